This design comes from an exercise in tuning for small area, a short achievable clock period and few clock cycles on the open sky130 flow, not from production work.
At most, simulation tests tie the RTL to the original design; equivalence was not proved.
The runs stand in the order in which they began. Some may have run side by side, so a run need not build on the results above it, and the first need not be the original design.
Not every run is shown, and edits may drop behaviour that the tests do not exercise.
Only the layout flow was run in runs 4 to 6, 12 to 15, 19, 27 to 35, 37 to 39, 42, 45, 47, 48, 52, 54 and 55; the RTL was not checked for function there.
The flow treats the clock pin as an ideal source, which a real chip does not have.

==> flow/design.v <==
module Adder (data1, data2, data_out) ;
    output [31:0]data_out;
    input [31:0]data1, data2;
    assign data_out = data1 + data2;
endmodule
module ALU (
    output reg [31:0]data_out,
    output reg zero,
    input [31:0]src_data,
    input [31:0]tar_data,
    input [4:0]shamt,
    input [5:0]funct
);
    always@(*)begin
        case(funct)
            6'b001001:  data_out <= src_data + tar_data;
            6'b001010:  data_out <= src_data - tar_data;
            6'b010010:  data_out <= src_data | tar_data;
            6'b100010:  data_out <= src_data >> shamt;
            default:    data_out <= 32'd0;
        endcase
        zero <= (data_out == 0)? 1'b1 : 1'b0;
    end
endmodule
module ALU_Control (
    output reg [5:0]funct,
    input [5:0]funct_ctrl,
    input [1:0]ALU_OP
);
    always@(*)begin
        if(ALU_OP == 2'b10)begin
            case(funct_ctrl)
                6'b001011:  funct <= 6'b001001;  
                6'b001101:  funct <= 6'b001010;  
                6'b100101:  funct <= 6'b010010;  
                6'b000010:  funct <= 6'b100010;  
                default:    funct <= 6'b000000;
            endcase
        end 
        else if(ALU_OP == 2'b00)begin
            funct <= 6'b001001;
        end
        else if(ALU_OP == 2'b01)begin
            funct <= 6'b001010;
        end
        else begin
            funct <= 0;
        end
    end
endmodule
module Control(
    output reg [1:0]ALU_OP,
    output reg reg_write,
    output reg reg_dst,
    output reg ALU_src,
    output reg mem_write,
    output reg mem_read,
    output reg mem2reg,
    output reg branch,
    output reg jump,
    input [5:0]OP
);
    always@(*)begin
        case(OP)
        6'd0:begin
            ALU_OP <= 2'b10;
            reg_write <= 1;
            reg_dst <= 1;
            ALU_src <= 0;
            mem_write <= 0;
            mem_read <= 0;
            mem2reg <= 0;
            branch <= 0;
            jump <= 0;
        end
        6'b001100:begin
            ALU_OP <= 2'b00;
            reg_write <= 1;
            reg_dst <= 0;
            ALU_src <= 1;
            mem_write <= 0;
            mem_read <= 0;
            mem2reg <= 0;
            branch <= 0;
            jump <= 0;
        end
        6'b001101:begin
            ALU_OP <= 2'b01;
            reg_write <= 1;
            reg_dst <= 0;
            ALU_src <= 1;
            mem_write <= 0;
            mem_read <= 0;
            mem2reg <= 0;
            branch <= 0;
            jump <= 0;
        end
        6'b010000:begin
            ALU_OP <= 2'b00;
            reg_write <= 0;
            reg_dst <= 0;	 
            ALU_src <= 1;
            mem_write <= 1;
            mem_read <= 0;
            mem2reg <= 0;	 
            branch <= 0;
            jump <= 0;
        end
        6'b010001:begin
            ALU_OP <= 2'b00;
            reg_write <= 1;
            reg_dst <= 0;
            ALU_src <= 1;
            mem_write <= 0;
            mem_read <= 1;
            mem2reg <= 1;
            branch <= 0;
            jump <= 0;
        end
        6'b010011:begin
            ALU_OP <= 2'b01;
            reg_write <= 0;
            reg_dst <= 0;	 
            ALU_src <= 0;
            mem_write <= 0;
            mem_read <= 0;
            mem2reg <= 0;	 
            branch <= 1;
            jump <= 0;
        end
        6'b011100:begin
            ALU_OP <= 2'b01;
            reg_write <= 0;
            reg_dst <= 0;	 
            ALU_src <= 0;
            mem_write <= 0;
            mem_read <= 0;
            mem2reg <= 0;	 
            branch <= 0;
            jump <= 1;
        end
        default:begin
            ALU_OP <= 2'b00;
            reg_write <= 0;
            reg_dst <= 0;
            ALU_src <= 0;
            mem_write <= 0;
            mem_read <= 0;
            mem2reg <= 0;
            branch <= 0;
		jump <= 0;
        end
        endcase
    end
endmodule
module DM(
	output [31:0]read_data,
	input [31:0]write_data,
	input [31:0]addr,
	input mem_read,
	input mem_write,
	input clk
);
	reg [7:0]DataMem[0:128 - 1];
	wire [6:0]a0 = addr[6:0];
	wire [6:0]a1 = addr[6:0] + 7'd1;
	wire [6:0]a2 = addr[6:0] + 7'd2;
	wire [6:0]a3 = addr[6:0] + 7'd3;
	assign read_data = {DataMem[a0], DataMem[a1], DataMem[a2], DataMem[a3]};
	always@(posedge clk)begin
		if(mem_write && !mem_read)begin
			DataMem[a0] <= write_data[31:24];
			DataMem[a1] <= write_data[23:16];
			DataMem[a2] <= write_data[15:8];
			DataMem[a3] <= write_data[7:0];
		end
	end
endmodule
module EX_MEM(
    output wb_out,
    output mem_read_out,
    output mem_write_out,
    output mem2reg_out,
    output branch_out,
    output jump_out,
    output [31:0]mem_write_data_out,
    output [31:0]ALU_result_out,
    output [4:0]dst_addr_out,
    input wb_in,
    input mem_read_in,
    input mem_write_in,
    input mem2reg_in,
    input branch_in,
    input jump_in,
    input [31:0]mem_write_data_in,
    input [31:0]ALU_result_in,
    input [4:0]dst_addr_in,
    input clk,
    input rst
);
reg wb, mem_read, mem_write, mem2reg, branch, jump;
reg [31:0]ALU_result, mem_write_data;
reg [4:0]dst_addr;
always @(posedge clk) begin
    if(rst)begin
        wb <= 1'b0;
        mem_read <= 1'b0;
        mem_write <= 1'b0;
        branch <= 1'b0;
        jump <= 1'b0;
    end
    else begin
        wb <= wb_in;
        mem_read <= mem_read_in;
        mem_write <= mem_write_in;
        branch <= branch_in;
        jump <= jump_in;
    end
    mem2reg <= mem2reg_in;
    mem_write_data <= mem_write_data_in;
    ALU_result <= ALU_result_in;
    dst_addr <= dst_addr_in;
end
assign wb_out = wb;
assign mem_read_out = mem_read;
assign mem_write_out = mem_write;
assign mem2reg_out = mem2reg;
assign branch_out = branch;
assign jump_out = jump;
assign mem_write_data_out = mem_write_data;
assign ALU_result_out = ALU_result;
assign dst_addr_out = dst_addr;
endmodule
module Forward(
    output reg [1:0]forward_src,
    output reg [1:0]forward_tar,
    input [4:0]MEM_dst_addr,
    input [4:0]dst_addr,
    input [4:0]EX_src_addr,
    input [4:0]I_dst_addr,
    input MEM_reg_write,
    input reg_write
);
always@(*)begin
    if(MEM_reg_write && (MEM_dst_addr != 0) && (MEM_dst_addr == EX_src_addr))begin
        forward_src <= 2'b10;
    end
    else if(reg_write && (dst_addr != 0) && (dst_addr ==EX_src_addr))begin
        forward_src = 2'b01;
    end
    else forward_src = 0;
    if(MEM_reg_write && (MEM_dst_addr != 0) && (MEM_dst_addr == I_dst_addr))begin
        forward_tar <= 2'b10;
    end
    else if(reg_write && (dst_addr != 0) && (dst_addr ==I_dst_addr))begin
        forward_tar = 2'b01;
    end
    else forward_tar = 0;
end
endmodule
module Hazard_Detection (
    output reg PC_write,
    output reg stall,
    output reg IF_ID_write,
    input [4:0]EX_tar_addr,
    input [4:0]ID_tar_addr,
    input [4:0]ID_src_addr,
    input EX_mem_read
);
    always @(*) begin
        if(EX_mem_read && ((ID_src_addr == EX_tar_addr) || (EX_tar_addr == ID_tar_addr)))begin
            stall <= 1;
            IF_ID_write <= 0;
            PC_write <= 0;
        end
        else begin
            stall <= 0;
            IF_ID_write <= 1;
            PC_write <= 1;
        end
    end
endmodule
module ID_EX(
    output wb_out,
    output ALU_src_out,
    output mem_read_out,
    output mem_write_out,
    output reg_dst_out,
    output mem2reg_out,
    output branch_out,
    output jump_out,
    output [1:0]ALU_OP_out,
    output [31:0]src_data_out,
    output [31:0]R_tar_data_out,
    output [31:0]I_tar_data_out,
    output [4:0]shamt_out,
    output [4:0]R_dst_addr_out,
    output [4:0]I_dst_addr_out,
    output [4:0]src_addr_out,
    output [5:0]funct_ctrl_out,
    input wb_in,
    input ALU_src_in,
    input mem_read_in,
    input mem_write_in,
    input reg_dst_in,
    input mem2reg_in,
    input branch_in,
    input jump_in,
    input [1:0]ALU_OP_in,
    input [31:0]src_data_in,
    input [31:0]R_tar_data_in,
    input [31:0]I_tar_data_in,
    input [4:0]shamt_in,
    input [4:0]R_dst_addr_in,
    input [4:0]I_dst_addr_in,
    input [4:0]src_addr_in,
    input [5:0]funct_ctrl_in,
    input clk,
    input rst
);
reg wb, ALU_src, mem_read, mem_write, reg_dst, mem2reg;
reg branch, jump;
reg [1:0]ALU_OP;
reg [31:0]src_data, R_tar_data, I_tar_data;
reg [4:0]shamt, R_dst_addr, I_dst_addr, src_addr;
reg [5:0]funct_ctrl;
always @(posedge clk) begin
    if(rst)begin
        wb <= 1'b0;
        mem_read <= 1'b0;
        mem_write <= 1'b0;
        branch <= 1'b0;
        jump <= 1'b0;
    end
    else begin
        wb <= wb_in;
        mem_read <= mem_read_in;
        mem_write <= mem_write_in;
        branch <= branch_in;
        jump <= jump_in;
    end
    ALU_src <= ALU_src_in;
    mem2reg <= mem2reg_in;
    reg_dst <= reg_dst_in;
    ALU_OP <= ALU_OP_in;
    src_data <= src_data_in;
    R_tar_data <= R_tar_data_in;
    I_tar_data <= I_tar_data_in;
    src_addr <= src_addr_in;
    shamt <= shamt_in;
    R_dst_addr <= R_dst_addr_in;
    I_dst_addr <= I_dst_addr_in;
    funct_ctrl <= funct_ctrl_in;
end
assign wb_out = wb;
assign ALU_src_out = ALU_src;
assign mem_read_out = mem_read;
assign mem_write_out = mem_write;
assign reg_dst_out = reg_dst;
assign mem2reg_out = mem2reg;
assign branch_out = branch;
assign jump_out = jump;
assign ALU_OP_out = ALU_OP;
assign src_data_out = src_data;
assign R_tar_data_out = R_tar_data;
assign I_tar_data_out = I_tar_data;
assign shamt_out = shamt;
assign R_dst_addr_out = R_dst_addr;
assign I_dst_addr_out = I_dst_addr;
assign src_addr_out = src_addr;
assign funct_ctrl_out = funct_ctrl;
endmodule
module IF_ID(
    output [31:0]instr_out,
    input [31:0]instr_in,
    input IF_ID_write,
    input clk,
    input rst
);
reg [31:0]instr_reg;
always @(posedge clk) begin
    if(rst)begin
        instr_reg <= 32'd0;
    end
    else if(IF_ID_write)begin
        instr_reg <= instr_in;
    end
end
assign instr_out = instr_reg;
endmodule
module MEM_WB(
    output wb_out,
    output mem2reg_out,
    output [31:0]mem_read_data_out,
    output [31:0]ALU_result_out,
    output [4:0]dst_addr_out,
    input wb_in,
    input mem2reg_in,
    input [31:0]mem_read_data_in,
    input [31:0]ALU_result_in,
    input [4:0]dst_addr_in,
    input clk,
    input rst
);
reg wb, mem2reg;
reg [31:0]ALU_result, mem_read_data;
reg [4:0]dst_addr;
always @(posedge clk) begin
    if(rst)begin
        wb <= 1'b0;
    end
    else begin
        wb <= wb_in;
    end
    mem2reg <= mem2reg_in;
    mem_read_data <= mem_read_data_in;
    ALU_result <= ALU_result_in;
    dst_addr <= dst_addr_in;
end
assign wb_out = wb;
assign mem2reg_out = mem2reg;
assign mem_read_data_out = mem_read_data;
assign ALU_result_out = ALU_result;
assign dst_addr_out = dst_addr;
endmodule
module MUX32(
	output reg [31:0]data_out,
	input [31:0]data0,
	input [31:0]data1,
	input select
);
always @(*) begin
	if(select)begin
		data_out <= data1;
	end else begin
		data_out <= data0;
	end
end
endmodule
module MUX32_3(
	output reg [31:0]data_out,
	input [31:0]data0,
	input [31:0]data1,
    input [31:0]data2,
	input [1:0]select
);
always @(*) begin
	case(select)
		0:  data_out <= data0;
		1:  data_out <= data1;
        2:  data_out <= data2;
        default:
            data_out <= 0;
	endcase
end
endmodule
module MUX5(
	output reg [4:0]data_out,
	input [4:0]data0,
	input [4:0]data1,
	input select
);
always @(*) begin
	if(select)begin
		data_out <= data1;
	end else begin
		data_out <= data0;
	end
end
endmodule
module RF(
	output [31:0]src_data,
	output [31:0]tar_data,
	input [4:0]src_addr,
	input [4:0]tar_addr,
	input [4:0]dst_addr,
	input [31:0]dst_data,
	input clk,
	input reg_write
);
	reg [31:0]R[0:32 - 1];
		assign src_data = (src_addr == 5'd0) ? 32'd0 :
			(reg_write && (dst_addr == src_addr)) ? dst_data : R[src_addr];
		assign tar_data = (tar_addr == 5'd0) ? 32'd0 :
			(reg_write && (dst_addr == tar_addr)) ? dst_data : R[tar_addr];
	always@(posedge clk)begin
		if(reg_write && (dst_addr != 5'd0))begin
			R[dst_addr] <= dst_data;
		end
	end
endmodule
module Sign_Extend(
    output reg [31:0]extend_out,
    input [15:0]immediate
);
always @(*) begin
    if(immediate[15] == 0)begin
        extend_out <= {16'd0, immediate};
    end
    else begin
        extend_out <= {16'hFFFF, immediate};
    end
end
endmodule
module Stall_MUX(
    output reg [4:0]src_addr_out,
    output reg [4:0]I_dst_addr_out,
    output reg [1:0]ALU_OP_out,
    output reg reg_write_out,
    output reg reg_dst_out,
    output reg ALU_src_out,
    output reg mem_write_out,
    output reg mem_read_out,
    output reg mem2reg_out,
    output reg branch_out,
    output reg jump_out,
    input [4:0]src_addr_in,
    input [4:0]I_dst_addr_in,
    input [1:0]ALU_OP_in,
    input reg_write_in,
    input reg_dst_in,
    input ALU_src_in,
    input mem_write_in,
    input mem_read_in,
    input mem2reg_in,
    input branch_in,
    input jump_in,
    input stall
);
always@(*)begin
    if(stall)begin
        src_addr_out <= 0;
        I_dst_addr_out <= 0;
        ALU_OP_out <= 0;
        reg_write_out <= 0;
        reg_dst_out <= 0;
        ALU_src_out <= 0;
        mem_write_out <= 0;
        mem_read_out <= 0;
        mem2reg_out <= 0;
        branch_out <= 0;
        jump_out <= 0;
    end
    else begin
        src_addr_out <= src_addr_in;
        I_dst_addr_out <= I_dst_addr_in;
        ALU_OP_out <= ALU_OP_in;
        reg_write_out <= reg_write_in;
        reg_dst_out <= reg_dst_in;
        ALU_src_out <= ALU_src_in;
        mem_write_out <= mem_write_in;
        mem_read_out <= mem_read_in;
        mem2reg_out <= mem2reg_in;
        branch_out <= branch_in;
        jump_out <= jump_in;
    end
end
endmodule
module FinalCPU(
	output	wire	[31:0]	imem_addr,
	output	wire			wb_valid,
	output	wire	[4:0]	wb_addr,
	output	wire	[31:0]	wb_data,
	input	wire	[31:0]	imem_data,
	input	wire			rst,
	input	wire			clk
);
	wire [31:0]IM_OUT, INSTR;
	wire [31:0]ID_SRC_DATA, SRC_DATA, FORWARD_SRC_DATA;
	wire [31:0]ID_R_TAR_DATA, R_TAR_DATA, FORWARD_TAR_DATA;
	wire [31:0]ID_I_TAR_DATA, I_TAR_DATA, TAR_DATA;
	wire [31:0]ALU_OUT, MEM_ALU_OUT, WB_ALU_OUT;
	wire [31:0]MEM_READ_DATA, WB_MEM_READ_DATA;
	wire [31:0]MEM_WRITE_DATA;
	wire [31:0]DST_DATA;
	wire [5:0]FUNCT_CTRL, FUNCT;
	wire [4:0]R_DST_ADDR, I_DST_ADDR, EX_DST_ADDR, MEM_DST_ADDR, DST_ADDR;
	wire [4:0]EX_SRC_ADDR;
	wire [4:0]ID_I_DST_ADDR, ID_SRC_ADDR;
	wire [4:0]SHAMT;
	wire [1:0]CTRL_ALU_OP, ID_ALU_OP, ALU_OP;
	wire [1:0]FORWARD_TAR, FORWARD_SRC;
	wire CTRL_REG_WRITE, ID_REG_WRITE, EX_REG_WRITE, MEM_REG_WRITE, REG_WRITE;
	wire CTRL_REG_DST, ID_REG_DST, REG_DST;
	wire CTRL_ALU_SRC, ID_ALU_SRC, ALU_SRC;
	wire CTRL_MEM_WRITE, ID_MEM_WRITE, EX_MEM_WRITE, MEM_WRITE;
	wire CTRL_MEM_READ, ID_MEM_READ, EX_MEM_READ, MEM_READ;
	wire CTRL_MEM2REG, ID_MEM2REG, EX_MEM2REG, MEM_MEM2REG, MEM2REG;
	wire CTRL_BRANCH, ID_BRANCH, EX_BRANCH, BRANCH;
	wire CTRL_JUMP, ID_JUMP, EX_JUMP, JUMP;
	wire ZERO_FLAG;
	wire STALL, IF_ID_WRITE;
	wire PCWrite;
	wire [31:0]Addr_In, Addr_Out;
	reg [31:0]PC;
	always @(posedge clk) begin
		if(rst)begin
			PC <= 32'd0;
		end
		else if(PCWrite)begin
			PC <= Addr_Out;
		end
	end
	assign Addr_In = PC;
	assign imem_addr = PC;
	assign IM_OUT = imem_data;
	assign wb_valid = REG_WRITE && (DST_ADDR != 5'd0);
	assign wb_addr = DST_ADDR;
	assign wb_data = DST_DATA;
	Adder Address_Adder(
		.data_out(Addr_Out),
		.data1(Addr_In),
		.data2(32'd4)
	);
	IF_ID IF_ID_Register(
		.instr_out(INSTR),
		.instr_in(IM_OUT),
		.IF_ID_write(IF_ID_WRITE),
		.clk(clk),
		.rst(rst)
	);
	Hazard_Detection Hazard_Detection_Unit(
		.PC_write(PCWrite),
		.stall(STALL),
		.IF_ID_write(IF_ID_WRITE),
		.EX_tar_addr(I_DST_ADDR),
		.ID_tar_addr(INSTR[20:16]),
		.ID_src_addr(INSTR[25:21]),
		.EX_mem_read(EX_MEM_READ)
	);
	Control Controller(
		.ALU_OP(CTRL_ALU_OP),
		.reg_write(CTRL_REG_WRITE),
		.reg_dst(CTRL_REG_DST),
		.ALU_src(CTRL_ALU_SRC),
		.mem_write(CTRL_MEM_WRITE),
		.mem_read(CTRL_MEM_READ),
		.mem2reg(CTRL_MEM2REG),
		.branch(CTRL_BRANCH),
		.jump(CTRL_JUMP),
		.OP(INSTR[31:26])
	);
	Stall_MUX Stallation_MUX(
		.src_addr_out(ID_SRC_ADDR),
		.I_dst_addr_out(ID_I_DST_ADDR),
		.ALU_OP_out(ID_ALU_OP),
		.reg_write_out(ID_REG_WRITE),
		.reg_dst_out(ID_REG_DST),
		.ALU_src_out(ID_ALU_SRC),
		.mem_write_out(ID_MEM_WRITE),
		.mem_read_out(ID_MEM_READ),
		.mem2reg_out(ID_MEM2REG),
		.branch_out(ID_BRANCH),
		.jump_out(ID_JUMP),
		.src_addr_in(INSTR[25:21]),
		.I_dst_addr_in(INSTR[20:16]),
		.ALU_OP_in(CTRL_ALU_OP),
		.reg_write_in(CTRL_REG_WRITE),
		.reg_dst_in(CTRL_REG_DST),
		.ALU_src_in(CTRL_ALU_SRC),
		.mem_write_in(CTRL_MEM_WRITE),
		.mem_read_in(CTRL_MEM_READ),
		.mem2reg_in(CTRL_MEM2REG),
		.branch_in(CTRL_BRANCH),
		.jump_in(CTRL_JUMP),
		.stall(STALL)
	);
	RF Register_File(
		.src_data(ID_SRC_DATA),
		.tar_data(ID_R_TAR_DATA),
		.src_addr(INSTR[25:21]),
		.tar_addr(INSTR[20:16]),
		.dst_addr(DST_ADDR),
		.dst_data(DST_DATA),
		.reg_write(REG_WRITE),
		.clk(clk)
	);
	Sign_Extend Sign_Extension(
		.extend_out(ID_I_TAR_DATA),
		.immediate(INSTR[15:0])
	);
	ID_EX ID_EX_Register(
		.wb_out(EX_REG_WRITE),
		.ALU_src_out(ALU_SRC),
		.mem_read_out(EX_MEM_READ),
		.mem_write_out(EX_MEM_WRITE),
		.reg_dst_out(REG_DST),
		.mem2reg_out(EX_MEM2REG),
		.branch_out(EX_BRANCH),
		.jump_out(EX_JUMP),
		.ALU_OP_out(ALU_OP),
		.src_data_out(SRC_DATA),
		.R_tar_data_out(R_TAR_DATA),
		.I_tar_data_out(I_TAR_DATA),
		.shamt_out(SHAMT),
		.R_dst_addr_out(R_DST_ADDR),
		.I_dst_addr_out(I_DST_ADDR),
		.src_addr_out(EX_SRC_ADDR),
		.funct_ctrl_out(FUNCT_CTRL),
		.wb_in(ID_REG_WRITE),
		.ALU_src_in(ID_ALU_SRC),
		.mem_read_in(ID_MEM_READ),
		.mem_write_in(ID_MEM_WRITE),
		.reg_dst_in(ID_REG_DST),
		.mem2reg_in(ID_MEM2REG),
		.branch_in(ID_BRANCH),
		.jump_in(ID_JUMP),
		.ALU_OP_in(ID_ALU_OP),
		.src_data_in(ID_SRC_DATA),
		.R_tar_data_in(ID_R_TAR_DATA),
		.I_tar_data_in(ID_I_TAR_DATA),
		.shamt_in(INSTR[10:6]),
		.R_dst_addr_in(INSTR[15:11]),
		.I_dst_addr_in(ID_I_DST_ADDR),
		.src_addr_in(ID_SRC_ADDR),
		.funct_ctrl_in(INSTR[5:0]),
		.clk(clk),
		.rst(rst)
	);
	Forward Forwarding_Unit(
		.forward_src(FORWARD_SRC),
		.forward_tar(FORWARD_TAR),
		.MEM_dst_addr(MEM_DST_ADDR),
		.dst_addr(DST_ADDR),
		.EX_src_addr(EX_SRC_ADDR),
		.I_dst_addr(I_DST_ADDR),
		.MEM_reg_write(MEM_REG_WRITE),
		.reg_write(REG_WRITE)
	);
	MUX32_3 Forward_SRC_MUX(
		.data_out(FORWARD_SRC_DATA),
		.data0(SRC_DATA),
		.data1(DST_DATA),
		.data2(MEM_ALU_OUT),
		.select(FORWARD_SRC)
	);
	MUX32_3 Forward_TAR_MUX(
		.data_out(FORWARD_TAR_DATA),
		.data0(R_TAR_DATA),
		.data1(DST_DATA),
		.data2(MEM_ALU_OUT),
		.select(FORWARD_TAR)
	);
	ALU_Control ALU_Controller(
		.funct(FUNCT),
		.funct_ctrl(FUNCT_CTRL),
		.ALU_OP(ALU_OP)
	);
	MUX32 ALU_SRC_MUX(
		.data_out(TAR_DATA),
		.data0(FORWARD_TAR_DATA),
		.data1(I_TAR_DATA),
		.select(ALU_SRC)
	);
	ALU ALU_Unit(
		.data_out(ALU_OUT),
		.zero(ZERO_FLAG),
		.src_data(FORWARD_SRC_DATA),
		.tar_data(TAR_DATA),
		.shamt(SHAMT),
		.funct(FUNCT)
	);
	MUX5 Reg_Dst_MUX(
		.data_out(EX_DST_ADDR),
		.data0(I_DST_ADDR),
		.data1(R_DST_ADDR),
		.select(REG_DST)
	);
	EX_MEM EX_MEM_Register(
		.wb_out(MEM_REG_WRITE),
		.mem_read_out(MEM_READ),
		.mem_write_out(MEM_WRITE),
		.mem2reg_out(MEM_MEM2REG),
		.branch_out(BRANCH),
		.jump_out(JUMP),
		.mem_write_data_out(MEM_WRITE_DATA),
		.ALU_result_out(MEM_ALU_OUT),
		.dst_addr_out(MEM_DST_ADDR),
		.wb_in(EX_REG_WRITE),
		.mem_read_in(EX_MEM_READ),
		.mem_write_in(EX_MEM_WRITE),
		.mem2reg_in(EX_MEM2REG),
		.branch_in(EX_BRANCH),
		.jump_in(EX_JUMP),
		.mem_write_data_in(FORWARD_TAR_DATA),
		.ALU_result_in(ALU_OUT),
		.dst_addr_in(EX_DST_ADDR),
		.clk(clk),
		.rst(rst)
	);
	DM Data_Memory(
		.read_data(MEM_READ_DATA),
		.write_data(MEM_WRITE_DATA),
		.addr(MEM_ALU_OUT),
		.mem_read(MEM_READ),
		.mem_write(MEM_WRITE),
		.clk(clk)
	);
	MEM_WB MEM_WB_Register(
		.wb_out(REG_WRITE),
		.mem2reg_out(MEM2REG),
		.mem_read_data_out(WB_MEM_READ_DATA),
		.ALU_result_out(WB_ALU_OUT),
		.dst_addr_out(DST_ADDR),
		.wb_in(MEM_REG_WRITE),
		.mem2reg_in(MEM_MEM2REG),
		.mem_read_data_in(MEM_READ_DATA),
		.ALU_result_in(MEM_ALU_OUT),
		.dst_addr_in(MEM_DST_ADDR),
		.clk(clk),
		.rst(rst)
	);
	MUX32 Dst_Data_MUX(
		.data_out(DST_DATA),
		.data0(WB_ALU_OUT),
		.data1(WB_MEM_READ_DATA),
		.select(MEM2REG)
	);
endmodule
==> flow/run.sh <==
#!/bin/bash
# synth_recipe.tcl (not shown) runs the flow's synth.tcl, then flattens the netlist and writes it again
# the make line also repeats each setting of config.mk as NAME=value (left out here)
make -C /OpenROAD-flow-scripts/flow DESIGN_CONFIG=/design/flow/config.mk WORK_HOME=/design/flow/orfs CLKGATE_MAP_FILE= SYNTH_SCRIPT=/design/flow/synth_recipe.tcl finish
==> flow/config.mk <==
export PLATFORM = sky130hd
export DESIGN_NAME = FinalCPU
export DESIGN_NICKNAME = FinalCPU
export VERILOG_FILES = /design/flow/design.v
export SDC_FILE = /design/flow/constraint.sdc
export NUM_CORES = 8
export LEC_CHECK = 0
export CAP_MARGIN = 20
export CORE_MARGIN = 2
export CORE_UTILIZATION = 40
export SLEW_MARGIN = 20
==> flow/constraint.sdc <==
create_clock -name core_clock -period 8.0 [get_ports {clk}]
set_input_delay 1.6000 -clock core_clock [delete_from_list [all_inputs] [get_ports {clk}]]
set_output_delay 1.6000 -clock core_clock [all_outputs]
set_load 0.01 [all_outputs]
==> flow_summary.toml, run 1 <==
[timing]
worst_slew_pin_slew_ps = 1430
setup_violations = 0
clock_skew_ps = 99.9
slew_viol_final = 0
tns_ps = 0
rsz0062_at_grt = "false"
fin_crit_ps = 7310
period_share_pct = 91.4
relSlewSlack_pct = 1.64
max_freq_mhz = 137
finalHoldViolations = 0

[setup_path]
endpoint = "EX_MEM_Register.ALU_result[28]"
cp.depth = 23
timing.critical_path.mode_cell = "o21ai_0"
arrival_ps = 8270
slowest_stage = "dfxtp_1"
path_buf_inv = 1
crit_path_start = "MEM_WB_Register.dst_addr[3]"
criticalPathCategory = "register to register"
rr_worst_depth = 23
start_kind = "register"
crit_path_end_kind = "register"
critPathMaxFanout = 14
r2r-end = "EX_MEM_Register.ALU_result[28]"
rrSetupSlack_ps = 690
path_delay_family = "compound AO/OA/AOI/OAI gates"
rr_startpoint = "MEM_WB_Register.dst_addr[3]"
slowest_delay_ps = 660
path_cells = "xnor2_1 -> nand4_1 -> nor2_4 -> buf_4 -> mux2i_1 -> o21ai_0 -> o21ai_0 -> ha_1 -> nand2_1 -> nand4b_1 -> o21ai_0 -> xnor2_1 -> ha_1 -> a21o_1 -> a221o_1 -> a21oi_1 -> o31ai_1 -> o31ai_1 -> o21ai_0 -> a21oi_1 -> o21ai_0 -> a2111o_1 -> nand3_1"
required_ps = 8960

[yosys]
synth_cell_type_count = 85
yosysTopAreaCell = "edfxtp_1"
synthesis.area_um2 = 162000
ys_top_cells_by_area = "edfxtp_1 (38%), mux4_2 (24%), mux2i_1 (5.7%)"
yosysWarnings = 17
synth_cells = 14008
yosys.area.top_type_share_pct = 38.0
yosysSeqAreaShare_pct = 41.7
synth_edf_count = 2048
avgSynthCellArea_um2 = 11.6
synth-main-ff-cell = "edfxtp_1"
ys_ff_latch = 2352
ys_async_sr_fraction_pct = 0

[global_routing]
grt_max_degree = 111
grt_pass1_wl_um = 1040000
grt_usage_pct = 36.2
overflow = 0
grt_pass1_vias = 124350
antenna_found_initial = 115

[clock_tree]
cts_setup_buffers = 0
cts_tree = "done"
htreeDepth = 5
post_cts_resized = 0
numCtsBuffers = 278
worstSkewPairLatency_ps = 1040
postCtsHoldBufs = 0
clockBufferDepth = 4
clockRootBuffer = "clkbuf_16"
clock_sinks = 2352
path_clk_slew_ps = 60

[die]
io_pins = 104
num_rows = 233
initial_core_util_pct = 40.2
dieArea_um2 = 410000
core_area_um2 = 403000
die_y_um = 640
fp.dieW_um = 640

[routing]
wl_um = 763000
wire_per_inst_um = 39.9
drc = 0
met2_length_um = 311000
ant_nets = 0
vias = 137903
drt_iter0_drc = 27048
viasPerCell = 7.21
wl_met3_um = 125000
drtPass1Iterations = 10
wl_met1_um = 257000
routed.top_layer = "met5"

[placed_design]
gp_congestion = 1.06
port_buffers = 101
dp_hpwl_um = 482000

[min_path]
min_path_type = "register to register"

[final_layout]
multi_input_area_um2 = 89600
drive_above_1_share_pct = 24.4
nets = 13492
syn2layout_area_growth_pct = 10.0
largestRegisters = "Data_Memory.DataMem (1024), Register_File.R (1024)"
fill_cells = 36738
register_area_um2 = 67800

[outcome]
status = "finished clean"

[job]
drv_cap = 0
## logic make-up (layout without fill, tap and decap cells)
kind of cell               Yosys count  in the layout  synth area share (%)
muxes                             3221           3221                  33.6
AOI/OAI and AO/OA                 2840           2840                  9.66
xor gates and xnor gates           147            147                 0.795
buffers and inverters             1480           1079                  3.47
adders and majority gates           42             42                 0.329
and+or+nand+nor                   3925           3925                  10.4
other                                1            117               0.00232
DFF                               2352           2352                  41.7
## layer usage
metal  GRT usage (%)  vias to the layer above
li1                -                    53388
met1            44.4                    67806
met2            50.1                    13209
met3            15.9                     3426
met4            26.4                       74
met5           0.756                        -
## worst min-delay path by stage
stage                                                to  cells past startpoint                          from  slack, ps
final                     ID_EX_Register.I_tar_data[30]                      0  IF_ID_Register.instr_reg[15]        310
after global routing            EX_MEM_Register.mem2reg                      0        ID_EX_Register.mem2reg        330
after CTS                       EX_MEM_Register.mem2reg                      0        ID_EX_Register.mem2reg        300
after detailed placement        EX_MEM_Register.mem2reg                      0        ID_EX_Register.mem2reg        320
after global placement          EX_MEM_Register.mem2reg                      0        ID_EX_Register.mem2reg        310
after floorplan                 EX_MEM_Register.mem2reg                      0        ID_EX_Register.mem2reg        310
## synth_stat cells, types with 23 or more instances
library cell and number:
o211ai_1 34, nand3b_1 60, ha_1 41, dfxtp_1 304, mux2_2 575, xor2_1 60
a221o_1 61, mux2i_1 928, and2_1 35, clkbuf_1 1155, o221ai_1 30, o21ai_0 1838
and3_1 23, nand4_1 24, nor2b_1 23, o22ai_1 112, edfxtp_1 2048, a211oi_1 60
nand2b_1 42, xnor2_1 87, nand2_1 1921, nor3_1 63, inv_1 42, buf_1 237
nand3_1 839, mux4_2 1718, buf_2 39, a221oi_1 48, nor2_1 809, a21oi_1 511
## placed cells by master, fill, tap and decap left out, types with 51 or more instances in the layout
master           synthesis  final
buf_4                    2    389
clkinv_1                 2     52
clkbuf_1              1155     52
nor3_1                  63     51
mux4_2                1718   1718
nand3_1                839    835
a211oi_1                60     60
nor2_1                 809    758
clkdlybuf4s50_1          0    100
diode_2                  0     83
o22ai_1                112    111
nand2_1               1921   1909
xor2_1                  60     52
a221o_1                 61     61
nand3b_1                60     60
xnor2_1                 87     77
mux2i_1                928    925
mux2_2                 575    575
edfxtp_1              2048   2048
a21oi_1                511    511
clkbuf_16                0    283
dfxtp_1                304    253
o21ai_0               1838   1831
## cell type report
cell class,count,share of cell area (%)
repair buffers,529,2.63
clock inverters,161,0.911
inverters,46,0.107
diodes,83,0.117
flip-flops and latches,2352,38.0
clock buffers,343,4.14
well taps,5405,3.80
multi-input cells,10209,50.3
## metrics by stage
| stage | utilization [%] | hold WS (ps) | instances | area [um^2] | setup WS [ps] |
|---|---|---|---|---|---|
| finish | 44.2 | 309 | 19128 | 178000 | 691 |
| global route | 44.2 | 325 | 19052 | 178000 | 167 |
| CTS | 44.1 | 303 | 19042 | 178000 | 840 |
| detailed placement | 41.9 | 322 | 18538 | 169000 | 855 |
| global placement | 41.9 | 312 | 18535 | 169000 | 860 |
| floorplan | - | 310 | 14041 | 162000 | 1530 |
Testbench counts, summed over its fixed seeds: cycles 4,759.
Power of run 1 is not shown: the default activity estimate is doubtful for this run.
--- run 2: outline of the changes from run 1 ---
flow/design.v: 819 -> 206 lines; modules unchanged: 0
  DM: edited, 23 -> 39 lines, not shown
  DM_Bank: new, 21 lines
  RF: edited, 21 -> 30 lines, not shown
  FinalCPU: edited, 261 -> 116 lines, not shown
  removed: Adder, ALU, ALU_Control, Control, EX_MEM, Forward, Hazard_Detection, ID_EX, IF_ID, MEM_WB, MUX32, MUX32_3, MUX5, Sign_Extend, Stall_MUX
==> module DM_Bank as of run 2 <==
module DM_Bank(
	output [7:0] q,
	input  [4:0] row,
	input  [7:0] d,
	input        we,
	input        clk
);
	reg [7:0] M [0:31];
	integer i;
	always @(posedge clk) begin
		for (i = 0; i < 32; i = i + 1)
			if (we && row == i) M[i] <= d;
	end
	reg [7:0] r;
	always @(*) begin
		r = 8'd0;
		for (i = 0; i < 32; i = i + 1)
			r = r | ({8{row == i}} & M[i]);
	end
	assign q = r;
endmodule
==> flow_summary.toml, run 2 <==
[outcome]
status = "finished clean"

[setup_path]
slowest_delay_ps = 950
path_cells = "buf_4 -> mux2_2 -> ha_1 -> mux2i_1 -> or3_2 -> nor4_1 -> a221oi_1 -> o2111ai_1 -> nor4_1 -> buf_4 -> a2bb2oi_1 -> a22o_1 -> a211o_1"
start_kind = "register"
crit_path_end_kind = "register"
arrival_ps = 7030
rr_worst_depth = 13
cp.depth = 13
path_delay_family = "simple AND/OR/NAND/NOR gates"
slowest_stage = "ha_1"
criticalPathCategory = "register to register"
required_ps = 8750
crit_path_start = "w_data[5]"
r2r-end = "w_data[25]"
rrSetupSlack_ps = 1720
critPathMaxFanout = 38
rr_startpoint = "w_data[5]"
endpoint = "w_data[25]"
path_buf_inv = 2

[die]
io_pins = 104
fp.dieW_um = 494
num_rows = 180
dieArea_um2 = 245000
die_y_um = 494
core_area_um2 = 240000
initial_core_util_pct = 40.1

[timing]
finalHoldViolations = 0
max_freq_mhz = 159
clock_skew_ps = 70.7
rsz0062_at_grt = "false"
relSlewSlack_pct = 14.4
slew_viol_final = 0
setup_violations = 0
fin_crit_ps = 6280
worst_slew_pin_slew_ps = 1270
period_share_pct = 78.5
tns_ps = 0
whs_ps = 393

[routing]
wl_met1_um = 144000
wire_per_inst_um = 39.3
drc = 0
met2_length_um = 177000
vias = 74434
viasPerCell = 7.10
drt_iter0_drc = 14864
ant_nets = 0
drtPass1Iterations = 10
wl_met3_um = 60700
wl_um = 413000
routed.top_layer = "met5"

[clock_tree]
numCtsBuffers = 224
htreeDepth = 4
post_cts_resized = 0
clockBufferDepth = 3
path_clk_slew_ps = 60
clockRootBuffer = "clkbuf_16"
cts_setup_buffers = 0
worstSkewPairLatency_ps = 920
clock_sinks = 2225
postCtsHoldBufs = 0
cts_tree = "done"

[placed_design]
dp_hpwl_um = 242000
gp_congestion = 1.02
port_buffers = 101

[yosys]
synth_cell_type_count = 105
synth-main-ff-cell = "edfxtp_1"
synth_edf_count = 2016
ys_top_cells_by_count = "edfxtp_1 (2016), a22oi_1 (750), nand2_1 (470)"
yosys.area.top_type_share_pct = 62.9
ys_async_sr_fraction_pct = 0
ys_ff_latch = 2225
synth_cells = 6951
ys_top_cells_by_area = "edfxtp_1 (63%), a22oi_1 (5.9%), dfxtp_1 (4.3%)"
yosysSeqAreaShare_pct = 67.3
synth_most_common_cell = "edfxtp_1"
synthesis.area_um2 = 96200
yosysTopAreaCell = "edfxtp_1"
yosysWarnings = 6
avgSynthCellArea_um2 = 13.8

[final_layout]
final_cell_mix = "edfxtp_1 (2016), a22oi_1 (750), nand2_1 (464)"
largest_reg_flops = 992
layout_commonest_cell = "edfxtp_1"
syn2layout_area_growth_pct = 14.7
nets = 7192
drive_above_1_share_pct = 13.2
max_flop_register = "Register_File.R"

[min_path]
min_path_type = "register to register"

[global_routing]
grt_pass1_wl_um = 563000
grt_pass1_vias = 70200
antenna_found_initial = 23
overflow = 0
grt_max_degree = 61
grt_usage_pct = 32.7

[job]
drv_cap = 0
==> run 2: worst min path at each step <==
stage	from	end	slack [ps]	depth (start not counted)
after global placement	e_dst[2]	w_dst[2]	380	0
after floorplan	ir[4]	e_off3[4]	330	0
after detailed placement	e_dst[3]	w_dst[3]	380	0
after CTS	e_dst[1]	w_dst[1]	390	0
after global routing	e_dst[1]	w_dst[1]	410	0
final	e_dst[1]	w_dst[1]	390	0
==> run 2: cell families after synthesis <==
group           share of synthesized area [%]
buf+inv                                  2.12
flops                                    67.3
simple gates                             8.34
fa+ha+maj                               0.788
mux                                      3.93
xor+xnor                                 1.47
compound gates                           16.1
other cells                           0.00390
==> run 2: per-stage QoR <==
stage / std cells / utilization [%] / setup slack [ps] / instance area, um^2
floorplan: 6952 / - / 2810 / 96200
global placement: 10051 / 42.7 / 1940 / 102000
detailed placement: 10054 / 42.8 / 1730 / 103000
CTS: 10474 / 46.0 / 1700 / 110000
global route: 10478 / 46.0 / 1720 / 110000
finish: 10488 / 46.0 / 1720 / 110000
==> run 2: per-layer routing <==
layer / vias up / GRT usage [%]
met3: 1933 / 11.5
met2: 7013 / 48.3
li1: 28774 / -
met5: - / 0.176
met4: 24 / 19.1
met1: 36690 / 41.3
==> run 2: layout make-up <==
class                           count  area [um^2]
Inverter                           60          225
Fill cell                       21029       129000
Sequential cell                  2225        64700
Tap cell                         3185         3990
Clock buffer                      276         5860
Timing Repair Buffer              383         3170
Clock inverter                    144         1880
Antenna cell                       11         27.5
Multi-Input combinational cell   4204        30500
Testbench counts for the RTL of run 2, summed over its fixed seeds: cycles 4,616.
Power of run 2 is not shown: the default activity estimate is doubtful for this run.
==> run 3: changes to the inputs <==
--- a/flow/config.mk
+++ b/flow/config.mk
@@ -5,7 +5,9 @@
 export SDC_FILE = /design/flow/constraint.sdc
 export NUM_CORES = 8
 export LEC_CHECK = 0
+export ABC_CLOCK_PERIOD_IN_PS = 3000
 export CAP_MARGIN = 20
 export CORE_MARGIN = 2
-export CORE_UTILIZATION = 40
+export CORE_UTILIZATION = 60
+export SETUP_SLACK_MARGIN = 5
 export SLEW_MARGIN = 20
==> flow_summary.toml, run 3 <==
[outcome]
status = "did not finish"
haltStage = "global routing (5_1_grt)"
error = "[ERROR GRT-0232] Routing congestion too high. Check the congestion heatmap in the GUI."

[yosys]
ys_ff_latch = 2225
yosysTopAreaCell = "edfxtp_1"
yosysSeqAreaShare_pct = 67.3
synth_cell_type_count = 105
ys_async_sr_fraction_pct = 0
yosysWarnings = 6
synth_most_common_cell = "edfxtp_1"
ys_top_cells_by_count = "edfxtp_1 (2016), a22oi_1 (750), nand2_1 (470)"
yosys.area.top_type_share_pct = 62.9
ys_top_cells_by_area = "edfxtp_1 (63%), a22oi_1 (5.9%), dfxtp_1 (4.3%)"
synthesis.area_um2 = 96200
synth-main-ff-cell = "edfxtp_1"
synth_cells = 6951
avgSynthCellArea_um2 = 13.8
synth_edf_count = 2016

[global_routing]
overflow = 3
grt_max_degree = 45
grt_usage_pct = 70.0

[die]
fp.dieW_um = 404
num_rows = 146
die_y_um = 404
initial_core_util_pct = 60.6
io_pins = 104

[clock_tree]
postCtsHoldBufs = 0
htreeDepth = 4
clock_sinks = 2225
clockBufferDepth = 3
numCtsBuffers = 215
clockRootBuffer = "clkbuf_16"

[placed_design]
dp_hpwl_um = 244000
port_buffers = 101
gp_congestion = 1.02
## run 3: cell counts after synthesis
No cell type changed its count.
## run 3: per-layer routing
| layer | overflow | global-route usage (%) |
|---|---|---|
| met3 | 0 | 53.6 |
| met4 | 1 | 62.3 |
| met2 | 1 | 85.3 |
| met5 | 0 | 32.7 |
| met1 | 1 | 74.3 |
## run 3: cells by family after synthesis
kind of cell,after synthesis,synth area share [%]
adders and majority gates,60,0.788
muxes,307,3.93
AOI/OAI and AO/OA,2025,16.1
xor gates and xnor gates,151,1.47
other,1,0.00390
and+or+nand+nor,1659,8.34
DFF,2225,67.3
buffers and inverters,523,2.12
## run 3: repair_timing
action,4_1_cts
buffers inserted,847
pin swaps,379
cloned,115
hold endpoints to repair,0
gates resized for setup,1728
setup endpoints to repair,2212
## run 3: how the worst min path moves through the flow
stage                   from         end  slack [ps]  cells past startpoint
CTS                 e_dst[2]    w_dst[2]         370                      0
detailed placement     ir[8]  e_shamt[2]         370                      0
global placement       ir[8]  e_shamt[2]         370                      0
floorplan              ir[4]   e_off3[4]         330                      0
## run 3: through the flow
stage          instances  util [%]  instance area, um^2  setup slack [ps]  hold slack, ps
3_5_place_dp        8885      64.4               102000              1760             374
4_1_cts            10256      80.0               127000              3720             374
3_3_place_gp        8884      64.3               102000              1870             374
2_1_floorplan       6952         -                98200              3900             329
==> run 4: changes to the inputs <==
--- a/flow/design.v
+++ b/flow/design.v
@@ -9,11 +9,7 @@
 	input         mem_write,
 	input         clk
 );
-	wire [6:0] a0 = base + off0;
-	wire [6:0] a1 = base + off1;
-	wire [6:0] a2 = base + off2;
-	wire [6:0] a3 = base + off3;	 
-	wire [1:0] o = a3[1:0];
+	wire [1:0] o = base[1:0] + off3[1:0];	 
 	wire [7:0] q0, q1, q2, q3;
 	reg [31:0] rd;
 	reg [7:0] d0, d1, d2, d3;
@@ -32,29 +28,65 @@
 		endcase
 	end
 	assign read_data = rd;
-	DM_Bank b0(.q(q0), .row(a0[6:2]), .d(d0), .we(mem_write), .clk(clk));
-	DM_Bank b1(.q(q1), .row(a1[6:2]), .d(d1), .we(mem_write), .clk(clk));
-	DM_Bank b2(.q(q2), .row(a2[6:2]), .d(d2), .we(mem_write), .clk(clk));
-	DM_Bank b3(.q(q3), .row(a3[6:2]), .d(d3), .we(mem_write), .clk(clk));
+	DM_Bank b0(.q(q0), .base(base), .off(off0), .d(d0), .we(mem_write), .clk(clk));
+	DM_Bank b1(.q(q1), .base(base), .off(off1), .d(d1), .we(mem_write), .clk(clk));
+	DM_Bank b2(.q(q2), .base(base), .off(off2), .d(d2), .we(mem_write), .clk(clk));
+	DM_Bank b3(.q(q3), .base(base), .off(off3), .d(d3), .we(mem_write), .clk(clk));
 endmodule
 module DM_Bank(
 	output [7:0] q,
-	input  [4:0] row,
+	input  [6:0] base,	 
+	input  [6:0] off,	 
 	input  [7:0] d,
 	input        we,
 	input        clk
 );
+	wire [4:0] u = base[6:2];
+	wire [4:0] v = off[6:2];
+	wire [4:0] p = u ^ v;
+	wire [4:0] g = u & v;
+	wire c = (base[1] & off[1]) | ((base[1] ^ off[1]) & base[0] & off[0]);
+	wire [4:0] t0a, t0b, t1a, t1b;
+	assign t0a[0] = ~(p[0] ^ c);
+	assign t1a[0] =  (p[0] ^ c);
+	assign t0b[0] = t0a[0];
+	assign t1b[0] = t1a[0];
+	genvar j;
+	generate
+		for (j = 1; j < 5; j = j + 1) begin : bits
+			wire ca = g[j-1] | p[j-1];	 
+			wire cb = g[j-1];		 
+			assign t0a[j] = ~(p[j] ^ ca);
+			assign t1a[j] =  (p[j] ^ ca);
+			assign t0b[j] = ~(p[j] ^ cb);
+			assign t1b[j] =  (p[j] ^ cb);
+		end
+	endgenerate
+	reg [31:0] sel;
+	integer k, i;
+	reg m;
+	always @(*) begin
+		for (k = 0; k < 32; k = k + 1) begin
+			m = 1'b1;
+			for (i = 0; i < 5; i = i + 1) begin
+				if (i == 0 || !k[i-1])
+					m = m & (k[i] ? t1a[i] : t0a[i]);
+				else
+					m = m & (k[i] ? t1b[i] : t0b[i]);
+			end
+			sel[k] = m;
+		end
+	end
 	reg [7:0] M [0:31];
-	integer i;
 	always @(posedge clk) begin
 		for (i = 0; i < 32; i = i + 1)
-			if (we && row == i) M[i] <= d;
+			if (we && sel[i]) M[i] <= d;
 	end
 	reg [7:0] r;
 	always @(*) begin
 		r = 8'd0;
 		for (i = 0; i < 32; i = i + 1)
-			r = r | ({8{row == i}} & M[i]);
+			r = r | ({8{sel[i]}} & M[i]);
 	end
 	assign q = r;
 endmodule
@@ -78,15 +110,15 @@
 	wire byp_t = reg_write && (dst_addr == tar_addr);
 	reg [31:0] s, t;
 	always @(*) begin
-		s = {32{byp_s}} & dst_data;
-		t = {32{byp_t}} & dst_data;
+		s = 32'd0;
+		t = 32'd0;
 		for (i = 1; i < 32; i = i + 1) begin
-			s = s | ({32{!byp_s && src_addr == i}} & R[i]);
-			t = t | ({32{!byp_t && tar_addr == i}} & R[i]);
-		end
-	end
-	assign src_data = s;
-	assign tar_data = t;
+			s = s | ({32{src_addr == i}} & R[i]);
+			t = t | ({32{tar_addr == i}} & R[i]);
+		end
+	end
+	assign src_data = byp_s ? dst_data : s;
+	assign tar_data = byp_t ? dst_data : t;
 endmodule
 module FinalCPU(
 	output	wire	[31:0]	imem_addr,
@@ -103,12 +135,8 @@
 		else     pc <= pc + 30'd1;
 	end
 	assign imem_addr = {pc, 2'b00};
-	reg [31:0] ir;
-	reg        d_valid;
-	always @(posedge clk) begin
-		ir      <= imem_data;
-		d_valid <= !rst;
-	end
+	wire [31:0] ir = imem_data;
+	wire        d_valid = !rst;
 	wire [5:0] op    = ir[31:26];
 	wire [4:0] rs    = ir[25:21];
 	wire [4:0] rt    = ir[20:16];
--- a/flow/config.mk
+++ b/flow/config.mk
@@ -5,9 +5,9 @@
 export SDC_FILE = /design/flow/constraint.sdc
 export NUM_CORES = 8
 export LEC_CHECK = 0
-export ABC_CLOCK_PERIOD_IN_PS = 3000
 export CAP_MARGIN = 20
 export CORE_MARGIN = 2
-export CORE_UTILIZATION = 60
+export CORE_UTILIZATION = 45
 export SETUP_SLACK_MARGIN = 5
 export SLEW_MARGIN = 20
+export TNS_END_PERCENT = 0
==> flow_summary.toml, run 4 <==
[setup_path]
criticalPathCategory = "input port to register"
arrival_ps = 5180
path_buf_inv = 2
path_cells = "clkdlybuf4s50_1 -> or3b_2 -> nor2_4 -> buf_6 -> a221oi_1 -> nand4_1 -> nor3_1 -> a21oi_1"
critPathMaxFanout = 24
crit_path_end_kind = "register"
slowest_delay_ps = 730
path_delay_family = "simple AND/OR/NAND/NOR gates"
required_ps = 8700
slowest_stage = "clkdlybuf4s50_1"
start_kind = "input port"

[final_layout]
max_flop_register = "Register_File.R"
fill_cells = 16591
syn2layout_area_growth_pct = 19.4
design_area_um2 = 111000
post-route-util_pct = 53.9
largest_reg_flops = 992
final_cell_mix = "edfxtp_1 (2016), a22oi_1 (576), buf_4 (453)"
multi_input_area_um2 = 30800
layout_commonest_cell = "edfxtp_1"
fin_cells = 9878
register_area_um2 = 64100
drive_above_1_share_pct = 20.3
nets = 7080

[yosys]
synth_most_common_cell = "edfxtp_1"
yosysSeqAreaShare_pct = 68.6
yosysWarnings = 6
synth_edf_count = 2016
yosys.area.top_type_share_pct = 64.8
ys_async_sr_fraction_pct = 0
synth_cells = 6493
yosysTopAreaCell = "edfxtp_1"
synth-main-ff-cell = "edfxtp_1"
ys_top_cells_by_area = "edfxtp_1 (65%), a22oi_1 (4.7%), dfxtp_1 (3.8%)"
synthesis.area_um2 = 93400
ys_ff_latch = 2192
avgSynthCellArea_um2 = 14.4
synth_cell_type_count = 99
ys_top_cells_by_count = "edfxtp_1 (2016), a22oi_1 (588), nor2_1 (405)"

[routing]
wl_met3_um = 72200
met2_length_um = 164000
routed.top_layer = "met5"
wl_met1_um = 147000
drc = 0
ant_nets = 0
vias = 73968
drt_iter0_drc = 17097
drtPass1Iterations = 15
viasPerCell = 7.49
wl_um = 413000
wire_per_inst_um = 41.8

[placed_design]
port_buffers = 101
placedInstanceArea_um2 = 100000
dp_hpwl_um = 245000
dp_slack_ps = 2380
dp.cells = 9214
gp_congestion = 0.997

[clock_tree]
clockRootBuffer = "clkbuf_16"
numCtsBuffers = 219
htreeDepth = 4
clockBufferDepth = 3
worstSkewPairLatency_ps = 900
cts_tree = "done"
path_clk_slew_ps = 60
postCtsHoldBufs = 0
clock_sinks = 2192

[die]
fp.dieW_um = 460
io_pins = 104
core_area_um2 = 207000
dieArea_um2 = 211000
die_y_um = 460
initial_core_util_pct = 45.2
num_rows = 167

[timing]
clock_skew_ps = 47.7
setup_violations = 0
worst_slew_pin_slew_ps = 1230
period_share_pct = 56.0
whs_ps = 400
tns_ps = 0
rsz0062_at_grt = "true"
relSlewSlack_pct = 17.5
finalHoldViolations = 0
fin_crit_ps = 4480
slew_viol_final = 0
max_freq_mhz = 223
worst_slack_ps = 3520

[global_routing]
grt_pass1_wl_um = 558000
overflow = 0
antenna_found_initial = 32
grt_max_degree = 65
grt_usage_pct = 38.0
grt_pass1_vias = 69053

[min_path]
min_path_type = "register to register"

[job]
drv_cap = 0

[outcome]
status = "finished clean"
==> run 4: cell count changes after synthesis, moves of 42 or more <==
cell      delta
nand2_1    -208
a22oi_1    -162
a22o_1      +98
and3_1      +52
a222oi_1    +49
nor3_1      +47
nor4_1      -43
a221oi_1    +42
==> run 4: layout make-up <==
class	count	share of cell area [%]
clock inverters	152	1.13
well taps	2704	3.04
inverters	59	0.216
clock buffers	260	5.20
multi-input cells	3862	27.6
flip-flops and latches	2192	57.5
repair buffers	637	5.27
diodes	12	0.0269
==> run 4: timing repair <==
| item | CTS | global route |
|---|---|---|
| gates cloned | 4 | 2 |
| resized for setup | 304 | 90 |
| buffers inserted | 163 | 60 |
| endpoints found under the setup margin | 2213 | 2355 |
| pin swaps | 86 | 53 |
==> run 4: kinds of logic after synthesis <==
kind of cell             after synthesis  share of synthesized area (%)
XOR/XNOR                             175                           1.89
flip-flops                          2192                           68.6
adder cells (fa/ha/maj)               75                           1.00
multiplexers                         220                           2.64
buffers and inverters                442                           1.88
AND/OR/NAND/NOR                     1488                           7.84
other                                  1                        0.00402
AO/OA/AOI/OAI                       1900                           16.1
==> run 4: worst register-to-register path, cell delays in order (launching register included) <==
cell	delay, ps
dfxtp_4	450
buf_4	170
mux2i_4	250
buf_12	170
clkinvlp_4	150
buf_12	170
ha_1	210
xor2_1	210
nand2_1	210
nor2_1	70
buf_4	210
a222oi_1	460
nor2_1	160
and4b_2	390
nand4_1	110
buf_4	190
mux2_2	280
nand2_1	90
o2111ai_1	140
==> run 4: final timing paths <==
kind | slack (ps) | end | cells after the start | start
setup / recovery | 3520 | e_a[19] | 8 | imem_data[24]
hold / removal | 400 | w_dst[0] | 0 | e_dst[0]
setup reg to reg | 3730 | w_data[10] | 18 | e_fa
hold reg to reg | 400 | w_dst[0] | 0 | e_dst[0]
==> run 4: metal layers <==
metal,track usage (%),vias up
met3,16.7,1914
met4,19.5,40
li1,-,27888
met5,0.344,-
met1,51.2,36376
met2,51.8,7750
Power of run 4 is not shown: the default activity estimate is doubtful for this run.
==> run 5: changes to the inputs <==
--- a/flow/config.mk
+++ b/flow/config.mk
@@ -5,9 +5,10 @@
 export SDC_FILE = /design/flow/constraint.sdc
 export NUM_CORES = 8
 export LEC_CHECK = 0
+export ABC_CLOCK_PERIOD_IN_PS = 2500
 export CAP_MARGIN = 20
 export CORE_MARGIN = 2
-export CORE_UTILIZATION = 45
+export CORE_UTILIZATION = 50
 export SETUP_SLACK_MARGIN = 5
 export SLEW_MARGIN = 20
 export TNS_END_PERCENT = 0
==> flow_summary.toml, run 5 <==
[clock_tree]
numCtsBuffers = 218
cts_tree = "done"
clockBufferDepth = 3
clock_sinks = 2192
path_clk_slew_ps = 60
clockRootBuffer = "clkbuf_16"
worstSkewPairLatency_ps = 930
htreeDepth = 4
postCtsHoldBufs = 0

[final_layout]
max_flop_register = "Register_File.R"
layout_commonest_cell = "edfxtp_1"
final_cell_mix = "edfxtp_1 (2016), a22oi_1 (580), buf_4 (381)"
nets = 7003
fill_cells = 14320
drive_above_1_share_pct = 18.9
largest_reg_flops = 992
syn2layout_area_growth_pct = 18.3

[setup_path]
rr_startpoint = "w_data[3]"
critPathMaxFanout = 17
r2r-end = "w_data[30]"
required_ps = 8810
rrSetupSlack_ps = 3580
rr_worst_depth = 14
start_kind = "input port"
crit_path_end_kind = "register"
arrival_ps = 5330
criticalPathCategory = "input port to register"

[min_path]
worstHoldEndpoint = "w_dst[2]"
min_path_type = "register to register"
min_from = "e_dst[2]"
holdPathStages = 0

[global_routing]
grt_pass1_wl_um = 554000
met1_usage_pct = 58.0
met3_usage_pct = 17.0
grt_usage_pct = 41.9
busiest_layer = "met1"
overflow = 0
grt_pass1_vias = 67470
grt_max_degree = 65
antenna_found_initial = 27
use_met2_pct = 57.4

[yosys]
ys_ff_latch = 2192
ys_top_cells_by_area = "edfxtp_1 (65%), a22oi_1 (4.7%), dfxtp_1 (3.8%)"
avgSynthCellArea_um2 = 14.4
synth-main-ff-cell = "edfxtp_1"
synthesis.area_um2 = 93400
ys_top_cells_by_count = "edfxtp_1 (2016), a22oi_1 (588), nor2_1 (405)"
synth_most_common_cell = "edfxtp_1"
synth_edf_count = 2016
yosysTopAreaCell = "edfxtp_1"
yosys.area.top_type_share_pct = 64.8
ys_async_sr_fraction_pct = 0
synth_cells = 6493
yosysSeqAreaShare_pct = 68.6
yosysWarnings = 6
synth_cell_type_count = 99

[timing]
relSlewSlack_pct = 14.3
rsz0062_at_grt = "true"
setup_violations = 0
fin_crit_ps = 4510
period_share_pct = 56.4
worst_slew_pin_slew_ps = 1290
max_freq_mhz = 222
tns_ps = 0
clock_skew_ps = 39.5
finalHoldViolations = 0
slew_viol_final = 0

[routing]
routed.top_layer = "met5"
wl_met3_um = 69900
vias = 73303
wl_um = 410000
wire_per_inst_um = 42.7
met2_length_um = 164000
drtPass1Iterations = 14
drt_iter0_drc = 16761
ant_nets = 0
drc = 0
wl_met1_um = 149000
viasPerCell = 7.65

[die]
die_y_um = 436
io_pins = 104
initial_core_util_pct = 50.4
dieArea_um2 = 190000
core_area_um2 = 185000
num_rows = 158
fp.dieW_um = 436

[outcome]
status = "finished clean"

[job]
drv_cap = 0

[placed_design]
port_buffers = 101
dp_hpwl_um = 246000
gp_congestion = 0.992
==> run 5: cell counts after synthesis <==
No cell type changed its count.
==> run 5: what timing repair did <==
item,4_1_cts,5_1_grt
resized for setup,245,97
endpoints found under the setup margin,2255,2616
setup buffers,139,39
pin swaps,72,40
gates cloned,4,0
==> run 5: cell families (layout without fill, tap and decap cells) <==
family | Yosys count | after routing | share of synthesized area [%]
compound gates | 1900 | 1900 | 16.1
xor+xnor | 175 | 175 | 1.89
fa+ha+maj | 75 | 75 | 1.00
buf+inv | 442 | 1026 | 1.88
flops | 2192 | 2192 | 68.6
mux | 220 | 220 | 2.64
other cells | 1 | 28 | 0.00402
simple gates | 1488 | 1490 | 7.84
==> run 5: layout make-up <==
class,instances,area [um^2],share of cell area [%]
antenna,26,65.1,0.0589
clock buffer,287,5970,5.41
clock inverter,119,1240,1.12
inverter,59,233,0.211
multi-input combinational,3862,30500,27.6
sequential,2192,64100,58.0
tap,2480,3100,2.81
timing repair buffer,561,5280,4.78
==> run 5: metrics by stage <==
step | worst slack [ps] | area, um^2 | hold slack [ps] | cells | util, %
2_1_floorplan | 4430 | 93900 | 373 | 6494 | -
3_3_place_gp | 2130 | 99400 | 382 | 8950 | 53.6
3_5_place_dp | 2050 | 99600 | 380 | 8958 | 53.7
4_1_cts | 3800 | 109000 | 393 | 9507 | 59.0
5_1_grt | 3600 | 110000 | 404 | 9568 | 59.5
6_report | 3490 | 110000 | 390 | 9586 | 59.6
==> run 5: worst max path at each step <==
stage | startpoint | endpoint | slack [ps] | cells past startpoint
2_1_floorplan | e_fa | w_data[30] | 4430 | 15
3_3_place_gp | e_fa | w_data[21] | 2130 | 13
3_5_place_dp | e_fa | w_data[21] | 2050 | 15
4_1_cts | e_fa | w_data[20] | 3800 | 15
5_1_grt | e_fa | w_data[30] | 3600 | 14
6_report | imem_data[25] | e_a[12] | 3490 | 9
==> run 5: worst max-delay path: stages <==
cell and delay, ps:
clkdlybuf4s50_1 770, nand3b_1 480, nor2_4 1060, buf_4 640, a22o_1 230, a221oi_1 50
nand4_1 160, nor3_1 140, a21oi_1 160
Power of run 5 is not shown: the default activity estimate is doubtful for this run.
## Run 6: large edit since run 5, in outline
flow/design.v: 234 -> 460 lines; modules unchanged: 0
  ALU_AddSub: new, 57 lines, not shown
  ALU_Shr: new, 26 lines, not shown
  ALU_ResBit: new, 17 lines, not shown
  DM: edited, 35 -> 32 lines, not shown
  DM_Bank: edited, 57 -> 27 lines, not shown
  DM_RowSel: new, 45 lines, not shown
  g_aoi22: new, 3 lines, not shown
  g_aoi21: new, 3 lines, not shown
  g_oai21: new, 3 lines, not shown
  g_nand2: new, 3 lines, not shown
  g_nand3: new, 3 lines, not shown
  g_nand4: new, 3 lines, not shown
  g_nor2: new, 3 lines, not shown
  g_xor2: new, 3 lines, not shown
  g_xnor2: new, 3 lines, not shown
  g_inv: new, 3 lines
  g_mux2i: new, 3 lines, not shown
  g_ao32: new, 18 lines, not shown
  g_ao31: new, 19 lines, not shown
  RF: edited, 30 -> 36 lines, not shown
  RF_Dec: new, 8 lines, not shown
  FinalCPU: edited, 112 -> 142 lines, shown in part
==> module g_inv as of run 6 <==
module g_inv(input a, output y);
	assign y = ~a;
endmodule
==> module FinalCPU, changes in run 6, first 6 of 69 lines <==
@@ -80,17 +80,32 @@
 			e_sw  <= d_valid && is_sw;
 		end
 	end
-	wire [31:0] a = e_fa ? w_data : e_a;
-	wire [31:0] b = e_fb ? w_data : e_b;
==> flow/config.mk (replaced) <==
export PLATFORM = sky130hd
export DESIGN_NAME = FinalCPU
export DESIGN_NICKNAME = FinalCPU
export VERILOG_FILES = /design/flow/design.v
export SDC_FILE = /design/flow/constraint.sdc
export NUM_CORES = 8
export LEC_CHECK = 0
export CAP_MARGIN = 20
export CORE_MARGIN = 2
export CORE_UTILIZATION = 45
export SETUP_SLACK_MARGIN = 5
export SLEW_MARGIN = 20
export SYNTH_HIERARCHICAL = 1
export SYNTH_MINIMUM_KEEP_SIZE = 0
export TNS_END_PERCENT = 0
==> flow_summary.toml, run 6 <==
[final_layout]
syn2layout_area_growth_pct = 20.8
drive_above_1_share_pct = 44.1
design_area_um2 = 121000
fin_cells = 10280
nets = 7132
largest_reg_flops = 992
max_flop_register = "Register_File.R"
final_cell_mix = "edfxtp_1 (2016), a22oi_2 (1568), nand4_1 (427)"
post-route-util_pct = 54.6
layout_commonest_cell = "edfxtp_1"

[yosys]
synth-main-ff-cell = "edfxtp_1"
synth_cell_type_count = 50
synth_edf_count = 2016
yosysTopAreaCell = "edfxtp_1"
synth_cells = 6445
ys_top_cells_by_area = "edfxtp_1 (60%), a22oi_2 (20%), dfxtp_1 (3.5%)"
ys_async_sr_fraction_pct = 0
ys_top_cells_by_count = "edfxtp_1 (2016), a22oi_2 (1568), nor2_1 (545)"
yosys.area.top_type_share_pct = 60.4
synth_most_common_cell = "edfxtp_1"
synthesis.area_um2 = 100000
yosysSeqAreaShare_pct = 63.9
yosysWarnings = 14
avgSynthCellArea_um2 = 15.6
ys_ff_latch = 2192

[routing]
viasPerCell = 6.39
wire_per_inst_um = 34.6
wl_um = 356000
drt_iter0_drc = 8415
ant_nets = 0
drc = 0
vias = 65725
drtPass1Iterations = 5

[global_routing]
grt_max_degree = 80
grt_pass1_vias = 63631
grt_pass1_wl_um = 489000
overflow = 0
grt_usage_pct = 30.6
antenna_found_initial = 30

[setup_path]
required_ps = 8760
slowest_delay_ps = 540
critPathMaxFanout = 15
arrival_ps = 4420
criticalPathCategory = "input port to register"
path_delay_family = "simple AND/OR/NAND/NOR gates"
slowest_stage = "nand4_1"
crit_path_end_kind = "register"
start_kind = "input port"
path_buf_inv = 3
path_cells = "clkdlybuf4s15_2 -> or2_4 -> buf_4 -> nor2_4 -> buf_4 -> a22oi_2 -> nand4_1 -> nor2_4 -> nand2_1 -> mux2_4"

[clock_tree]
path_clk_slew_ps = 60
htreeDepth = 4
clock_sinks = 2192
cts_setup_buffers = 115
postCtsHoldBufs = 0
clockBufferDepth = 3
post_cts_resized = 687
clockRootBuffer = "clkbuf_16"
worstSkewPairLatency_ps = 910
numCtsBuffers = 224
cts_tree = "done"

[placed_design]
placedInstanceArea_um2 = 107000
dp_hpwl_um = 208000
dp_slack_ps = 2440
port_buffers = 101
gp_congestion = 0.985
dp.cells = 9632

[job]
drv_cap = 0

[outcome]
status = "finished clean"

[timing]
setup_violations = 0
max_freq_mhz = 273
clock_skew_ps = 74.9
worst_slew_pin_slew_ps = 1050
worst_slack_ps = 4340
tns_ps = 0
fin_crit_ps = 3660
relSlewSlack_pct = 30.1
whs_ps = 381
finalHoldViolations = 0
slew_viol_final = 0
period_share_pct = 45.8
rsz0062_at_grt = "true"

[die]
fp.dieW_um = 476
core_area_um2 = 222000
num_rows = 173
io_pins = 104
die_y_um = 476
initial_core_util_pct = 45.2
dieArea_um2 = 227000

[min_path]
min_path_type = "register to register"
==> run 6: cell types whose count changed in the layout (fill, tap and decap cells not counted), sizes merged, moves of 95 or more <==
cell,previous run,this run
a221oi,310,0
a222oi,97,0
a22o,302,0
a22oi,592,1568
and2,32,136
and3,99,4
buf,456,346
nand2,263,458
nand3,246,147
nand4,199,427
nor2,408,553
nor3,134,6
o21ai,164,63
==> run 6: metal layers <==
layer | GRT usage [%] | vias up | part of all wire [%]
met5 | 0 | - | 0.035
met4 | 16.1 | 20 | 6.5
met3 | 6.99 | 816 | 9.3
met2 | 46.8 | 3273 | 45
met1 | 40.8 | 33915 | 39
li1 | - | 27701 | -
==> run 6: worst paths after layout <==
path                            cells past startpoint          start    endpoint  slack [ps]
worst max-delay path                               10  imem_data[24]     e_a[20]        4340
worst min-delay path                                0       e_dst[4]    w_dst[4]         380
worst max register to register                     13           e_fa  w_data[23]        4470
worst min register to register                      0       e_dst[4]    w_dst[4]         380
==> run 6: cells by family after synthesis <==
kind of cell / Yosys count / share of synthesized area, %
DFF: 2192 / 63.9
and+or+nand+nor: 1796 / 8.77
AOI/OAI and AO/OA: 1747 / 20.8
muxes: 340 / 3.65
xor gates and xnor gates: 236 / 2.08
buffers and inverters: 121 / 0.633
adders and majority gates: 12 / 0.145
other: 1 / 0.00374
==> run 6: area by class of cell <==
type / count / area (um^2)
inverter: 62 / 233
fill: 17715 / 101000
multi-input combinational: 4144 / 40100
clock buffer: 287 / 5990
antenna: 17 / 42.5
timing repair buffer: 466 / 5170
tap: 2975 / 3720
sequential: 2192 / 64200
clock inverter: 137 / 1630
==> run 6: modules after synthesis (local to each module, per instance), a selection <==
module | area (um^2) | copies in the design | flip-flops and latches
g_xnor2 | 8.76 | 87 | 0
FinalCPU | 5260 | 1 | 176
g_inv | 3.75 | 32 | 0
g_aoi21 | 8.76 | 73 | 0
DM_Bank | 7940 | 4 | 256
DM_RowSel | 43.8 | 4 | 0
DM | 828 | 1 | 0
RF | 31100 | 1 | 992
RF_Dec | 218 | 2 | 0
g_nand2 | 3.75 | 430 | 0
Power of run 6 is not shown: the default activity estimate is doubtful for this run.
==> run 7: changes to the inputs <==
--- a/flow/design.v
+++ b/flow/design.v
@@ -105,7 +105,10 @@
 	output [7:0]  q3,
 	output [3:0]  oh,
 	input  [31:0] nwrite_data,	 
-	input  [6:0]  nbase,
+	input         base_fwd_next,	 
+	input  [6:0]  base_reg,	 
+	input  [6:0]  base_wb,	 
+	input  [1:0]  nbase_lo,	 
 	input  [6:0]  off0,
 	input  [6:0]  off1,
 	input  [6:0]  off2,
@@ -113,7 +116,7 @@
 	input         mem_write,
 	input         clk
 );
-	wire [1:0] o = ~nbase[1:0] + off3[1:0];
+	wire [1:0] o = ~nbase_lo + off3[1:0];
 	assign oh = 4'b0001 << o;
 	wire [31:0] wd = ~nwrite_data;
 	reg [7:0] d0, d1, d2, d3;
@@ -125,19 +128,30 @@
 			default: {d3, d0, d1, d2} = wd;
 		endcase
 	end
-	DM_Bank b0(.q(q0), .nbase(nbase), .off(off0), .d(d0), .we(mem_write), .clk(clk));
-	DM_Bank b1(.q(q1), .nbase(nbase), .off(off1), .d(d1), .we(mem_write), .clk(clk));
-	DM_Bank b2(.q(q2), .nbase(nbase), .off(off2), .d(d2), .we(mem_write), .clk(clk));
-	DM_Bank b3(.q(q3), .nbase(nbase), .off(off3), .d(d3), .we(mem_write), .clk(clk));
+	DM_Bank b0(.q(q0), .fwd_next(base_fwd_next), .base_reg(base_reg), .base_wb(base_wb), .off(off0), .d(d0), .we(mem_write), .clk(clk));
+	DM_Bank b1(.q(q1), .fwd_next(base_fwd_next), .base_reg(base_reg), .base_wb(base_wb), .off(off1), .d(d1), .we(mem_write), .clk(clk));
+	DM_Bank b2(.q(q2), .fwd_next(base_fwd_next), .base_reg(base_reg), .base_wb(base_wb), .off(off2), .d(d2), .we(mem_write), .clk(clk));
+	DM_Bank b3(.q(q3), .fwd_next(base_fwd_next), .base_reg(base_reg), .base_wb(base_wb), .off(off3), .d(d3), .we(mem_write), .clk(clk));
 endmodule
 module DM_Bank(
 	output [7:0] q,
-	input  [6:0] nbase,	 
+	input        fwd_next,
+	input  [6:0] base_reg,
+	input  [6:0] base_wb,
 	input  [6:0] off,	 
 	input  [7:0] d,
 	input        we,
 	input        clk
 );
+	reg fwd;
+	always @(posedge clk) fwd <= fwd_next;
+	wire [6:0] nbase;
+	genvar m;
+	generate
+		for (m = 0; m < 7; m = m + 1) begin : bm
+			g_mux2i g(.a0(base_reg[m]), .a1(base_wb[m]), .s(fwd), .y(nbase[m]));
+		end
+	endgenerate
 	wire [31:0] sel;
 	DM_RowSel rowsel(.sel(sel), .nbase(nbase), .off(off));
 	reg [7:0] M [0:31];
@@ -417,13 +431,16 @@
 	wire [7:0] q [0:3];
 	wire [3:0] oh;
 	DM Data_Memory(
+		.base_fwd_next(e_wen && (e_dst == rs)),
+		.base_reg(e_a[6:0]),
+		.base_wb(w_data[6:0]),
+		.nbase_lo(na[1:0]),
 		.q0(q[0]),
 		.q1(q[1]),
 		.q2(q[2]),
 		.q3(q[3]),
 		.oh(oh),
 		.nwrite_data(nb),
-		.nbase(na[6:0]),
 		.off0(e_off0),
 		.off1(e_off1),
 		.off2(e_off2),
@@ -454,7 +471,28 @@
 		if (rst) w_wen <= 1'b0;
 		else     w_wen <= e_wen;
 	end
-	assign wb_valid = w_wen;
-	assign wb_addr  = w_dst;
-	assign wb_data  = w_data;
+	Out_Reg Output_Register(
+		.wb_valid(wb_valid),
+		.wb_addr(wb_addr),
+		.wb_data(wb_data),
+		.valid_in(!rst && e_wen),
+		.addr_in(e_dst),
+		.data_in(result),
+		.clk(clk)
+	);
+endmodule
+module Out_Reg(
+	output reg        wb_valid,
+	output reg [4:0]  wb_addr,
+	output reg [31:0] wb_data,
+	input             valid_in,
+	input      [4:0]  addr_in,
+	input      [31:0] data_in,
+	input             clk
+);
+	always @(posedge clk) begin
+		wb_valid <= valid_in;
+		wb_addr  <= addr_in;
+		wb_data  <= data_in;
+	end
 endmodule
==> flow_summary.toml, run 7 <==
[outcome]
status = "finished clean"

[global_routing]
overflow = 0
antenna_found_initial = 18
grt_usage_pct = 29.2
grt_pass1_wl_um = 480000
grt_pass1_vias = 64348
grt_max_degree = 71

[final_layout]
seq_share_pct = 53.7
flops_and_latches = 2234
multi_input_area_share_pct = 33.3
syn2layout_area_growth_pct = 19.3
nClkBuffers = 308
drive_above_1_share_pct = 43.9
largest_cell_class = "flip-flops and latches"
layout_commonest_cell = "edfxtp_1"
area_share_nonclk_buffers_pct = 3.44
n_antenna_cell = 10
buffers = 452
clk_share_pct = 6.20
fill_cells = 17917
largest_reg_flops = 992
register_area_um2 = 65000
comb.multi_input.count = 4165
inv_count = 62
max_flop_register = "Register_File.R"
nets = 7186
final_cell_mix = "edfxtp_1 (2016), a22oi_2 (1568), nand4_1 (425)"
multi_input_area_um2 = 40300

[min_path]
min_path_type = "register to register"

[die]
die_y_um = 479
fp.dieW_um = 479
num_rows = 174
io_pins = 104
dieArea_um2 = 229000
initial_core_util_pct = 45.2
core_area_um2 = 224000
well_tap_count = 2992

[timing]
slew_viol_final = 0
finalHoldViolations = 0
clock_skew_ps = 43.3
fin_crit_ps = 3600
tns_ps = 0
worst_slew_pin_slew_ps = 1070
period_share_pct = 45.1
rsz0062_at_grt = "true"
max_freq_mhz = 277
setup_violations = 0
relSlewSlack_pct = 28.4

[yosys]
ys_top_cells_by_count = "edfxtp_1 (2016), a22oi_2 (1568), nor2_1 (547)"
synth_most_common_cell = "edfxtp_1"
yosysSeqAreaShare_pct = 64.0
yosysTopAreaCell = "edfxtp_1"
ys_async_sr_fraction_pct = 0
ys_top_cells_by_area = "edfxtp_1 (60%), a22oi_2 (19%), dfxtp_1 (4.3%)"
synth_cells = 6515
yosysWarnings = 15
synthesis.area_um2 = 101000
yosys.area.top_type_share_pct = 59.7
synth_cell_type_count = 50
avgSynthCellArea_um2 = 15.6
synth_edf_count = 2016
synth-main-ff-cell = "edfxtp_1"
ys_ff_latch = 2234

[setup_path]
path_delay_family = "compound AO/OA/AOI/OAI gates"
crit_path_end_kind = "register"
path_cells = "buf_8 -> buf_8 -> buf_12 -> mux2i_4 -> xor2_2 -> xor2_2 -> nand2_1 -> nor2_4 -> nand2_1 -> o21ai_1 -> a21oi_2 -> xnor2_1 -> a22oi_2 -> nand4_1 -> buf_4"
path_buf_inv = 4
slowest_delay_ps = 520
criticalPathCategory = "register to register"
required_ps = 8750
slowest_stage = "dfxtp_4"
arrival_ps = 4350
start_kind = "register"
critPathMaxFanout = 8

[routing]
drc = 0
wire_per_inst_um = 32.9
wl_um = 341000
met2_length_um = 155000
drtPass1Iterations = 6
wl_met3_um = 30300
wl_met1_um = 141000
routed.top_layer = "met5"
drt_iter0_drc = 7526
ant_nets = 0
viasPerCell = 6.32
vias = 65415

[clock_tree]
clockBufferDepth = 3
worstSkewPairLatency_ps = 890
path_clk_slew_ps = 60
clockRootBuffer = "clkbuf_16"
numCtsBuffers = 229
clock_sinks = 2234
cts_tree = "done"
htreeDepth = 4

[job]
drv_cap = 0

[placed_design]
dp_hpwl_um = 215000
port_buffers = 101
gp_congestion = 0.954
==> run 7: cells by family after synthesis <==
logic type,after synthesis,synth area share [%]
and+or+nand+nor,1796,8.67
AOI/OAI and AO/OA,1742,20.5
other,1,0.00370
DFF,2234,64.0
adders and majority gates,12,0.143
muxes,370,3.91
buffers and inverters,124,0.638
xor gates and xnor gates,236,2.05
==> run 7: per-stage QoR <==
step / instances / util (%) / hold WS (ps) / worst slack (ps) / instance area (um^2)
floorplan: 6516 / - / 382 / 4600 / 102000
global placement: 9733 / 48.0 / 408 / 2830 / 108000
detailed placement: 9733 / 48.0 / 412 / 2810 / 108000
CTS: 10309 / 53.5 / 421 / 4580 / 120000
global route: 10336 / 53.9 / 425 / 4400 / 121000
finish: 10345 / 53.9 / 408 / 4400 / 121000
==> run 7: worst reg2reg max path: cells and delay by family, from the launching register on <==
kind | cells | cell delay (ps)
flip-flops | 1 | 520
multiplexers | 1 | 290
AO/OA/AOI/OAI | 3 | 720
buffers and inverters | 4 | 680
XOR/XNOR | 3 | 620
AND/OR/NAND/NOR | 4 | 660
==> run 7: timing repair <==
item / 4_1_cts / 5_1_grt
pin swaps: 78 / 29
setup buffers: 137 / 26
gates resized for setup: 821 / 83
hold buffers: 0 / 0
endpoints found under the setup margin: 2248 / 2113
cloned: 9 / 0
==> run 7: Yosys stat by module (local to each module, per instance), excerpt <==
module   cell area [um^2]  cells  flip-flops and latches
g_xnor2              8.76      1                       0
g_nand3              5.00      1                       0
DM                    828     79                       0
g_xor2               8.76      1                       0
RF_Dec                218     46                       0
DM_Bank              7960    292                     257
==> run 7: worst paths after layout <==
check / from / to / slack [ps] / cells after the start
max: e_fb / Output_Register.wb_data[27] / 4400 / 15
min: e_dst[0] / w_dst[0] / 410 / 0
max reg2reg: e_fb / Output_Register.wb_data[27] / 4400 / 15
min reg2reg: e_dst[0] / w_dst[0] / 410 / 0
==> run 7: layer usage <==
metal	vias up	GRT usage, %
met3	617	6.35
met5	-	0.456
li1	27824	-
met2	3009	44.9
met4	18	11.6
met1	33947	40.3
Testbench counts for the RTL of run 7, summed over its fixed seeds: cycles 4,608.
Power of run 7 is not shown: the default activity estimate is doubtful for this run.
==> run 8: changes to the inputs <==
==> flow/flow/run.sh (new file) <==
#!/bin/bash
# Layout flow: the standard flow, with one extra step before floorplanning
# (flow/downsize.tcl, run by ORFS's PRE_FLOORPLAN_TCL hook) that returns each
# combinational cell to its smallest size; timing repair then upsizes where
# needed. Each step's full output goes to a log file here.
set -euo pipefail
W=$(pwd)
bash standard.sh synth > synth.log 2>&1
bash standard.sh floorplan PRE_FLOORPLAN_TCL="$W/flow/downsize.tcl" > floorplan.log 2>&1
bash standard.sh finish > layout.log 2>&1
test -f out/final.def
==> flow/flow/downsize.tcl (new file) <==
# Swap each combinational cell (not buffers, inverters or flip-flops) for the
# smallest-area cell of the same function and footprint family. Synthesis maps
# the small gate modules of this design one at a time and sizes each for an
# assumed load; the timing repair that follows upsizes where timing needs it.
set swapped 0
set saved 0.0
foreach inst [get_cells *] {
  set lc [get_lib_cells -of_objects $inst]
  set name [get_name $lc]
  if {![regexp {^sky130_fd_sc_hd__([a-z0-9]+)_([0-9]+)$} $name -> base drive]} { continue }
  if {[regexp {^(df|edf|sdf|dl|sdl|buf|inv|clk|conb|tap|fill|decap|dly|probe|lpflow|ebuf|einv|bufinv|bufbuf|macro|diode)} $base]} { continue }
  set best $lc
  set best_area [get_property $lc area]
  foreach cand [get_lib_cells sky130_fd_sc_hd__${base}_*] {
    if {![regexp "^sky130_fd_sc_hd__${base}_\[0-9\]+\$" [get_name $cand]]} { continue }
    if {[get_property $cand dont_use]} { continue }
    set a [get_property $cand area]
    if {$a < $best_area} { set best $cand; set best_area $a }
  }
  if {$best ne $lc} {
    set saved [expr {$saved + [get_property $lc area] - $best_area}]
    replace_cell $inst $best
    incr swapped
  }
}
puts "downsize: swapped $swapped cells, saved [format %.1f $saved] um2"
==> flow/standard.sh (new file) <==
#!/bin/bash
# synth_recipe.tcl (not shown) runs the flow's synth.tcl, then flattens the netlist and writes it again
# the make line also repeats each setting of config.mk as NAME=value (left out here)
make -C /OpenROAD-flow-scripts/flow DESIGN_CONFIG=/design/flow/config.mk WORK_HOME=/design/flow/orfs CLKGATE_MAP_FILE= SYNTH_SCRIPT=/design/flow/synth_recipe.tcl "${@:-finish}"
removed: flow/run.sh
==> flow_summary.toml, run 8 <==
[global_routing]
busiest_layer = "met2"
antenna_found_initial = 26
overflow = 0
grt_pass1_vias = 65249
grt_max_degree = 71
grt_usage_pct = 31.8
met1_usage_pct = 41.8
met3_usage_pct = 8.91
grt_pass1_wl_um = 479000
use_met2_pct = 47.6

[clock_tree]
numCtsBuffers = 223
htreeDepth = 4
path_clk_slew_ps = 60
worstSkewPairLatency_ps = 880
cts_tree = "done"
postCtsHoldBufs = 0
clock_sinks = 2234
clockBufferDepth = 3
clockRootBuffer = "clkbuf_16"

[routing]
ant_nets = 0
drt_iter0_drc = 9559
vias = 67651
drtPass1Iterations = 8
wl_um = 343000
wire_per_inst_um = 33.9
viasPerCell = 6.70
drc = 0

[setup_path]
slowest_stage = "nor2_2"
criticalPathCategory = "input port to register"
path_delay_family = "simple AND/OR/NAND/NOR gates"
slowest_delay_ps = 380
required_ps = 8720
crit_path_end_kind = "register"
arrival_ps = 4160
path_cells = "buf_2 -> nand3b_1 -> buf_4 -> nor2_4 -> buf_4 -> a22oi_1 -> nand4_1 -> nor2_2 -> nand2_1 -> mux2_1 -> nand2_1 -> o21ai_0"
start_kind = "input port"
critPathMaxFanout = 32
rrSetupSlack_ps = 4560
path_buf_inv = 3

[die]
fp.dieW_um = 458
die_y_um = 458
dieArea_um2 = 210000
initial_core_util_pct = 45.3
num_rows = 166
io_pins = 104
core_area_um2 = 205000

[final_layout]
fill_cells = 16054
largest_reg_flops = 992
final_cell_mix = "edfxtp_1 (2016), a22oi_1 (1460), nand4_1 (425)"
max_flop_register = "Register_File.R"
layout_commonest_cell = "edfxtp_1"
nets = 7242
drive_above_1_share_pct = 23.5

[timing]
max_freq_mhz = 290
tns_ps = 0
rsz0062_at_grt = "true"
relSlewSlack_pct = 14.8
worst_slew_pin_slew_ps = 1280
clock_skew_ps = 64.0
worst_slack_ps = 4550
period_share_pct = 43.1
setup_violations = 0
fin_crit_ps = 3450
finalHoldViolations = 0
slew_viol_final = 0

[placed_design]
dp_hpwl_um = 205000
port_buffers = 101
gp_congestion = 1.05
dp_slack_ps = 2860

[yosys]
yosysWarnings = 15
synth_cells = 6515

[job]
drv_cap = 0

[outcome]
status = "finished clean"

[min_path]
min_path_type = "register to register"
[run 8: layout make-up]
type | instances | area [um^2] | area share, %
multi-input cells | 4187 | 33500 | 29.3
flip-flops and latches | 2234 | 65000 | 56.7
clock inverters | 145 | 1620 | 1.42
repair buffers | 492 | 4880 | 4.26
inverters | 62 | 233 | 0.203
clock buffers | 275 | 5970 | 5.21
well taps | 2688 | 3360 | 2.93
diodes | 19 | 47.5 | 0.0415
[run 8: worst register-to-register path: stages (launching register included)]
cell     delay, ps
dfxtp_4        430
buf_16         190
buf_16         220
buf_12         130
mux2i_4        250
xor2_2         230
nor2_1         120
a21oi_1        320
o21ai_2        150
a21oi_2        220
o21ai_1        130
a21oi_2        190
xnor2_1        110
a22oi_2        250
nand4_1        280
[run 8: stage by stage]
stage / util [%] / cells / hold WS [ps] / cell area, um^2
6_report: 55.9 / 10102 / 459 / 115000
2_1_floorplan: - / 6516 / 382 / 93300
3_5_place_dp: 48.4 / 9423 / 452 / 99200
5_1_grt: 55.9 / 10093 / 487 / 115000
4_1_cts: 55.1 / 10041 / 463 / 113000
3_3_place_gp: 48.2 / 9409 / 436 / 98900
[run 8: repair_timing]
action / in CTS / in global routing
pin swaps: 159 / 101
endpoints found under the setup margin: 2256 / 1803
gates cloned: 33 / 5
gates resized for setup: 1066 / 231
setup buffers: 165 / 37
[run 8: per-layer routing]
layer	vias to the layer above	routed length (um)
met5	-	319
met4	20	22300
met3	978	40600
met2	4528	151000
met1	34116	128000
li1	28009	-
[run 8: worst paths after layout]
path | endpoint | depth (start not counted) | start
worst min register to register | pc[0] | 1 | pc[0]
worst min-delay path | pc[0] | 1 | pc[0]
worst max register to register | w_data[30] | 14 | e_fb
worst max-delay path | e_b[0] | 12 | imem_data[16]
Power of run 8 is not shown: the default activity estimate is doubtful for this run.
==> run 9: changes to the inputs <==
==> flow/run.sh (new file) <==
#!/bin/bash
# synth_recipe.tcl (not shown) runs the flow's synth.tcl, then flattens the netlist and writes it again
# the make line also repeats each setting of config.mk as NAME=value (left out here)
make -C /OpenROAD-flow-scripts/flow DESIGN_CONFIG=/design/flow/config.mk WORK_HOME=/design/flow/orfs CLKGATE_MAP_FILE= SYNTH_SCRIPT=/design/flow/synth_recipe.tcl finish
--- a/flow/config.mk
+++ b/flow/config.mk
@@ -7,7 +7,9 @@
 export LEC_CHECK = 0
 export CAP_MARGIN = 20
 export CORE_MARGIN = 2
-export CORE_UTILIZATION = 45
+export CORE_UTILIZATION = 55
+export CTS_CLUSTER_DIAMETER = 100
+export CTS_CLUSTER_SIZE = 30
 export SETUP_SLACK_MARGIN = 5
 export SLEW_MARGIN = 20
 export SYNTH_HIERARCHICAL = 1
removed: flow/flow/run.sh
removed: flow/flow/downsize.tcl
removed: flow/standard.sh
==> flow_summary.toml, run 9 <==
[global_routing]
met3_usage_pct = 8.84
grt_pass1_vias = 63375
antenna_found_initial = 26
grt_max_degree = 66
use_met2_pct = 55.5
overflow = 0
met1_usage_pct = 50.4
grt_pass1_wl_um = 481000
grt_usage_pct = 36.5
busiest_layer = "met2"

[final_layout]
layout_commonest_cell = "edfxtp_1"
drive_above_1_share_pct = 43.6
max_flop_register = "Register_File.R"
nets = 7088
fin_cells = 9599
final_cell_mix = "edfxtp_1 (2016), a22oi_2 (1568), nand4_1 (425)"
design_area_um2 = 117000
largest_reg_flops = 992
syn2layout_area_growth_pct = 15.1
post-route-util_pct = 63.7

[yosys]
yosysWarnings = 15
ys_async_sr_fraction_pct = 0
yosysTopAreaCell = "edfxtp_1"
yosys.area.top_type_share_pct = 59.7
synth_mux_area_share_pct = 3.91
synth_cell_type_count = 50
synthAdderAreaFrac_pct = 0.143
synth_top_family_by_area = "compound AO/OA/AOI/OAI gates"
synthXorXnorAreaFrac_pct = 2.05
ys_ff_latch = 2234
synth_edf_count = 2016
ys_top_cells_by_count = "edfxtp_1 (2016), a22oi_2 (1568), nor2_1 (547)"
synth_simple_gate_area_share_pct = 8.67
ys_top_cells_by_area = "edfxtp_1 (60%), a22oi_2 (19%), dfxtp_1 (4.3%)"
avgSynthCellArea_um2 = 15.6
synthesis.area_um2 = 101000
synth_most_common_cell = "edfxtp_1"
synth-main-ff-cell = "edfxtp_1"
synth_cells = 6515
yosysSeqAreaShare_pct = 64.0
synth-compound-area-share_pct = 20.5

[die]
fp.dieW_um = 433
initial_core_util_pct = 55.4
core_area_um2 = 183000
die_y_um = 433
dieArea_um2 = 188000
io_pins = 104
num_rows = 157

[timing]
worst_slack_ps = 4530
worst_slew_pin_slew_ps = 1050
setup_violations = 0
clock_skew_ps = 35.0
relSlewSlack_pct = 29.2
fin_crit_ps = 3470
finalHoldViolations = 0
slew_viol_final = 0
rsz0062_at_grt = "true"
whs_ps = 437
period_share_pct = 43.4
tns_ps = 0
max_freq_mhz = 288

[setup_path]
rr_startpoint = "w_data[8]"
criticalPathCategory = "register to register"
critPathMaxFanout = 35
slowest_delay_ps = 780
path_buf_inv = 2
crit_path_start = "w_data[8]"
path_cells = "buf_12 -> mux2i_1 -> xor2_2 -> a21oi_2 -> o21ai_2 -> a21oi_2 -> o21ai_2 -> a21oi_4 -> xnor2_1 -> a22oi_2 -> nand4_1 -> buf_4"
path_delay_family = "compound AO/OA/AOI/OAI gates"
slowest_stage = "mux2i_1"
crit_path_end_kind = "register"
start_kind = "register"
required_ps = 8690
arrival_ps = 4160

[min_path]
min_path_type = "register to register"
min_from = "e_dst[3]"

[routing]
ant_nets = 0
viasPerCell = 6.86
met2_length_um = 157000
routed.top_layer = "met5"
drtPass1Iterations = 7
wl_um = 348000
wire_per_inst_um = 36.2
drc = 0
drt_iter0_drc = 8498
vias = 65822
wl_met3_um = 36200
wl_met1_um = 138000

[placed_design]
placedInstanceArea_um2 = 107000
dp_hpwl_um = 217000
dp.cells = 9189
port_buffers = 101
gp_congestion = 0.993
dp_slack_ps = 2660

[clock_tree]
clockBufferDepth = 3
cts_tree = "done"
numCtsBuffers = 89
worstSkewPairLatency_ps = 800
path_clk_slew_ps = 110
htreeDepth = 3
clockRootBuffer = "clkbuf_16"
clock_sinks = 2234

[outcome]
status = "finished clean"

[job]
drv_cap = 0
## run 9: cell count changes in the layout (fill, tap and decap cells not counted), moves of 30 or more
cell,before,now
mux2_1,36,6
and2_2,1,128
a21oi_2,37,70
clkinv_1,49,0
a21oi_1,44,14
bufinv_16,32,0
a22oi_2,108,1568
clkbuf_16,229,94
nor2_2,126,72
a22oi_1,1460,0
clkinv_2,39,1
and2_0,128,0
## run 9: cell type report
cell class              count  area, um^2
fillers                 13321       66400
flip-flops and latches   2234       65100
multi-input cells        4177       40900
repair buffers            482        4580
well taps                2464        3080
clock buffers             150        2580
inverters                  62         233
clock inverters            16         214
diodes                     14        35.0
## run 9: per-module statistics from Yosys (local to each module, per instance), excerpt
| module | cell area, um^2 | flip-flops and latches |
|---|---|---|
| Out_Reg | 761 | 38 |
| FinalCPU | 5260 | 176 |
| DM_RowSel | 43.8 | 0 |
| ALU_Shr | 7.51 | 0 |
| g_oai21 | 5.00 | 0 |
| g_inv | 3.75 | 0 |
| DM | 828 | 0 |
| RF_Dec | 218 | 0 |
| g_nor2 | 3.75 | 0 |
| DM_Bank | 7960 | 257 |
| g_mux2i | 10.0 | 0 |
| g_xnor2 | 8.76 | 0 |
| RF | 31100 | 992 |
| g_nand3 | 5.00 | 0 |
## run 9: worst paths after layout
kind	endpoint	slack, ps	cells past startpoint
min reg2reg	Output_Register.wb_addr[3]	440	0
max	Output_Register.wb_data[29]	4530	12
max reg2reg	Output_Register.wb_data[29]	4530	12
min	Output_Register.wb_addr[3]	440	0
## run 9: kinds of logic (layout without fill, tap and decap cells)
family | Yosys count | in the layout
AOI/OAI and AO/OA | 1742 | 1742
xor gates and xnor gates | 236 | 237
adders and majority gates | 12 | 12
buffers and inverters | 124 | 710
DFF | 2234 | 2234
muxes | 370 | 382
other | 1 | 16
and+or+nand+nor | 1796 | 1802
## run 9: timing repair
action | 4_1_cts | 5_1_grt
resized for setup | 985 | 102
setup endpoints to repair | 2255 | 1971
pin swaps | 130 | 45
hold buffers | 0 | 0
buffers inserted | 183 | 23
gates cloned | 22 | 2
Power of run 9 is not shown: the default activity estimate is doubtful for this run.
==> run 10: changes to the inputs <==
==> flow/flow/run.sh (new file) <==
#!/bin/bash
# Layout flow: the standard flow, with one extra step before floorplanning
# (flow/downsize.tcl, run by ORFS's PRE_FLOORPLAN_TCL hook) that returns each
# combinational cell to its smallest size; timing repair then upsizes where
# needed. Each step's full output goes to a log file here.
set -euo pipefail
W=$(pwd)
bash standard.sh synth > synth.log 2>&1
bash standard.sh floorplan PRE_FLOORPLAN_TCL="$W/flow/downsize.tcl" > floorplan.log 2>&1
bash standard.sh finish > layout.log 2>&1
test -f out/final.def
==> flow/flow/downsize.tcl (new file) <==
# Swap each combinational cell (not buffers, inverters or flip-flops) for the
# smallest-area cell of the same function and footprint family. Synthesis maps
# the small gate modules of this design one at a time and sizes each for an
# assumed load; the timing repair that follows upsizes where timing needs it.
set swapped 0
set saved 0.0
foreach inst [get_cells *] {
  set lc [get_lib_cells -of_objects $inst]
  set name [get_name $lc]
  if {![regexp {^sky130_fd_sc_hd__([a-z0-9]+)_([0-9]+)$} $name -> base drive]} { continue }
  if {[regexp {^(df|edf|sdf|dl|sdl|buf|inv|clk|conb|tap|fill|decap|dly|probe|lpflow|ebuf|einv|bufinv|bufbuf|macro|diode)} $base]} { continue }
  set best $lc
  set best_area [get_property $lc area]
  foreach cand [get_lib_cells sky130_fd_sc_hd__${base}_*] {
    if {![regexp "^sky130_fd_sc_hd__${base}_\[0-9\]+\$" [get_name $cand]]} { continue }
    if {[get_property $cand dont_use]} { continue }
    set a [get_property $cand area]
    if {$a < $best_area} { set best $cand; set best_area $a }
  }
  if {$best ne $lc} {
    set saved [expr {$saved + [get_property $lc area] - $best_area}]
    replace_cell $inst $best
    incr swapped
  }
}
puts "downsize: swapped $swapped cells, saved [format %.1f $saved] um2"
==> flow/standard.sh (new file) <==
#!/bin/bash
# synth_recipe.tcl (not shown) runs the flow's synth.tcl, then flattens the netlist and writes it again
# the make line also repeats each setting of config.mk as NAME=value (left out here)
make -C /OpenROAD-flow-scripts/flow DESIGN_CONFIG=/design/flow/config.mk WORK_HOME=/design/flow/orfs CLKGATE_MAP_FILE= SYNTH_SCRIPT=/design/flow/synth_recipe.tcl "${@:-finish}"
--- a/flow/config.mk
+++ b/flow/config.mk
@@ -8,8 +8,8 @@
 export CAP_MARGIN = 20
 export CORE_MARGIN = 2
 export CORE_UTILIZATION = 55
-export CTS_CLUSTER_DIAMETER = 100
-export CTS_CLUSTER_SIZE = 30
+export CTS_CLUSTER_DIAMETER = 80
+export CTS_CLUSTER_SIZE = 24
 export SETUP_SLACK_MARGIN = 5
 export SLEW_MARGIN = 20
 export SYNTH_HIERARCHICAL = 1
removed: flow/run.sh
==> flow_summary.toml, run 10 <==
[placed_design]
dp_slack_ps = 2800
port_buffers = 101
dp_hpwl_um = 205000
gp_congestion = 1.04

[global_routing]
grt_pass1_vias = 63521
grt_usage_pct = 37.8
antenna_found_initial = 27
overflow = 0
grt_max_degree = 69
grt_pass1_wl_um = 464000

[clock_tree]
clockBufferDepth = 3
postCtsHoldBufs = 0
numCtsBuffers = 120
cts_tree = "done"
clockRootBuffer = "clkbuf_16"
path_clk_slew_ps = 90
htreeDepth = 3
worstSkewPairLatency_ps = 830
clock_sinks = 2234

[timing]
clock_skew_ps = 46.9
worst_slew_pin_slew_ps = 1210
worst_slack_ps = 4570
setup_violations = 0
slew_viol_final = 0
relSlewSlack_pct = 18.5
fin_crit_ps = 3430
max_freq_mhz = 291
whs_ps = 435
period_share_pct = 42.9
rsz0062_at_grt = "true"
tns_ps = 0
finalHoldViolations = 0

[routing]
drtPass1Iterations = 6
wl_um = 334000
vias = 66715
viasPerCell = 7.12
drt_iter0_drc = 10049
wire_per_inst_um = 35.6
drc = 0
ant_nets = 0

[final_layout]
drive_above_1_share_pct = 19.7
nets = 7097
largest_reg_flops = 992
max_flop_register = "Register_File.R"
final_cell_mix = "edfxtp_1 (2016), a22oi_1 (1523), nand4_1 (425)"
layout_commonest_cell = "edfxtp_1"
fill_cells = 12258

[die]
die_y_um = 415
initial_core_util_pct = 55.5
num_rows = 150
core_area_um2 = 167000
fp.dieW_um = 415
dieArea_um2 = 172000
io_pins = 104

[yosys]
yosysWarnings = 15
synth_cells = 6515

[setup_path]
arrival_ps = 4070
crit_path_end_kind = "register"
criticalPathCategory = "register to register"
critPathMaxFanout = 8
start_kind = "register"
required_ps = 8640

[outcome]
status = "finished clean"

[job]
drv_cap = 0

[min_path]
min_path_type = "register to register"
-- run 10: cell count changes in the layout (fill, tap and decap cells not counted), sizes merged, moves of 9 or more --
| cell | change |
|---|---|
| clkinv | +18 |
| mux2 | -12 |
| clkdlybuf4s50 | -13 |
| dlygate4sd2 | +13 |
| clkbuf | +15 |
| inv | +9 |
| buf | -13 |
-- run 10: through the flow --
step / utilization (%) / instances / instance area [um^2]
finish: 65.0 / 9364 / 109000
global route: 65.0 / 9358 / 109000
CTS: 64.3 / 9314 / 108000
detailed placement: 58.7 / 8937 / 98400
global placement: 58.7 / 8937 / 98400
floorplan: - / 6516 / 93300
-- run 10: what timing repair did --
item | CTS | global route
endpoints found under the setup margin | 2256 | 2251
setup buffers | 148 | 39
endpoints found under the hold margin | 0 | 0
pin swaps | 109 | 57
cloned | 11 | 2
gates resized for setup | 921 | 195
-- run 10: cell type report --
| cell class | instances | area [um^2] | share of cell area (%) |
|---|---|---|---|
| tap | 2204 | 2760 | 2.53 |
| inverter | 62 | 233 | 0.214 |
| clock inverter | 53 | 742 | 0.682 |
| antenna | 9 | 22.5 | 0.0207 |
| clock buffer | 165 | 3360 | 3.09 |
| timing repair buffer | 469 | 4260 | 3.91 |
| multi-input combinational | 4168 | 32500 | 29.8 |
| sequential | 2234 | 65000 | 59.7 |
-- run 10: path summary, 6_finish.rpt --
kind	from	end	slack, ps	cells after the start
min reg2reg	e_dst[4]	w_dst[4]	440	0
max	e_fb	Output_Register.wb_data[30]	4570	13
max reg2reg	e_fb	Output_Register.wb_data[30]	4570	13
min	e_dst[4]	w_dst[4]	440	0
-- run 10: layer usage --
metal	up-vias	GRT usage [%]	routed length (um)
met5	-	0.417	173
met4	14	18.3	18900
met3	866	11.1	42700
met2	4650	56.2	147000
met1	33654	51.3	125000
li1	27531	-	-
-- run 10: worst max-delay path, stage by stage (launching register included) --
cell and delay, ps:
dfxtp_4 510, buf_12 220, mux2i_1 250, buf_4 240
xor2_4 230, xor2_4 320, nand2_2 170, o21ai_4 210
a21oi_2 60, o21ai_1 220, a21oi_2 120, xnor2_1 150
a22oi_2 280, nand4_1 240
Power of run 10 is not shown: the default activity estimate is doubtful for this run.
==> run 11: changes to the inputs <==
--- a/flow/design.v
+++ b/flow/design.v
@@ -1,12 +1,27 @@
 module ALU_AddSub(
 	output [31:0] sum,
-	input  [31:0] na,
-	input  [31:0] nb,
-	input         sub
+	input  [31:0] a_reg,	 
+	input  [31:0] b_reg,
+	input  [31:0] wb,	 
+	input         fa_next,	 
+	input         fb_next,
+	input         sub,
+	input         clk
 );
-	wire [31:0] nbx, p, g;
+	reg fa, fb;
+	always @(posedge clk) begin
+		fa <= fa_next;
+		fb <= fb_next;
+	end
+	wire [31:0] na, nb, nbx, p, g;
 	genvar i, l;
 	generate
+		for (i = 0; i < 32; i = i + 1) begin : fwd
+			g_mux2i ma(.a0(a_reg[i]), .a1(wb[i]), .s(fa), .y(na[i]));
+			g_mux2i mb(.a0(b_reg[i]), .a1(wb[i]), .s(fb), .y(nb[i]));
+		end
+	endgenerate
+	generate
 		for (i = 0; i < 32; i = i + 1) begin : pg
 			g_xor2 gx(.a(nb[i]), .b(sub), .y(nbx[i]));	 
 			g_xor2 gpp(.a(na[i]), .b(nbx[i]), .y(p[i]));	 
@@ -412,16 +427,27 @@
 			e_sw  <= d_valid && is_sw;
 		end
 	end
+	wire [31:0] w_fwd;
+	wire [31:0] result;
 	wire [31:0] na, nb;
 	genvar i;
 	generate
 		for (i = 0; i < 32; i = i + 1) begin : fwd
-			g_mux2i ma(.a0(e_a[i]), .a1(w_data[i]), .s(e_fa), .y(na[i]));
-			g_mux2i mb(.a0(e_b[i]), .a1(w_data[i]), .s(e_fb), .y(nb[i]));
+			g_mux2i ma(.a0(e_a[i]), .a1(w_fwd[i]), .s(e_fa), .y(na[i]));
+			g_mux2i mb(.a0(e_b[i]), .a1(w_fwd[i]), .s(e_fb), .y(nb[i]));
 		end
 	endgenerate
 	wire [31:0] sum, srl, orv;
-	ALU_AddSub adder(.sum(sum), .na(na), .nb(nb), .sub(e_sub));
+	ALU_AddSub adder(
+		.sum(sum),
+		.a_reg(e_a),
+		.b_reg(e_b),
+		.wb(w_fwd),
+		.fa_next(e_wen && (e_dst == rs)),
+		.fb_next(d_use_rt && e_wen && (e_dst == rt)),
+		.sub(e_sub),
+		.clk(clk)
+	);
 	ALU_Shr shifter(.y(srl), .na(na), .sh(e_shamt));
 	generate
 		for (i = 0; i < 32; i = i + 1) begin : orb
@@ -433,7 +459,7 @@
 	DM Data_Memory(
 		.base_fwd_next(e_wen && (e_dst == rs)),
 		.base_reg(e_a[6:0]),
-		.base_wb(w_data[6:0]),
+		.base_wb(w_fwd[6:0]),
 		.nbase_lo(na[1:0]),
 		.q0(q[0]),
 		.q1(q[1]),
@@ -449,7 +475,6 @@
 		.clk(clk)
 	);
 	wire [3:0] l = {4{e_ld}} & oh;
-	wire [31:0] result;
 	generate
 		for (i = 0; i < 32; i = i + 1) begin : res
 			localparam integer K = 3 - i / 8;
@@ -465,6 +490,7 @@
 			);
 		end
 	endgenerate
+	Fwd_Reg Forward_Register(.q(w_fwd), .d(result), .clk(clk));
 	always @(posedge clk) begin
 		w_data <= result;
 		w_dst  <= e_dst;
@@ -496,3 +522,10 @@
 		wb_data  <= data_in;
 	end
 endmodule
+module Fwd_Reg(
+	output reg [31:0] q,
+	input      [31:0] d,
+	input             clk
+);
+	always @(posedge clk) q <= d;
+endmodule
==> flow_summary.toml, run 11 <==
[routing]
drt_iter0_drc = 9866
wire_per_inst_um = 34.4
ant_nets = 0
wl_um = 323000
drtPass1Iterations = 8
vias = 66149
drc = 0
viasPerCell = 7.03

[clock_tree]
worstSkewPairLatency_ps = 840
clock_sinks = 2268
clockBufferDepth = 3
path_clk_slew_ps = 100
clockRootBuffer = "clkbuf_16"
cts_tree = "done"
htreeDepth = 3
numCtsBuffers = 118
postCtsHoldBufs = 0

[timing]
fin_crit_ps = 3290
worst_slack_ps = 4710
whs_ps = 413
clock_skew_ps = 42.8
tns_ps = 0
rsz0062_at_grt = "true"
period_share_pct = 41.2
worst_slew_pin_slew_ps = 1090
finalHoldViolations = 0
max_freq_mhz = 304
setup_violations = 0
slew_viol_final = 0
relSlewSlack_pct = 27.0

[setup_path]
required_ps = 8700
path_cells = "buf_4 -> mux2i_4 -> buf_12 -> xnor2_4 -> buf_6 -> xnor2_1 -> buf_4 -> nand3_2 -> nor2_4 -> a22oi_1 -> nand4_1 -> nor2_4 -> nand2_8 -> a22oi_1 -> nand4_1 -> buf_4"
critPathMaxFanout = 9
slowest_stage = "dfxtp_4"
crit_path_end_kind = "register"
rrSetupSlack_ps = 4710
path_delay_family = "simple AND/OR/NAND/NOR gates"
arrival_ps = 4000
start_kind = "register"
path_buf_inv = 5
slowest_delay_ps = 390
criticalPathCategory = "register to register"
timing.critical_path.mode_cell = "buf_4"

[yosys]
yosysWarnings = 16
synth_cells = 6613

[die]
io_pins = 104
initial_core_util_pct = 55.5
die_y_um = 418
num_rows = 151
fp.dieW_um = 418
core_area_um2 = 170000
dieArea_um2 = 175000

[final_layout]
nets = 7118
layout_commonest_cell = "edfxtp_1"
fill_cells = 12360
largest_reg_flops = 992
drive_above_1_share_pct = 18.9
max_flop_register = "Register_File.R"
register_area_um2 = 65700
final_cell_mix = "edfxtp_1 (2016), a22oi_1 (1428), nand4_1 (425)"
multi_input_area_um2 = 32900

[job]
drv_cap = 0

[placed_design]
dp_slack_ps = 2960
port_buffers = 101
dp_hpwl_um = 206000
gp_congestion = 1.05

[global_routing]
overflow = 0
grt_pass1_wl_um = 456000
grt_max_degree = 75
grt_usage_pct = 36.4
grt_pass1_vias = 63169
antenna_found_initial = 13

[min_path]
min_path_type = "register to register"

[outcome]
status = "finished clean"
run 11: layout make-up:
cell class / instances / area share, %
flip-flops and latches: 2268 / 60.1
multi-input cells: 4230 / 30.1
repair buffers: 396 / 3.50
clock buffers: 169 / 3.03
well taps: 2218 / 2.54
clock inverters: 50 / 0.523
inverters: 62 / 0.213
diodes: 10 / 0.0229
run 11: worst register-to-register path, cell delays in order (launching register included):
cell and delay (ps):
dfxtp_4 390, buf_4 160, mux2i_4 250, buf_12 160, xnor2_4 90, buf_6 140
xnor2_1 140, buf_4 200, nand3_2 110, nor2_4 90, a22oi_1 220, nand4_1 240
nor2_4 260, nand2_8 140, a22oi_1 250, nand4_1 130, buf_4 210
run 11: timing repair:
action / in CTS / in global routing
cloned: 10 / 4
pin swaps: 173 / 108
gates resized for setup: 944 / 178
setup buffers: 124 / 11
endpoints found under the hold margin: 0 / 0
endpoints found under the setup margin: 2288 / 2223
run 11: stage by stage:
step                cells  instance area, um^2  utilization (%)
floorplan            6614                94600                -
global placement     9012                99400             58.5
detailed placement   9025                99700             58.7
CTS                  9378               108000             63.8
global route         9396               109000             64.4
finish               9403               109000             64.4
run 11: path summary, 6_finish.rpt:
kind                                      end                from  depth (start not counted)
hold reg to reg    Output_Register.wb_addr[4]            e_dst[4]                          0
setup / recovery  Output_Register.wb_data[31]  Data_Memory.b1.fwd                         16
setup reg to reg  Output_Register.wb_data[31]  Data_Memory.b1.fwd                         16
hold / removal     Output_Register.wb_addr[4]            e_dst[4]                          0
run 11: per-layer routing:
metal / GRT usage, % / vias up / share of wire, %
met3: 7.84 / 835 / 11
met4: 16.9 / 12 / 5.5
met2: 55.0 / 4157 / 45
met5: 0 / - / 0.022
met1: 50.6 / 33370 / 39
li1: - / 27775 / -
Testbench counts for the RTL of run 11, summed over its fixed seeds: cycles 4,608.
Power of run 11 is not shown: the default activity estimate is doubtful for this run.
--- run 12: outline of the changes from run 11 ---
flow/design.v: 531 -> 546 lines; modules unchanged: 20
  ALU_AddSub: edited, 72 -> 67 lines, not shown
  g_ao31: edited, 19 -> 19 lines, not shown
  RF: edited, 36 -> 39 lines, not shown
  FinalCPU: edited, 162 -> 163 lines, not shown
  Fwd_Mux8: new, 16 lines
==> module Fwd_Mux8 as of run 12 <==
module Fwd_Mux8(
	output [7:0] y,
	input  [7:0] a0,
	input  [7:0] a1,
	input        s_next,
	input        clk
);
	reg s;
	always @(posedge clk) s <= s_next;
	genvar i;
	generate
		for (i = 0; i < 8; i = i + 1) begin : m
			g_mux2i g(.a0(a0[i]), .a1(a1[i]), .s(s), .y(y[i]));
		end
	endgenerate
endmodule
==> flow_summary.toml, run 12 <==
[final_layout]
drive_above_1_share_pct = 19.7
final_cell_mix = "edfxtp_1 (2016), a22oi_1 (1503), nand4_1 (425)"
max_flop_register = "Register_File.R"
layout_commonest_cell = "edfxtp_1"
largest_reg_flops = 992
nets = 7170

[clock_tree]
htreeDepth = 4
cts_tree = "done"
clock_sinks = 2280
worstSkewPairLatency_ps = 860
clockRootBuffer = "clkbuf_16"
path_clk_slew_ps = 90
numCtsBuffers = 131
postCtsHoldBufs = 0
clockBufferDepth = 3

[die]
die_y_um = 419
initial_core_util_pct = 55.2
fp.dieW_um = 419
num_rows = 152
core_area_um2 = 171000
io_pins = 104
dieArea_um2 = 175000

[min_path]
min_from = "pc[0]"
holdPathStages = 1
min_path_type = "register to register"
worstHoldEndpoint = "pc[0]"

[global_routing]
overflow = 0
grt_pass1_vias = 63663
grt_max_degree = 79
grt_pass1_wl_um = 471000
grt_usage_pct = 37.8
antenna_found_initial = 14

[routing]
wire_per_inst_um = 35.7
drt_iter0_drc = 10922
vias = 68114
wl_um = 341000
drtPass1Iterations = 7
drc = 0
viasPerCell = 7.13
ant_nets = 0

[placed_design]
dp_hpwl_um = 211000
gp_congestion = 0.998
port_buffers = 101

[timing]
max_freq_mhz = 299
slew_viol_final = 0
tns_ps = 0
period_share_pct = 41.8
setup_violations = 0
rsz0062_at_grt = "true"
worst_slew_pin_slew_ps = 1050
finalHoldViolations = 0
relSlewSlack_pct = 30.3
fin_crit_ps = 3340
clock_skew_ps = 46.7

[setup_path]
crit_path_end_kind = "register"
path_delay_family = "simple AND/OR/NAND/NOR gates"
start_kind = "register"
rr_worst_depth = 15
criticalPathCategory = "register to register"
slowest_delay_ps = 410
path_cells = "buf_8 -> mux2i_4 -> buf_12 -> xnor2_4 -> buf_4 -> xor2_4 -> nand3_2 -> nor2_4 -> a22oi_2 -> nand4_1 -> nor2_4 -> nand2_4 -> a22oi_2 -> nand4_1 -> buf_6"
rrSetupSlack_ps = 4660
rr_startpoint = "e_a[4]"
required_ps = 8750
critPathMaxFanout = 8
slowest_stage = "xor2_4"
path_buf_inv = 4
r2r-end = "Forward_Register.q[31]"
arrival_ps = 4100

[yosys]
synth_cells = 6626
yosysWarnings = 17

[job]
drv_cap = 0

[outcome]
status = "finished clean"
==> run 12: cell types whose count changed in the layout (fill, tap and decap cells not counted), moves of 32 or more <==
| cell | previous run | this run |
|---|---|---|
| nor2_1 | 216 | 119 |
| a22oi_2 | 140 | 193 |
| mux2_2 | 47 | 8 |
| a41oi_1 | 0 | 32 |
| mux2_1 | 36 | 0 |
| nand3_1 | 114 | 196 |
| nand2_1 | 419 | 336 |
| a22oi_1 | 1428 | 1503 |
==> run 12: what timing repair did <==
item,4_1_cts,5_1_grt
endpoints found under the setup margin,2286,2073
setup buffers,109,32
pin swaps,146,168
gates resized for setup,900,341
gates cloned,31,18
==> run 12: how the worst max path moves through the flow <==
stage	cells past startpoint	end	start	slack (ps)
global route	15	Output_Register.wb_data[21]	e_a[4]	4640
CTS	13	w_data[6]	Data_Memory.b3.fwd	4810
finish	15	Forward_Register.q[31]	e_a[4]	4660
detailed placement	9	e_b[17]	imem_data[26]	2620
global placement	9	e_b[17]	imem_data[26]	2590
floorplan	7	e_b[0]	imem_data[29]	3220
==> run 12: per-layer routing <==
metal  routed length (um)  track usage (%)  up-vias
met5                  117                0        -
met4                20900             19.9        8
met1               128000             51.8    34222
met2               151000             56.1     4724
li1                     -                -    28350
met3                40600             9.35      810
==> run 12: final cells by class <==
cell class	count	area [um^2]
antenna	15	37.5
clock buffer	170	3540
clock inverter	65	856
fill	12259	59800
inverter	63	236
multi-input combinational	4251	34000
sequential	2280	66000
tap	2310	2890
timing repair buffer	401	4080
==> run 12: metrics by stage <==
stage / hold slack, ps / util (%) / worst slack, ps / instance area [um^2] / cells
final: 473 / 65.1 / 4660 / 112000 / 9555
after floorplan: 382 / - / 3220 / 94700 / 6627
after detailed placement: 458 / 58.4 / 2620 / 100000 / 9115
after global placement: 449 / 58.3 / 2590 / 99900 / 9111
after global routing: 486 / 65.1 / 4640 / 112000 / 9541
after CTS: 478 / 63.8 / 4810 / 109000 / 9490
Power of run 12 is not shown: the default activity estimate is doubtful for this run.
==> run 13: changes to the inputs <==
==> flow/flow/run.sh (replaced) <==
#!/bin/bash
# Layout flow: the standard flow, with one extra step before floorplanning
# (flow/downsize.tcl, run by ORFS's PRE_FLOORPLAN_TCL hook) that returns each
# combinational cell to its smallest size; timing repair then upsizes where
# needed. The timing repair right after clock-tree synthesis is skipped; the
# one after global routing remains. Each step's full output goes to a log
# file here.
set -euo pipefail
W=$(pwd)
bash standard.sh synth > synth.log 2>&1
bash standard.sh floorplan PRE_FLOORPLAN_TCL="$W/flow/downsize.tcl" > floorplan.log 2>&1
bash standard.sh finish SKIP_CTS_REPAIR_TIMING=1 > layout.log 2>&1
test -f out/final.def
==> flow_summary.toml, run 13 <==
[min_path]
holdPathStages = 1
min_path_type = "register to register"

[setup_path]
required_ps = 8700
arrival_ps = 4130
criticalPathCategory = "register to register"
crit_path_end_kind = "register"
start_kind = "register"
critPathMaxFanout = 9
rr_worst_depth = 14

[final_layout]
layout_commonest_cell = "edfxtp_1"
register_area_um2 = 65900
final_cell_mix = "edfxtp_1 (2016), a22oi_1 (1605), nand4_1 (425)"
nets = 7086
post-route-util_pct = 63.6
largest_reg_flops = 992
drive_above_1_share_pct = 15.8
fill_cells = 12588
multi_input_area_um2 = 32200
fin_cells = 9465
max_flop_register = "Register_File.R"

[placed_design]
gp_congestion = 0.998
dp_hpwl_um = 211000
dp.cells = 9115
port_buffers = 101

[timing]
period_share_pct = 42.9
slew_viol_final = 0
rsz0062_at_grt = "true"
relSlewSlack_pct = 32.8
finalHoldViolations = 0
max_freq_mhz = 291
tns_ps = 0
setup_violations = 0
fin_crit_ps = 3430
clock_skew_ps = 46.2
worst_slew_pin_slew_ps = 979

[routing]
wire_per_inst_um = 35.0
viasPerCell = 7.08
drtPass1Iterations = 7
ant_nets = 0
wl_um = 331000
vias = 67037
drc = 0
drt_iter0_drc = 10566

[outcome]
status = "finished clean"

[global_routing]
grt_pass1_wl_um = 452000
overflow = 0
antenna_found_initial = 13
grt_usage_pct = 36.1
met3_usage_pct = 7.93
grt_pass1_vias = 61428
busiest_layer = "met2"
use_met2_pct = 53.7
met1_usage_pct = 50.8
grt_max_degree = 97

[die]
die_y_um = 419
core_area_um2 = 171000
io_pins = 104
fp.dieW_um = 419
dieArea_um2 = 175000
initial_core_util_pct = 55.2
num_rows = 152

[clock_tree]
htreeDepth = 4
clockRootBuffer = "clkbuf_16"
path_clk_slew_ps = 90
cts_tree = "done"
numCtsBuffers = 131
worstSkewPairLatency_ps = 860
clockBufferDepth = 3
clock_sinks = 2280

[job]
drv_cap = 0

[yosys]
yosysWarnings = 17
synth_cells = 6626
==> run 13: stage by stage <==
| step | hold WS (ps) | instance area [um^2] | worst slack, ps |
|---|---|---|---|
| final | 476 | 109000 | 4570 |
| after global routing | 489 | 109000 | 4470 |
| after CTS | 480 | 104000 | 3270 |
| after detailed placement | 458 | 100000 | 2620 |
| after global placement | 449 | 99900 | 2590 |
| after floorplan | 382 | 94700 | 3220 |
==> run 13: cell type report <==
type,instances,area share [%]
clock inverter,65,0.785
inverter,63,0.217
timing repair buffer,334,3.04
antenna,9,0.0207
sequential,2280,60.5
tap,2310,2.65
multi-input combinational,4234,29.5
clock buffer,170,3.25
==> run 13: per-layer routing <==
metal  part of all wire, %  vias to the layer above
li1                      -                    28131
met1                    38                    33693
met2                    44                     4435
met3                    12                      772
met4                   6.1                        6
met5                 0.037                        -
==> run 13: worst max-delay path, cell delays in order (launching register included) <==
cell     delay (ps)
dfxtp_4         430
buf_4           160
mux2i_4         410
xnor2_4         180
buf_12          170
xor2_4          220
nand3_1         180
nor2_4           90
a22oi_2         230
nand4_1         170
nor2_2          260
nand2_4         170
a22oi_2         240
nand4_1         140
buf_4           220
==> run 13: path summary, 6_finish.rpt <==
path | from | endpoint | slack, ps
setup / recovery | Data_Memory.b1.fwd | Forward_Register.q[26] | 4570
hold reg to reg | pc[0] | pc[0] | 480
hold / removal | pc[0] | pc[0] | 480
setup reg to reg | Data_Memory.b1.fwd | Forward_Register.q[26] | 4570
Power of run 13 is not shown: the default activity estimate is doubtful for this run.
==> run 14: changes to the inputs <==
--- a/flow/design.v
+++ b/flow/design.v
@@ -8,17 +8,18 @@
 	input         sub,
 	input         clk
 );
-	wire [31:0] na, nb, nbx, p, g;
+	wire [31:0] na, nbx, p, g;
+	wire [31:0] bx_reg = b_reg ^ {32{sub}};
+	wire [31:0] bx_wb = wb ^ {32{sub}};
 	genvar i, l;
 	generate
 		for (i = 0; i < 32; i = i + 8) begin : fwd
 			Fwd_Mux8 ma(.y(na[i+7:i]), .a0(a_reg[i+7:i]), .a1(wb[i+7:i]), .s_next(fa_next), .clk(clk));
-			Fwd_Mux8 mb(.y(nb[i+7:i]), .a0(b_reg[i+7:i]), .a1(wb[i+7:i]), .s_next(fb_next), .clk(clk));
+			Fwd_Mux8 mb(.y(nbx[i+7:i]), .a0(bx_reg[i+7:i]), .a1(bx_wb[i+7:i]), .s_next(fb_next), .clk(clk));
 		end
 	endgenerate
 	generate
 		for (i = 0; i < 32; i = i + 1) begin : pg
-			g_xor2 gx(.a(nb[i]), .b(sub), .y(nbx[i]));	 
 			g_xor2 gpp(.a(na[i]), .b(nbx[i]), .y(p[i]));	 
 			g_nor2 ggg(.a(na[i]), .b(nbx[i]), .y(g[i]));	 
 		end
@@ -385,9 +386,9 @@
 	reg        e_addsub, e_sub, e_or, e_srl, e_ld;
 	reg        e_wen, e_sw;
 	reg [4:0]  e_dst;
-	reg        w_wen;
-	reg [4:0]  w_dst;
-	reg [31:0] w_data;
+	wire        w_wen;
+	wire [4:0]  w_dst;
+	wire [31:0] w_data;
 	wire [31:0] rs_val, rt_val;	 
 	RF Register_File(
 		.src_data(rs_val),
@@ -490,21 +491,18 @@
 		end
 	endgenerate
 	Fwd_Reg Forward_Register(.q(w_fwd), .d(result), .clk(clk));
-	always @(posedge clk) begin
-		w_data <= result;
-		w_dst  <= e_dst;
-		if (rst) w_wen <= 1'b0;
-		else     w_wen <= e_wen;
-	end
 	Out_Reg Output_Register(
-		.wb_valid(wb_valid),
-		.wb_addr(wb_addr),
-		.wb_data(wb_data),
+		.wb_valid(w_wen),
+		.wb_addr(w_dst),
+		.wb_data(w_data),
 		.valid_in(!rst && e_wen),
 		.addr_in(e_dst),
 		.data_in(result),
 		.clk(clk)
 	);
+	assign wb_valid = w_wen;
+	assign wb_addr  = w_dst;
+	assign wb_data  = w_data;
 endmodule
 module Out_Reg(
 	output reg        wb_valid,
==> flow/flow/run.sh (replaced) <==
#!/bin/bash
# Layout flow: the standard flow, with one extra step before floorplanning
# (flow/downsize.tcl, run by ORFS's PRE_FLOORPLAN_TCL hook) that returns each
# combinational cell to its smallest size; timing repair then upsizes where
# needed. Each step's full output goes to a log file here.
set -euo pipefail
W=$(pwd)
bash standard.sh synth > synth.log 2>&1
bash standard.sh floorplan PRE_FLOORPLAN_TCL="$W/flow/downsize.tcl" > floorplan.log 2>&1
bash standard.sh finish > layout.log 2>&1
test -f out/final.def
==> flow_summary.toml, run 14 <==
[final_layout]
final_cell_mix = "edfxtp_1 (2016), a22oi_1 (1613), nand4_1 (421)"
fin_cells = 9405
max_flop_register = "Register_File.R"
drive_above_1_share_pct = 16.7
multi_input_area_um2 = 32100
largest_reg_flops = 992
design_area_um2 = 109000
layout_commonest_cell = "edfxtp_1"
register_area_um2 = 65300
nets = 7123
fill_cells = 12324

[timing]
whs_ps = 396
max_freq_mhz = 288
relSlewSlack_pct = 28.0
period_share_pct = 43.4
slew_viol_final = 0
rsz0062_at_grt = "true"
finalHoldViolations = 0
tns_ps = 0
fin_crit_ps = 3480
worst_slew_pin_slew_ps = 1050
setup_violations = 0
clock_skew_ps = 56.4

[placed_design]
placedInstanceArea_um2 = 99600
port_buffers = 101
dp_hpwl_um = 203000
gp_congestion = 0.983
dp.cells = 9032

[setup_path]
crit_path_end_kind = "register"
timing.critical_path.mode_cell = "buf_4"
rr_worst_depth = 14
slowest_delay_ps = 470
slowest_stage = "dlygate4sd2_1"
start_kind = "input port"
arrival_ps = 4150
required_ps = 8670
criticalPathCategory = "input port to register"
path_cells = "dlygate4sd2_1 -> nand3b_1 -> buf_4 -> nor2_4 -> buf_4 -> a22oi_1 -> nand4_1 -> a22oi_2 -> nand3_1"
rrSetupSlack_ps = 4600
critPathMaxFanout = 32

[routing]
viasPerCell = 7.14
drt_iter0_drc = 10386
vias = 67179
drtPass1Iterations = 6
wire_per_inst_um = 35.9
drc = 0
ant_nets = 0
wl_um = 337000

[clock_tree]
path_clk_slew_ps = 90
clockBufferDepth = 3
worstSkewPairLatency_ps = 840
clockRootBuffer = "clkbuf_16"
numCtsBuffers = 118
cts_tree = "done"
clock_sinks = 2242
htreeDepth = 3

[global_routing]
grt_usage_pct = 38.1
met3_usage_pct = 11.0
grt_max_degree = 101
use_met2_pct = 56.0
met1_usage_pct = 52.1
busiest_layer = "met2"
grt_pass1_wl_um = 473000
antenna_found_initial = 27
grt_pass1_vias = 64580
overflow = 0

[die]
dieArea_um2 = 175000
die_y_um = 418
num_rows = 151
io_pins = 104
core_area_um2 = 170000
fp.dieW_um = 418
initial_core_util_pct = 55.5

[outcome]
status = "finished clean"

[job]
drv_cap = 0

[min_path]
holdPathStages = 0
min_path_type = "register to register"

[yosys]
synth_cells = 6631
yosysWarnings = 17
==> run 14: routing by layer <==
layer | part of all wire [%] | up-vias
met5 | 0.11 | -
met4 | 5.8 | 30
met3 | 13 | 911
met2 | 44 | 4552
met1 | 38 | 33545
li1 | - | 28141
==> run 14: worst paths after layout <==
| kind | start | endpoint |
|---|---|---|
| setup reg to reg | Data_Memory.b3.fwd | Output_Register.wb_data[10] |
| hold / removal | e_dst[3] | Output_Register.wb_addr[3] |
| hold reg to reg | e_dst[3] | Output_Register.wb_addr[3] |
| setup / recovery | imem_data[23] | e_a[25] |
==> run 14: worst max-delay path: cells and delay by family <==
kind	cells	cell delay [ps]
simple gates	4	730
buf+inv	3	1060
compound gates	2	700
==> run 14: layout make-up <==
| class | count | share of cell area, % |
|---|---|---|
| sequential | 2242 | 59.8 |
| multi-input combinational | 4253 | 29.5 |
| timing repair buffer | 400 | 4.27 |
| clock buffer | 164 | 2.99 |
| tap | 2218 | 2.54 |
| clock inverter | 54 | 0.639 |
| inverter | 66 | 0.227 |
| antenna | 8 | 0.0184 |
==> run 14: what timing repair did <==
item	4_1_cts	5_1_grt
cloned	36	0
resized for setup	985	15
pin swaps	121	13
buffers inserted	107	4
hold buffers	0	0
endpoints found under the setup margin	2255	2256
==> run 14: metrics by stage <==
stage	utilization [%]	worst slack (ps)
finish	64.2	4520
detailed placement	58.6	3230
global placement	58.6	2960
CTS	64.1	4770
floorplan	-	3570
global route	64.2	4540
Power of run 14 is not shown: the default activity estimate is doubtful for this run.
==> run 15: changes to the inputs <==
--- a/flow/design.v
+++ b/flow/design.v
@@ -8,18 +8,17 @@
 	input         sub,
 	input         clk
 );
-	wire [31:0] na, nbx, p, g;
-	wire [31:0] bx_reg = b_reg ^ {32{sub}};
-	wire [31:0] bx_wb = wb ^ {32{sub}};
+	wire [31:0] na, nb, nbx, p, g;
 	genvar i, l;
 	generate
 		for (i = 0; i < 32; i = i + 8) begin : fwd
 			Fwd_Mux8 ma(.y(na[i+7:i]), .a0(a_reg[i+7:i]), .a1(wb[i+7:i]), .s_next(fa_next), .clk(clk));
-			Fwd_Mux8 mb(.y(nbx[i+7:i]), .a0(bx_reg[i+7:i]), .a1(bx_wb[i+7:i]), .s_next(fb_next), .clk(clk));
+			Fwd_Mux8 mb(.y(nb[i+7:i]), .a0(b_reg[i+7:i]), .a1(wb[i+7:i]), .s_next(fb_next), .clk(clk));
 		end
 	endgenerate
 	generate
 		for (i = 0; i < 32; i = i + 1) begin : pg
+			g_xor2 gx(.a(nb[i]), .b(sub), .y(nbx[i]));	 
 			g_xor2 gpp(.a(na[i]), .b(nbx[i]), .y(p[i]));	 
 			g_nor2 ggg(.a(na[i]), .b(nbx[i]), .y(g[i]));	 
 		end
@@ -386,9 +385,9 @@
 	reg        e_addsub, e_sub, e_or, e_srl, e_ld;
 	reg        e_wen, e_sw;
 	reg [4:0]  e_dst;
-	wire        w_wen;
-	wire [4:0]  w_dst;
-	wire [31:0] w_data;
+	reg        w_wen;
+	reg [4:0]  w_dst;
+	reg [31:0] w_data;
 	wire [31:0] rs_val, rt_val;	 
 	RF Register_File(
 		.src_data(rs_val),
@@ -491,18 +490,21 @@
 		end
 	endgenerate
 	Fwd_Reg Forward_Register(.q(w_fwd), .d(result), .clk(clk));
+	always @(posedge clk) begin
+		w_data <= result;
+		w_dst  <= e_dst;
+		if (rst) w_wen <= 1'b0;
+		else     w_wen <= e_wen;
+	end
 	Out_Reg Output_Register(
-		.wb_valid(w_wen),
-		.wb_addr(w_dst),
-		.wb_data(w_data),
+		.wb_valid(wb_valid),
+		.wb_addr(wb_addr),
+		.wb_data(wb_data),
 		.valid_in(!rst && e_wen),
 		.addr_in(e_dst),
 		.data_in(result),
 		.clk(clk)
 	);
-	assign wb_valid = w_wen;
-	assign wb_addr  = w_dst;
-	assign wb_data  = w_data;
 endmodule
 module Out_Reg(
 	output reg        wb_valid,
--- a/flow/config.mk
+++ b/flow/config.mk
@@ -10,7 +10,7 @@
 export CORE_UTILIZATION = 55
 export CTS_CLUSTER_DIAMETER = 80
 export CTS_CLUSTER_SIZE = 24
-export SETUP_SLACK_MARGIN = 5
+export SETUP_SLACK_MARGIN = 4.7
 export SLEW_MARGIN = 20
 export SYNTH_HIERARCHICAL = 1
 export SYNTH_MINIMUM_KEEP_SIZE = 0
==> flow_summary.toml, run 15 <==
[clock_tree]
clockBufferDepth = 3
clock_sinks = 2280
numCtsBuffers = 131
clockRootBuffer = "clkbuf_16"
path_clk_slew_ps = 90
worstSkewPairLatency_ps = 850
cts_tree = "done"
htreeDepth = 4

[timing]
rsz0062_at_grt = "true"
tns_ps = 0
setup_violations = 0
worst_slack_ps = 4430
relSlewSlack_pct = 30.6
slew_viol_final = 0
max_freq_mhz = 280
clock_skew_ps = 50.4
worst_slew_pin_slew_ps = 1010
period_share_pct = 44.6
fin_crit_ps = 3570
finalHoldViolations = 0

[placed_design]
placedInstanceArea_um2 = 100000
gp_congestion = 0.998
port_buffers = 101
dp_slack_ps = 2620
dp_hpwl_um = 211000

[routing]
drt_iter0_drc = 10844
drtPass1Iterations = 9
vias = 67223
wire_per_inst_um = 35.1
wl_um = 332000
drc = 0
ant_nets = 0
viasPerCell = 7.11

[min_path]
worstHoldEndpoint = "pc[0]"
holdPathStages = 1
min_path_type = "register to register"
min_from = "pc[0]"

[setup_path]
criticalPathCategory = "input port to register"
arrival_ps = 4340
critPathMaxFanout = 17
rr_startpoint = "Data_Memory.b1.fwd"
crit_path_end_kind = "register"
rrSetupSlack_ps = 4480
required_ps = 8770
r2r-end = "Forward_Register.q[25]"
rr_worst_depth = 14
start_kind = "input port"

[die]
fp.dieW_um = 419
num_rows = 152
die_y_um = 419
io_pins = 104
initial_core_util_pct = 55.2
dieArea_um2 = 175000
core_area_um2 = 171000

[final_layout]
largest_reg_flops = 992
design_area_um2 = 108000
nets = 7084
drive_above_1_share_pct = 14.4
layout_commonest_cell = "edfxtp_1"
final_cell_mix = "edfxtp_1 (2016), a22oi_1 (1644), nand4_1 (425)"
max_flop_register = "Register_File.R"
post-route-util_pct = 63.1

[global_routing]
antenna_found_initial = 12
use_met2_pct = 55.2
grt_pass1_wl_um = 461000
busiest_layer = "met2"
grt_pass1_vias = 62624
grt_usage_pct = 37.0
overflow = 0
met3_usage_pct = 8.54
grt_max_degree = 97
met1_usage_pct = 51.5

[outcome]
status = "finished clean"

[yosys]
synth_cells = 6626
yosysWarnings = 17

[job]
drv_cap = 0
-- run 15: worst max path at each step --
stage | start | to | slack, ps
floorplan | imem_data[29] | e_b[0] | 3220
global placement | imem_data[26] | e_b[17] | 2590
detailed placement | imem_data[26] | e_b[17] | 2620
CTS | Data_Memory.b0.fwd | Forward_Register.q[26] | 4350
global route | Data_Memory.b1.fwd | Forward_Register.q[22] | 4470
finish | imem_data[16] | e_b[3] | 4430
-- run 15: metal layers --
metal  part of all wire, %  wire (um)  up-vias
li1                      -          -    28121
met1                    38     126000    33676
met2                    44     146000     4578
met3                    12      39100      844
met4                   6.3      20800        4
met5                 0.033        110        -
-- run 15: worst max-delay path: stages --
cell and delay, ps:
clkdlybuf4s15_1 570, or3b_4 690, nor2_4 610, buf_16 250
a22oi_1 90, nand4_1 200, a22oi_1 170, nand3_1 130
-- run 15: cell type report --
cell class | count | area (um^2)
antenna | 6 | 15.0
inverter | 63 | 236
multi-input combinational | 4238 | 31700
fill | 12663 | 63200
clock buffer | 170 | 3540
timing repair buffer | 328 | 3020
clock inverter | 65 | 856
sequential | 2280 | 65900
tap | 2310 | 2890
-- run 15: per-stage QoR --
stage,hold WS (ps),cells
detailed placement,458,9115
global route,489,9454
CTS,480,9421
global placement,449,9111
floorplan,382,6627
finish,475,9460
-- run 15: repair_timing --
action / 4_1_cts / 5_1_grt
pin swaps: 52 / 43
hold buffers: 0 / 0
endpoints found under the setup margin: 2282 / 2090
cloned: 17 / 4
buffers inserted: 54 / 29
gates resized for setup: 284 / 360
Power of run 15 is not shown: the default activity estimate is doubtful for this run.
==> run 16: changes to the inputs <==
--- a/flow/design.v
+++ b/flow/design.v
@@ -8,17 +8,18 @@
 	input         sub,
 	input         clk
 );
-	wire [31:0] na, nb, nbx, p, g;
+	wire [31:0] na, nbx, p, g;
+	wire [31:0] bx_reg = b_reg ^ {32{sub}};
+	wire [31:0] bx_wb = wb ^ {32{sub}};
 	genvar i, l;
 	generate
 		for (i = 0; i < 32; i = i + 8) begin : fwd
 			Fwd_Mux8 ma(.y(na[i+7:i]), .a0(a_reg[i+7:i]), .a1(wb[i+7:i]), .s_next(fa_next), .clk(clk));
-			Fwd_Mux8 mb(.y(nb[i+7:i]), .a0(b_reg[i+7:i]), .a1(wb[i+7:i]), .s_next(fb_next), .clk(clk));
+			Fwd_Mux8 mb(.y(nbx[i+7:i]), .a0(bx_reg[i+7:i]), .a1(bx_wb[i+7:i]), .s_next(fb_next), .clk(clk));
 		end
 	endgenerate
 	generate
 		for (i = 0; i < 32; i = i + 1) begin : pg
-			g_xor2 gx(.a(nb[i]), .b(sub), .y(nbx[i]));	 
 			g_xor2 gpp(.a(na[i]), .b(nbx[i]), .y(p[i]));	 
 			g_nor2 ggg(.a(na[i]), .b(nbx[i]), .y(g[i]));	 
 		end
@@ -229,6 +230,9 @@
 module g_aoi22(input a, input b, input c, input d, output y);
 	assign y = ~((a & b) | (c & d));
 endmodule
+module g_aoi222(input a, input b, input c, input d, input e, input f, output y);
+	assign y = ~((a & b) | (c & d) | (e & f));
+endmodule
 module g_aoi21(input a, input b, input c, output y);
 	assign y = ~((a & b) | c);
 endmodule
@@ -278,22 +282,22 @@
 	g_nand2 l4(.a(n3[0]), .b(n3[1]), .y(y));
 endmodule
 module g_ao31(input [31:1] sel, input [31:1] d, input en, input nz, output y);
-	wire [15:0] n1;
-	wire [3:0]  n2;
+	wire [10:0] n1;
+	wire [2:0]  n2;
 	wire [1:0]  n3;
 	genvar i;
 	generate
-		for (i = 0; i < 15; i = i + 1) begin : l1
-			g_aoi22 g(.a(sel[2*i+1]), .b(d[2*i+1]), .c(sel[2*i+2]), .d(d[2*i+2]), .y(n1[i]));
-		end
-		for (i = 0; i < 4; i = i + 1) begin : l2
-			g_nand4 g(.a(n1[4*i]), .b(n1[4*i+1]), .c(n1[4*i+2]), .d(n1[4*i+3]), .y(n2[i]));
-		end
-		for (i = 0; i < 2; i = i + 1) begin : l3
-			g_aoi22 g(.a(n2[2*i]), .b(en), .c(n2[2*i+1]), .d(en), .y(n3[i]));
+		for (i = 0; i < 10; i = i + 1) begin : l1
+			g_aoi222 g(.a(sel[3*i+1]), .b(d[3*i+1]), .c(sel[3*i+2]), .d(d[3*i+2]),
+				.e(sel[3*i+3]), .f(d[3*i+3]), .y(n1[i]));
 		end
 	endgenerate
-	g_nand2 l1x(.a(sel[31]), .b(d[31]), .y(n1[15]));
+	g_nand2 l1x(.a(sel[31]), .b(d[31]), .y(n1[10]));
+	g_nand4 l2a(.a(n1[0]), .b(n1[1]), .c(n1[2]), .d(n1[3]), .y(n2[0]));
+	g_nand4 l2b(.a(n1[4]), .b(n1[5]), .c(n1[6]), .d(n1[7]), .y(n2[1]));
+	g_nand3 l2c(.a(n1[8]), .b(n1[9]), .c(n1[10]), .y(n2[2]));
+	g_aoi22 l3a(.a(n2[0]), .b(en), .c(n2[1]), .d(en), .y(n3[0]));
+	g_nand2 l3b(.a(n2[2]), .b(en), .y(n3[1]));
 	g_nand3 l4(.a(n3[0]), .b(n3[1]), .c(nz), .y(y));
 endmodule
 module RF(
@@ -358,8 +362,12 @@
 		else     pc <= pc + 30'd1;
 	end
 	assign imem_addr = {pc, 2'b00};
-	wire [31:0] ir = imem_data;
-	wire        d_valid = !rst;
+	reg [31:0] ir;
+	reg        d_valid;
+	always @(posedge clk) begin
+		ir      <= imem_data;
+		d_valid <= !rst;
+	end
 	wire [5:0] op    = ir[31:26];
 	wire [4:0] rs    = ir[25:21];
 	wire [4:0] rt    = ir[20:16];
@@ -385,9 +393,9 @@
 	reg        e_addsub, e_sub, e_or, e_srl, e_ld;
 	reg        e_wen, e_sw;
 	reg [4:0]  e_dst;
-	reg        w_wen;
-	reg [4:0]  w_dst;
-	reg [31:0] w_data;
+	wire        w_wen;
+	wire [4:0]  w_dst;
+	wire [31:0] w_data;
 	wire [31:0] rs_val, rt_val;	 
 	RF Register_File(
 		.src_data(rs_val),
@@ -490,21 +498,18 @@
 		end
 	endgenerate
 	Fwd_Reg Forward_Register(.q(w_fwd), .d(result), .clk(clk));
-	always @(posedge clk) begin
-		w_data <= result;
-		w_dst  <= e_dst;
-		if (rst) w_wen <= 1'b0;
-		else     w_wen <= e_wen;
-	end
 	Out_Reg Output_Register(
-		.wb_valid(wb_valid),
-		.wb_addr(wb_addr),
-		.wb_data(wb_data),
+		.wb_valid(w_wen),
+		.wb_addr(w_dst),
+		.wb_data(w_data),
 		.valid_in(!rst && e_wen),
 		.addr_in(e_dst),
 		.data_in(result),
 		.clk(clk)
 	);
+	assign wb_valid = w_wen;
+	assign wb_addr  = w_dst;
+	assign wb_data  = w_data;
 endmodule
 module Out_Reg(
 	output reg        wb_valid,
--- a/flow/config.mk
+++ b/flow/config.mk
@@ -10,8 +10,8 @@
 export CORE_UTILIZATION = 55
 export CTS_CLUSTER_DIAMETER = 80
 export CTS_CLUSTER_SIZE = 24
-export SETUP_SLACK_MARGIN = 4.7
+export SETUP_SLACK_MARGIN = 5
 export SLEW_MARGIN = 20
 export SYNTH_HIERARCHICAL = 1
 export SYNTH_MINIMUM_KEEP_SIZE = 0
-export TNS_END_PERCENT = 0
+export TNS_END_PERCENT = 4
==> flow_summary.toml, run 16 <==
[setup_path]
crit_path_start = "ir[25]"
path_buf_inv = 2
endpoint = "e_a[4]"
path_delay_family = "compound AO/OA/AOI/OAI gates"
crit_path_end_kind = "register"
criticalPathCategory = "register to register"
critPathMaxFanout = 32
slowest_stage = "a22oi_2"
required_ps = 8620
slowest_delay_ps = 970
rr_worst_depth = 8
rrSetupSlack_ps = 4580
cp.depth = 8
start_kind = "register"
path_cells = "nand2b_4 -> buf_12 -> nor2_4 -> buf_6 -> a222oi_1 -> nand4_1 -> a22oi_2 -> nand3_2"
arrival_ps = 4040
r2r-end = "e_a[4]"
rr_startpoint = "ir[25]"

[routing]
viasPerCell = 7.40
wl_um = 361000
wire_per_inst_um = 39.3
drt_iter0_drc = 14296
drtPass1Iterations = 13
vias = 67913
ant_nets = 0
drc = 0

[timing]
fin_crit_ps = 3420
period_share_pct = 42.7
clock_skew_ps = 47.2
rsz0062_at_grt = "true"
worst_slew_pin_slew_ps = 1040
slew_viol_final = 0
finalHoldViolations = 0
tns_ps = 0
relSlewSlack_pct = 30.4
setup_violations = 0
max_freq_mhz = 293

[final_layout]
nets = 6892
layout_commonest_cell = "edfxtp_1"
largest_reg_flops = 992
max_flop_register = "Register_File.R"
drive_above_1_share_pct = 23.9
final_cell_mix = "edfxtp_1 (2016), a222oi_1 (640), a22oi_1 (470)"

[global_routing]
antenna_found_initial = 43
grt_usage_pct = 40.1
grt_max_degree = 86
grt_pass1_vias = 62828
overflow = 0
grt_pass1_wl_um = 487000

[placed_design]
port_buffers = 101
dp_hpwl_um = 208000
gp_congestion = 1.05

[die]
num_rows = 151
fp.dieW_um = 416
initial_core_util_pct = 55.3
io_pins = 104
die_y_um = 416
core_area_um2 = 169000
dieArea_um2 = 173000

[clock_tree]
cts_tree = "done"
path_clk_slew_ps = 100
postCtsHoldBufs = 0
worstSkewPairLatency_ps = 850
clockRootBuffer = "clkbuf_16"
htreeDepth = 3
clock_sinks = 2275
clockBufferDepth = 3
numCtsBuffers = 120

[job]
drv_cap = 0

[min_path]
min_path_type = "register to register"
holdPathStages = 0

[yosys]
yosysWarnings = 17
synth_cells = 6284

[outcome]
status = "finished clean"
run 16: timing repair:
item | 4_1_cts | 5_1_grt
endpoints found under the setup margin | 2244 | 2164
pin swaps | 76 | 244
gates cloned | 38 | 14
setup buffers | 110 | 97
resized for setup | 1109 | 511
run 16: layout make-up:
type	count	area (um^2)
sequential	2275	66000
timing repair buffer	503	5710
multi-input combinational	3885	33000
fill	11800	57400
antenna	21	52.6
inverter	65	244
clock buffer	160	3220
tap	2218	2780
clock inverter	53	668
run 16: how the worst min path moves through the flow:
stage,slack (ps),from,end
6_report,380,e_dst[2],Output_Register.wb_addr[2]
5_1_grt,390,e_dst[2],Output_Register.wb_addr[2]
4_1_cts,390,e_dst[2],Output_Register.wb_addr[2]
3_5_place_dp,380,e_dst[4],Output_Register.wb_addr[4]
3_3_place_gp,380,e_dst[4],Output_Register.wb_addr[4]
2_1_floorplan,320,ir[7],e_shamt[1]
run 16: per-stage QoR:
step / hold WS [ps] / area, um^2 / utilization (%) / setup WS [ps] / instances
after floorplan: 324 / 93500 / - / 4660 / 6285
after global placement: 382 / 98600 / 58.3 / 3630 / 8686
after detailed placement: 382 / 98600 / 58.3 / 3590 / 8687
after CTS: 386 / 108000 / 64.0 / 4840 / 9048
after global routing: 395 / 112000 / 66.0 / 4590 / 9163
final: 384 / 112000 / 66.1 / 4580 / 9180
run 16: layer usage:
layer	vias to the layer above	track usage (%)	wire, um
li1	27715	-	-
met1	33870	54.1	130000
met2	5332	57.3	153000
met3	966	12.9	51000
met4	30	23.0	26800
met5	-	0	204
Testbench counts for the RTL of run 16, summed over its fixed seeds: cycles 4,616.
Power of run 16 is not shown: the default activity estimate is doubtful for this run.
==> run 17: changes to the inputs <==
--- a/flow/config.mk
+++ b/flow/config.mk
@@ -14,4 +14,4 @@
 export SLEW_MARGIN = 20
 export SYNTH_HIERARCHICAL = 1
 export SYNTH_MINIMUM_KEEP_SIZE = 0
-export TNS_END_PERCENT = 4
+export TNS_END_PERCENT = 10
==> flow_summary.toml, run 17 <==
[routing]
drt_iter0_drc = 13413
drtPass1Iterations = 14
ant_nets = 0
vias = 67872
viasPerCell = 7.41
drc = 0
wire_per_inst_um = 39.0
wl_um = 357000

[timing]
setup_violations = 0
clock_skew_ps = 46.2
relSlewSlack_pct = 31.3
max_freq_mhz = 303
period_share_pct = 41.3
finalHoldViolations = 0
slew_viol_final = 0
worst_slew_pin_slew_ps = 1030
fin_crit_ps = 3300
tns_ps = 0
rsz0062_at_grt = "true"

[job]
drv_cap = 0

[yosys]
synth_cells = 6284
yosysWarnings = 17

[setup_path]
arrival_ps = 3970
path_cells = "buf_12 -> buf_12 -> mux2i_4 -> buf_12 -> xnor2_4 -> buf_12 -> xnor2_4 -> buf_12 -> nand2_4 -> nor2_4 -> buf_6 -> a22oi_2 -> nand4_1 -> nor2_1 -> nand2_2 -> a22oi_2 -> nand4_1"
path_buf_inv = 6
slowest_delay_ps = 380
crit_path_end_kind = "register"
required_ps = 8660
slowest_stage = "dfxtp_4"
criticalPathCategory = "register to register"
path_delay_family = "simple AND/OR/NAND/NOR gates"
start_kind = "register"
critPathMaxFanout = 6
timing.critical_path.mode_cell = "buf_12"
rrSetupSlack_ps = 4700

[final_layout]
final_cell_mix = "edfxtp_1 (2016), a222oi_1 (640), a22oi_1 (509)"
largest_reg_flops = 992
drive_above_1_share_pct = 21.2
layout_commonest_cell = "edfxtp_1"
max_flop_register = "Register_File.R"
nets = 6864

[die]
core_area_um2 = 169000
initial_core_util_pct = 55.3
dieArea_um2 = 173000
fp.dieW_um = 416
io_pins = 104
die_y_um = 416
num_rows = 151

[placed_design]
dp_hpwl_um = 206000
port_buffers = 101
gp_congestion = 1.00

[global_routing]
grt_max_degree = 71
overflow = 0
grt_pass1_vias = 62947
grt_usage_pct = 40.3
antenna_found_initial = 35
grt_pass1_wl_um = 489000

[clock_tree]
postCtsHoldBufs = 0
worstSkewPairLatency_ps = 830
numCtsBuffers = 131
cts_tree = "done"
clockBufferDepth = 3
htreeDepth = 4
clockRootBuffer = "clkbuf_16"
path_clk_slew_ps = 100
clock_sinks = 2275

[min_path]
min_path_type = "register to register"

[outcome]
status = "finished clean"
-- run 17: layer usage --
metal	global-route usage, %	part of all wire (%)	vias to the layer above
met5	0.528	0.051	-
met2	57.0	42	5344
met1	54.3	36	33961
met4	23.0	6.7	22
met3	13.7	15	880
li1	-	-	27665
-- run 17: worst paths after layout --
kind,depth (start not counted),endpoint,from
hold reg to reg,0,Output_Register.wb_addr[3],e_dst[3]
hold / removal,0,Output_Register.wb_addr[3],e_dst[3]
setup / recovery,17,Output_Register.wb_data[1],Data_Memory.b1.fwd
setup reg to reg,17,Output_Register.wb_data[1],Data_Memory.b1.fwd
-- run 17: area by class of cell --
class	count	area [um^2]
diodes	27	67.6
clock buffers	167	3530
clock inverters	64	788
fillers	12140	58500
inverters	65	244
multi-input cells	3883	31800
flip-flops and latches	2275	66000
well taps	2218	2780
repair buffers	466	5350
-- run 17: per-stage QoR --
stage | worst slack, ps | hold WS, ps | instance area, um^2 | cells | util [%]
after global placement | 3550 | 384 | 98700 | 8694 | 58.4
after global routing | 4670 | 396 | 111000 | 9144 | 65.4
final | 4700 | 390 | 111000 | 9165 | 65.4
after CTS | 4790 | 392 | 109000 | 9093 | 64.6
after floorplan | 4890 | 324 | 93500 | 6285 | -
after detailed placement | 3450 | 388 | 98700 | 8696 | 58.4
-- run 17: worst register-to-register path, cell delays in order, from the launching register on --
cell and delay (ps):
dfxtp_4 380, buf_12 150, buf_12 130, mux2i_4 180, buf_12 160, xnor2_4 130
buf_12 160, xnor2_4 130, buf_12 170, nand2_4 90, nor2_4 70, buf_6 140
a22oi_2 140, nand4_1 310, nor2_1 230, nand2_2 200, a22oi_2 190, nand4_1 190
-- run 17: repair_timing --
action                     in CTS  in global routing
setup buffers                 124                 42
gates resized for setup      1104                203
pin swaps                     156                 87
cloned                         42                  2
setup endpoints to repair    2244               1869
Power of run 17 is not shown: the default activity estimate is doubtful for this run.
==> run 18: changes to the inputs <==
--- a/flow/config.mk
+++ b/flow/config.mk
@@ -14,4 +14,4 @@
 export SLEW_MARGIN = 20
 export SYNTH_HIERARCHICAL = 1
 export SYNTH_MINIMUM_KEEP_SIZE = 0
-export TNS_END_PERCENT = 10
+export TNS_END_PERCENT = 0
==> flow_summary.toml, run 18 <==
[placed_design]
dp_hpwl_um = 205000
placedInstanceArea_um2 = 98600
gp_congestion = 1.07
port_buffers = 101

[outcome]
status = "finished clean"

[clock_tree]
cts_tree = "done"
worstSkewPairLatency_ps = 840
postCtsHoldBufs = 0
clock_sinks = 2275
clockBufferDepth = 3
path_clk_slew_ps = 100
clockRootBuffer = "clkbuf_16"
htreeDepth = 3
numCtsBuffers = 119

[final_layout]
max_flop_register = "Register_File.R"
nets = 6829
drive_above_1_share_pct = 20.1
design_area_um2 = 110000
largest_reg_flops = 992
final_cell_mix = "edfxtp_1 (2016), a222oi_1 (640), a22oi_1 (545)"
layout_commonest_cell = "edfxtp_1"
fill_cells = 12077

[routing]
viasPerCell = 7.32
drc = 0
drt_iter0_drc = 12675
wire_per_inst_um = 38.0
vias = 66824
ant_nets = 0
wl_um = 347000
drtPass1Iterations = 14

[setup_path]
start_kind = "register"
crit_path_end_kind = "register"
timing.critical_path.mode_cell = "buf_4"
path_buf_inv = 2
criticalPathCategory = "register to register"
required_ps = 8620
slowest_stage = "a22oi_2"
path_delay_family = "compound AO/OA/AOI/OAI gates"
path_cells = "nand2b_4 -> buf_4 -> nor2_4 -> buf_4 -> a222oi_1 -> nand4_1 -> a22oi_2 -> nand3_2"
arrival_ps = 3920
slowest_delay_ps = 750
critPathMaxFanout = 32

[global_routing]
overflow = 0
antenna_found_initial = 37
grt_pass1_vias = 61236
grt_usage_pct = 38.8
grt_pass1_wl_um = 473000
grt_max_degree = 80

[timing]
whs_ps = 348
finalHoldViolations = 0
tns_ps = 0
clock_skew_ps = 45.1
slew_viol_final = 0
fin_crit_ps = 3290
setup_violations = 0
relSlewSlack_pct = 21.0
worst_slew_pin_slew_ps = 1180
period_share_pct = 41.2
max_freq_mhz = 304
rsz0062_at_grt = "true"

[die]
fp.dieW_um = 416
num_rows = 151
io_pins = 104
initial_core_util_pct = 55.3
core_area_um2 = 169000
die_y_um = 416
dieArea_um2 = 173000

[min_path]
min_path_type = "register to register"

[yosys]
synth_cells = 6284
yosysWarnings = 17

[job]
drv_cap = 0
run 18: final timing paths:
check                            start  cells past startpoint    endpoint  slack [ps]
worst max register to register  ir[20]                      8      e_b[3]        4710
worst max-delay path            ir[20]                      8      e_b[3]        4710
worst min register to register   ir[7]                      0  e_shamt[1]         350
worst min-delay path             ir[7]                      0  e_shamt[1]         350
run 18: layout make-up:
type	instances	area, um^2	area share (%)
clock inverter	51	606	0.552
inverter	65	244	0.223
multi-input combinational	3877	31500	28.8
timing repair buffer	449	5100	4.65
clock buffer	167	3320	3.03
antenna	26	65.1	0.0594
tap	2218	2780	2.53
sequential	2275	66000	60.2
run 18: repair_timing:
item / 4_1_cts / 5_1_grt
gates resized for setup: 650 / 613
cloned: 33 / 10
endpoints found under the setup margin: 2244 / 2239
buffers inserted: 61 / 93
pin swaps: 19 / 162
run 18: through the flow:
stage | util [%] | worst slack (ps) | cells
global route | 64.8 | 4790 | 9114
floorplan | - | 4660 | 6285
global placement | 58.3 | 3860 | 8683
detailed placement | 58.3 | 3830 | 8683
finish | 64.8 | 4710 | 9128
CTS | 62.7 | 4720 | 8995
run 18: metal layers:
metal / share of wire, % / routed length (um) / global-route usage [%] / vias to the layer above
met3: 13 / 43800 / 11.2 / 902
met2: 44 / 152000 / 58.0 / 4686
met1: 36 / 125000 / 51.2 / 33625
li1: - / - / - / 27579
met5: 0.067 / 231 / 0 / -
met4: 7.4 / 25700 / 21.3 / 32
Power of run 18 is not shown: the default activity estimate is doubtful for this run.
==> run 19: changes to the inputs <==
--- a/flow/design.v
+++ b/flow/design.v
@@ -5,23 +5,18 @@
 	input  [31:0] wb,	 
 	input         fa_next,	 
 	input         fb_next,
-	input         sub,
+	input         sub_next,	 
 	input         clk
 );
-	wire [31:0] na, nbx, p, g;
-	wire [31:0] bx_reg = b_reg ^ {32{sub}};
-	wire [31:0] bx_wb = wb ^ {32{sub}};
+	wire [31:0] p, g;
+	wire [3:0] subq;
+	wire sub = subq[0];
 	genvar i, l;
 	generate
-		for (i = 0; i < 32; i = i + 8) begin : fwd
-			Fwd_Mux8 ma(.y(na[i+7:i]), .a0(a_reg[i+7:i]), .a1(wb[i+7:i]), .s_next(fa_next), .clk(clk));
-			Fwd_Mux8 mb(.y(nbx[i+7:i]), .a0(bx_reg[i+7:i]), .a1(bx_wb[i+7:i]), .s_next(fb_next), .clk(clk));
-		end
-	endgenerate
-	generate
-		for (i = 0; i < 32; i = i + 1) begin : pg
-			g_xor2 gpp(.a(na[i]), .b(nbx[i]), .y(p[i]));	 
-			g_nor2 ggg(.a(na[i]), .b(nbx[i]), .y(g[i]));	 
+		for (i = 0; i < 32; i = i + 8) begin : in8
+			AddSub_In8 u(.p(p[i+7:i]), .g(g[i+7:i]), .sub(subq[i/8]),
+				.a_reg(a_reg[i+7:i]), .b_reg(b_reg[i+7:i]), .wb(wb[i+7:i]),
+				.fa_next(fa_next), .fb_next(fb_next), .sub_next(sub_next), .clk(clk));
 		end
 	endgenerate
 	wire [31:0] G [0:5];
@@ -109,6 +104,38 @@
 	g_nand2 g3(.a(l3), .b(q3), .y(n3));
 	g_nand4 g4(.a(n0), .b(n1), .c(n2), .d(n3), .y(y));
 endmodule
+module AddSub_In8(
+	output [7:0] p,
+	output [7:0] g,
+	output       sub,
+	input  [7:0] a_reg,
+	input  [7:0] b_reg,
+	input  [7:0] wb,
+	input        fa_next,
+	input        fb_next,
+	input        sub_next,
+	input        clk
+);
+	reg fa, fb, s;
+	always @(posedge clk) begin
+		fa <= fa_next;
+		fb <= fb_next;
+		s  <= sub_next;
+	end
+	assign sub = s;
+	wire [7:0] na, nbx;
+	wire [7:0] bx_reg = b_reg ^ {8{s}};
+	wire [7:0] bx_wb = wb ^ {8{s}};
+	genvar i;
+	generate
+		for (i = 0; i < 8; i = i + 1) begin : b
+			g_mux2i ma(.a0(a_reg[i]), .a1(wb[i]), .s(fa), .y(na[i]));
+			g_mux2i mb(.a0(bx_reg[i]), .a1(bx_wb[i]), .s(fb), .y(nbx[i]));
+			g_xor2 gp(.a(na[i]), .b(nbx[i]), .y(p[i]));
+			g_nor2 gg(.a(na[i]), .b(nbx[i]), .y(g[i]));
+		end
+	endgenerate
+endmodule
 module DM(
 	output [7:0]  q0,
 	output [7:0]  q1,
@@ -390,7 +417,7 @@
 	reg [31:0] e_a, e_b;
 	reg [4:0]  e_shamt;
 	reg [6:0]  e_off0, e_off1, e_off2, e_off3;
-	reg        e_addsub, e_sub, e_or, e_srl, e_ld;
+	reg        e_addsub, e_or, e_srl, e_ld;
 	reg        e_wen, e_sw;
 	reg [4:0]  e_dst;
 	wire        w_wen;
@@ -418,7 +445,6 @@
 		e_off2  <= imm[6:0] + 7'd1;
 		e_off3  <= imm[6:0];
 		e_addsub <= f_add || f_sub || is_addi || is_subi;
-		e_sub   <= f_sub || is_subi;
 		e_or    <= f_or;
 		e_srl   <= f_srl;
 		e_ld    <= is_lw;
@@ -452,7 +478,7 @@
 		.wb(w_fwd),
 		.fa_next(d_fa),
 		.fb_next(d_fb),
-		.sub(e_sub),
+		.sub_next(f_sub || is_subi),
 		.clk(clk)
 	);
 	ALU_Shr shifter(.y(srl), .na(na), .sh(e_shamt));
==> flow_summary.toml, run 19 <==
[clock_tree]
cts_tree = "done"
clockRootBuffer = "clkbuf_16"
numCtsBuffers = 117
clockBufferDepth = 3
postCtsHoldBufs = 0
path_clk_slew_ps = 100
worstSkewPairLatency_ps = 840
clock_sinks = 2278
htreeDepth = 3

[final_layout]
largest_reg_flops = 992
max_flop_register = "Register_File.R"
drive_above_1_share_pct = 17.1
post-route-util_pct = 63.5
syn2layout_area_growth_pct = 14.8
nets = 6767
multi_input_area_um2 = 30200
layout_commonest_cell = "edfxtp_1"
register_area_um2 = 66100
fill_cells = 12386
final_cell_mix = "edfxtp_1 (2016), a222oi_1 (640), a22oi_1 (606)"

[placed_design]
gp_congestion = 1.00
dp_hpwl_um = 207000
port_buffers = 101

[setup_path]
critPathMaxFanout = 32
criticalPathCategory = "register to register"
rr_worst_depth = 7
required_ps = 8600
rrSetupSlack_ps = 4620
start_kind = "register"
crit_path_end_kind = "register"
arrival_ps = 3980

[timing]
max_freq_mhz = 296
whs_ps = 402
slew_viol_final = 0
clock_skew_ps = 49.7
worst_slew_pin_slew_ps = 1410
setup_violations = 0
fin_crit_ps = 3380
relSlewSlack_pct = 5.69
finalHoldViolations = 0
period_share_pct = 42.3
rsz0062_at_grt = "true"
tns_ps = 0

[global_routing]
grt_pass1_wl_um = 476000
grt_max_degree = 73
antenna_found_initial = 27
grt_usage_pct = 39.0
grt_pass1_vias = 62814
overflow = 0

[routing]
drc = 0
viasPerCell = 7.35
ant_nets = 0
vias = 66593
drt_iter0_drc = 11902
wl_um = 345000
wire_per_inst_um = 38.1
drtPass1Iterations = 14

[yosys]
synth_cells = 6288
synthesis.area_um2 = 93500
avgSynthCellArea_um2 = 14.9
yosysWarnings = 18

[die]
dieArea_um2 = 173000
num_rows = 151
initial_core_util_pct = 55.3
io_pins = 104
core_area_um2 = 169000
fp.dieW_um = 416
die_y_um = 416

[min_path]
min_path_type = "register to register"
holdPathStages = 0

[job]
drv_cap = 0

[outcome]
status = "finished clean"
==> run 19: layout make-up <==
cell class	instances	area share (%)
multi-input cells	3874	28.1
repair buffers	389	3.90
clock inverters	40	0.494
well taps	2218	2.58
inverters	65	0.227
flip-flops and latches	2278	61.5
diodes	18	0.0419
clock buffers	176	3.13
==> run 19: timing repair <==
item	CTS	global route
pin swaps	32	67
setup endpoints to repair	2244	2233
gates cloned	28	0
setup buffers	85	24
resized for setup	826	191
==> run 19: routing by layer <==
layer	vias to the layer above	track usage [%]	part of all wire, %
met4	33	24.4	7.5
met3	990	10.9	12
li1	27440	-	-
met1	33473	49.3	35
met5	-	0	0.072
met2	4657	59.7	45
==> run 19: metrics by stage <==
stage	std cells	worst slack [ps]	cell area, um^2
6_report	9058	4620	107000
5_1_grt	9042	4760	107000
4_1_cts	9016	4860	106000
3_5_place_dp	8687	3780	98700
3_3_place_gp	8687	3790	98700
2_1_floorplan	6289	4660	93600
==> run 19: worst max-delay path, cell delays in order (launching register included) <==
cell,delay (ps)
dfxtp_4,430
nand3_1,370
nor2_4,30
buf_4,310
a222oi_1,430
nand4_1,620
a22oi_2,560
nand3_2,330
==> run 19: final timing paths <==
kind | endpoint | start
setup / recovery | e_b[27] | ir[18]
hold / removal | e_shamt[3] | ir[9]
setup reg to reg | e_b[27] | ir[18]
hold reg to reg | e_shamt[3] | ir[9]
Power of run 19 is not shown: the default activity estimate is doubtful for this run.
==> run 20: changes to the inputs <==
--- a/flow/design.v
+++ b/flow/design.v
@@ -332,6 +332,10 @@
 	output [31:0] tar_data,	 
 	input  [4:0]  src_addr,
 	input  [4:0]  tar_addr,
+	input  [3:0]  src_lo,	 
+	input  [7:0]  src_hi,
+	input  [3:0]  tar_lo,
+	input  [7:0]  tar_hi,
 	input         tar_use,
 	input  [31:0] tar_alt,
 	input  [4:0]  dst_addr,
@@ -346,8 +350,8 @@
 			if (reg_write && dst_addr == i) R[i] <= dst_data;
 	end
 	wire [31:1] ssel, tsel;
-	RF_Dec dec_s(.a(src_addr), .sel(ssel));
-	RF_Dec dec_t(.a(tar_addr), .sel(tsel));
+	RF_Dec dec_s(.lo(src_lo), .hi(src_hi), .sel(ssel));
+	RF_Dec dec_t(.lo(tar_lo), .hi(tar_hi), .sel(tsel));
 	wire byp_s = reg_write && (dst_addr == src_addr);
 	wire byp_t = reg_write && (dst_addr == tar_addr);
 	wire en_s = !byp_s;
@@ -366,11 +370,11 @@
 		end
 	endgenerate
 endmodule
-module RF_Dec(input [4:0] a, output [31:1] sel);
+module RF_Dec(input [3:0] lo, input [7:0] hi, output [31:1] sel);
 	genvar k;
 	generate
 		for (k = 1; k < 32; k = k + 1) begin : d
-			assign sel[k] = (a == k);
+			assign sel[k] = lo[k % 4] & hi[k / 4];
 		end
 	endgenerate
 endmodule
@@ -391,9 +395,15 @@
 	assign imem_addr = {pc, 2'b00};
 	reg [31:0] ir;
 	reg        d_valid;
+	reg [3:0]  rs_lo, rt_lo;
+	reg [7:0]  rs_hi, rt_hi;
 	always @(posedge clk) begin
 		ir      <= imem_data;
 		d_valid <= !rst;
+		rs_lo   <= 4'b0001 << imem_data[22:21];
+		rs_hi   <= 8'b00000001 << imem_data[25:23];
+		rt_lo   <= 4'b0001 << imem_data[17:16];
+		rt_hi   <= 8'b00000001 << imem_data[20:18];
 	end
 	wire [5:0] op    = ir[31:26];
 	wire [4:0] rs    = ir[25:21];
@@ -420,15 +430,19 @@
 	reg        e_addsub, e_or, e_srl, e_ld;
 	reg        e_wen, e_sw;
 	reg [4:0]  e_dst;
-	wire        w_wen;
-	wire [4:0]  w_dst;
-	wire [31:0] w_data;
+	reg        w_wen;
+	reg [4:0]  w_dst;
+	reg [31:0] w_data;
 	wire [31:0] rs_val, rt_val;	 
 	RF Register_File(
 		.src_data(rs_val),
 		.tar_data(rt_val),
 		.src_addr(rs),
 		.tar_addr(rt),
+		.src_lo(rs_lo),
+		.src_hi(rs_hi),
+		.tar_lo(rt_lo),
+		.tar_hi(rt_hi),
 		.tar_use(d_use_rt),
 		.tar_alt({{16{imm[15]}}, imm}),
 		.dst_addr(w_dst),
@@ -524,18 +538,21 @@
 		end
 	endgenerate
 	Fwd_Reg Forward_Register(.q(w_fwd), .d(result), .clk(clk));
+	always @(posedge clk) begin
+		w_data <= result;
+		w_dst  <= e_dst;
+		if (rst) w_wen <= 1'b0;
+		else     w_wen <= e_wen;
+	end
 	Out_Reg Output_Register(
-		.wb_valid(w_wen),
-		.wb_addr(w_dst),
-		.wb_data(w_data),
+		.wb_valid(wb_valid),
+		.wb_addr(wb_addr),
+		.wb_data(wb_data),
 		.valid_in(!rst && e_wen),
 		.addr_in(e_dst),
 		.data_in(result),
 		.clk(clk)
 	);
-	assign wb_valid = w_wen;
-	assign wb_addr  = w_dst;
-	assign wb_data  = w_data;
 endmodule
 module Out_Reg(
 	output reg        wb_valid,
==> flow/flow/run.sh (replaced) <==
#!/bin/bash
# Layout flow: the standard flow with two extra steps, run through ORFS's
# step hooks:
#  - before floorplanning (flow/downsize.tcl): each combinational cell goes
#    back to its smallest size; timing repair then upsizes where needed;
#  - before clock-tree synthesis (flow/io_buffers.tcl): the port buffers get a
#    plain buffer cell.
# Each step's full output goes to a log file here.
set -euo pipefail
W=$(pwd)
bash standard.sh synth > synth.log 2>&1
bash standard.sh floorplan PRE_FLOORPLAN_TCL="$W/flow/downsize.tcl" > floorplan.log 2>&1
bash standard.sh place > place.log 2>&1
bash standard.sh cts PRE_CTS_TCL="$W/flow/io_buffers.tcl" > cts.log 2>&1
bash standard.sh finish > layout.log 2>&1
test -f out/final.def
==> flow/flow/io_buffers.tcl (new file) <==
# Give every port buffer (the cells ORFS inserts between each input or output
# port and the logic) a plain buffer cell, sky130_fd_sc_hd__buf_4, in place of
# the delay cells it sometimes ends up with; the next legalization places
# them.
set n 0
foreach bterm [[ord::get_db_block] getBTerms] {
  if {[$bterm getName] eq "clk"} { continue }
  set net [$bterm getNet]
  if {$net eq "NULL"} { continue }
  set io [$bterm getIoType]
  foreach iterm [$net getITerms] {
    if {($io eq "INPUT" && [$iterm isInputSignal]) || ($io eq "OUTPUT" && [$iterm isOutputSignal])} {
      set inst [$iterm getInst]
      set lc [[$inst getMaster] getName]
      if {[regexp {^sky130_fd_sc_hd__(clkdlybuf|dlygate|buf_1$|buf_2$|clkbuf)} $lc]} {
        replace_cell [get_cells [$inst getName]] sky130_fd_sc_hd__buf_4
        incr n
      }
    }
  }
}
puts "io_buffers: replaced $n port buffers"
==> flow_summary.toml, run 20 <==
[outcome]
status = "finished clean"

[setup_path]
rrSetupSlack_ps = 4490
r2r-end = "e_b[30]"
criticalPathCategory = "register to register"
arrival_ps = 4140
required_ps = 8630
start_kind = "register"
rr_worst_depth = 6
critPathMaxFanout = 17
rr_startpoint = "rt_lo[1]"
crit_path_end_kind = "register"

[final_layout]
syn2layout_area_growth_pct = 12.2
nets = 6744
drive_above_1_share_pct = 14.5
fill_cells = 12988
final_cell_mix = "edfxtp_1 (2016), a222oi_1 (640), a22oi_1 (609)"
max_flop_register = "Register_File.R"
layout_commonest_cell = "edfxtp_1"
largest_reg_flops = 992

[global_routing]
grt_max_degree = 70
grt_pass1_vias = 61678
overflow = 0
grt_usage_pct = 36.4
antenna_found_initial = 11
grt_pass1_wl_um = 454000

[min_path]
min_from = "ir[10]"
holdPathStages = 0
worstHoldEndpoint = "e_shamt[4]"
min_path_type = "register to register"

[timing]
period_share_pct = 43.9
fin_crit_ps = 3510
slew_viol_final = 0
max_freq_mhz = 285
whs_ps = 367
clock_skew_ps = 42.7
tns_ps = 0
relSlewSlack_pct = 22.9
rsz0062_at_grt = "true"
finalHoldViolations = 0
worst_slew_pin_slew_ps = 1160
setup_violations = 0

[routing]
ant_nets = 0
vias = 65156
drt_iter0_drc = 12216
drtPass1Iterations = 11
wl_um = 326000
wire_per_inst_um = 35.8
viasPerCell = 7.14
drc = 0

[die]
dieArea_um2 = 176000
die_y_um = 419
io_pins = 104
num_rows = 152
initial_core_util_pct = 55.3
fp.dieW_um = 419
core_area_um2 = 172000

[clock_tree]
clock_sinks = 2340
postCtsHoldBufs = 0
worstSkewPairLatency_ps = 830
path_clk_slew_ps = 110
numCtsBuffers = 118
cts_tree = "done"

[job]
drv_cap = 0

[placed_design]
port_buffers = 101
gp_congestion = 1.03
dp_hpwl_um = 205000

[yosys]
synth_cells = 6348
synthesis.area_um2 = 94900
yosysWarnings = 18
avgSynthCellArea_um2 = 14.9
## run 20: changes by cell type in the layout (fill, tap and decap cells not counted), sizes merged, moves of 14 or more
cell,delta
dlygate4sd2,-17
dfxtp,+62
clkdlybuf4s15,-14
bufbuf,-26
and2,+63
nor2,-56
clkdlybuf4s50,-33
## run 20: worst max path at each step
stage / from / end / cells past startpoint / slack, ps
floorplan: e_shamt[0] / Data_Memory.b3.M[2][0] / 5 / 4660
global placement: Data_Memory.b3.fwd / Forward_Register.q[11] / 11 / 3510
detailed placement: Data_Memory.b3.fwd / Forward_Register.q[11] / 11 / 3400
CTS: Data_Memory.b1.fwd / Forward_Register.q[27] / 13 / 4780
global route: Data_Memory.b1.fwd / Forward_Register.q[27] / 15 / 4610
finish: rt_lo[1] / e_b[30] / 6 / 4490
## run 20: layer usage
metal  global-route usage (%)  vias up  wire (um)
met2                     53.2     4316     142000
met3                     9.65      590      41700
met5                        0        -         22
met4                     16.7        4      17300
met1                     51.1    32823     126000
li1                         -    27423          -
## run 20: stage by stage
stage,cell area [um^2],worst slack (ps),instances,util [%]
after floorplan,94900,4660,6349,-
after global placement,99800,3510,8852,58.2
after detailed placement,99800,3400,8852,58.2
after CTS,106000,4780,9100,61.6
after global routing,106000,4610,9116,62.0
final,106000,4490,9127,62.1
## run 20: critical path: stages (launching register included)
cell and delay (ps):
dfxtp_1 560, and2_1 580, buf_4 400, a222oi_1 410, nand4_1 280, a22oi_1 870, nand3_1 210
## run 20: final cells by class
class | count | area [um^2] | share of cell area (%)
clock buffers | 182 | 3360 | 3.16
flip-flops and latches | 2340 | 67100 | 63.0
repair buffers | 296 | 2400 | 2.26
multi-input cells | 3880 | 29900 | 28.1
clock inverters | 41 | 552 | 0.518
inverters | 66 | 248 | 0.233
well taps | 2310 | 2890 | 2.72
diodes | 12 | 30.0 | 0.0282
## run 20: timing repair
action / 4_1_cts / 5_1_grt
hold endpoints to repair: 0 / 0
pin swaps: 37 / 30
setup buffers: 22 / 13
endpoints found under the setup margin: 2251 / 2245
gates cloned: 3 / 2
gates resized for setup: 446 / 102
Testbench counts for the RTL of run 20, summed over its fixed seeds: cycles 4,616.
Power of run 20 is not shown: the default activity estimate is doubtful for this run.
==> run 21: changes to the inputs <==
==> flow/flow/run.sh (replaced) <==
#!/bin/bash
# Layout flow: the standard flow with three extra steps, run through
# ORFS's step hooks:
#  - before floorplanning (flow/downsize.tcl): each combinational cell goes
#    back to its smallest size; timing repair then upsizes where needed;
#  - before clock-tree synthesis (flow/io_buffers.tcl): the port buffers get a
#    plain buffer cell;
#  - at the end of global routing (flow/post_grt.tcl): a second timing repair
#    of all endpoints within 0.15 ns of the worst.
# Each step's full output goes to a log file here.
set -euo pipefail
W=$(pwd)
bash standard.sh synth > synth.log 2>&1
bash standard.sh floorplan PRE_FLOORPLAN_TCL="$W/flow/downsize.tcl" > floorplan.log 2>&1
bash standard.sh place > place.log 2>&1
bash standard.sh cts PRE_CTS_TCL="$W/flow/io_buffers.tcl" > cts.log 2>&1
bash standard.sh grt POST_GLOBAL_ROUTE_TCL="$W/flow/post_grt.tcl" > grt.log 2>&1
bash standard.sh finish > layout.log 2>&1
test -f out/final.def
==> flow/flow/post_grt.tcl (new file) <==
# After ORFS's own repair at global routing: repair every endpoint whose slack
# is within 0.15 ns of the worst, so that the near-critical paths (which the
# repair of the single worst path leaves as they are) get some margin before
# detailed routing changes the parasitics. Then re-route the changed nets and
# rewrite the route guides, as global_route.tcl does.
estimate_parasitics -global_routing
set wns [worst_slack -max]
set margin [expr {$wns + 0.15}]
puts "post_grt: worst slack $wns, repairing endpoints below [format %.3f $margin]"
repair_timing -setup -setup_margin $margin -repair_tns 100 -match_cell_footprint -verbose
global_route -start_incremental
detailed_placement
global_route -end_incremental -congestion_report_file $::env(REPORTS_DIR)/congestion_post_grt_hook.rpt
estimate_parasitics -global_routing
puts "post_grt: worst slack now [worst_slack -max]"
write_guides $::env(RESULTS_DIR)/route.guide
==> flow_summary.toml, run 21 <==
[final_layout]
syn2layout_area_growth_pct = 13.4
max_flop_register = "Register_File.R"
drive_above_1_share_pct = 16.3
fin_cells = 9152
final_cell_mix = "edfxtp_1 (2016), a222oi_1 (640), a22oi_1 (566)"
nets = 6769
largest_reg_flops = 992
fill_cells = 12838
layout_commonest_cell = "edfxtp_1"

[setup_path]
arrival_ps = 3980
rr_startpoint = "rt_lo[2]"
start_kind = "register"
criticalPathCategory = "register to register"
r2r-end = "e_b[3]"
crit_path_end_kind = "register"
rrSetupSlack_ps = 4660
required_ps = 8640
critPathMaxFanout = 32
rr_worst_depth = 5

[clock_tree]
path_clk_slew_ps = 100
clock_sinks = 2340
numCtsBuffers = 118
post_cts_resized = 446
postCtsHoldBufs = 0
worstSkewPairLatency_ps = 840
cts_setup_buffers = 22
cts_tree = "done"

[die]
fp.dieW_um = 419
dieArea_um2 = 176000
core_area_um2 = 172000
io_pins = 104
die_y_um = 419
num_rows = 152
initial_core_util_pct = 55.3

[routing]
vias = 65479
drc = 0
drt_iter0_drc = 12282
wire_per_inst_um = 35.9
drtPass1Iterations = 12
wl_um = 329000
ant_nets = 0
viasPerCell = 7.15

[outcome]
status = "finished clean"

[yosys]
avgSynthCellArea_um2 = 14.9
synth_cells = 6348
yosysWarnings = 18
synthesis.area_um2 = 94900

[placed_design]
gp_congestion = 1.03
dp.cells = 8852
dp_hpwl_um = 205000
port_buffers = 101

[global_routing]
grt_pass1_vias = 61678
overflow = 0
grt_usage_pct = 36.4
antenna_found_initial = 11
grt_pass1_wl_um = 454000
grt_max_degree = 70

[min_path]
min_path_type = "register to register"
worstHoldEndpoint = "e_shamt[3]"
holdPathStages = 0
min_from = "ir[9]"

[timing]
finalHoldViolations = 0
period_share_pct = 41.7
max_freq_mhz = 300
clock_skew_ps = 41.5
tns_ps = 0
relSlewSlack_pct = 19.3
slew_viol_final = 0
fin_crit_ps = 3340
setup_violations = 0
worst_slew_pin_slew_ps = 1210

[job]
drv_cap = 0
[run 21: layout make-up]
type,instances,area (um^2),share of cell area (%)
diodes,12,30.0,0.0279
clock buffers,182,3360,3.13
clock inverters,41,552,0.513
inverters,66,248,0.230
multi-input cells,3882,30800,28.6
flip-flops and latches,2340,67100,62.3
well taps,2310,2890,2.69
repair buffers,319,2670,2.48
[run 21: worst max-delay path: stages, from the launching register on]
cell and delay [ps]:
dfxtp_1 530, and2_2 640, a222oi_1 490, nand4_1 360
a22oi_1 940, nand3_1 160
[run 21: how the worst max path moves through the flow]
stage / startpoint / end / slack (ps) / cells after the start
floorplan: e_shamt[0] / Data_Memory.b3.M[2][0] / 4660 / 5
global placement: Data_Memory.b3.fwd / Forward_Register.q[11] / 3510 / 11
detailed placement: Data_Memory.b3.fwd / Forward_Register.q[11] / 3400 / 11
CTS: Data_Memory.b1.fwd / Forward_Register.q[27] / 4780 / 13
finish: rt_lo[2] / e_b[3] / 4660 / 5
[run 21: metrics by stage]
stage	instance area [um^2]	util (%)	setup slack (ps)	hold WS, ps
2_1_floorplan	94900	-	4660	324
3_3_place_gp	99800	58.2	3510	342
3_5_place_dp	99800	58.2	3400	350
4_1_cts	106000	61.6	4780	364
6_report	108000	62.7	4660	373
[run 21: routing by layer]
| layer | up-vias | track usage [%] | part of all wire, % |
|---|---|---|---|
| met5 | - | 0 | 0.0067 |
| met4 | 4 | 16.7 | 5.2 |
| met3 | 607 | 9.65 | 13 |
| met2 | 4570 | 53.2 | 44 |
| met1 | 32841 | 51.1 | 38 |
| li1 | 27457 | - | - |
Power of run 21 is not shown: the default activity estimate is doubtful for this run.
==> run 22: changes to the inputs <==
==> flow/design.v: back to that of run 16 <==
==> flow/flow/run.sh (replaced) <==
#!/bin/bash
# Layout flow: the standard flow with two extra steps, run through ORFS's
# step hooks:
#  - before floorplanning (flow/downsize.tcl): each combinational cell goes
#    back to its smallest size; timing repair then upsizes where needed;
#  - at the end of global routing (flow/post_grt.tcl): a second timing repair
#    of all endpoints within 0.15 ns of the worst.
# Each step's full output goes to a log file here.
set -euo pipefail
W=$(pwd)
bash standard.sh synth > synth.log 2>&1
bash standard.sh floorplan PRE_FLOORPLAN_TCL="$W/flow/downsize.tcl" > floorplan.log 2>&1
bash standard.sh grt POST_GLOBAL_ROUTE_TCL="$W/flow/post_grt.tcl" > grt.log 2>&1
bash standard.sh finish > layout.log 2>&1
test -f out/final.def
removed: flow/flow/io_buffers.tcl
==> flow_summary.toml, run 22 <==
[die]
dieArea_um2 = 173000
num_rows = 151
io_pins = 104
initial_core_util_pct = 55.3
fp.dieW_um = 416
die_y_um = 416
core_area_um2 = 169000

[placed_design]
port_buffers = 101
dp_hpwl_um = 205000
gp_congestion = 1.07
placedInstanceArea_um2 = 98600

[global_routing]
grt_pass1_vias = 61236
overflow = 0
antenna_found_initial = 37
grt_pass1_wl_um = 473000
grt_max_degree = 80
grt_usage_pct = 38.8

[timing]
relSlewSlack_pct = 20.3
finalHoldViolations = 0
period_share_pct = 44.3
setup_violations = 0
slew_viol_final = 0
whs_ps = 350
tns_ps = 0
clock_skew_ps = 46.7
worst_slew_pin_slew_ps = 1200
max_freq_mhz = 282
fin_crit_ps = 3550

[routing]
wl_um = 359000
wire_per_inst_um = 38.8
drc = 0
drtPass1Iterations = 13
vias = 68164
ant_nets = 0
drt_iter0_drc = 13503
viasPerCell = 7.35

[clock_tree]
clockRootBuffer = "clkbuf_16"
numCtsBuffers = 119
post_cts_resized = 650
clock_sinks = 2275
worstSkewPairLatency_ps = 840
clockBufferDepth = 3
htreeDepth = 3
path_clk_slew_ps = 110
cts_setup_buffers = 61
postCtsHoldBufs = 0
cts_tree = "done"

[yosys]
synth_cells = 6284
yosysWarnings = 17

[setup_path]
arrival_ps = 4180
criticalPathCategory = "register to register"
required_ps = 8630
start_kind = "register"
path_cells = "buf_8 -> nand3b_1 -> buf_12 -> nor2_4 -> buf_6 -> a222oi_1 -> nand4_1 -> a22oi_1 -> nand3_1"
critPathMaxFanout = 32
crit_path_end_kind = "register"
slowest_stage = "a22oi_1"
slowest_delay_ps = 1000

[job]
drv_cap = 0

[final_layout]
design_area_um2 = 113000
layout_commonest_cell = "edfxtp_1"
register_area_um2 = 66000
drive_above_1_share_pct = 24.0
fill_cells = 11723
largest_reg_flops = 992
post-route-util_pct = 66.7
multi_input_area_um2 = 32600
nets = 6964
final_cell_mix = "edfxtp_1 (2016), a222oi_1 (640), a22oi_1 (479)"
max_flop_register = "Register_File.R"

[outcome]
status = "finished clean"

[min_path]
min_path_type = "register to register"
[run 22: layout make-up]
type	instances	area share (%)
Timing Repair Buffer	581	6.34
Multi-Input combinational cell	3880	28.9
Tap cell	2218	2.46
Antenna cell	33	0.0732
Clock buffer	167	2.95
Clock inverter	51	0.537
Inverter	65	0.216
Sequential cell	2275	58.6
[run 22: per-stage QoR]
| step | setup slack [ps] | cells |
|---|---|---|
| after floorplan | 4660 | 6285 |
| after detailed placement | 3830 | 8683 |
| after CTS | 4720 | 8995 |
| final | 4450 | 9270 |
| after global placement | 3860 | 8683 |
[run 22: final timing paths]
check,cells after the start,endpoint,slack (ps),startpoint
setup / recovery,9,e_a[23],4450,ir[21]
hold / removal,0,e_shamt[1],350,ir[7]
setup reg to reg,9,e_a[23],4450,ir[21]
hold reg to reg,0,e_shamt[1],350,ir[7]
[run 22: worst max-delay path, delay by kind of cell, from the launching register on]
kind | cells | cell delay (ps)
AOI/OAI and AO/OA | 2 | 1480
buffers and inverters | 3 | 520
DFF | 1 | 440
and+or+nand+nor | 4 | 830
[run 22: layer usage]
layer / track usage [%] / part of all wire, %
met1: 51.2 / 35
met2: 58.0 / 44
met3: 11.2 / 13
met4: 21.3 / 7.8
met5: 0 / 0.059
Testbench counts for the RTL of run 22, summed over its fixed seeds: cycles 4,616.
Power of run 22 is not shown: the default activity estimate is doubtful for this run.
==> run 23: changes to the inputs <==
==> flow/design.v: back to that of run 20 <==
==> flow/flow/run.sh (replaced) <==
#!/bin/bash
# Layout flow: the standard flow with three extra steps, run through
# ORFS's step hooks:
#  - before floorplanning (flow/downsize.tcl): each combinational cell goes
#    back to its smallest size; timing repair then upsizes where needed;
#  - before clock-tree synthesis (flow/io_buffers.tcl): the port buffers get a
#    plain buffer cell;
#  - at the end of global routing (flow/post_grt.tcl): a second timing repair
#    of all endpoints within 0.15 ns of the worst.
# Each step's full output goes to a log file here.
set -euo pipefail
W=$(pwd)
bash standard.sh synth > synth.log 2>&1
bash standard.sh floorplan PRE_FLOORPLAN_TCL="$W/flow/downsize.tcl" > floorplan.log 2>&1
bash standard.sh place > place.log 2>&1
bash standard.sh cts PRE_CTS_TCL="$W/flow/io_buffers.tcl" > cts.log 2>&1
bash standard.sh grt POST_GLOBAL_ROUTE_TCL="$W/flow/post_grt.tcl" > grt.log 2>&1
bash standard.sh finish > layout.log 2>&1
test -f out/final.def
==> flow/flow/io_buffers.tcl (new file) <==
# Give every port buffer (the cells ORFS inserts between each input or output
# port and the logic) a plain buffer cell, sky130_fd_sc_hd__buf_4, in place of
# the delay cells it sometimes ends up with; the next legalization places
# them.
set n 0
foreach bterm [[ord::get_db_block] getBTerms] {
  if {[$bterm getName] eq "clk"} { continue }
  set net [$bterm getNet]
  if {$net eq "NULL"} { continue }
  set io [$bterm getIoType]
  foreach iterm [$net getITerms] {
    if {($io eq "INPUT" && [$iterm isInputSignal]) || ($io eq "OUTPUT" && [$iterm isOutputSignal])} {
      set inst [$iterm getInst]
      set lc [[$inst getMaster] getName]
      if {[regexp {^sky130_fd_sc_hd__(clkdlybuf|dlygate|buf_1$|buf_2$|clkbuf)} $lc]} {
        replace_cell [get_cells [$inst getName]] sky130_fd_sc_hd__buf_4
        incr n
      }
    }
  }
}
puts "io_buffers: replaced $n port buffers"
--- a/flow/config.mk
+++ b/flow/config.mk
@@ -11,7 +11,7 @@
 export CTS_CLUSTER_DIAMETER = 80
 export CTS_CLUSTER_SIZE = 24
 export SETUP_SLACK_MARGIN = 5
-export SLEW_MARGIN = 20
+export SLEW_MARGIN = 75
 export SYNTH_HIERARCHICAL = 1
 export SYNTH_MINIMUM_KEEP_SIZE = 0
 export TNS_END_PERCENT = 0
==> flow_summary.toml, run 23 <==
[placed_design]
dp.cells = 9040
dp_hpwl_um = 213000
dp_slack_ps = 4160
gp_congestion = 1.03
port_buffers = 101

[die]
core_area_um2 = 172000
io_pins = 104
initial_core_util_pct = 55.3
num_rows = 152
fp.dieW_um = 419
dieArea_um2 = 176000
die_y_um = 419

[final_layout]
nets = 7001
largest_reg_flops = 992
syn2layout_area_growth_pct = 19.5
drive_above_1_share_pct = 25.5
final_cell_mix = "edfxtp_1 (2016), a222oi_1 (640), a22oi_1 (472)"
fin_cells = 9374
max_flop_register = "Register_File.R"
layout_commonest_cell = "edfxtp_1"

[routing]
wl_um = 333000
vias = 66831
drt_iter0_drc = 12633
met2_length_um = 145000
drtPass1Iterations = 11
wire_per_inst_um = 35.5
ant_nets = 0
wl_met1_um = 126000
routed.top_layer = "met4"
wl_met3_um = 42200
drc = 0
viasPerCell = 7.13

[global_routing]
antenna_found_initial = 5
grt_pass1_wl_um = 459000
grt_pass1_vias = 63051
grt_usage_pct = 36.8
grt_max_degree = 53
overflow = 0

[setup_path]
path_delay_family = "simple AND/OR/NAND/NOR gates"
crit_path_end_kind = "register"
slowest_stage = "dfxtp_4"
path_cells = "buf_12 -> mux2i_4 -> xnor2_2 -> buf_2 -> buf_2 -> xor2_4 -> nand3_2 -> nor2_4 -> a22oi_2 -> nand4_1 -> nor2_4 -> nand2_4 -> a22oi_1 -> nand4_1"
slowest_delay_ps = 390
required_ps = 8610
rrSetupSlack_ps = 4720
start_kind = "register"
path_buf_inv = 3
critPathMaxFanout = 9
arrival_ps = 3890
criticalPathCategory = "register to register"

[clock_tree]
post_cts_resized = 264
cts_tree = "done"
cts_setup_buffers = 25
numCtsBuffers = 118
postCtsHoldBufs = 0
path_clk_slew_ps = 100
worstSkewPairLatency_ps = 840
clock_sinks = 2340

[timing]
period_share_pct = 41.0
worst_slack_ps = 4720
relSlewSlack_pct = 67.5
fin_crit_ps = 3280
slew_viol_final = 0
setup_violations = 0
clock_skew_ps = 46.0
finalHoldViolations = 0
max_freq_mhz = 305
tns_ps = 0
worst_slew_pin_slew_ps = 478

[yosys]
yosysWarnings = 18
avgSynthCellArea_um2 = 14.9
synth_cells = 6348
synthesis.area_um2 = 94900

[min_path]
min_path_type = "register to register"

[job]
drv_cap = 0

[outcome]
status = "finished clean"
-- run 23: area by class of cell --
| class | count | area (um^2) |
|---|---|---|
| multi-input cells | 3886 | 33500 |
| clock inverters | 40 | 531 |
| fillers | 12129 | 58100 |
| repair buffers | 547 | 5700 |
| diodes | 5 | 12.5 |
| well taps | 2310 | 2890 |
| flip-flops and latches | 2340 | 67200 |
| inverters | 66 | 248 |
| clock buffers | 180 | 3340 |
-- run 23: per-layer routing --
layer	track usage, %	up-vias
met3	10.2	698
met2	53.8	4576
li1	-	27907
met1	51.1	33650
met4	17.7	0
met5	0	-
-- run 23: per-stage QoR --
| stage | hold slack (ps) | utilization (%) | cell area, um^2 |
|---|---|---|---|
| after floorplan | 324 | - | 94900 |
| after global placement | 342 | 58.2 | 99800 |
| after detailed placement | 347 | 61.7 | 106000 |
| after CTS | 361 | 64.6 | 111000 |
| final | 361 | 66.1 | 113000 |
-- run 23: worst paths after layout --
| kind | from | end | cells after the start |
|---|---|---|---|
| setup / recovery | Data_Memory.b1.fwd | w_data[7] | 14 |
| hold / removal | ir[10] | e_shamt[4] | 0 |
| setup reg to reg | Data_Memory.b1.fwd | w_data[7] | 14 |
| hold reg to reg | ir[10] | e_shamt[4] | 0 |
Testbench counts for the RTL of run 23, summed over its fixed seeds: cycles 4,616.
Power of run 23 is not shown: the default activity estimate is doubtful for this run.
==> run 24: changes to the inputs <==
--- a/flow/config.mk
+++ b/flow/config.mk
@@ -5,13 +5,13 @@
 export SDC_FILE = /design/flow/constraint.sdc
 export NUM_CORES = 8
 export LEC_CHECK = 0
-export CAP_MARGIN = 20
+export CAP_MARGIN = 50
 export CORE_MARGIN = 2
 export CORE_UTILIZATION = 55
 export CTS_CLUSTER_DIAMETER = 80
 export CTS_CLUSTER_SIZE = 24
 export SETUP_SLACK_MARGIN = 5
-export SLEW_MARGIN = 75
+export SLEW_MARGIN = 65
 export SYNTH_HIERARCHICAL = 1
 export SYNTH_MINIMUM_KEEP_SIZE = 0
 export TNS_END_PERCENT = 0
==> flow_summary.toml, run 24 <==
[routing]
wl_met1_um = 127000
viasPerCell = 7.16
wl_um = 330000
wl_met3_um = 41600
routed.top_layer = "met5"
drt_iter0_drc = 12815
met2_length_um = 143000
wire_per_inst_um = 35.8
ant_nets = 0
vias = 65868
drc = 0
drtPass1Iterations = 13

[clock_tree]
post_cts_resized = 234
cts_tree = "done"
numCtsBuffers = 120
worstSkewPairLatency_ps = 830
clock_sinks = 2340
path_clk_slew_ps = 100
postCtsHoldBufs = 0
cts_setup_buffers = 25

[setup_path]
required_ps = 8660
crit_path_end_kind = "register"
arrival_ps = 3880
criticalPathCategory = "register to register"
start_kind = "register"
rrSetupSlack_ps = 4780
rr_worst_depth = 13
rr_startpoint = "Data_Memory.b1.fwd"
r2r-end = "w_data[27]"
critPathMaxFanout = 9

[die]
fp.dieW_um = 419
core_area_um2 = 172000
die_y_um = 419
io_pins = 104
dieArea_um2 = 176000
num_rows = 152
initial_core_util_pct = 55.3

[final_layout]
nets = 6809
max_flop_register = "Register_File.R"
syn2layout_area_growth_pct = 15.2
register_area_um2 = 67100
final_cell_mix = "edfxtp_1 (2016), a222oi_1 (640), a22oi_1 (514)"
largest_reg_flops = 992
layout_commonest_cell = "edfxtp_1"
drive_above_1_share_pct = 18.7
multi_input_area_um2 = 31400
fill_cells = 12648

[placed_design]
dp_hpwl_um = 207000
port_buffers = 101
gp_congestion = 1.03

[timing]
finalHoldViolations = 0
max_freq_mhz = 311
setup_violations = 0
relSlewSlack_pct = 61.2
worst_slew_pin_slew_ps = 566
clock_skew_ps = 44.6
slew_viol_final = 0
fin_crit_ps = 3220
tns_ps = 0
period_share_pct = 40.3

[yosys]
synth_cells = 6348
avgSynthCellArea_um2 = 14.9
yosysWarnings = 18
synthesis.area_um2 = 94900

[min_path]
holdPathStages = 0
min_from = "ir[7]"
min_path_type = "register to register"
worstHoldEndpoint = "e_shamt[1]"

[outcome]
status = "finished clean"

[global_routing]
grt_max_degree = 70
grt_pass1_wl_um = 457000
antenna_found_initial = 12
grt_pass1_vias = 62076
overflow = 0
grt_usage_pct = 36.7

[job]
drv_cap = 0
==> run 24: routing by layer <==
layer | up-vias | GRT usage (%)
met5 | - | 0
met2 | 4446 | 53.0
li1 | 27558 | -
met4 | 6 | 17.6
met1 | 33178 | 51.9
met3 | 680 | 9.50
==> run 24: final cells by class <==
type / count / share of cell area (%)
clock inverters: 44 / 0.534
inverters: 66 / 0.227
multi-input cells: 3882 / 28.7
diodes: 12 / 0.0275
well taps: 2310 / 2.65
repair buffers: 357 / 3.16
clock buffers: 184 / 3.21
flip-flops and latches: 2340 / 61.4
==> run 24: critical path, cell delays in order, from the launching register on <==
cell	delay (ps)
dfxtp_4	450
mux2i_1	210
nor2b_1	80
maj3_2	410
xor2_4	230
clkbuf_16	200
nand3_2	90
nor2_4	80
a22oi_2	210
nand4_1	240
nor2_4	250
nand2_4	150
a22oi_2	250
nand4_1	200
==> run 24: worst max path at each step <==
stage / startpoint / to
6_report: Data_Memory.b1.fwd / w_data[27]
3_3_place_gp: Data_Memory.b3.fwd / Forward_Register.q[11]
2_1_floorplan: e_shamt[0] / Data_Memory.b3.M[2][0]
3_5_place_dp: Data_Memory.b1.fwd / Output_Register.wb_data[27]
4_1_cts: Data_Memory.b1.fwd / Forward_Register.q[27]
==> run 24: through the flow <==
step	cells	utilization [%]	hold WS [ps]	worst slack, ps	instance area [um^2]
floorplan	6349	-	324	4660	94900
detailed placement	8886	59.5	350	4010	102000
global placement	8852	58.2	342	3510	99800
CTS	9143	62.5	366	4820	107000
finish	9195	63.7	369	4780	109000
Power of run 24 is not shown: the default activity estimate is doubtful for this run.
==> run 25: changes to the inputs <==
--- a/flow/config.mk
+++ b/flow/config.mk
@@ -5,7 +5,7 @@
 export SDC_FILE = /design/flow/constraint.sdc
 export NUM_CORES = 8
 export LEC_CHECK = 0
-export CAP_MARGIN = 50
+export CAP_MARGIN = 20
 export CORE_MARGIN = 2
 export CORE_UTILIZATION = 55
 export CTS_CLUSTER_DIAMETER = 80
==> flow_summary.toml, run 25 <==
[outcome]
status = "finished clean"

[clock_tree]
postCtsHoldBufs = 0
cts_setup_buffers = 25
numCtsBuffers = 120
worstSkewPairLatency_ps = 830
path_clk_slew_ps = 100
cts_tree = "done"
clock_sinks = 2340
post_cts_resized = 234

[placed_design]
gp_congestion = 1.03
dp_hpwl_um = 207000
dp.cells = 8886
port_buffers = 101

[final_layout]
post-route-util_pct = 63.7
register_area_um2 = 67100
nets = 6809
max_flop_register = "Register_File.R"
layout_commonest_cell = "edfxtp_1"
final_cell_mix = "edfxtp_1 (2016), a222oi_1 (640), a22oi_1 (514)"
syn2layout_area_growth_pct = 15.2
fin_cells = 9195
drive_above_1_share_pct = 18.7
fill_cells = 12648
multi_input_area_um2 = 31400
largest_reg_flops = 992

[yosys]
avgSynthCellArea_um2 = 14.9
yosysWarnings = 18
synthesis.area_um2 = 94900
synth_cells = 6348

[job]
drv_cap = 0

[global_routing]
grt_max_degree = 70
grt_pass1_vias = 62076
grt_usage_pct = 36.7
grt_pass1_wl_um = 457000
antenna_found_initial = 12
overflow = 0

[timing]
tns_ps = 0
clock_skew_ps = 44.6
max_freq_mhz = 311
finalHoldViolations = 0
period_share_pct = 40.3
setup_violations = 0
fin_crit_ps = 3220
worst_slew_pin_slew_ps = 566
slew_viol_final = 0
relSlewSlack_pct = 61.2

[setup_path]
required_ps = 8660
start_kind = "register"
path_buf_inv = 1
path_delay_family = "simple AND/OR/NAND/NOR gates"
slowest_stage = "dfxtp_4"
criticalPathCategory = "register to register"
crit_path_end_kind = "register"
arrival_ps = 3880
path_cells = "mux2i_1 -> nor2b_1 -> maj3_2 -> xor2_4 -> clkbuf_16 -> nand3_2 -> nor2_4 -> a22oi_2 -> nand4_1 -> nor2_4 -> nand2_4 -> a22oi_2 -> nand4_1"
slowest_delay_ps = 450
critPathMaxFanout = 9

[die]
num_rows = 152
dieArea_um2 = 176000
core_area_um2 = 172000
initial_core_util_pct = 55.3
die_y_um = 419
io_pins = 104
fp.dieW_um = 419

[routing]
wire_per_inst_um = 35.8
drtPass1Iterations = 13
ant_nets = 0
viasPerCell = 7.16
drt_iter0_drc = 12815
drc = 0
vias = 65868
wl_um = 330000

[min_path]
min_path_type = "register to register"
==> run 25: final timing paths <==
path,start,endpoint,slack (ps),depth (start not counted)
worst max-delay path,Data_Memory.b1.fwd,w_data[27],4780,13
worst min-delay path,ir[7],e_shamt[1],370,0
worst max register to register,Data_Memory.b1.fwd,w_data[27],4780,13
worst min register to register,ir[7],e_shamt[1],370,0
==> run 25: area by class of cell <==
cell class / count / area share, %
Antenna cell: 12 / 0.0275
Sequential cell: 2340 / 61.4
Tap cell: 2310 / 2.65
Clock inverter: 44 / 0.534
Inverter: 66 / 0.227
Clock buffer: 184 / 3.21
Timing Repair Buffer: 357 / 3.16
Multi-Input combinational cell: 3882 / 28.7
==> run 25: per-stage QoR <==
| stage | cell area [um^2] | hold WS (ps) | setup slack, ps |
|---|---|---|---|
| 2_1_floorplan | 94900 | 324 | 4660 |
| 4_1_cts | 107000 | 366 | 4820 |
| 6_report | 109000 | 369 | 4780 |
| 3_3_place_gp | 99800 | 342 | 3510 |
| 3_5_place_dp | 102000 | 350 | 4010 |
==> run 25: layer usage <==
| metal | GRT usage, % | up-vias | wire length [um] |
|---|---|---|---|
| li1 | - | 27558 | - |
| met1 | 51.9 | 33178 | 127000 |
| met2 | 53.0 | 4446 | 143000 |
| met3 | 9.50 | 680 | 41600 |
| met4 | 17.6 | 6 | 17800 |
| met5 | 0 | - | 37 |
Power of run 25 is not shown: the default activity estimate is doubtful for this run.
==> run 26: changes to the inputs <==
==> flow/flow/run.sh (replaced) <==
#!/bin/bash
# Layout flow: the standard flow with two extra steps, run through ORFS's
# step hooks:
#  - before floorplanning (flow/downsize.tcl): each combinational cell goes
#    back to its smallest size; timing repair then upsizes where needed;
#  - before clock-tree synthesis (flow/io_buffers.tcl): the port buffers get a
#    plain buffer cell.
# Each step's full output goes to a log file here.
set -euo pipefail
W=$(pwd)
bash standard.sh synth > synth.log 2>&1
bash standard.sh floorplan PRE_FLOORPLAN_TCL="$W/flow/downsize.tcl" > floorplan.log 2>&1
bash standard.sh place > place.log 2>&1
bash standard.sh cts PRE_CTS_TCL="$W/flow/io_buffers.tcl" > cts.log 2>&1
bash standard.sh finish > layout.log 2>&1
test -f out/final.def
removed: flow/flow/post_grt.tcl
==> flow_summary.toml, run 26 <==
[clock_tree]
postCtsHoldBufs = 0
numCtsBuffers = 120
path_clk_slew_ps = 100
worstSkewPairLatency_ps = 820
clock_sinks = 2340
cts_tree = "done"

[routing]
vias = 65939
drt_iter0_drc = 12831
viasPerCell = 7.18
wire_per_inst_um = 35.8
drtPass1Iterations = 13
wl_um = 329000
ant_nets = 0
drc = 0

[global_routing]
overflow = 0
grt_usage_pct = 36.7
grt_pass1_vias = 62076
antenna_found_initial = 12
grt_max_degree = 70
grt_pass1_wl_um = 457000

[yosys]
avgSynthCellArea_um2 = 14.9
synth_cells = 6348
synthesis.area_um2 = 94900
yosysWarnings = 18

[timing]
tns_ps = 0
worst_slew_pin_slew_ps = 543
fin_crit_ps = 3290
setup_violations = 0
relSlewSlack_pct = 62.7
max_freq_mhz = 304
rsz0062_at_grt = "true"
slew_viol_final = 0
whs_ps = 364
period_share_pct = 41.1
clock_skew_ps = 39.3
finalHoldViolations = 0

[final_layout]
layout_commonest_cell = "edfxtp_1"
syn2layout_area_growth_pct = 14.2
max_flop_register = "Register_File.R"
multi_input_area_um2 = 30600
nets = 6797
final_cell_mix = "edfxtp_1 (2016), a222oi_1 (640), a22oi_1 (563)"
register_area_um2 = 67100
fill_cells = 12723
largest_reg_flops = 992
design_area_um2 = 108000
drive_above_1_share_pct = 17.2

[job]
drv_cap = 0

[die]
dieArea_um2 = 176000
core_area_um2 = 172000
io_pins = 104
initial_core_util_pct = 55.3
die_y_um = 419
num_rows = 152
fp.dieW_um = 419

[setup_path]
slowest_stage = "dfxtp_4"
criticalPathCategory = "register to register"
critPathMaxFanout = 9
slowest_delay_ps = 440
crit_path_end_kind = "register"
start_kind = "register"
timing.critical_path.mode_cell = "buf_4"
path_buf_inv = 4
required_ps = 8660
path_delay_family = "simple AND/OR/NAND/NOR gates"
arrival_ps = 3940
path_cells = "buf_4 -> mux2i_4 -> buf_12 -> xnor2_4 -> buf_4 -> xnor2_1 -> buf_4 -> nand3_1 -> nor2_4 -> a22oi_2 -> nand4_1 -> nor2_4 -> nand2_4 -> a22oi_2 -> nand4_1"

[placed_design]
dp_hpwl_um = 207000
port_buffers = 101
gp_congestion = 1.03
placedInstanceArea_um2 = 102000

[min_path]
min_path_type = "register to register"

[outcome]
status = "finished clean"
==> run 26: cell count changes in the layout (fill, tap and decap cells not counted), moves of 5 or more <==
cell	previous run	this run
nand2_1	415	420
xor2_2	28	35
nor2_1	143	156
a22oi_1	514	563
nand3_1	282	293
nor2_4	136	97
nor2_2	83	109
a22oi_2	158	109
xor2_4	18	8
nand3_2	22	11
mux2i_1	264	269
==> run 26: final cells by class <==
type                       instances  area share [%]
inverter                          66           0.229
clock inverter                    44           0.538
antenna                           12          0.0277
sequential                      2340            62.0
timing repair buffer             346            3.07
tap                             2310            2.67
clock buffer                     184            3.24
multi-input combinational       3881            28.3
==> run 26: worst reg2reg max path: stages, from the launching register on <==
cell and delay (ps):
dfxtp_4 440, buf_4 160, mux2i_4 250, buf_12 160, xnor2_4 90, buf_4 140, xnor2_1 110, buf_4 200
nand3_1 160, nor2_4 100, a22oi_2 230, nand4_1 250, nor2_4 220, nand2_4 140, a22oi_2 270, nand4_1 200
==> run 26: metal layers <==
metal / track usage, % / share of wire (%) / vias up
li1: - / - / 27513
met1: 51.9 / 39 / 33203
met2: 53.0 / 43 / 4569
met3: 9.50 / 13 / 648
met4: 17.6 / 5.3 / 6
met5: 0 / 0.011 / -
==> run 26: final timing paths <==
kind	from	to	slack, ps	depth (start not counted)
worst max-delay path	Data_Memory.b1.fwd	w_data[27]	4710	15
worst max register to register	Data_Memory.b1.fwd	w_data[27]	4710	15
worst min-delay path	ir[7]	e_shamt[1]	360	0
worst min register to register	ir[7]	e_shamt[1]	360	0
==> run 26: timing repair <==
item	4_1_cts	5_1_grt
pin swaps	44	55
gates cloned	4	1
setup endpoints to repair	1777	1559
setup buffers	25	6
endpoints found under the hold margin	0	0
resized for setup	234	95
==> run 26: per-stage QoR <==
| step | util [%] | worst slack [ps] | cells |
|---|---|---|---|
| finish | 63.1 | 4710 | 9183 |
| global route | 63.1 | 4690 | 9173 |
| CTS | 62.5 | 4820 | 9143 |
| detailed placement | 59.5 | 4010 | 8886 |
| global placement | 58.2 | 3510 | 8852 |
| floorplan | - | 4660 | 6349 |
Power of run 26 is not shown: the default activity estimate is doubtful for this run.
==> run 27: changes to the inputs <==
--- a/flow/design.v
+++ b/flow/design.v
@@ -1,5 +1,7 @@
 module ALU_AddSub(
 	output [31:0] sum,
+	output [31:0] na,	 
+	output [31:0] nbx,	 
 	input  [31:0] a_reg,	 
 	input  [31:0] b_reg,
 	input  [31:0] wb,	 
@@ -15,6 +17,7 @@
 	generate
 		for (i = 0; i < 32; i = i + 8) begin : in8
 			AddSub_In8 u(.p(p[i+7:i]), .g(g[i+7:i]), .sub(subq[i/8]),
+				.na(na[i+7:i]), .nbx(nbx[i+7:i]),
 				.a_reg(a_reg[i+7:i]), .b_reg(b_reg[i+7:i]), .wb(wb[i+7:i]),
 				.fa_next(fa_next), .fb_next(fb_next), .sub_next(sub_next), .clk(clk));
 		end
@@ -108,6 +111,8 @@
 	output [7:0] p,
 	output [7:0] g,
 	output       sub,
+	output [7:0] na,
+	output [7:0] nbx,
 	input  [7:0] a_reg,
 	input  [7:0] b_reg,
 	input  [7:0] wb,
@@ -123,7 +128,6 @@
 		s  <= sub_next;
 	end
 	assign sub = s;
-	wire [7:0] na, nbx;
 	wire [7:0] bx_reg = b_reg ^ {8{s}};
 	wire [7:0] bx_wb = wb ^ {8{s}};
 	genvar i;
@@ -478,15 +482,11 @@
 	wire d_fa = e_wen && (e_dst == rs);
 	wire d_fb = d_use_rt && e_wen && (e_dst == rt);
 	genvar i;
-	generate
-		for (i = 0; i < 32; i = i + 8) begin : fwd
-			Fwd_Mux8 ma(.y(na[i+7:i]), .a0(e_a[i+7:i]), .a1(w_fwd[i+7:i]), .s_next(d_fa), .clk(clk));
-			Fwd_Mux8 mb(.y(nb[i+7:i]), .a0(e_b[i+7:i]), .a1(w_fwd[i+7:i]), .s_next(d_fb), .clk(clk));
-		end
-	endgenerate
 	wire [31:0] sum, srl, orv;
 	ALU_AddSub adder(
 		.sum(sum),
+		.na(na),
+		.nbx(nb),
 		.a_reg(e_a),
 		.b_reg(e_b),
 		.wb(w_fwd),
@@ -576,19 +576,3 @@
 );
 	always @(posedge clk) q <= d;
 endmodule
-module Fwd_Mux8(
-	output [7:0] y,
-	input  [7:0] a0,
-	input  [7:0] a1,
-	input        s_next,
-	input        clk
-);
-	reg s;
-	always @(posedge clk) s <= s_next;
-	genvar i;
-	generate
-		for (i = 0; i < 8; i = i + 1) begin : m
-			g_mux2i g(.a0(a0[i]), .a1(a1[i]), .s(s), .y(y[i]));
-		end
-	endgenerate
-endmodule
==> flow/flow/run.sh (replaced) <==
#!/bin/bash
# Layout flow: the standard flow with three extra steps, run through
# ORFS's step hooks:
#  - before floorplanning (flow/downsize.tcl): each combinational cell goes
#    back to its smallest size; timing repair then upsizes where needed;
#  - before clock-tree synthesis (flow/io_buffers.tcl): the port buffers get a
#    plain buffer cell;
#  - at the end of global routing (flow/post_grt.tcl): a second timing repair
#    of all endpoints within 0.15 ns of the worst.
# Each step's full output goes to a log file here.
set -euo pipefail
W=$(pwd)
bash standard.sh synth > synth.log 2>&1
bash standard.sh floorplan PRE_FLOORPLAN_TCL="$W/flow/downsize.tcl" > floorplan.log 2>&1
bash standard.sh place > place.log 2>&1
bash standard.sh cts PRE_CTS_TCL="$W/flow/io_buffers.tcl" > cts.log 2>&1
bash standard.sh grt POST_GLOBAL_ROUTE_TCL="$W/flow/post_grt.tcl" > grt.log 2>&1
bash standard.sh finish > layout.log 2>&1
test -f out/final.def
==> flow/flow/post_grt.tcl (new file) <==
# After ORFS's own repair at global routing: repair every endpoint whose slack
# is within 0.15 ns of the worst, so that the near-critical paths (which the
# repair of the single worst path leaves as they are) get some margin before
# detailed routing changes the parasitics. Then re-route the changed nets and
# rewrite the route guides, as global_route.tcl does.
estimate_parasitics -global_routing
set wns [worst_slack -max]
set margin [expr {$wns + 0.15}]
puts "post_grt: worst slack $wns, repairing endpoints below [format %.3f $margin]"
repair_timing -setup -setup_margin $margin -repair_tns 100 -match_cell_footprint -verbose
global_route -start_incremental
detailed_placement
global_route -end_incremental -congestion_report_file $::env(REPORTS_DIR)/congestion_post_grt_hook.rpt
estimate_parasitics -global_routing
puts "post_grt: worst slack now [worst_slack -max]"
write_guides $::env(RESULTS_DIR)/route.guide
==> flow_summary.toml, run 27 <==
[final_layout]
syn2layout_area_growth_pct = 17.9
layout_commonest_cell = "edfxtp_1"
max_flop_register = "Register_File.R"
design_area_um2 = 111000
nets = 6820
drive_above_1_share_pct = 22.0
final_cell_mix = "edfxtp_1 (2016), a222oi_1 (640), a22oi_1 (503)"
largest_reg_flops = 992

[die]
dieArea_um2 = 174000
fp.dieW_um = 418
io_pins = 104
die_y_um = 418
initial_core_util_pct = 55.4
num_rows = 151
core_area_um2 = 170000

[timing]
worst_slack_ps = 4800
setup_violations = 0
period_share_pct = 40.1
relSlewSlack_pct = 61.2
slew_viol_final = 0
max_freq_mhz = 312
whs_ps = 423
clock_skew_ps = 41.3
finalHoldViolations = 0
tns_ps = 0
worst_slew_pin_slew_ps = 582
fin_crit_ps = 3200

[setup_path]
required_ps = 8630
start_kind = "register"
crit_path_end_kind = "register"
criticalPathCategory = "register to register"
arrival_ps = 3830
critPathMaxFanout = 16

[clock_tree]
postCtsHoldBufs = 0
numCtsBuffers = 130
cts_tree = "done"
clock_sinks = 2332
path_clk_slew_ps = 90
post_cts_resized = 369
worstSkewPairLatency_ps = 830
cts_setup_buffers = 37

[yosys]
synthesis.area_um2 = 94100
avgSynthCellArea_um2 = 15.0
yosysWarnings = 17
synth_cells = 6276

[global_routing]
antenna_found_initial = 13
grt_pass1_vias = 61573
grt_pass1_wl_um = 459000
grt_max_degree = 78
grt_usage_pct = 37.2
overflow = 0

[outcome]
status = "finished clean"

[placed_design]
port_buffers = 101
dp_slack_ps = 4170
gp_congestion = 1.11
placedInstanceArea_um2 = 102000
dp_hpwl_um = 207000

[job]
drv_cap = 0

[min_path]
min_path_type = "register to register"

[routing]
viasPerCell = 7.27
drtPass1Iterations = 11
ant_nets = 0
vias = 66072
drt_iter0_drc = 12570
wire_per_inst_um = 36.6
wl_um = 333000
drc = 0
[run 27: path summary, 6_finish.rpt]
path	cells after the start	to	slack, ps	start
max	13	Output_Register.wb_data[17]	4800	Data_Memory.b3.fwd
min	0	Output_Register.wb_addr[0]	420	e_dst[0]
max reg2reg	13	Output_Register.wb_data[17]	4800	Data_Memory.b3.fwd
min reg2reg	0	Output_Register.wb_addr[0]	420	e_dst[0]
[run 27: critical path, stage by stage, from the launching register on]
cell	delay, ps
dfxtp_4	430
mux2i_1	220
inv_1	60
maj3_2	370
xor2_2	200
buf_6	180
nand3_1	150
nor2_4	90
a22oi_1	200
nand4_1	300
nor2_4	220
nand2_4	150
a22oi_1	170
nand4_1	230
[run 27: metal layers]
layer | part of all wire, % | up-vias | GRT usage [%]
li1 | - | 27471 | -
met1 | 39 | 33311 | 52.8
met2 | 43 | 4585 | 53.6
met3 | 13 | 697 | 10.1
met4 | 5.5 | 8 | 17.2
met5 | 0.014 | - | 0
[run 27: per-stage QoR]
stage / utilization (%) / std cells
after floorplan: - / 6277
after global placement: 58.3 / 8691
after detailed placement: 59.9 / 8739
after CTS: 63.6 / 9008
final: 65.4 / 9091
[run 27: area by class of cell]
class | instances | area (um^2)
flip-flops and latches | 2332 | 67000
fillers | 12090 | 58800
multi-input cells | 3832 | 32300
repair buffers | 416 | 4330
clock buffers | 175 | 3650
well taps | 2218 | 2780
clock inverters | 47 | 514
inverters | 66 | 248
diodes | 5 | 12.5
Power of run 27 is not shown: the default activity estimate is doubtful for this run.
==> run 28: changes to the inputs <==
--- a/flow/design.v
+++ b/flow/design.v
@@ -221,17 +221,25 @@
 	wire [4:0] nu = nbase[6:2];
 	wire [4:0] v  = off[6:2];
 	wire [4:0] nv = ~off[6:2];
-	wire c = (~nbase[1] & off[1]) | ((~nbase[1] | off[1]) & ~nbase[0] & off[0]);
+	wire s11 = off[1] & off[0];
+	wire s10 = off[1] & ~off[0];
+	wire s01 = ~off[1] & off[0];
+	wire x1_or_x0, x1, x1_and_x0, nc;
+	g_nand2 gc0(.a(nbase[1]), .b(nbase[0]), .y(x1_or_x0));
+	g_inv   gc1(.a(nbase[1]), .y(x1));
+	g_nor2  gc2(.a(nbase[1]), .b(nbase[0]), .y(x1_and_x0));
+	g_aoi222 gc3(.a(s11), .b(x1_or_x0), .c(s10), .d(x1), .e(s01), .f(x1_and_x0), .y(nc));
 	wire [4:0] p, t0a, t1a, t0b, t1b;
+	wire [1:0] t0h, t1h;
 	genvar j, k;
 	generate
 		for (j = 0; j < 5; j = j + 1) begin : bits
 			g_xnor2 gp(.a(nu[j]), .b(v[j]), .y(p[j]));
 			if (j == 0) begin : b0
-				g_xor2  g1(.a(p[0]), .b(c), .y(t1a[0]));
-				g_xnor2 g0(.a(p[0]), .b(c), .y(t0a[0]));
-				assign t1b[0] = t1a[0];
-				assign t0b[0] = t0a[0];
+				g_xnor2 g1l(.a(p[0]), .b(nc), .y(t1h[0]));
+				g_xor2  g0l(.a(p[0]), .b(nc), .y(t0h[0]));
+				g_xnor2 g1h(.a(p[0]), .b(nc), .y(t1h[1]));
+				g_xor2  g0h(.a(p[0]), .b(nc), .y(t0h[1]));
 			end
 			else begin : bn
 				wire ca, cb;
@@ -245,16 +253,17 @@
 		end
 		for (k = 0; k < 32; k = k + 1) begin : rows
 			wire [4:0] t;
-			for (j = 0; j < 5; j = j + 1) begin : tb
-				if (j == 0 || ((k >> (j - 1)) & 1) == 0)
+			assign t[0] = (k & 1) ? t1h[k / 16] : t0h[k / 16];
+			for (j = 1; j < 5; j = j + 1) begin : tb
+				if (((k >> (j - 1)) & 1) == 0)
 					assign t[j] = ((k >> j) & 1) ? t1a[j] : t0a[j];
 				else
 					assign t[j] = ((k >> j) & 1) ? t1b[j] : t0b[j];
 			end
-			wire n012, n34;
-			g_nand3 ga(.a(t[0]), .b(t[1]), .c(t[2]), .y(n012));
-			g_nand2 gb(.a(t[3]), .b(t[4]), .y(n34));
-			g_nor2  gc(.a(n012), .b(n34), .y(sel[k]));
+			wire n01, n234;
+			g_nand2 ga(.a(t[0]), .b(t[1]), .y(n01));
+			g_nand3 gb(.a(t[2]), .b(t[3]), .c(t[4]), .y(n234));
+			g_nor2  gc(.a(n01), .b(n234), .y(sel[k]));
 		end
 	endgenerate
 endmodule
==> flow_summary.toml, run 28 <==
[global_routing]
grt_max_degree = 71
grt_usage_pct = 37.2
grt_pass1_vias = 61890
overflow = 0
grt_pass1_wl_um = 459000
antenna_found_initial = 18

[clock_tree]
worstSkewPairLatency_ps = 840
numCtsBuffers = 118
path_clk_slew_ps = 100
cts_tree = "done"
post_cts_resized = 285
cts_setup_buffers = 13
clock_sinks = 2332
postCtsHoldBufs = 0

[setup_path]
crit_path_end_kind = "register"
rrSetupSlack_ps = 4620
criticalPathCategory = "register to register"
required_ps = 8650
arrival_ps = 4030
rr_worst_depth = 12
start_kind = "register"
critPathMaxFanout = 15

[die]
dieArea_um2 = 175000
initial_core_util_pct = 55.5
fp.dieW_um = 418
core_area_um2 = 170000
num_rows = 151
die_y_um = 418
io_pins = 104

[timing]
setup_violations = 0
period_share_pct = 42.2
clock_skew_ps = 36.9
finalHoldViolations = 0
fin_crit_ps = 3380
worst_slew_pin_slew_ps = 569
slew_viol_final = 0
tns_ps = 0
worst_slack_ps = 4620
max_freq_mhz = 296
relSlewSlack_pct = 62.1

[final_layout]
design_area_um2 = 109000
layout_commonest_cell = "edfxtp_1"
largest_reg_flops = 992
final_cell_mix = "edfxtp_1 (2016), a222oi_1 (644), a22oi_1 (488)"
max_flop_register = "Register_File.R"
syn2layout_area_growth_pct = 15.9
nets = 6769
post-route-util_pct = 64.3
drive_above_1_share_pct = 19.8

[routing]
wl_um = 334000
vias = 65790
drc = 0
drt_iter0_drc = 12327
drtPass1Iterations = 13
wire_per_inst_um = 36.8
ant_nets = 0
viasPerCell = 7.26

[job]
drv_cap = 0

[min_path]
min_path_type = "register to register"
holdPathStages = 0

[yosys]
avgSynthCellArea_um2 = 15.0
yosysWarnings = 17
synth_cells = 6300
synthesis.area_um2 = 94200

[placed_design]
dp_hpwl_um = 210000
gp_congestion = 1.03
port_buffers = 101
placedInstanceArea_um2 = 102000
dp_slack_ps = 3840

[outcome]
status = "finished clean"
## run 28: path summary, 6_finish.rpt
check	startpoint	endpoint
setup / recovery	adder.in8[24].u.s	Output_Register.wb_data[27]
hold / removal	e_dst[1]	w_dst[1]
hold reg to reg	e_dst[1]	w_dst[1]
setup reg to reg	adder.in8[24].u.s	Output_Register.wb_data[27]
## run 28: routing by layer
metal  vias up  track usage, %  part of all wire [%]
met4         8            19.2                   6.0
met1     33241            51.6                    38
met2      4483            54.6                    44
met5         -               0                 0.014
met3       681            9.42                    12
li1      27377               -                     -
## run 28: through the flow
stage,instances,hold slack [ps]
after floorplan,6301,324
after global placement,8710,424
after detailed placement,8776,422
after CTS,9017,436
final,9057,440
## run 28: area by class of cell
class	count	area [um^2]
sequential	2332	67000
fill	12404	60600
clock inverter	41	531
timing repair buffer	367	3500
multi-input combinational	3842	31800
clock buffer	185	3390
antenna	6	15.0
inverter	66	248
tap	2218	2780
## run 28: critical path, cell delays in order, from the launching register on
cell and delay (ps):
dfxtp_1 360, buf_4 350, xor2_2 200, mux2i_2 380, xor2_1 380, nand2_1 170
nor2_1 230, nand2_1 110, o21ai_1 130, a21oi_1 70, xnor2_1 160, a22oi_1 410
nand4_1 240
Power of run 28 is not shown: the default activity estimate is doubtful for this run.
==> run 29: changes to the inputs <==
--- a/flow/design.v
+++ b/flow/design.v
@@ -11,14 +11,14 @@
 	input         clk
 );
 	wire [31:0] p, g;
-	wire [3:0] subq;
+	wire [7:0] subq;
 	wire sub = subq[0];
 	genvar i, l;
 	generate
-		for (i = 0; i < 32; i = i + 8) begin : in8
-			AddSub_In8 u(.p(p[i+7:i]), .g(g[i+7:i]), .sub(subq[i/8]),
-				.na(na[i+7:i]), .nbx(nbx[i+7:i]),
-				.a_reg(a_reg[i+7:i]), .b_reg(b_reg[i+7:i]), .wb(wb[i+7:i]),
+		for (i = 0; i < 32; i = i + 4) begin : in4
+			AddSub_In4 u(.p(p[i+3:i]), .g(g[i+3:i]), .sub(subq[i/4]),
+				.na(na[i+3:i]), .nbx(nbx[i+3:i]),
+				.a_reg(a_reg[i+3:i]), .b_reg(b_reg[i+3:i]), .wb(wb[i+3:i]),
 				.fa_next(fa_next), .fb_next(fb_next), .sub_next(sub_next), .clk(clk));
 		end
 	endgenerate
@@ -107,15 +107,15 @@
 	g_nand2 g3(.a(l3), .b(q3), .y(n3));
 	g_nand4 g4(.a(n0), .b(n1), .c(n2), .d(n3), .y(y));
 endmodule
-module AddSub_In8(
-	output [7:0] p,
-	output [7:0] g,
+module AddSub_In4(
+	output [3:0] p,
+	output [3:0] g,
 	output       sub,
-	output [7:0] na,
-	output [7:0] nbx,
-	input  [7:0] a_reg,
-	input  [7:0] b_reg,
-	input  [7:0] wb,
+	output [3:0] na,
+	output [3:0] nbx,
+	input  [3:0] a_reg,
+	input  [3:0] b_reg,
+	input  [3:0] wb,
 	input        fa_next,
 	input        fb_next,
 	input        sub_next,
@@ -128,11 +128,11 @@
 		s  <= sub_next;
 	end
 	assign sub = s;
-	wire [7:0] bx_reg = b_reg ^ {8{s}};
-	wire [7:0] bx_wb = wb ^ {8{s}};
+	wire [3:0] bx_reg = b_reg ^ {4{s}};
+	wire [3:0] bx_wb = wb ^ {4{s}};
 	genvar i;
 	generate
-		for (i = 0; i < 8; i = i + 1) begin : b
+		for (i = 0; i < 4; i = i + 1) begin : b
 			g_mux2i ma(.a0(a_reg[i]), .a1(wb[i]), .s(fa), .y(na[i]));
 			g_mux2i mb(.a0(bx_reg[i]), .a1(bx_wb[i]), .s(fb), .y(nbx[i]));
 			g_xor2 gp(.a(na[i]), .b(nbx[i]), .y(p[i]));
@@ -362,9 +362,11 @@
 		for (i = 1; i < 32; i = i + 1)
 			if (reg_write && dst_addr == i) R[i] <= dst_data;
 	end
-	wire [31:1] ssel, tsel;
-	RF_Dec dec_s(.lo(src_lo), .hi(src_hi), .sel(ssel));
-	RF_Dec dec_t(.lo(tar_lo), .hi(tar_hi), .sel(tsel));
+	wire [31:1] ssel_lo, tsel_lo, ssel_hi, tsel_hi;
+	RF_Dec dec_s0(.lo(src_lo), .hi(src_hi), .sel(ssel_lo));
+	RF_Dec dec_t0(.lo(tar_lo), .hi(tar_hi), .sel(tsel_lo));
+	RF_Dec dec_s1(.lo(src_lo), .hi(src_hi), .sel(ssel_hi));
+	RF_Dec dec_t1(.lo(tar_lo), .hi(tar_hi), .sel(tsel_hi));
 	wire byp_s = reg_write && (dst_addr == src_addr);
 	wire byp_t = reg_write && (dst_addr == tar_addr);
 	wire en_s = !byp_s;
@@ -378,8 +380,8 @@
 			for (k = 1; k < 32; k = k + 1) begin : regs
 				assign col[k] = R[k][j];
 			end
-			g_ao31 rs(.sel(ssel), .d(col), .en(en_s), .nz(nz_s[j]), .y(src_data[j]));
-			g_ao31 rt(.sel(tsel), .d(col), .en(en_t), .nz(nz_t[j]), .y(tar_data[j]));
+			g_ao31 rs(.sel(j < 16 ? ssel_lo : ssel_hi), .d(col), .en(en_s), .nz(nz_s[j]), .y(src_data[j]));
+			g_ao31 rt(.sel(j < 16 ? tsel_lo : tsel_hi), .d(col), .en(en_t), .nz(nz_t[j]), .y(tar_data[j]));
 		end
 	endgenerate
 endmodule
==> flow_summary.toml, run 29 <==
[routing]
drtPass1Iterations = 10
drc = 0
drt_iter0_drc = 11646
ant_nets = 0
vias = 65205
viasPerCell = 7.13
wl_um = 315000
wire_per_inst_um = 34.5

[final_layout]
syn2layout_area_growth_pct = 15.3
max_flop_register = "Register_File.R"
final_cell_mix = "edfxtp_1 (2016), a222oi_1 (644), a22oi_1 (522)"
largest_reg_flops = 992
drive_above_1_share_pct = 19.9
nets = 6774
layout_commonest_cell = "edfxtp_1"

[timing]
worst_slew_pin_slew_ps = 653
fin_crit_ps = 3340
finalHoldViolations = 0
relSlewSlack_pct = 56.3
clock_skew_ps = 34.1
setup_violations = 0
period_share_pct = 41.7
max_freq_mhz = 300
slew_viol_final = 0
tns_ps = 0

[yosys]
synthesis.area_um2 = 94800
avgSynthCellArea_um2 = 14.9
yosysWarnings = 17
synth_cells = 6374

[setup_path]
path_buf_inv = 1
start_kind = "register"
arrival_ps = 3960
path_delay_family = "simple AND/OR/NAND/NOR gates"
required_ps = 8620
slowest_delay_ps = 440
path_cells = "buf_12 -> mux2i_4 -> nand2_1 -> xor2_2 -> nand3_1 -> nor2_2 -> a22oi_2 -> nand4_1 -> nor2_4 -> nand2_4 -> a22oi_1 -> nand4_1"
crit_path_end_kind = "register"
critPathMaxFanout = 9
timing.critical_path.mode_cell = "nand4_1"
slowest_stage = "dfxtp_4"
criticalPathCategory = "register to register"

[clock_tree]
worstSkewPairLatency_ps = 830
numCtsBuffers = 134
cts_setup_buffers = 12
path_clk_slew_ps = 100
clock_sinks = 2344
cts_tree = "done"
post_cts_resized = 280
postCtsHoldBufs = 0

[die]
io_pins = 104
die_y_um = 419
fp.dieW_um = 419
initial_core_util_pct = 55.3
core_area_um2 = 171000
dieArea_um2 = 176000
num_rows = 152

[outcome]
status = "finished clean"

[global_routing]
grt_usage_pct = 34.8
overflow = 0
antenna_found_initial = 11
grt_pass1_wl_um = 440000
grt_max_degree = 71
grt_pass1_vias = 61892

[job]
drv_cap = 0

[placed_design]
dp_hpwl_um = 204000
gp_congestion = 0.939
port_buffers = 101

[min_path]
min_path_type = "register to register"
[run 29: cell count changes in the layout (fill, tap and decap cells not counted), moves of 22 or more]
cell,change
clkbuf_1,-32
buf_6,-46
and2_1,-23
a22oi_2,-34
buf_2,-24
and2_2,+76
nor2_4,-22
a22oi_1,+34
[run 29: area by class of cell]
cell class	count	area [um^2]
Antenna cell	8	20.0
Clock buffer	169	3700
Clock inverter	60	777
Fill cell	12502	62000
Inverter	66	248
Multi-Input combinational cell	3909	32000
Sequential cell	2344	67200
Tap cell	2310	2890
Timing Repair Buffer	277	2490
[run 29: layer usage]
layer  track usage (%)  wire length, um  vias up
met4              15.2            16300       10
met2              56.5           150000     4140
met1              46.4           118000    32820
met5                 0               69        -
met3              5.96            30800      720
li1                  -                -    27515
[run 29: per-stage QoR]
stage | instance area [um^2] | utilization (%) | cells | hold WS [ps] | setup slack, ps
2_1_floorplan | 94800 | - | 6375 | 324 | 4610
3_3_place_gp | 99400 | 58.0 | 8827 | 336 | 3530
3_5_place_dp | 102000 | 59.4 | 8857 | 338 | 3910
4_1_cts | 107000 | 62.6 | 9099 | 352 | 4720
6_report | 109000 | 63.8 | 9143 | 356 | 4660
[run 29: path summary, 6_finish.rpt]
check	start	to	slack [ps]	cells after the start
worst min-delay path	ir[8]	e_shamt[2]	360	0
worst max-delay path	Data_Memory.b3.fwd	Forward_Register.q[9]	4660	12
worst min register to register	ir[8]	e_shamt[2]	360	0
worst max register to register	Data_Memory.b3.fwd	Forward_Register.q[9]	4660	12
Power of run 29 is not shown: the default activity estimate is doubtful for this run.
==> run 30: changes to the inputs <==
--- a/flow/design.v
+++ b/flow/design.v
@@ -1,7 +1,5 @@
 module ALU_AddSub(
 	output [31:0] sum,
-	output [31:0] na,	 
-	output [31:0] nbx,	 
 	input  [31:0] a_reg,	 
 	input  [31:0] b_reg,
 	input  [31:0] wb,	 
@@ -10,7 +8,7 @@
 	input         sub_next,	 
 	input         clk
 );
-	wire [31:0] p, g;
+	wire [31:0] p, g, na, nbx;
 	wire [7:0] subq;
 	wire sub = subq[0];
 	genvar i, l;
@@ -493,11 +491,15 @@
 	wire d_fa = e_wen && (e_dst == rs);
 	wire d_fb = d_use_rt && e_wen && (e_dst == rt);
 	genvar i;
+	generate
+		for (i = 0; i < 32; i = i + 8) begin : fwd
+			Fwd_Mux8 ma(.y(na[i+7:i]), .a0(e_a[i+7:i]), .a1(w_fwd[i+7:i]), .s_next(d_fa), .clk(clk));
+			Fwd_Mux8 mb(.y(nb[i+7:i]), .a0(e_b[i+7:i]), .a1(w_fwd[i+7:i]), .s_next(d_fb), .clk(clk));
+		end
+	endgenerate
 	wire [31:0] sum, srl, orv;
 	ALU_AddSub adder(
 		.sum(sum),
-		.na(na),
-		.nbx(nb),
 		.a_reg(e_a),
 		.b_reg(e_b),
 		.wb(w_fwd),
@@ -587,3 +589,19 @@
 );
 	always @(posedge clk) q <= d;
 endmodule
+module Fwd_Mux8(
+	output [7:0] y,
+	input  [7:0] a0,
+	input  [7:0] a1,
+	input        s_next,
+	input        clk
+);
+	reg s;
+	always @(posedge clk) s <= s_next;
+	genvar i;
+	generate
+		for (i = 0; i < 8; i = i + 1) begin : m
+			g_mux2i g(.a0(a0[i]), .a1(a1[i]), .s(s), .y(y[i]));
+		end
+	endgenerate
+endmodule
==> flow_summary.toml, run 30 <==
[outcome]
status = "finished clean"

[setup_path]
slowest_delay_ps = 410
slowest_stage = "dfxtp_4"
path_delay_family = "simple AND/OR/NAND/NOR gates"
rrSetupSlack_ps = 4660
crit_path_end_kind = "register"
start_kind = "register"
criticalPathCategory = "register to register"
arrival_ps = 4030
r2r-end = "w_data[17]"
critPathMaxFanout = 9
rr_worst_depth = 15
rr_startpoint = "Data_Memory.b2.fwd"
required_ps = 8690
path_cells = "mux2i_4 -> nand2_1 -> a222oi_1 -> buf_2 -> buf_6 -> buf_4 -> xor2_4 -> nand2_1 -> nor2_2 -> a22oi_1 -> nand4_1 -> nor2_4 -> nand2_4 -> a22oi_2 -> nand4_1"
path_buf_inv = 3

[timing]
tns_ps = 0
fin_crit_ps = 3340
slew_viol_final = 0
max_freq_mhz = 300
setup_violations = 0
clock_skew_ps = 45.2
finalHoldViolations = 0
relSlewSlack_pct = 58.1
period_share_pct = 41.7
worst_slew_pin_slew_ps = 628

[routing]
drt_iter0_drc = 11073
drc = 0
drtPass1Iterations = 10
vias = 65614
wire_per_inst_um = 34.5
viasPerCell = 7.08
wl_um = 320000
ant_nets = 0

[final_layout]
drive_above_1_share_pct = 18.5
layout_commonest_cell = "edfxtp_1"
syn2layout_area_growth_pct = 14.6
final_cell_mix = "edfxtp_1 (2016), a222oi_1 (644), a22oi_1 (565)"
fill_cells = 12802
largest_reg_flops = 992
max_flop_register = "Register_File.R"
nets = 6896

[global_routing]
grt_max_degree = 71
overflow = 0
grt_pass1_wl_um = 449000
antenna_found_initial = 13
grt_usage_pct = 35.1
grt_pass1_vias = 63027

[die]
dieArea_um2 = 177000
fp.dieW_um = 421
initial_core_util_pct = 55.2
core_area_um2 = 173000
num_rows = 153
die_y_um = 421
io_pins = 104

[placed_design]
gp_congestion = 0.993
port_buffers = 101
dp_hpwl_um = 212000

[min_path]
worstHoldEndpoint = "e_shamt[1]"
min_from = "ir[7]"
min_path_type = "register to register"
holdPathStages = 0

[yosys]
yosysWarnings = 18
synth_cells = 6446
synthesis.area_um2 = 95600
avgSynthCellArea_um2 = 14.8

[job]
drv_cap = 0

[clock_tree]
postCtsHoldBufs = 0
worstSkewPairLatency_ps = 850
path_clk_slew_ps = 90
cts_tree = "done"
post_cts_resized = 186
cts_setup_buffers = 12
numCtsBuffers = 131
clock_sinks = 2352
## run 30: worst max path at each step
stage / startpoint / end / slack, ps / depth (start not counted)
2_1_floorplan: e_shamt[0] / Data_Memory.b3.M[2][0] / 4610 / 5
3_3_place_gp: Data_Memory.b3.fwd / w_data[17] / 3530 / 11
3_5_place_dp: Data_Memory.b2.fwd / w_data[6] / 3880 / 15
4_1_cts: Data_Memory.b3.fwd / w_data[17] / 4710 / 13
6_report: Data_Memory.b2.fwd / w_data[17] / 4660 / 15
## run 30: per-layer routing
metal	vias up	wire [um]	track usage, %
li1	27827	-	-
met1	33136	119000	46.0
met2	3924	152000	56.4
met3	719	30900	6.51
met4	8	18100	17.4
met5	-	51	0
## run 30: worst register-to-register path, stage by stage, from the launching register on
cell	delay (ps)
dfxtp_4	410
mux2i_4	260
nand2_1	70
a222oi_1	290
buf_2	220
buf_6	120
buf_4	120
xor2_4	350
nand2_1	120
nor2_2	340
a22oi_1	180
nand4_1	190
nor2_4	80
nand2_4	130
a22oi_2	100
nand4_1	260
## run 30: layout make-up
class	count	area (um^2)	share of cell area (%)
Tap cell	2325	2910	2.66
Multi-Input combinational cell	3965	31600	28.9
Sequential cell	2352	67400	61.5
Inverter	66	248	0.226
Timing Repair Buffer	338	3040	2.77
Clock inverter	49	632	0.577
Clock buffer	170	3670	3.35
Antenna cell	4	10.0	0.00914
## run 30: metrics by stage
step	utilization (%)	hold slack, ps	instance area, um^2	setup slack, ps	cells
after floorplan	-	324	95600	4610	6447
after global placement	57.9	394	100000	3530	8916
after detailed placement	59.3	389	103000	3880	8987
after CTS	62.1	397	108000	4710	9218
final	63.2	388	110000	4660	9269
Power of run 30 is not shown: the default activity estimate is doubtful for this run.
==> run 31: changes to the inputs <==
--- a/flow/config.mk
+++ b/flow/config.mk
@@ -7,9 +7,10 @@
 export LEC_CHECK = 0
 export CAP_MARGIN = 20
 export CORE_MARGIN = 2
-export CORE_UTILIZATION = 55
+export CORE_UTILIZATION = 62
 export CTS_CLUSTER_DIAMETER = 80
 export CTS_CLUSTER_SIZE = 24
+export PLACE_DENSITY = 0.7
 export SETUP_SLACK_MARGIN = 5
 export SLEW_MARGIN = 65
 export SYNTH_HIERARCHICAL = 1
==> flow_summary.toml, run 31 <==
[outcome]
status = "finished clean"

[setup_path]
required_ps = 8600
critPathMaxFanout = 9
rr_worst_depth = 11
rr_startpoint = "e_a[3]"
criticalPathCategory = "register to register"
rrSetupSlack_ps = 4560
crit_path_end_kind = "register"
r2r-end = "Output_Register.wb_data[19]"
arrival_ps = 4040
start_kind = "register"

[die]
io_pins = 104
core_area_um2 = 154000
num_rows = 144
dieArea_um2 = 157000
die_y_um = 397
initial_core_util_pct = 62.2
fp.dieW_um = 397

[routing]
ant_nets = 0
wl_um = 311000
drc = 0
drt_iter0_drc = 12318
viasPerCell = 7.48
wire_per_inst_um = 34.7
drtPass1Iterations = 13
vias = 67050

[clock_tree]
postCtsHoldBufs = 0
path_clk_slew_ps = 100
worstSkewPairLatency_ps = 800
numCtsBuffers = 117
clock_sinks = 2352
cts_tree = "done"
cts_setup_buffers = 9
post_cts_resized = 180

[yosys]
synthesis.area_um2 = 95600
synth_cells = 6446
yosysWarnings = 18
avgSynthCellArea_um2 = 14.8

[final_layout]
drive_above_1_share_pct = 17.5
layout_commonest_cell = "edfxtp_1"
syn2layout_area_growth_pct = 13.1
largest_reg_flops = 992
final_cell_mix = "edfxtp_1 (2016), a222oi_1 (644), a22oi_1 (560)"
multi_input_area_um2 = 31500
max_flop_register = "Register_File.R"
fill_cells = 10120
design_area_um2 = 108000
register_area_um2 = 67400
nets = 6854
fin_cells = 8967

[job]
drv_cap = 0

[placed_design]
dp.cells = 8684
dp_slack_ps = 3750
port_buffers = 101
dp_hpwl_um = 204000
gp_congestion = 0.991
placedInstanceArea_um2 = 102000

[min_path]
holdPathStages = 0
min_path_type = "register to register"
min_from = "ir[7]"
worstHoldEndpoint = "e_shamt[1]"

[global_routing]
busiest_layer = "met2"
use_met2_pct = 59.8
met3_usage_pct = 8.72
met1_usage_pct = 51.5
grt_pass1_wl_um = 439000
grt_max_degree = 67
antenna_found_initial = 4
grt_pass1_vias = 63862
overflow = 0
grt_usage_pct = 38.5

[timing]
setup_violations = 0
relSlewSlack_pct = 57.3
finalHoldViolations = 0
period_share_pct = 43.0
worst_slack_ps = 4560
slew_viol_final = 0
tns_ps = 0
fin_crit_ps = 3440
max_freq_mhz = 291
worst_slew_pin_slew_ps = 641
clock_skew_ps = 39.5
## run 31: area by class of cell
cell class | count | area share (%)
multi-input combinational | 3965 | 29.2
antenna | 6 | 0.0139
timing repair buffer | 310 | 2.53
inverter | 66 | 0.229
sequential | 2352 | 62.3
clock buffer | 189 | 3.06
tap | 2044 | 2.37
clock inverter | 35 | 0.341
## run 31: worst max-delay path by stage
stage	startpoint	slack, ps	end	depth (start not counted)
2_1_floorplan	e_shamt[0]	4610	Data_Memory.b3.M[2][0]	5
3_3_place_gp	Data_Memory.b2.fwd	3570	Output_Register.wb_data[19]	12
3_5_place_dp	Data_Memory.b2.fwd	3750	Output_Register.wb_data[19]	15
4_1_cts	Data_Memory.b0.fwd	4640	Forward_Register.q[6]	13
6_report	e_a[3]	4560	Output_Register.wb_data[19]	11
## run 31: critical path: stages, from the launching register on
cell and delay [ps]:
dfxtp_1 680, mux2i_4 220, xnor2_4 460, xor2_2 300, nand2_1 160, nor2_2 100
a22oi_2 160, nand4_1 280, nor2_4 290, nand2_4 130, a22oi_2 180, nand4_1 250
## run 31: stage by stage
stage	hold slack (ps)	util, %
after detailed placement	378	66.4
after CTS	386	69.1
final	391	70.3
after floorplan	324	-
after global placement	374	64.9
## run 31: per-layer routing
layer  share of wire (%)  wire length (um)  up-vias
li1                    -                 -    27789
met1                  35            110000    33217
met2                  46            143000     5083
met3                  13             39000      953
met4                 6.0             18500        8
met5               0.046               143        -
Power of run 31 is not shown: the default activity estimate is doubtful for this run.
==> run 32: changes to the inputs <==
--- a/flow/config.mk
+++ b/flow/config.mk
@@ -7,10 +7,10 @@
 export LEC_CHECK = 0
 export CAP_MARGIN = 20
 export CORE_MARGIN = 2
-export CORE_UTILIZATION = 62
-export CTS_CLUSTER_DIAMETER = 80
-export CTS_CLUSTER_SIZE = 24
-export PLACE_DENSITY = 0.7
+export CORE_UTILIZATION = 55
+export CTS_BUF_LIST = sky130_fd_sc_hd__clkbuf_8
+export CTS_CLUSTER_DIAMETER = 60
+export CTS_CLUSTER_SIZE = 14
 export SETUP_SLACK_MARGIN = 5
 export SLEW_MARGIN = 65
 export SYNTH_HIERARCHICAL = 1
==> flow_summary.toml, run 32 <==
[setup_path]
start_kind = "register"
rrSetupSlack_ps = 4700
arrival_ps = 4140
critPathMaxFanout = 9
r2r-end = "Output_Register.wb_data[22]"
rr_startpoint = "Data_Memory.b2.fwd"
criticalPathCategory = "register to register"
rr_worst_depth = 15
required_ps = 8840
crit_path_end_kind = "register"

[min_path]
min_from = "ir[7]"
min_path_type = "register to register"
worstHoldEndpoint = "e_shamt[1]"
holdPathStages = 0

[global_routing]
overflow = 0
grt_usage_pct = 35.3
grt_max_degree = 71
grt_pass1_vias = 63828
antenna_found_initial = 11
grt_pass1_wl_um = 452000

[die]
fp.dieW_um = 421
die_y_um = 421
initial_core_util_pct = 55.2
num_rows = 153
core_area_um2 = 173000
io_pins = 104
dieArea_um2 = 177000

[routing]
drt_iter0_drc = 10800
wire_per_inst_um = 34.2
drtPass1Iterations = 13
viasPerCell = 7.03
ant_nets = 0
wl_um = 321000
vias = 65893
drc = 0

[clock_tree]
worstSkewPairLatency_ps = 1050
post_cts_resized = 278
cts_setup_buffers = 18
numCtsBuffers = 197
path_clk_slew_ps = 100
postCtsHoldBufs = 0
clock_sinks = 2352
cts_tree = "done"

[final_layout]
syn2layout_area_growth_pct = 14.5
post-route-util_pct = 63.2
nets = 6966
layout_commonest_cell = "edfxtp_1"
final_cell_mix = "edfxtp_1 (2016), a222oi_1 (644), a22oi_1 (488)"
fill_cells = 12921
multi_input_area_um2 = 32300
max_flop_register = "Register_File.R"
drive_above_1_share_pct = 21.1
register_area_um2 = 67500
largest_reg_flops = 992

[timing]
slew_viol_final = 0
fin_crit_ps = 3300
finalHoldViolations = 0
max_freq_mhz = 303
tns_ps = 0
period_share_pct = 41.2
relSlewSlack_pct = 58.9
setup_violations = 0
worst_slew_pin_slew_ps = 614
clock_skew_ps = 50.0

[placed_design]
dp_hpwl_um = 212000
gp_congestion = 0.993
port_buffers = 101

[yosys]
synth_cells = 6446
avgSynthCellArea_um2 = 14.8
yosysWarnings = 18
synthesis.area_um2 = 95600

[outcome]
status = "finished clean"

[job]
drv_cap = 0
-- run 32: changes by cell type in the layout (fill, tap and decap cells not counted), sizes merged --
| cell | before | now |
|---|---|---|
| buf | 281 | 310 |
| diode | 6 | 10 |
| clkinvlp | 4 | 3 |
| clkinv | 14 | 21 |
| dlymetal6s2s | 0 | 2 |
| clkbuf | 213 | 226 |
| bufinv | 1 | 3 |
| clkdlybuf4s18 | 5 | 9 |
| bufbuf | 0 | 1 |
| inv | 82 | 151 |
-- run 32: worst max path at each step --
stage,from,to,slack [ps],cells after the start
detailed placement,Data_Memory.b2.fwd,w_data[6],3880,15
global placement,Data_Memory.b3.fwd,w_data[17],3530,11
floorplan,e_shamt[0],Data_Memory.b3.M[2][0],4610,5
finish,Data_Memory.b2.fwd,Output_Register.wb_data[22],4700,15
CTS,Data_Memory.b3.fwd,Output_Register.wb_data[13],4730,14
-- run 32: stage by stage --
stage / cell area (um^2) / hold WS (ps) / setup WS [ps] / std cells
floorplan: 95600 / 324 / 4610 / 6447
global placement: 100000 / 394 / 3530 / 8916
detailed placement: 103000 / 389 / 3880 / 8987
CTS: 107000 / 403 / 4730 / 9324
finish: 109000 / 399 / 4700 / 9378
-- run 32: cell type report --
| class | count | share of cell area [%] |
|---|---|---|
| clock buffer | 206 | 2.59 |
| tap | 2325 | 2.66 |
| timing repair buffer | 342 | 2.82 |
| clock inverter | 112 | 0.556 |
| multi-input combinational | 3965 | 29.5 |
| antenna | 10 | 0.0229 |
| sequential | 2352 | 61.7 |
| inverter | 66 | 0.226 |
-- run 32: routing by layer --
metal	wire (um)	vias up	track usage, %
li1	-	27950	-
met1	120000	33248	46.0
met3	30300	769	6.85
met2	152000	3922	56.5
met5	23	-	0
met4	18900	4	18.1
-- run 32: worst max-delay path, stage by stage (launching register included) --
cell and delay [ps]:
dfxtp_4 400, mux2i_4 250, nand2_1 70, a222oi_1 290
buf_2 210, buf_6 120, buf_4 130, xor2_4 140
nand2_2 140, nor2_4 70, a22oi_1 240, nand4_1 290
nor2_4 230, nand2_4 140, a22oi_1 200, nand4_1 200
Power of run 32 is not shown: the default activity estimate is doubtful for this run.
==> run 33: changes to the inputs <==
--- a/flow/design.v
+++ b/flow/design.v
@@ -443,9 +443,9 @@
 	reg        e_addsub, e_or, e_srl, e_ld;
 	reg        e_wen, e_sw;
 	reg [4:0]  e_dst;
-	reg        w_wen;
-	reg [4:0]  w_dst;
-	reg [31:0] w_data;
+	wire        w_wen;
+	wire [4:0]  w_dst;
+	wire [31:0] w_data;
 	wire [31:0] rs_val, rt_val;	 
 	RF Register_File(
 		.src_data(rs_val),
@@ -551,21 +551,18 @@
 		end
 	endgenerate
 	Fwd_Reg Forward_Register(.q(w_fwd), .d(result), .clk(clk));
-	always @(posedge clk) begin
-		w_data <= result;
-		w_dst  <= e_dst;
-		if (rst) w_wen <= 1'b0;
-		else     w_wen <= e_wen;
-	end
 	Out_Reg Output_Register(
-		.wb_valid(wb_valid),
-		.wb_addr(wb_addr),
-		.wb_data(wb_data),
+		.wb_valid(w_wen),
+		.wb_addr(w_dst),
+		.wb_data(w_data),
 		.valid_in(!rst && e_wen),
 		.addr_in(e_dst),
 		.data_in(result),
 		.clk(clk)
 	);
+	assign wb_valid = w_wen;
+	assign wb_addr  = w_dst;
+	assign wb_data  = w_data;
 endmodule
 module Out_Reg(
 	output reg        wb_valid,
--- a/flow/config.mk
+++ b/flow/config.mk
@@ -8,9 +8,8 @@
 export CAP_MARGIN = 20
 export CORE_MARGIN = 2
 export CORE_UTILIZATION = 55
-export CTS_BUF_LIST = sky130_fd_sc_hd__clkbuf_8
-export CTS_CLUSTER_DIAMETER = 60
-export CTS_CLUSTER_SIZE = 14
+export CTS_CLUSTER_DIAMETER = 80
+export CTS_CLUSTER_SIZE = 24
 export SETUP_SLACK_MARGIN = 5
 export SLEW_MARGIN = 65
 export SYNTH_HIERARCHICAL = 1
==> flow_summary.toml, run 33 <==
[final_layout]
final_cell_mix = "edfxtp_1 (2016), a222oi_1 (644), a22oi_1 (530)"
max_flop_register = "Register_File.R"
drive_above_1_share_pct = 20.2
fin_cells = 9249
nets = 6881
syn2layout_area_growth_pct = 16.0
largest_reg_flops = 992
layout_commonest_cell = "edfxtp_1"

[setup_path]
path_cells = "mux2i_1 -> inv_1 -> ha_2 -> xnor3_4 -> buf_8 -> buf_16 -> mux2i_1 -> mux2_4"
path_buf_inv = 3
slowest_stage = "xnor3_4"
slowest_delay_ps = 580
required_ps = 8560
criticalPathCategory = "register to register"
path_delay_family = "multiplexers"
start_kind = "register"
crit_path_end_kind = "register"
timing.critical_path.mode_cell = "mux2i_1"
arrival_ps = 3850
critPathMaxFanout = 32

[die]
fp.dieW_um = 419
io_pins = 104
die_y_um = 419
initial_core_util_pct = 55.3
dieArea_um2 = 176000
core_area_um2 = 172000
num_rows = 152

[routing]
drt_iter0_drc = 11355
vias = 66451
wire_per_inst_um = 35.1
drc = 0
wl_um = 325000
drtPass1Iterations = 13
ant_nets = 0
viasPerCell = 7.18

[timing]
setup_violations = 0
max_freq_mhz = 304
finalHoldViolations = 0
clock_skew_ps = 43.7
relSlewSlack_pct = 56.9
period_share_pct = 41.1
tns_ps = 0
fin_crit_ps = 3290
worst_slew_pin_slew_ps = 646
whs_ps = 402
slew_viol_final = 0

[global_routing]
grt_usage_pct = 36.1
antenna_found_initial = 20
met3_usage_pct = 7.83
busiest_layer = "met2"
grt_pass1_wl_um = 451000
met1_usage_pct = 48.6
use_met2_pct = 56.4
overflow = 0
grt_max_degree = 68
grt_pass1_vias = 63178

[clock_tree]
path_clk_slew_ps = 90
numCtsBuffers = 120
cts_tree = "done"
cts_setup_buffers = 46
postCtsHoldBufs = 0
clock_sinks = 2314
worstSkewPairLatency_ps = 840
post_cts_resized = 468

[outcome]
status = "finished clean"

[yosys]
synthesis.area_um2 = 94800
avgSynthCellArea_um2 = 14.8
synth_cells = 6403
yosysWarnings = 18

[job]
drv_cap = 0

[placed_design]
port_buffers = 101
gp_congestion = 0.979
dp.cells = 8911
dp_hpwl_um = 206000

[min_path]
min_path_type = "register to register"
-- run 33: cell type report --
| class | count | area, um^2 |
|---|---|---|
| sequential | 2314 | 66700 |
| clock inverter | 48 | 498 |
| multi-input combinational | 3963 | 32000 |
| clock buffer | 170 | 3340 |
| timing repair buffer | 374 | 4360 |
| tap | 2310 | 2890 |
| antenna | 4 | 10.0 |
| fill | 12602 | 61500 |
| inverter | 66 | 248 |
-- run 33: final timing paths --
path | from | endpoint | slack (ps) | depth (start not counted)
setup / recovery | fwd[0].ma.s | Data_Memory.b2.M[2][7] | 4710 | 8
hold / removal | e_dst[4] | Output_Register.wb_addr[4] | 400 | 0
setup reg to reg | fwd[0].ma.s | Data_Memory.b2.M[2][7] | 4710 | 8
hold reg to reg | e_dst[4] | Output_Register.wb_addr[4] | 400 | 0
-- run 33: per-layer routing --
layer  vias to the layer above  wire (um)
met5                         -        113
met4                        16      17200
met3                       783      35600
met2                      4237     150000
met1                     33625     122000
li1                      27790          -
-- run 33: metrics by stage --
stage               utilization, %  worst slack (ps)  cell area (um^2)
floorplan                        -              4610             94900
global placement              57.9              3370             99300
detailed placement            59.3              3920            102000
CTS                           63.3              4790            109000
finish                        64.2              4710            110000
Power of run 33 is not shown: the default activity estimate is doubtful for this run.
--- run 34: outline of the changes from run 33 ---
flow/design.v: 604 -> 621 lines; modules unchanged: 21
  ALU_AddSub: edited, 64 -> 63 lines, not shown
  AddSub_In8: new, 32 lines, not shown
  DM_Bank: edited, 38 -> 50 lines, not shown
  DM_RowSel: edited, 54 -> 45 lines, not shown
  g_ao22: new, 3 lines
  g_and2: new, 3 lines
  RF: edited, 45 -> 52 lines, not shown
  FinalCPU: edited, 173 -> 176 lines, not shown
  removed: AddSub_In4
==> module g_ao22 as of run 34 <==
module g_ao22(input a, input b, input c, input d, output y);
	assign y = (a & b) | (c & d);
endmodule
==> module g_and2 as of run 34 <==
module g_and2(input a, input b, output y);
	assign y = a & b;
endmodule
==> flow_summary.toml, run 34 <==
[timing]
clock_skew_ps = 32.2
relSlewSlack_pct = 60.9
worst_slew_pin_slew_ps = 586
period_share_pct = 40.6
max_freq_mhz = 308
setup_violations = 0
slew_viol_final = 0
fin_crit_ps = 3250
finalHoldViolations = 0
tns_ps = 0

[die]
initial_core_util_pct = 55.5
dieArea_um2 = 172000
num_rows = 150
fp.dieW_um = 415
core_area_um2 = 168000
die_y_um = 415
io_pins = 104

[clock_tree]
post_cts_resized = 275
cts_tree = "done"
postCtsHoldBufs = 0
clock_sinks = 2340
worstSkewPairLatency_ps = 850
numCtsBuffers = 132
path_clk_slew_ps = 90
cts_setup_buffers = 20

[min_path]
holdPathStages = 0
min_path_type = "register to register"
min_from = "e_dst[1]"
worstHoldEndpoint = "w_dst[1]"

[routing]
wire_per_inst_um = 35.4
wl_um = 402000
vias = 87782
ant_nets = 0
viasPerCell = 7.74
drc = 0
drtPass1Iterations = 14
drt_iter0_drc = 16367

[global_routing]
grt_pass1_vias = 82035
overflow = 0
antenna_found_initial = 29
grt_usage_pct = 43.9
grt_pass1_wl_um = 567000
grt_max_degree = 70

[setup_path]
r2r-end = "Output_Register.wb_data[31]"
rr_startpoint = "Forward_Register.q[22]"
crit_path_start = "Forward_Register.q[22]"
crit_path_end_kind = "register"
start_kind = "register"
criticalPathCategory = "register to register"
rrSetupSlack_ps = 4750
required_ps = 8690
critPathMaxFanout = 4
rr_worst_depth = 11
arrival_ps = 3940

[yosys]
avgSynthCellArea_um2 = 10.9
yosysWarnings = 20
synth_cells = 8531
synthesis.area_um2 = 93000

[final_layout]
fill_cells = 13214
drive_above_1_share_pct = 16.4
largest_reg_flops = 992
max_flop_register = "Register_File.R"
syn2layout_area_growth_pct = 17.5
layout_commonest_cell = "dfxtp_1"
nets = 9087
final_cell_mix = "dfxtp_1 (2245), a22o_1 (2016), a222oi_1 (640)"

[job]
drv_cap = 0

[placed_design]
port_buffers = 101
dp_hpwl_um = 250000
gp_congestion = 1.12

[outcome]
status = "finished clean"
-- run 34: worst max path at each step --
stage / to / slack, ps / depth (start not counted)
2_1_floorplan: e_b[0] / 4820 / 7
3_3_place_gp: Forward_Register.q[8] / 3680 / 11
3_5_place_dp: Output_Register.wb_data[8] / 4200 / 13
4_1_cts: wb_data[24] / 4900 / 1
6_report: Output_Register.wb_data[31] / 4750 / 11
-- run 34: critical path, cell delays in order, from the launching register on --
cell	delay, ps
dfxtp_1	600
xor2_1	120
mux2i_1	310
xor2_2	220
a21oi_1	310
o21ai_1	180
a21oi_1	290
o21ai_1	120
a21oi_1	410
xnor2_1	130
a22oi_1	230
nand4_1	170
-- run 34: area by class of cell --
| class | instances | area (um^2) | area share (%) |
|---|---|---|---|
| clock inverters | 65 | 858 | 0.786 |
| diodes | 10 | 25.0 | 0.0229 |
| well taps | 2204 | 2760 | 2.52 |
| inverters | 71 | 267 | 0.244 |
| clock buffers | 151 | 3570 | 3.27 |
| multi-input cells | 6066 | 50400 | 46.1 |
| flip-flops and latches | 2340 | 47000 | 43.1 |
| repair buffers | 434 | 4350 | 3.98 |
-- run 34: metal layers --
metal	up-vias	GRT usage [%]	routed length, um
li1	36391	-	-
met1	42815	57.0	150000
met2	6909	61.7	162000
met3	1639	16.4	59200
met4	28	26.7	29500
met5	-	0.111	413
-- run 34: stage by stage --
stage	cell area, um^2	setup slack [ps]	hold WS [ps]	utilization, %	cells
floorplan	93000	4820	324	-	8532
finish	109000	4750	419	65.2	11341
detailed placement	101000	4200	406	60.3	11031
global placement	98000	3680	410	58.5	10955
CTS	107000	4900	422	63.6	11271
Power of run 34 is not shown: the default activity estimate is doubtful for this run.
==> run 35: changes to the inputs <==
--- a/flow/design.v
+++ b/flow/design.v
@@ -1,5 +1,6 @@
 module ALU_AddSub(
-	output [31:0] sum,
+	output [31:0] p,	 
+	output [31:0] nc,	 
 	input  [31:0] a_reg,	 
 	input  [31:0] b_reg,
 	input  [31:0] wb,	 
@@ -8,7 +9,7 @@
 	input         sub_next,	 
 	input         clk
 );
-	wire [31:0] p, g;
+	wire [31:0] g;
 	wire [3:0] subq;
 	wire sub = subq[0];
 	genvar i, l;
@@ -54,12 +55,8 @@
 			end
 		end
 	endgenerate
-	g_xor2 gs0(.a(p[0]), .b(sub), .y(sum[0]));
-	generate
-		for (i = 1; i < 32; i = i + 1) begin : s
-			g_xnor2 gs(.a(p[i]), .b(G[5][i-1]), .y(sum[i]));
-		end
-	endgenerate
+	g_inv gs0(.a(sub), .y(nc[0]));
+	assign nc[31:1] = G[5][30:0];
 endmodule
 module ALU_Shr(
 	output [31:0] y,
@@ -89,7 +86,7 @@
 endmodule
 module ALU_ResBit(
 	output y,
-	input  as, input sum,
+	input  as, input nas, input p, input nc,
 	input  orr, input orv,
 	input  srl, input shf,
 	input  l0, input q0,
@@ -97,11 +94,14 @@
 	input  l2, input q2,
 	input  l3, input q3
 );
-	wire n0, n1, n2, n3;
-	g_aoi22 g0(.a(as), .b(sum), .c(orr), .d(orv), .y(n0));
-	g_aoi22 g1(.a(srl), .b(shf), .c(l0), .d(q0), .y(n1));
-	g_aoi22 g2(.a(l1), .b(q1), .c(l2), .d(q2), .y(n2));
-	g_nand2 g3(.a(l3), .b(q3), .y(n3));
+	wire ap, anp, c, n0, n1, n2, n3;
+	g_and2  ga(.a(as), .b(p), .y(ap));
+	g_nor2  gb(.a(nas), .b(p), .y(anp));
+	g_inv   gc(.a(nc), .y(c));
+	g_aoi22 g0(.a(nc), .b(ap), .c(c), .d(anp), .y(n0));
+	g_aoi22 g1(.a(orr), .b(orv), .c(srl), .d(shf), .y(n1));
+	g_aoi22 g2(.a(l0), .b(q0), .c(l1), .d(q1), .y(n2));
+	g_aoi22 g3(.a(l2), .b(q2), .c(l3), .d(q3), .y(n3));
 	g_nand4 g4(.a(n0), .b(n1), .c(n2), .d(n3), .y(y));
 endmodule
 module AddSub_In8(
@@ -192,24 +192,12 @@
 	endgenerate
 	wire [31:0] sel;
 	DM_RowSel rowsel(.sel(sel), .nbase(nbase), .off(off));
-	reg  [7:0] M  [0:31];
-	wire [7:0] Md [0:31];
+	reg [7:0] M [0:31];
 	integer i;
 	always @(posedge clk) begin
 		for (i = 0; i < 32; i = i + 1)
-			M[i] <= Md[i];
+			if (we && sel[i]) M[i] <= d;
 	end
-	genvar r, b;
-	generate
-		for (r = 0; r < 32; r = r + 1) begin : wr
-			wire wen, nwen;
-			g_and2  ge(.a(we), .b(sel[r]), .y(wen));
-			g_nand2 gn(.a(we), .b(sel[r]), .y(nwen));
-			for (b = 0; b < 8; b = b + 1) begin : bb
-				g_ao22 m(.a(wen), .b(d[b]), .c(nwen), .d(M[r][b]), .y(Md[r][b]));
-			end
-		end
-	endgenerate
 	genvar j, k;
 	generate
 		for (j = 0; j < 8; j = j + 1) begin : bits
@@ -272,9 +260,6 @@
 module g_aoi222(input a, input b, input c, input d, input e, input f, output y);
 	assign y = ~((a & b) | (c & d) | (e & f));
 endmodule
-module g_ao22(input a, input b, input c, input d, output y);
-	assign y = (a & b) | (c & d);
-endmodule
 module g_aoi21(input a, input b, input c, output y);
 	assign y = ~((a & b) | c);
 endmodule
@@ -361,13 +346,11 @@
 	input         reg_write,	 
 	input         clk
 );
-	reg  [31:0] R  [1:31];
-	wire [31:0] Rd [1:31];
-	wire [31:1] we, nwe;
+	reg [31:0] R [1:31];
 	integer i;
 	always @(posedge clk) begin
 		for (i = 1; i < 32; i = i + 1)
-			R[i] <= Rd[i];
+			if (reg_write && dst_addr == i) R[i] <= dst_data;
 	end
 	wire [31:1] ssel, tsel;
 	RF_Dec dec_s(.lo(src_lo), .hi(src_hi), .sel(ssel));
@@ -380,13 +363,6 @@
 	wire [31:0] nz_t = ~(({32{tar_use && byp_t}} & dst_data) | ({32{!tar_use}} & tar_alt));
 	genvar j, k;
 	generate
-		for (k = 1; k < 32; k = k + 1) begin : wr
-			assign we[k] = reg_write && (dst_addr == k);
-			assign nwe[k] = !we[k];
-			for (j = 0; j < 32; j = j + 1) begin : b
-				g_ao22 m(.a(we[k]), .b(dst_data[j]), .c(nwe[k]), .d(R[k][j]), .y(Rd[k][j]));
-			end
-		end
 		for (j = 0; j < 32; j = j + 1) begin : bits
 			wire [31:1] col;
 			for (k = 1; k < 32; k = k + 1) begin : regs
@@ -454,7 +430,7 @@
 	reg [31:0] e_a, e_b;
 	reg [4:0]  e_shamt;
 	reg [6:0]  e_off0, e_off1, e_off2, e_off3;
-	reg        e_addsub, e_or, e_srl, e_ld;
+	reg        e_addsub, e_naddsub, e_or, e_srl, e_ld;
 	reg        e_wen, e_sw;
 	reg [4:0]  e_dst;
 	reg        w_wen;
@@ -486,6 +462,7 @@
 		e_off2  <= imm[6:0] + 7'd1;
 		e_off3  <= imm[6:0];
 		e_addsub <= f_add || f_sub || is_addi || is_subi;
+		e_naddsub <= !(f_add || f_sub || is_addi || is_subi);
 		e_or    <= f_or;
 		e_srl   <= f_srl;
 		e_ld    <= is_lw;
@@ -511,9 +488,10 @@
 			Fwd_Mux8 mb(.y(nb[i+7:i]), .a0(e_b[i+7:i]), .a1(w_fwd[i+7:i]), .s_next(d_fb), .clk(clk));
 		end
 	endgenerate
-	wire [31:0] sum, srl, orv;
+	wire [31:0] sum_p, sum_nc, srl, orv;
 	ALU_AddSub adder(
-		.sum(sum),
+		.p(sum_p),
+		.nc(sum_nc),
 		.a_reg(e_a),
 		.b_reg(e_b),
 		.wb(w_fwd),
@@ -554,7 +532,7 @@
 			localparam integer K = 3 - i / 8;
 			ALU_ResBit rb(
 				.y(result[i]),
-				.as(e_addsub), .sum(sum[i]),
+				.as(e_addsub), .nas(e_naddsub), .p(sum_p[i]), .nc(sum_nc[i]),
 				.orr(e_or), .orv(orv[i]),
 				.srl(e_srl), .shf(srl[i]),
 				.l0(l[0]), .q0(q[(0 + K) % 4][i % 8]),
==> flow_summary.toml, run 35 <==
[timing]
relSlewSlack_pct = 60.7
worst_slew_pin_slew_ps = 573
slew_viol_final = 0
period_share_pct = 40.6
finalHoldViolations = 0
tns_ps = 0
max_freq_mhz = 308
setup_violations = 0
fin_crit_ps = 3250
clock_skew_ps = 36.7

[placed_design]
port_buffers = 101
dp_hpwl_um = 213000
gp_congestion = 1.09
placedInstanceArea_um2 = 103000

[die]
die_y_um = 420
io_pins = 104
num_rows = 152
initial_core_util_pct = 55.4
fp.dieW_um = 420
core_area_um2 = 172000
dieArea_um2 = 176000

[global_routing]
grt_pass1_vias = 61819
grt_usage_pct = 37.1
overflow = 0
antenna_found_initial = 18
grt_max_degree = 60
grt_pass1_wl_um = 461000

[min_path]
min_path_type = "register to register"

[setup_path]
critPathMaxFanout = 8
required_ps = 8680
crit_path_end_kind = "register"
start_kind = "register"
criticalPathCategory = "register to register"
arrival_ps = 3920

[outcome]
status = "finished clean"

[final_layout]
drive_above_1_share_pct = 19.6
nets = 6921
design_area_um2 = 110000
max_flop_register = "Register_File.R"
fill_cells = 12616
syn2layout_area_growth_pct = 15.9
largest_reg_flops = 992
layout_commonest_cell = "edfxtp_1"
final_cell_mix = "edfxtp_1 (2016), a222oi_1 (640), a22oi_1 (547)"

[yosys]
synth_cells = 6411
synthesis.area_um2 = 95200
yosysWarnings = 18
avgSynthCellArea_um2 = 14.8

[routing]
drt_iter0_drc = 12893
wl_um = 335000
drtPass1Iterations = 11
ant_nets = 0
drc = 0
vias = 66962
viasPerCell = 7.21
wire_per_inst_um = 36.1

[clock_tree]
worstSkewPairLatency_ps = 850
postCtsHoldBufs = 0
post_cts_resized = 150
cts_tree = "done"
path_clk_slew_ps = 100
cts_setup_buffers = 10
numCtsBuffers = 130
clock_sinks = 2341

[job]
drv_cap = 0
-- run 35: layer usage --
| metal | track usage, % | up-vias | part of all wire, % |
|---|---|---|---|
| li1 | - | 27893 | - |
| met1 | 52.0 | 33637 | 38 |
| met2 | 53.8 | 4698 | 44 |
| met3 | 9.69 | 730 | 13 |
| met4 | 18.4 | 4 | 5.6 |
| met5 | 0 | - | 0.0075 |
-- run 35: worst paths after layout --
kind / start / to / slack, ps / cells past startpoint
worst min register to register: ir[9] / e_shamt[3] / 350 / 0
worst max-delay path: Forward_Register.q[5] / Output_Register.wb_data[25] / 4750 / 10
worst max register to register: Forward_Register.q[5] / Output_Register.wb_data[25] / 4750 / 10
worst min-delay path: ir[9] / e_shamt[3] / 350 / 0
-- run 35: worst max-delay path, stage by stage (launching register included) --
cell,delay (ps)
dfxtp_2,560
xor2_1,110
mux2i_1,270
xor2_1,400
nand2_1,170
nor2_1,240
nand2_1,100
o21ai_1,370
a21oi_1,200
a22oi_1,440
nand4_1,230
-- run 35: area by class of cell --
type,count,area (um^2),share of cell area (%)
Clock buffer,166,3580,3.24
Clock inverter,53,548,0.497
Tap cell,2310,2890,2.62
Timing Repair Buffer,395,3930,3.56
Multi-Input combinational cell,3914,31900,28.9
Inverter,97,364,0.330
Antenna cell,13,32.5,0.0295
Sequential cell,2341,67200,60.9
-- run 35: through the flow --
step                hold slack, ps  instances  util, %  setup slack [ps]
floorplan                      324       6412        -              4640
global placement               345       8909     58.3              3420
detailed placement             331       8970     59.8              3840
CTS                            351       9202     62.5              4760
finish                         352       9289     64.3              4750
Power of run 35 is not shown: the default activity estimate is doubtful for this run.
==> run 36: changes to the inputs <==
==> flow/design.v: back to that of run 20 <==
--- a/flow/config.mk
+++ b/flow/config.mk
@@ -11,7 +11,7 @@
 export CTS_CLUSTER_DIAMETER = 80
 export CTS_CLUSTER_SIZE = 24
 export SETUP_SLACK_MARGIN = 5
-export SLEW_MARGIN = 65
+export SLEW_MARGIN = 55
 export SYNTH_HIERARCHICAL = 1
 export SYNTH_MINIMUM_KEEP_SIZE = 0
 export TNS_END_PERCENT = 0
==> flow_summary.toml, run 36 <==
[job]
drv_cap = 0

[final_layout]
register_area_um2 = 67100
fill_cells = 12729
nets = 6789
largest_reg_flops = 992
multi_input_area_um2 = 31000
max_flop_register = "Register_File.R"
layout_commonest_cell = "edfxtp_1"
design_area_um2 = 108000
drive_above_1_share_pct = 17.5
syn2layout_area_growth_pct = 14.0
final_cell_mix = "edfxtp_1 (2016), a222oi_1 (640), a22oi_1 (548)"

[yosys]
synth_cells = 6348
avgSynthCellArea_um2 = 14.9
yosysWarnings = 18
synthesis.area_um2 = 94900

[placed_design]
placedInstanceArea_um2 = 101000
port_buffers = 101
gp_congestion = 1.03
dp_hpwl_um = 205000

[timing]
tns_ps = 0
finalHoldViolations = 0
setup_violations = 0
fin_crit_ps = 3370
max_freq_mhz = 297
clock_skew_ps = 46.6
period_share_pct = 42.1
whs_ps = 362
slew_viol_final = 0
relSlewSlack_pct = 47.7
worst_slew_pin_slew_ps = 763

[global_routing]
antenna_found_initial = 9
grt_pass1_vias = 62062
grt_pass1_wl_um = 456000
grt_max_degree = 70
grt_usage_pct = 36.5
overflow = 0

[routing]
wl_um = 328000
vias = 65556
viasPerCell = 7.15
wire_per_inst_um = 35.8
drt_iter0_drc = 12087
drc = 0
ant_nets = 0
drtPass1Iterations = 13

[setup_path]
rr_worst_depth = 16
critPathMaxFanout = 9
crit_path_start = "Data_Memory.b1.fwd"
criticalPathCategory = "register to register"
timing.critical_path.mode_cell = "buf_12"
crit_path_end_kind = "register"
r2r-end = "Output_Register.wb_data[7]"
rrSetupSlack_ps = 4630
endpoint = "Output_Register.wb_data[7]"
arrival_ps = 3960
path_cells = "buf_6 -> buf_12 -> mux2i_4 -> buf_12 -> xnor2_4 -> buf_12 -> xnor2_1 -> buf_4 -> nand3_1 -> nor2_2 -> a22oi_1 -> nand4_1 -> nor2_2 -> nand2_4 -> a22oi_1 -> nand4_1"
slowest_delay_ps = 400
slowest_stage = "dfxtp_4"
start_kind = "register"
rr_startpoint = "Data_Memory.b1.fwd"
required_ps = 8600

[clock_tree]
cts_tree = "done"
worstSkewPairLatency_ps = 840
post_cts_resized = 328
cts_setup_buffers = 26
clock_sinks = 2340
path_clk_slew_ps = 100
numCtsBuffers = 118
postCtsHoldBufs = 0

[die]
initial_core_util_pct = 55.3
die_y_um = 419
io_pins = 104
num_rows = 152
fp.dieW_um = 419
core_area_um2 = 172000
dieArea_um2 = 176000

[min_path]
min_path_type = "register to register"

[outcome]
status = "finished clean"
==> run 36: cell count changes in the layout (fill, tap and decap cells not counted), moves of 21 or more <==
cell     before  now
inv_1        97   66
buf_6        82   22
mux2i_1     260  290
and2_0        1  117
nor2_1      170  149
a22oi_2     157  124
nand2_1     376  415
and2_1      196   52
buf_4       207  266
xnor2_1      23   60
==> run 36: how the worst min path moves through the flow <==
stage,startpoint,endpoint,cells after the start
floorplan,ir[7],e_shamt[1],0
global placement,ir[10],e_shamt[4],0
detailed placement,ir[10],e_shamt[4],0
CTS,ir[7],e_shamt[1],0
finish,ir[7],e_shamt[1],0
==> run 36: worst max-delay path: cells and delay by family, from the launching register on <==
kind            cells  cell delay (ps)
xor+xnor            2              280
simple gates        6             1120
buf+inv             5              770
flops               1              400
compound gates      2              390
mux                 1              180
==> run 36: through the flow <==
| step | cells | util, % | setup WS, ps |
|---|---|---|---|
| floorplan | 6349 | - | 4660 |
| global placement | 8852 | 58.2 | 3510 |
| detailed placement | 8879 | 58.7 | 3710 |
| CTS | 9127 | 61.8 | 4810 |
| finish | 9163 | 63.0 | 4630 |
==> run 36: final cells by class <==
cell class	count	share of cell area (%)
sequential	2340	62.1
timing repair buffer	340	2.62
tap	2310	2.67
clock buffer	176	3.21
inverter	66	0.229
multi-input combinational	3881	28.7
clock inverter	42	0.492
antenna	8	0.0185
==> run 36: metal layers <==
layer / vias up / wire length [um] / track usage (%) / share of wire, %
met5: - / 22 / 0 / 0.0067
met4: 4 / 18200 / 16.8 / 5.5
met3: 670 / 42600 / 10.2 / 13
met2: 4414 / 142000 / 53.2 / 43
met1: 32977 / 125000 / 51.2 / 38
li1: 27491 / - / - / -
Testbench counts for the RTL of run 36, summed over its fixed seeds: cycles 4,616.
Power of run 36 is not shown: the default activity estimate is doubtful for this run.
==> run 37: changes to the inputs <==
==> flow/design.v: back to that of run 35 <==
--- a/flow/flow/run.sh
+++ b/flow/flow/run.sh
@@ -6,7 +6,7 @@
 #  - before clock-tree synthesis (flow/io_buffers.tcl): the port buffers get a
 #    plain buffer cell;
 #  - at the end of global routing (flow/post_grt.tcl): a second timing repair
-#    of all endpoints within 0.15 ns of the worst.
+#    of all endpoints within 0.3 ns of the worst.
 # Each step's full output goes to a log file here.
 set -euo pipefail
 W=$(pwd)
--- a/flow/flow/post_grt.tcl
+++ b/flow/flow/post_grt.tcl
@@ -1,11 +1,11 @@
 # After ORFS's own repair at global routing: repair every endpoint whose slack
-# is within 0.15 ns of the worst, so that the near-critical paths (which the
+# is within 0.3 ns of the worst, so that the near-critical paths (which the
 # repair of the single worst path leaves as they are) get some margin before
 # detailed routing changes the parasitics. Then re-route the changed nets and
 # rewrite the route guides, as global_route.tcl does.
 estimate_parasitics -global_routing
 set wns [worst_slack -max]
-set margin [expr {$wns + 0.15}]
+set margin [expr {$wns + 0.3}]
 puts "post_grt: worst slack $wns, repairing endpoints below [format %.3f $margin]"
 repair_timing -setup -setup_margin $margin -repair_tns 100 -match_cell_footprint -verbose
 global_route -start_incremental
--- a/flow/config.mk
+++ b/flow/config.mk
@@ -11,7 +11,7 @@
 export CTS_CLUSTER_DIAMETER = 80
 export CTS_CLUSTER_SIZE = 24
 export SETUP_SLACK_MARGIN = 5
-export SLEW_MARGIN = 55
+export SLEW_MARGIN = 65
 export SYNTH_HIERARCHICAL = 1
 export SYNTH_MINIMUM_KEEP_SIZE = 0
 export TNS_END_PERCENT = 0
==> flow_summary.toml, run 37 <==
[timing]
clock_skew_ps = 38.8
relSlewSlack_pct = 49.4
worst_slack_ps = 4680
max_freq_mhz = 301
worst_slew_pin_slew_ps = 739
finalHoldViolations = 0
slew_viol_final = 0
setup_violations = 0
period_share_pct = 41.6
fin_crit_ps = 3320
tns_ps = 0

[final_layout]
fill_cells = 12392
nets = 6968
largest_reg_flops = 992
drive_above_1_share_pct = 22.5
layout_commonest_cell = "edfxtp_1"
syn2layout_area_growth_pct = 17.9
max_flop_register = "Register_File.R"
final_cell_mix = "edfxtp_1 (2016), a222oi_1 (640), a22oi_1 (484)"

[setup_path]
rr_startpoint = "adder.in8[0].u.s"
start_kind = "register"
rrSetupSlack_ps = 4680
arrival_ps = 4000
criticalPathCategory = "register to register"
r2r-end = "Output_Register.wb_data[25]"
critPathMaxFanout = 10
rr_worst_depth = 11
crit_path_end_kind = "register"
required_ps = 8680

[global_routing]
antenna_found_initial = 18
grt_pass1_vias = 61819
overflow = 0
grt_max_degree = 60
grt_usage_pct = 37.1
grt_pass1_wl_um = 461000

[die]
fp.dieW_um = 420
initial_core_util_pct = 55.4
die_y_um = 420
io_pins = 104
core_area_um2 = 172000
num_rows = 152
dieArea_um2 = 176000

[yosys]
avgSynthCellArea_um2 = 14.8
synthesis.area_um2 = 95200
yosysWarnings = 18
synth_cells = 6411

[clock_tree]
cts_tree = "done"
numCtsBuffers = 130
clock_sinks = 2341
cts_setup_buffers = 10
worstSkewPairLatency_ps = 850
path_clk_slew_ps = 100
post_cts_resized = 150
postCtsHoldBufs = 0

[routing]
drc = 0
wire_per_inst_um = 36.9
drtPass1Iterations = 11
wl_um = 344000
drt_iter0_drc = 13194
vias = 67638
viasPerCell = 7.24
ant_nets = 0

[min_path]
holdPathStages = 0
min_path_type = "register to register"
worstHoldEndpoint = "e_shamt[3]"
min_from = "ir[9]"

[outcome]
status = "finished clean"

[placed_design]
port_buffers = 101
dp_hpwl_um = 213000
dp_slack_ps = 3840
gp_congestion = 1.09

[job]
drv_cap = 0
[run 37: cell types whose count changed in the layout (fill, tap and decap cells not counted), moves of 31 or more]
cell,before,now
a22oi_1,548,484
a22oi_2,124,220
and2_0,117,1
and2_1,52,196
buf_4,266,211
buf_6,22,93
dfxtp_1,275,230
dfxtp_2,36,72
inv_1,66,97
mux2i_1,290,242
nand2_1,415,357
nor2_4,135,169
xnor2_1,60,21
[run 37: cell type report]
class | count | area, um^2 | area share [%]
Clock buffer | 166 | 3580 | 3.19
Timing Repair Buffer | 422 | 4360 | 3.88
Sequential cell | 2341 | 67200 | 59.9
Antenna cell | 13 | 32.5 | 0.0290
Clock inverter | 53 | 548 | 0.488
Multi-Input combinational cell | 3934 | 33200 | 29.6
Inverter | 97 | 364 | 0.324
Tap cell | 2310 | 2890 | 2.58
[run 37: critical path: stages, from the launching register on]
cell	delay [ps]
dfxtp_4	460
buf_4	250
xor2_1	90
mux2i_1	260
xor2_1	460
nand2_1	150
nor2_1	180
nand2_1	90
o21ai_1	400
a21oi_2	160
a22oi_2	440
nand4_1	220
[run 37: per-stage QoR]
stage          hold slack (ps)  instance area (um^2)  utilization (%)  std cells
2_1_floorplan              324                 95200                -       6412
3_3_place_gp               345                100000             58.3       8909
3_5_place_dp               331                103000             59.8       8970
4_1_cts                    351                107000             62.5       9202
6_report                   352                112000             65.3       9336
[run 37: worst max-delay path by stage]
stage / start / endpoint / depth (start not counted)
after detailed placement: Data_Memory.b1.fwd / w_data[30] / 13
after CTS: fwd[0].ma.s / Data_Memory.b2.M[11][7] / 7
after floorplan: ir[29] / e_b[0] / 7
after global placement: Data_Memory.b3.fwd / Forward_Register.q[16] / 11
final: adder.in8[0].u.s / Output_Register.wb_data[25] / 11
[run 37: metal layers]
metal,wire [um],GRT usage (%),vias up
met2,150000,53.8,4925
met5,66,0,-
li1,-,-,28016
met3,46000,9.69,754
met1,128000,52.0,33937
met4,19800,18.4,6
Power of run 37 is not shown: the default activity estimate is doubtful for this run.
==> run 38: changes to the inputs <==
--- a/flow/design.v
+++ b/flow/design.v
@@ -335,10 +335,8 @@
 	output [31:0] tar_data,	 
 	input  [4:0]  src_addr,
 	input  [4:0]  tar_addr,
-	input  [3:0]  src_lo,	 
-	input  [7:0]  src_hi,
-	input  [3:0]  tar_lo,
-	input  [7:0]  tar_hi,
+	input  [31:1] src_sel,	 
+	input  [31:1] tar_sel,
 	input         tar_use,
 	input  [31:0] tar_alt,
 	input  [4:0]  dst_addr,
@@ -352,9 +350,8 @@
 		for (i = 1; i < 32; i = i + 1)
 			if (reg_write && dst_addr == i) R[i] <= dst_data;
 	end
-	wire [31:1] ssel, tsel;
-	RF_Dec dec_s(.lo(src_lo), .hi(src_hi), .sel(ssel));
-	RF_Dec dec_t(.lo(tar_lo), .hi(tar_hi), .sel(tsel));
+	wire [31:1] ssel = src_sel;
+	wire [31:1] tsel = tar_sel;
 	wire byp_s = reg_write && (dst_addr == src_addr);
 	wire byp_t = reg_write && (dst_addr == tar_addr);
 	wire en_s = !byp_s;
@@ -373,14 +370,6 @@
 		end
 	endgenerate
 endmodule
-module RF_Dec(input [3:0] lo, input [7:0] hi, output [31:1] sel);
-	genvar k;
-	generate
-		for (k = 1; k < 32; k = k + 1) begin : d
-			assign sel[k] = lo[k % 4] & hi[k / 4];
-		end
-	endgenerate
-endmodule
 module FinalCPU(
 	output	wire	[31:0]	imem_addr,
 	output	wire			wb_valid,
@@ -398,15 +387,15 @@
 	assign imem_addr = {pc, 2'b00};
 	reg [31:0] ir;
 	reg        d_valid;
-	reg [3:0]  rs_lo, rt_lo;
-	reg [7:0]  rs_hi, rt_hi;
+	reg [31:1] rs_sel, rt_sel;
+	integer n;
 	always @(posedge clk) begin
 		ir      <= imem_data;
 		d_valid <= !rst;
-		rs_lo   <= 4'b0001 << imem_data[22:21];
-		rs_hi   <= 8'b00000001 << imem_data[25:23];
-		rt_lo   <= 4'b0001 << imem_data[17:16];
-		rt_hi   <= 8'b00000001 << imem_data[20:18];
+		for (n = 1; n < 32; n = n + 1) begin
+			rs_sel[n] <= (imem_data[25:21] == n);
+			rt_sel[n] <= (imem_data[20:16] == n);
+		end
 	end
 	wire [5:0] op    = ir[31:26];
 	wire [4:0] rs    = ir[25:21];
@@ -442,10 +431,8 @@
 		.tar_data(rt_val),
 		.src_addr(rs),
 		.tar_addr(rt),
-		.src_lo(rs_lo),
-		.src_hi(rs_hi),
-		.tar_lo(rt_lo),
-		.tar_hi(rt_hi),
+		.src_sel(rs_sel),
+		.tar_sel(rt_sel),
 		.tar_use(d_use_rt),
 		.tar_alt({{16{imm[15]}}, imm}),
 		.dst_addr(w_dst),
--- a/flow/flow/run.sh
+++ b/flow/flow/run.sh
@@ -6,7 +6,7 @@
 #  - before clock-tree synthesis (flow/io_buffers.tcl): the port buffers get a
 #    plain buffer cell;
 #  - at the end of global routing (flow/post_grt.tcl): a second timing repair
-#    of all endpoints within 0.3 ns of the worst.
+#    of all endpoints within 0.15 ns of the worst.
 # Each step's full output goes to a log file here.
 set -euo pipefail
 W=$(pwd)
--- a/flow/flow/post_grt.tcl
+++ b/flow/flow/post_grt.tcl
@@ -1,11 +1,11 @@
 # After ORFS's own repair at global routing: repair every endpoint whose slack
-# is within 0.3 ns of the worst, so that the near-critical paths (which the
+# is within 0.15 ns of the worst, so that the near-critical paths (which the
 # repair of the single worst path leaves as they are) get some margin before
 # detailed routing changes the parasitics. Then re-route the changed nets and
 # rewrite the route guides, as global_route.tcl does.
 estimate_parasitics -global_routing
 set wns [worst_slack -max]
-set margin [expr {$wns + 0.3}]
+set margin [expr {$wns + 0.15}]
 puts "post_grt: worst slack $wns, repairing endpoints below [format %.3f $margin]"
 repair_timing -setup -setup_margin $margin -repair_tns 100 -match_cell_footprint -verbose
 global_route -start_incremental
==> flow_summary.toml, run 38 <==
[timing]
finalHoldViolations = 0
setup_violations = 0
tns_ps = 0
whs_ps = 333
max_freq_mhz = 305
clock_skew_ps = 59.6
relSlewSlack_pct = 53.1
slew_viol_final = 0
period_share_pct = 41.0
fin_crit_ps = 3280
worst_slew_pin_slew_ps = 690

[min_path]
holdPathStages = 0
min_path_type = "register to register"
min_from = "ir[7]"
worstHoldEndpoint = "e_shamt[1]"

[routing]
wire_per_inst_um = 37.0
wl_um = 347000
drc = 0
drtPass1Iterations = 11
ant_nets = 0
drt_iter0_drc = 13621
viasPerCell = 7.26
vias = 67921

[setup_path]
rrSetupSlack_ps = 4720
criticalPathCategory = "register to register"
r2r-end = "w_data[30]"
required_ps = 8670
critPathMaxFanout = 8
crit_path_end_kind = "register"
rr_worst_depth = 10
arrival_ps = 3950
rr_startpoint = "adder.in8[8].u.fa"
start_kind = "register"

[die]
core_area_um2 = 174000
initial_core_util_pct = 55.2
num_rows = 153
die_y_um = 422
io_pins = 104
fp.dieW_um = 422
dieArea_um2 = 178000

[global_routing]
grt_max_degree = 73
grt_pass1_wl_um = 469000
antenna_found_initial = 22
overflow = 0
grt_pass1_vias = 62336
grt_usage_pct = 37.2

[yosys]
synthesis.area_um2 = 95900
yosysWarnings = 18
avgSynthCellArea_um2 = 14.8
synth_cells = 6465

[clock_tree]
cts_tree = "done"
worstSkewPairLatency_ps = 860
clock_sinks = 2379
post_cts_resized = 134
numCtsBuffers = 131
path_clk_slew_ps = 90
cts_setup_buffers = 26
postCtsHoldBufs = 0

[final_layout]
fin_cells = 9358
nets = 6979
fill_cells = 12747
largest_reg_flops = 992
drive_above_1_share_pct = 19.9
final_cell_mix = "edfxtp_1 (2016), a222oi_1 (640), a22oi_1 (570)"
design_area_um2 = 112000
layout_commonest_cell = "edfxtp_1"
syn2layout_area_growth_pct = 16.6
max_flop_register = "Register_File.R"

[placed_design]
dp_hpwl_um = 212000
placedInstanceArea_um2 = 103000
port_buffers = 101
dp.cells = 9019
gp_congestion = 1.04

[job]
drv_cap = 0

[outcome]
status = "finished clean"
-- run 38: changes by cell type in the layout (fill, tap and decap cells not counted), moves of 29 or more --
cell / before / now
a22oi_1: 484 / 570
nor2_4: 169 / 138
and2_1: 196 / 166
dfxtp_1: 230 / 277
nand2_1: 357 / 386
a22oi_2: 220 / 134
nor2_1: 164 / 212
-- run 38: area by class of cell --
| cell class | instances | area, um^2 | area share, % |
|---|---|---|---|
| clock buffer | 172 | 3610 | 3.23 |
| inverter | 94 | 353 | 0.316 |
| timing repair buffer | 397 | 4140 | 3.71 |
| tap | 2325 | 2910 | 2.60 |
| multi-input combinational | 3934 | 32200 | 28.8 |
| sequential | 2379 | 68000 | 60.8 |
| clock inverter | 52 | 583 | 0.522 |
| antenna | 5 | 12.5 | 0.0112 |
-- run 38: worst max path at each step --
stage / from / endpoint / slack, ps / cells after the start
floorplan: e_shamt[0] / Data_Memory.b3.M[2][0] / 4660 / 5
global placement: Data_Memory.b3.fwd / w_data[22] / 3360 / 11
detailed placement: Data_Memory.b2.fwd / w_data[22] / 4050 / 13
CTS: fwd[0].ma.s / Data_Memory.b2.M[17][7] / 4670 / 7
finish: adder.in8[8].u.fa / w_data[30] / 4720 / 10
-- run 38: through the flow --
stage | utilization, % | worst slack [ps]
detailed placement | 59.5 | 4050
global placement | 58.1 | 3360
floorplan | - | 4660
CTS | 62.3 | 4670
finish | 64.4 | 4720
-- run 38: worst max-delay path, cell delays in order, from the launching register on --
cell and delay (ps):
dfxtp_2 510, mux2i_1 410, xor2_2 470, nand2_1 210, nor2_1 230, nand2_1 100, o21ai_1 320, a21oi_2 170
a22oi_1 210, clkdlybuf4s18_2 310, nand4_1 200
-- run 38: per-layer routing --
layer  vias to the layer above  wire [um]  global-route usage (%)
li1                      28095          -                       -
met1                     33860     127000                    51.5
met2                      5145     151000                    54.0
met3                       797      47800                    10.4
met4                        24      20900                    19.2
met5                         -        170                       0
Power of run 38 is not shown: the default activity estimate is doubtful for this run.
--- run 39: outline of the changes from run 38 ---
flow/design.v: 586 -> 610 lines; modules unchanged: 22
  ALU_AddSub: edited, 60 -> 60 lines, not shown
  AddSub_In4: new, 32 lines, not shown
  DM_RowSel: edited, 45 -> 54 lines, not shown
  RF: edited, 40 -> 45 lines, not shown
  RF_Dec: new, 8 lines
  FinalCPU: edited, 176 -> 178 lines, not shown
  removed: AddSub_In8
==> module RF_Dec as of run 39 <==
module RF_Dec(input [3:0] lo, input [7:0] hi, output [31:1] sel);
	genvar k;
	generate
		for (k = 1; k < 32; k = k + 1) begin : d
			assign sel[k] = lo[k % 4] & hi[k / 4];
		end
	endgenerate
endmodule
==> flow_summary.toml, run 39 <==
[outcome]
status = "finished clean"

[setup_path]
slowest_delay_ps = 500
path_buf_inv = 2
critPathMaxFanout = 9
rr_startpoint = "Data_Memory.b0.fwd"
arrival_ps = 4120
start_kind = "register"
rr_worst_depth = 14
required_ps = 8600
path_cells = "mux2i_4 -> nand2_1 -> a222oi_1 -> buf_4 -> buf_6 -> xnor2_4 -> nand2_1 -> nor2_2 -> a22oi_1 -> nand4_1 -> nor2_4 -> nand2_4 -> a22oi_2 -> nand4_1"
crit_path_start = "Data_Memory.b0.fwd"
path_delay_family = "simple AND/OR/NAND/NOR gates"
endpoint = "Output_Register.wb_data[12]"
r2r-end = "Output_Register.wb_data[12]"
cp.depth = 14
rrSetupSlack_ps = 4480
criticalPathCategory = "register to register"
crit_path_end_kind = "register"
slowest_stage = "a222oi_1"

[placed_design]
port_buffers = 101
gp_congestion = 1.03
dp_hpwl_um = 213000
dp_slack_ps = 3880

[final_layout]
post-route-util_pct = 63.0
syn2layout_area_growth_pct = 14.0
nets = 6950
multi_input_area_um2 = 31600
fill_cells = 12950
register_area_um2 = 67400
largest_reg_flops = 992
final_cell_mix = "edfxtp_1 (2016), a222oi_1 (644), a22oi_1 (621)"
layout_commonest_cell = "edfxtp_1"
max_flop_register = "Register_File.R"
drive_above_1_share_pct = 18.0

[clock_tree]
worstSkewPairLatency_ps = 840
post_cts_resized = 204
postCtsHoldBufs = 0
numCtsBuffers = 132
cts_setup_buffers = 16
clock_sinks = 2353
cts_tree = "done"
path_clk_slew_ps = 90

[timing]
tns_ps = 0
worst_slew_pin_slew_ps = 635
period_share_pct = 44.0
finalHoldViolations = 0
max_freq_mhz = 284
setup_violations = 0
worst_slack_ps = 4480
slew_viol_final = 0
whs_ps = 371
fin_crit_ps = 3520
clock_skew_ps = 36.6
relSlewSlack_pct = 57.7

[routing]
ant_nets = 0
wl_um = 320000
vias = 66304
drtPass1Iterations = 13
drc = 0
wire_per_inst_um = 34.4
drt_iter0_drc = 11704
viasPerCell = 7.11

[die]
core_area_um2 = 174000
fp.dieW_um = 422
initial_core_util_pct = 55.3
die_y_um = 422
io_pins = 104
num_rows = 153
dieArea_um2 = 178000

[global_routing]
grt_usage_pct = 35.1
grt_max_degree = 69
grt_pass1_vias = 63187
antenna_found_initial = 10
grt_pass1_wl_um = 451000
overflow = 0

[yosys]
synth_cells = 6509
synthesis.area_um2 = 95900
yosysWarnings = 18
avgSynthCellArea_um2 = 14.7

[min_path]
min_path_type = "register to register"

[job]
drv_cap = 0
-- run 39: cell type report --
cell class                 instances  area share (%)
multi-input combinational       3995            28.9
clock inverter                    57           0.579
timing repair buffer             329            2.57
tap                             2325            2.66
antenna                            7          0.0160
sequential                      2353            61.6
inverter                          97           0.333
clock buffer                     162            3.30
-- run 39: worst min-delay path by stage --
stage,depth (start not counted),slack (ps),startpoint,to
finish,0,370,ir[10],e_shamt[4]
CTS,0,360,ir[10],e_shamt[4]
detailed placement,0,340,ir[10],e_shamt[4]
global placement,0,340,ir[10],e_shamt[4]
floorplan,0,320,ir[7],e_shamt[1]
-- run 39: per-stage QoR --
| stage | area (um^2) | instances |
|---|---|---|
| 3_3_place_gp | 101000 | 8981 |
| 3_5_place_dp | 103000 | 9043 |
| 6_report | 109000 | 9325 |
| 4_1_cts | 108000 | 9278 |
| 2_1_floorplan | 96000 | 6510 |
-- run 39: routing by layer --
layer	vias to the layer above	GRT usage (%)	share of wire, %
li1	28046	-	-
met1	33416	46.7	37
met2	4102	55.4	47
met3	738	6.38	9.9
met4	2	18.3	6.1
met5	-	0.403	0.030
Power of run 39 is not shown: the default activity estimate is doubtful for this run.
==> run 40: changes to the inputs <==
==> flow/design.v: back to that of run 20 <==
==> flow/flow/run.sh (replaced) <==
#!/bin/bash
# Layout flow: the standard flow with three extra steps, run through
# ORFS's step hooks:
#  - before floorplanning (flow/downsize.tcl): each combinational cell goes
#    back to its smallest size; timing repair then upsizes where needed;
#  - before clock-tree synthesis (flow/io_buffers.tcl): the port buffers get a
#    plain buffer cell (the timing repair after clock-tree synthesis is
#    skipped);
#  - at the end of global routing (flow/post_grt.tcl): a second timing repair
#    of all endpoints within 0.15 ns of the worst.
# Each step's full output goes to a log file here.
set -euo pipefail
W=$(pwd)
bash standard.sh synth > synth.log 2>&1
bash standard.sh floorplan PRE_FLOORPLAN_TCL="$W/flow/downsize.tcl" > floorplan.log 2>&1
bash standard.sh place > place.log 2>&1
bash standard.sh cts PRE_CTS_TCL="$W/flow/io_buffers.tcl" SKIP_CTS_REPAIR_TIMING=1 > cts.log 2>&1
bash standard.sh grt POST_GLOBAL_ROUTE_TCL="$W/flow/post_grt.tcl" > grt.log 2>&1
bash standard.sh finish SKIP_CTS_REPAIR_TIMING=1 > layout.log 2>&1
test -f out/final.def
==> flow_summary.toml, run 40 <==
[global_routing]
antenna_found_initial = 9
grt_pass1_wl_um = 452000
overflow = 0
grt_usage_pct = 36.3
grt_max_degree = 70
grt_pass1_vias = 61671

[timing]
fin_crit_ps = 3220
tns_ps = 0
finalHoldViolations = 0
clock_skew_ps = 43.0
setup_violations = 0
max_freq_mhz = 310
relSlewSlack_pct = 59.6
period_share_pct = 40.3
worst_slew_pin_slew_ps = 606
slew_viol_final = 0

[die]
num_rows = 152
fp.dieW_um = 419
io_pins = 104
core_area_um2 = 172000
die_y_um = 419
initial_core_util_pct = 55.3
dieArea_um2 = 176000

[final_layout]
largest_reg_flops = 992
nets = 6808
max_flop_register = "Register_File.R"
drive_above_1_share_pct = 18.2
layout_commonest_cell = "edfxtp_1"
fill_cells = 12629
design_area_um2 = 109000
fin_cells = 9187
final_cell_mix = "edfxtp_1 (2016), a222oi_1 (640), a22oi_1 (529)"
post-route-util_pct = 63.6
syn2layout_area_growth_pct = 15.0

[clock_tree]
path_clk_slew_ps = 100
cts_tree = "done"
clock_sinks = 2340
numCtsBuffers = 120
worstSkewPairLatency_ps = 830

[routing]
drc = 0
viasPerCell = 7.15
drt_iter0_drc = 12553
vias = 65679
wire_per_inst_um = 35.7
ant_nets = 0
drtPass1Iterations = 13
wl_um = 328000

[placed_design]
placedInstanceArea_um2 = 102000
dp.cells = 8886
dp_hpwl_um = 207000
port_buffers = 101
gp_congestion = 1.03

[setup_path]
criticalPathCategory = "register to register"
crit_path_end_kind = "register"
slowest_stage = "dfxtp_2"
start_kind = "register"
path_delay_family = "simple AND/OR/NAND/NOR gates"
path_cells = "mux2i_1 -> xnor2_2 -> buf_2 -> xnor2_2 -> nand2_1 -> nor2_4 -> a22oi_1 -> nand4_1 -> nor2_4 -> nand2_4 -> a22oi_2 -> nand4_1"
required_ps = 8660
arrival_ps = 3890
slowest_delay_ps = 520
path_buf_inv = 1
critPathMaxFanout = 9

[yosys]
synthesis.area_um2 = 94900
yosysWarnings = 18
synth_cells = 6348
avgSynthCellArea_um2 = 14.9

[job]
drv_cap = 0

[outcome]
status = "finished clean"

[min_path]
min_path_type = "register to register"
## run 40: changes by cell type in the layout (fill, tap and decap cells not counted), sizes merged, moves of 5 or more
cell / delta
a22oi: -32
inv: -43
nand2: +28
clkinv: -5
and2: -98
xor2: -6
o31ai: -6
xnor2: +33
clkbuf: +16
dfxtp: -13
buf: +42
o21ai: +5
nor2: -35
## run 40: worst paths after layout
path | cells past startpoint | endpoint | startpoint | slack, ps
worst max-delay path | 12 | w_data[26] | e_a[6] | 4780
worst min-delay path | 0 | e_shamt[1] | ir[7] | 370
worst max register to register | 12 | w_data[26] | e_a[6] | 4780
worst min register to register | 0 | e_shamt[1] | ir[7] | 370
## run 40: routing by layer
metal	wire, um	GRT usage (%)
met4	17000	16.8
met2	143000	52.6
met1	125000	51.2
met5	0	0
met3	43200	9.76
## run 40: stage by stage
stage	worst slack, ps	hold WS [ps]
6_report	4780	368
3_3_place_gp	3510	342
4_1_cts	3980	366
2_1_floorplan	4660	324
3_5_place_dp	4010	350
## run 40: final cells by class
type | count | area [um^2] | area share (%)
repair buffers | 359 | 3560 | 3.26
flip-flops and latches | 2340 | 67100 | 61.5
diodes | 5 | 12.5 | 0.0115
clock inverters | 44 | 583 | 0.534
clock buffers | 184 | 3510 | 3.21
multi-input cells | 3879 | 31200 | 28.6
well taps | 2310 | 2890 | 2.65
inverters | 66 | 248 | 0.227
Testbench counts for the RTL of run 40, summed over its fixed seeds: cycles 4,616.
Power of run 40 is not shown: the default activity estimate is doubtful for this run.
==> run 41: changes to the inputs <==
==> flow/flow/run.sh (replaced) <==
#!/bin/bash
# Layout flow: the standard flow with three extra steps, run through
# ORFS's step hooks:
#  - before floorplanning (flow/downsize.tcl): each combinational cell goes
#    back to its smallest size; timing repair then upsizes where needed;
#  - before clock-tree synthesis (flow/io_buffers.tcl): the port buffers get a
#    plain buffer cell;
#  - at the end of global routing (flow/post_grt.tcl): a second timing repair
#    of all endpoints within 0.15 ns of the worst.
# Each step's full output goes to a log file here.
set -euo pipefail
W=$(pwd)
bash standard.sh synth > synth.log 2>&1
bash standard.sh floorplan PRE_FLOORPLAN_TCL="$W/flow/downsize.tcl" > floorplan.log 2>&1
bash standard.sh place > place.log 2>&1
bash standard.sh cts PRE_CTS_TCL="$W/flow/io_buffers.tcl" > cts.log 2>&1
bash standard.sh grt POST_GLOBAL_ROUTE_TCL="$W/flow/post_grt.tcl" > grt.log 2>&1
bash standard.sh finish > layout.log 2>&1
test -f out/final.def
--- a/flow/config.mk
+++ b/flow/config.mk
@@ -8,8 +8,8 @@
 export CAP_MARGIN = 20
 export CORE_MARGIN = 2
 export CORE_UTILIZATION = 55
-export CTS_CLUSTER_DIAMETER = 80
-export CTS_CLUSTER_SIZE = 24
+export CTS_CLUSTER_DIAMETER = 60
+export CTS_CLUSTER_SIZE = 20
 export SETUP_SLACK_MARGIN = 5
 export SLEW_MARGIN = 65
 export SYNTH_HIERARCHICAL = 1
==> flow_summary.toml, run 41 <==
[outcome]
status = "finished clean"

[setup_path]
slowest_stage = "dfxtp_2"
rr_worst_depth = 12
criticalPathCategory = "register to register"
rrSetupSlack_ps = 4680
critPathMaxFanout = 9
path_cells = "mux2i_1 -> xnor2_2 -> buf_2 -> xnor2_4 -> nand2_1 -> nor2_4 -> a22oi_2 -> nand4_1 -> nor2_4 -> nand2_4 -> a22oi_2 -> nand4_1"
slowest_delay_ps = 530
required_ps = 8670
start_kind = "register"
arrival_ps = 3990
crit_path_end_kind = "register"

[die]
num_rows = 152
initial_core_util_pct = 55.3
die_y_um = 419
dieArea_um2 = 176000
core_area_um2 = 172000
fp.dieW_um = 419
io_pins = 104

[final_layout]
drive_above_1_share_pct = 20.0
largest_reg_flops = 992
final_cell_mix = "edfxtp_1 (2016), a222oi_1 (640), a22oi_1 (538)"
design_area_um2 = 111000
layout_commonest_cell = "edfxtp_1"
max_flop_register = "Register_File.R"
syn2layout_area_growth_pct = 17.2
nets = 6873

[routing]
ant_nets = 0
wl_um = 336000
drt_iter0_drc = 12552
viasPerCell = 7.21
drc = 0
vias = 66893
wire_per_inst_um = 36.2
drtPass1Iterations = 14

[timing]
relSlewSlack_pct = 42.1
fin_crit_ps = 3320
slew_viol_final = 0
worst_slew_pin_slew_ps = 845
worst_slack_ps = 4680
tns_ps = 0
finalHoldViolations = 0
max_freq_mhz = 301
period_share_pct = 41.5
clock_skew_ps = 48.3
setup_violations = 0
whs_ps = 376

[global_routing]
grt_pass1_wl_um = 462000
antenna_found_initial = 17
overflow = 0
grt_pass1_vias = 62673
grt_max_degree = 70
grt_usage_pct = 37.2

[clock_tree]
clock_sinks = 2340
cts_tree = "done"
post_cts_resized = 273
cts_setup_buffers = 31
worstSkewPairLatency_ps = 870
path_clk_slew_ps = 80
postCtsHoldBufs = 0
numCtsBuffers = 161

[placed_design]
placedInstanceArea_um2 = 102000
port_buffers = 101
gp_congestion = 1.03
dp_hpwl_um = 207000
dp_slack_ps = 4010

[yosys]
yosysWarnings = 18
avgSynthCellArea_um2 = 14.9
synth_cells = 6348
synthesis.area_um2 = 94900

[job]
drv_cap = 0

[min_path]
min_path_type = "register to register"
holdPathStages = 0
==> run 41: final cells by class <==
class                           count  area (um^2)
Fill cell                       12472        60400
Timing Repair Buffer              374         3730
Clock inverter                     83          912
Tap cell                         2310         2890
Sequential cell                  2340        67200
Clock buffer                      209         4500
Antenna cell                       14         35.0
Multi-Input combinational cell   3888        31700
Inverter                           66          248
==> run 41: per-stage QoR <==
stage               instances  utilization [%]
floorplan                6349                -
global placement         8852             58.2
detailed placement       8886             59.5
CTS                      9215             63.5
finish                   9284             64.8
==> run 41: worst max-delay path: cells and delay by family, from the launching register on <==
family          cells  cell delay, ps
compound gates      2             510
xor+xnor            2             470
buf+inv             1             300
flops               1             530
mux                 1             190
simple gates        6            1130
==> run 41: final timing paths <==
kind,to,start
setup / recovery,Forward_Register.q[27],e_a[6]
hold / removal,e_shamt[1],ir[7]
setup reg to reg,Forward_Register.q[27],e_a[6]
hold reg to reg,e_shamt[1],ir[7]
==> run 41: metal layers <==
| layer | global-route usage, % | wire (um) | vias up |
|---|---|---|---|
| met5 | 0.0278 | 97 | - |
| met4 | 18.6 | 17800 | 12 |
| met3 | 10.1 | 43300 | 741 |
| met2 | 53.6 | 145000 | 4777 |
| met1 | 52.3 | 129000 | 33606 |
| li1 | - | - | 27757 |
Power of run 41 is not shown: the default activity estimate is doubtful for this run.
==> run 42: changes to the inputs <==
==> flow/design.v: back to that of run 35 <==
--- a/flow/config.mk
+++ b/flow/config.mk
@@ -7,9 +7,9 @@
 export LEC_CHECK = 0
 export CAP_MARGIN = 20
 export CORE_MARGIN = 2
-export CORE_UTILIZATION = 55
-export CTS_CLUSTER_DIAMETER = 60
-export CTS_CLUSTER_SIZE = 20
+export CORE_UTILIZATION = 50
+export CTS_CLUSTER_DIAMETER = 80
+export CTS_CLUSTER_SIZE = 24
 export SETUP_SLACK_MARGIN = 5
 export SLEW_MARGIN = 65
 export SYNTH_HIERARCHICAL = 1
==> flow_summary.toml, run 42 <==
[outcome]
status = "finished clean"

[die]
core_area_um2 = 190000
num_rows = 160
fp.dieW_um = 440
initial_core_util_pct = 50.2
die_y_um = 440
io_pins = 104
dieArea_um2 = 194000

[clock_tree]
cts_tree = "done"
worstSkewPairLatency_ps = 840
postCtsHoldBufs = 0
path_clk_slew_ps = 100
numCtsBuffers = 121
cts_setup_buffers = 17
post_cts_resized = 211
clock_sinks = 2341

[global_routing]
grt_max_degree = 68
overflow = 0
grt_usage_pct = 33.8
grt_pass1_wl_um = 465000
grt_pass1_vias = 62837
antenna_found_initial = 11

[min_path]
min_from = "ir[7]"
min_path_type = "register to register"

[setup_path]
endpoint = "Output_Register.wb_data[27]"
rrSetupSlack_ps = 4650
critPathMaxFanout = 9
crit_path_end_kind = "register"
rr_worst_depth = 14
criticalPathCategory = "register to register"
rr_startpoint = "Data_Memory.b1.fwd"
crit_path_start = "Data_Memory.b1.fwd"
start_kind = "register"
r2r-end = "Output_Register.wb_data[27]"
required_ps = 8650
arrival_ps = 4000

[placed_design]
dp_hpwl_um = 213000
gp_congestion = 1.01
port_buffers = 101

[final_layout]
fill_cells = 14653
drive_above_1_share_pct = 18.1
max_flop_register = "Register_File.R"
syn2layout_area_growth_pct = 15.6
largest_reg_flops = 992
nets = 6897
layout_commonest_cell = "edfxtp_1"
final_cell_mix = "edfxtp_1 (2016), a222oi_1 (640), a22oi_1 (608)"

[timing]
fin_crit_ps = 3350
tns_ps = 0
max_freq_mhz = 299
worst_slew_pin_slew_ps = 640
setup_violations = 0
slew_viol_final = 0
period_share_pct = 41.8
finalHoldViolations = 0
clock_skew_ps = 55.8
relSlewSlack_pct = 56.1

[yosys]
avgSynthCellArea_um2 = 14.8
synth_cells = 6411
yosysWarnings = 18
synthesis.area_um2 = 95200

[routing]
drt_iter0_drc = 12876
vias = 66715
wl_um = 338000
drc = 0
viasPerCell = 7.05
wire_per_inst_um = 35.7
drtPass1Iterations = 13
ant_nets = 0

[job]
drv_cap = 0
[run 42: worst min-delay path by stage]
| stage | to | slack [ps] | depth (start not counted) |
|---|---|---|---|
| floorplan | e_shamt[1] | 320 | 0 |
| global placement | e_shamt[1] | 340 | 0 |
| detailed placement | e_shamt[1] | 340 | 0 |
| CTS | e_shamt[1] | 350 | 0 |
| finish | e_shamt[1] | 350 | 0 |
[run 42: routing by layer]
metal	routed length (um)	global-route usage, %	up-vias	part of all wire (%)
met5	40	0	-	0.012
met4	18900	16.4	6	5.6
met3	41300	8.21	717	12
met2	149000	50.0	4506	44
met1	129000	46.7	33634	38
li1	-	-	27852	-
[run 42: final cells by class]
type / count / area (um^2) / share of cell area [%]
antenna: 9 / 22.5 / 0.0205
clock buffer: 171 / 3400 / 3.09
clock inverter: 43 / 554 / 0.504
inverter: 97 / 364 / 0.331
multi-input combinational: 3914 / 31500 / 28.7
sequential: 2341 / 67200 / 61.0
tap: 2511 / 3140 / 2.85
timing repair buffer: 380 / 3880 / 3.53
[run 42: per-stage QoR]
step / hold slack [ps] / cells / instance area [um^2] / utilization [%] / setup slack (ps)
6_report: 352 / 9466 / 110000 / 58.1 / 4650
3_3_place_gp: 341 / 9102 / 100000 / 52.9 / 3530
3_5_place_dp: 337 / 9167 / 103000 / 54.2 / 4070
2_1_floorplan: 324 / 6412 / 95200 / - / 4640
4_1_cts: 353 / 9402 / 108000 / 56.8 / 4750
[run 42: worst max-delay path, stage by stage, from the launching register on]
cell	delay (ps)
dfxtp_4	440
mux2i_1	230
nor2b_1	80
maj3_2	400
xor2_2	240
buf_6	180
nand3_1	130
nor2_4	90
a22oi_2	220
nand4_1	270
nor2_4	230
nand2_4	130
buf_4	170
a22oi_2	160
nand4_1	170
Power of run 42 is not shown: the default activity estimate is doubtful for this run.
==> run 43: changes to the inputs <==
==> flow/design.v: back to that of run 20 <==
--- a/flow/config.mk
+++ b/flow/config.mk
@@ -7,7 +7,7 @@
 export LEC_CHECK = 0
 export CAP_MARGIN = 20
 export CORE_MARGIN = 2
-export CORE_UTILIZATION = 50
+export CORE_UTILIZATION = 45
 export CTS_CLUSTER_DIAMETER = 80
 export CTS_CLUSTER_SIZE = 24
 export SETUP_SLACK_MARGIN = 5
==> flow_summary.toml, run 43 <==
[setup_path]
criticalPathCategory = "register to register"
cp.depth = 13
rrSetupSlack_ps = 4820
required_ps = 8680
slowest_delay_ps = 430
path_cells = "mux2i_2 -> nor2b_1 -> maj3_2 -> xnor2_4 -> buf_8 -> nand3_2 -> nor2_4 -> a22oi_1 -> nand4_1 -> nor2_4 -> nand2_4 -> a22oi_1 -> nand4_1"
path_delay_family = "simple AND/OR/NAND/NOR gates"
critPathMaxFanout = 9
rr_worst_depth = 13
rr_startpoint = "Data_Memory.b1.fwd"
path_buf_inv = 1
arrival_ps = 3860
r2r-end = "w_data[3]"
crit_path_end_kind = "register"
start_kind = "register"
slowest_stage = "dfxtp_4"

[clock_tree]
postCtsHoldBufs = 0
worstSkewPairLatency_ps = 850
clock_sinks = 2340
path_clk_slew_ps = 100
cts_setup_buffers = 31
numCtsBuffers = 120
post_cts_resized = 352
cts_tree = "done"

[final_layout]
largest_reg_flops = 992
layout_commonest_cell = "edfxtp_1"
final_cell_mix = "edfxtp_1 (2016), a222oi_1 (640), a22oi_1 (520)"
nets = 6821
syn2layout_area_growth_pct = 17.1
post-route-util_pct = 53.0
drive_above_1_share_pct = 19.9
fill_cells = 17151
max_flop_register = "Register_File.R"
design_area_um2 = 111000

[die]
fp.dieW_um = 463
dieArea_um2 = 215000
initial_core_util_pct = 45.3
die_y_um = 463
num_rows = 168
io_pins = 104
core_area_um2 = 210000

[min_path]
min_from = "e_dst[3]"
worstHoldEndpoint = "w_dst[3]"
min_path_type = "register to register"
holdPathStages = 0

[global_routing]
overflow = 0
grt_pass1_vias = 62008
antenna_found_initial = 10
grt_max_degree = 64
grt_pass1_wl_um = 465000
grt_usage_pct = 30.1

[outcome]
status = "finished clean"

[routing]
drc = 0
drt_iter0_drc = 12131
routed.top_layer = "met5"
vias = 66099
wl_um = 335000
wl_met1_um = 132000
viasPerCell = 6.82
met2_length_um = 142000
wire_per_inst_um = 34.6
wl_met3_um = 40200
drtPass1Iterations = 11
ant_nets = 0

[timing]
finalHoldViolations = 0
whs_ps = 422
slew_viol_final = 0
tns_ps = 0
relSlewSlack_pct = 56.5
clock_skew_ps = 59.8
max_freq_mhz = 314
worst_slew_pin_slew_ps = 650
fin_crit_ps = 3180
period_share_pct = 39.8
setup_violations = 0

[placed_design]
dp_hpwl_um = 213000
gp_congestion = 1.02
port_buffers = 101
placedInstanceArea_um2 = 103000

[job]
drv_cap = 0

[yosys]
synthesis.area_um2 = 94900
avgSynthCellArea_um2 = 14.9
synth_cells = 6348
yosysWarnings = 18
[run 43: changes by cell type in the layout (fill, tap and decap cells not counted), moves of 33 or more]
cell     previous run  this run
a22oi_2            96       152
xnor2_1            20        56
dfxtp_1           272       233
nand2_1           376       409
mux2i_1           269       232
a22oi_1           608       520
[run 43: stage by stage]
step / cells / setup slack (ps)
global placement: 9328 / 3720
CTS: 9646 / 4870
floorplan: 6349 / 4660
detailed placement: 9383 / 4030
finish: 9689 / 4820
[run 43: worst max path at each step]
stage                            start                     endpoint  slack [ps]
global placement    Data_Memory.b2.fwd       Forward_Register.q[28]        3720
floorplan                   e_shamt[0]       Data_Memory.b3.M[2][0]        4660
CTS                 Data_Memory.b1.fwd  Output_Register.wb_data[26]        4870
finish              Data_Memory.b1.fwd                    w_data[3]        4820
detailed placement  Data_Memory.b1.fwd                   w_data[26]        4030
[run 43: cell type report]
class / instances / area (um^2) / share of cell area, %
multi-input combinational: 3889 / 32100 / 28.9
clock buffer: 178 / 3310 / 2.98
antenna: 6 / 15.0 / 0.0135
clock inverter: 43 / 504 / 0.454
inverter: 66 / 248 / 0.223
timing repair buffer: 362 / 4190 / 3.77
tap: 2805 / 3510 / 3.16
sequential: 2340 / 67200 / 60.5
[run 43: metal layers]
layer	up-vias	track usage (%)
met3	622	6.82
li1	27609	-
met1	33582	42.7
met2	4282	43.3
met5	-	0
met4	4	15.6
Testbench counts for the RTL of run 43, summed over its fixed seeds: cycles 4,616.
Power of run 43 is not shown: the default activity estimate is doubtful for this run.
==> run 44: changes to the inputs <==
--- a/flow/config.mk
+++ b/flow/config.mk
@@ -7,7 +7,7 @@
 export LEC_CHECK = 0
 export CAP_MARGIN = 20
 export CORE_MARGIN = 2
-export CORE_UTILIZATION = 45
+export CORE_UTILIZATION = 50
 export CTS_CLUSTER_DIAMETER = 80
 export CTS_CLUSTER_SIZE = 24
 export SETUP_SLACK_MARGIN = 5
==> flow_summary.toml, run 44 <==
[outcome]
status = "finished clean"

[setup_path]
rrSetupSlack_ps = 4830
arrival_ps = 3810
crit_path_end_kind = "register"
required_ps = 8640
start_kind = "register"
criticalPathCategory = "register to register"
critPathMaxFanout = 47

[clock_tree]
path_clk_slew_ps = 90
postCtsHoldBufs = 0
post_cts_resized = 270
cts_setup_buffers = 20
cts_tree = "done"
worstSkewPairLatency_ps = 840
numCtsBuffers = 120
clock_sinks = 2340

[global_routing]
use_met2_pct = 48.4
grt_usage_pct = 33.1
grt_max_degree = 76
met1_usage_pct = 46.9
antenna_found_initial = 16
grt_pass1_wl_um = 457000
overflow = 0
met3_usage_pct = 7.92
busiest_layer = "met2"
grt_pass1_vias = 61537

[final_layout]
max_flop_register = "Register_File.R"
nets = 6829
drive_above_1_share_pct = 20.1
largest_reg_flops = 992
final_cell_mix = "edfxtp_1 (2016), a222oi_1 (640), a22oi_1 (520)"
syn2layout_area_growth_pct = 16.5
layout_commonest_cell = "edfxtp_1"

[die]
fp.dieW_um = 440
num_rows = 159
initial_core_util_pct = 50.4
die_y_um = 440
dieArea_um2 = 193000
core_area_um2 = 188000
io_pins = 104

[yosys]
synthesis.area_um2 = 94900
synth_cells = 6348
avgSynthCellArea_um2 = 14.9
yosysWarnings = 18

[routing]
viasPerCell = 7.03
drt_iter0_drc = 12563
wl_um = 331000
drc = 0
wire_per_inst_um = 35.2
vias = 66029
ant_nets = 0
drtPass1Iterations = 14

[placed_design]
dp_hpwl_um = 210000
gp_congestion = 1.00
port_buffers = 101

[timing]
max_freq_mhz = 315
fin_crit_ps = 3170
relSlewSlack_pct = 60.5
slew_viol_final = 0
setup_violations = 0
worst_slew_pin_slew_ps = 580
tns_ps = 0
period_share_pct = 39.6
clock_skew_ps = 45.6
finalHoldViolations = 0

[job]
drv_cap = 0

[min_path]
min_path_type = "register to register"
==> run 44: changes by cell type in the layout (fill, tap and decap cells not counted), sizes merged, moves of 4 or more <==
| cell | before | now |
|---|---|---|
| buf | 354 | 359 |
| clkdlybuf4s18 | 3 | 11 |
| clkbuf | 183 | 187 |
| mux2 | 47 | 42 |
| inv | 85 | 89 |
| bufinv | 3 | 8 |
| clkinv | 20 | 15 |
==> run 44: metrics by stage <==
step           setup WS [ps]  area, um^2  instances  hold WS, ps  utilization [%]
2_1_floorplan           4660       94900       6349          324                -
3_3_place_gp            3690      100000       9025          403             53.1
6_report                4830      111000       9393          414             58.7
3_5_place_dp            4250      102000       9085          407             54.4
4_1_cts                 4870      108000       9340          419             57.2
==> run 44: path summary, 6_finish.rpt <==
kind,start,endpoint,cells after the start
min reg2reg,e_dst[3],w_dst[3],0
max reg2reg,w_dst[3],e_b[28],9
max,w_dst[3],e_b[28],9
min,e_dst[3],w_dst[3],0
==> run 44: worst max-delay path, cell delays in order (launching register included) <==
cell and delay (ps):
dfxtp_1 620, xor2_1 160, nor3_2 200, buf_6 320
a21boi_4 110, buf_12 190, buf_8 220, buf_12 200
a22oi_1 520, nand3_1 330
==> run 44: final cells by class <==
cell class	count	area, um^2
inverters	66	248
multi-input cells	3886	32000
flip-flops and latches	2340	67200
repair buffers	373	3900
clock inverters	46	608
clock buffers	184	3460
diodes	3	7.51
well taps	2495	3120
fillers	14557	77700
==> run 44: routing by layer <==
layer | wire length (um) | share of wire, %
met5 | 44 | 0.013
met4 | 18000 | 5.4
met3 | 40400 | 12
met2 | 144000 | 44
met1 | 128000 | 39
Power of run 44 is not shown: the default activity estimate is doubtful for this run.
==> run 45: changes to the inputs <==
--- a/flow/design.v
+++ b/flow/design.v
@@ -192,12 +192,24 @@
 	endgenerate
 	wire [31:0] sel;
 	DM_RowSel rowsel(.sel(sel), .nbase(nbase), .off(off));
-	reg [7:0] M [0:31];
+	reg  [7:0] M  [0:31];
+	wire [7:0] Md [0:31];
 	integer i;
 	always @(posedge clk) begin
 		for (i = 0; i < 32; i = i + 1)
-			if (we && sel[i]) M[i] <= d;
+			M[i] <= Md[i];
 	end
+	genvar r, b;
+	generate
+		for (r = 0; r < 32; r = r + 1) begin : wr
+			wire wen, nwen;
+			g_and2  ge(.a(we), .b(sel[r]), .y(wen));
+			g_nand2 gn(.a(we), .b(sel[r]), .y(nwen));
+			for (b = 0; b < 8; b = b + 1) begin : bb
+				g_ao22 m(.a(wen), .b(d[b]), .c(nwen), .d(M[r][b]), .y(Md[r][b]));
+			end
+		end
+	endgenerate
 	genvar j, k;
 	generate
 		for (j = 0; j < 8; j = j + 1) begin : bits
@@ -260,12 +272,18 @@
 module g_aoi222(input a, input b, input c, input d, input e, input f, output y);
 	assign y = ~((a & b) | (c & d) | (e & f));
 endmodule
+module g_ao22(input a, input b, input c, input d, output y);
+	assign y = (a & b) | (c & d);
+endmodule
 module g_aoi21(input a, input b, input c, output y);
 	assign y = ~((a & b) | c);
 endmodule
 module g_oai21(input a, input b, input c, output y);
 	assign y = ~((a | b) & c);
 endmodule
+module g_and2(input a, input b, output y);
+	assign y = a & b;
+endmodule
 module g_nand2(input a, input b, output y);
 	assign y = ~(a & b);
 endmodule
@@ -343,11 +361,13 @@
 	input         reg_write,	 
 	input         clk
 );
-	reg [31:0] R [1:31];
+	reg  [31:0] R  [1:31];
+	wire [31:0] Rd [1:31];
+	wire [31:1] we, nwe;
 	integer i;
 	always @(posedge clk) begin
 		for (i = 1; i < 32; i = i + 1)
-			if (reg_write && dst_addr == i) R[i] <= dst_data;
+			R[i] <= Rd[i];
 	end
 	wire [31:1] ssel, tsel;
 	RF_Dec dec_s(.lo(src_lo), .hi(src_hi), .sel(ssel));
@@ -360,6 +380,13 @@
 	wire [31:0] nz_t = ~(({32{tar_use && byp_t}} & dst_data) | ({32{!tar_use}} & tar_alt));
 	genvar j, k;
 	generate
+		for (k = 1; k < 32; k = k + 1) begin : wr
+			assign we[k] = reg_write && (dst_addr == k);
+			assign nwe[k] = !we[k];
+			for (j = 0; j < 32; j = j + 1) begin : b
+				g_ao22 m(.a(we[k]), .b(dst_data[j]), .c(nwe[k]), .d(R[k][j]), .y(Rd[k][j]));
+			end
+		end
 		for (j = 0; j < 32; j = j + 1) begin : bits
 			wire [31:1] col;
 			for (k = 1; k < 32; k = k + 1) begin : regs
==> flow_summary.toml, run 45 <==
[job]
drv_cap = 0

[timing]
fin_crit_ps = 3190
tns_ps = 0
max_freq_mhz = 314
finalHoldViolations = 0
worst_slack_ps = 4810
worst_slew_pin_slew_ps = 588
clock_skew_ps = 31.5
period_share_pct = 39.8
setup_violations = 0
relSlewSlack_pct = 60.7
slew_viol_final = 0

[setup_path]
path_cells = "mux2i_1 -> nor2b_1 -> maj3_2 -> buf_12 -> xor2_4 -> nand3_1 -> nor2_4 -> a22oi_2 -> nand4_1 -> nor2_4 -> nand2_4 -> a22oi_2 -> nand4_1"
arrival_ps = 3840
path_delay_family = "simple AND/OR/NAND/NOR gates"
slowest_delay_ps = 430
path_buf_inv = 1
slowest_stage = "dfxtp_4"
criticalPathCategory = "register to register"
critPathMaxFanout = 10
required_ps = 8650
start_kind = "register"
crit_path_end_kind = "register"

[clock_tree]
numCtsBuffers = 134
path_clk_slew_ps = 90
clock_sinks = 2340
cts_tree = "done"
postCtsHoldBufs = 0
post_cts_resized = 192
worstSkewPairLatency_ps = 840
cts_setup_buffers = 17

[final_layout]
largest_reg_flops = 992
syn2layout_area_growth_pct = 19.1
max_flop_register = "Register_File.R"
final_cell_mix = "dfxtp_1 (2250), a22o_1 (2016), a222oi_1 (640)"
drive_above_1_share_pct = 17.8
nets = 9112
fin_cells = 11636
layout_commonest_cell = "dfxtp_1"

[global_routing]
grt_pass1_wl_um = 574000
grt_pass1_vias = 81665
grt_max_degree = 90
antenna_found_initial = 12
overflow = 0
grt_usage_pct = 40.4

[routing]
ant_nets = 0
wire_per_inst_um = 35.0
vias = 86432
viasPerCell = 7.43
drc = 0
drtPass1Iterations = 15
drt_iter0_drc = 15142
wl_um = 407000

[yosys]
avgSynthCellArea_um2 = 10.9
yosysWarnings = 20
synthesis.area_um2 = 93000
synth_cells = 8531

[placed_design]
dp_slack_ps = 4190
dp_hpwl_um = 253000
port_buffers = 101
gp_congestion = 1.10
dp.cells = 11310

[die]
num_rows = 158
io_pins = 104
initial_core_util_pct = 50.2
die_y_um = 435
fp.dieW_um = 435
core_area_um2 = 185000
dieArea_um2 = 189000

[min_path]
min_path_type = "register to register"

[outcome]
status = "finished clean"
-- run 45: final cells by class --
class | instances | area, um^2
Inverter | 71 | 269
Antenna cell | 5 | 12.5
Sequential cell | 2340 | 47000
Clock buffer | 162 | 3680
Fill cell | 15387 | 74300
Multi-Input combinational cell | 6071 | 51400
Clock inverter | 55 | 761
Tap cell | 2480 | 3100
Timing Repair Buffer | 452 | 4520
-- run 45: routing by layer --
layer	part of all wire [%]	track usage [%]	wire length, um
met4	6.5	22.5	26500
met3	13	12.2	52600
met2	41	57.5	168000
met5	0.0066	0.0252	27
met1	39	54.4	160000
-- run 45: worst register-to-register path, cell delays in order, from the launching register on --
cell and delay [ps]:
dfxtp_4 430, mux2i_1 210, nor2b_1 70, maj3_2 360, buf_12 170, xor2_4 200
nand3_1 180, nor2_4 100, a22oi_2 200, nand4_1 230, nor2_4 250, nand2_4 140
a22oi_2 260, nand4_1 220
-- run 45: through the flow --
| step | hold WS, ps | util [%] | cell area [um^2] |
|---|---|---|---|
| floorplan | 324 | - | 93000 |
| global placement | 426 | 53.1 | 98300 |
| detailed placement | 414 | 55.0 | 102000 |
| CTS | 432 | 57.8 | 107000 |
| finish | 432 | 59.9 | 111000 |
-- run 45: final timing paths --
kind / startpoint / end / slack (ps) / depth (start not counted)
worst min-delay path: e_dst[4] / w_dst[4] / 430 / 0
worst min register to register: e_dst[4] / w_dst[4] / 430 / 0
worst max register to register: Data_Memory.b0.fwd / Output_Register.wb_data[24] / 4810 / 13
worst max-delay path: Data_Memory.b0.fwd / Output_Register.wb_data[24] / 4810 / 13
Power of run 45 is not shown: the default activity estimate is doubtful for this run.
==> run 46: changes to the inputs <==
--- a/flow/design.v
+++ b/flow/design.v
@@ -192,24 +192,12 @@
 	endgenerate
 	wire [31:0] sel;
 	DM_RowSel rowsel(.sel(sel), .nbase(nbase), .off(off));
-	reg  [7:0] M  [0:31];
-	wire [7:0] Md [0:31];
+	reg [7:0] M [0:31];
 	integer i;
 	always @(posedge clk) begin
 		for (i = 0; i < 32; i = i + 1)
-			M[i] <= Md[i];
+			if (we && sel[i]) M[i] <= d;
 	end
-	genvar r, b;
-	generate
-		for (r = 0; r < 32; r = r + 1) begin : wr
-			wire wen, nwen;
-			g_and2  ge(.a(we), .b(sel[r]), .y(wen));
-			g_nand2 gn(.a(we), .b(sel[r]), .y(nwen));
-			for (b = 0; b < 8; b = b + 1) begin : bb
-				g_ao22 m(.a(wen), .b(d[b]), .c(nwen), .d(M[r][b]), .y(Md[r][b]));
-			end
-		end
-	endgenerate
 	genvar j, k;
 	generate
 		for (j = 0; j < 8; j = j + 1) begin : bits
@@ -272,18 +260,12 @@
 module g_aoi222(input a, input b, input c, input d, input e, input f, output y);
 	assign y = ~((a & b) | (c & d) | (e & f));
 endmodule
-module g_ao22(input a, input b, input c, input d, output y);
-	assign y = (a & b) | (c & d);
-endmodule
 module g_aoi21(input a, input b, input c, output y);
 	assign y = ~((a & b) | c);
 endmodule
 module g_oai21(input a, input b, input c, output y);
 	assign y = ~((a | b) & c);
 endmodule
-module g_and2(input a, input b, output y);
-	assign y = a & b;
-endmodule
 module g_nand2(input a, input b, output y);
 	assign y = ~(a & b);
 endmodule
@@ -361,13 +343,11 @@
 	input         reg_write,	 
 	input         clk
 );
-	reg  [31:0] R  [1:31];
-	wire [31:0] Rd [1:31];
-	wire [31:1] we, nwe;
+	reg [31:0] R [1:31];
 	integer i;
 	always @(posedge clk) begin
 		for (i = 1; i < 32; i = i + 1)
-			R[i] <= Rd[i];
+			if (reg_write && dst_addr == i) R[i] <= dst_data;
 	end
 	wire [31:1] ssel, tsel;
 	RF_Dec dec_s(.lo(src_lo), .hi(src_hi), .sel(ssel));
@@ -380,13 +360,6 @@
 	wire [31:0] nz_t = ~(({32{tar_use && byp_t}} & dst_data) | ({32{!tar_use}} & tar_alt));
 	genvar j, k;
 	generate
-		for (k = 1; k < 32; k = k + 1) begin : wr
-			assign we[k] = reg_write && (dst_addr == k);
-			assign nwe[k] = !we[k];
-			for (j = 0; j < 32; j = j + 1) begin : b
-				g_ao22 m(.a(we[k]), .b(dst_data[j]), .c(nwe[k]), .d(R[k][j]), .y(Rd[k][j]));
-			end
-		end
 		for (j = 0; j < 32; j = j + 1) begin : bits
 			wire [31:1] col;
 			for (k = 1; k < 32; k = k + 1) begin : regs
--- a/flow/config.mk
+++ b/flow/config.mk
@@ -5,6 +5,7 @@
 export SDC_FILE = /design/flow/constraint.sdc
 export NUM_CORES = 8
 export LEC_CHECK = 0
+export ABC_AREA = 1
 export CAP_MARGIN = 20
 export CORE_MARGIN = 2
 export CORE_UTILIZATION = 50
==> flow_summary.toml, run 46 <==
[placed_design]
dp_hpwl_um = 260000
gp_congestion = 0.985
port_buffers = 101
dp_slack_ps = 4190

[die]
die_y_um = 490
num_rows = 178
initial_core_util_pct = 50.3
dieArea_um2 = 241000
fp.dieW_um = 490
core_area_um2 = 235000
io_pins = 104

[routing]
ant_nets = 0
drtPass1Iterations = 7
routed.top_layer = "met5"
met2_length_um = 174000
wl_met3_um = 36400
drt_iter0_drc = 10964
drc = 0
wl_um = 395000
viasPerCell = 4.96
vias = 95919
wire_per_inst_um = 20.5
wl_met1_um = 164000

[clock_tree]
worstSkewPairLatency_ps = 840
post_cts_resized = 302
postCtsHoldBufs = 0
numCtsBuffers = 136
clock_sinks = 2340
cts_setup_buffers = 11
path_clk_slew_ps = 90
cts_tree = "done"

[yosys]
synthesis.area_um2 = 118000
yosysWarnings = 18
synth_cells = 15582
avgSynthCellArea_um2 = 7.59

[outcome]
status = "finished clean"

[final_layout]
layout_commonest_cell = "nand2_1"
final_cell_mix = "nand2_1 (7634), inv_1 (3474), edfxtp_1 (2016)"
post-route-util_pct = 57.1
largest_reg_flops = 992
nets = 16098
syn2layout_area_growth_pct = 13.5
drive_above_1_share_pct = 8.33
fill_cells = 21937
max_flop_register = "Register_File.R"

[timing]
clock_skew_ps = 46.9
max_freq_mhz = 325
slew_viol_final = 0
worst_slack_ps = 4930
finalHoldViolations = 0
worst_slew_pin_slew_ps = 549
period_share_pct = 38.4
setup_violations = 0
fin_crit_ps = 3070
relSlewSlack_pct = 63.4
tns_ps = 0

[global_routing]
grt_pass1_vias = 86455
antenna_found_initial = 18
overflow = 0
grt_max_degree = 97
grt_pass1_wl_um = 563000
grt_usage_pct = 31.6

[job]
drv_cap = 0

[setup_path]
critPathMaxFanout = 33
arrival_ps = 3720
start_kind = "register"
required_ps = 8640
crit_path_end_kind = "register"
criticalPathCategory = "register to register"

[min_path]
min_path_type = "register to register"
## run 46: worst max-delay path, stage by stage, from the launching register on
cell	delay, ps
dfxtp_1	590
o21ai_0	190
nor2_2	150
buf_6	390
nand3_4	320
buf_16	270
buf_16	170
nand2_1	250
nand2_1	110
inv_1	150
nand3_1	240
## run 46: routing by layer
metal,GRT usage (%),vias to the layer above
met5,0,-
met4,14.0,10
met3,5.26,705
met2,49.1,3861
met1,43.7,44041
li1,-,47302
## run 46: through the flow
step           std cells  hold slack, ps  area [um^2]
6_report           19322             467       134000
4_1_cts            19194             498       131000
3_5_place_dp       18936             464       126000
3_3_place_gp       18889             461       124000
2_1_floorplan      15583             331       118000
## run 46: path summary, 6_finish.rpt
path / startpoint / to / slack, ps / cells after the start
max reg2reg: w_wen / e_a[2] / 4930 / 10
max: w_wen / e_a[2] / 4930 / 10
min: ir[7] / e_shamt[1] / 470 / 0
min reg2reg: ir[7] / e_shamt[1] / 470 / 0
## run 46: final cells by class
cell class | instances | area [um^2] | share of cell area (%)
clock inverter | 69 | 744 | 0.554
timing repair buffer | 351 | 3920 | 2.92
inverter | 3529 | 13400 | 10.0
clock buffer | 178 | 3850 | 2.87
multi-input combinational | 9698 | 41000 | 30.6
tap | 3150 | 3940 | 2.94
antenna | 7 | 17.5 | 0.0130
sequential | 2340 | 67300 | 50.1
Testbench counts for the RTL of run 46, summed over its fixed seeds: cycles 4,616.
Power of run 46 is not shown: the default activity estimate is doubtful for this run.
==> run 47: changes to the inputs <==
==> flow/design.v: back to that of run 19 <==
--- a/flow/config.mk
+++ b/flow/config.mk
@@ -5,7 +5,6 @@
 export SDC_FILE = /design/flow/constraint.sdc
 export NUM_CORES = 8
 export LEC_CHECK = 0
-export ABC_AREA = 1
 export CAP_MARGIN = 20
 export CORE_MARGIN = 2
 export CORE_UTILIZATION = 50
==> flow_summary.toml, run 47 <==
[final_layout]
design_area_um2 = 112000
nets = 6915
final_cell_mix = "edfxtp_1 (2016), a222oi_1 (640), a22oi_1 (511)"
max_flop_register = "Register_File.R"
largest_reg_flops = 992
syn2layout_area_growth_pct = 19.7
drive_above_1_share_pct = 23.5
layout_commonest_cell = "edfxtp_1"
fill_cells = 14041

[routing]
vias = 67337
wire_per_inst_um = 36.9
drc = 0
drtPass1Iterations = 13
drt_iter0_drc = 12950
ant_nets = 0
viasPerCell = 7.12
wl_um = 349000

[clock_tree]
path_clk_slew_ps = 100
cts_tree = "done"
post_cts_resized = 283
clock_sinks = 2278
numCtsBuffers = 119
postCtsHoldBufs = 0
cts_setup_buffers = 45
worstSkewPairLatency_ps = 850

[die]
num_rows = 158
dieArea_um2 = 191000
core_area_um2 = 186000
io_pins = 104
fp.dieW_um = 437
initial_core_util_pct = 50.4
die_y_um = 437

[timing]
whs_ps = 396
setup_violations = 0
finalHoldViolations = 0
max_freq_mhz = 312
worst_slack_ps = 4800
clock_skew_ps = 61.5
period_share_pct = 40.0
tns_ps = 0
slew_viol_final = 0
worst_slew_pin_slew_ps = 688
fin_crit_ps = 3200
relSlewSlack_pct = 52.9

[global_routing]
grt_usage_pct = 34.7
overflow = 0
grt_pass1_vias = 61679
grt_pass1_wl_um = 469000
grt_max_degree = 87
antenna_found_initial = 29

[setup_path]
arrival_ps = 3960
criticalPathCategory = "register to register"
required_ps = 8760
start_kind = "register"
critPathMaxFanout = 8
crit_path_end_kind = "register"

[yosys]
yosysWarnings = 18
synth_cells = 6288
synthesis.area_um2 = 93500
avgSynthCellArea_um2 = 14.9

[placed_design]
dp_hpwl_um = 206000
gp_congestion = 0.986
port_buffers = 101
dp_slack_ps = 4170
placedInstanceArea_um2 = 101000

[min_path]
min_path_type = "register to register"

[job]
drv_cap = 0

[outcome]
status = "finished clean"
## run 47: cell count changes in the layout (fill, tap and decap cells not counted), sizes merged, moves of 99 or more
cell,previous run,this run
inv,3554,89
and2,0,135
a22oi,0,672
buf,351,467
xnor2,5,104
nor2,1132,432
xor2,19,162
mux2i,0,317
a222oi,0,640
nand4,103,300
nand2,7859,456
## run 47: area by class of cell
type                    instances  area (um^2)  area share (%)
clock buffers                 159         3320            2.96
multi-input cells            3894        32600            29.1
repair buffers                515         5980            5.34
well taps                    2480         3100            2.77
diodes                         16         40.0          0.0358
clock inverters                49          596           0.532
flip-flops and latches       2278        66000            59.0
inverters                      65          244           0.218
## run 47: path summary, 6_finish.rpt
| path | start | cells after the start | end | slack, ps |
|---|---|---|---|---|
| worst min-delay path | e_dst[2] | 0 | Output_Register.wb_addr[2] | 400 |
| worst max register to register | Data_Memory.b2.fwd | 13 | Output_Register.wb_data[5] | 4800 |
| worst min register to register | e_dst[2] | 0 | Output_Register.wb_addr[2] | 400 |
| worst max-delay path | Data_Memory.b2.fwd | 13 | Output_Register.wb_data[5] | 4800 |
## run 47: metrics by stage
step	cells	util, %
final	9456	60.3
after CTS	9275	57.7
after detailed placement	8995	54.6
after global placement	8953	53.3
after floorplan	6289	-
## run 47: metal layers
layer / GRT usage [%] / vias to the layer above / share of wire, %
met2: 50.9 / 4788 / 44
li1: - / 27752 / -
met5: 0 / - / 0.034
met3: 9.51 / 815 / 13
met4: 19.3 / 20 / 6.6
met1: 46.8 / 33962 / 37
## run 47: critical path: stages (launching register included)
cell and delay, ps:
dfxtp_4 400, buf_4 140, mux2i_4 380, xnor2_4 170, buf_12 170, xor2_4 400
nand3_4 180, nor2_4 280, a22oi_1 140, nand4_1 210, nor2_4 80, nand2_2 210
nand2_1 180, nand4_1 150
Power of run 47 is not shown: the default activity estimate is doubtful for this run.
==> run 48: changes to the inputs <==
==> flow/design.v: back to that of run 27 <==
==> flow_summary.toml, run 48 <==
[outcome]
status = "finished clean"

[yosys]
yosysWarnings = 17
synthesis.area_um2 = 94100
avgSynthCellArea_um2 = 15.0
synth_cells = 6276

[final_layout]
layout_commonest_cell = "edfxtp_1"
final_cell_mix = "edfxtp_1 (2016), a222oi_1 (640), a22oi_1 (540)"
largest_reg_flops = 992
nets = 6806
max_flop_register = "Register_File.R"
fill_cells = 14510
syn2layout_area_growth_pct = 17.1
design_area_um2 = 110000
drive_above_1_share_pct = 19.9

[placed_design]
gp_congestion = 1.03
port_buffers = 101
placedInstanceArea_um2 = 102000
dp_hpwl_um = 206000
dp_slack_ps = 4000

[clock_tree]
cts_setup_buffers = 45
post_cts_resized = 296
numCtsBuffers = 119
path_clk_slew_ps = 90
cts_tree = "done"
clock_sinks = 2332
postCtsHoldBufs = 0
worstSkewPairLatency_ps = 830

[routing]
wl_um = 335000
viasPerCell = 7.05
drtPass1Iterations = 13
routed.top_layer = "met5"
vias = 66058
drt_iter0_drc = 12622
met2_length_um = 147000
ant_nets = 0
drc = 0
wl_met3_um = 42200
wire_per_inst_um = 35.8
wl_met1_um = 128000

[timing]
slew_viol_final = 0
tns_ps = 0
relSlewSlack_pct = 59.7
period_share_pct = 42.1
finalHoldViolations = 0
clock_skew_ps = 45.4
fin_crit_ps = 3370
worst_slew_pin_slew_ps = 605
worst_slack_ps = 4630
max_freq_mhz = 297
setup_violations = 0

[setup_path]
start_kind = "register"
criticalPathCategory = "register to register"
required_ps = 8650
slowest_delay_ps = 390
path_delay_family = "simple AND/OR/NAND/NOR gates"
cp.depth = 15
r2r-end = "w_data[26]"
critPathMaxFanout = 9
rrSetupSlack_ps = 4630
timing.critical_path.mode_cell = "buf_12"
crit_path_start = "Data_Memory.b1.fwd"
path_cells = "buf_12 -> buf_12 -> mux2i_4 -> buf_12 -> xnor2_4 -> buf_12 -> xnor2_4 -> nand3_2 -> nor2_4 -> a22oi_2 -> nand4_1 -> nor2_4 -> nand2_4 -> a22oi_2 -> nand4_1"
crit_path_end_kind = "register"
slowest_stage = "dfxtp_4"
rr_startpoint = "Data_Memory.b1.fwd"
path_buf_inv = 4
rr_worst_depth = 15
arrival_ps = 4020
endpoint = "w_data[26]"

[die]
initial_core_util_pct = 50.2
fp.dieW_um = 438
core_area_um2 = 187000
dieArea_um2 = 192000
die_y_um = 438
num_rows = 159
io_pins = 104

[job]
drv_cap = 0

[min_path]
min_path_type = "register to register"

[global_routing]
grt_usage_pct = 33.8
grt_max_degree = 77
grt_pass1_vias = 61749
grt_pass1_wl_um = 462000
overflow = 0
antenna_found_initial = 12
==> run 48: per-layer routing <==
metal / track usage [%] / up-vias
li1: - / 27452
met1: 47.6 / 33360
met2: 49.8 / 4575
met3: 8.14 / 661
met4: 16.2 / 10
met5: 0 / -
==> run 48: worst reg2reg max path: stages (launching register included) <==
cell and delay, ps:
dfxtp_4 390, buf_12 140, buf_12 120, mux2i_4 180, buf_12 160, xnor2_4 150
buf_12 160, xnor2_4 230, nand3_2 150, nor2_4 80, a22oi_2 250, nand4_1 260
nor2_4 230, nand2_4 120, a22oi_2 350, nand4_1 210
==> run 48: how the worst min path moves through the flow <==
| stage | startpoint | endpoint | cells after the start |
|---|---|---|---|
| floorplan | ir[7] | e_shamt[1] | 0 |
| CTS | e_dst[0] | Output_Register.wb_addr[0] | 0 |
| finish | e_dst[1] | w_dst[1] | 0 |
| global placement | e_dst[0] | w_dst[0] | 0 |
| detailed placement | e_dst[0] | w_dst[0] | 0 |
==> run 48: metrics by stage <==
stage          hold slack (ps)  instances  utilization [%]
2_1_floorplan              324       6277                -
3_3_place_gp               411       8963             53.0
3_5_place_dp               413       9013             54.3
4_1_cts                    418       9301             57.5
6_report                   412       9368             58.8
==> run 48: area by class of cell <==
| cell class | count | area [um^2] | area share (%) |
|---|---|---|---|
| repair buffers | 413 | 4260 | 3.87 |
| diodes | 5 | 12.5 | 0.0114 |
| well taps | 2495 | 3120 | 2.83 |
| multi-input cells | 3832 | 31600 | 28.7 |
| inverters | 66 | 248 | 0.225 |
| clock buffers | 179 | 3420 | 3.11 |
| flip-flops and latches | 2332 | 67000 | 60.8 |
| clock inverters | 46 | 500 | 0.454 |
Power of run 48 is not shown: the default activity estimate is doubtful for this run.
==> run 49: changes to the inputs <==
--- a/flow/design.v
+++ b/flow/design.v
@@ -1,7 +1,5 @@
 module ALU_AddSub(
 	output [31:0] sum,
-	output [31:0] na,	 
-	output [31:0] nbx,	 
 	input  [31:0] a_reg,	 
 	input  [31:0] b_reg,
 	input  [31:0] wb,	 
@@ -17,7 +15,6 @@
 	generate
 		for (i = 0; i < 32; i = i + 8) begin : in8
 			AddSub_In8 u(.p(p[i+7:i]), .g(g[i+7:i]), .sub(subq[i/8]),
-				.na(na[i+7:i]), .nbx(nbx[i+7:i]),
 				.a_reg(a_reg[i+7:i]), .b_reg(b_reg[i+7:i]), .wb(wb[i+7:i]),
 				.fa_next(fa_next), .fb_next(fb_next), .sub_next(sub_next), .clk(clk));
 		end
@@ -111,8 +108,6 @@
 	output [7:0] p,
 	output [7:0] g,
 	output       sub,
-	output [7:0] na,
-	output [7:0] nbx,
 	input  [7:0] a_reg,
 	input  [7:0] b_reg,
 	input  [7:0] wb,
@@ -128,6 +123,7 @@
 		s  <= sub_next;
 	end
 	assign sub = s;
+	wire [7:0] na, nbx;
 	wire [7:0] bx_reg = b_reg ^ {8{s}};
 	wire [7:0] bx_wb = wb ^ {8{s}};
 	genvar i;
@@ -482,11 +478,15 @@
 	wire d_fa = e_wen && (e_dst == rs);
 	wire d_fb = d_use_rt && e_wen && (e_dst == rt);
 	genvar i;
+	generate
+		for (i = 0; i < 32; i = i + 8) begin : fwd
+			Fwd_Mux8 ma(.y(na[i+7:i]), .a0(e_a[i+7:i]), .a1(w_fwd[i+7:i]), .s_next(d_fa), .clk(clk));
+			Fwd_Mux8 mb(.y(nb[i+7:i]), .a0(e_b[i+7:i]), .a1(w_fwd[i+7:i]), .s_next(d_fb), .clk(clk));
+		end
+	endgenerate
 	wire [31:0] sum, srl, orv;
 	ALU_AddSub adder(
 		.sum(sum),
-		.na(na),
-		.nbx(nb),
 		.a_reg(e_a),
 		.b_reg(e_b),
 		.wb(w_fwd),
@@ -576,3 +576,19 @@
 );
 	always @(posedge clk) q <= d;
 endmodule
+module Fwd_Mux8(
+	output [7:0] y,
+	input  [7:0] a0,
+	input  [7:0] a1,
+	input        s_next,
+	input        clk
+);
+	reg s;
+	always @(posedge clk) s <= s_next;
+	genvar i;
+	generate
+		for (i = 0; i < 8; i = i + 1) begin : m
+			g_mux2i g(.a0(a0[i]), .a1(a1[i]), .s(s), .y(y[i]));
+		end
+	endgenerate
+endmodule
--- a/flow/config.mk
+++ b/flow/config.mk
@@ -11,7 +11,7 @@
 export CTS_CLUSTER_DIAMETER = 80
 export CTS_CLUSTER_SIZE = 24
 export SETUP_SLACK_MARGIN = 5
-export SLEW_MARGIN = 65
+export SLEW_MARGIN = 60
 export SYNTH_HIERARCHICAL = 1
 export SYNTH_MINIMUM_KEEP_SIZE = 0
 export TNS_END_PERCENT = 0
==> flow_summary.toml, run 49 <==
[outcome]
status = "finished clean"

[routing]
ant_nets = 0
drtPass1Iterations = 12
viasPerCell = 7.02
wire_per_inst_um = 35.0
drt_iter0_drc = 12725
drc = 0
vias = 65785
wl_um = 328000

[die]
core_area_um2 = 188000
initial_core_util_pct = 50.4
die_y_um = 440
io_pins = 104
fp.dieW_um = 440
num_rows = 159
dieArea_um2 = 193000

[yosys]
synthesis.area_um2 = 94900
synth_cells = 6348
yosysWarnings = 18
avgSynthCellArea_um2 = 14.9

[setup_path]
slowest_delay_ps = 620
path_cells = "and2_2 -> buf_4 -> a222oi_1 -> nand4_1 -> a22oi_1 -> nand3_1"
critPathMaxFanout = 32
criticalPathCategory = "register to register"
slowest_stage = "a22oi_1"
required_ps = 8620
path_buf_inv = 1
rrSetupSlack_ps = 4850
crit_path_end_kind = "register"
arrival_ps = 3780
start_kind = "register"
path_delay_family = "simple AND/OR/NAND/NOR gates"

[timing]
max_freq_mhz = 317
tns_ps = 0
relSlewSlack_pct = 53.8
fin_crit_ps = 3150
worst_slew_pin_slew_ps = 674
setup_violations = 0
slew_viol_final = 0
period_share_pct = 39.4
clock_skew_ps = 60.5
finalHoldViolations = 0

[clock_tree]
post_cts_resized = 346
numCtsBuffers = 120
worstSkewPairLatency_ps = 840
postCtsHoldBufs = 0
cts_tree = "done"
clock_sinks = 2340
path_clk_slew_ps = 100
cts_setup_buffers = 21

[final_layout]
fill_cells = 14720
drive_above_1_share_pct = 18.3
max_flop_register = "Register_File.R"
layout_commonest_cell = "edfxtp_1"
final_cell_mix = "edfxtp_1 (2016), a222oi_1 (640), a22oi_1 (559)"
syn2layout_area_growth_pct = 14.7
nets = 6809
largest_reg_flops = 992

[placed_design]
dp_hpwl_um = 207000
port_buffers = 101
gp_congestion = 1.00

[global_routing]
overflow = 0
grt_pass1_wl_um = 454000
antenna_found_initial = 12
grt_pass1_vias = 61457
grt_max_degree = 76
grt_usage_pct = 32.8

[job]
drv_cap = 0

[min_path]
min_path_type = "register to register"
==> run 49: worst paths after layout <==
path / start / endpoint / depth (start not counted)
max reg2reg: rs_lo[1] / e_a[0] / 6
max: rs_lo[1] / e_a[0] / 6
min reg2reg: e_dst[3] / w_dst[3] / 0
min: e_dst[3] / w_dst[3] / 0
==> run 49: per-stage QoR <==
step	area, um^2	setup WS (ps)	util (%)	cells	hold WS, ps
finish	109000	4850	57.8	9374	404
CTS	107000	4890	56.7	9326	416
detailed placement	101000	4070	53.9	9075	402
global placement	100000	3690	53.1	9025	403
floorplan	94900	4660	-	6349	324
==> run 49: final cells by class <==
type	count	area, um^2	share of cell area [%]
Multi-Input combinational cell	3880	31300	28.7
Sequential cell	2340	67200	61.8
Timing Repair Buffer	359	3070	2.82
Clock inverter	45	459	0.422
Antenna cell	6	15.0	0.0138
Tap cell	2495	3120	2.87
Inverter	66	248	0.228
Clock buffer	183	3440	3.16
==> run 49: per-layer routing <==
| metal | up-vias | track usage [%] | part of all wire [%] |
|---|---|---|---|
| met5 | - | 0 | 0.0070 |
| met4 | 4 | 13.9 | 5.0 |
| met3 | 603 | 7.99 | 12 |
| met2 | 4306 | 48.7 | 44 |
| met1 | 33310 | 46.3 | 39 |
| li1 | 27562 | - | - |
==> run 49: worst reg2reg max path, delay by kind of cell (launching register included) <==
kind,cells,cell delay [ps]
AOI/OAI and AO/OA,2,1060
and+or+nand+nor,3,1070
buffers and inverters,1,310
DFF,1,510
Testbench counts for the RTL of run 49, summed over its fixed seeds: cycles 4,616.
Power of run 49 is not shown: the default activity estimate is doubtful for this run.
==> run 50: changes to the inputs <==
--- a/flow/config.mk
+++ b/flow/config.mk
@@ -11,7 +11,7 @@
 export CTS_CLUSTER_DIAMETER = 80
 export CTS_CLUSTER_SIZE = 24
 export SETUP_SLACK_MARGIN = 5
-export SLEW_MARGIN = 60
+export SLEW_MARGIN = 55
 export SYNTH_HIERARCHICAL = 1
 export SYNTH_MINIMUM_KEEP_SIZE = 0
 export TNS_END_PERCENT = 0
==> flow_summary.toml, run 50 <==
[outcome]
status = "finished clean"

[clock_tree]
path_clk_slew_ps = 100
clock_sinks = 2340
worstSkewPairLatency_ps = 840
cts_tree = "done"
numCtsBuffers = 120
post_cts_resized = 351
cts_setup_buffers = 12
postCtsHoldBufs = 0

[routing]
viasPerCell = 7.01
wire_per_inst_um = 35.0
drt_iter0_drc = 12604
vias = 65425
drc = 0
wl_um = 327000
ant_nets = 0
drtPass1Iterations = 14

[die]
initial_core_util_pct = 50.4
fp.dieW_um = 440
die_y_um = 440
core_area_um2 = 188000
dieArea_um2 = 193000
io_pins = 104
num_rows = 159

[yosys]
yosysWarnings = 18
avgSynthCellArea_um2 = 14.9
synthesis.area_um2 = 94900
synth_cells = 6348

[final_layout]
largest_reg_flops = 992
fill_cells = 14860
syn2layout_area_growth_pct = 14.2
layout_commonest_cell = "edfxtp_1"
drive_above_1_share_pct = 17.6
final_cell_mix = "edfxtp_1 (2016), a222oi_1 (640), a22oi_1 (550)"
nets = 6775
max_flop_register = "Register_File.R"

[setup_path]
crit_path_end_kind = "register"
rr_startpoint = "rs_lo[1]"
arrival_ps = 3840
path_delay_family = "simple AND/OR/NAND/NOR gates"
slowest_delay_ps = 650
critPathMaxFanout = 32
r2r-end = "e_a[0]"
required_ps = 8640
criticalPathCategory = "register to register"
path_cells = "and2_2 -> buf_4 -> a222oi_1 -> nand4_1 -> a22oi_1 -> nand3_1"
rr_worst_depth = 6
start_kind = "register"
path_buf_inv = 1
rrSetupSlack_ps = 4800
slowest_stage = "a22oi_1"

[timing]
finalHoldViolations = 0
max_freq_mhz = 312
clock_skew_ps = 31.5
slew_viol_final = 0
setup_violations = 0
period_share_pct = 40.0
worst_slew_pin_slew_ps = 741
fin_crit_ps = 3200
relSlewSlack_pct = 50.6
tns_ps = 0

[global_routing]
grt_pass1_wl_um = 452000
grt_usage_pct = 32.7
antenna_found_initial = 12
grt_pass1_vias = 61117
grt_max_degree = 76
overflow = 0

[min_path]
min_path_type = "register to register"
worstHoldEndpoint = "w_dst[0]"
holdPathStages = 0
min_from = "e_dst[0]"

[placed_design]
port_buffers = 101
gp_congestion = 1.00
dp_hpwl_um = 207000

[job]
drv_cap = 0
-- run 50: final cells by class --
class / count / area (um^2) / area share (%)
Sequential cell: 2340 / 67200 / 62.0
Timing Repair Buffer: 322 / 2650 / 2.44
Clock inverter: 42 / 487 / 0.449
Antenna cell: 3 / 7.51 / 0.00693
Clock buffer: 187 / 3540 / 3.27
Tap cell: 2495 / 3120 / 2.88
Multi-Input combinational cell: 3883 / 31200 / 28.8
Inverter: 66 / 248 / 0.229
-- run 50: stage by stage --
step | hold slack [ps] | cells | utilization [%] | setup slack [ps] | cell area (um^2)
4_1_cts | 412 | 9291 | 56.4 | 4840 | 106000
6_report | 411 | 9338 | 57.6 | 4800 | 108000
3_3_place_gp | 403 | 9025 | 53.1 | 3690 | 100000
2_1_floorplan | 324 | 6349 | - | 4660 | 94900
3_5_place_dp | 398 | 9049 | 53.5 | 3760 | 101000
-- run 50: per-layer routing --
layer / part of all wire (%) / wire length (um) / up-vias / track usage (%)
met3: 12 / 39700 / 551 / 8.11
li1: - / - / 27483 / -
met1: 39 / 127000 / 33217 / 46.4
met4: 5.0 / 16300 / 6 / 13.4
met2: 44 / 143000 / 4168 / 48.3
met5: 0.011 / 36 / - / 0
-- run 50: how the worst max path moves through the flow --
stage          cells after the start                      to             startpoint
6_report                           6                  e_a[0]               rs_lo[1]
3_3_place_gp                      11   Forward_Register.q[8]     Data_Memory.b3.fwd
4_1_cts                            6                  e_a[1]               rs_lo[0]
2_1_floorplan                      5  Data_Memory.b3.M[2][0]             e_shamt[0]
3_5_place_dp                      11  Forward_Register.q[28]  Forward_Register.q[4]
-- run 50: worst reg2reg max path, stage by stage, from the launching register on --
cell,delay [ps]
dfxtp_1,500
and2_2,300
buf_4,310
a222oi_1,450
nand4_1,460
a22oi_1,650
nand3_1,350
Power of run 50 is not shown: the default activity estimate is doubtful for this run.
==> run 51: changes to the inputs <==
--- a/flow/config.mk
+++ b/flow/config.mk
@@ -7,11 +7,11 @@
 export LEC_CHECK = 0
 export CAP_MARGIN = 20
 export CORE_MARGIN = 2
-export CORE_UTILIZATION = 50
+export CORE_UTILIZATION = 45
 export CTS_CLUSTER_DIAMETER = 80
 export CTS_CLUSTER_SIZE = 24
 export SETUP_SLACK_MARGIN = 5
-export SLEW_MARGIN = 55
+export SLEW_MARGIN = 60
 export SYNTH_HIERARCHICAL = 1
 export SYNTH_MINIMUM_KEEP_SIZE = 0
 export TNS_END_PERCENT = 0
==> flow_summary.toml, run 51 <==
[outcome]
status = "finished clean"

[global_routing]
grt_pass1_wl_um = 460000
grt_pass1_vias = 61638
grt_usage_pct = 29.7
antenna_found_initial = 18
overflow = 0
grt_max_degree = 64

[routing]
drc = 0
drtPass1Iterations = 10
vias = 66019
wire_per_inst_um = 34.4
wl_um = 334000
ant_nets = 0
viasPerCell = 6.81
drt_iter0_drc = 12459

[clock_tree]
postCtsHoldBufs = 0
path_clk_slew_ps = 90
cts_tree = "done"
worstSkewPairLatency_ps = 860
cts_setup_buffers = 25
numCtsBuffers = 121
post_cts_resized = 295
clock_sinks = 2340

[timing]
max_freq_mhz = 311
fin_crit_ps = 3220
tns_ps = 0
clock_skew_ps = 66.7
finalHoldViolations = 0
worst_slack_ps = 4780
worst_slew_pin_slew_ps = 626
whs_ps = 417
relSlewSlack_pct = 57.1
slew_viol_final = 0
period_share_pct = 40.2
setup_violations = 0

[placed_design]
port_buffers = 101
dp_hpwl_um = 208000
dp_slack_ps = 3990
gp_congestion = 1.02

[setup_path]
criticalPathCategory = "register to register"
rr_worst_depth = 15
crit_path_end_kind = "register"
endpoint = "w_data[3]"
crit_path_start = "Data_Memory.b0.fwd"
r2r-end = "w_data[3]"
rrSetupSlack_ps = 4780
critPathMaxFanout = 8
required_ps = 8670
start_kind = "register"
rr_startpoint = "Data_Memory.b0.fwd"
arrival_ps = 3890

[final_layout]
largest_reg_flops = 992
drive_above_1_share_pct = 20.5
syn2layout_area_growth_pct = 16.3
nets = 6826
max_flop_register = "Register_File.R"
final_cell_mix = "edfxtp_1 (2016), a222oi_1 (640), a22oi_1 (501)"
layout_commonest_cell = "edfxtp_1"

[die]
fp.dieW_um = 463
num_rows = 168
dieArea_um2 = 215000
initial_core_util_pct = 45.3
core_area_um2 = 210000
io_pins = 104
die_y_um = 463

[yosys]
synthesis.area_um2 = 94900
synth_cells = 6348
avgSynthCellArea_um2 = 14.9
yosysWarnings = 18

[job]
drv_cap = 0

[min_path]
min_path_type = "register to register"
## run 51: how the worst min path moves through the flow
stage / endpoint / cells after the start / start / slack, ps
CTS: Output_Register.wb_addr[4] / 0 / e_dst[4] / 420
finish: Output_Register.wb_addr[4] / 0 / e_dst[4] / 420
detailed placement: Output_Register.wb_addr[4] / 0 / e_dst[4] / 410
floorplan: e_shamt[1] / 0 / ir[7] / 320
global placement: Output_Register.wb_addr[4] / 0 / e_dst[4] / 420
## run 51: cell type report
cell class | count | area, um^2
antenna | 5 | 12.5
clock buffer | 168 | 3280
tap | 2805 | 3510
multi-input combinational | 3887 | 32100
fill | 17227 | 99200
clock inverter | 55 | 623
timing repair buffer | 368 | 3360
inverter | 66 | 248
sequential | 2340 | 67200
## run 51: per-stage QoR
step | std cells | cell area [um^2] | util [%]
global placement | 9328 | 100000 | 47.9
detailed placement | 9370 | 102000 | 48.6
finish | 9694 | 110000 | 52.7
CTS | 9623 | 107000 | 51.0
floorplan | 6349 | 94900 | -
## run 51: worst max-delay path, stage by stage, from the launching register on
cell and delay [ps]:
dfxtp_4 400, buf_6 130, mux2i_4 180, buf_12 160, xnor2_4 310, buf_12 160, buf_8 100, xnor2_4 120
nand3_4 150, nor2_4 70, a22oi_2 190, nand4_1 290, nor2_4 280, nand2_4 130, a22oi_2 170, nand4_1 200
## run 51: routing by layer
layer | GRT usage (%) | up-vias | wire, um
li1 | - | 27579 | -
met1 | 42.2 | 33487 | 131000
met2 | 43.4 | 4322 | 144000
met3 | 6.64 | 623 | 40200
met4 | 13.9 | 8 | 18300
met5 | 0 | - | 110
Power of run 51 is not shown: the default activity estimate is doubtful for this run.
==> run 52: changes to the inputs <==
--- a/flow/design.v
+++ b/flow/design.v
@@ -192,12 +192,24 @@
 	endgenerate
 	wire [31:0] sel;
 	DM_RowSel rowsel(.sel(sel), .nbase(nbase), .off(off));
-	reg [7:0] M [0:31];
+	reg  [7:0] M  [0:31];
+	wire [7:0] Md [0:31];
 	integer i;
 	always @(posedge clk) begin
 		for (i = 0; i < 32; i = i + 1)
-			if (we && sel[i]) M[i] <= d;
+			M[i] <= Md[i];
 	end
+	genvar r, b;
+	generate
+		for (r = 0; r < 32; r = r + 1) begin : wr
+			wire wen, nwen;
+			g_and2  ge(.a(we), .b(sel[r]), .y(wen));
+			g_nand2 gn(.a(we), .b(sel[r]), .y(nwen));
+			for (b = 0; b < 8; b = b + 1) begin : bb
+				g_ao22 m(.a(wen), .b(d[b]), .c(nwen), .d(M[r][b]), .y(Md[r][b]));
+			end
+		end
+	endgenerate
 	genvar j, k;
 	generate
 		for (j = 0; j < 8; j = j + 1) begin : bits
@@ -260,12 +272,18 @@
 module g_aoi222(input a, input b, input c, input d, input e, input f, output y);
 	assign y = ~((a & b) | (c & d) | (e & f));
 endmodule
+module g_ao22(input a, input b, input c, input d, output y);
+	assign y = (a & b) | (c & d);
+endmodule
 module g_aoi21(input a, input b, input c, output y);
 	assign y = ~((a & b) | c);
 endmodule
 module g_oai21(input a, input b, input c, output y);
 	assign y = ~((a | b) & c);
 endmodule
+module g_and2(input a, input b, output y);
+	assign y = a & b;
+endmodule
 module g_nand2(input a, input b, output y);
 	assign y = ~(a & b);
 endmodule
@@ -343,11 +361,13 @@
 	input         reg_write,	 
 	input         clk
 );
-	reg [31:0] R [1:31];
+	reg  [31:0] R  [1:31];
+	wire [31:0] Rd [1:31];
+	wire [31:1] we, nwe;
 	integer i;
 	always @(posedge clk) begin
 		for (i = 1; i < 32; i = i + 1)
-			if (reg_write && dst_addr == i) R[i] <= dst_data;
+			R[i] <= Rd[i];
 	end
 	wire [31:1] ssel, tsel;
 	RF_Dec dec_s(.lo(src_lo), .hi(src_hi), .sel(ssel));
@@ -360,6 +380,13 @@
 	wire [31:0] nz_t = ~(({32{tar_use && byp_t}} & dst_data) | ({32{!tar_use}} & tar_alt));
 	genvar j, k;
 	generate
+		for (k = 1; k < 32; k = k + 1) begin : wr
+			assign we[k] = reg_write && (dst_addr == k);
+			assign nwe[k] = !we[k];
+			for (j = 0; j < 32; j = j + 1) begin : b
+				g_ao22 m(.a(we[k]), .b(dst_data[j]), .c(nwe[k]), .d(R[k][j]), .y(Rd[k][j]));
+			end
+		end
 		for (j = 0; j < 32; j = j + 1) begin : bits
 			wire [31:1] col;
 			for (k = 1; k < 32; k = k + 1) begin : regs
--- a/flow/config.mk
+++ b/flow/config.mk
@@ -7,7 +7,7 @@
 export LEC_CHECK = 0
 export CAP_MARGIN = 20
 export CORE_MARGIN = 2
-export CORE_UTILIZATION = 45
+export CORE_UTILIZATION = 50
 export CTS_CLUSTER_DIAMETER = 80
 export CTS_CLUSTER_SIZE = 24
 export SETUP_SLACK_MARGIN = 5
==> flow_summary.toml, run 52 <==
[placed_design]
port_buffers = 101
dp_hpwl_um = 253000
gp_congestion = 1.10
placedInstanceArea_um2 = 101000
dp_slack_ps = 3940

[global_routing]
grt_pass1_wl_um = 573000
grt_max_degree = 101
grt_usage_pct = 40.3
overflow = 0
grt_pass1_vias = 81724
antenna_found_initial = 18

[final_layout]
largest_reg_flops = 992
layout_commonest_cell = "dfxtp_1"
register_area_um2 = 47000
nets = 9102
post-route-util_pct = 59.2
syn2layout_area_growth_pct = 17.7
final_cell_mix = "dfxtp_1 (2275), a22o_1 (2016), a222oi_1 (640)"
design_area_um2 = 109000
multi_input_area_um2 = 50600
fill_cells = 15415
drive_above_1_share_pct = 16.5
max_flop_register = "Register_File.R"

[clock_tree]
cts_tree = "done"
cts_setup_buffers = 19
postCtsHoldBufs = 0
clock_sinks = 2340
worstSkewPairLatency_ps = 860
post_cts_resized = 217
numCtsBuffers = 132
path_clk_slew_ps = 90

[die]
io_pins = 104
die_y_um = 435
fp.dieW_um = 435
core_area_um2 = 185000
num_rows = 158
initial_core_util_pct = 50.2
dieArea_um2 = 189000

[routing]
wl_met1_um = 159000
viasPerCell = 7.40
met2_length_um = 169000
routed.top_layer = "met5"
drtPass1Iterations = 13
wl_um = 406000
drc = 0
wl_met3_um = 53600
ant_nets = 0
vias = 86083
drt_iter0_drc = 15693
wire_per_inst_um = 34.9

[setup_path]
required_ps = 8570
arrival_ps = 3820
critPathMaxFanout = 32
start_kind = "register"
criticalPathCategory = "register to register"
crit_path_end_kind = "register"

[timing]
fin_crit_ps = 3260
relSlewSlack_pct = 53.8
slew_viol_final = 0
max_freq_mhz = 307
worst_slew_pin_slew_ps = 674
finalHoldViolations = 0
clock_skew_ps = 42.5
worst_slack_ps = 4740
setup_violations = 0
tns_ps = 0
period_share_pct = 40.7

[job]
drv_cap = 0

[outcome]
status = "finished clean"

[min_path]
min_path_type = "register to register"

[yosys]
yosysWarnings = 20
avgSynthCellArea_um2 = 10.9
synthesis.area_um2 = 93000
synth_cells = 8531
[run 52: cell count changes in the layout (fill, tap and decap cells not counted), moves of 29 or more]
cell / delta
clkbuf_1: -38
buf_4: +29
a22o_1: +2016
nand2_1: +160
mux2i_1: +32
buf_6: +30
and2_0: -29
dfxtp_1: +2041
edfxtp_1: -2016
[run 52: layout make-up]
type / instances / area share (%)
antenna: 9 / 0.0206
clock buffer: 149 / 3.23
clock inverter: 61 / 0.728
inverter: 71 / 0.245
multi-input combinational: 6071 / 46.2
sequential: 2340 / 42.9
tap: 2480 / 2.84
timing repair buffer: 444 / 3.80
[run 52: critical path: stages, from the launching register on]
cell and delay (ps):
dfxtp_1 530, and2_2 310, buf_4 310, a222oi_1 450, nand4_1 360, a22oi_1 360
buf_2 250, nand3_1 360
[run 52: worst paths after layout]
| path | start | endpoint | slack, ps | cells past startpoint |
|---|---|---|---|---|
| hold reg to reg | e_dst[4] | w_dst[4] | 420 | 0 |
| hold / removal | e_dst[4] | w_dst[4] | 420 | 0 |
| setup reg to reg | rs_lo[2] | e_a[5] | 4740 | 7 |
| setup / recovery | rs_lo[2] | e_a[5] | 4740 | 7 |
[run 52: through the flow]
step / hold slack (ps) / std cells
global placement: 426 / 11222
floorplan: 324 / 8532
CTS: 430 / 11548
detailed placement: 411 / 11318
finish: 420 / 11625
[run 52: per-layer routing]
metal / GRT usage (%) / vias up
met2: 57.8 / 6180
met5: 0 / -
li1: - / 36442
met4: 21.5 / 16
met1: 54.0 / 42171
met3: 12.7 / 1274
Power of run 52 is not shown: the default activity estimate is doubtful for this run.
==> run 53: changes to the inputs <==
--- a/flow/design.v
+++ b/flow/design.v
@@ -192,24 +192,12 @@
 	endgenerate
 	wire [31:0] sel;
 	DM_RowSel rowsel(.sel(sel), .nbase(nbase), .off(off));
-	reg  [7:0] M  [0:31];
-	wire [7:0] Md [0:31];
+	reg [7:0] M [0:31];
 	integer i;
 	always @(posedge clk) begin
 		for (i = 0; i < 32; i = i + 1)
-			M[i] <= Md[i];
+			if (we && sel[i]) M[i] <= d;
 	end
-	genvar r, b;
-	generate
-		for (r = 0; r < 32; r = r + 1) begin : wr
-			wire wen, nwen;
-			g_and2  ge(.a(we), .b(sel[r]), .y(wen));
-			g_nand2 gn(.a(we), .b(sel[r]), .y(nwen));
-			for (b = 0; b < 8; b = b + 1) begin : bb
-				g_ao22 m(.a(wen), .b(d[b]), .c(nwen), .d(M[r][b]), .y(Md[r][b]));
-			end
-		end
-	endgenerate
 	genvar j, k;
 	generate
 		for (j = 0; j < 8; j = j + 1) begin : bits
@@ -272,18 +260,12 @@
 module g_aoi222(input a, input b, input c, input d, input e, input f, output y);
 	assign y = ~((a & b) | (c & d) | (e & f));
 endmodule
-module g_ao22(input a, input b, input c, input d, output y);
-	assign y = (a & b) | (c & d);
-endmodule
 module g_aoi21(input a, input b, input c, output y);
 	assign y = ~((a & b) | c);
 endmodule
 module g_oai21(input a, input b, input c, output y);
 	assign y = ~((a | b) & c);
 endmodule
-module g_and2(input a, input b, output y);
-	assign y = a & b;
-endmodule
 module g_nand2(input a, input b, output y);
 	assign y = ~(a & b);
 endmodule
@@ -361,13 +343,11 @@
 	input         reg_write,	 
 	input         clk
 );
-	reg  [31:0] R  [1:31];
-	wire [31:0] Rd [1:31];
-	wire [31:1] we, nwe;
+	reg [31:0] R [1:31];
 	integer i;
 	always @(posedge clk) begin
 		for (i = 1; i < 32; i = i + 1)
-			R[i] <= Rd[i];
+			if (reg_write && dst_addr == i) R[i] <= dst_data;
 	end
 	wire [31:1] ssel, tsel;
 	RF_Dec dec_s(.lo(src_lo), .hi(src_hi), .sel(ssel));
@@ -380,13 +360,6 @@
 	wire [31:0] nz_t = ~(({32{tar_use && byp_t}} & dst_data) | ({32{!tar_use}} & tar_alt));
 	genvar j, k;
 	generate
-		for (k = 1; k < 32; k = k + 1) begin : wr
-			assign we[k] = reg_write && (dst_addr == k);
-			assign nwe[k] = !we[k];
-			for (j = 0; j < 32; j = j + 1) begin : b
-				g_ao22 m(.a(we[k]), .b(dst_data[j]), .c(nwe[k]), .d(R[k][j]), .y(Rd[k][j]));
-			end
-		end
 		for (j = 0; j < 32; j = j + 1) begin : bits
 			wire [31:1] col;
 			for (k = 1; k < 32; k = k + 1) begin : regs
--- a/flow/config.mk
+++ b/flow/config.mk
@@ -8,8 +8,8 @@
 export CAP_MARGIN = 20
 export CORE_MARGIN = 2
 export CORE_UTILIZATION = 50
-export CTS_CLUSTER_DIAMETER = 80
-export CTS_CLUSTER_SIZE = 24
+export CTS_CLUSTER_DIAMETER = 90
+export CTS_CLUSTER_SIZE = 28
 export SETUP_SLACK_MARGIN = 5
 export SLEW_MARGIN = 60
 export SYNTH_HIERARCHICAL = 1
==> flow_summary.toml, run 53 <==
[outcome]
status = "finished clean"

[final_layout]
final_cell_mix = "edfxtp_1 (2016), a222oi_1 (640), a22oi_1 (498)"
layout_commonest_cell = "edfxtp_1"
largest_reg_flops = 992
fill_cells = 14635
drive_above_1_share_pct = 19.9
register_area_um2 = 67200
nets = 6811
multi_input_area_um2 = 32100
max_flop_register = "Register_File.R"
syn2layout_area_growth_pct = 15.2

[min_path]
min_path_type = "register to register"
holdPathStages = 0
min_from = "e_dst[3]"

[yosys]
avgSynthCellArea_um2 = 14.9
synth_cells = 6348
yosysWarnings = 18
synthesis.area_um2 = 94900

[job]
drv_cap = 0

[setup_path]
crit_path_start = "rt_lo[2]"
start_kind = "register"
crit_path_end_kind = "register"
rr_startpoint = "rt_lo[2]"
required_ps = 8630
criticalPathCategory = "register to register"
rr_worst_depth = 6
arrival_ps = 3860
critPathMaxFanout = 32

[die]
dieArea_um2 = 193000
fp.dieW_um = 440
initial_core_util_pct = 50.4
num_rows = 159
die_y_um = 440
core_area_um2 = 188000
io_pins = 104

[placed_design]
port_buffers = 101
dp_hpwl_um = 207000
gp_congestion = 1.00

[clock_tree]
path_clk_slew_ps = 100
clock_sinks = 2340
cts_tree = "done"
cts_setup_buffers = 16
post_cts_resized = 255
numCtsBuffers = 104
worstSkewPairLatency_ps = 830
postCtsHoldBufs = 0

[routing]
drc = 0
viasPerCell = 7.04
vias = 65875
wire_per_inst_um = 35.2
wl_um = 329000
ant_nets = 0
drtPass1Iterations = 13
drt_iter0_drc = 12529

[timing]
slew_viol_final = 0
period_share_pct = 40.4
clock_skew_ps = 68.0
tns_ps = 0
max_freq_mhz = 309
fin_crit_ps = 3240
finalHoldViolations = 0
setup_violations = 0
worst_slew_pin_slew_ps = 672
relSlewSlack_pct = 53.9

[global_routing]
grt_pass1_vias = 60841
overflow = 0
grt_pass1_wl_um = 452000
antenna_found_initial = 14
grt_max_degree = 76
grt_usage_pct = 32.7
## run 53: final timing paths
| kind | to | slack (ps) |
|---|---|---|
| max | e_b[28] | 4760 |
| min | w_dst[3] | 410 |
| max reg2reg | e_b[28] | 4760 |
| min reg2reg | w_dst[3] | 410 |
## run 53: per-stage QoR
stage / instances / hold slack, ps / setup slack [ps] / cell area (um^2) / utilization, %
6_report: 9360 / 405 / 4760 / 109000 / 58.0
3_5_place_dp: 9075 / 402 / 4070 / 101000 / 53.9
3_3_place_gp: 9025 / 403 / 3690 / 100000 / 53.1
2_1_floorplan: 6349 / 324 / 4660 / 94900 / -
4_1_cts: 9286 / 418 / 4830 / 106000 / 56.1
## run 53: critical path, stage by stage, from the launching register on
cell      delay, ps
dfxtp_1         550
and2_2          320
buf_4           300
a222oi_1        460
nand4_1         390
a22oi_1         640
nand3_1         360
## run 53: cell type report
class | count | area share (%)
Antenna cell | 7 | 0.0160
Clock inverter | 45 | 0.452
Clock buffer | 150 | 2.64
Timing Repair Buffer | 375 | 2.93
Tap cell | 2495 | 2.86
Sequential cell | 2340 | 61.5
Multi-Input combinational cell | 3882 | 29.4
Inverter | 66 | 0.227
## run 53: metal layers
| metal | GRT usage (%) | part of all wire [%] |
|---|---|---|
| met2 | 48.5 | 44 |
| met1 | 46.4 | 39 |
| met3 | 7.80 | 12 |
| met4 | 13.3 | 5.0 |
| met5 | 0.571 | 0.054 |
Testbench counts for the RTL of run 53, summed over its fixed seeds: cycles 4,616.
Power of run 53 is not shown: the default activity estimate is doubtful for this run.
==> run 54: changes to the inputs <==
==> flow/design.v: back to that of run 30 <==
--- a/flow/config.mk
+++ b/flow/config.mk
@@ -8,8 +8,8 @@
 export CAP_MARGIN = 20
 export CORE_MARGIN = 2
 export CORE_UTILIZATION = 50
-export CTS_CLUSTER_DIAMETER = 90
-export CTS_CLUSTER_SIZE = 28
+export CTS_CLUSTER_DIAMETER = 80
+export CTS_CLUSTER_SIZE = 24
 export SETUP_SLACK_MARGIN = 5
 export SLEW_MARGIN = 60
 export SYNTH_HIERARCHICAL = 1
==> flow_summary.toml, run 54 <==
[global_routing]
antenna_found_initial = 6
grt_max_degree = 75
grt_pass1_wl_um = 444000
grt_pass1_vias = 62766
grt_usage_pct = 31.5
overflow = 0

[routing]
drt_iter0_drc = 10965
wl_um = 315000
drtPass1Iterations = 11
ant_nets = 0
drc = 0
viasPerCell = 6.97
vias = 65300
wire_per_inst_um = 33.6

[die]
num_rows = 160
io_pins = 104
fp.dieW_um = 441
dieArea_um2 = 195000
die_y_um = 441
initial_core_util_pct = 50.3
core_area_um2 = 190000

[clock_tree]
worstSkewPairLatency_ps = 850
cts_tree = "done"
postCtsHoldBufs = 0
post_cts_resized = 273
cts_setup_buffers = 11
clock_sinks = 2352
path_clk_slew_ps = 100
numCtsBuffers = 121

[setup_path]
crit_path_end_kind = "register"
crit_path_start = "Data_Memory.b0.fwd"
required_ps = 8630
r2r-end = "Output_Register.wb_data[13]"
rr_worst_depth = 12
arrival_ps = 4110
rr_startpoint = "Data_Memory.b0.fwd"
rrSetupSlack_ps = 4520
start_kind = "register"
criticalPathCategory = "register to register"
critPathMaxFanout = 8

[min_path]
holdPathStages = 0
min_from = "ir[8]"
min_path_type = "register to register"
worstHoldEndpoint = "e_shamt[2]"

[timing]
setup_violations = 0
clock_skew_ps = 35.4
period_share_pct = 43.5
fin_crit_ps = 3480
worst_slack_ps = 4520
relSlewSlack_pct = 56.0
slew_viol_final = 0
finalHoldViolations = 0
tns_ps = 0
whs_ps = 383
max_freq_mhz = 287
worst_slew_pin_slew_ps = 641

[placed_design]
dp_hpwl_um = 207000
gp_congestion = 0.997
placedInstanceArea_um2 = 102000
port_buffers = 101
dp_slack_ps = 3570

[yosys]
synthesis.area_um2 = 95600
synth_cells = 6446
yosysWarnings = 18
avgSynthCellArea_um2 = 14.8

[final_layout]
final_cell_mix = "edfxtp_1 (2016), a222oi_1 (644), a22oi_1 (587)"
drive_above_1_share_pct = 16.3
syn2layout_area_growth_pct = 12.6
layout_commonest_cell = "edfxtp_1"
largest_reg_flops = 992
max_flop_register = "Register_File.R"
design_area_um2 = 108000
fill_cells = 15130
nets = 6795

[job]
drv_cap = 0

[outcome]
status = "finished clean"
-- run 54: cell types whose count changed in the layout (fill, tap and decap cells not counted), sizes merged, moves of 5 or more --
cell    delta
clkbuf    +22
and2      +66
dfxtp     +12
buf      -125
inv        -5
-- run 54: per-layer routing --
metal  share of wire (%)  wire length, um  GRT usage, %  up-vias
met2                  47           147000          50.1     3958
met3                 9.4            29800          5.63      730
li1                    -                -             -    27637
met5              0.0041               13             0        -
met1                  38           120000          41.8    32973
met4                 5.6            17700          15.8        2
-- run 54: area by class of cell --
cell class / count / area, um^2 / area share (%)
well taps: 2511 / 3140 / 2.92
diodes: 4 / 10.0 / 0.00929
clock buffers: 175 / 3480 / 3.23
clock inverters: 46 / 509 / 0.473
repair buffers: 247 / 2160 / 2.00
inverters: 66 / 248 / 0.230
flip-flops and latches: 2352 / 67400 / 62.5
multi-input cells: 3965 / 30800 / 28.6
-- run 54: metrics by stage --
stage	utilization, %	std cells
finish	56.6	9366
CTS	56.2	9347
detailed placement	53.6	9115
global placement	52.7	9079
floorplan	-	6447
-- run 54: critical path: stages, from the launching register on --
cell     delay, ps
dfxtp_4        400
buf_4          220
mux2i_4        430
nand2_1        240
xor2_2         280
nand3_1        280
nor2_4         130
a22oi_2        190
nand4_1        260
nor2_2         250
nand2_4        150
a22oi_2        180
nand4_1        250
-- run 54: worst max path at each step --
stage / to / depth (start not counted)
final: Output_Register.wb_data[13] / 12
after CTS: Output_Register.wb_data[27] / 16
after detailed placement: Forward_Register.q[27] / 16
after global placement: Forward_Register.q[13] / 13
after floorplan: Data_Memory.b3.M[2][0] / 5
Power of run 54 is not shown: the default activity estimate is doubtful for this run.
==> run 55: changes to the inputs <==
==> flow/design.v: back to that of run 35 <==
==> flow_summary.toml, run 55 <==
[setup_path]
rr_worst_depth = 14
crit_path_end_kind = "register"
arrival_ps = 3950
required_ps = 8630
start_kind = "register"
criticalPathCategory = "register to register"
critPathMaxFanout = 16
rr_startpoint = "Data_Memory.b1.fwd"
rrSetupSlack_ps = 4680
r2r-end = "Output_Register.wb_data[27]"

[final_layout]
register_area_um2 = 67200
max_flop_register = "Register_File.R"
fin_cells = 9452
largest_reg_flops = 992
post-route-util_pct = 57.6
fill_cells = 14827
final_cell_mix = "edfxtp_1 (2016), a222oi_1 (640), a22oi_1 (610)"
syn2layout_area_growth_pct = 14.8
drive_above_1_share_pct = 18.0
nets = 6883
multi_input_area_um2 = 31500
layout_commonest_cell = "edfxtp_1"

[timing]
finalHoldViolations = 0
period_share_pct = 41.5
whs_ps = 355
slew_viol_final = 0
worst_slew_pin_slew_ps = 644
setup_violations = 0
max_freq_mhz = 301
tns_ps = 0
relSlewSlack_pct = 57.1
fin_crit_ps = 3320
clock_skew_ps = 50.1

[clock_tree]
cts_tree = "done"
cts_setup_buffers = 27
post_cts_resized = 265
postCtsHoldBufs = 0
worstSkewPairLatency_ps = 830
clock_sinks = 2341
numCtsBuffers = 119
path_clk_slew_ps = 100

[yosys]
yosysWarnings = 18
synthesis.area_um2 = 95200
avgSynthCellArea_um2 = 14.8
synth_cells = 6411

[global_routing]
grt_pass1_wl_um = 460000
grt_pass1_vias = 62414
overflow = 0
grt_usage_pct = 33.3
antenna_found_initial = 18
grt_max_degree = 68

[die]
io_pins = 104
initial_core_util_pct = 50.2
core_area_um2 = 190000
die_y_um = 440
fp.dieW_um = 440
dieArea_um2 = 194000
num_rows = 160

[routing]
viasPerCell = 7.04
drc = 0
vias = 66556
drtPass1Iterations = 14
wire_per_inst_um = 35.4
wl_um = 334000
ant_nets = 0
drt_iter0_drc = 12901

[placed_design]
dp_hpwl_um = 212000
dp.cells = 9158
port_buffers = 101
gp_congestion = 1.01

[min_path]
min_from = "ir[7]"
worstHoldEndpoint = "e_shamt[1]"
min_path_type = "register to register"
holdPathStages = 0

[job]
drv_cap = 0

[outcome]
status = "finished clean"
## run 55: cell count changes in the layout (fill, tap and decap cells not counted), moves of 29 or more
cell,change
and2_2,-80
buf_4,+57
and2_1,+47
nor2_4,+43
buf_2,+42
xnor2_1,-34
nand2_1,-32
nand3_2,+32
inv_1,+31
nand3_1,-29
## run 55: stage by stage
step	setup WS [ps]	instance area, um^2
2_1_floorplan	4640	95200
3_3_place_gp	3530	100000
3_5_place_dp	3910	102000
4_1_cts	4800	107000
6_report	4680	109000
## run 55: critical path, stage by stage (launching register included)
cell and delay [ps]:
dfxtp_4 410, mux2i_1 240, inv_1 70, maj3_2 380, xnor2_1 180, buf_6 180
nand3_1 140, nor2_4 90, a22oi_2 260, nand4_1 270, nor2_4 240, nand2_4 130
buf_4 160, a22oi_2 180, nand4_1 170
## run 55: cell type report
cell class / count / share of cell area [%]
antenna: 6 / 0.0137
clock buffer: 177 / 2.98
clock inverter: 38 / 0.459
inverter: 97 / 0.333
multi-input combinational: 3908 / 28.8
sequential: 2341 / 61.5
tap: 2511 / 2.87
timing repair buffer: 374 / 3.09
## run 55: worst max path at each step
stage	from	end	slack [ps]	depth (start not counted)
finish	Data_Memory.b1.fwd	Output_Register.wb_data[27]	4680	14
global placement	fwd[0].ma.s	Forward_Register.q[11]	3530	8
floorplan	ir[29]	e_b[0]	4640	7
detailed placement	Data_Memory.b1.fwd	Output_Register.wb_data[25]	3910	13
CTS	Data_Memory.b1.fwd	Forward_Register.q[11]	4800	13
## run 55: per-layer routing
metal / wire (um) / GRT usage, %
met1: 127000 / 46.1
met2: 148000 / 49.5
met3: 40900 / 8.09
met4: 19000 / 16.3
met5: 95 / 0
Power of run 55 is not shown: the default activity estimate is doubtful for this run.
==> run 56: changes to the inputs <==
==> flow/design.v: back to that of run 20 <==
--- a/flow/config.mk
+++ b/flow/config.mk
@@ -7,7 +7,7 @@
 export LEC_CHECK = 0
 export CAP_MARGIN = 20
 export CORE_MARGIN = 2
-export CORE_UTILIZATION = 50
+export CORE_UTILIZATION = 52
 export CTS_CLUSTER_DIAMETER = 80
 export CTS_CLUSTER_SIZE = 24
 export SETUP_SLACK_MARGIN = 5
==> flow_summary.toml, run 56 <==
[outcome]
status = "finished clean"

[placed_design]
port_buffers = 101
gp_congestion = 0.999
dp_hpwl_um = 211000

[routing]
ant_nets = 0
wire_per_inst_um = 36.3
vias = 66583
viasPerCell = 7.17
drc = 0
wl_um = 338000
drt_iter0_drc = 12479
drtPass1Iterations = 13

[die]
initial_core_util_pct = 52.4
io_pins = 104
die_y_um = 431
num_rows = 156
dieArea_um2 = 186000
core_area_um2 = 181000
fp.dieW_um = 431

[setup_path]
path_buf_inv = 1
required_ps = 8640
slowest_delay_ps = 430
path_cells = "mux2i_1 -> nor2b_1 -> maj3_4 -> buf_12 -> xor2_4 -> nand3_2 -> nor2_4 -> a22oi_2 -> nand4_1 -> nor2_2 -> nand2_4 -> a22oi_2 -> nand4_1"
crit_path_end_kind = "register"
criticalPathCategory = "register to register"
slowest_stage = "maj3_4"
rrSetupSlack_ps = 4690
path_delay_family = "simple AND/OR/NAND/NOR gates"
critPathMaxFanout = 9
start_kind = "register"
arrival_ps = 3950

[final_layout]
final_cell_mix = "edfxtp_1 (2016), a222oi_1 (640), a22oi_1 (537)"
layout_commonest_cell = "edfxtp_1"
nets = 6856
fill_cells = 13456
max_flop_register = "Register_File.R"
syn2layout_area_growth_pct = 16.0
drive_above_1_share_pct = 20.2
largest_reg_flops = 992

[timing]
worst_slew_pin_slew_ps = 659
finalHoldViolations = 0
slew_viol_final = 0
fin_crit_ps = 3310
setup_violations = 0
relSlewSlack_pct = 56.1
tns_ps = 0
max_freq_mhz = 302
period_share_pct = 41.4
clock_skew_ps = 39.2

[yosys]
avgSynthCellArea_um2 = 14.9
synthesis.area_um2 = 94900
yosysWarnings = 18
synth_cells = 6348

[global_routing]
antenna_found_initial = 15
grt_max_degree = 75
grt_usage_pct = 35.2
grt_pass1_vias = 62906
overflow = 0
grt_pass1_wl_um = 466000

[min_path]
min_path_type = "register to register"

[clock_tree]
worstSkewPairLatency_ps = 840
postCtsHoldBufs = 0
numCtsBuffers = 130
cts_tree = "done"
clock_sinks = 2340
cts_setup_buffers = 52
post_cts_resized = 530
path_clk_slew_ps = 90

[job]
drv_cap = 0
-- run 56: cell count changes in the layout (fill, tap and decap cells not counted), sizes merged, moves of 5 or more --
cell	change
o21ai	+5
nand2	+31
a22oi	-32
xnor2	+37
inv	-29
clkinv	+5
o31ai	-6
and2	-32
buf	+15
nor2	-22
-- run 56: cell type report --
type / count / area [um^2] / area share (%)
timing repair buffer: 390 / 3590 / 3.26
sequential: 2340 / 67200 / 61.0
inverter: 66 / 248 / 0.225
clock inverter: 49 / 591 / 0.537
multi-input combinational: 3886 / 31900 / 28.9
tap: 2370 / 2970 / 2.69
clock buffer: 179 / 3620 / 3.29
antenna: 9 / 22.5 / 0.0205
-- run 56: final timing paths --
check / cells after the start / to / start
worst max-delay path: 13 / Forward_Register.q[15] / Data_Memory.b3.fwd
worst min-delay path: 0 / e_shamt[1] / ir[7]
worst max register to register: 13 / Forward_Register.q[15] / Data_Memory.b3.fwd
worst min register to register: 0 / e_shamt[1] / ir[7]
-- run 56: stage by stage --
step	util (%)	worst slack (ps)	area (um^2)	hold slack [ps]	instances
2_1_floorplan	-	4660	94900	324	6349
3_3_place_gp	55.2	3530	99900	386	8912
3_5_place_dp	56.0	3950	101000	377	8961
4_1_cts	59.9	4910	108000	386	9247
6_report	60.8	4690	110000	374	9289
-- run 56: layer usage --
metal	wire length, um	track usage [%]
met1	128000	49.2
met3	43500	8.78
met4	19000	16.8
met2	147000	51.9
met5	24	0
Testbench counts for the RTL of run 56, summed over its fixed seeds: cycles 4,616.
Power of run 56 is not shown: the default activity estimate is doubtful for this run.
==> run 57: changes to the inputs <==
--- a/flow/config.mk
+++ b/flow/config.mk
@@ -7,7 +7,7 @@
 export LEC_CHECK = 0
 export CAP_MARGIN = 20
 export CORE_MARGIN = 2
-export CORE_UTILIZATION = 52
+export CORE_UTILIZATION = 48
 export CTS_CLUSTER_DIAMETER = 80
 export CTS_CLUSTER_SIZE = 24
 export SETUP_SLACK_MARGIN = 5
==> flow_summary.toml, run 57 <==
[setup_path]
crit_path_start = "rs_lo[2]"
arrival_ps = 3840
criticalPathCategory = "register to register"
start_kind = "register"
rrSetupSlack_ps = 4790
rr_startpoint = "rs_lo[2]"
required_ps = 8640
crit_path_end_kind = "register"
critPathMaxFanout = 32

[clock_tree]
cts_setup_buffers = 12
clock_sinks = 2340
cts_tree = "done"
numCtsBuffers = 121
worstSkewPairLatency_ps = 840
post_cts_resized = 286
path_clk_slew_ps = 90
postCtsHoldBufs = 0

[yosys]
synthesis.area_um2 = 94900
avgSynthCellArea_um2 = 14.9
synth_cells = 6348
yosysWarnings = 18

[final_layout]
largest_reg_flops = 992
nets = 6793
max_flop_register = "Register_File.R"
layout_commonest_cell = "edfxtp_1"
final_cell_mix = "edfxtp_1 (2016), a222oi_1 (640), a22oi_1 (509)"
syn2layout_area_growth_pct = 15.6
design_area_um2 = 110000
drive_above_1_share_pct = 19.4

[timing]
max_freq_mhz = 312
relSlewSlack_pct = 51.5
setup_violations = 0
period_share_pct = 40.1
fin_crit_ps = 3210
slew_viol_final = 0
whs_ps = 411
clock_skew_ps = 45.4
finalHoldViolations = 0
tns_ps = 0
worst_slew_pin_slew_ps = 707

[placed_design]
placedInstanceArea_um2 = 102000
gp_congestion = 0.971
port_buffers = 101
dp_hpwl_um = 206000

[die]
initial_core_util_pct = 48.2
fp.dieW_um = 449
core_area_um2 = 197000
dieArea_um2 = 201000
die_y_um = 449
io_pins = 104
num_rows = 163

[routing]
wl_um = 330000
drt_iter0_drc = 12504
ant_nets = 0
drtPass1Iterations = 13
wire_per_inst_um = 34.8
viasPerCell = 6.91
drc = 0
vias = 65522

[global_routing]
use_met2_pct = 46.0
grt_pass1_vias = 61258
overflow = 0
grt_pass1_wl_um = 456000
grt_max_degree = 71
antenna_found_initial = 18
met3_usage_pct = 7.42
met1_usage_pct = 44.5
grt_usage_pct = 31.5
busiest_layer = "met2"

[outcome]
status = "finished clean"

[min_path]
min_path_type = "register to register"
min_from = "e_dst[2]"

[job]
drv_cap = 0
run 57: changes by cell type in the layout (fill, tap and decap cells not counted), sizes merged, moves of 4 or more:
cell,before,now
buf,387,341
diode,9,4
clkinv,19,15
clkbuf,181,166
nor2,369,362
bufinv,6,13
run 57: layer usage:
metal  up-vias  share of wire (%)
met2      4265                 43
met3       566                 12
met5         -              0.011
li1      27507                  -
met1     33178                 39
met4         6                5.4
run 57: final timing paths:
kind              endpoint  cells after the start
setup / recovery   e_a[15]                      6
hold / removal    w_dst[2]                      0
setup reg to reg   e_a[15]                      6
hold reg to reg   w_dst[2]                      0
run 57: metrics by stage:
| stage | std cells | util, % | setup WS, ps |
|---|---|---|---|
| after floorplan | 6349 | - | 4660 |
| after global placement | 9164 | 50.9 | 3790 |
| after detailed placement | 9206 | 51.6 | 4010 |
| after CTS | 9434 | 54.1 | 4830 |
| final | 9487 | 55.7 | 4790 |
run 57: area by class of cell:
type	count	area [um^2]
Multi-Input combinational cell	3879	31800
Clock inverter	50	767
Sequential cell	2340	67200
Inverter	66	248
Timing Repair Buffer	343	3080
Tap cell	2640	3300
Fill cell	15590	87100
Antenna cell	4	10.0
Clock buffer	165	3300
run 57: critical path, stage by stage, from the launching register on:
cell and delay, ps:
dfxtp_1 510, and2_2 300, buf_4 300, a222oi_1 520, nand4_1 480, a22oi_2 600, nand3_1 250
Power of run 57 is not shown: the default activity estimate is doubtful for this run.

re-timing with driven ports:
The results above use ideal ports. As a check the final layouts listed here were re-extracted and re-timed, cells and wires unchanged.
Step 1 assumes that a clkbuf_16 drives the clock port and a buf_2 every other input.
Step 2 also shifts input and output timing later by t, the mid clock arrival at the registers, as if the neighbouring blocks saw the same clock.
Three values: ideal ports, drivers, drivers and shift; two values: the first two.
run	t (ns)	slack for setup (ns)	hold WS [ns]	worst setup path after step 2	worst register clock-pin slew, ns
run 1	1.109	0.691 / 0.691 / 0.691	0.309 / 0.309 / 0.309	register to register	0.07 / 0.07
run 2	0.988	1.719 / 1.719 / 1.719	0.393 / 0.393 / 0.393	register to register	0.07 / 0.07
run 4	0.992	3.524 / 3.590 / 2.597	0.400 / 0.400 / 0.400	input to register	0.07 / 0.07
run 5	0.994	3.488 / 3.517 / 2.523	0.390 / 0.390 / 0.390	input to register	0.07 / 0.07
run 6	0.972	4.338 / 4.409 / 3.437	0.381 / 0.381 / 0.381	input to register	0.08 / 0.08
run 7	0.960	4.395 / 4.395 / 3.555	0.408 / 0.408 / 0.408	input to register	0.07 / 0.07
run 8	0.949	4.553 / 4.503 / 3.555	0.459 / 0.459 / 0.459	input to register	0.07 / 0.07
run 9	0.875	4.531 / 4.531 / 3.731	0.437 / 0.437 / 0.437	input to register	0.12 / 0.12
run 10	0.905	4.566 / 4.566 / 3.785	0.435 / 0.435 / 0.435	input to register	0.10 / 0.10
run 11	0.903	4.706 / 4.706 / 3.877	0.413 / 0.413 / 0.413	input to register	0.11 / 0.11
run 12	0.930	4.655 / 4.655 / 3.843	0.473 / 0.473 / 0.473	input to register	0.10 / 0.10
run 13	0.924	4.568 / 4.561 / 3.704	0.476 / 0.476 / 0.476	input to register	0.10 / 0.10
run 14	0.895	4.524 / 4.590 / 3.695	0.396 / 0.396 / 0.396	input to register	0.10 / 0.10
run 15	0.915	4.429 / 4.454 / 3.571	0.475 / 0.475 / 0.475	input to register	0.10 / 0.10
run 16	0.924	4.585 / 4.585 / 4.585	0.384 / 0.384 / 0.384	register to register	0.10 / 0.10
run 17	0.903	4.695 / 4.695 / 4.695	0.390 / 0.390 / 0.390	register to register	0.10 / 0.10
run 18	0.911	4.705 / 4.705 / 4.705	0.348 / 0.348 / 0.348	register to register	0.11 / 0.11
run 19	0.909	4.620 / 4.620 / 4.234	0.402 / 0.402 / 0.402	input to register	0.10 / 0.10
run 20	0.908	4.491 / 4.491 / 4.491	0.367 / 0.367 / 0.367	register to register	0.11 / 0.11
run 21	0.913	4.662 / 4.662 / 4.662	0.373 / 0.373 / 0.373	register to register	0.10 / 0.10
run 22	0.907	4.453 / 4.453 / 4.453	0.350 / 0.350 / 0.350	register to register	0.11 / 0.11
run 23	0.904	4.721 / 4.721 / 4.721	0.361 / 0.361 / 0.361	register to register	0.10 / 0.10
run 24	0.898	4.780 / 4.780 / 4.780	0.369 / 0.369 / 0.369	register to register	0.10 / 0.10
run 25	0.898	4.780 / 4.780 / 4.780	0.369 / 0.369 / 0.369	register to register	0.10 / 0.10
run 26	0.898	4.715 / 4.715 / 4.715	0.364 / 0.364 / 0.364	register to register	0.10 / 0.10
run 27	0.898	4.795 / 4.795 / 4.795	0.423 / 0.423 / 0.423	register to register	0.10 / 0.10
run 28	0.915	4.622 / 4.622 / 4.622	0.440 / 0.440 / 0.440	register to register	0.11 / 0.11
run 29	0.907	4.661 / 4.661 / 4.661	0.356 / 0.356 / 0.356	register to register	0.10 / 0.10
run 30	0.923	4.663 / 4.663 / 4.663	0.388 / 0.388 / 0.388	register to register	0.10 / 0.10
run 31	0.876	4.560 / 4.560 / 4.560	0.391 / 0.391 / 0.391	register to register	0.10 / 0.10
run 32	1.112	4.701 / 4.701 / 4.701	0.399 / 0.399 / 0.399	register to register	0.10 / 0.10
run 33	0.909	4.712 / 4.712 / 4.712	0.402 / 0.402 / 0.402	register to register	0.10 / 0.10
run 34	0.933	4.749 / 4.748 / 4.749	0.419 / 0.419 / 0.419	register to register	0.10 / 0.10
run 35	0.918	4.751 / 4.703 / 4.751	0.352 / 0.352 / 0.352	register to register	0.10 / 0.10
run 36	0.911	4.632 / 4.632 / 4.632	0.362 / 0.362 / 0.362	register to register	0.10 / 0.10
run 37	0.919	4.676 / 4.676 / 4.676	0.352 / 0.352 / 0.352	register to register	0.10 / 0.10
run 38	0.923	4.724 / 4.660 / 4.724	0.333 / 0.333 / 0.333	register to register	0.10 / 0.10
run 39	0.925	4.481 / 4.481 / 4.481	0.371 / 0.371 / 0.371	register to register	0.10 / 0.10
run 40	0.903	4.775 / 4.750 / 4.749	0.368 / 0.368 / 0.368	input to register	0.10 / 0.10
run 41	0.936	4.683 / 4.683 / 4.683	0.376 / 0.376 / 0.376	register to register	0.09 / 0.09
run 42	0.901	4.655 / 4.655 / 4.655	0.352 / 0.352 / 0.352	register to register	0.10 / 0.10
run 43	0.915	4.819 / 4.816 / 4.800	0.422 / 0.422 / 0.422	input to register	0.10 / 0.10
run 44	0.925	4.828 / 4.828 / 4.828	0.414 / 0.414 / 0.414	register to register	0.10 / 0.10
run 45	0.921	4.813 / 4.768 / 4.813	0.432 / 0.432 / 0.432	register to register	0.10 / 0.10
run 46	0.923	4.926 / 4.854 / 4.579	0.467 / 0.467 / 0.467	input to register	0.10 / 0.10
run 47	0.912	4.798 / 4.723 / 4.798	0.396 / 0.396 / 0.396	register to register	0.10 / 0.10
run 48	0.899	4.635 / 4.635 / 4.635	0.412 / 0.412 / 0.412	register to register	0.10 / 0.10
run 49	0.908	4.847 / 4.822 / 4.828	0.404 / 0.404 / 0.404	input to register	0.10 / 0.10
run 50	0.923	4.797 / 4.780 / 4.473	0.411 / 0.411 / 0.411	input to register	0.10 / 0.10
run 51	0.925	4.784 / 4.784 / 4.765	0.417 / 0.417 / 0.417	input to register	0.10 / 0.10
run 52	0.934	4.744 / 4.744 / 4.744	0.420 / 0.420 / 0.420	register to register	0.10 / 0.10
run 53	0.899	4.765 / 4.762 / 4.765	0.405 / 0.405 / 0.405	register to register	0.12 / 0.12
run 54	0.925	4.519 / 4.519 / 4.519	0.383 / 0.383 / 0.383	register to register	0.10 / 0.10
run 55	0.899	4.680 / 4.680 / 4.680	0.355 / 0.355 / 0.355	register to register	0.10 / 0.10
run 56	0.907	4.690 / 4.690 / 4.690	0.374 / 0.374 / 0.374	register to register	0.10 / 0.10
run 57	0.907	4.792 / 4.784 / 4.747	0.411 / 0.411 / 0.411	input to register	0.10 / 0.10
After both steps every run listed still meets setup and hold. For run 8, which loses most, drivers alone change the setup slack by -0.050 ns; drivers and shift together by -0.998 ns.
